This design comes from an exercise in tuning for small area and a short achievable clock period on the open sky130 flow, not from production work. At most, simulation tests tie the RTL to the original design; equivalence was not proved. Order is by start time. A run may have started before the one above it ended, and the first run may already hold edits. Not every run is shown, and edits may drop behaviour that the tests do not exercise. The RTL of runs 13, 16, 17, 21, 22, 24, 25 and 27 to 31 was laid out without a check of its function.

`flow/run.sh`:
```
#!/bin/bash
# synth_recipe.tcl (not shown) runs the flow's synth.tcl, then flattens the netlist and writes it again
# the make line also repeats each setting of config.mk as NAME=value (left out here)
make -C /OpenROAD-flow-scripts/flow DESIGN_CONFIG=/design/flow/config.mk WORK_HOME=/design/flow/orfs CLKGATE_MAP_FILE= SYNTH_SCRIPT=/design/flow/synth_recipe.tcl finish
```
`flow/config.mk`:
```
export PLATFORM = sky130hd
export DESIGN_NAME = DOUBLY_PIPELINE
export DESIGN_NICKNAME = DOUBLY_PIPELINE
export VERILOG_FILES = /design/flow/design.v
export SDC_FILE = /design/flow/constraint.sdc
export NUM_CORES = 4
export LEC_CHECK = 0
export CAP_MARGIN = 20
export CORE_MARGIN = 2
export CORE_UTILIZATION = 40
export SLEW_MARGIN = 20
```
`flow/constraint.sdc`:
```
create_clock -name core_clock -period 22.0 [get_ports {clk}]
set_input_delay 4.4000 -clock core_clock [delete_from_list [all_inputs] [get_ports {clk}]]
set_output_delay 4.4000 -clock core_clock [all_outputs]
set_load 0.01 [all_outputs]
```
`flow/design.v`:
```
module DOUBLY_PIPELINE(clk,xi,yi,r,ang,xf,yf);
input signed[15:0] xi,yi;
input clk;
output reg signed [15:0] r,ang;
output reg signed [15:0] xf,yf;
 wire signed [15:0] ri,angi;
 wire  signed [15:0] xfi,yfi;
wire  signed [15:0] g1,g2,g3,g4,g5,g6,g7,g8;
mycordic x1(clk,xi,yi,g1,g2,g3,g4,g5,g6,g7,g8,xfi,yfi);     
cordic_vec x2(clk,xi,yi,g1,g2,g3,g4,g5,g6,g7,g8,ri,angi);  
always @(*)
begin 
xf<=xfi;
yf<=yfi;  
r<=ri;
ang<=angi;
end
endmodule
module mycordic(clk,xi,yi,a1,a2,a3,a4,a5,a6,a7,a8,xf,yf);
input signed[15:0] xi,yi;
input   signed [15:0] a1,a2,a3,a4,a5,a6,a7,a8;
input clk;
output reg  signed [15:0] xf,yf;
reg  signed [15:0] x1,x2,x3,x4,x5,x6,x7,x8;
reg  signed [15:0] y1,y2,y3,y4,y5,y6,y7,y8;
wire signed [15:0] angle45,angle26,angle14,angle7,angle3_5,angle1_79,angle0_89,angle0_44;
reg  signed [15:0] angle_i [8:0];  
wire signed [15:0] s = 16'd607;
assign angle45 = 16'd4500;           
assign angle26  = 16'd2657;  
assign angle14  = 16'd1404;   
assign angle7   = 16'd713;   
assign angle3_5 = 16'd358;   
assign angle1_79 = 16'd179;  
assign angle0_89 = 16'd89;  
assign angle0_44 = 16'd44;  
always @(posedge clk)
begin  
    angle_i[0] <= angle45 ;
	    x1<= xi + yi;   
		y1<= yi - xi;
	   if (angle_i[0] > a2)
		begin 
		x2<= x1 - (y1>>>1);  
		y2<= y1 + (x1>>>1); 
		angle_i[1] <= angle_i[0] - angle26 ; 
		end 
	   else
		begin 
		x2<= x1+(y1>>>1); 
		y2<= y1-(x1>>>1);
	    angle_i[1] <= angle_i[0] + angle26 ;  
	   end
	 if (angle_i[1] > a3)
	    begin 
		 angle_i[2] <= angle_i[1] - angle14 ;  
		  x3<= x2 - (y2>>>2); 
		  y3<= y2 +(x2>>>2);
		end 
		else 
		begin 
	      angle_i[2] <= angle_i[1] + angle14 ;  
		  x3<= x2+(y2>>>2); 
		  y3<= y2-(x2>>>2);
		end 
	if (angle_i[2] > a4)
	    begin 
		  angle_i[3] <= angle_i[2] - angle7 ;  
		  x4<= x3 - (y3>>>3); 
		  y4<= y3 +(x3>>>3);
		 end 
		else 
		begin 
	     angle_i[3] <= angle_i[2] + angle7 ;  
		  x4<= x3+(y3>>>3); 
		  y4<= y3-(x3>>>3);
		end 
		if (angle_i[3] > a5)
	    begin 
			angle_i[4] <= angle_i[3] - angle3_5 ;  
			x5<= x4 - (y4>>>4); 
			y5<= y4 + (x4>>>4);
		 end 
		else 
		begin
			angle_i[4] <= angle_i[3] + angle3_5 ;  
			x5<= x4+(y4>>>4); 
			y5<= y4-(x4>>>4);
		end 
	   if (angle_i[4] > a6)
	    begin 
			angle_i[5] <= angle_i[4] - angle1_79 ;  
			x6<= x5 - (y5>>>5); 
			y6<= y5 +(x5>>>5);
		end
		else 
		begin 
	       angle_i[5] <= angle_i[4] + angle1_79 ;  
		   x6<= x5+(y5>>>5); 
		   y6<= y5-(x5>>>5);
		end 
		if (angle_i[5] > a7)
	    begin 
			angle_i[6] <= angle_i[5] - angle0_89 ;  
			x7<= x6 - (y6>>>6); 
			y7<= y6 +(x6>>>6);
		end
		else 
		begin 
			angle_i[6] <= angle_i[5] + angle0_89;  
			x7<= x6+(y6>>>6); 
			y7<= y6-(x6>>>6);
		end 
		if (angle_i[6] > a8)
	     begin 
			angle_i[7] <= angle_i[6] - angle0_44 ;  
			x8<= x7 - (y7>>>7); 
			y8<= y7 +(x7>>>7);
		 end 
		 else 
         begin 	     
			angle_i[7] <= angle_i[6] + angle0_44 ;  
			x8<= x7+(y7>>>7); 
			y8<= y7-(x7>>>7);
		 end  
      xf <=  (s*x8)/1000 ;
      yf <=  (s*y8)/1000 ;	  
end 
endmodule
module cordic_vec(clk,a0,b0,ang1,ang2,ang3,ang4,ang5,ang6,ang7,ang8,r,ang);
input signed[15:0]a0,b0;
input clk;
  output reg signed [15:0]r,ang;  
  output reg signed[15:0] ang1,ang2,ang3,ang4,ang5,ang6,ang7,ang8;  
  reg signed [15:0] a1,a2,a3,a4,a5,a6,a7,a8;
  reg signed [15:0] b1,b2,b3,b4,b5,b6,b7,b8;
  reg signed[15:0] angle_x1,angle_x2,angle_x3,angle_x4,angle_x5,angle_x6,angle_x7,angle_x8;
wire signed [15:0] v;
assign v=16'd0607;
wire [15:0]angle[7:0];
  assign angle[0]=16'd4500;
  assign angle[1]=16'd2657;
  assign angle[2]=16'd1404;
  assign angle[3]=16'd713;
  assign angle[4]=16'd358;
  assign angle[5]=16'd179;
  assign angle[6]=16'd089;
  assign angle[7]=16'd044;
  always @ (posedge clk)
   begin
      a1<=a0+b0;
      b1<=b0-a0;
      angle_x1 <= angle[0];
	  ang1 <= angle_x1;
    if(b1 < 0)  
   begin
      a2<= a1 - (b1>>>1);
      b2<= b1 + (a1>>>1);
     angle_x2<=angle_x1-angle[1];
	   ang2<= angle_x2;
     end
    else
   begin
      a2<=a1+(b1>>>1);
      b2<=b1-(a1>>>1);
      angle_x2<=angle_x1+angle[1];
	  ang2<= angle_x2;
    end
     if(b2<0)
	begin
     a3<=a2-(b2>>>2);
     b3<=b2+(a2>>>2);
     angle_x3<=angle_x2-angle[2];
	  ang3<= angle_x3;
     end
  	else
  	begin
      a3<=a2+(b2>>>2);
      b3<=b2-(a2>>>2);
      angle_x3<=angle_x2+angle[2];
	  ang3<= angle_x3;
	end
     if(b3<0)
	begin
     a4<=a3-(b3>>>3);
     b4<=b3+(a3>>>3);
     angle_x4<=angle_x3-angle[3];
	 ang4<=angle_x4;
     end
  	else
  	begin
      a4<=a3+(b3>>>3);
      b4<=b3-(a3>>>3);
     angle_x4<=angle_x3+angle[3];
	 ang4<=angle_x4;
	end
     if(b4<0)
	begin
     a5<=a4-(b4>>>4);
     b5<=b4+(a4>>>4);
      angle_x5<=angle_x4-angle[4];
	   ang5<=angle_x5;
     end
  	else
  	begin
      a5<=a4+(b4>>>4);
      b5<=b4-(a4>>>4);
      angle_x5<=angle_x4+angle[4];
	   ang5<=angle_x5;
	end
     if(b5<0)
	begin
     a6<=a5-(b5>>>5);
     b6<=b5+(a5>>>5);
    angle_x6<=angle_x5-angle[5];
	 ang6<=angle_x6;
     end
  	else
  	begin
      a6<=a5+(b5>>>5);
      b6<=b5-(a5>>>5);
      angle_x6<=angle_x5+angle[5];
	  ang6<=angle_x6;
	end
     if(b6<0)
	begin
     a7<=a6-(b6>>>6);
     b7<=b6+(a6>>>6);
     angle_x7<=angle_x6-angle[6];
	 ang7<=angle_x7;
     end
  	else
  	begin
     a7<=a6+(b6>>>6);
     b7<=b6-(a6>>>6);
      angle_x7<=angle_x6+angle[6];
	  ang7<=angle_x7;
 	 end
     if(b7<0)
	begin
      a8<=a7-(b7>>>7);
      b8<=b7+(a7>>>7);
      angle_x8<=angle_x7-angle[7];
	  ang8<=angle_x8;
     end
  	else
      begin
      a8<=a7+(b7>>>7);
      b8<=b7-(a7>>>7);
       angle_x8<=angle_x7-angle[7];
	   ang8<=angle_x8;
     end
r<=v*a8/1000;
ang<=angle_x8;
end
endmodule
```
==> impl_results.md, run 1 <==
* Core area at 0.1827 sq mm
* Worst slew pin tran at 1.056 ns
* Via Count at 59480
* WS Path Type: flip-flop to flip-flop
* Simple-gate share of the synthesized area at 0.1362
* Clk slew on worst S/H paths at 0.06 ns
* Cell mode on critical path: mux2i_1
* Share of cells above drive strength 1 at 0.05037
* Biggest register: x1.angle_i
* Synth Area in Compound Gates at 0.2173
* Layout Skew at 0.02721 ns
* Most common cell in the netlist: inv_1
* Antenna diode count at 0
* Non-filler cells, final at 11200
* Ranking of synthesized cells by area: dfxtp_1, ha_1, xnor2_1, fa_1, inv_1
* Startpoint Class: flip-flop
* DR vias/cell at 5.311
* Largest family of logic cells by synthesized area: adder cells
* Critical path arrival at 20.96 ns
* Crit-path max cell delay at 0.88 ns
* Avg Cell Area, Syn at 8.407 sq um
* Grt ovf at 0
* Post-synthesis sequential area ratio at 0.2047
* RSZ-0062 raised after global routing: false
* Ys flop type: dfxtp_1
* Placed cell count at 11040
* Share of the synthesized area in the top cell type at 0.2047
* Drt drc at 0
* Post-synth ARST share at 0
* First-pass DRT Iterations at 5
* Max stage delay cell, worst path: a21boi_1
* Iter 0 DRT Violations at 2962
* Multiplexer share of the synthesized area at 0.02555
* Final period utilization at 0.9274
* FMAX at 0.04901 GHz
* Gr usage total at 0.1776
* Vias in the first global route at 58770
* Port Buffers at 95
* Die Y-Extent at 432.2 um
* Post-CTS Hold Buffers at 0
* Initial antenna violation count at 0
* First-pass GRT wire length at 283900 um
* Clock Latency Late Sink at 0.70 ns
* Slew Limit Fails at 0
* CP required at 22.56 ns
* Post-CTS Setup Bufs at 0
* Instance count of the mapped netlist at 8725
* Register bit total from synthesis at 750
* Yosys cell types at 155
* Area Overhead vs Synth at 8.607%
* Number of flip-flops in the largest register at 74
* YS warnings at 4
* TritonCTS clock tree: built
* CTS Buffer Depth at 3
* Initial Util at 0.4015
* Final ANT Viol Nets at 0
* Number of flops mapped to enable cells by yosys at 0
* DIE WIDTH at 432.2 um
* Final WL at 168200 um
* Clock net sink count at 750
* Status: complete, no violations
* FP Rows at 157
* Largest net degree at the start of global routing at 42
* I/O pin cnt at 97
* WL/cell at 15.02 um
* Setup TNS at 0 ns
* Endpoint type of the worst setup path: flip-flop
* Endpoints failing setup at 0
* Syn Nets at 9923
* Tmin final at 20.40 ns
* Detailed Place HPWL at 137900 um
* Crit path max fanout at 15
* CTS buffer count at 87
* Slew HR at 0.2850
* Syn Std Cell Area at 0.07335 sq mm
* XOR/XNOR share of the synthesized area at 0.1258
* Yosys top cell by area: dfxtp_1
* Clock root cell: clkbuf_16
* Post-synthesis adder-cell area fraction at 0.2267
* MaxCap Viol Count at 0
* Final net count at 9946
* Top cells by count, synth: inv_1, ha_1, dfxtp_1
* Die ar. at 0.1868 sq mm
* Gpl congestion at 0.8945
* Final count of hold timing violations at 0
* H-tree depth at 3
* Hold WC Path Type: flip-flop to flip-flop
[cell families (layout without fill, tap and decap cells)]
group | Yosys count | count (layout)
AO/OA/AOI/OAI | 2358 | 2358
AND/OR/NAND/NOR | 2018 | 2018
buffers and inverters | 1198 | 1287
adder cells (fa/ha/maj) | 1178 | 1178
XOR/XNOR | 1045 | 1045
flip-flops | 750 | 750
multiplexers | 177 | 177
other | 1 | 1
[cell type report]
cell class / count / area (sq um)
flip-flops and latches: 750 / 15010
clock buffers: 107 / 2352
clock inverters: 48 / 644.4
multi-input cells: 6777 / 53710
fillers: 18040 / 103000
inverters: 1006 / 3776
repair buffers: 126 / 1184
well taps: 2385 / 2984
[worst max-delay path, delay by kind of cell, from the launching register on]
family | cells | cell delay [ns]
xor gates and xnor gates | 5 | 0.99
AOI/OAI and AO/OA | 29 | 10.28
muxes | 7 | 2.41
buffers and inverters | 3 | 0.43
DFF | 1 | 0.69
and+or+nand+nor | 9 | 2.96
adders and majority gates | 6 | 2.50
[stage by stage]
step	setup WS [ns]	util	hold slack (ns)	instance area [sq um]
floorplan	4.847	-	0.3096	73350
global placement	2.352	0.4196	0.3100	76650
detailed placement	1.826	0.4196	0.3121	76650
CTS	1.755	0.4360	0.3235	79650
global route	0.03390	0.4361	0.3294	79670
finish	1.598	0.4361	0.3235	79670
[routing by layer]
layer  track usage  up-vias  wire, um
met5             0        -         0
met2        0.3152      900     81230
met1        0.2247    27780     77090
li1              -    30580         -
met3       0.01824      227      5209
met4       0.05531        0      4695
[repair_timing]
| item | in CTS | in global routing |
|---|---|---|
| endpoints found under the setup margin | 0 | 1 |
| endpoints found under the hold margin | 0 | 0 |
| gates resized for setup | 0 | 1 |
[path summary, 6_finish.rpt]
| kind | start | to | slack, ns | cells after the start |
|---|---|---|---|---|
| max reg2reg | x2.a8[15] | x2.r[14] | 1.60 | 59 |
| min reg2reg | x2.angle_x8[12] | x2.ang8[12] | 0.32 | 0 |
| min | x2.angle_x8[12] | x2.ang8[12] | 0.32 | 0 |
| max | x2.a8[15] | x2.r[14] | 1.60 | 59 |
[placed cells by master (no fill, tap or decap), types with 49 or more instances in the layout]
| cell type | count |
|---|---|
| inv_1 | 1003 |
| ha_1 | 909 |
| dfxtp_1 | 750 |
| a21oi_1 | 717 |
| xnor2_1 | 669 |
| nor2_1 | 629 |
| nand2_1 | 398 |
| xor2_1 | 368 |
| o21ai_0 | 366 |
| fa_1 | 256 |
| a21o_1 | 211 |
| nor3_1 | 203 |
| o21bai_1 | 190 |
| nand3_1 | 147 |
| mux2i_1 | 121 |
| clkdlybuf4s50_1 | 95 |
| clkbuf_16 | 87 |
| nand2b_1 | 82 |
| o21a_1 | 81 |
| a211oi_1 | 79 |
| or3_1 | 73 |
| o211ai_1 | 69 |
| a31oi_1 | 67 |
| and2_1 | 67 |
| nor2b_1 | 61 |
| o31ai_1 | 58 |
| nor4_1 | 56 |
| and3_1 | 55 |
| nand4_1 | 50 |
| mux2_2 | 49 |
Power of run 1 is not shown: default switching activity piles up to over one toggle a cycle in this logic, so the estimate is an artifact.
==> run 2, diff against run 1 <==
==> flow/design.v (replaced) <==
module DOUBLY_PIPELINE(clk,xi,yi,r,ang,xf,yf);
input signed [15:0] xi,yi;
input clk;
output signed [15:0] r,ang;
output signed [15:0] xf,yf;
function [15:0] scale;
  input signed [15:0] v;
  reg signed [27:0] e, s;
  begin
    e = v;
    s = (e>>>11) - (e>>>9) - (e>>>7) + (e>>>5) + (e>>>2)
      - (e<<1) - (e<<3) - (e<<6) + (e<<9) + (e<<11)
      + (v[15] ? 28'sd4093 : 28'sd1);
    scale = s[27:12];
  end
endfunction
reg signed [15:0] a1,b1;
reg signed [15:0] a2,a3,a4,a5,a6,a7,a8;
reg signed [15:0] b2,b3,b4,b5,b6,b7;
reg        t2;
reg [1:0]  t3;
reg [2:0]  t4;
reg [3:0]  t5;
reg [4:0]  t6;
reg [5:0]  t7;
reg [5:0]  t8;
reg signed [15:0] x2,x3,x4,x5,x6,x7,x8;
reg signed [15:0] y2,y3,y4,y5,y6,y7,y8;
reg signed [15:0] r_q, xf_q, yf_q;
reg [13:0] ang_q;
wire [13:0] ang_half = 14'd4928 - (t8[0] ? 14'd2657 : 14'd0) - (t8[1] ? 14'd1404 : 14'd0)
                     - (t8[2] ? 14'd713 : 14'd0) - (t8[3] ? 14'd358 : 14'd0)
                     - (t8[4] ? 14'd179 : 14'd0) - (t8[5] ? 14'd89 : 14'd0);
always @(posedge clk) begin
  a1 <= xi + yi;
  b1 <= yi - xi;
  a2 <= b1[15] ? a1 - (b1>>>1) : a1 + (b1>>>1);
  b2 <= b1[15] ? b1 + (a1>>>1) : b1 - (a1>>>1);
  a3 <= b2[15] ? a2 - (b2>>>2) : a2 + (b2>>>2);
  b3 <= b2[15] ? b2 + (a2>>>2) : b2 - (a2>>>2);
  a4 <= b3[15] ? a3 - (b3>>>3) : a3 + (b3>>>3);
  b4 <= b3[15] ? b3 + (a3>>>3) : b3 - (a3>>>3);
  a5 <= b4[15] ? a4 - (b4>>>4) : a4 + (b4>>>4);
  b5 <= b4[15] ? b4 + (a4>>>4) : b4 - (a4>>>4);
  a6 <= b5[15] ? a5 - (b5>>>5) : a5 + (b5>>>5);
  b6 <= b5[15] ? b5 + (a5>>>5) : b5 - (a5>>>5);
  a7 <= b6[15] ? a6 - (b6>>>6) : a6 + (b6>>>6);
  b7 <= b6[15] ? b6 + (a6>>>6) : b6 - (a6>>>6);
  a8 <= b7[15] ? a7 - (b7>>>7) : a7 + (b7>>>7);
  t2 <= b1[15];
  t3 <= {b2[15], t2};
  t4 <= {b3[15], t3};
  t5 <= {b4[15], t4};
  t6 <= {b5[15], t5};
  t7 <= {b6[15], t6};
  t8 <= t7;
  x2 <= t3[0] ? a1 - (b1>>>1) : a1 + (b1>>>1);
  y2 <= t3[0] ? b1 + (a1>>>1) : b1 - (a1>>>1);
  x3 <= t4[1] ? x2 - (y2>>>2) : x2 + (y2>>>2);
  y3 <= t4[1] ? y2 + (x2>>>2) : y2 - (x2>>>2);
  x4 <= t5[2] ? x3 - (y3>>>3) : x3 + (y3>>>3);
  y4 <= t5[2] ? y3 + (x3>>>3) : y3 - (x3>>>3);
  x5 <= t6[3] ? x4 - (y4>>>4) : x4 + (y4>>>4);
  y5 <= t6[3] ? y4 + (x4>>>4) : y4 - (x4>>>4);
  x6 <= t7[4] ? x5 - (y5>>>5) : x5 + (y5>>>5);
  y6 <= t7[4] ? y5 + (x5>>>5) : y5 - (x5>>>5);
  x7 <= t8[5] ? x6 - (y6>>>6) : x6 + (y6>>>6);
  y7 <= t8[5] ? y6 + (x6>>>6) : y6 - (x6>>>6);
  x8 <= x7 - (y7>>>7);
  y8 <= y7 + (x7>>>7);
  r_q   <= scale(a8);
  xf_q  <= scale(x8);
  yf_q  <= scale(y8);
  ang_q <= ang_half;
end
assign r = r_q;
assign xf = xf_q;
assign yf = yf_q;
assign ang = {ang_q[13], ang_q, 1'b0};
endmodule
==> run 2 against run 1 <==
Against the previous run: hold slack worse by 0.0070 ns; fmax grew to 3.0 times the previous value; wire length is 37% lower; synthesized area is 34% lower; count of clock-buffer cells in the layout is 18 lower; first-iteration DRC count is 49% lower; clock skew is 0.00063 ns lower; design area is 33% lower; via count is 40% lower; critical path type is now input port to flip-flop; highest routed layer unchanged.
==> impl_results.md, run 2 <==
* Status: complete, no violations
* CP required at 22.57 ns (about the same)
* FMAX at 0.1470 GHz (+200%)
* Initial antenna violation count at 0 (unchanged)
* First-pass GRT wire length at 179500 um (-37%)
* Post-synthesis sequential area ratio at 0.2251 (+0.02043)
* Hold WC Path Type: flip-flop to flip-flop
* Initial Util at 0.4030 (+0.001499)
* Share of the synthesized area in the top cell type at 0.2251 (+0.02043)
* I/O pin cnt at 97 (unchanged)
* CTS buffer count at 68 (-22%)
* RSZ-0062 raised after global routing: false
* Share of cells above drive strength 1 at 0.03511 (-0.01526)
* Crit path max fanout at 4 (-11)
* Post-CTS Setup Bufs at 0 (unchanged)
* Via Count at 35670 (-40%)
* Post-synth ARST share at 0 (unchanged)
* Die ar. at 0.1235 sq mm (-34%)
* Grt ovf at 0 (unchanged)
* Endpoint type of the worst setup path: flip-flop
* MaxCap Viol Count at 0 (unchanged)
* Final net count at 6523 (-34%)
* Worst slew pin tran at 0.9716 ns (-0.08415 ns)
* Gpl congestion at 0.9030 (+0.95%)
* Antenna diode count at 0 (unchanged)
* Tmin final at 6.803 ns (-13.60 ns)
* Yosys cell types at 82 (-47%)
* Placed cell count at 7017 (-36%)
* TritonCTS clock tree: built
* Die Y-Extent at 351.4 um (-19%)
* Final period utilization at 0.3092 (-0.6182)
* Iter 0 DRT Violations at 1510 (-49%)
* Final WL at 106200 um (-37%)
* Top cells by count, synth: inv_1, ha_1, dfxtp_1
* Register bit total from synthesis at 543 (-28%)
* Post-CTS Hold Buffers at 0 (unchanged)
* Final Cell Area at 0.05337 sq mm (-33%)
* Instance count of the mapped netlist at 5367 (-38%)
* DIE WIDTH at 351.4 um (-19%)
* Ranking of synthesized cells by area: dfxtp_1, ha_1, fa_1, xnor2_1, inv_1
* Layout Skew at 0.02658 ns (-0.0006316 ns)
* Final ANT Viol Nets at 0 (unchanged)
* Area Overhead vs Synth at 10.53%
* Yosys top cell by area: dfxtp_1
* Largest net degree at the start of global routing at 35 (-17%)
* Port Buffers at 95 (unchanged)
* Drt drc at 0 (unchanged)
* Ys flop type: dfxtp_1
* Syn Std Cell Area at 0.04829 sq mm (-34%)
* Gr usage total at 0.1755 (-0.002147)
* YS warnings at 1 (-3)
* Detailed Place HPWL at 88130 um (-36%)
* Final count of hold timing violations at 0 (unchanged)
* WS Path Type: input port to flip-flop
* Avg Cell Area, Syn at 8.997 sq um (+7.0%)
* Endpoints failing setup at 0 (unchanged)
* Vias in the first global route at 36230 (-38%)
* Clock root cell: clkbuf_16
* Startpoint Class: input port
* WL/cell at 14.88 um (-0.94%)
* Number of flops mapped to enable cells by yosys at 0 (unchanged)
* DR vias/cell at 4.998 (-5.9%)
* Slew HR at 0.3515 (+0.06652)
* Core area at 0.1198 sq mm (-34%)
* Non-filler cells, final at 7137 (-36%)
* CTS-repair resized insts at 0 (unchanged)
* Setup TNS at 0 ns (unchanged)
* Most common cell in the netlist: inv_1
* H-tree depth at 3 (unchanged)
* Clock Latency Late Sink at 0.65 ns (-0.05 ns)
* FP Rows at 127 (-19%)
* CTS Buffer Depth at 3 (unchanged)
* Clk slew on worst S/H paths at 0.05 ns (about the same)
* Commonest non-fill, non-tap cell in the layout: inv_1
* Clock net sink count at 543 (-28%)
* First-pass DRT Iterations at 7 (+2)
* Most frequent cells in the layout: inv_1, ha_1, dfxtp_1
* Critical path arrival at 7.38 ns (-13.58 ns)
* Syn Nets at 6415 (-35%)
* Slew Limit Fails at 0 (unchanged)
* DP Area at 0.05105 sq mm (-33%)
-- run 2: cell types whose count changed in the layout (fill, tap and decap cells not counted), moves of 90 or more --
cell / delta
dfxtp_1: -207
xnor2_1: -238
ha_1: -240
a21oi_1: -294
nand3_1: -98
o21bai_1: -142
xor2_1: -160
fa_1: +90
o21ai_0: -176
inv_1: -234
nand2_1: -240
nor2_1: -204
-- run 2: final timing paths --
path | startpoint | end | slack, ns | cells after the start
worst max-delay path | xi[1] | a1[15] | 15.20 | 11
worst min register to register | t3[1] | t4[1] | 0.32 | 0
worst max register to register | x8[15] | xf_q[11] | 16.21 | 19
worst min-delay path | t3[1] | t4[1] | 0.32 | 0
-- run 2: kinds of logic (layout without fill, tap and decap cells) --
group                      count (synthesis)  in the layout  synth area share
AOI/OAI and AO/OA                       1124           1124            0.1466
xor gates and xnor gates                 639            639            0.1159
adders and majority gates               1015           1015            0.3168
buffers and inverters                    846           1004           0.06716
DFF                                      543            543            0.2251
muxes                                     64             64           0.01376
other                                      1              1        0.00007766
and+or+nand+nor                         1135           1135            0.1146
-- run 2: metrics by stage --
stage | worst slack, ns | hold slack [ns] | utilization
after global placement | 14.62 | 0.3121 | 0.4260
after CTS | 15.23 | 0.3172 | 0.4455
final | 15.20 | 0.3164 | 0.4455
after global routing | 15.08 | 0.3120 | 0.4455
after detailed placement | 14.56 | 0.3121 | 0.4260
after floorplan | 15.62 | 0.3096 | -
-- run 2: worst max-delay path, stage by stage --
cell and delay (ns):
clkdlybuf4s50_1 0.54, inv_1 0.10, ha_1 0.29, nand2b_1 0.10
a21oi_1 0.07, o21ai_0 0.19, a21oi_1 0.12, o41ai_2 0.54
a21oi_1 0.24, or4b_2 0.67, nand3_1 0.11
-- run 2: cell type report --
cell class                      instances  area (sq um)
Clock buffer                           89          1932
Timing Repair Buffer                  114          1094
Fill cell                           11740         66440
Multi-Input combinational cell       3978         34170
Tap cell                             1612          2017
Clock inverter                         31         396.6
Sequential cell                       543         10870
Inverter                              770          2890
-- run 2: layer usage --
metal | up-vias | GRT usage | wire [um]
li1 | 18250 | - | -
met1 | 16710 | 0.2101 | 46290
met2 | 514 | 0.3240 | 53620
met3 | 199 | 0.02094 | 2963
met4 | 0 | 0.05651 | 3327
met5 | - | 0 | 0
Power of run 2 is left out for the same reason.
==> run 3, diff against run 2 <==
==> flow/design.v (replaced) <==
module DOUBLY_PIPELINE(clk,xi,yi,r,ang,xf,yf);
input signed [15:0] xi,yi;
input clk;
output signed [15:0] r,ang;
output signed [15:0] xf,yf;
function [15:0] scale;
  input signed [15:0] v;
  reg signed [27:0] e, s;
  begin
    e = v;
    s = (e>>>11) - (e>>>9) - (e>>>7) + (e>>>5) + (e>>>2)
      - (e<<1) - (e<<3) - (e<<6) + (e<<9) + (e<<11)
      + (v[15] ? 28'sd4093 : 28'sd1);
    scale = s[27:12];
  end
endfunction
reg signed [15:0] xr, yr;
reg signed [15:0] a2,a3,a4,a5,a6,a7,a8;
reg signed [15:0] b2,b3,b4,b5,b6,b7;
reg        t2;
reg [1:0]  t3;
reg [2:0]  t4;
reg [3:0]  t5;
reg [4:0]  t6;
reg [5:0]  t7;
reg [5:0]  t8;
reg signed [15:0] x2,x3,x4,x5,x6,x7,x8;
reg signed [15:0] y2,y3,y4,y5,y6,y7,y8;
reg signed [15:0] r_q, xf_q, yf_q;
reg [13:0] ang_q;
wire signed [15:0] a1, b1;
wire c_a1, c_b1;
add_skl16 u_a1(.a(xr), .b(yr), .cin(1'b0), .s(a1), .cout(c_a1));
add_skl16 u_b1(.a(yr), .b(~xr), .cin(1'b1), .s(b1), .cout(c_b1));
wire signed [15:0] sh_a2 = b1 >>> 1;
wire [15:0] n_a2; wire co_a2;
add_skl16 u_a2(.a(a1), .b(sh_a2 ^ {16{b1[15]}}), .cin(b1[15]), .s(n_a2), .cout(co_a2));
wire signed [15:0] sh_b2 = a1 >>> 1;
wire [15:0] n_b2; wire co_b2;
add_skl16 u_b2(.a(b1), .b(sh_b2 ^ {16{~b1[15]}}), .cin(~b1[15]), .s(n_b2), .cout(co_b2));
wire signed [15:0] sh_x2 = b1 >>> 1;
wire [15:0] n_x2; wire co_x2;
add_skl16 u_x2(.a(a1), .b(sh_x2 ^ {16{t3[0]}}), .cin(t3[0]), .s(n_x2), .cout(co_x2));
wire signed [15:0] sh_y2 = a1 >>> 1;
wire [15:0] n_y2; wire co_y2;
add_skl16 u_y2(.a(b1), .b(sh_y2 ^ {16{~t3[0]}}), .cin(~t3[0]), .s(n_y2), .cout(co_y2));
wire signed [15:0] sh_a3 = b2 >>> 2;
wire [15:0] n_a3; wire co_a3;
add_skl8 u_a3(.a(a2), .b(sh_a3 ^ {16{b2[15]}}), .cin(b2[15]), .s(n_a3), .cout(co_a3));
wire signed [15:0] sh_b3 = a2 >>> 2;
wire [15:0] n_b3; wire co_b3;
add_skl8 u_b3(.a(b2), .b(sh_b3 ^ {16{~b2[15]}}), .cin(~b2[15]), .s(n_b3), .cout(co_b3));
wire signed [15:0] sh_a4 = b3 >>> 3;
wire [15:0] n_a4; wire co_a4;
add_skl8 u_a4(.a(a3), .b(sh_a4 ^ {16{b3[15]}}), .cin(b3[15]), .s(n_a4), .cout(co_a4));
wire signed [15:0] sh_b4 = a3 >>> 3;
wire [15:0] n_b4; wire co_b4;
add_skl8 u_b4(.a(b3), .b(sh_b4 ^ {16{~b3[15]}}), .cin(~b3[15]), .s(n_b4), .cout(co_b4));
wire signed [15:0] sh_a5 = b4 >>> 4;
wire [15:0] n_a5; wire co_a5;
add_skl8 u_a5(.a(a4), .b(sh_a5 ^ {16{b4[15]}}), .cin(b4[15]), .s(n_a5), .cout(co_a5));
wire signed [15:0] sh_b5 = a4 >>> 4;
wire [15:0] n_b5; wire co_b5;
add_skl8 u_b5(.a(b4), .b(sh_b5 ^ {16{~b4[15]}}), .cin(~b4[15]), .s(n_b5), .cout(co_b5));
wire signed [15:0] sh_a6 = b5 >>> 5;
wire [15:0] n_a6; wire co_a6;
add_skl8 u_a6(.a(a5), .b(sh_a6 ^ {16{b5[15]}}), .cin(b5[15]), .s(n_a6), .cout(co_a6));
wire signed [15:0] sh_b6 = a5 >>> 5;
wire [15:0] n_b6; wire co_b6;
add_skl8 u_b6(.a(b5), .b(sh_b6 ^ {16{~b5[15]}}), .cin(~b5[15]), .s(n_b6), .cout(co_b6));
wire signed [15:0] sh_a7 = b6 >>> 6;
wire [15:0] n_a7; wire co_a7;
add_skl8 u_a7(.a(a6), .b(sh_a7 ^ {16{b6[15]}}), .cin(b6[15]), .s(n_a7), .cout(co_a7));
wire signed [15:0] sh_b7 = a6 >>> 6;
wire [15:0] n_b7; wire co_b7;
add_skl8 u_b7(.a(b6), .b(sh_b7 ^ {16{~b6[15]}}), .cin(~b6[15]), .s(n_b7), .cout(co_b7));
wire signed [15:0] sh_a8 = b7 >>> 7;
wire [15:0] n_a8; wire co_a8;
add_skl8 u_a8(.a(a7), .b(sh_a8 ^ {16{b7[15]}}), .cin(b7[15]), .s(n_a8), .cout(co_a8));
wire signed [15:0] sh_x3 = y2 >>> 2;
wire [15:0] n_x3; wire co_x3;
add_skl8 u_x3(.a(x2), .b(sh_x3 ^ {16{t4[1]}}), .cin(t4[1]), .s(n_x3), .cout(co_x3));
wire signed [15:0] sh_y3 = x2 >>> 2;
wire [15:0] n_y3; wire co_y3;
add_skl8 u_y3(.a(y2), .b(sh_y3 ^ {16{~t4[1]}}), .cin(~t4[1]), .s(n_y3), .cout(co_y3));
wire signed [15:0] sh_x4 = y3 >>> 3;
wire [15:0] n_x4; wire co_x4;
add_skl8 u_x4(.a(x3), .b(sh_x4 ^ {16{t5[2]}}), .cin(t5[2]), .s(n_x4), .cout(co_x4));
wire signed [15:0] sh_y4 = x3 >>> 3;
wire [15:0] n_y4; wire co_y4;
add_skl8 u_y4(.a(y3), .b(sh_y4 ^ {16{~t5[2]}}), .cin(~t5[2]), .s(n_y4), .cout(co_y4));
wire signed [15:0] sh_x5 = y4 >>> 4;
wire [15:0] n_x5; wire co_x5;
add_skl8 u_x5(.a(x4), .b(sh_x5 ^ {16{t6[3]}}), .cin(t6[3]), .s(n_x5), .cout(co_x5));
wire signed [15:0] sh_y5 = x4 >>> 4;
wire [15:0] n_y5; wire co_y5;
add_skl8 u_y5(.a(y4), .b(sh_y5 ^ {16{~t6[3]}}), .cin(~t6[3]), .s(n_y5), .cout(co_y5));
wire signed [15:0] sh_x6 = y5 >>> 5;
wire [15:0] n_x6; wire co_x6;
add_skl8 u_x6(.a(x5), .b(sh_x6 ^ {16{t7[4]}}), .cin(t7[4]), .s(n_x6), .cout(co_x6));
wire signed [15:0] sh_y6 = x5 >>> 5;
wire [15:0] n_y6; wire co_y6;
add_skl8 u_y6(.a(y5), .b(sh_y6 ^ {16{~t7[4]}}), .cin(~t7[4]), .s(n_y6), .cout(co_y6));
wire signed [15:0] sh_x7 = y6 >>> 6;
wire [15:0] n_x7; wire co_x7;
add_skl8 u_x7(.a(x6), .b(sh_x7 ^ {16{t8[5]}}), .cin(t8[5]), .s(n_x7), .cout(co_x7));
wire signed [15:0] sh_y7 = x6 >>> 6;
wire [15:0] n_y7; wire co_y7;
add_skl8 u_y7(.a(y6), .b(sh_y7 ^ {16{~t8[5]}}), .cin(~t8[5]), .s(n_y7), .cout(co_y7));
wire signed [15:0] sh_x8 = y7 >>> 7;
wire [15:0] n_x8; wire co_x8;
add_skl8 u_x8(.a(x7), .b(sh_x8 ^ {16{1'b1}}), .cin(1'b1), .s(n_x8), .cout(co_x8));
wire signed [15:0] sh_y8 = x7 >>> 7;
wire [15:0] n_y8; wire co_y8;
add_skl8 u_y8(.a(y7), .b(sh_y8 ^ {16{1'b0}}), .cin(1'b0), .s(n_y8), .cout(co_y8));
wire [13:0] ang_half = 14'd4928 - (t8[0] ? 14'd2657 : 14'd0) - (t8[1] ? 14'd1404 : 14'd0)
                     - (t8[2] ? 14'd713 : 14'd0) - (t8[3] ? 14'd358 : 14'd0)
                     - (t8[4] ? 14'd179 : 14'd0) - (t8[5] ? 14'd89 : 14'd0);
always @(posedge clk) begin
  xr <= xi;
  yr <= yi;
  a2 <= n_a2; b2 <= n_b2;
  a3 <= n_a3; b3 <= n_b3;
  a4 <= n_a4; b4 <= n_b4;
  a5 <= n_a5; b5 <= n_b5;
  a6 <= n_a6; b6 <= n_b6;
  a7 <= n_a7; b7 <= n_b7;
  a8 <= n_a8;
  t2 <= b1[15];
  t3 <= {b2[15], t2};
  t4 <= {b3[15], t3};
  t5 <= {b4[15], t4};
  t6 <= {b5[15], t5};
  t7 <= {b6[15], t6};
  t8 <= t7;
  x2 <= n_x2; y2 <= n_y2;
  x3 <= n_x3; y3 <= n_y3;
  x4 <= n_x4; y4 <= n_y4;
  x5 <= n_x5; y5 <= n_y5;
  x6 <= n_x6; y6 <= n_y6;
  x7 <= n_x7; y7 <= n_y7;
  x8 <= n_x8; y8 <= n_y8;
  r_q   <= scale(a8);
  xf_q  <= scale(x8);
  yf_q  <= scale(y8);
  ang_q <= ang_half;
end
assign r = r_q;
assign xf = xf_q;
assign yf = yf_q;
assign ang = {ang_q[13], ang_q, 1'b0};
endmodule
module add_skl16(input [15:0] a, b, input cin, output [15:0] s, output cout);
wire [15:0] p = a ^ b; wire [15:0] g = a & b;
wire gg0 = g[0] | (p[0] & cin);
wire gg1 = g[2] | (p[2] & g[1]); wire pp1 = p[2] & p[1];
wire gg2 = g[4] | (p[4] & g[3]); wire pp2 = p[4] & p[3];
wire gg3 = g[6] | (p[6] & g[5]); wire pp3 = p[6] & p[5];
wire gg4 = g[8] | (p[8] & g[7]); wire pp4 = p[8] & p[7];
wire gg5 = g[10] | (p[10] & g[9]); wire pp5 = p[10] & p[9];
wire gg6 = g[12] | (p[12] & g[11]); wire pp6 = p[12] & p[11];
wire gg7 = g[14] | (p[14] & g[13]); wire pp7 = p[14] & p[13];
wire gg8 = g[1] | (p[1] & gg0);
wire gg9 = gg1 | (pp1 & gg0);
wire gg10 = g[5] | (p[5] & gg2); wire pp10 = p[5] & pp2;
wire gg11 = gg3 | (pp3 & gg2); wire pp11 = pp3 & pp2;
wire gg12 = g[9] | (p[9] & gg4); wire pp12 = p[9] & pp4;
wire gg13 = gg5 | (pp5 & gg4); wire pp13 = pp5 & pp4;
wire gg14 = g[13] | (p[13] & gg6); wire pp14 = p[13] & pp6;
wire gg15 = gg7 | (pp7 & gg6); wire pp15 = pp7 & pp6;
wire gg16 = g[3] | (p[3] & gg9);
wire gg17 = gg2 | (pp2 & gg9);
wire gg18 = gg10 | (pp10 & gg9);
wire gg19 = gg11 | (pp11 & gg9);
wire gg20 = g[11] | (p[11] & gg13); wire pp20 = p[11] & pp13;
wire gg21 = gg6 | (pp6 & gg13); wire pp21 = pp6 & pp13;
wire gg22 = gg14 | (pp14 & gg13); wire pp22 = pp14 & pp13;
wire gg23 = gg15 | (pp15 & gg13); wire pp23 = pp15 & pp13;
wire gg24 = g[7] | (p[7] & gg19);
wire gg25 = gg4 | (pp4 & gg19);
wire gg26 = gg12 | (pp12 & gg19);
wire gg27 = gg13 | (pp13 & gg19);
wire gg28 = gg20 | (pp20 & gg19);
wire gg29 = gg21 | (pp21 & gg19);
wire gg30 = gg22 | (pp22 & gg19);
wire gg31 = gg23 | (pp23 & gg19);
wire gg32 = g[15] | (p[15] & gg31);
assign s[0] = p[0] ^ cin;
assign s[1] = p[1] ^ gg0;
assign s[2] = p[2] ^ gg8;
assign s[3] = p[3] ^ gg9;
assign s[4] = p[4] ^ gg16;
assign s[5] = p[5] ^ gg17;
assign s[6] = p[6] ^ gg18;
assign s[7] = p[7] ^ gg19;
assign s[8] = p[8] ^ gg24;
assign s[9] = p[9] ^ gg25;
assign s[10] = p[10] ^ gg26;
assign s[11] = p[11] ^ gg27;
assign s[12] = p[12] ^ gg28;
assign s[13] = p[13] ^ gg29;
assign s[14] = p[14] ^ gg30;
assign s[15] = p[15] ^ gg31;
assign cout = gg32;
endmodule
module add_skl8(input [15:0] a, b, input cin, output [15:0] s, output cout);
wire [15:0] p = a ^ b; wire [15:0] g = a & b;
wire gg0 = g[0] | (p[0] & cin);
wire gg1 = g[2] | (p[2] & g[1]); wire pp1 = p[2] & p[1];
wire gg2 = g[4] | (p[4] & g[3]); wire pp2 = p[4] & p[3];
wire gg3 = g[6] | (p[6] & g[5]); wire pp3 = p[6] & p[5];
wire gg4 = g[1] | (p[1] & gg0);
wire gg5 = gg1 | (pp1 & gg0);
wire gg6 = g[5] | (p[5] & gg2); wire pp6 = p[5] & pp2;
wire gg7 = gg3 | (pp3 & gg2); wire pp7 = pp3 & pp2;
wire gg8 = g[3] | (p[3] & gg5);
wire gg9 = gg2 | (pp2 & gg5);
wire gg10 = gg6 | (pp6 & gg5);
wire gg11 = gg7 | (pp7 & gg5);
wire gg12 = g[7] | (p[7] & gg11);
assign s[0] = p[0] ^ cin;
assign s[1] = p[1] ^ gg0;
assign s[2] = p[2] ^ gg4;
assign s[3] = p[3] ^ gg5;
assign s[4] = p[4] ^ gg8;
assign s[5] = p[5] ^ gg9;
assign s[6] = p[6] ^ gg10;
assign s[7] = p[7] ^ gg11;
wire [16:8] c; assign c[8] = gg12;
assign s[8] = a[8]^b[8]^c[8]; assign c[9] = (a[8]&b[8]) | (c[8]&(a[8]^b[8]));
assign s[9] = a[9]^b[9]^c[9]; assign c[10] = (a[9]&b[9]) | (c[9]&(a[9]^b[9]));
assign s[10] = a[10]^b[10]^c[10]; assign c[11] = (a[10]&b[10]) | (c[10]&(a[10]^b[10]));
assign s[11] = a[11]^b[11]^c[11]; assign c[12] = (a[11]&b[11]) | (c[11]&(a[11]^b[11]));
assign s[12] = a[12]^b[12]^c[12]; assign c[13] = (a[12]&b[12]) | (c[12]&(a[12]^b[12]));
assign s[13] = a[13]^b[13]^c[13]; assign c[14] = (a[13]&b[13]) | (c[13]&(a[13]^b[13]));
assign s[14] = a[14]^b[14]^c[14]; assign c[15] = (a[14]&b[14]) | (c[14]&(a[14]^b[14]));
assign s[15] = a[15]^b[15]^c[15]; assign c[16] = (a[15]&b[15]) | (c[15]&(a[15]^b[15]));
assign cout = c[16];
endmodule
==> run 3 against run 2 <==
Against the previous run: still clean on timing, DRC and antenna; sequential share of layout area grew 4.0 points; via count shrank 35%; first-iteration DRC count shrank 49%; critical path type is now flip-flop to flip-flop; die area shrank 17%; synthesized cell count shrank 30%; flip-flop and latch count grew 3; synthesized area shrank 17%; core utilization grew 0.46 points; global-route usage shrank 2.7 points.
==> impl_results.md, run 3 <==
* CP required at 22.49 ns (-0.08 ns)
* Critical path arrival at 6.82 ns (-0.56 ns)
* YS warnings at 1 (unchanged)
* Slew Limit Fails at 0 (unchanged)
* Register bit total from synthesis at 546 (+0.55%)
* Grt ovf at 0 (unchanged)
* Final ANT Viol Nets at 0 (unchanged)
* CTS Buffer Depth at 3 (unchanged)
* Worst slew pin tran at 0.9848 ns (+0.01318 ns)
* MaxCap Viol Count at 0 (unchanged)
* Detailed Place HPWL at 59760 um (-32%)
* Final period utilization at 0.2876 (-0.02158)
* WP buf/inv at 4 (+2)
* Gr usage total at 0.1487 (-0.02680)
* Commonest non-fill, non-tap cell in the layout: inv_1
* Delay-heaviest family, CP: adder cells
* Ys flop type: dfxtp_1
* Clock root cell: clkbuf_16
* Core area at 0.09971 sq mm (-17%)
* Setup TNS at 0 ns (unchanged)
* Iter 0 DRT Violations at 763 (-49%)
* Ranking of synthesized cells by area: dfxtp_1, fa_1, ha_1, inv_1, xnor2_1
* H-tree depth at 3 (unchanged)
* Endpoints failing setup at 0 (unchanged)
* FILL cells at 9302 (-21%)
* Startpoint Class: flip-flop
* Die Y-Extent at 320.4 um (-8.8%)
* FP Rows at 116 (-8.7%)
* Cell depth of the worst setup path at 17 (+6)
* Most common cell in the netlist: inv_1
* CTS-repair resized insts at 0 (unchanged)
* Final net count at 4935 (-24%)
* RSZ-0062 raised after global routing: false
* Final count of hold timing violations at 0 (unchanged)
* DIE WIDTH at 320.4 um (-8.8%)
* WL/cell at 13.77 um (-7.4%)
* Clock Latency Late Sink at 0.62 ns (-0.03 ns)
* Gpl congestion at 0.8869 (-1.8%)
* Clk slew on worst S/H paths at 0.06 ns (about the same)
* First-pass GRT wire length at 123300 um (-31%)
* I/O pin cnt at 97 (unchanged)
* Post-synth ARST share at 0 (unchanged)
* Share of cells above drive strength 1 at 0.04328 (+0.008167)
* Layout Skew at 0.02195 ns (-0.004627 ns)
* Final WL at 72300 um (-32%)
* Endpoint type of the worst setup path: flip-flop
* Max stage delay cell, worst path: clkinv_1
* Post-synthesis sequential area ratio at 0.2729 (+0.04778)
* Cell mode on critical path: fa_1
* Antenna diode count at 0 (unchanged)
* Drt drc at 0 (unchanged)
* Clock net sink count at 546 (+0.55%)
* Yosys top cell by area: dfxtp_1
* Placed cell count at 5128 (-27%)
* Port Buffers at 95 (unchanged)
* CP cell instances: buf_4, clkinv_1, ha_1, inv_1, fa_1, inv_1, fa_1, fa_1, ha_1, a2111oi_0, o221ai_1, o211a_1, o211ai_1, a21boi_0, o311a_1, o41a_1, xor2_1
* Non-filler cells, final at 5249 (-26%)
* Crit path max fanout at 25 (+21)
* Crit-path max cell delay at 0.85 ns (+0.18 ns)
* Largest net degree at the start of global routing at 30 (-14%)
* Most frequent cells in the layout: inv_1, dfxtp_1, fa_1
* Area Overhead vs Synth at 12.04%
* Syn Nets at 4791 (-25%)
* DR vias/cell at 4.432 (-11%)
* Via Count at 23260 (-35%)
* First-pass DRT Iterations at 5 (-2)
* Avg Cell Area, Syn at 10.67 sq um (+19%)
* Tmin final at 6.328 ns (-0.4747 ns)
* Top cells by count, synth: inv_1, dfxtp_1, fa_1
* Initial Util at 0.4017 (-0.001330)
* Hold WC Path Type: flip-flop to flip-flop
* WHS Path Cells at 0 (unchanged)
* Initial antenna violation count at 1 (+1)
* Number of flops mapped to enable cells by yosys at 0 (unchanged)
* Slew HR at 0.3387 (-0.01279)
* Post-CTS Setup Bufs at 0 (unchanged)
* Status: complete, no violations
* TritonCTS clock tree: built
* Syn Std Cell Area at 0.04005 sq mm (-17%)
* Vias in the first global route at 25110 (-31%)
* FMAX at 0.1580 GHz (+7.5%)
* Share of the synthesized area in the top cell type at 0.2729 (+0.04778)
* WS Path Type: flip-flop to flip-flop
* Post-CTS Hold Buffers at 0 (unchanged)
* CTS buffer count at 67 (-1.5%)
* Instance count of the mapped netlist at 3755 (-30%)
* Setup ws final at 15.67 ns (+0.4747 ns)
* Die ar. at 0.1027 sq mm (-17%)
* Worst r2r path cells at 17 (-2)
* Yosys cell types at 77 (-6.1%)
* Pre-CTS WS at 15.67 ns (+1.109 ns)
## run 3: cells by family (layout without fill, tap and decap cells)
kind of cell             count (synthesis)  after routing  synth area share
adder cells (fa/ha/maj)               1003           1003            0.4134
buffers and inverters                  947           1143           0.08934
flip-flops                             546            546            0.2729
XOR/XNOR                               516            516            0.1136
AO/OA/AOI/OAI                          373            373           0.06257
AND/OR/NAND/NOR                        347            347           0.04214
multiplexers                            22             22          0.005967
other                                    1              1        0.00009362
## run 3: cell type report
class	instances	area, sq um	area share
clock buffer	85	1864	0.04154
timing repair buffer	115	1101	0.02454
tap	1298	1624	0.03619
sequential	546	10930	0.2436
multi-input combinational	2262	25540	0.5692
clock inverter	36	402.9	0.008978
inverter	907	3410	0.07598
## run 3: path summary, 6_finish.rpt
check	startpoint	to	slack [ns]
setup reg to reg	a8[15]	r_q[14]	15.67
hold / removal	t4[2]	t5[2]	0.33
hold reg to reg	t4[2]	t5[2]	0.33
setup / recovery	a8[15]	r_q[14]	15.67
## run 3: routing by layer
layer  GRT usage  vias up  share of wire
met5           0        -        0.00018
met4     0.05373        2          0.035
met3     0.02418      145          0.031
met2      0.2697      279           0.51
met1      0.1765    11100           0.42
li1            -    11740              -
## run 3: stage by stage
| stage | hold slack, ns | util | area (sq um) |
|---|---|---|---|
| after floorplan | 0.3096 | - | 40050 |
| after global placement | 0.3121 | 0.4273 | 42610 |
| after detailed placement | 0.3121 | 0.4273 | 42610 |
| after CTS | 0.3262 | 0.4501 | 44880 |
| after global routing | 0.3332 | 0.4501 | 44880 |
| final | 0.3257 | 0.4501 | 44880 |
Power of run 3 is left out for the same reason.
==> run 4, diff against run 3 <==
--- a/flow/design.v
+++ b/flow/design.v
@@ -3,17 +3,6 @@
 input clk;
 output signed [15:0] r,ang;
 output signed [15:0] xf,yf;
-function [15:0] scale;
-  input signed [15:0] v;
-  reg signed [27:0] e, s;
-  begin
-    e = v;
-    s = (e>>>11) - (e>>>9) - (e>>>7) + (e>>>5) + (e>>>2)
-      - (e<<1) - (e<<3) - (e<<6) + (e<<9) + (e<<11)
-      + (v[15] ? 28'sd4093 : 28'sd1);
-    scale = s[27:12];
-  end
-endfunction
 reg signed [15:0] xr, yr;
 reg signed [15:0] a2,a3,a4,a5,a6,a7,a8;
 reg signed [15:0] b2,b3,b4,b5,b6,b7;
@@ -28,6 +17,10 @@
 reg signed [15:0] y2,y3,y4,y5,y6,y7,y8;
 reg signed [15:0] r_q, xf_q, yf_q;
 reg [13:0] ang_q;
+wire [15:0] sc_r, sc_x, sc_y;
+scale16 u_sr(.v(a8), .q(sc_r));
+scale16 u_sx(.v(x8), .q(sc_x));
+scale16 u_sy(.v(y8), .q(sc_y));
 wire signed [15:0] a1, b1;
 wire c_a1, c_b1;
 add_skl16 u_a1(.a(xr), .b(yr), .cin(1'b0), .s(a1), .cout(c_a1));
@@ -140,9 +133,9 @@
   x6 <= n_x6; y6 <= n_y6;
   x7 <= n_x7; y7 <= n_y7;
   x8 <= n_x8; y8 <= n_y8;
-  r_q   <= scale(a8);
-  xf_q  <= scale(x8);
-  yf_q  <= scale(y8);
+  r_q   <= sc_r;
+  xf_q  <= sc_x;
+  yf_q  <= sc_y;
   ang_q <= ang_half;
 end
 assign r = r_q;
@@ -237,3 +230,217 @@
 assign s[15] = a[15]^b[15]^c[15]; assign c[16] = (a[15]&b[15]) | (c[15]&(a[15]^b[15]));
 assign cout = c[16];
 endmodule
+module scale16(input [15:0] v, output [15:0] q);
+wire fs0 = v[13] ^ v[7]; wire fc0 = v[13] & v[7];
+wire fs1 = v[14] ^ v[8] ^ v[5]; wire fc1 = (v[14] & v[8]) | (v[14] & v[5]) | (v[8] & v[5]);
+wire fs2 = ~v[12] ^ ~v[10]; wire fc2 = ~v[12] & ~v[10];
+wire fs3 = v[9] ^ v[6] ^ ~v[15]; wire fc3 = (v[9] & v[6]) | (v[9] & ~v[15]) | (v[6] & ~v[15]);
+wire fs4 = v[13] ^ v[11] ^ v[3]; wire fc4 = (v[13] & v[11]) | (v[13] & v[3]) | (v[11] & v[3]);
+wire fs5 = v[10] ^ v[7] ^ ~v[14]; wire fc5 = (v[10] & v[7]) | (v[10] & ~v[14]) | (v[7] & ~v[14]);
+wire fs6 = ~v[12] ^ ~v[4]; wire fc6 = ~v[12] & ~v[4];
+wire fs7 = v[15] ^ v[11] ^ v[8]; wire fc7 = (v[15] & v[11]) | (v[15] & v[8]) | (v[11] & v[8]);
+wire fs8 = v[13] ^ v[5] ^ v[3]; wire fc8 = (v[13] & v[5]) | (v[13] & v[3]) | (v[5] & v[3]);
+wire fs9 = v[12] ^ v[9] ^ ~v[14]; wire fc9 = (v[12] & v[9]) | (v[12] & ~v[14]) | (v[9] & ~v[14]);
+wire fs10 = ~v[6] ^ ~v[4]; wire fc10 = ~v[6] & ~v[4];
+wire fs11 = v[15] ^ v[13] ^ v[10]; wire fc11 = (v[15] & v[13]) | (v[15] & v[10]) | (v[13] & v[10]);
+wire fs12 = v[14] ^ v[11] ^ v[0]; wire fc12 = (v[14] & v[11]) | (v[14] & v[0]) | (v[11] & v[0]);
+wire fs13 = v[12] ^ v[1]; wire fc13 = v[12] & v[1];
+wire fs14 = v[13] ^ v[2] ^ v[0]; wire fc14 = (v[13] & v[2]) | (v[13] & v[0]) | (v[2] & v[0]);
+wire fs15 = v[14] ^ v[3] ^ v[1]; wire fc15 = (v[14] & v[3]) | (v[14] & v[1]) | (v[3] & v[1]);
+wire fs16 = v[15] ^ ~v[11]; wire fc16 = v[15] & ~v[11];
+wire fs17 = v[4] ^ v[2] ^ ~v[15]; wire fc17 = (v[4] & v[2]) | (v[4] & ~v[15]) | (v[2] & ~v[15]);
+wire fs18 = v[5] ^ v[3]; wire fc18 = v[5] & v[3];
+wire fs19 = v[6] ^ v[4]; wire fc19 = v[6] & v[4];
+wire fs20 = v[11] ^ v[5] ^ v[2]; wire fc20 = (v[11] & v[5]) | (v[11] & v[2]) | (v[5] & v[2]);
+wire fs21 = v[12] ^ v[6] ^ v[3]; wire fc21 = (v[12] & v[6]) | (v[12] & v[3]) | (v[6] & v[3]);
+wire fs22 = ~v[10] ^ ~v[8]; wire fc22 = ~v[10] & ~v[8];
+wire fs23 = fs0 ^ v[4] ^ ~v[11]; wire fc23 = (fs0 & v[4]) | (fs0 & ~v[11]) | (v[4] & ~v[11]);
+wire fs24 = v[9] ^ v[1] ^ v[15]; wire fc24 = (v[9] & v[1]) | (v[9] & v[15]) | (v[1] & v[15]);
+wire fs25 = fc0 ^ fs1 ^ fs2; wire fc25 = (fc0 & fs1) | (fc0 & fs2) | (fs1 & fs2);
+wire fs26 = v[2] ^ v[0] ^ ~1'b1; wire fc26 = (v[2] & v[0]) | (v[2] & ~1'b1) | (v[0] & ~1'b1);
+wire fs27 = fc1 ^ fc2 ^ fs3; wire fc27 = (fc1 & fc2) | (fc1 & fs3) | (fc2 & fs3);
+wire fs28 = fs4 ^ v[1] ^ ~1'b1; wire fc28 = (fs4 & v[1]) | (fs4 & ~1'b1) | (v[1] & ~1'b1);
+wire fs29 = fc3 ^ fs5 ^ fs6; wire fc29 = (fc3 & fs5) | (fc3 & fs6) | (fs5 & fs6);
+wire fs30 = fc4 ^ v[2] ^ ~1'b1; wire fc30 = (fc4 & v[2]) | (fc4 & ~1'b1) | (v[2] & ~1'b1);
+wire fs31 = fc5 ^ fc6 ^ fs7; wire fc31 = (fc5 & fc6) | (fc5 & fs7) | (fc6 & fs7);
+wire fs32 = fs8 ^ v[0] ^ ~1'b1; wire fc32 = (fs8 & v[0]) | (fs8 & ~1'b1) | (v[0] & ~1'b1);
+wire fs33 = fc7 ^ fs9 ^ fs10; wire fc33 = (fc7 & fs9) | (fc7 & fs10) | (fs9 & fs10);
+wire fs34 = fc8 ^ v[1] ^ ~1'b1; wire fc34 = (fc8 & v[1]) | (fc8 & ~1'b1) | (v[1] & ~1'b1);
+wire fs35 = fc9 ^ fc10 ^ fs11; wire fc35 = (fc9 & fc10) | (fc9 & fs11) | (fc10 & fs11);
+wire fs36 = v[7] ^ v[5] ^ v[2]; wire fc36 = (v[7] & v[5]) | (v[7] & v[2]) | (v[5] & v[2]);
+wire fs37 = fc11 ^ fs12 ^ ~v[8]; wire fc37 = (fc11 & fs12) | (fc11 & ~v[8]) | (fs12 & ~v[8]);
+wire fs38 = v[6] ^ v[3] ^ ~1'b1; wire fc38 = (v[6] & v[3]) | (v[6] & ~1'b1) | (v[3] & ~1'b1);
+wire fs39 = fc12 ^ fs13 ^ ~v[15]; wire fc39 = (fc12 & fs13) | (fc12 & ~v[15]) | (fs13 & ~v[15]);
+wire fs40 = v[9] ^ v[7] ^ v[4]; wire fc40 = (v[9] & v[7]) | (v[9] & v[4]) | (v[7] & v[4]);
+wire fs41 = fc13 ^ fs14 ^ ~v[10]; wire fc41 = (fc13 & fs14) | (fc13 & ~v[10]) | (fs14 & ~v[10]);
+wire fs42 = v[8] ^ v[5] ^ ~1'b1; wire fc42 = (v[8] & v[5]) | (v[8] & ~1'b1) | (v[5] & ~1'b1);
+wire fs43 = fc14 ^ fs15 ^ fs16; wire fc43 = (fc14 & fs15) | (fc14 & fs16) | (fs15 & fs16);
+wire fs44 = v[9] ^ v[6] ^ ~1'b1; wire fc44 = (v[9] & v[6]) | (v[9] & ~1'b1) | (v[6] & ~1'b1);
+wire fs45 = fc15 ^ fc16 ^ fs17; wire fc45 = (fc15 & fc16) | (fc15 & fs17) | (fc16 & fs17);
+wire fs46 = v[12] ^ v[10] ^ v[7]; wire fc46 = (v[12] & v[10]) | (v[12] & v[7]) | (v[10] & v[7]);
+wire fs47 = fc17 ^ fs18 ^ ~v[13]; wire fc47 = (fc17 & fs18) | (fc17 & ~v[13]) | (fs18 & ~v[13]);
+wire fs48 = v[11] ^ v[8] ^ ~1'b1; wire fc48 = (v[11] & v[8]) | (v[11] & ~1'b1) | (v[8] & ~1'b1);
+wire fs49 = fc18 ^ fs19 ^ ~v[14]; wire fc49 = (fc18 & fs19) | (fc18 & ~v[14]) | (fs19 & ~v[14]);
+wire fs50 = v[12] ^ v[9] ^ ~1'b1; wire fc50 = (v[12] & v[9]) | (v[12] & ~1'b1) | (v[9] & ~1'b1);
+wire fs51 = fc19 ^ v[15] ^ v[7]; wire fc51 = (fc19 & v[15]) | (fc19 & v[7]) | (v[15] & v[7]);
+wire fs52 = ~v[5] ^ v[13] ^ v[10]; wire fc52 = (~v[5] & v[13]) | (~v[5] & v[10]) | (v[13] & v[10]);
+wire fs53 = v[8] ^ v[6] ^ ~v[14]; wire fc53 = (v[8] & v[6]) | (v[8] & ~v[14]) | (v[6] & ~v[14]);
+wire fs54 = ~v[11] ^ 1'b1; wire fc54 = ~v[11] & 1'b1;
+wire fs55 = v[15] ^ v[9] ^ v[7]; wire fc55 = (v[15] & v[9]) | (v[15] & v[7]) | (v[9] & v[7]);
+wire fs56 = v[10] ^ v[8]; wire fc56 = v[10] & v[8];
+wire fs57 = v[11] ^ v[9]; wire fc57 = v[11] & v[9];
+wire fs58 = fs20 ^ ~v[9]; wire fc58 = fs20 & ~v[9];
+wire fs59 = fc20 ^ fs21 ^ fs22; wire fc59 = (fc20 & fs21) | (fc20 & fs22) | (fs21 & fs22);
+wire fs60 = fc21 ^ fc22 ^ fs23; wire fc60 = (fc21 & fc22) | (fc21 & fs23) | (fc22 & fs23);
+wire fs61 = fc23 ^ fs25 ^ ~fc24; wire fc61 = (fc23 & fs25) | (fc23 & ~fc24) | (fs25 & ~fc24);
+wire fs62 = fc25 ^ fs27 ^ ~fc26; wire fc62 = (fc25 & fs27) | (fc25 & ~fc26) | (fs27 & ~fc26);
+wire fs63 = fc27 ^ fs29 ^ ~fc28; wire fc63 = (fc27 & fs29) | (fc27 & ~fc28) | (fs29 & ~fc28);
+wire fs64 = fc29 ^ fs31 ^ ~fc30; wire fc64 = (fc29 & fs31) | (fc29 & ~fc30) | (fs31 & ~fc30);
+wire fs65 = fc31 ^ fs33 ^ ~fc32; wire fc65 = (fc31 & fs33) | (fc31 & ~fc32) | (fs33 & ~fc32);
+wire fs66 = fc33 ^ fs35 ^ ~fc34; wire fc66 = (fc33 & fs35) | (fc33 & ~fc34) | (fs35 & ~fc34);
+wire fs67 = fc35 ^ fs37 ^ ~fc36; wire fc67 = (fc35 & fs37) | (fc35 & ~fc36) | (fs37 & ~fc36);
+wire fs68 = fc37 ^ fs39 ^ ~fc38; wire fc68 = (fc37 & fs39) | (fc37 & ~fc38) | (fs39 & ~fc38);
+wire fs69 = fc39 ^ fs41 ^ ~fc40; wire fc69 = (fc39 & fs41) | (fc39 & ~fc40) | (fs41 & ~fc40);
+wire fs70 = fc41 ^ fs43 ^ ~fc42; wire fc70 = (fc41 & fs43) | (fc41 & ~fc42) | (fs43 & ~fc42);
+wire fs71 = fc43 ^ fs45 ^ ~fc44; wire fc71 = (fc43 & fs45) | (fc43 & ~fc44) | (fs45 & ~fc44);
+wire fs72 = fc45 ^ fs47 ^ ~fc46; wire fc72 = (fc45 & fs47) | (fc45 & ~fc46) | (fs47 & ~fc46);
+wire fs73 = fc47 ^ fs49 ^ ~fc48; wire fc73 = (fc47 & fs49) | (fc47 & ~fc48) | (fs49 & ~fc48);
+wire fs74 = fc49 ^ fs51 ^ ~fc50; wire fc74 = (fc49 & fs51) | (fc49 & ~fc50) | (fs51 & ~fc50);
+wire fs75 = fc51 ^ fs53 ^ fs54; wire fc75 = (fc51 & fs53) | (fc51 & fs54) | (fs53 & fs54);
+wire fs76 = fc53 ^ fc54 ^ fs55; wire fc76 = (fc53 & fc54) | (fc53 & fs55) | (fc54 & fs55);
+wire fs77 = fc55 ^ fs56 ^ ~v[13]; wire fc77 = (fc55 & fs56) | (fc55 & ~v[13]) | (fs56 & ~v[13]);
+wire fs78 = fc56 ^ fs57 ^ ~v[14]; wire fc78 = (fc56 & fs57) | (fc56 & ~v[14]) | (fs57 & ~v[14]);
+wire fs79 = fc57 ^ v[15] ^ v[12]; wire fc79 = (fc57 & v[15]) | (fc57 & v[12]) | (v[15] & v[12]);
+wire fs80 = v[13] ^ v[11]; wire fc80 = v[13] & v[11];
+wire fs81 = v[14] ^ v[12]; wire fc81 = v[14] & v[12];
+wire fs82 = fs58 ^ ~v[7]; wire fc82 = fs58 & ~v[7];
+wire fs83 = fc58 ^ fs59 ^ ~v[0]; wire fc83 = (fc58 & fs59) | (fc58 & ~v[0]) | (fs59 & ~v[0]);
+wire fs84 = fc59 ^ fs60 ^ ~fs24; wire fc84 = (fc59 & fs60) | (fc59 & ~fs24) | (fs60 & ~fs24);
+wire fs85 = fc60 ^ fs61 ^ ~fs26; wire fc85 = (fc60 & fs61) | (fc60 & ~fs26) | (fs61 & ~fs26);
+wire fs86 = fc61 ^ fs62 ^ ~fs28; wire fc86 = (fc61 & fs62) | (fc61 & ~fs28) | (fs62 & ~fs28);
+wire fs87 = fc62 ^ fs63 ^ ~fs30; wire fc87 = (fc62 & fs63) | (fc62 & ~fs30) | (fs63 & ~fs30);
+wire fs88 = fc63 ^ fs64 ^ ~fs32; wire fc88 = (fc63 & fs64) | (fc63 & ~fs32) | (fs64 & ~fs32);
+wire fs89 = fc64 ^ fs65 ^ ~fs34; wire fc89 = (fc64 & fs65) | (fc64 & ~fs34) | (fs65 & ~fs34);
+wire fs90 = fc65 ^ fs66 ^ ~fs36; wire fc90 = (fc65 & fs66) | (fc65 & ~fs36) | (fs66 & ~fs36);
+wire fs91 = fc66 ^ fs67 ^ ~fs38; wire fc91 = (fc66 & fs67) | (fc66 & ~fs38) | (fs67 & ~fs38);
+wire fs92 = fc67 ^ fs68 ^ ~fs40; wire fc92 = (fc67 & fs68) | (fc67 & ~fs40) | (fs68 & ~fs40);
+wire fs93 = fc68 ^ fs69 ^ ~fs42; wire fc93 = (fc68 & fs69) | (fc68 & ~fs42) | (fs69 & ~fs42);
+wire fs94 = fc69 ^ fs70 ^ ~fs44; wire fc94 = (fc69 & fs70) | (fc69 & ~fs44) | (fs70 & ~fs44);
+wire fs95 = fc70 ^ fs71 ^ ~fs46; wire fc95 = (fc70 & fs71) | (fc70 & ~fs46) | (fs71 & ~fs46);
+wire fs96 = fc71 ^ fs72 ^ ~fs48; wire fc96 = (fc71 & fs72) | (fc71 & ~fs48) | (fs72 & ~fs48);
+wire fs97 = fc72 ^ fs73 ^ ~fs50; wire fc97 = (fc72 & fs73) | (fc72 & ~fs50) | (fs73 & ~fs50);
+wire fs98 = fc73 ^ fs74 ^ ~fs52; wire fc98 = (fc73 & fs74) | (fc73 & ~fs52) | (fs74 & ~fs52);
+wire fs99 = fc74 ^ fs75 ^ ~fc52; wire fc99 = (fc74 & fs75) | (fc74 & ~fc52) | (fs75 & ~fc52);
+wire fs100 = fc75 ^ fs76 ^ ~v[12]; wire fc100 = (fc75 & fs76) | (fc75 & ~v[12]) | (fs76 & ~v[12]);
+wire fs101 = fc76 ^ fs77 ^ 1'b1; wire fc101 = (fc76 & fs77) | (fc76 & 1'b1) | (fs77 & 1'b1);
+wire fs102 = fc77 ^ fs78 ^ 1'b1; wire fc102 = (fc77 & fs78) | (fc77 & 1'b1) | (fs78 & 1'b1);
+wire fs103 = fc78 ^ fs79 ^ v[10]; wire fc103 = (fc78 & fs79) | (fc78 & v[10]) | (fs79 & v[10]);
+wire fs104 = fc79 ^ fs80 ^ 1'b1; wire fc104 = (fc79 & fs80) | (fc79 & 1'b1) | (fs80 & 1'b1);
+wire fs105 = fc80 ^ fs81 ^ 1'b1; wire fc105 = (fc80 & fs81) | (fc80 & 1'b1) | (fs81 & 1'b1);
+wire fs106 = fc81 ^ v[13] ^ ~v[15]; wire fc106 = (fc81 & v[13]) | (fc81 & ~v[15]) | (v[13] & ~v[15]);
+wire fs107 = v[14] ^ 1'b1; wire fc107 = v[14] & 1'b1;
+wire [27:0] ra = {1'b1, fc107, fc106, fc105, fc104, fc103, fc102, fc101, fc100, fc99, fc98, fc97, fc96, fc95, fc94, fc93, fc92, fc91, fc90, fc89, fc88, fc87, fc86, fc85, fc84, fc83, fc82, fs82};
+wire [27:0] rb = {1'b0, ~v[15], fs107, fs106, fs105, fs104, fs103, fs102, fs101, fs100, fs99, fs98, fs97, fs96, fs95, fs94, fs93, fs92, fs91, fs90, fs89, fs88, fs87, fs86, fs85, fs84, fs83, 1'b1};
+wire [27:0] rs; wire rco;
+scale16_fin u_fin(.a(ra), .b(rb), .cin(1'b0), .s(rs), .cout(rco));
+assign q = rs[27:12];
+endmodule
+module scale16_fin(input [27:0] a, b, input cin, output [27:0] s, output cout);
+wire [27:0] p = a ^ b; wire [27:0] g = a & b;
+wire gg0 = g[0] | (p[0] & cin);
+wire gg1 = g[2] | (p[2] & g[1]); wire pp1 = p[2] & p[1];
+wire gg2 = g[4] | (p[4] & g[3]); wire pp2 = p[4] & p[3];
+wire gg3 = g[6] | (p[6] & g[5]); wire pp3 = p[6] & p[5];
+wire gg4 = g[8] | (p[8] & g[7]); wire pp4 = p[8] & p[7];
+wire gg5 = g[10] | (p[10] & g[9]); wire pp5 = p[10] & p[9];
+wire gg6 = g[12] | (p[12] & g[11]); wire pp6 = p[12] & p[11];
+wire gg7 = g[14] | (p[14] & g[13]); wire pp7 = p[14] & p[13];
+wire gg8 = g[16] | (p[16] & g[15]); wire pp8 = p[16] & p[15];
+wire gg9 = g[18] | (p[18] & g[17]); wire pp9 = p[18] & p[17];
+wire gg10 = g[20] | (p[20] & g[19]); wire pp10 = p[20] & p[19];
+wire gg11 = g[22] | (p[22] & g[21]); wire pp11 = p[22] & p[21];
+wire gg12 = g[24] | (p[24] & g[23]); wire pp12 = p[24] & p[23];
+wire gg13 = g[26] | (p[26] & g[25]); wire pp13 = p[26] & p[25];
+wire gg14 = g[1] | (p[1] & gg0);
+wire gg15 = gg1 | (pp1 & gg0);
+wire gg16 = g[5] | (p[5] & gg2); wire pp16 = p[5] & pp2;
+wire gg17 = gg3 | (pp3 & gg2); wire pp17 = pp3 & pp2;
+wire gg18 = g[9] | (p[9] & gg4); wire pp18 = p[9] & pp4;
+wire gg19 = gg5 | (pp5 & gg4); wire pp19 = pp5 & pp4;
+wire gg20 = g[13] | (p[13] & gg6); wire pp20 = p[13] & pp6;
+wire gg21 = gg7 | (pp7 & gg6); wire pp21 = pp7 & pp6;
+wire gg22 = g[17] | (p[17] & gg8); wire pp22 = p[17] & pp8;
+wire gg23 = gg9 | (pp9 & gg8); wire pp23 = pp9 & pp8;
+wire gg24 = g[21] | (p[21] & gg10); wire pp24 = p[21] & pp10;
+wire gg25 = gg11 | (pp11 & gg10); wire pp25 = pp11 & pp10;
+wire gg26 = g[25] | (p[25] & gg12); wire pp26 = p[25] & pp12;
+wire gg27 = gg13 | (pp13 & gg12); wire pp27 = pp13 & pp12;
+wire gg28 = g[3] | (p[3] & gg15);
+wire gg29 = gg2 | (pp2 & gg15);
+wire gg30 = gg16 | (pp16 & gg15);
+wire gg31 = gg17 | (pp17 & gg15);
+wire gg32 = g[11] | (p[11] & gg19); wire pp32 = p[11] & pp19;
+wire gg33 = gg6 | (pp6 & gg19); wire pp33 = pp6 & pp19;
+wire gg34 = gg20 | (pp20 & gg19); wire pp34 = pp20 & pp19;
+wire gg35 = gg21 | (pp21 & gg19); wire pp35 = pp21 & pp19;
+wire gg36 = g[19] | (p[19] & gg23); wire pp36 = p[19] & pp23;
+wire gg37 = gg10 | (pp10 & gg23); wire pp37 = pp10 & pp23;
+wire gg38 = gg24 | (pp24 & gg23); wire pp38 = pp24 & pp23;
+wire gg39 = gg25 | (pp25 & gg23); wire pp39 = pp25 & pp23;
+wire gg40 = g[27] | (p[27] & gg27); wire pp40 = p[27] & pp27;
+wire gg41 = g[7] | (p[7] & gg31);
+wire gg42 = gg4 | (pp4 & gg31);
+wire gg43 = gg18 | (pp18 & gg31);
+wire gg44 = gg19 | (pp19 & gg31);
+wire gg45 = gg32 | (pp32 & gg31);
+wire gg46 = gg33 | (pp33 & gg31);
+wire gg47 = gg34 | (pp34 & gg31);
+wire gg48 = gg35 | (pp35 & gg31);
+wire gg49 = g[23] | (p[23] & gg39); wire pp49 = p[23] & pp39;
+wire gg50 = gg12 | (pp12 & gg39); wire pp50 = pp12 & pp39;
+wire gg51 = gg26 | (pp26 & gg39); wire pp51 = pp26 & pp39;
+wire gg52 = gg27 | (pp27 & gg39); wire pp52 = pp27 & pp39;
+wire gg53 = gg40 | (pp40 & gg39); wire pp53 = pp40 & pp39;
+wire gg54 = g[15] | (p[15] & gg48);
+wire gg55 = gg8 | (pp8 & gg48);
+wire gg56 = gg22 | (pp22 & gg48);
+wire gg57 = gg23 | (pp23 & gg48);
+wire gg58 = gg36 | (pp36 & gg48);
+wire gg59 = gg37 | (pp37 & gg48);
+wire gg60 = gg38 | (pp38 & gg48);
+wire gg61 = gg39 | (pp39 & gg48);
+wire gg62 = gg49 | (pp49 & gg48);
+wire gg63 = gg50 | (pp50 & gg48);
+wire gg64 = gg51 | (pp51 & gg48);
+wire gg65 = gg52 | (pp52 & gg48);
+wire gg66 = gg53 | (pp53 & gg48);
+assign s[0] = p[0] ^ cin;
+assign s[1] = p[1] ^ gg0;
+assign s[2] = p[2] ^ gg14;
+assign s[3] = p[3] ^ gg15;
+assign s[4] = p[4] ^ gg28;
+assign s[5] = p[5] ^ gg29;
+assign s[6] = p[6] ^ gg30;
+assign s[7] = p[7] ^ gg31;
+assign s[8] = p[8] ^ gg41;
+assign s[9] = p[9] ^ gg42;
+assign s[10] = p[10] ^ gg43;
+assign s[11] = p[11] ^ gg44;
+assign s[12] = p[12] ^ gg45;
+assign s[13] = p[13] ^ gg46;
+assign s[14] = p[14] ^ gg47;
+assign s[15] = p[15] ^ gg48;
+assign s[16] = p[16] ^ gg54;
+assign s[17] = p[17] ^ gg55;
+assign s[18] = p[18] ^ gg56;
+assign s[19] = p[19] ^ gg57;
+assign s[20] = p[20] ^ gg58;
+assign s[21] = p[21] ^ gg59;
+assign s[22] = p[22] ^ gg60;
+assign s[23] = p[23] ^ gg61;
+assign s[24] = p[24] ^ gg62;
+assign s[25] = p[25] ^ gg63;
+assign s[26] = p[26] ^ gg64;
+assign s[27] = p[27] ^ gg65;
+assign cout = gg66;
+endmodule
==> run 4 against run 3 <==
Against the previous run: still clean on timing, DRC and antenna; global-route usage shrank 0.45 points; fmax grew 8.1%; count of clock-buffer cells in the layout grew 11; hold slack lost 0.0068 ns.
==> impl_results.md, run 4 <==
* Status: complete, no violations
* Syn Std Cell Area at 0.03758 sq mm (-6.2%)
* Post-synth ARST share at 0 (unchanged)
* Synth Area in Compound Gates at 0.06176 (-0.0008090)
* Port Buffers at 95 (unchanged)
* Post-synthesis sequential area ratio at 0.2909 (+0.01796)
* DR vias/cell at 4.368 (-1.4%)
* Initial Util at 0.4033 (+0.001566)
* CP cell instances: clkdlybuf4s50_1
* Clock Latency Late Sink at 0.61 ns (about the same)
* Ys flop type: dfxtp_1
* FF-to-FF setup slack at 16.24 ns (+0.57 ns)
* Die Y-Extent at 310.5 um (-3.1%)
* WP buf/inv at 1 (-3)
* Detailed Place HPWL at 55790 um (-6.6%)
* Iter 0 DRT Violations at 685 (-10%)
* CP required at 17.60 ns (-4.89 ns)
* DIE WIDTH at 310.5 um (-3.1%)
* Simple-gate share of the synthesized area at 0.04105 (-0.001088)
* Die ar. at 0.09642 sq mm (-6.1%)
* Antenna diode count at 0 (unchanged)
* CTS-repair resized insts at 0 (unchanged)
* FP Rows at 112 (-3.4%)
* First-pass DRT Iterations at 5 (unchanged)
* Post-CTS Hold Buffers at 0 (unchanged)
* Pre-CTS WS at 16.25 ns (+0.5839 ns)
* MaxCap Viol Count at 0 (unchanged)
* Core area at 0.09319 sq mm (-6.5%)
* Startpoint Class: flip-flop
* Final WL at 66910 um (-7.5%)
* Max stage delay cell, worst path: clkdlybuf4s50_1
* YS warnings at 1 (unchanged)
* Drt drc at 0 (unchanged)
* Final ANT Viol Nets at 0 (unchanged)
* Final count of hold timing violations at 0 (unchanged)
* Setup ws final at 16.14 ns (+0.4717 ns)
* Share of cells above drive strength 1 at 0.04150 (-0.001783)
* FMAX at 0.1708 GHz (+8.1%)
* Post-CTS Setup Bufs at 0 (unchanged)
* Most common cell in the netlist: inv_1
* Worst slew pin tran at 1.021 ns (+0.03657 ns)
* I/O pin cnt at 97 (unchanged)
* Largest family of logic cells by synthesized area: adder cells
* Slew Limit Fails at 0 (unchanged)
* Crit-path max cell delay at 0.54 ns (-0.31 ns)
* Slew HR at 0.3142 (-0.02456)
* Layout Skew at 0.01372 ns (-0.008232 ns)
* Crit path max fanout at 1 (-96%)
* WL/cell at 13.54 um (-1.7%)
* Area of the multi-input gates at 0.02339 sq mm (-8.4%)
* Share of the synthesized area in the top cell type at 0.2909 (+0.01796)
* Instance count of the mapped netlist at 3500 (-6.8%)
* Initial antenna violation count at 0 (-1)
* R2R Path End: b7[15]
* Worst r2r path cells at 18 (+1)
* Ranking of synthesized cells by area: dfxtp_1, fa_1, ha_1, inv_1, xnor2_1
* Clock net sink count at 546 (unchanged)
* TritonCTS clock tree: built
* Endpoints failing setup at 0 (unchanged)
* Most frequent cells in the layout: inv_1, dfxtp_1, fa_1
* Via Count at 21580 (-7.2%)
* FILL cells at 8772 (-5.7%)
* H-tree depth at 3 (unchanged)
* Critical hold path startpoint: t7[3]
* Number of flops mapped to enable cells by yosys at 0 (unchanged)
* First-pass GRT wire length at 114000 um (-7.5%)
* Critical R2R Launch: b6[15]
* Clk slew on worst S/H paths at 0.06 ns (about the same)
* Sequential standard cell area at 0.01093 sq mm (unchanged)
* CTS Buffer Depth at 3 (unchanged)
* Largest net degree at the start of global routing at 30 (unchanged)
* Final net count at 4593 (-6.9%)
* WHS Path Cells at 0 (unchanged)
* WS Path Type: flip-flop to output port
* Post-synthesis adder-cell area fraction at 0.3993 (-0.01414)
* Critical path arrival at 1.46 ns (-5.36 ns)
* Grt ovf at 0 (unchanged)
* Commonest non-fill, non-tap cell in the layout: inv_1
* XOR/XNOR share of the synthesized area at 0.1165 (+0.002882)
* Setup TNS at 0 ns (unchanged)
* Tmin final at 5.856 ns (-0.4717 ns)
* Delay-heaviest family, CP: buffers and inverters
* Gpl congestion at 0.8839 (-0.34%)
* Top cells by count, synth: inv_1, dfxtp_1, fa_1
* Vias in the first global route at 23300 (-7.2%)
* Final period utilization at 0.2662 (-0.02144)
* Clock root cell: clkbuf_16
* CTS buffer count at 67 (unchanged)
* Area Overhead vs Synth at 12.38%
* Register bit total from synthesis at 546 (unchanged)
* Syn Nets at 4455 (-7.0%)
* RSZ-0062 raised after global routing: false
* Yosys top cell by area: dfxtp_1
* Yosys cell types at 72 (-6.5%)
* Non-filler cells, final at 4941 (-5.9%)
* Placed cell count at 4823 (-5.9%)
* Gr usage total at 0.1442 (-0.004488)
* Hold WC Path Type: flip-flop to flip-flop
* Multiplexer share of the synthesized area at 0.003829 (-0.002138)
* Hold Path Sink: t8[3]
* Endpoint type of the worst setup path: output port
* Avg Cell Area, Syn at 10.74 sq um (+0.66%)
==> run 4: cell count changes after synthesis, sizes merged, moves of 8 or more <==
cell,previous run,this run
inv,905,828
fa,534,462
nand2,51,27
nor2,128,109
xnor2,273,256
o21a,52,40
ha,469,460
a31oi,11,3
mux2i,10,2
==> run 4: cell type report <==
type	instances	share of cell area
Multi-Input combinational cell	2089	0.5539
Sequential cell	546	0.2588
Inverter	828	0.07360
Clock buffer	96	0.04640
Tap cell	1254	0.03715
Timing Repair Buffer	106	0.02447
Clock inverter	22	0.005629
==> run 4: metal layers <==
metal / track usage / wire length [um] / vias to the layer above / part of all wire
li1: - / - / 11010 / -
met1: 0.1777 / 29840 / 10200 / 0.45
met2: 0.2567 / 33270 / 248 / 0.50
met3: 0.02343 / 1921 / 122 / 0.029
met4: 0.04490 / 1878 / 0 / 0.028
met5: 0 / 0 / - / 0
==> run 4: metrics by stage <==
step / utilization / hold WS (ns) / instance area (sq um)
floorplan: - / 0.3096 / 37580
global placement: 0.4296 / 0.3149 / 40030
detailed placement: 0.4296 / 0.3121 / 40030
CTS: 0.4532 / 0.3177 / 42230
global route: 0.4532 / 0.3224 / 42230
finish: 0.4532 / 0.3189 / 42230
==> run 4: worst max-delay path by stage <==
stage                  start      to  slack (ns)  cells past startpoint
floorplan             b5[15]  b6[15]       15.96                     21
global placement      b6[15]  b7[15]       16.34                     18
detailed placement    b6[15]  b7[15]       16.25                     18
CTS                 ang_q[0]  ang[1]       16.07                      1
global route          b6[15]  b7[15]       15.87                     18
finish              ang_q[0]  ang[1]       16.14                      1
==> run 4: cells by family after synthesis <==
kind of cell               count (synthesis)
adders and majority gates                922
buffers and inverters                    865
DFF                                      546
xor gates and xnor gates                 498
AOI/OAI and AO/OA                        350
and+or+nand+nor                          305
muxes                                     13
other                                      1
Power of run 4 is left out for the same reason.
==> run 5, diff against run 4 <==
--- a/flow/config.mk
+++ b/flow/config.mk
@@ -8,4 +8,5 @@
 export CAP_MARGIN = 20
 export CORE_MARGIN = 2
 export CORE_UTILIZATION = 40
+export CTS_BUF_LIST = sky130_fd_sc_hd__clkbuf_8
 export SLEW_MARGIN = 20
==> run 5 against run 4 <==
Against the previous run: synthesized cell count unchanged; register-to-register slack improved by 0.07 ns; clock skew rose by 0.023 ns; wire length is essentially flat; fmax down 1.7%; worst setup slack lost 0.099 ns; first-iteration DRC count down 18%; still clean; critical endpoint is now ang[15]; critical path depth did not move; final cell count rose by 1.2%; highest routed layer unchanged; count of clock-buffer cells in the layout is 22 higher.
==> impl_results.md, run 5 <==
* RSZ-0062 raised after global routing: false
* CTS buffer count at 98 (+46%)
* Share of the synthesized area in the top cell type at 0.2909 (unchanged)
* Via Count at 21730 (+0.70%)
* Clock root cell: clkbuf_8
* Max stage delay cell, worst path: clkdlybuf4s50_1
* Detailed Place HPWL at 55790 um (unchanged)
* Tmin final at 5.955 ns (+0.09860 ns)
* FILL cells at 8815 (+0.49%)
* Status: complete, no violations
* Area Overhead vs Synth at 11.98%
* Delay-heaviest family, CP: buffers and inverters
* Die Y-Extent at 310.5 um (unchanged)
* CTS-repair resized insts at 0 (unchanged)
* Startpoint Class: flip-flop
* Area of the multi-input gates at 0.02339 sq mm (unchanged)
* Iter 0 DRT Violations at 561 (-18%)
* Final WL at 66950 um (about the same)
* Core area at 0.09319 sq mm (unchanged)
* Endpoints failing setup at 0 (unchanged)
* CTS Buffer Depth at 3 (unchanged)
* Final net count at 4624 (+0.67%)
* CP cell instances: clkdlybuf4s50_1
* Ranking of synthesized cells by area: dfxtp_1, fa_1, ha_1, inv_1, xnor2_1
* DIE WIDTH at 310.5 um (unchanged)
* Worst slew pin tran at 1.003 ns (-0.01857 ns)
* WP buf/inv at 1 (unchanged)
* CP required at 17.60 ns (about the same)
* Post-synthesis sequential area ratio at 0.2909 (unchanged)
* First-pass GRT wire length at 114100 um (about the same)
* Instance count of the mapped netlist at 3500 (unchanged)
* Crit path max fanout at 2 (+1)
* Drt drc at 0 (unchanged)
* Die ar. at 0.09642 sq mm (unchanged)
* Slew Limit Fails at 0 (unchanged)
* Ys flop type: dfxtp_1
* Port Buffers at 95 (unchanged)
* Syn Std Cell Area at 0.03758 sq mm (unchanged)
* Final Cell Area at 0.04208 sq mm (-0.35%)
* Grt ovf at 0 (unchanged)
* WL/cell at 13.38 um (-1.2%)
* YS warnings at 1 (unchanged)
* Initial Util at 0.4033 (unchanged)
* Avg Cell Area, Syn at 10.74 sq um (unchanged)
* Gpl congestion at 0.8839 (unchanged)
* Syn Nets at 4455 (unchanged)
* Setup ws final at 16.05 ns (-0.09860 ns)
* Crit-path max cell delay at 0.53 ns (about the same)
* MaxCap Viol Count at 0 (unchanged)
* Initial antenna violation count at 1 (+1)
* Endpoint type of the worst setup path: output port
* Commonest non-fill, non-tap cell in the layout: inv_1
* FMAX at 0.1679 GHz (-1.7%)
* Pre-CTS WS at 16.25 ns (unchanged)
* Clk slew on worst S/H paths at 0.06 ns (about the same)
* Yosys cell types at 72 (unchanged)
* WS Path Type: flip-flop to output port
* Yosys top cell by area: dfxtp_1
* Post-CTS Setup Bufs at 0 (unchanged)
* Final ANT Viol Nets at 0 (unchanged)
* Number of flops mapped to enable cells by yosys at 0 (unchanged)
* Most common cell in the netlist: inv_1
* DP Area at 0.04003 sq mm (unchanged)
* FP Rows at 112 (unchanged)
* I/O pin cnt at 97 (unchanged)
* Gr usage total at 0.1442 (about the same)
* Hold WC Path Type: flip-flop to flip-flop
* Post-synth ARST share at 0 (unchanged)
* Post-CTS Hold Buffers at 0 (unchanged)
* Slew HR at 0.3267 (+0.01247)
* Final period utilization at 0.2707 (+0.004482)
* Largest net degree at the start of global routing at 30 (unchanged)
* Sequential standard cell area at 0.01093 sq mm (unchanged)
* Final count of hold timing violations at 0 (unchanged)
* DR vias/cell at 4.345 (-0.53%)
* Share of cells above drive strength 1 at 0.05284 (+0.01135)
* H-tree depth at 3 (unchanged)
* Critical path arrival at 1.55 ns (+0.09 ns)
* Setup TNS at 0 ns (unchanged)
* Clock net sink count at 546 (unchanged)
* Layout Skew at 0.03649 ns (+0.02277 ns)
* Clock Latency Late Sink at 0.70 ns (+0.09 ns)
* Top cells by count, synth: inv_1, dfxtp_1, fa_1
* Vias in the first global route at 23490 (+0.79%)
* Register bit total from synthesis at 546 (unchanged)
* Most frequent cells in the layout: inv_1, dfxtp_1, fa_1
* First-pass DRT Iterations at 4 (-1)
* TritonCTS clock tree: built
## run 5: path summary, 6_finish.rpt
check | from | endpoint | slack (ns) | depth (start not counted)
setup / recovery | ang_q[13] | ang[15] | 16.05 | 1
hold / removal | t5[0] | t6[0] | 0.32 | 0
setup reg to reg | b6[15] | b7[15] | 16.31 | 18
hold reg to reg | t5[0] | t6[0] | 0.32 | 0
## run 5: final cells by class
type	instances	area share
multi-input combinational	2089	0.5559
sequential	546	0.2597
timing repair buffer	106	0.02456
antenna	1	0.00005947
clock inverter	60	0.01002
clock buffer	118	0.03859
inverter	828	0.07386
tap	1254	0.03728
## run 5: through the flow
| step | hold WS [ns] | utilization | std cells |
|---|---|---|---|
| final | 0.3170 | 0.4516 | 5002 |
| after floorplan | 0.3096 | - | 3500 |
| after global routing | 0.3319 | 0.4516 | 5002 |
| after global placement | 0.3149 | 0.4296 | 4823 |
| after detailed placement | 0.3121 | 0.4296 | 4823 |
| after CTS | 0.3210 | 0.4515 | 5001 |
## run 5: logic make-up (layout without fill, tap and decap cells)
kind of cell             after synthesis  count (layout)  synth area share
buffers and inverters                865            1112           0.08667
adder cells (fa/ha/maj)              922             922            0.3993
XOR/XNOR                             498             498            0.1165
other                                  1               2        0.00009979
flip-flops                           546             546            0.2909
AND/OR/NAND/NOR                      305             305           0.04105
multiplexers                          13              13          0.003829
AO/OA/AOI/OAI                        350             350           0.06176
## run 5: per-layer routing
metal	vias to the layer above	global-route usage	wire length, um
met5	-	0	0
met4	0	0.04921	1838
met3	131	0.02463	2127
met2	262	0.2560	33310
met1	10250	0.1758	29670
li1	11090	-	-
Power of run 5 is left out for the same reason.
==> run 6, diff against run 5 <==
==> flow/flow/run.sh (new file) <==
#!/bin/bash
set -euo pipefail
export BUFFER_PORTS_ARGS="-buffer_cell sky130_fd_sc_hd__buf_2"
bash standard.sh > standard_flow.log 2>&1
==> flow/standard.sh (new file) <==
#!/bin/bash
# synth_recipe.tcl (not shown) runs the flow's synth.tcl, then flattens the netlist and writes it again
# the make line also repeats each setting of config.mk as NAME=value (left out here)
make -C /OpenROAD-flow-scripts/flow DESIGN_CONFIG=/design/flow/config.mk WORK_HOME=/design/flow/orfs CLKGATE_MAP_FILE= SYNTH_SCRIPT=/design/flow/synth_recipe.tcl "${@:-finish}"
--- a/flow/config.mk
+++ b/flow/config.mk
@@ -8,5 +8,4 @@
 export CAP_MARGIN = 20
 export CORE_MARGIN = 2
 export CORE_UTILIZATION = 40
-export CTS_BUF_LIST = sky130_fd_sc_hd__clkbuf_8
 export SLEW_MARGIN = 20
removed: flow/run.sh
==> run 6 against run 5 <==
Against the previous run: sequential share of layout area rose by 0.070 points; core utilization fell by 0.12 points; design area fell by 0.27%; global-route usage is 0.081 points lower; hold slack worse by 0.00084 ns; wire length down 0.36%; non-clock buffer count fell by 1; first-iteration DRC count grew 15%; register-to-register slack lost 0.46 ns.
==> impl_results.md, run 6 <==
* Final WL at 66710 um (-0.36%)
* Slew HR at 0.2817 (-0.04500)
* First-pass GRT wire length at 113200 um (-0.85%)
* Post-CTS Hold Buffers at 0 (unchanged)
* Antenna diode count at 0 (-1)
* Clk slew on worst S/H paths at 0.06 ns (about the same)
* Yosys cell types at 72 (unchanged)
* Hold WC Path Type: flip-flop to flip-flop
* FP Rows at 112 (unchanged)
* Top cells by count, synth: inv_1, dfxtp_1, fa_1
* Post-synthesis adder-cell area fraction at 0.3993 (unchanged)
* Final period utilization at 0.2794 (+0.008705)
* Simple-gate share of the synthesized area at 0.04105 (unchanged)
* Instance count of the mapped netlist at 3500 (unchanged)
* Non-filler cells, final at 4944 (-1.2%)
* Endpoints failing setup at 0 (unchanged)
* First-pass DRT Iterations at 5 (+1)
* Final net count at 4595 (-0.63%)
* WL/cell at 13.49 um (+0.81%)
* Placed cell count at 4822 (-0.021%)
* RSZ-0062 raised after global routing: false
* FF-to-FF setup slack at 15.85 ns (-0.46 ns)
* CP cell instances: xnor2_1, ha_1, a21o_1, a21o_1, a21oi_1, inv_1, a21oi_1, nor2b_1, o21a_1, nor2_1, fa_1, fa_1, fa_1, fa_1, fa_1, fa_1, fa_1, fa_1, xor2_1
* Final count of hold timing violations at 0 (unchanged)
* Gpl congestion at 0.8721 (-1.3%)
* CP required at 22.49 ns (+4.89 ns)
* MaxCap Viol Count at 0 (unchanged)
* Cell mode on critical path: fa_1
* Post-synthesis sequential area ratio at 0.2909 (unchanged)
* Share of cells above drive strength 1 at 0.07019 (+0.01735)
* DP Area at 0.03955 sq mm (-1.2%)
* Core area at 0.09319 sq mm (unchanged)
* Multiplexer share of the synthesized area at 0.003829 (unchanged)
* Syn Nets at 4455 (unchanged)
* Iter 0 DRT Violations at 647 (+15%)
* Ys flop type: dfxtp_1
* Drt drc at 0 (unchanged)
* Initial antenna violation count at 0 (-1)
* Hold Slack at 0.3161 ns (-0.0008450 ns)
* Initial Util at 0.4033 (unchanged)
* Crit-path max cell delay at 1.03 ns (+0.50 ns)
* Detailed Place HPWL at 55100 um (-1.2%)
* Avg Cell Area, Syn at 10.74 sq um (unchanged)
* Final Cell Area at 0.04197 sq mm (-0.27%)
* WS Path Type: flip-flop to flip-flop
* Die Y-Extent at 310.5 um (unchanged)
* Status: complete, no violations
* Synth Area in Compound Gates at 0.06176 (unchanged)
* WP buf/inv at 1 (unchanged)
* CTS buffer count at 70 (-29%)
* Commonest non-fill, non-tap cell in the layout: inv_1
* Worst slew pin tran at 1.076 ns (+0.07323 ns)
* Via Count at 21640 (-0.45%)
* Tmin final at 6.146 ns (+0.1915 ns)
* CTS-repair resized insts at 0 (unchanged)
* FMAX at 0.1627 GHz (-3.1%)
* Gr usage total at 0.1434 (-0.0008125)
* Share of the synthesized area in the top cell type at 0.2909 (unchanged)
* DR vias/cell at 4.376 (+0.72%)
* H-tree depth at 3 (unchanged)
* Delay-heaviest family, CP: adder cells
* Slew Limit Fails at 0 (unchanged)
* Setup TNS at 0 ns (unchanged)
* Max stage delay cell, worst path: dfxtp_1
* Final ANT Viol Nets at 0 (unchanged)
* Most frequent cells in the layout: inv_1, dfxtp_1, fa_1
* CTS Buffer Depth at 3 (unchanged)
* Post-synth ARST share at 0 (unchanged)
* XOR/XNOR share of the synthesized area at 0.1165 (unchanged)
* Syn Std Cell Area at 0.03758 sq mm (unchanged)
* Layout Skew at 0.01973 ns (-0.01677 ns)
* Post-CTS Setup Bufs at 0 (unchanged)
* Number of flops mapped to enable cells by yosys at 0 (unchanged)
* Port Buffers at 95 (unchanged)
* I/O pin cnt at 97 (unchanged)
* Most common cell in the netlist: inv_1
* Clock root cell: clkbuf_16
* Crit path max fanout at 22 (+20)
* DIE WIDTH at 310.5 um (unchanged)
* Endpoint type of the worst setup path: flip-flop
* Vias in the first global route at 23320 (-0.69%)
* Critical path arrival at 6.63 ns (+5.08 ns)
* TritonCTS clock tree: built
* Register bit total from synthesis at 546 (unchanged)
* YS warnings at 1 (unchanged)
* Yosys top cell by area: dfxtp_1
* Ranking of synthesized cells by area: dfxtp_1, fa_1, ha_1, inv_1, xnor2_1
* Grt ovf at 0 (unchanged)
* Area Overhead vs Synth at 11.68%
* Largest net degree at the start of global routing at 30 (unchanged)
* Clock net sink count at 546 (unchanged)
* Die ar. at 0.09642 sq mm (unchanged)
* Startpoint Class: flip-flop
* Clock Latency Late Sink at 0.61 ns (-0.09 ns)
* Largest family of logic cells by synthesized area: adder cells
[run 6: area by class of cell]
class	count	area, sq um
timing repair buffer	105	550.5
clock buffer	96	2073
sequential	546	10930
inverter	828	3108
fill	8808	51220
tap	1254	1569
multi-input combinational	2089	23390
clock inverter	26	345.3
[run 6: worst register-to-register path: cells and delay by family (launching register included)]
kind	cells	cell delay [ns]
adder cells (fa/ha/maj)	9	3.76
flip-flops	1	1.03
AO/OA/AOI/OAI	5	0.57
XOR/XNOR	2	0.40
AND/OR/NAND/NOR	2	0.23
buffers and inverters	1	0.05
[run 6: through the flow]
step / utilization / setup WS (ns)
6_report: 0.4504 / 15.85
3_3_place_gp: 0.4244 / 15.92
3_5_place_dp: 0.4244 / 15.84
2_1_floorplan: - / 15.96
5_1_grt: 0.4504 / 15.51
4_1_cts: 0.4504 / 15.79
[run 6: cells by family after synthesis]
kind of cell               count (synthesis)
xor gates and xnor gates                 498
adders and majority gates                922
muxes                                     13
DFF                                      546
other                                      1
AOI/OAI and AO/OA                        350
buffers and inverters                    865
and+or+nand+nor                          305
[run 6: worst paths after layout]
kind              startpoint     end  cells past startpoint
setup / recovery      b5[15]  b6[15]                     19
hold / removal            t2   t3[0]                      0
hold reg to reg           t2   t3[0]                      0
setup reg to reg      b5[15]  b6[15]                     19
[run 6: per-layer routing]
layer | vias up | track usage | share of wire
li1 | 11020 | - | -
met2 | 247 | 0.2556 | 0.49
met1 | 10240 | 0.1749 | 0.45
met3 | 124 | 0.02476 | 0.031
met4 | 0 | 0.04634 | 0.029
met5 | - | 0 | 0
Power of run 6 is left out for the same reason.
==> run 7, diff against run 6 <==
==> flow/run.sh (new file) <==
#!/bin/bash
# synth_recipe.tcl (not shown) runs the flow's synth.tcl, then flattens the netlist and writes it again
# the make line also repeats each setting of config.mk as NAME=value (left out here)
make -C /OpenROAD-flow-scripts/flow DESIGN_CONFIG=/design/flow/config.mk WORK_HOME=/design/flow/orfs CLKGATE_MAP_FILE= SYNTH_SCRIPT=/design/flow/synth_recipe.tcl finish
--- a/flow/config.mk
+++ b/flow/config.mk
@@ -8,4 +8,6 @@
 export CAP_MARGIN = 20
 export CORE_MARGIN = 2
 export CORE_UTILIZATION = 40
+export CTS_BUF_LIST = sky130_fd_sc_hd__clkbuf_8
+export CTS_CLUSTER_SIZE = 30
 export SLEW_MARGIN = 20
removed: flow/flow/run.sh
removed: flow/standard.sh
==> run 7 against run 6 <==
Against the previous run: still clean on timing, DRC and antenna; first-iteration DRC count down 13%; flip-flop and latch count did not move; synthesized area did not move.
==> impl_results.md, run 7 <==
* CTS buffer count at 98 (+40%)
* CTS-repair resized insts at 0 (unchanged)
* Endpoint type of the worst setup path: output port
* I/O pin cnt at 97 (unchanged)
* Clock Latency Late Sink at 0.70 ns (+0.09 ns)
* Gpl congestion at 0.8839 (+1.4%)
* Non-filler cells, final at 5002 (+1.2%)
* Final WL at 66950 um (+0.36%)
* Slew Limit Fails at 0 (unchanged)
* Avg Cell Area, Syn at 10.74 sq um (unchanged)
* WL/cell at 13.38 um (-0.80%)
* R2R Path End: b7[15]
* Hold WC Path Type: flip-flop to flip-flop
* MaxCap Viol Count at 0 (unchanged)
* Yosys top cell by area: dfxtp_1
* FMAX at 0.1679 GHz (+3.2%)
* Worst slew pin tran at 1.003 ns (-0.07323 ns)
* CP cell instances: clkdlybuf4s50_1
* Syn Std Cell Area at 0.03758 sq mm (unchanged)
* Endpoints failing setup at 0 (unchanged)
* Critical hold path startpoint: t5[0]
* FF-to-FF setup slack at 16.31 ns (+0.46 ns)
* Core area at 0.09319 sq mm (unchanged)
* Share of cells above drive strength 1 at 0.05284 (-0.01735)
* Setup TNS at 0 ns (unchanged)
* Final count of hold timing violations at 0 (unchanged)
* Top cells by count, synth: inv_1, dfxtp_1, fa_1
* First-pass GRT wire length at 114100 um (+0.86%)
* Gr usage total at 0.1442 (+0.0008125)
* Hold Path Sink: t6[0]
* Ranking of synthesized cells by area: dfxtp_1, fa_1, ha_1, inv_1, xnor2_1
* Instance count of the mapped netlist at 3500 (unchanged)
* Slew HR at 0.3267 (+0.04500)
* Commonest non-fill, non-tap cell in the layout: inv_1
* Iter 0 DRT Violations at 561 (-13%)
* Most common cell in the netlist: inv_1
* H-tree depth at 3 (unchanged)
* Syn Nets at 4455 (unchanged)
* First-pass DRT Iterations at 4 (-1)
* WP buf/inv at 1 (unchanged)
* Most frequent cells in the layout: inv_1, dfxtp_1, fa_1
* Worst r2r path cells at 18 (-1)
* Setup ws final at 16.05 ns (+0.1915 ns)
* Crit-path max cell delay at 0.53 ns (-0.50 ns)
* Delay-heaviest family, CP: buffers and inverters
* Layout Skew at 0.03649 ns (+0.01677 ns)
* Vias in the first global route at 23490 (+0.69%)
* WHS Path Cells at 0 (unchanged)
* Clock net sink count at 546 (unchanged)
* Drt drc at 0 (unchanged)
* Die ar. at 0.09642 sq mm (unchanged)
* FP Rows at 112 (unchanged)
* CTS Buffer Depth at 3 (unchanged)
* Final net count at 4624 (+0.63%)
* Status: complete, no violations
* Register bit total from synthesis at 546 (unchanged)
* Port Buffers at 95 (unchanged)
* Clk slew on worst S/H paths at 0.06 ns (about the same)
* Pre-CTS WS at 16.25 ns (+0.4111 ns)
* Startpoint Class: flip-flop
* WS Path Type: flip-flop to output port
* Max stage delay cell, worst path: clkdlybuf4s50_1
* Die Y-Extent at 310.5 um (unchanged)
* Post-CTS Hold Buffers at 0 (unchanged)
* Ys flop type: dfxtp_1
* Grt ovf at 0 (unchanged)
* DIE WIDTH at 310.5 um (unchanged)
* RSZ-0062 raised after global routing: false
* Critical R2R Launch: b6[15]
* TritonCTS clock tree: built
* Tmin final at 5.955 ns (-0.1915 ns)
* Yosys cell types at 72 (unchanged)
* Critical path arrival at 1.55 ns (-5.08 ns)
* Largest net degree at the start of global routing at 30 (unchanged)
* CP required at 17.60 ns (-4.89 ns)
* Detailed Place HPWL at 55790 um (+1.2%)
* Post-synth ARST share at 0 (unchanged)
* Initial antenna violation count at 1 (+1)
* Post-CTS Setup Bufs at 0 (unchanged)
* Final ANT Viol Nets at 0 (unchanged)
* Via Count at 21730 (+0.45%)
* YS warnings at 1 (unchanged)
* Clock root cell: clkbuf_8
* DR vias/cell at 4.345 (-0.72%)
* Share of the synthesized area in the top cell type at 0.2909 (unchanged)
* Number of flops mapped to enable cells by yosys at 0 (unchanged)
* Crit path max fanout at 2 (-91%)
* Post-synthesis sequential area ratio at 0.2909 (unchanged)
* Final period utilization at 0.2707 (-0.008705)
* Placed cell count at 4823 (+0.021%)
* Initial Util at 0.4033 (unchanged)
* Area Overhead vs Synth at 11.98%
run 7: cell counts after synthesis:
No cell type changed its count.
run 7: area by class of cell:
class / count / area (sq um)
well taps: 1254 / 1569
repair buffers: 106 / 1033
flip-flops and latches: 546 / 10930
diodes: 1 / 2.502
fillers: 8815 / 51110
inverters: 828 / 3108
clock inverters: 60 / 421.7
multi-input cells: 2089 / 23390
clock buffers: 118 / 1624
run 7: kinds of logic (layout without fill, tap and decap cells):
logic type | count (synthesis) | count (layout) | synth area share
other | 1 | 2 | 0.00009979
DFF | 546 | 546 | 0.2909
adders and majority gates | 922 | 922 | 0.3993
muxes | 13 | 13 | 0.003829
AOI/OAI and AO/OA | 350 | 350 | 0.06176
buffers and inverters | 865 | 1112 | 0.08667
and+or+nand+nor | 305 | 305 | 0.04105
xor gates and xnor gates | 498 | 498 | 0.1165
run 7: through the flow:
step | hold slack, ns | area, sq um | utilization
2_1_floorplan | 0.3096 | 37580 | -
3_3_place_gp | 0.3149 | 40030 | 0.4296
3_5_place_dp | 0.3121 | 40030 | 0.4296
4_1_cts | 0.3210 | 42080 | 0.4515
5_1_grt | 0.3319 | 42080 | 0.4516
6_report | 0.3170 | 42080 | 0.4516
run 7: worst register-to-register path, delay by kind of cell, from the launching register on:
family	cells	cell delay, ns
AOI/OAI and AO/OA	5	0.41
xor gates and xnor gates	2	0.32
adders and majority gates	9	3.72
DFF	1	0.97
and+or+nand+nor	2	0.16
run 7: how the worst max path moves through the flow:
stage	start	end	slack, ns	cells after the start
detailed placement	b6[15]	b7[15]	16.25	18
floorplan	b5[15]	b6[15]	15.96	21
global route	b6[15]	b7[15]	15.91	18
global placement	b6[15]	b7[15]	16.34	18
finish	ang_q[13]	ang[15]	16.05	1
CTS	yf_q[13]	yf[13]	15.94	1
run 7: metal layers:
layer  GRT usage  vias to the layer above  share of wire
li1            -                    11090              -
met1      0.1758                    10250           0.44
met2      0.2560                      262           0.50
met3     0.02463                      131          0.032
met4     0.04921                        0          0.027
met5           0                        -              0
Power of run 7 is left out for the same reason.
==> run 8, diff against run 7 <==
--- a/flow/config.mk
+++ b/flow/config.mk
@@ -8,6 +8,5 @@
 export CAP_MARGIN = 20
 export CORE_MARGIN = 2
 export CORE_UTILIZATION = 40
-export CTS_BUF_LIST = sky130_fd_sc_hd__clkbuf_8
-export CTS_CLUSTER_SIZE = 30
+export CTS_CLUSTER_SIZE = 40
 export SLEW_MARGIN = 20
==> run 8 against run 7 <==
Against the previous run: still clean; via count fell by 0.77%; non-clock buffer count did not move; critical path depth stayed put; hold slack improved by 0.0018 ns; clock skew decreased by 0.019 ns; sequential share of layout area down 0.089 points; register-to-register slack got worse by 0.07 ns; critical endpoint is now ang[1]; highest routed layer unchanged.
==> impl_results.md, run 8 <==
* FMAX at 0.1708 GHz (+1.7%)
* Vias in the first global route at 23300 (-0.79%)
* Most frequent cells in the layout: inv_1, dfxtp_1, fa_1
* Clock net sink count at 546 (unchanged)
* Metal3 WL at 1989 um (-6.5%)
* H-tree depth at 3 (unchanged)
* Final period utilization at 0.2662 (-0.004495)
* Tmin final at 5.856 ns (-0.09890 ns)
* I/O pin cnt at 97 (unchanged)
* Antenna diode count at 0 (-1)
* Yosys cell types at 72 (unchanged)
* Yosys top cell by area: dfxtp_1
* Drt drc at 0 (unchanged)
* Post-CTS Hold Buffers at 0 (unchanged)
* TritonCTS clock tree: built
* RSZ-0062 raised after global routing: false
* CTS buffer count at 67 (-32%)
* Area Overhead vs Synth at 12.36%
* Startpoint Class: flip-flop
* YS warnings at 1 (unchanged)
* Worst slew pin tran at 1.021 ns (+0.01856 ns)
* Post-synthesis sequential area ratio at 0.2909 (unchanged)
* Critical hold path startpoint: t7[3]
* Via Count at 21560 (-0.77%)
* Ys flop type: dfxtp_1
* WL met2 at 33250 um (-0.20%)
* Commonest non-fill, non-tap cell in the layout: inv_1
* Gpl congestion at 0.8839 (unchanged)
* Initial Util at 0.4033 (unchanged)
* DIE WIDTH at 310.5 um (unchanged)
* Final ANT Viol Nets at 0 (unchanged)
* Crit path max fanout at 1 (-1)
* Most common cell in the netlist: inv_1
* WP buf/inv at 1 (unchanged)
* Endpoints failing setup at 0 (unchanged)
* Setup crit start: ang_q[0]
* Instance count of the mapped netlist at 3500 (unchanged)
* WS Path Type: flip-flop to output port
* Post-synth ARST share at 0 (unchanged)
* CTS-repair resized insts at 0 (unchanged)
* Share of the synthesized area in the top cell type at 0.2909 (unchanged)
* Initial antenna violation count at 0 (-1)
* Post-CTS Setup Bufs at 0 (unchanged)
* Endpoint type of the worst setup path: output port
* First-pass GRT wire length at 114000 um (-0.12%)
* FP Rows at 112 (unchanged)
* CP required at 17.60 ns (about the same)
* Register bit total from synthesis at 546 (unchanged)
* Iter 0 DRT Violations at 635 (+13%)
* Final net count at 4593 (-0.67%)
* Avg Cell Area, Syn at 10.74 sq um (unchanged)
* Final WL at 66820 um (-0.19%)
* Critical path arrival at 1.46 ns (-0.09 ns)
* Delay-heaviest family, CP: buffers and inverters
* CP cell instances: clkdlybuf4s50_1
* Syn Nets at 4455 (unchanged)
* Grt ovf at 0 (unchanged)
* Clock Latency Late Sink at 0.61 ns (-0.09 ns)
* Crit-path max cell delay at 0.54 ns (about the same)
* Number of flops mapped to enable cells by yosys at 0 (unchanged)
* Top cells by count, synth: inv_1, dfxtp_1, fa_1
* First-pass DRT Iterations at 4 (unchanged)
* Hold WC Path Type: flip-flop to flip-flop
* MaxCap Viol Count at 0 (unchanged)
* DR vias/cell at 4.365 (+0.47%)
* Slew HR at 0.3142 (-0.01247)
* Non-filler cells, final at 4940 (-1.2%)
* Die Y-Extent at 310.5 um (unchanged)
* Critical R2R Launch: b6[15]
* CTS Buffer Depth at 3 (unchanged)
* Top sig layer: met4
* Clk slew on worst S/H paths at 0.06 ns (about the same)
* WL/cell at 13.53 um (+1.1%)
* Clock root cell: clkbuf_16
* Layout Skew at 0.01753 ns (-0.01896 ns)
* Setup TNS at 0 ns (unchanged)
* Detailed Place HPWL at 55790 um (unchanged)
* Final count of hold timing violations at 0 (unchanged)
* Max stage delay cell, worst path: clkdlybuf4s50_1
* Port Buffers at 95 (unchanged)
* Status: complete, no violations
* Gr usage total at 0.1442 (about the same)
* Core area at 0.09319 sq mm (unchanged)
* Placed cell count at 4823 (unchanged)
* Slew Limit Fails at 0 (unchanged)
* Largest net degree at the start of global routing at 30 (unchanged)
* FILL cells at 8771 (-0.50%)
* Syn Std Cell Area at 0.03758 sq mm (unchanged)
* Die ar. at 0.09642 sq mm (unchanged)
* Share of cells above drive strength 1 at 0.04097 (-0.01188)
* Ranking of synthesized cells by area: dfxtp_1, fa_1, ha_1, inv_1, xnor2_1
* Wire length on met1 at 29730 um (+0.21%)
## run 8: cell count changes in the layout (fill, tap and decap cells not counted), sizes merged
| cell | previous run | this run |
|---|---|---|
| bufinv | 5 | 4 |
| clkbuf | 118 | 95 |
| clkinv | 18 | 12 |
| clkinvlp | 6 | 2 |
| diode | 1 | 0 |
| inv | 859 | 832 |
## run 8: kinds of logic after synthesis
group                    count (synthesis)  synth area share
AO/OA/AOI/OAI                          350           0.06176
AND/OR/NAND/NOR                        305           0.04105
XOR/XNOR                               498            0.1165
flip-flops                             546            0.2909
multiplexers                            13          0.003829
adder cells (fa/ha/maj)                922            0.3993
buffers and inverters                  865           0.08667
other                                    1        0.00009979
## run 8: final timing paths
check             endpoint  slack (ns)  depth (start not counted)
setup / recovery    ang[1]       16.14                          1
hold / removal       t8[3]        0.32                          0
setup reg to reg    b7[15]       16.24                         18
hold reg to reg      t8[3]        0.32                          0
## run 8: per-stage QoR
step           area [sq um]  hold slack, ns    util  worst slack, ns
4_1_cts               42230          0.3177  0.4531            16.07
3_5_place_dp          40030          0.3121  0.4296            16.25
3_3_place_gp          40030          0.3149  0.4296            16.34
2_1_floorplan         37580          0.3096       -            15.96
5_1_grt               42230          0.3224  0.4531            15.87
6_report              42230          0.3188  0.4531            16.14
## run 8: area by class of cell
| cell class | count | area [sq um] | area share |
|---|---|---|---|
| sequential | 546 | 10930 | 0.2589 |
| multi-input combinational | 2089 | 23390 | 0.5540 |
| tap | 1254 | 1569 | 0.03716 |
| clock buffer | 95 | 1936 | 0.04584 |
| inverter | 828 | 3108 | 0.07360 |
| clock inverter | 22 | 256.5 | 0.006074 |
| timing repair buffer | 106 | 1033 | 0.02448 |
## run 8: per-layer routing
layer,vias to the layer above,track usage
met5,-,0
met4,0,0.04468
met3,121,0.02343
met2,251,0.2568
met1,10180,0.1777
li1,11010,-
Power of run 8 is left out for the same reason.
==> run 9, diff against run 8 <==
--- a/flow/config.mk
+++ b/flow/config.mk
@@ -8,5 +8,6 @@
 export CAP_MARGIN = 20
 export CORE_MARGIN = 2
 export CORE_UTILIZATION = 40
-export CTS_CLUSTER_SIZE = 40
+export CTS_CLUSTER_DIAMETER = 150
+export CTS_CLUSTER_SIZE = 20
 export SLEW_MARGIN = 20
==> run 9 against run 8 <==
Against the previous run: first-iteration DRC count rose by 2.7%; synthesized area did not move; worst setup slack got worse by 0.019 ns; non-clock buffer count did not move; flip-flop and latch count did not move; hold slack improved by 0.0081 ns; die area did not move; register-to-register slack improved by 0.03 ns; core utilization fell by 1.5 points.
==> impl_results.md, run 9 <==
* Status: complete, no violations
* WL/cell at 13.51 um (-0.14%)
* Delay-heaviest family, CP: buffers and inverters
* Setup TNS at 0 ns (unchanged)
* Syn Nets at 4455 (unchanged)
* Post-CTS Hold Buffers at 0 (unchanged)
* CTS-repair resized insts at 0 (unchanged)
* Port Buffers at 95 (unchanged)
* CP cell instances: clkdlybuf4s50_1
* Critical hold path startpoint: t7[3]
* Layout Skew at 0.01782 ns (+0.0002822 ns)
* Synth Area in Compound Gates at 0.06176 (unchanged)
* FMAX at 0.1702 GHz (-0.32%)
* Hold WC Path Type: flip-flop to flip-flop
* MaxCap Viol Count at 0 (unchanged)
* Clock net sink count at 546 (unchanged)
* Final ANT Viol Nets at 0 (unchanged)
* FP Rows at 112 (unchanged)
* Simple-gate share of the synthesized area at 0.04105 (unchanged)
* Number of flops mapped to enable cells by yosys at 0 (unchanged)
* Crit-path max cell delay at 0.53 ns (about the same)
* Avg Cell Area, Syn at 10.74 sq um (unchanged)
* CTS buffer count at 31 (-54%)
* WHS Path Cells at 0 (unchanged)
* Via Count at 21250 (-1.5%)
* Syn Std Cell Area at 0.03758 sq mm (unchanged)
* Die ar. at 0.09642 sq mm (unchanged)
* Die Y-Extent at 310.5 um (unchanged)
* Hold Slack at 0.3268 ns (+0.008074 ns)
* Vias in the first global route at 22800 (-2.1%)
* Drt drc at 0 (unchanged)
* Tmin final at 5.875 ns (+0.01870 ns)
* H-tree depth at 1 (-2)
* Largest net degree at the start of global routing at 30 (unchanged)
* Final count of hold timing violations at 0 (unchanged)
* Clk slew on worst S/H paths at 0.09 ns (+0.03 ns)
* Yosys cell types at 72 (unchanged)
* Register bit total from synthesis at 546 (unchanged)
* Final net count at 4557 (-0.78%)
* Ys flop type: dfxtp_1
* Yosys top cell by area: dfxtp_1
* Share of cells above drive strength 1 at 0.02331 (-0.01765)
* Post-synthesis adder-cell area fraction at 0.3993 (unchanged)
* Top cells by count, synth: inv_1, dfxtp_1, fa_1
* Post-CTS Setup Bufs at 0 (unchanged)
* Critical path arrival at 1.47 ns (about the same)
* Endpoint type of the worst setup path: output port
* Grt ovf at 0 (unchanged)
* Final Cell Area at 0.04084 sq mm (-3.3%)
* Slew Limit Fails at 0 (unchanged)
* XOR/XNOR share of the synthesized area at 0.1165 (unchanged)
* I/O pin cnt at 97 (unchanged)
* Startpoint Class: flip-flop
* CP required at 17.60 ns (about the same)
* Crit path max fanout at 2 (+1)
* R2R Path End: b7[15]
* Post-synthesis sequential area ratio at 0.2909 (unchanged)
* Iter 0 DRT Violations at 652 (+2.7%)
* Instance count of the mapped netlist at 3500 (unchanged)
* Max stage delay cell, worst path: clkdlybuf4s50_1
* Initial Util at 0.4033 (unchanged)
* Slew HR at 0.3233 (+0.009116)
* Final period utilization at 0.2670 (+0.0008500)
* First-pass DRT Iterations at 4 (unchanged)
* Hold Path Sink: t8[3]
* Endpoints failing setup at 0 (unchanged)
* RSZ-0062 raised after global routing: false
* Ranking of synthesized cells by area: dfxtp_1, fa_1, ha_1, inv_1, xnor2_1
* Most common cell in the netlist: inv_1
* Most frequent cells in the layout: inv_1, dfxtp_1, fa_1
* FF-to-FF setup slack at 16.27 ns (+0.03 ns)
* CTS Buffer Depth at 3 (unchanged)
* Detailed Place HPWL at 55790 um (unchanged)
* Commonest non-fill, non-tap cell in the layout: inv_1
* Multiplexer share of the synthesized area at 0.003829 (unchanged)
* Initial antenna violation count at 0 (unchanged)
* DR vias/cell at 4.375 (+0.22%)
* WP buf/inv at 1 (unchanged)
* Gpl congestion at 0.8839 (unchanged)
* TritonCTS clock tree: built
* DP Area at 0.04003 sq mm (unchanged)
* Antenna diode count at 0 (unchanged)
* Clock Latency Late Sink at 0.62 ns (about the same)
* Critical R2R Launch: b6[15]
* Clock root cell: clkbuf_16
* Worst slew pin tran at 1.008 ns (-0.01358 ns)
* YS warnings at 1 (unchanged)
* Share of the synthesized area in the top cell type at 0.2909 (unchanged)
* Largest family of logic cells by synthesized area: adder cells
* DIE WIDTH at 310.5 um (unchanged)
* Final WL at 65610 um (-1.8%)
* Gr usage total at 0.1397 (-0.004474)
* Core area at 0.09319 sq mm (unchanged)
* Post-synth ARST share at 0 (unchanged)
* WS Path Type: flip-flop to output port
* Area Overhead vs Synth at 8.663%
* First-pass GRT wire length at 111900 um (-1.8%)
* Worst r2r path cells at 18 (unchanged)
run 9: changes by cell type in the layout (fill, tap and decap cells not counted), moves of 2 or more:
cell / delta
clkbuf_16: -39
clkinvlp_4: -2
clkbuf_8: -9
clkinv_2: -10
clkbuf_1: -16
bufinv_16: -4
run 9: final cells by class:
| cell class | count | area [sq um] |
|---|---|---|
| Inverter | 828 | 3108 |
| Tap cell | 1254 | 1569 |
| Fill cell | 8886 | 52350 |
| Sequential cell | 546 | 10930 |
| Clock inverter | 3 | 26.28 |
| Clock buffer | 31 | 775.7 |
| Timing Repair Buffer | 106 | 1033 |
| Multi-Input combinational cell | 2089 | 23390 |
run 9: layer usage:
metal,global-route usage,vias up,part of all wire
met3,0.01415,75,0.022
met2,0.2565,190,0.50
met4,0.02913,0,0.020
li1,-,10890,-
met5,0,-,0
met1,0.1768,10100,0.45
run 9: cell families after synthesis:
| kind of cell | Yosys count |
|---|---|
| adder cells (fa/ha/maj) | 922 |
| buffers and inverters | 865 |
| flip-flops | 546 |
| XOR/XNOR | 498 |
| AO/OA/AOI/OAI | 350 |
| AND/OR/NAND/NOR | 305 |
| multiplexers | 13 |
| other | 1 |
run 9: per-stage QoR:
step / cells / utilization / setup slack, ns
after global placement: 4823 / 0.4296 / 16.34
final: 4857 / 0.4382 / 16.13
after floorplan: 3500 / - / 15.96
after global routing: 4857 / 0.4382 / 15.90
after CTS: 4857 / 0.4382 / 16.06
after detailed placement: 4823 / 0.4296 / 16.25
run 9: worst max-delay path by stage:
stage                     slack (ns)       from      end  cells after the start
after floorplan                15.96     b5[15]   b6[15]                     21
after global placement         16.34     b6[15]   b7[15]                     18
after detailed placement       16.25     b6[15]   b7[15]                     18
after CTS                      16.06   yf_q[13]   yf[13]                      1
after global routing           15.90     b6[15]   b7[15]                     18
final                          16.13  ang_q[13]  ang[15]                      1
Power of run 9 is left out for the same reason.
==> run 10, diff against run 9 <==
--- a/flow/config.mk
+++ b/flow/config.mk
@@ -8,6 +8,6 @@
 export CAP_MARGIN = 20
 export CORE_MARGIN = 2
 export CORE_UTILIZATION = 40
-export CTS_CLUSTER_DIAMETER = 150
-export CTS_CLUSTER_SIZE = 20
+export CTS_CLUSTER_DIAMETER = 200
+export CTS_CLUSTER_SIZE = 25
 export SLEW_MARGIN = 20
==> run 10 against run 9 <==
Against the previous run: still clean on timing, DRC and antenna; hold slack improved by 0.0023 ns; die area did not move; sequential share of layout area rose by 0.096 points; via count is 0.42% lower; flip-flop and latch count unchanged; non-clock buffer count unchanged; synthesized area did not move; synthesized cell count unchanged; worst setup slack improved by 0.020 ns; critical path depth unchanged; global-route usage about the same.
==> impl_results.md, run 10 <==
* DR vias/cell at 4.364 (-0.25%)
* Simple-gate share of the synthesized area at 0.04105 (unchanged)
* Ys flop type: dfxtp_1
* CP required at 17.60 ns (about the same)
* H-tree depth at 1 (unchanged)
* Register bit total from synthesis at 546 (unchanged)
* Critical R2R Launch: b6[15]
* MaxCap Viol Count at 0 (unchanged)
* Worst slew pin tran at 1.002 ns (-0.005368 ns)
* Startpoint Class: flip-flop
* Setup crit start: yf_q[12]
* Core area at 0.09319 sq mm (unchanged)
* Port Buffers at 95 (unchanged)
* WHS Path Cells at 0 (unchanged)
* Antenna diode count at 0 (unchanged)
* Gpl congestion at 0.8839 (unchanged)
* Syn Std Cell Area at 0.03758 sq mm (unchanged)
* Tmin final at 5.854 ns (-0.02030 ns)
* Initial Util at 0.4033 (unchanged)
* Multiplexer share of the synthesized area at 0.003829 (unchanged)
* Die Y-Extent at 310.5 um (unchanged)
* Hold WC Path Type: flip-flop to flip-flop
* WS Path Type: flip-flop to output port
* Initial antenna violation count at 0 (unchanged)
* Commonest non-fill, non-tap cell in the layout: inv_1
* Crit path max fanout at 1 (-1)
* Hold Path Sink: t6[1]
* Detailed Place HPWL at 55790 um (unchanged)
* Post-CTS Hold Buffers at 0 (unchanged)
* Share of cells above drive strength 1 at 0.02114 (-0.002173)
* Endpoint type of the worst setup path: output port
* WL/cell at 13.49 um (-0.16%)
* RSZ-0062 raised after global routing: false
* CTS Buffer Depth at 3 (unchanged)
* Post-synth ARST share at 0 (unchanged)
* Final ANT Viol Nets at 0 (unchanged)
* FMAX at 0.1708 GHz (+0.35%)
* Iter 0 DRT Violations at 676 (+3.7%)
* Die ar. at 0.09642 sq mm (unchanged)
* Avg Cell Area, Syn at 10.74 sq um (unchanged)
* Largest family of logic cells by synthesized area: adder cells
* Setup TNS at 0 ns (unchanged)
* Clock root cell: clkbuf_16
* XOR/XNOR share of the synthesized area at 0.1165 (unchanged)
* Grt ovf at 0 (unchanged)
* I/O pin cnt at 97 (unchanged)
* Clock Latency Late Sink at 0.59 ns (-0.03 ns)
* Post-synthesis sequential area ratio at 0.2909 (unchanged)
* Endpoints failing setup at 0 (unchanged)
* FP Rows at 112 (unchanged)
* Share of the synthesized area in the top cell type at 0.2909 (unchanged)
* Critical path arrival at 1.45 ns (-0.02 ns)
* Max stage delay cell, worst path: clkdlybuf4s50_1
* Number of flops mapped to enable cells by yosys at 0 (unchanged)
* Delay-heaviest family, CP: buffers and inverters
* Most common cell in the netlist: inv_1
* TritonCTS clock tree: built
* CP cell instances: clkdlybuf4s50_1
* Gr usage total at 0.1396 (-0.0001488)
* R2R Path End: b7[15]
* Post-synthesis adder-cell area fraction at 0.3993 (unchanged)
* First-pass GRT wire length at 111700 um (-0.14%)
* Clock net sink count at 546 (unchanged)
* Final net count at 4551 (-0.13%)
* CTS buffer count at 25 (-19%)
* Largest net degree at the start of global routing at 30 (unchanged)
* Slew HR at 0.3269 (+0.003604)
* First-pass DRT Iterations at 4 (unchanged)
* WP buf/inv at 1 (unchanged)
* Via Count at 21160 (-0.42%)
* Drt drc at 0 (unchanged)
* YS warnings at 1 (unchanged)
* Slew Limit Fails at 0 (unchanged)
* FF-to-FF setup slack at 16.30 ns (+0.03 ns)
* Synth Area in Compound Gates at 0.06176 (unchanged)
* Final WL at 65400 um (-0.32%)
* Syn Nets at 4455 (unchanged)
* Yosys cell types at 72 (unchanged)
* Critical hold path startpoint: t5[1]
* Crit-path max cell delay at 0.54 ns (about the same)
* Area Overhead vs Synth at 8.274%
* Instance count of the mapped netlist at 3500 (unchanged)
* Final period utilization at 0.2661 (-0.0009227)
* Worst r2r path cells at 18 (unchanged)
* Post-CTS Setup Bufs at 0 (unchanged)
* Vias in the first global route at 22720 (-0.36%)
* Ranking of synthesized cells by area: dfxtp_1, fa_1, ha_1, inv_1, xnor2_1
* Clk slew on worst S/H paths at 0.10 ns (about the same)
* Status: complete, no violations
* CTS-repair resized insts at 0 (unchanged)
* Yosys top cell by area: dfxtp_1
* Layout Skew at 0.01789 ns (+0.00007850 ns)
* Most frequent cells in the layout: inv_1, dfxtp_1, fa_1
* DIE WIDTH at 310.5 um (unchanged)
* Top cells by count, synth: inv_1, dfxtp_1, fa_1
* Final count of hold timing violations at 0 (unchanged)
## run 10: cell counts after synthesis
Identical to the previous run, type by type.
## run 10: kinds of logic (layout without fill, tap and decap cells)
logic type / count (synthesis) / after routing
buffers and inverters: 865 / 960
XOR/XNOR: 498 / 498
adder cells (fa/ha/maj): 922 / 922
multiplexers: 13 / 13
AND/OR/NAND/NOR: 305 / 305
other: 1 / 1
AO/OA/AOI/OAI: 350 / 350
flip-flops: 546 / 546
## run 10: per-stage QoR
stage	hold WS (ns)	worst slack, ns	std cells	utilization	cell area (sq um)
2_1_floorplan	0.3096	15.96	3500	-	37580
3_3_place_gp	0.3149	16.34	4823	0.4296	40030
3_5_place_dp	0.3121	16.25	4823	0.4296	40030
4_1_cts	0.3183	16.05	4849	0.4366	40690
5_1_grt	0.3308	15.91	4849	0.4366	40690
6_report	0.3292	16.15	4849	0.4366	40690
## run 10: metal layers
layer	vias up	global-route usage	wire [um]
li1	10870	-	-
met1	10030	0.1768	29640
met2	191	0.2558	32970
met3	69	0.01368	1345
met4	0	0.03023	1446
met5	-	0	0
## run 10: final cells by class
class | count | area (sq um)
fillers | 8884 | 52500
flip-flops and latches | 546 | 10930
multi-input cells | 2089 | 23390
well taps | 1254 | 1569
inverters | 828 | 3108
clock buffers | 25 | 625.6
repair buffers | 106 | 1033
clock inverters | 1 | 30.03
## run 10: how the worst max path moves through the flow
stage	to	depth (start not counted)	slack, ns
after CTS	yf[13]	1	16.05
after global routing	b7[15]	18	15.91
after detailed placement	b7[15]	18	16.25
after floorplan	b6[15]	21	15.96
final	yf[12]	1	16.15
after global placement	b7[15]	18	16.34
Power of run 10 is left out for the same reason.
==> run 11: too many edits to list; what changed since run 10 <==
flow/design.v: 446 -> 460 lines; modules unchanged: 3
  DOUBLY_PIPELINE: edited, 145 -> 158 lines, not shown
  scale16: edited, 115 -> 116 lines, shown in part
==> module scale16, changes in run 11, first 24 of 116 lines <==
@@ -1,28 +1,29 @@
 module scale16(input [15:0] v, output [15:0] q);
+wire [15:0] nv = ~v;
 wire fs0 = v[13] ^ v[7]; wire fc0 = v[13] & v[7];
 wire fs1 = v[14] ^ v[8] ^ v[5]; wire fc1 = (v[14] & v[8]) | (v[14] & v[5]) | (v[8] & v[5]);
-wire fs2 = ~v[12] ^ ~v[10]; wire fc2 = ~v[12] & ~v[10];
-wire fs3 = v[9] ^ v[6] ^ ~v[15]; wire fc3 = (v[9] & v[6]) | (v[9] & ~v[15]) | (v[6] & ~v[15]);
+wire fs2 = nv[12] ^ nv[10]; wire fc2 = nv[12] & nv[10];
+wire fs3 = v[9] ^ v[6] ^ nv[15]; wire fc3 = (v[9] & v[6]) | (v[9] & nv[15]) | (v[6] & nv[15]);
 wire fs4 = v[13] ^ v[11] ^ v[3]; wire fc4 = (v[13] & v[11]) | (v[13] & v[3]) | (v[11] & v[3]);
-wire fs5 = v[10] ^ v[7] ^ ~v[14]; wire fc5 = (v[10] & v[7]) | (v[10] & ~v[14]) | (v[7] & ~v[14]);
-wire fs6 = ~v[12] ^ ~v[4]; wire fc6 = ~v[12] & ~v[4];
+wire fs5 = v[10] ^ v[7] ^ nv[14]; wire fc5 = (v[10] & v[7]) | (v[10] & nv[14]) | (v[7] & nv[14]);
+wire fs6 = nv[12] ^ nv[4]; wire fc6 = nv[12] & nv[4];
 wire fs7 = v[15] ^ v[11] ^ v[8]; wire fc7 = (v[15] & v[11]) | (v[15] & v[8]) | (v[11] & v[8]);
 wire fs8 = v[13] ^ v[5] ^ v[3]; wire fc8 = (v[13] & v[5]) | (v[13] & v[3]) | (v[5] & v[3]);
-wire fs9 = v[12] ^ v[9] ^ ~v[14]; wire fc9 = (v[12] & v[9]) | (v[12] & ~v[14]) | (v[9] & ~v[14]);
-wire fs10 = ~v[6] ^ ~v[4]; wire fc10 = ~v[6] & ~v[4];
+wire fs9 = v[12] ^ v[9] ^ nv[14]; wire fc9 = (v[12] & v[9]) | (v[12] & nv[14]) | (v[9] & nv[14]);
+wire fs10 = nv[6] ^ nv[4]; wire fc10 = nv[6] & nv[4];
 wire fs11 = v[15] ^ v[13] ^ v[10]; wire fc11 = (v[15] & v[13]) | (v[15] & v[10]) | (v[13] & v[10]);
 wire fs12 = v[14] ^ v[11] ^ v[0]; wire fc12 = (v[14] & v[11]) | (v[14] & v[0]) | (v[11] & v[0]);
 wire fs13 = v[12] ^ v[1]; wire fc13 = v[12] & v[1];
 wire fs14 = v[13] ^ v[2] ^ v[0]; wire fc14 = (v[13] & v[2]) | (v[13] & v[0]) | (v[2] & v[0]);
==> run 11 against run 10 <==
Against the previous run: non-clock buffer count is 8 lower; largest cell class unchanged; core utilization increased by 0.077 points; register-to-register slack worse by 0.39 ns; final cell count shrank 0.14%; global-route usage is 0.10 points lower; critical endpoint is now r_q[14]; design area up 0.63%.
==> impl_results.md, run 11 <==
* Die Y-Extent at 311.8 um (+0.40%)
* Post-synth ARST share at 0 (unchanged)
* Critical path arrival at 6.58 ns (+5.13 ns)
* Endpoints failing setup at 0 (unchanged)
* Commonest non-fill, non-tap cell in the layout: inv_1
* Most common cell in the netlist: inv_1
* Share of the synthesized area in the top cell type at 0.2943 (+0.003469)
* Register bit total from synthesis at 557 (+2.0%)
* Port Buffers at 95 (unchanged)
* MaxCap Viol Count at 0 (unchanged)
* First-pass GRT wire length at 111200 um (-0.45%)
* Final ANT Viol Nets at 0 (unchanged)
* Final period utilization at 0.2770 (+0.01093)
* Via Count at 20950 (-0.97%)
* Yosys top cell by area: dfxtp_1
* Tmin final at 6.095 ns (+0.2405 ns)
* Crit path max fanout at 8 (+7)
* Post-CTS Hold Buffers at 0 (unchanged)
* WL/cell at 13.42 um (-0.47%)
* Endpoint type of the worst setup path: flip-flop
* Gr usage total at 0.1385 (-0.001031)
* Slew Limit Fails at 0 (unchanged)
* Ys flop type: dfxtp_1
* Avg Cell Area, Syn at 10.81 sq um (+0.67%)
* Clock net sink count at 557 (+2.0%)
* Slew HR at 0.3609 (+0.03402)
* CP required at 22.49 ns (+4.89 ns)
* Critical hold path startpoint: t5[0]
* Setup crit start: a8[15]
* Vias in the first global route at 22750 (+0.16%)
* Largest net degree at the start of global routing at 33 (+10%)
* Hold WC Path Type: flip-flop to flip-flop
* H-tree depth at 1 (unchanged)
* Core area at 0.09361 sq mm (+0.45%)
* Drt drc at 0 (unchanged)
* Share of cells above drive strength 1 at 0.01728 (-0.003861)
* WHS Path Cells at 0 (unchanged)
* Yosys cell types at 66 (-8.3%)
* Post-synthesis sequential area ratio at 0.2943 (+0.003469)
* DR vias/cell at 4.328 (-0.83%)
* FF-to-FF setup slack at 15.91 ns (-0.39 ns)
* R2R Path End: r_q[14]
* Number of flops mapped to enable cells by yosys at 0 (unchanged)
* Post-CTS Setup Bufs at 0 (unchanged)
* Final net count at 4542 (-0.20%)
* Instance count of the mapped netlist at 3505 (+0.14%)
* Status: complete, no violations
* Setup TNS at 0 ns (unchanged)
* Clock root cell: clkbuf_16
* Syn Nets at 4460 (+0.11%)
* First-pass DRT Iterations at 5 (+1)
* Detailed Place HPWL at 55760 um (about the same)
* Antenna diode count at 0 (unchanged)
* Hold Path Sink: t6[0]
* WS Path Type: flip-flop to flip-flop
* RSZ-0062 raised after global routing: false
* Initial Util at 0.4047 (+0.001450)
* Initial antenna violation count at 0 (unchanged)
* Clock Latency Late Sink at 0.60 ns (about the same)
* Most frequent cells in the layout: inv_1, dfxtp_1, fa_1
* FMAX at 0.1641 GHz (-3.9%)
* Ranking of synthesized cells by area: dfxtp_1, fa_1, ha_1, inv_1, xnor2_1
* Clk slew on worst S/H paths at 0.09 ns (about the same)
* CTS buffer count at 26 (+4.0%)
* Worst slew pin tran at 0.9573 ns (-0.04514 ns)
* TritonCTS clock tree: built
* Gpl congestion at 0.8571 (-3.0%)
* Area Overhead vs Synth at 8.075%
* Top cells by count, synth: inv_1, dfxtp_1, fa_1
* I/O pin cnt at 97 (unchanged)
* YS warnings at 1 (unchanged)
* Layout Skew at 0.01751 ns (-0.0003865 ns)
* Critical R2R Launch: a8[15]
* Die ar. at 0.09719 sq mm (+0.80%)
* Final WL at 65000 um (-0.61%)
* FP Rows at 112 (unchanged)
* Grt ovf at 0 (unchanged)
* DIE WIDTH at 311.8 um (+0.40%)
* CTS-repair resized insts at 0 (unchanged)
* Startpoint Class: flip-flop
* Iter 0 DRT Violations at 595 (-12%)
* Final count of hold timing violations at 0 (unchanged)
* CTS Buffer Depth at 3 (unchanged)
* Worst r2r path cells at 19 (+1)
* Syn Std Cell Area at 0.03789 sq mm (+0.81%)
run 11: cell types whose count changed after synthesis, sizes merged, moves of 6 or more:
cell / before / now
a21o: 77 / 88
buf: 11 / 23
dfxtp: 546 / 557
mux2i: 2 / 12
nand2: 27 / 21
nand3: 12 / 25
nor2b: 41 / 35
nor3: 52 / 36
o21ai: 49 / 35
o31ai: 2 / 8
xnor2: 256 / 270
xor2: 242 / 248
run 11: final cells by class:
| class | count | area (sq um) |
|---|---|---|
| repair buffers | 98 | 973.4 |
| inverters | 832 | 3123 |
| clock inverters | 1 | 20.02 |
| clock buffers | 28 | 679.4 |
| multi-input cells | 2072 | 23430 |
| well taps | 1254 | 1569 |
| flip-flops and latches | 557 | 11150 |
| fillers | 9067 | 52670 |
run 11: metal layers:
metal	track usage	vias up	part of all wire	routed length (um)
li1	-	10830	-	-
met1	0.1727	9879	0.45	29490
met2	0.2562	186	0.50	32620
met3	0.01584	60	0.024	1545
met4	0.02852	0	0.021	1336
met5	0	-	0	0
run 11: worst max-delay path, cell delays in order (launching register included):
cell and delay (ns):
dfxtp_1 0.61, inv_1 0.28, fa_1 0.54, inv_1 0.05, fa_1 0.52, fa_1 0.55, inv_1 0.06, fa_1 0.45
ha_1 0.33, a21o_1 0.17, a21oi_1 0.26, nand3b_1 0.14, a211oi_1 0.57, a211oi_1 0.21, a211oi_1 0.35, o31ai_1 0.17
a21oi_1 0.28, nand3b_1 0.18, nand3b_1 0.12, xor2_1 0.15
run 11: how the worst max path moves through the flow:
stage / slack (ns) / depth (start not counted) / to
final: 15.91 / 19 / r_q[14]
after global routing: 15.44 / 19 / r_q[14]
after CTS: 15.85 / 19 / r_q[14]
after detailed placement: 15.89 / 19 / r_q[14]
after global placement: 15.97 / 20 / b3[15]
after floorplan: 16.18 / 21 / x3[15]
run 11: stage by stage:
step                std cells  hold slack [ns]  cell area [sq um]  setup slack, ns  utilization
floorplan                3505           0.3096              37890            16.18            -
global placement         4813           0.3117              40240            15.97       0.4299
detailed placement       4813           0.3121              40240            15.89       0.4299
CTS                      4842           0.3366              40940            15.85       0.4374
global route             4842           0.3394              40940            15.44       0.4374
finish                   4842           0.3341              40940            15.91       0.4374
run 11: logic make-up (layout without fill, tap and decap cells):
| family | count (synthesis) | after routing | share of synthesized area |
|---|---|---|---|
| muxes | 24 | 24 | 0.006737 |
| DFF | 557 | 557 | 0.2943 |
| xor gates and xnor gates | 518 | 518 | 0.1198 |
| and+or+nand+nor | 276 | 276 | 0.03600 |
| buffers and inverters | 876 | 959 | 0.08726 |
| adders and majority gates | 922 | 922 | 0.3961 |
| other | 1 | 1 | 0.00009898 |
| AOI/OAI and AO/OA | 331 | 331 | 0.05978 |
Power of run 11 is left out for the same reason.
==> run 12, diff against run 11 <==
--- a/flow/config.mk
+++ b/flow/config.mk
@@ -10,4 +10,5 @@
 export CORE_UTILIZATION = 40
 export CTS_CLUSTER_DIAMETER = 200
 export CTS_CLUSTER_SIZE = 25
+export GPL_TIMING_DRIVEN = 0
 export SLEW_MARGIN = 20
==> run 12 against run 11 <==
Against the previous run: sequential share of layout area shrank 0.10 points; fmax shrank 6.0%; synthesized cell count is the same; flip-flop and latch count is the same; hold slack lost 0.0095 ns; register-to-register slack lost 0.39 ns; via count grew 1.1%; first-iteration DRC count shrank 14%; core utilization grew 0.16 points; non-clock buffer count grew 41; global-route usage grew 0.43 points.
==> impl_results.md, run 12 <==
* Initial Util at 0.4047 (unchanged)
* Syn Nets at 4460 (unchanged)
* Endpoint type of the worst setup path: flip-flop
* Post-CTS Hold Buffers at 0 (unchanged)
* XOR/XNOR share of the synthesized area at 0.1198 (unchanged)
* Synth Area in Compound Gates at 0.05978 (unchanged)
* Tmin final at 6.487 ns (+0.3922 ns)
* Final period utilization at 0.2949 (+0.01783)
* Antenna diode count at 0 (unchanged)
* Hold Path Sink: t8[0]
* Final count of hold timing violations at 0 (unchanged)
* Final WL at 66420 um (+2.2%)
* Crit-path max cell delay at 0.58 ns (-0.03 ns)
* CP cell instances: clkbuf_1, clkbuf_1, xnor2_1, ha_1, a21o_1, a21oi_1, inv_1, a21oi_1, nor2b_1, o21a_1, nor2_1, fa_1, fa_1, fa_1, fa_1, fa_1, fa_1, fa_1, fa_1, xnor2_1, xnor2_1
* CTS-repair resized insts at 0 (unchanged)
* DIE WIDTH at 311.8 um (unchanged)
* Endpoints failing setup at 0 (unchanged)
* Clk slew on worst S/H paths at 0.10 ns (about the same)
* CTS Buffer Depth at 3 (unchanged)
* H-tree depth at 1 (unchanged)
* Ranking of synthesized cells by area: dfxtp_1, fa_1, ha_1, inv_1, xnor2_1
* Yosys cell types at 66 (unchanged)
* Simple-gate share of the synthesized area at 0.03600 (unchanged)
* Number of flops mapped to enable cells by yosys at 0 (unchanged)
* Critical R2R Launch: dxn2
* WL met2 at 33550 um (+2.8%)
* I/O pin cnt at 97 (unchanged)
* WL/cell at 13.60 um (+1.3%)
* Top sig layer: met4
* Core area at 0.09361 sq mm (unchanged)
* R2R Path End: x3[15]
* Post-CTS Setup Bufs at 0 (unchanged)
* RSZ-0062 raised after global routing: false
* Most frequent cells in the layout: inv_1, dfxtp_1, fa_1
* Slew HR at 0.4283 (+0.06738)
* Detailed Place HPWL at 56670 um (+1.6%)
* Worst r2r path cells at 21 (+2)
* Commonest non-fill, non-tap cell in the layout: inv_1
* Setup TNS at 0 ns (unchanged)
* Crit path max fanout at 10 (+2)
* YS warnings at 1 (unchanged)
* Yosys top cell by area: dfxtp_1
* DP Area at 0.04041 sq mm (+0.40%)
* Area Overhead vs Synth at 8.475%
* FP Rows at 112 (unchanged)
* Setup ws final at 15.51 ns (-0.3922 ns)
* Largest net degree at the start of global routing at 26 (-21%)
* Most common cell in the netlist: inv_1
* Grt ovf at 0 (unchanged)
* First-pass DRT Iterations at 4 (-1)
* Top cells by count, synth: inv_1, dfxtp_1, fa_1
* TritonCTS clock tree: built
* Pre-CTS WS at 15.49 ns (-0.3963 ns)
* Wire length on met1 at 29520 um (+0.11%)
* Multiplexer share of the synthesized area at 0.006737 (unchanged)
* Gr usage total at 0.1428 (+0.004250)
* Clock Latency Late Sink at 0.61 ns (about the same)
* Post-synth ARST share at 0 (unchanged)
* Max stage delay cell, worst path: clkbuf_1
* Port Buffers at 95 (unchanged)
* Share of cells above drive strength 1 at 0.01873 (+0.001453)
* Critical path arrival at 6.99 ns (+0.41 ns)
* Metal3 WL at 1721 um (+11%)
* Status: complete, no violations
* Critical hold path startpoint: t7[0]
* Post-synthesis sequential area ratio at 0.2943 (unchanged)
* Startpoint Class: flip-flop
* WHS Path Cells at 0 (unchanged)
* FF-to-FF setup slack at 15.51 ns (-0.39 ns)
* Clock net sink count at 557 (unchanged)
* Drt drc at 0 (unchanged)
* Post-synthesis adder-cell area fraction at 0.3961 (unchanged)
* Share of the synthesized area in the top cell type at 0.2943 (unchanged)
* First-pass GRT wire length at 114000 um (+2.5%)
* Vias in the first global route at 23090 (+1.5%)
* Register bit total from synthesis at 557 (unchanged)
* Final ANT Viol Nets at 0 (unchanged)
* Cell mode on critical path: fa_1
* Initial antenna violation count at 0 (unchanged)
* Largest family of logic cells by synthesized area: adder cells
* CTS buffer count at 26 (unchanged)
* Final net count at 4583 (+0.90%)
* FMAX at 0.1542 GHz (-6.0%)
* Avg Cell Area, Syn at 10.81 sq um (unchanged)
* Layout Skew at 0.02469 ns (+0.007181 ns)
* DR vias/cell at 4.337 (+0.22%)
* MaxCap Viol Count at 0 (unchanged)
* WS Path Type: flip-flop to flip-flop
* Clock root cell: clkbuf_16
* Worst slew pin tran at 0.8546 ns (-0.1027 ns)
* Die ar. at 0.09719 sq mm (unchanged)
* Die Y-Extent at 311.8 um (unchanged)
* Hold Slack at 0.3246 ns (-0.009480 ns)
* Slew Limit Fails at 0 (unchanged)
* Iter 0 DRT Violations at 512 (-14%)
* Syn Std Cell Area at 0.03789 sq mm (unchanged)
* Hold WC Path Type: flip-flop to flip-flop
* Ys flop type: dfxtp_1
* Instance count of the mapped netlist at 3505 (unchanged)
* CP required at 22.50 ns (about the same)
* Gpl congestion at 0.8861 (+3.4%)
* Final Cell Area at 0.04110 sq mm (+0.37%)
* Via Count at 21180 (+1.1%)
[run 12: cell counts after synthesis]
No cell type changed its count.
[run 12: worst max path at each step]
stage | slack [ns] | cells after the start | endpoint | from
6_report | 15.51 | 21 | x3[15] | dxn2
4_1_cts | 15.47 | 21 | x3[15] | dxn2
2_1_floorplan | 16.18 | 21 | x3[15] | dxn2
3_3_place_gp | 15.51 | 21 | x3[15] | dxn2
5_1_grt | 15.20 | 21 | x3[15] | dxn2
3_5_place_dp | 15.49 | 21 | x3[15] | dxn2
[run 12: stage by stage]
stage               instances    util
floorplan                3505       -
global placement         4854  0.4316
detailed placement       4854  0.4316
CTS                      4884  0.4390
global route             4884  0.4390
finish                   4884  0.4390
[run 12: cells by family (layout without fill, tap and decap cells)]
| family | Yosys count | in the layout |
|---|---|---|
| simple gates | 276 | 276 |
| mux | 24 | 24 |
| compound gates | 331 | 331 |
| flops | 557 | 557 |
| other cells | 1 | 1 |
| xor+xnor | 518 | 518 |
| fa+ha+maj | 922 | 922 |
| buf+inv | 876 | 1001 |
[run 12: area by class of cell]
cell class              instances  area [sq um]
plain buffers                  44         182.7
clock buffers                  27         654.4
clock inverters                 3         36.28
fillers                      9116         52510
inverters                     832          3123
multi-input cells            2072         23430
flip-flops and latches        557         11150
well taps                    1254          1569
repair buffers                 95         950.9
[run 12: routing by layer]
layer	vias to the layer above	global-route usage
li1	10910	-
met2	203	0.2632
met5	-	0
met3	75	0.01637
met4	0	0.03409
met1	9992	0.1769
[run 12: critical path, delay by kind of cell (launching register included)]
kind,cells,cell delay [ns]
AO/OA/AOI/OAI,4,0.50
XOR/XNOR,3,0.48
AND/OR/NAND/NOR,2,0.22
flip-flops,1,0.32
buffers and inverters,3,1.06
adder cells (fa/ha/maj),9,3.80
Power of run 12 is left out for the same reason.
==> run 13, diff against run 12 <==
--- a/flow/design.v
+++ b/flow/design.v
@@ -41,73 +41,73 @@
 add_skl16 u_y2(.a(b1), .b(sh_y2 ^ {16{~t3[0]}}), .cin(~t3[0]), .s(n_y2), .cout(co_y2));
 wire signed [15:0] sh_a3 = b2 >>> 2;
 wire [15:0] n_a3; wire co_a3;
-add_skl8 u_a3(.a(a2), .b(sh_a3 ^ {16{b2[15]}}), .cin(b2[15]), .s(n_a3), .cout(co_a3));
+add_skl12 u_a3(.a(a2), .b(sh_a3 ^ {16{b2[15]}}), .cin(b2[15]), .s(n_a3), .cout(co_a3));
 wire signed [15:0] sh_b3 = a2 >>> 2;
 wire [15:0] n_b3; wire co_b3;
-add_skl8 u_b3(.a(b2), .b(sh_b3 ^ {16{svn2}}), .cin(svn2), .s(n_b3), .cout(co_b3));
+add_skl12 u_b3(.a(b2), .b(sh_b3 ^ {16{svn2}}), .cin(svn2), .s(n_b3), .cout(co_b3));
 wire signed [15:0] sh_a4 = b3 >>> 3;
 wire [15:0] n_a4; wire co_a4;
-add_skl8 u_a4(.a(a3), .b(sh_a4 ^ {16{b3[15]}}), .cin(b3[15]), .s(n_a4), .cout(co_a4));
+add_skl12 u_a4(.a(a3), .b(sh_a4 ^ {16{b3[15]}}), .cin(b3[15]), .s(n_a4), .cout(co_a4));
 wire signed [15:0] sh_b4 = a3 >>> 3;
 wire [15:0] n_b4; wire co_b4;
-add_skl8 u_b4(.a(b3), .b(sh_b4 ^ {16{svn3}}), .cin(svn3), .s(n_b4), .cout(co_b4));
+add_skl12 u_b4(.a(b3), .b(sh_b4 ^ {16{svn3}}), .cin(svn3), .s(n_b4), .cout(co_b4));
 wire signed [15:0] sh_a5 = b4 >>> 4;
 wire [15:0] n_a5; wire co_a5;
-add_skl8 u_a5(.a(a4), .b(sh_a5 ^ {16{b4[15]}}), .cin(b4[15]), .s(n_a5), .cout(co_a5));
+add_skl12 u_a5(.a(a4), .b(sh_a5 ^ {16{b4[15]}}), .cin(b4[15]), .s(n_a5), .cout(co_a5));
 wire signed [15:0] sh_b5 = a4 >>> 4;
 wire [15:0] n_b5; wire co_b5;
-add_skl8 u_b5(.a(b4), .b(sh_b5 ^ {16{svn4}}), .cin(svn4), .s(n_b5), .cout(co_b5));
+add_skl12 u_b5(.a(b4), .b(sh_b5 ^ {16{svn4}}), .cin(svn4), .s(n_b5), .cout(co_b5));
 wire signed [15:0] sh_a6 = b5 >>> 5;
 wire [15:0] n_a6; wire co_a6;
-add_skl8 u_a6(.a(a5), .b(sh_a6 ^ {16{b5[15]}}), .cin(b5[15]), .s(n_a6), .cout(co_a6));
+add_skl12 u_a6(.a(a5), .b(sh_a6 ^ {16{b5[15]}}), .cin(b5[15]), .s(n_a6), .cout(co_a6));
 wire signed [15:0] sh_b6 = a5 >>> 5;
 wire [15:0] n_b6; wire co_b6;
-add_skl8 u_b6(.a(b5), .b(sh_b6 ^ {16{svn5}}), .cin(svn5), .s(n_b6), .cout(co_b6));
+add_skl12 u_b6(.a(b5), .b(sh_b6 ^ {16{svn5}}), .cin(svn5), .s(n_b6), .cout(co_b6));
 wire signed [15:0] sh_a7 = b6 >>> 6;
 wire [15:0] n_a7; wire co_a7;
-add_skl8 u_a7(.a(a6), .b(sh_a7 ^ {16{b6[15]}}), .cin(b6[15]), .s(n_a7), .cout(co_a7));
+add_skl12 u_a7(.a(a6), .b(sh_a7 ^ {16{b6[15]}}), .cin(b6[15]), .s(n_a7), .cout(co_a7));
 wire signed [15:0] sh_b7 = a6 >>> 6;
 wire [15:0] n_b7; wire co_b7;
-add_skl8 u_b7(.a(b6), .b(sh_b7 ^ {16{svn6}}), .cin(svn6), .s(n_b7), .cout(co_b7));
+add_skl12 u_b7(.a(b6), .b(sh_b7 ^ {16{svn6}}), .cin(svn6), .s(n_b7), .cout(co_b7));
 wire signed [15:0] sh_a8 = b7 >>> 7;
 wire [15:0] n_a8; wire co_a8;
-add_skl8 u_a8(.a(a7), .b(sh_a8 ^ {16{b7[15]}}), .cin(b7[15]), .s(n_a8), .cout(co_a8));
+add_skl12 u_a8(.a(a7), .b(sh_a8 ^ {16{b7[15]}}), .cin(b7[15]), .s(n_a8), .cout(co_a8));
 wire signed [15:0] sh_x3 = y2 >>> 2;
 wire [15:0] n_x3; wire co_x3;
-add_skl8 u_x3(.a(x2), .b(sh_x3 ^ {16{~dxn2}}), .cin(~dxn2), .s(n_x3), .cout(co_x3));
+add_skl12 u_x3(.a(x2), .b(sh_x3 ^ {16{~dxn2}}), .cin(~dxn2), .s(n_x3), .cout(co_x3));
 wire signed [15:0] sh_y3 = x2 >>> 2;
 wire [15:0] n_y3; wire co_y3;
-add_skl8 u_y3(.a(y2), .b(sh_y3 ^ {16{~t4[1]}}), .cin(~t4[1]), .s(n_y3), .cout(co_y3));
+add_skl12 u_y3(.a(y2), .b(sh_y3 ^ {16{~t4[1]}}), .cin(~t4[1]), .s(n_y3), .cout(co_y3));
 wire signed [15:0] sh_x4 = y3 >>> 3;
 wire [15:0] n_x4; wire co_x4;
-add_skl8 u_x4(.a(x3), .b(sh_x4 ^ {16{~dxn3}}), .cin(~dxn3), .s(n_x4), .cout(co_x4));
+add_skl12 u_x4(.a(x3), .b(sh_x4 ^ {16{~dxn3}}), .cin(~dxn3), .s(n_x4), .cout(co_x4));
 wire signed [15:0] sh_y4 = x3 >>> 3;
 wire [15:0] n_y4; wire co_y4;
-add_skl8 u_y4(.a(y3), .b(sh_y4 ^ {16{~t5[2]}}), .cin(~t5[2]), .s(n_y4), .cout(co_y4));
+add_skl12 u_y4(.a(y3), .b(sh_y4 ^ {16{~t5[2]}}), .cin(~t5[2]), .s(n_y4), .cout(co_y4));
 wire signed [15:0] sh_x5 = y4 >>> 4;
 wire [15:0] n_x5; wire co_x5;
-add_skl8 u_x5(.a(x4), .b(sh_x5 ^ {16{~dxn4}}), .cin(~dxn4), .s(n_x5), .cout(co_x5));
+add_skl12 u_x5(.a(x4), .b(sh_x5 ^ {16{~dxn4}}), .cin(~dxn4), .s(n_x5), .cout(co_x5));
 wire signed [15:0] sh_y5 = x4 >>> 4;
 wire [15:0] n_y5; wire co_y5;
-add_skl8 u_y5(.a(y4), .b(sh_y5 ^ {16{~t6[3]}}), .cin(~t6[3]), .s(n_y5), .cout(co_y5));
+add_skl12 u_y5(.a(y4), .b(sh_y5 ^ {16{~t6[3]}}), .cin(~t6[3]), .s(n_y5), .cout(co_y5));
 wire signed [15:0] sh_x6 = y5 >>> 5;
 wire [15:0] n_x6; wire co_x6;
-add_skl8 u_x6(.a(x5), .b(sh_x6 ^ {16{~dxn5}}), .cin(~dxn5), .s(n_x6), .cout(co_x6));
+add_skl12 u_x6(.a(x5), .b(sh_x6 ^ {16{~dxn5}}), .cin(~dxn5), .s(n_x6), .cout(co_x6));
 wire signed [15:0] sh_y6 = x5 >>> 5;
 wire [15:0] n_y6; wire co_y6;
-add_skl8 u_y6(.a(y5), .b(sh_y6 ^ {16{~t7[4]}}), .cin(~t7[4]), .s(n_y6), .cout(co_y6));
+add_skl12 u_y6(.a(y5), .b(sh_y6 ^ {16{~t7[4]}}), .cin(~t7[4]), .s(n_y6), .cout(co_y6));
 wire signed [15:0] sh_x7 = y6 >>> 6;
 wire [15:0] n_x7; wire co_x7;
-add_skl8 u_x7(.a(x6), .b(sh_x7 ^ {16{~dxn6}}), .cin(~dxn6), .s(n_x7), .cout(co_x7));
+add_skl12 u_x7(.a(x6), .b(sh_x7 ^ {16{~dxn6}}), .cin(~dxn6), .s(n_x7), .cout(co_x7));
 wire signed [15:0] sh_y7 = x6 >>> 6;
 wire [15:0] n_y7; wire co_y7;
-add_skl8 u_y7(.a(y6), .b(sh_y7 ^ {16{~t8[5]}}), .cin(~t8[5]), .s(n_y7), .cout(co_y7));
+add_skl12 u_y7(.a(y6), .b(sh_y7 ^ {16{~t8[5]}}), .cin(~t8[5]), .s(n_y7), .cout(co_y7));
 wire signed [15:0] sh_x8 = y7 >>> 7;
 wire [15:0] n_x8; wire co_x8;
-add_skl8 u_x8(.a(x7), .b(sh_x8 ^ {16{1'b1}}), .cin(1'b1), .s(n_x8), .cout(co_x8));
+add_skl12 u_x8(.a(x7), .b(sh_x8 ^ {16{1'b1}}), .cin(1'b1), .s(n_x8), .cout(co_x8));
 wire signed [15:0] sh_y8 = x7 >>> 7;
 wire [15:0] n_y8; wire co_y8;
-add_skl8 u_y8(.a(y7), .b(sh_y8 ^ {16{1'b0}}), .cin(1'b0), .s(n_y8), .cout(co_y8));
+add_skl12 u_y8(.a(y7), .b(sh_y8 ^ {16{1'b0}}), .cin(1'b0), .s(n_y8), .cout(co_y8));
 wire [13:0] ang_half = 14'd4928 - (t8[0] ? 14'd2657 : 14'd0) - (t8[1] ? 14'd1404 : 14'd0)
                      - (t8[2] ? 14'd713 : 14'd0) - (t8[3] ? 14'd358 : 14'd0)
                      - (t8[4] ? 14'd179 : 14'd0) - (t8[5] ? 14'd89 : 14'd0);
@@ -156,6 +156,49 @@
 assign yf = yf_q;
 assign ang = {ang_q[13], ang_q, 1'b0};
 endmodule
+module add_skl12(input [15:0] a, b, input cin, output [15:0] s, output cout);
+wire [15:0] p = a ^ b; wire [15:0] g = a & b;
+wire gg0 = g[0] | (p[0] & cin);
+wire gg1 = g[2] | (p[2] & g[1]); wire pp1 = p[2] & p[1];
+wire gg2 = g[4] | (p[4] & g[3]); wire pp2 = p[4] & p[3];
+wire gg3 = g[6] | (p[6] & g[5]); wire pp3 = p[6] & p[5];
+wire gg4 = g[8] | (p[8] & g[7]); wire pp4 = p[8] & p[7];
+wire gg5 = g[10] | (p[10] & g[9]); wire pp5 = p[10] & p[9];
+wire gg6 = g[1] | (p[1] & gg0);
+wire gg7 = gg1 | (pp1 & gg0);
+wire gg8 = g[5] | (p[5] & gg2); wire pp8 = p[5] & pp2;
+wire gg9 = gg3 | (pp3 & gg2); wire pp9 = pp3 & pp2;
+wire gg10 = g[9] | (p[9] & gg4); wire pp10 = p[9] & pp4;
+wire gg11 = gg5 | (pp5 & gg4); wire pp11 = pp5 & pp4;
+wire gg12 = g[3] | (p[3] & gg7);
+wire gg13 = gg2 | (pp2 & gg7);
+wire gg14 = gg8 | (pp8 & gg7);
+wire gg15 = gg9 | (pp9 & gg7);
+wire gg16 = g[11] | (p[11] & gg11); wire pp16 = p[11] & pp11;
+wire gg17 = g[7] | (p[7] & gg15);
+wire gg18 = gg4 | (pp4 & gg15);
+wire gg19 = gg10 | (pp10 & gg15);
+wire gg20 = gg11 | (pp11 & gg15);
+wire gg21 = gg16 | (pp16 & gg15);
+assign s[0] = p[0] ^ cin;
+assign s[1] = p[1] ^ gg0;
+assign s[2] = p[2] ^ gg6;
+assign s[3] = p[3] ^ gg7;
+assign s[4] = p[4] ^ gg12;
+assign s[5] = p[5] ^ gg13;
+assign s[6] = p[6] ^ gg14;
+assign s[7] = p[7] ^ gg15;
+assign s[8] = p[8] ^ gg17;
+assign s[9] = p[9] ^ gg18;
+assign s[10] = p[10] ^ gg19;
+assign s[11] = p[11] ^ gg20;
+wire [16:12] c; assign c[12] = gg21;
+assign s[12] = a[12]^b[12]^c[12]; assign c[13] = (a[12]&b[12]) | (c[12]&(a[12]^b[12]));
+assign s[13] = a[13]^b[13]^c[13]; assign c[14] = (a[13]&b[13]) | (c[13]&(a[13]^b[13]));
+assign s[14] = a[14]^b[14]^c[14]; assign c[15] = (a[14]&b[14]) | (c[14]&(a[14]^b[14]));
+assign s[15] = a[15]^b[15]^c[15]; assign c[16] = (a[15]&b[15]) | (c[15]&(a[15]^b[15]));
+assign cout = c[16];
+endmodule
 module add_skl16(input [15:0] a, b, input cin, output [15:0] s, output cout);
 wire [15:0] p = a ^ b; wire [15:0] g = a & b;
 wire gg0 = g[0] | (p[0] & cin);
@@ -209,40 +252,6 @@
 assign s[15] = p[15] ^ gg31;
 assign cout = gg32;
 endmodule
-module add_skl8(input [15:0] a, b, input cin, output [15:0] s, output cout);
-wire [15:0] p = a ^ b; wire [15:0] g = a & b;
-wire gg0 = g[0] | (p[0] & cin);
-wire gg1 = g[2] | (p[2] & g[1]); wire pp1 = p[2] & p[1];
-wire gg2 = g[4] | (p[4] & g[3]); wire pp2 = p[4] & p[3];
-wire gg3 = g[6] | (p[6] & g[5]); wire pp3 = p[6] & p[5];
-wire gg4 = g[1] | (p[1] & gg0);
-wire gg5 = gg1 | (pp1 & gg0);
-wire gg6 = g[5] | (p[5] & gg2); wire pp6 = p[5] & pp2;
-wire gg7 = gg3 | (pp3 & gg2); wire pp7 = pp3 & pp2;
-wire gg8 = g[3] | (p[3] & gg5);
-wire gg9 = gg2 | (pp2 & gg5);
-wire gg10 = gg6 | (pp6 & gg5);
-wire gg11 = gg7 | (pp7 & gg5);
-wire gg12 = g[7] | (p[7] & gg11);
-assign s[0] = p[0] ^ cin;
-assign s[1] = p[1] ^ gg0;
-assign s[2] = p[2] ^ gg4;
-assign s[3] = p[3] ^ gg5;
-assign s[4] = p[4] ^ gg8;
-assign s[5] = p[5] ^ gg9;
-assign s[6] = p[6] ^ gg10;
-assign s[7] = p[7] ^ gg11;
-wire [16:8] c; assign c[8] = gg12;
-assign s[8] = a[8]^b[8]^c[8]; assign c[9] = (a[8]&b[8]) | (c[8]&(a[8]^b[8]));
-assign s[9] = a[9]^b[9]^c[9]; assign c[10] = (a[9]&b[9]) | (c[9]&(a[9]^b[9]));
-assign s[10] = a[10]^b[10]^c[10]; assign c[11] = (a[10]&b[10]) | (c[10]&(a[10]^b[10]));
-assign s[11] = a[11]^b[11]^c[11]; assign c[12] = (a[11]&b[11]) | (c[11]&(a[11]^b[11]));
-assign s[12] = a[12]^b[12]^c[12]; assign c[13] = (a[12]&b[12]) | (c[12]&(a[12]^b[12]));
-assign s[13] = a[13]^b[13]^c[13]; assign c[14] = (a[13]&b[13]) | (c[13]&(a[13]^b[13]));
-assign s[14] = a[14]^b[14]^c[14]; assign c[15] = (a[14]&b[14]) | (c[14]&(a[14]^b[14]));
-assign s[15] = a[15]^b[15]^c[15]; assign c[16] = (a[15]&b[15]) | (c[15]&(a[15]^b[15]));
-assign cout = c[16];
-endmodule
 module scale16(input [15:0] v, output [15:0] q);
 wire [15:0] nv = ~v;
 wire fs0 = v[13] ^ v[7]; wire fc0 = v[13] & v[7];
--- a/flow/config.mk
+++ b/flow/config.mk
@@ -10,5 +10,4 @@
 export CORE_UTILIZATION = 40
 export CTS_CLUSTER_DIAMETER = 200
 export CTS_CLUSTER_SIZE = 25
-export GPL_TIMING_DRIVEN = 0
 export SLEW_MARGIN = 20
==> run 13 against run 12 <==
Against the previous run: count of clock-buffer cells in the layout fell by 1; sequential share of layout area fell by 1.0 points; highest routed layer unchanged; global-route usage rose by 0.073 points; clock skew fell by 0.0024 ns; critical path type is now flip-flop to output port; final cell count rose by 6.0%; synthesized cell count rose by 8.3%; via count rose by 11%.
==> impl_results.md, run 13 <==
* R2R Path End: r_q[14]
* Ranking of synthesized cells by area: dfxtp_1, fa_1, ha_1, xnor2_1, inv_1
* First-pass GRT wire length at 120700 um (+5.9%)
* Initial Util at 0.4030 (-0.001666)
* TritonCTS clock tree: built
* Hold WC Path Type: flip-flop to flip-flop
* Layout Skew at 0.02227 ns (-0.002424 ns)
* Detailed Place HPWL at 61070 um (+7.8%)
* Die Y-Extent at 318.5 um (+2.1%)
* Yosys top cell by area: dfxtp_1
* CTS Buffer Depth at 3 (unchanged)
* Final WL at 71360 um (+7.4%)
* Grt ovf at 0 (unchanged)
* FF-to-FF setup slack at 16.42 ns (+0.91 ns)
* First-pass DRT Iterations at 5 (+1)
* Most common cell in the netlist: inv_1
* CTS buffer count at 26 (unchanged)
* Register bit total from synthesis at 557 (unchanged)
* Final count of hold timing violations at 0 (unchanged)
* Post-synthesis sequential area ratio at 0.2819 (-0.01240)
* RSZ-0062 raised after global routing: false
* Vias in the first global route at 24560 (+6.4%)
* Slew Limit Fails at 0 (unchanged)
* YS warnings at 1 (unchanged)
* Ys flop type: dfxtp_1
* Syn Std Cell Area at 0.03955 sq mm (+4.4%)
* WP buf/inv at 1 (-2)
* DIE WIDTH at 318.5 um (+2.1%)
* Clock root cell: clkbuf_16
* MaxCap Viol Count at 0 (unchanged)
* H-tree depth at 1 (unchanged)
* Most frequent cells in the layout: inv_1, dfxtp_1, ha_1
* DR vias/cell at 4.524 (+4.3%)
* FP Rows at 115 (+2.7%)
* Commonest non-fill, non-tap cell in the layout: inv_1
* CTS-repair resized insts at 0 (unchanged)
* Worst r2r path cells at 19 (-9.5%)
* Die ar. at 0.1014 sq mm (+4.3%)
* Crit-path max cell delay at 0.56 ns (-0.02 ns)
* Post-CTS Setup Bufs at 0 (unchanged)
* Number of flops mapped to enable cells by yosys at 0 (unchanged)
* Gpl congestion at 0.8719 (-1.6%)
* Slew HR at 0.3974 (-0.03097)
* I/O pin cnt at 97 (unchanged)
* Worst slew pin tran at 0.8975 ns (+0.04290 ns)
* WHS Path Cells at 0 (unchanged)
* Endpoint type of the worst setup path: output port
* Critical hold path startpoint: t7[2]
* Avg Cell Area, Syn at 10.42 sq um (-3.6%)
* Antenna diode count at 0 (unchanged)
* WS Path Type: flip-flop to output port
* Final period utilization at 0.2708 (-0.02409)
* Endpoints failing setup at 0 (unchanged)
* Clock Latency Late Sink at 0.62 ns (about the same)
* Core area at 0.09813 sq mm (+4.8%)
* Delay-heaviest family, CP: buffers and inverters
* Post-synth ARST share at 0 (unchanged)
* CP Capture Point: r[15]
* Cell depth of the worst setup path at 1 (-95%)
* Crit path max fanout at 1 (-9)
* FMAX at 0.1679 GHz (+8.9%)
* Critical R2R Launch: a8[9]
* Share of cells above drive strength 1 at 0.02700 (+0.008266)
* Syn Nets at 4764 (+6.8%)
* FILL cells at 9411 (+3.2%)
* Setup crit start: r_q[15]
* Share of the synthesized area in the top cell type at 0.2819 (-0.01240)
* Clock net sink count at 557 (unchanged)
* Final ANT Viol Nets at 0 (unchanged)
* Drt drc at 0 (unchanged)
* Instance count of the mapped netlist at 3796 (+8.3%)
* Gr usage total at 0.1435 (+0.0007252)
* Final net count at 4857 (+6.0%)
* Initial antenna violation count at 0 (unchanged)
* Iter 0 DRT Violations at 738 (+44%)
* Area Overhead vs Synth at 7.972%
* Clk slew on worst S/H paths at 0.10 ns (about the same)
* Tmin final at 5.957 ns (-0.5299 ns)
* Via Count at 23420 (+11%)
* CP required at 17.60 ns (-4.90 ns)
* Largest net degree at the start of global routing at 26 (unchanged)
* Port Buffers at 95 (unchanged)
* Critical path arrival at 1.56 ns (-5.43 ns)
* Post-CTS Hold Buffers at 0 (unchanged)
* CP cell instances: clkdlybuf4s50_1
* Max stage delay cell, worst path: clkdlybuf4s50_1
* Startpoint Class: flip-flop
* Status: complete, no violations
* WL/cell at 13.79 um (+1.4%)
* Yosys cell types at 81 (+23%)
* Top cells by count, synth: inv_1, dfxtp_1, ha_1
* Setup TNS at 0 ns (unchanged)
-- run 13: changes by cell type in the layout (fill, tap and decap cells not counted), moves of 16 or more --
| cell | before | now |
|---|---|---|
| a21o_1 | 88 | 109 |
| nor3_1 | 36 | 63 |
| nand2b_1 | 14 | 53 |
| a31o_2 | 1 | 20 |
| fa_1 | 462 | 380 |
| xor2_1 | 248 | 264 |
| nand2_1 | 21 | 70 |
| nor2b_1 | 35 | 18 |
| clkbuf_1 | 22 | 0 |
| nor2_1 | 104 | 175 |
| xnor2_1 | 270 | 342 |
| inv_1 | 832 | 728 |
| ha_1 | 460 | 555 |
-- run 13: stage by stage --
stage | cell area [sq um] | hold WS, ns | util | setup WS, ns | std cells
5_1_grt | 42700 | 0.3449 | 0.4352 | 15.95 | 5176
2_1_floorplan | 39550 | 0.3096 | - | 16.94 | 3796
4_1_cts | 42700 | 0.3364 | 0.4352 | 15.94 | 5176
6_report | 42700 | 0.3325 | 0.4352 | 16.04 | 5176
3_3_place_gp | 42020 | 0.3125 | 0.4282 | 16.47 | 5148
3_5_place_dp | 42020 | 0.3121 | 0.4282 | 16.43 | 5148
-- run 13: per-layer routing --
| layer | vias up | track usage | routed length, um |
|---|---|---|---|
| li1 | 12190 | - | - |
| met1 | 10900 | 0.1785 | 32500 |
| met2 | 246 | 0.2667 | 35660 |
| met3 | 86 | 0.01386 | 1583 |
| met4 | 0 | 0.03170 | 1623 |
| met5 | - | 0 | 0 |
-- run 13: logic make-up (layout without fill, tap and decap cells) --
kind of cell / count (synthesis) / after routing / synth area share
buf+inv: 772 / 865 / 0.07399
simple gates: 452 / 452 / 0.05429
fa+ha+maj: 935 / 935 / 0.3679
flops: 557 / 557 / 0.2819
compound gates: 454 / 454 / 0.08165
other cells: 1 / 1 / 0.00009481
mux: 16 / 16 / 0.004714
xor+xnor: 609 / 609 / 0.1354
-- run 13: worst min-delay path by stage --
stage / endpoint / slack (ns)
2_1_floorplan: t5[0] / 0.31
3_3_place_gp: t8[3] / 0.31
3_5_place_dp: t6[1] / 0.31
4_1_cts: t6[1] / 0.34
5_1_grt: t5[0] / 0.34
6_report: t8[2] / 0.33
-- run 13: final cells by class --
type                    instances  area [sq um]  area share
clock inverters                 2         36.28   0.0008497
well taps                    1287          1610     0.03771
multi-input cells            2467         25470      0.5965
repair buffers                106          1033     0.02420
flip-flops and latches        557         11150      0.2611
inverters                     731          2749     0.06437
clock buffers                  26         650.6     0.01524
Power of run 13 is left out for the same reason.
==> run 14, diff against run 13 <==
--- a/flow/design.v
+++ b/flow/design.v
@@ -41,73 +41,73 @@
 add_skl16 u_y2(.a(b1), .b(sh_y2 ^ {16{~t3[0]}}), .cin(~t3[0]), .s(n_y2), .cout(co_y2));
 wire signed [15:0] sh_a3 = b2 >>> 2;
 wire [15:0] n_a3; wire co_a3;
-add_skl12 u_a3(.a(a2), .b(sh_a3 ^ {16{b2[15]}}), .cin(b2[15]), .s(n_a3), .cout(co_a3));
+add_skl10 u_a3(.a(a2), .b(sh_a3 ^ {16{b2[15]}}), .cin(b2[15]), .s(n_a3), .cout(co_a3));
 wire signed [15:0] sh_b3 = a2 >>> 2;
 wire [15:0] n_b3; wire co_b3;
-add_skl12 u_b3(.a(b2), .b(sh_b3 ^ {16{svn2}}), .cin(svn2), .s(n_b3), .cout(co_b3));
+add_skl10 u_b3(.a(b2), .b(sh_b3 ^ {16{svn2}}), .cin(svn2), .s(n_b3), .cout(co_b3));
 wire signed [15:0] sh_a4 = b3 >>> 3;
 wire [15:0] n_a4; wire co_a4;
-add_skl12 u_a4(.a(a3), .b(sh_a4 ^ {16{b3[15]}}), .cin(b3[15]), .s(n_a4), .cout(co_a4));
+add_skl10 u_a4(.a(a3), .b(sh_a4 ^ {16{b3[15]}}), .cin(b3[15]), .s(n_a4), .cout(co_a4));
 wire signed [15:0] sh_b4 = a3 >>> 3;
 wire [15:0] n_b4; wire co_b4;
-add_skl12 u_b4(.a(b3), .b(sh_b4 ^ {16{svn3}}), .cin(svn3), .s(n_b4), .cout(co_b4));
+add_skl10 u_b4(.a(b3), .b(sh_b4 ^ {16{svn3}}), .cin(svn3), .s(n_b4), .cout(co_b4));
 wire signed [15:0] sh_a5 = b4 >>> 4;
 wire [15:0] n_a5; wire co_a5;
-add_skl12 u_a5(.a(a4), .b(sh_a5 ^ {16{b4[15]}}), .cin(b4[15]), .s(n_a5), .cout(co_a5));
+add_skl10 u_a5(.a(a4), .b(sh_a5 ^ {16{b4[15]}}), .cin(b4[15]), .s(n_a5), .cout(co_a5));
 wire signed [15:0] sh_b5 = a4 >>> 4;
 wire [15:0] n_b5; wire co_b5;
-add_skl12 u_b5(.a(b4), .b(sh_b5 ^ {16{svn4}}), .cin(svn4), .s(n_b5), .cout(co_b5));
+add_skl10 u_b5(.a(b4), .b(sh_b5 ^ {16{svn4}}), .cin(svn4), .s(n_b5), .cout(co_b5));
 wire signed [15:0] sh_a6 = b5 >>> 5;
 wire [15:0] n_a6; wire co_a6;
-add_skl12 u_a6(.a(a5), .b(sh_a6 ^ {16{b5[15]}}), .cin(b5[15]), .s(n_a6), .cout(co_a6));
+add_skl10 u_a6(.a(a5), .b(sh_a6 ^ {16{b5[15]}}), .cin(b5[15]), .s(n_a6), .cout(co_a6));
 wire signed [15:0] sh_b6 = a5 >>> 5;
 wire [15:0] n_b6; wire co_b6;
-add_skl12 u_b6(.a(b5), .b(sh_b6 ^ {16{svn5}}), .cin(svn5), .s(n_b6), .cout(co_b6));
+add_skl10 u_b6(.a(b5), .b(sh_b6 ^ {16{svn5}}), .cin(svn5), .s(n_b6), .cout(co_b6));
 wire signed [15:0] sh_a7 = b6 >>> 6;
 wire [15:0] n_a7; wire co_a7;
-add_skl12 u_a7(.a(a6), .b(sh_a7 ^ {16{b6[15]}}), .cin(b6[15]), .s(n_a7), .cout(co_a7));
+add_skl10 u_a7(.a(a6), .b(sh_a7 ^ {16{b6[15]}}), .cin(b6[15]), .s(n_a7), .cout(co_a7));
 wire signed [15:0] sh_b7 = a6 >>> 6;
 wire [15:0] n_b7; wire co_b7;
-add_skl12 u_b7(.a(b6), .b(sh_b7 ^ {16{svn6}}), .cin(svn6), .s(n_b7), .cout(co_b7));
+add_skl10 u_b7(.a(b6), .b(sh_b7 ^ {16{svn6}}), .cin(svn6), .s(n_b7), .cout(co_b7));
 wire signed [15:0] sh_a8 = b7 >>> 7;
 wire [15:0] n_a8; wire co_a8;
-add_skl12 u_a8(.a(a7), .b(sh_a8 ^ {16{b7[15]}}), .cin(b7[15]), .s(n_a8), .cout(co_a8));
+add_skl10 u_a8(.a(a7), .b(sh_a8 ^ {16{b7[15]}}), .cin(b7[15]), .s(n_a8), .cout(co_a8));
 wire signed [15:0] sh_x3 = y2 >>> 2;
 wire [15:0] n_x3; wire co_x3;
-add_skl12 u_x3(.a(x2), .b(sh_x3 ^ {16{~dxn2}}), .cin(~dxn2), .s(n_x3), .cout(co_x3));
+add_skl10 u_x3(.a(x2), .b(sh_x3 ^ {16{~dxn2}}), .cin(~dxn2), .s(n_x3), .cout(co_x3));
 wire signed [15:0] sh_y3 = x2 >>> 2;
 wire [15:0] n_y3; wire co_y3;
-add_skl12 u_y3(.a(y2), .b(sh_y3 ^ {16{~t4[1]}}), .cin(~t4[1]), .s(n_y3), .cout(co_y3));
+add_skl10 u_y3(.a(y2), .b(sh_y3 ^ {16{~t4[1]}}), .cin(~t4[1]), .s(n_y3), .cout(co_y3));
 wire signed [15:0] sh_x4 = y3 >>> 3;
 wire [15:0] n_x4; wire co_x4;
-add_skl12 u_x4(.a(x3), .b(sh_x4 ^ {16{~dxn3}}), .cin(~dxn3), .s(n_x4), .cout(co_x4));
+add_skl10 u_x4(.a(x3), .b(sh_x4 ^ {16{~dxn3}}), .cin(~dxn3), .s(n_x4), .cout(co_x4));
 wire signed [15:0] sh_y4 = x3 >>> 3;
 wire [15:0] n_y4; wire co_y4;
-add_skl12 u_y4(.a(y3), .b(sh_y4 ^ {16{~t5[2]}}), .cin(~t5[2]), .s(n_y4), .cout(co_y4));
+add_skl10 u_y4(.a(y3), .b(sh_y4 ^ {16{~t5[2]}}), .cin(~t5[2]), .s(n_y4), .cout(co_y4));
 wire signed [15:0] sh_x5 = y4 >>> 4;
 wire [15:0] n_x5; wire co_x5;
-add_skl12 u_x5(.a(x4), .b(sh_x5 ^ {16{~dxn4}}), .cin(~dxn4), .s(n_x5), .cout(co_x5));
+add_skl10 u_x5(.a(x4), .b(sh_x5 ^ {16{~dxn4}}), .cin(~dxn4), .s(n_x5), .cout(co_x5));
 wire signed [15:0] sh_y5 = x4 >>> 4;
 wire [15:0] n_y5; wire co_y5;
-add_skl12 u_y5(.a(y4), .b(sh_y5 ^ {16{~t6[3]}}), .cin(~t6[3]), .s(n_y5), .cout(co_y5));
+add_skl10 u_y5(.a(y4), .b(sh_y5 ^ {16{~t6[3]}}), .cin(~t6[3]), .s(n_y5), .cout(co_y5));
 wire signed [15:0] sh_x6 = y5 >>> 5;
 wire [15:0] n_x6; wire co_x6;
-add_skl12 u_x6(.a(x5), .b(sh_x6 ^ {16{~dxn5}}), .cin(~dxn5), .s(n_x6), .cout(co_x6));
+add_skl10 u_x6(.a(x5), .b(sh_x6 ^ {16{~dxn5}}), .cin(~dxn5), .s(n_x6), .cout(co_x6));
 wire signed [15:0] sh_y6 = x5 >>> 5;
 wire [15:0] n_y6; wire co_y6;
-add_skl12 u_y6(.a(y5), .b(sh_y6 ^ {16{~t7[4]}}), .cin(~t7[4]), .s(n_y6), .cout(co_y6));
+add_skl10 u_y6(.a(y5), .b(sh_y6 ^ {16{~t7[4]}}), .cin(~t7[4]), .s(n_y6), .cout(co_y6));
 wire signed [15:0] sh_x7 = y6 >>> 6;
 wire [15:0] n_x7; wire co_x7;
-add_skl12 u_x7(.a(x6), .b(sh_x7 ^ {16{~dxn6}}), .cin(~dxn6), .s(n_x7), .cout(co_x7));
+add_skl10 u_x7(.a(x6), .b(sh_x7 ^ {16{~dxn6}}), .cin(~dxn6), .s(n_x7), .cout(co_x7));
 wire signed [15:0] sh_y7 = x6 >>> 6;
 wire [15:0] n_y7; wire co_y7;
-add_skl12 u_y7(.a(y6), .b(sh_y7 ^ {16{~t8[5]}}), .cin(~t8[5]), .s(n_y7), .cout(co_y7));
+add_skl10 u_y7(.a(y6), .b(sh_y7 ^ {16{~t8[5]}}), .cin(~t8[5]), .s(n_y7), .cout(co_y7));
 wire signed [15:0] sh_x8 = y7 >>> 7;
 wire [15:0] n_x8; wire co_x8;
-add_skl12 u_x8(.a(x7), .b(sh_x8 ^ {16{1'b1}}), .cin(1'b1), .s(n_x8), .cout(co_x8));
+add_skl10 u_x8(.a(x7), .b(sh_x8 ^ {16{1'b1}}), .cin(1'b1), .s(n_x8), .cout(co_x8));
 wire signed [15:0] sh_y8 = x7 >>> 7;
 wire [15:0] n_y8; wire co_y8;
-add_skl12 u_y8(.a(y7), .b(sh_y8 ^ {16{1'b0}}), .cin(1'b0), .s(n_y8), .cout(co_y8));
+add_skl10 u_y8(.a(y7), .b(sh_y8 ^ {16{1'b0}}), .cin(1'b0), .s(n_y8), .cout(co_y8));
 wire [13:0] ang_half = 14'd4928 - (t8[0] ? 14'd2657 : 14'd0) - (t8[1] ? 14'd1404 : 14'd0)
                      - (t8[2] ? 14'd713 : 14'd0) - (t8[3] ? 14'd358 : 14'd0)
                      - (t8[4] ? 14'd179 : 14'd0) - (t8[5] ? 14'd89 : 14'd0);
@@ -156,43 +156,38 @@
 assign yf = yf_q;
 assign ang = {ang_q[13], ang_q, 1'b0};
 endmodule
-module add_skl12(input [15:0] a, b, input cin, output [15:0] s, output cout);
+module add_skl10(input [15:0] a, b, input cin, output [15:0] s, output cout);
 wire [15:0] p = a ^ b; wire [15:0] g = a & b;
 wire gg0 = g[0] | (p[0] & cin);
 wire gg1 = g[2] | (p[2] & g[1]); wire pp1 = p[2] & p[1];
 wire gg2 = g[4] | (p[4] & g[3]); wire pp2 = p[4] & p[3];
 wire gg3 = g[6] | (p[6] & g[5]); wire pp3 = p[6] & p[5];
 wire gg4 = g[8] | (p[8] & g[7]); wire pp4 = p[8] & p[7];
-wire gg5 = g[10] | (p[10] & g[9]); wire pp5 = p[10] & p[9];
-wire gg6 = g[1] | (p[1] & gg0);
-wire gg7 = gg1 | (pp1 & gg0);
-wire gg8 = g[5] | (p[5] & gg2); wire pp8 = p[5] & pp2;
-wire gg9 = gg3 | (pp3 & gg2); wire pp9 = pp3 & pp2;
-wire gg10 = g[9] | (p[9] & gg4); wire pp10 = p[9] & pp4;
-wire gg11 = gg5 | (pp5 & gg4); wire pp11 = pp5 & pp4;
-wire gg12 = g[3] | (p[3] & gg7);
-wire gg13 = gg2 | (pp2 & gg7);
-wire gg14 = gg8 | (pp8 & gg7);
-wire gg15 = gg9 | (pp9 & gg7);
-wire gg16 = g[11] | (p[11] & gg11); wire pp16 = p[11] & pp11;
-wire gg17 = g[7] | (p[7] & gg15);
-wire gg18 = gg4 | (pp4 & gg15);
-wire gg19 = gg10 | (pp10 & gg15);
-wire gg20 = gg11 | (pp11 & gg15);
-wire gg21 = gg16 | (pp16 & gg15);
+wire gg5 = g[1] | (p[1] & gg0);
+wire gg6 = gg1 | (pp1 & gg0);
+wire gg7 = g[5] | (p[5] & gg2); wire pp7 = p[5] & pp2;
+wire gg8 = gg3 | (pp3 & gg2); wire pp8 = pp3 & pp2;
+wire gg9 = g[9] | (p[9] & gg4); wire pp9 = p[9] & pp4;
+wire gg10 = g[3] | (p[3] & gg6);
+wire gg11 = gg2 | (pp2 & gg6);
+wire gg12 = gg7 | (pp7 & gg6);
+wire gg13 = gg8 | (pp8 & gg6);
+wire gg14 = g[7] | (p[7] & gg13);
+wire gg15 = gg4 | (pp4 & gg13);
+wire gg16 = gg9 | (pp9 & gg13);
 assign s[0] = p[0] ^ cin;
 assign s[1] = p[1] ^ gg0;
-assign s[2] = p[2] ^ gg6;
-assign s[3] = p[3] ^ gg7;
-assign s[4] = p[4] ^ gg12;
-assign s[5] = p[5] ^ gg13;
-assign s[6] = p[6] ^ gg14;
-assign s[7] = p[7] ^ gg15;
-assign s[8] = p[8] ^ gg17;
-assign s[9] = p[9] ^ gg18;
-assign s[10] = p[10] ^ gg19;
-assign s[11] = p[11] ^ gg20;
-wire [16:12] c; assign c[12] = gg21;
+assign s[2] = p[2] ^ gg5;
+assign s[3] = p[3] ^ gg6;
+assign s[4] = p[4] ^ gg10;
+assign s[5] = p[5] ^ gg11;
+assign s[6] = p[6] ^ gg12;
+assign s[7] = p[7] ^ gg13;
+assign s[8] = p[8] ^ gg14;
+assign s[9] = p[9] ^ gg15;
+wire [16:10] c; assign c[10] = gg16;
+assign s[10] = a[10]^b[10]^c[10]; assign c[11] = (a[10]&b[10]) | (c[10]&(a[10]^b[10]));
+assign s[11] = a[11]^b[11]^c[11]; assign c[12] = (a[11]&b[11]) | (c[11]&(a[11]^b[11]));
 assign s[12] = a[12]^b[12]^c[12]; assign c[13] = (a[12]&b[12]) | (c[12]&(a[12]^b[12]));
 assign s[13] = a[13]^b[13]^c[13]; assign c[14] = (a[13]&b[13]) | (c[13]&(a[13]^b[13]));
 assign s[14] = a[14]^b[14]^c[14]; assign c[15] = (a[14]&b[14]) | (c[14]&(a[14]^b[14]));
==> run 14 against run 13 <==
Against the previous run: global-route usage fell by 0.30 points; final cell count decreased by 5.1%; count of clock-buffer cells in the layout up 1; via count is 8.8% lower; first-iteration DRC count decreased by 25%; non-clock buffer count fell by 5; sequential share of layout area increased by 0.66 points; register-to-register slack better by 0.02 ns; fmax rose by 1.4%; critical path depth did not move; synthesized area is 2.5% lower; core utilization increased by 0.19 points; highest routed layer unchanged.
==> impl_results.md, run 14 <==
* Status: complete, no violations
* RSZ-0062 raised after global routing: false
* Number of flops mapped to enable cells by yosys at 0 (unchanged)
* Cell depth of the worst setup path at 1 (unchanged)
* CP cell instances: clkdlybuf4s50_1
* Vias in the first global route at 23320 (-5.0%)
* CTS-repair resized insts at 0 (unchanged)
* Share of cells above drive strength 1 at 0.02057 (-0.006429)
* Most frequent cells in the layout: inv_1, dfxtp_1, ha_1
* Gpl congestion at 0.8825 (+1.2%)
* Tmin final at 5.872 ns (-0.08480 ns)
* Yosys cell types at 74 (-8.6%)
* WL/cell at 13.47 um (-2.3%)
* FMAX at 0.1703 GHz (+1.4%)
* Critical path arrival at 1.47 ns (-0.09 ns)
* WS Path Type: flip-flop to output port
* Slew HR at 0.3835 (-0.01381)
* CP Capture Point: xf[14]
* Detailed Place HPWL at 57110 um (-6.5%)
* Drt drc at 0 (unchanged)
* Ranking of synthesized cells by area: dfxtp_1, fa_1, ha_1, inv_1, xnor2_1
* CTS buffer count at 26 (unchanged)
* R2R Path End: r_q[14]
* Final net count at 4620 (-4.9%)
* WP buf/inv at 1 (unchanged)
* Initial antenna violation count at 0 (unchanged)
* CP required at 17.60 ns (about the same)
* Slew Limit Fails at 0 (unchanged)
* H-tree depth at 1 (unchanged)
* Register bit total from synthesis at 557 (unchanged)
* DIE WIDTH at 314.5 um (-1.2%)
* Initial Util at 0.4047 (+0.001656)
* Antenna diode count at 0 (unchanged)
* I/O pin cnt at 97 (unchanged)
* Crit path max fanout at 1 (unchanged)
* Setup TNS at 0 ns (unchanged)
* Most common cell in the netlist: inv_1
* Iter 0 DRT Violations at 553 (-25%)
* FP Rows at 113 (-1.7%)
* Post-synth ARST share at 0 (unchanged)
* TritonCTS clock tree: built
* Endpoint type of the worst setup path: output port
* Hold WC Path Type: flip-flop to flip-flop
* Post-CTS Hold Buffers at 0 (unchanged)
* WHS Path Cells at 0 (unchanged)
* Syn Nets at 4535 (-4.8%)
* Ys flop type: dfxtp_1
* Post-CTS Setup Bufs at 0 (unchanged)
* Delay-heaviest family, CP: buffers and inverters
* Top cells by count, synth: inv_1, dfxtp_1, ha_1
* FF-to-FF setup slack at 16.44 ns (+0.02 ns)
* Syn Std Cell Area at 0.03857 sq mm (-2.5%)
* Via Count at 21350 (-8.8%)
* Final WL at 66140 um (-7.3%)
* Clock root cell: clkbuf_16
* Port Buffers at 95 (unchanged)
* First-pass DRT Iterations at 5 (unchanged)
* Crit-path max cell delay at 0.53 ns (-0.03 ns)
* DR vias/cell at 4.346 (-3.9%)
* CTS Buffer Depth at 3 (unchanged)
* First-pass GRT wire length at 114600 um (-5.0%)
* Worst r2r path cells at 16 (-3)
* Grt ovf at 0 (unchanged)
* Gr usage total at 0.1405 (-0.003012)
* Setup crit start: xf_q[14]
* Startpoint Class: flip-flop
* Non-filler cells, final at 4911 (-5.1%)
* Worst slew pin tran at 0.9216 ns (+0.02404 ns)
* Share of the synthesized area in the top cell type at 0.2891 (+0.007208)
* Placed cell count at 4882 (-5.2%)
* Final count of hold timing violations at 0 (unchanged)
* Final ANT Viol Nets at 0 (unchanged)
* Clock Latency Late Sink at 0.62 ns (about the same)
* Clock net sink count at 557 (unchanged)
* Post-synthesis sequential area ratio at 0.2891 (+0.007208)
* MaxCap Viol Count at 0 (unchanged)
* Layout Skew at 0.02854 ns (+0.006271 ns)
* Area Overhead vs Synth at 8.010% (about the same)
* Die Y-Extent at 314.5 um (-1.2%)
* Instance count of the mapped netlist at 3560 (-6.2%)
* Die ar. at 0.09891 sq mm (-2.5%)
* Endpoints failing setup at 0 (unchanged)
* Critical R2R Launch: a8[15]
* Clk slew on worst S/H paths at 0.10 ns (about the same)
* Avg Cell Area, Syn at 10.83 sq um (+4.0%)
* Largest net degree at the start of global routing at 31 (+19%)
* Commonest non-fill, non-tap cell in the layout: inv_1
* Yosys top cell by area: dfxtp_1
* YS warnings at 1 (unchanged)
* Final period utilization at 0.2669 (-0.003855)
* Max stage delay cell, worst path: clkdlybuf4s50_1
* Core area at 0.09529 sq mm (-2.9%)
run 14: changes by cell type in the layout (fill, tap and decap cells not counted), sizes merged, moves of 15 or more:
| cell | change |
|---|---|
| nor2 | -85 |
| fa | +39 |
| xnor2 | -37 |
| nand2 | -34 |
| ha | -32 |
| nor3 | -31 |
| o21ai | -15 |
| xor2 | +15 |
run 14: final cells by class:
| cell class | count | area [sq um] |
|---|---|---|
| Inverter | 734 | 2755 |
| Clock inverter | 2 | 25.02 |
| Timing Repair Buffer | 101 | 996.0 |
| Multi-Input combinational cell | 2225 | 24470 |
| Tap cell | 1265 | 1583 |
| Fill cell | 9138 | 53640 |
| Sequential cell | 557 | 11150 |
| Clock buffer | 27 | 675.6 |
run 14: how the worst min path moves through the flow:
stage | start | endpoint
finish | t7[3] | t8[3]
global route | t7[3] | t8[3]
CTS | t7[3] | t8[3]
detailed placement | t7[1] | t8[1]
global placement | t7[2] | t8[2]
floorplan | t4[0] | t5[0]
run 14: metrics by stage:
step	setup slack, ns	hold slack (ns)	utilization	area [sq um]
after floorplan	16.95	0.3096	-	38570
after global placement	16.48	0.3115	0.4298	40950
after detailed placement	16.41	0.3121	0.4298	40950
after CTS	16.06	0.3215	0.4371	41660
after global routing	16.01	0.3232	0.4371	41660
final	16.13	0.3308	0.4371	41660
run 14: cells by family (layout without fill, tap and decap cells):
logic type      Yosys count  count (layout)  synth area share
xor+xnor                587             587            0.1335
other cells               1               1        0.00009724
mux                      14              14          0.003991
flops                   557             557            0.2891
fa+ha+maj               942             942            0.3872
simple gates            285             285           0.03718
buf+inv                 778             864           0.07657
compound gates          396             396           0.07235
run 14: per-layer routing:
layer	routed length, um	global-route usage
met1	30440	0.1792
met4	1000	0.02262
met2	33270	0.2602
met5	0	0
met3	1425	0.01298
Power of run 14 is left out for the same reason.
==> run 15, diff against run 14 <==
==> flow/flow/run.sh (new file) <==
#!/bin/bash
set -euo pipefail
export BUFFER_PORTS_ARGS="-buffer_cell sky130_fd_sc_hd__buf_2"
bash standard.sh > standard_flow.log 2>&1
==> flow/standard.sh (new file) <==
#!/bin/bash
# synth_recipe.tcl (not shown) runs the flow's synth.tcl, then flattens the netlist and writes it again
# the make line also repeats each setting of config.mk as NAME=value (left out here)
make -C /OpenROAD-flow-scripts/flow DESIGN_CONFIG=/design/flow/config.mk WORK_HOME=/design/flow/orfs CLKGATE_MAP_FILE= SYNTH_SCRIPT=/design/flow/synth_recipe.tcl "${@:-finish}"
removed: flow/run.sh
==> run 15 against run 14 <==
Against the previous run: critical path depth increased by 15; sequential share of layout area is 0.31 points higher; worst setup slack gained 0.28 ns; core utilization shrank 0.50 points; synthesized area unchanged; synthesized cell count is the same; design area is 1.2% lower; flip-flop and latch count is the same; final cell count hardly changed; critical endpoint is now r_q[14]; highest routed layer unchanged.
==> impl_results.md, run 15 <==
* Status: complete, no violations
* Vias in the first global route at 23150 (-0.75%)
* Avg Cell Area, Syn at 10.83 sq um (unchanged)
* Startpoint Class: flip-flop
* RSZ-0062 raised after global routing: false
* Hold WC Path Type: flip-flop to flip-flop
* Register bit total from synthesis at 557 (unchanged)
* Yosys cell types at 74 (unchanged)
* Number of flops mapped to enable cells by yosys at 0 (unchanged)
* Share of cells above drive strength 1 at 0.04636 (+0.02579)
* Setup TNS at 0 ns (unchanged)
* Tmin final at 5.596 ns (-0.2765 ns)
* Clock Latency Late Sink at 0.60 ns (-0.02 ns)
* Area Overhead vs Synth at 6.764%
* Die Y-Extent at 314.5 um (unchanged)
* TritonCTS clock tree: built
* Post-synth ARST share at 0 (unchanged)
* Crit path max fanout at 8 (+7)
* FF-to-FF setup slack at 16.40 ns (-0.04 ns)
* Share of the synthesized area in the top cell type at 0.2891 (unchanged)
* Die ar. at 0.09891 sq mm (unchanged)
* Critical hold path startpoint: t7[2]
* Via Count at 21610 (+1.2%)
* Yosys top cell by area: dfxtp_1
* H-tree depth at 1 (unchanged)
* First-pass DRT Iterations at 5 (unchanged)
* YS warnings at 1 (unchanged)
* Most frequent cells in the layout: inv_1, dfxtp_1, ha_1
* Worst r2r path cells at 16 (unchanged)
* Slew Limit Fails at 0 (unchanged)
* DR vias/cell at 4.400 (+1.2%)
* CTS buffer count at 26 (unchanged)
* Post-CTS Hold Buffers at 0 (unchanged)
* Gr usage total at 0.1420 (+0.001462)
* Commonest non-fill, non-tap cell in the layout: inv_1
* Most common cell in the netlist: inv_1
* First-pass GRT wire length at 114800 um (+0.15%)
* Endpoints failing setup at 0 (unchanged)
* Critical path arrival at 6.10 ns (+4.63 ns)
* Endpoint type of the worst setup path: flip-flop
* WL/cell at 13.77 um (+2.3%)
* Critical R2R Launch: a8[15]
* Clk slew on worst S/H paths at 0.11 ns (about the same)
* Detailed Place HPWL at 58020 um (+1.6%)
* Syn Nets at 4535 (unchanged)
* Antenna diode count at 0 (unchanged)
* WHS Path Cells at 0 (unchanged)
* Final ANT Viol Nets at 0 (unchanged)
* Final net count at 4620 (unchanged)
* Final period utilization at 0.2544 (-0.01257)
* Layout Skew at 0.01732 ns (-0.01122 ns)
* Gpl congestion at 0.8767 (-0.66%)
* Hold Path Sink: t8[2]
* Worst slew pin tran at 0.9299 ns (+0.008384 ns)
* Largest net degree at the start of global routing at 31 (unchanged)
* FMAX at 0.1787 GHz (+4.9%)
* Port Buffers at 95 (unchanged)
* CTS Buffer Depth at 3 (unchanged)
* Initial antenna violation count at 0 (unchanged)
* WS Path Type: flip-flop to flip-flop
* Initial Util at 0.4047 (unchanged)
* FP Rows at 113 (unchanged)
* Iter 0 DRT Violations at 564 (+2.0%)
* Slew HR at 0.3779 (-0.005608)
* Post-CTS Setup Bufs at 0 (unchanged)
* Final WL at 67630 um (+2.3%)
* Final count of hold timing violations at 0 (unchanged)
* Drt drc at 0 (unchanged)
* R2R Path End: r_q[14]
* Post-synthesis sequential area ratio at 0.2891 (unchanged)
* I/O pin cnt at 97 (unchanged)
* Top cells by count, synth: inv_1, dfxtp_1, ha_1
* CTS-repair resized insts at 0 (unchanged)
* Clock root cell: clkbuf_16
* Ranking of synthesized cells by area: dfxtp_1, fa_1, ha_1, inv_1, xnor2_1
* Syn Std Cell Area at 0.03857 sq mm (unchanged)
* Grt ovf at 0 (unchanged)
* Ys flop type: dfxtp_1
* CP required at 22.50 ns (+4.90 ns)
* MaxCap Viol Count at 0 (unchanged)
* Instance count of the mapped netlist at 3560 (unchanged)
* DIE WIDTH at 314.5 um (unchanged)
* Core area at 0.09529 sq mm (unchanged)
* Clock net sink count at 557 (unchanged)
run 15: changes by cell type in the layout (fill, tap and decap cells not counted):
cell             previous run  this run
buf_2                       0        95
clkdlybuf4s50_1            95         0
clkinv_8                    1         0
inv_16                      0         1
inv_6                       1         0
run 15: layer usage:
layer | part of all wire | vias up | track usage
li1 | - | 11200 | -
met1 | 0.46 | 10150 | 0.1815
met2 | 0.50 | 188 | 0.2571
met3 | 0.023 | 65 | 0.01509
met4 | 0.022 | 0 | 0.03095
met5 | 0 | - | 0
run 15: worst max path at each step:
stage / start / endpoint / slack [ns] / cells past startpoint
6_report: a8[15] / r_q[14] / 16.40 / 16
5_1_grt: a8[15] / r_q[15] / 16.06 / 16
4_1_cts: a8[15] / r_q[14] / 16.34 / 16
3_5_place_dp: a8[15] / r_q[14] / 16.34 / 16
3_3_place_gp: a8[15] / r_q[14] / 16.43 / 16
2_1_floorplan: dxn2 / x3[15] / 16.95 / 20
run 15: worst max-delay path, stage by stage (launching register included):
cell,delay (ns)
dfxtp_1,0.66
inv_1,0.27
fa_1,0.54
fa_1,0.52
fa_1,0.51
inv_1,0.05
fa_1,0.45
ha_1,0.22
or3_1,0.36
a221oi_1,0.30
o32ai_1,0.22
a41o_1,0.30
a41oi_1,0.28
a21oi_1,0.17
a211o_1,0.31
a21o_1,0.20
xor2_1,0.14
run 15: cells by family (layout without fill, tap and decap cells):
logic type               Yosys count  in the layout  share of synthesized area
flip-flops                       557            557                     0.2891
adder cells (fa/ha/maj)          942            942                     0.3872
XOR/XNOR                         587            587                     0.1335
other                              1              1                 0.00009724
AO/OA/AOI/OAI                    396            396                    0.07235
multiplexers                      14             14                   0.003991
AND/OR/NAND/NOR                  285            285                    0.03718
buffers and inverters            778            863                    0.07657
run 15: final cells by class:
cell class	count	area, sq um
repair buffers	101	520.5
fillers	9082	54120
well taps	1265	1583
clock inverters	1	20.02
flip-flops and latches	557	11150
inverters	734	2755
multi-input cells	2225	24470
clock buffers	27	675.6
run 15: per-stage QoR:
stage               utilization  cells  hold WS, ns  worst slack [ns]  instance area [sq um]
CTS                      0.4321   4910       0.3291             16.34                  41170
global placement         0.4248   4882       0.3113             16.43                  40480
detailed placement       0.4248   4882       0.3121             16.34                  40480
global route             0.4321   4910       0.3214             16.06                  41170
finish                   0.4321   4910       0.3338             16.40                  41170
floorplan                     -   3560       0.3096             16.95                  38570
Power of run 15 is left out for the same reason.
==> run 16, diff against run 15 <==
--- a/flow/design.v
+++ b/flow/design.v
@@ -35,43 +35,43 @@
 add_skl16 u_b2(.a(b1), .b(sh_b2 ^ {16{~b1[15]}}), .cin(~b1[15]), .s(n_b2), .cout(co_b2));
 wire signed [15:0] sh_x2 = b1 >>> 1;
 wire [15:0] n_x2; wire co_x2;
-add_skl16 u_x2(.a(a1), .b(sh_x2 ^ {16{~dxn1}}), .cin(~dxn1), .s(n_x2), .cout(co_x2));
+add_skl12 u_x2(.a(a1), .b(sh_x2 ^ {16{~dxn1}}), .cin(~dxn1), .s(n_x2), .cout(co_x2));
 wire signed [15:0] sh_y2 = a1 >>> 1;
 wire [15:0] n_y2; wire co_y2;
-add_skl16 u_y2(.a(b1), .b(sh_y2 ^ {16{~t3[0]}}), .cin(~t3[0]), .s(n_y2), .cout(co_y2));
+add_skl12 u_y2(.a(b1), .b(sh_y2 ^ {16{~t3[0]}}), .cin(~t3[0]), .s(n_y2), .cout(co_y2));
 wire signed [15:0] sh_a3 = b2 >>> 2;
 wire [15:0] n_a3; wire co_a3;
-add_skl10 u_a3(.a(a2), .b(sh_a3 ^ {16{b2[15]}}), .cin(b2[15]), .s(n_a3), .cout(co_a3));
+add_skl6 u_a3(.a(a2), .b(sh_a3 ^ {16{b2[15]}}), .cin(b2[15]), .s(n_a3), .cout(co_a3));
 wire signed [15:0] sh_b3 = a2 >>> 2;
 wire [15:0] n_b3; wire co_b3;
 add_skl10 u_b3(.a(b2), .b(sh_b3 ^ {16{svn2}}), .cin(svn2), .s(n_b3), .cout(co_b3));
 wire signed [15:0] sh_a4 = b3 >>> 3;
 wire [15:0] n_a4; wire co_a4;
-add_skl10 u_a4(.a(a3), .b(sh_a4 ^ {16{b3[15]}}), .cin(b3[15]), .s(n_a4), .cout(co_a4));
+add_skl6 u_a4(.a(a3), .b(sh_a4 ^ {16{b3[15]}}), .cin(b3[15]), .s(n_a4), .cout(co_a4));
 wire signed [15:0] sh_b4 = a3 >>> 3;
 wire [15:0] n_b4; wire co_b4;
 add_skl10 u_b4(.a(b3), .b(sh_b4 ^ {16{svn3}}), .cin(svn3), .s(n_b4), .cout(co_b4));
 wire signed [15:0] sh_a5 = b4 >>> 4;
 wire [15:0] n_a5; wire co_a5;
-add_skl10 u_a5(.a(a4), .b(sh_a5 ^ {16{b4[15]}}), .cin(b4[15]), .s(n_a5), .cout(co_a5));
+add_skl6 u_a5(.a(a4), .b(sh_a5 ^ {16{b4[15]}}), .cin(b4[15]), .s(n_a5), .cout(co_a5));
 wire signed [15:0] sh_b5 = a4 >>> 4;
 wire [15:0] n_b5; wire co_b5;
 add_skl10 u_b5(.a(b4), .b(sh_b5 ^ {16{svn4}}), .cin(svn4), .s(n_b5), .cout(co_b5));
 wire signed [15:0] sh_a6 = b5 >>> 5;
 wire [15:0] n_a6; wire co_a6;
-add_skl10 u_a6(.a(a5), .b(sh_a6 ^ {16{b5[15]}}), .cin(b5[15]), .s(n_a6), .cout(co_a6));
+add_skl6 u_a6(.a(a5), .b(sh_a6 ^ {16{b5[15]}}), .cin(b5[15]), .s(n_a6), .cout(co_a6));
 wire signed [15:0] sh_b6 = a5 >>> 5;
 wire [15:0] n_b6; wire co_b6;
 add_skl10 u_b6(.a(b5), .b(sh_b6 ^ {16{svn5}}), .cin(svn5), .s(n_b6), .cout(co_b6));
 wire signed [15:0] sh_a7 = b6 >>> 6;
 wire [15:0] n_a7; wire co_a7;
-add_skl10 u_a7(.a(a6), .b(sh_a7 ^ {16{b6[15]}}), .cin(b6[15]), .s(n_a7), .cout(co_a7));
+add_skl6 u_a7(.a(a6), .b(sh_a7 ^ {16{b6[15]}}), .cin(b6[15]), .s(n_a7), .cout(co_a7));
 wire signed [15:0] sh_b7 = a6 >>> 6;
 wire [15:0] n_b7; wire co_b7;
 add_skl10 u_b7(.a(b6), .b(sh_b7 ^ {16{svn6}}), .cin(svn6), .s(n_b7), .cout(co_b7));
 wire signed [15:0] sh_a8 = b7 >>> 7;
 wire [15:0] n_a8; wire co_a8;
-add_skl10 u_a8(.a(a7), .b(sh_a8 ^ {16{b7[15]}}), .cin(b7[15]), .s(n_a8), .cout(co_a8));
+add_skl6 u_a8(.a(a7), .b(sh_a8 ^ {16{b7[15]}}), .cin(b7[15]), .s(n_a8), .cout(co_a8));
 wire signed [15:0] sh_x3 = y2 >>> 2;
 wire [15:0] n_x3; wire co_x3;
 add_skl10 u_x3(.a(x2), .b(sh_x3 ^ {16{~dxn2}}), .cin(~dxn2), .s(n_x3), .cout(co_x3));
@@ -104,10 +104,10 @@
 add_skl10 u_y7(.a(y6), .b(sh_y7 ^ {16{~t8[5]}}), .cin(~t8[5]), .s(n_y7), .cout(co_y7));
 wire signed [15:0] sh_x8 = y7 >>> 7;
 wire [15:0] n_x8; wire co_x8;
-add_skl10 u_x8(.a(x7), .b(sh_x8 ^ {16{1'b1}}), .cin(1'b1), .s(n_x8), .cout(co_x8));
+add_skl6 u_x8(.a(x7), .b(sh_x8 ^ {16{1'b1}}), .cin(1'b1), .s(n_x8), .cout(co_x8));
 wire signed [15:0] sh_y8 = x7 >>> 7;
 wire [15:0] n_y8; wire co_y8;
-add_skl10 u_y8(.a(y7), .b(sh_y8 ^ {16{1'b0}}), .cin(1'b0), .s(n_y8), .cout(co_y8));
+add_skl6 u_y8(.a(y7), .b(sh_y8 ^ {16{1'b0}}), .cin(1'b0), .s(n_y8), .cout(co_y8));
 wire [13:0] ang_half = 14'd4928 - (t8[0] ? 14'd2657 : 14'd0) - (t8[1] ? 14'd1404 : 14'd0)
                      - (t8[2] ? 14'd713 : 14'd0) - (t8[3] ? 14'd358 : 14'd0)
                      - (t8[4] ? 14'd179 : 14'd0) - (t8[5] ? 14'd89 : 14'd0);
@@ -194,6 +194,49 @@
 assign s[15] = a[15]^b[15]^c[15]; assign c[16] = (a[15]&b[15]) | (c[15]&(a[15]^b[15]));
 assign cout = c[16];
 endmodule
+module add_skl12(input [15:0] a, b, input cin, output [15:0] s, output cout);
+wire [15:0] p = a ^ b; wire [15:0] g = a & b;
+wire gg0 = g[0] | (p[0] & cin);
+wire gg1 = g[2] | (p[2] & g[1]); wire pp1 = p[2] & p[1];
+wire gg2 = g[4] | (p[4] & g[3]); wire pp2 = p[4] & p[3];
+wire gg3 = g[6] | (p[6] & g[5]); wire pp3 = p[6] & p[5];
+wire gg4 = g[8] | (p[8] & g[7]); wire pp4 = p[8] & p[7];
+wire gg5 = g[10] | (p[10] & g[9]); wire pp5 = p[10] & p[9];
+wire gg6 = g[1] | (p[1] & gg0);
+wire gg7 = gg1 | (pp1 & gg0);
+wire gg8 = g[5] | (p[5] & gg2); wire pp8 = p[5] & pp2;
+wire gg9 = gg3 | (pp3 & gg2); wire pp9 = pp3 & pp2;
+wire gg10 = g[9] | (p[9] & gg4); wire pp10 = p[9] & pp4;
+wire gg11 = gg5 | (pp5 & gg4); wire pp11 = pp5 & pp4;
+wire gg12 = g[3] | (p[3] & gg7);
+wire gg13 = gg2 | (pp2 & gg7);
+wire gg14 = gg8 | (pp8 & gg7);
+wire gg15 = gg9 | (pp9 & gg7);
+wire gg16 = g[11] | (p[11] & gg11); wire pp16 = p[11] & pp11;
+wire gg17 = g[7] | (p[7] & gg15);
+wire gg18 = gg4 | (pp4 & gg15);
+wire gg19 = gg10 | (pp10 & gg15);
+wire gg20 = gg11 | (pp11 & gg15);
+wire gg21 = gg16 | (pp16 & gg15);
+assign s[0] = p[0] ^ cin;
+assign s[1] = p[1] ^ gg0;
+assign s[2] = p[2] ^ gg6;
+assign s[3] = p[3] ^ gg7;
+assign s[4] = p[4] ^ gg12;
+assign s[5] = p[5] ^ gg13;
+assign s[6] = p[6] ^ gg14;
+assign s[7] = p[7] ^ gg15;
+assign s[8] = p[8] ^ gg17;
+assign s[9] = p[9] ^ gg18;
+assign s[10] = p[10] ^ gg19;
+assign s[11] = p[11] ^ gg20;
+wire [16:12] c; assign c[12] = gg21;
+assign s[12] = a[12]^b[12]^c[12]; assign c[13] = (a[12]&b[12]) | (c[12]&(a[12]^b[12]));
+assign s[13] = a[13]^b[13]^c[13]; assign c[14] = (a[13]&b[13]) | (c[13]&(a[13]^b[13]));
+assign s[14] = a[14]^b[14]^c[14]; assign c[15] = (a[14]&b[14]) | (c[14]&(a[14]^b[14]));
+assign s[15] = a[15]^b[15]^c[15]; assign c[16] = (a[15]&b[15]) | (c[15]&(a[15]^b[15]));
+assign cout = c[16];
+endmodule
 module add_skl16(input [15:0] a, b, input cin, output [15:0] s, output cout);
 wire [15:0] p = a ^ b; wire [15:0] g = a & b;
 wire gg0 = g[0] | (p[0] & cin);
@@ -247,6 +290,36 @@
 assign s[15] = p[15] ^ gg31;
 assign cout = gg32;
 endmodule
+module add_skl6(input [15:0] a, b, input cin, output [15:0] s, output cout);
+wire [15:0] p = a ^ b; wire [15:0] g = a & b;
+wire gg0 = g[0] | (p[0] & cin);
+wire gg1 = g[2] | (p[2] & g[1]); wire pp1 = p[2] & p[1];
+wire gg2 = g[4] | (p[4] & g[3]); wire pp2 = p[4] & p[3];
+wire gg3 = g[1] | (p[1] & gg0);
+wire gg4 = gg1 | (pp1 & gg0);
+wire gg5 = g[5] | (p[5] & gg2); wire pp5 = p[5] & pp2;
+wire gg6 = g[3] | (p[3] & gg4);
+wire gg7 = gg2 | (pp2 & gg4);
+wire gg8 = gg5 | (pp5 & gg4);
+assign s[0] = p[0] ^ cin;
+assign s[1] = p[1] ^ gg0;
+assign s[2] = p[2] ^ gg3;
+assign s[3] = p[3] ^ gg4;
+assign s[4] = p[4] ^ gg6;
+assign s[5] = p[5] ^ gg7;
+wire [16:6] c; assign c[6] = gg8;
+assign s[6] = a[6]^b[6]^c[6]; assign c[7] = (a[6]&b[6]) | (c[6]&(a[6]^b[6]));
+assign s[7] = a[7]^b[7]^c[7]; assign c[8] = (a[7]&b[7]) | (c[7]&(a[7]^b[7]));
+assign s[8] = a[8]^b[8]^c[8]; assign c[9] = (a[8]&b[8]) | (c[8]&(a[8]^b[8]));
+assign s[9] = a[9]^b[9]^c[9]; assign c[10] = (a[9]&b[9]) | (c[9]&(a[9]^b[9]));
+assign s[10] = a[10]^b[10]^c[10]; assign c[11] = (a[10]&b[10]) | (c[10]&(a[10]^b[10]));
+assign s[11] = a[11]^b[11]^c[11]; assign c[12] = (a[11]&b[11]) | (c[11]&(a[11]^b[11]));
+assign s[12] = a[12]^b[12]^c[12]; assign c[13] = (a[12]&b[12]) | (c[12]&(a[12]^b[12]));
+assign s[13] = a[13]^b[13]^c[13]; assign c[14] = (a[13]&b[13]) | (c[13]&(a[13]^b[13]));
+assign s[14] = a[14]^b[14]^c[14]; assign c[15] = (a[14]&b[14]) | (c[14]&(a[14]^b[14]));
+assign s[15] = a[15]^b[15]^c[15]; assign c[16] = (a[15]&b[15]) | (c[15]&(a[15]^b[15]));
+assign cout = c[16];
+endmodule
 module scale16(input [15:0] v, output [15:0] q);
 wire [15:0] nv = ~v;
 wire fs0 = v[13] ^ v[7]; wire fc0 = v[13] & v[7];
==> run 16 against run 15 <==
Against the previous run: non-clock buffer count shrank 2; count of clock-buffer cells in the layout shrank 1; first-iteration DRC count grew 0.89%; die area shrank 0.22%; synthesized area shrank 0.22%; flip-flop and latch count is the same; final cell count grew 1.1%; critical path type unchanged.
==> impl_results.md, run 16 <==
* Setup ws final at 16.32 ns (-0.08250 ns)
* Share of the synthesized area in the top cell type at 0.2898 (+0.0006487)
* Critical R2R Launch: a8[15]
* Yosys cell types at 75 (+1.4%)
* DIE WIDTH at 314.2 um (-0.11%)
* Tmin final at 5.678 ns (+0.08250 ns)
* Met2 Usage GRT at 0.2569 (about the same)
* Max stage delay cell, worst path: o41ai_1
* Layout Skew at 0.01872 ns (+0.001395 ns)
* Final period utilization at 0.2581 (+0.003750)
* Met3 usage at 0.01370 (-0.001383)
* Endpoint type of the worst setup path: flip-flop
* R2R Path End: r_q[15]
* Number of flops mapped to enable cells by yosys at 0 (unchanged)
* Delay-heaviest family, CP: adder cells
* CTS Buffer Depth at 3 (unchanged)
* WP buf/inv at 2 (unchanged)
* Vias in the first global route at 23230 (+0.38%)
* Iter 0 DRT Violations at 569 (+0.89%)
* Hold Path Sink: t3[0]
* Synth Area in Compound Gates at 0.06373 (-0.008617)
* H-tree depth at 1 (unchanged)
* Avg Cell Area, Syn at 10.65 sq um (-1.7%)
* Critical hold path startpoint: t2
* TritonCTS clock tree: built
* Area of the multi-input gates at 0.02381 sq mm (-2.7%)
* CTS buffer count at 26 (unchanged)
* Clk slew on worst S/H paths at 0.11 ns (about the same)
* Largest net degree at the start of global routing at 26 (-16%)
* Top cells by count, synth: inv_1, dfxtp_1, ha_1
* Non-filler cells, final at 4964 (+1.1%)
* Clock Latency Late Sink at 0.61 ns (about the same)
* Initial antenna violation count at 0 (unchanged)
* Busiest grt layer: met2
* FP Rows at 113 (unchanged)
* First-pass DRT Iterations at 4 (-1)
* Clock net sink count at 557 (unchanged)
* Die Y-Extent at 314.2 um (-0.11%)
* Final ANT Viol Nets at 0 (unchanged)
* Ranking of synthesized cells by area: dfxtp_1, fa_1, ha_1, inv_1, xnor2_1
* Slew HR at 0.3966 (+0.01870)
* Post-synth ARST share at 0 (unchanged)
* CTS-repair resized insts at 0 (unchanged)
* Final count of hold timing violations at 0 (unchanged)
* Crit-path max cell delay at 0.69 ns (+0.03 ns)
* Simple-gate share of the synthesized area at 0.03148 (-0.005704)
* XOR/XNOR share of the synthesized area at 0.1281 (-0.005391)
* Area Overhead vs Synth at 6.744% (about the same)
* Hold Slack at 0.3351 ns (+0.001261 ns)
* Initial Util at 0.4044 (about the same)
* Final WL at 65920 um (-2.5%)
* Sequential standard cell area at 0.01115 sq mm (unchanged)
* Antenna diode count at 0 (unchanged)
* Core area at 0.09515 sq mm (-0.15%)
* WL/cell at 13.28 um (-3.6%)
* WHS Path Cells at 0 (unchanged)
* DR vias/cell at 4.330 (-1.6%)
* Ys flop type: dfxtp_1
* FF-to-FF setup slack at 16.32 ns (-0.08 ns)
* CP cell instances: inv_1, fa_1, fa_1, fa_1, inv_1, fa_1, ha_1, o21ai_1, a211oi_1, and2_1, a221oi_1, o41ai_1, a21oi_1, nor2b_1, o21ai_1, nand4b_1, and3b_1
* Startpoint Class: flip-flop
* MaxCap Viol Count at 0 (unchanged)
* First-pass GRT wire length at 113400 um (-1.2%)
* Yosys top cell by area: dfxtp_1
* Worst r2r path cells at 17 (+1)
* I/O pin cnt at 97 (unchanged)
* YS warnings at 1 (unchanged)
* Final net count at 4668 (+1.0%)
* Pre-CTS WS at 16.29 ns (-0.05460 ns)
* FILL cells at 9114 (+0.35%)
* Post-synthesis sequential area ratio at 0.2898 (+0.0006487)
* Clock root cell: clkbuf_16
* Share of cells above drive strength 1 at 0.04569 (-0.0006769)
* Port Buffers at 95 (unchanged)
* Via Count at 21500 (-0.51%)
* Status: complete, no violations
* Gpl congestion at 0.8642 (-1.4%)
* Crit path max fanout at 9 (+1)
* Placed cell count at 4935 (+1.1%)
* Register bit total from synthesis at 557 (unchanged)
* Post-CTS Hold Buffers at 0 (unchanged)
* CP required at 22.51 ns (about the same)
* Detailed Place HPWL at 56600 um (-2.4%)
* Post-synthesis adder-cell area fraction at 0.3917 (+0.004510)
* Worst slew pin tran at 0.9038 ns (-0.02613 ns)
* Critical path arrival at 6.19 ns (+0.09 ns)
* WS Path Type: flip-flop to flip-flop
* Most common cell in the netlist: inv_1
* Die ar. at 0.09870 sq mm (-0.22%)
* Syn Std Cell Area at 0.03848 sq mm (-0.22%)
* Hold WC Path Type: flip-flop to flip-flop
* Syn Nets at 4583 (+1.1%)
* Endpoints failing setup at 0 (unchanged)
* Most frequent cells in the layout: inv_1, dfxtp_1, ha_1
* Slew Limit Fails at 0 (unchanged)
* RSZ-0062 raised after global routing: false
* Instance count of the mapped netlist at 3613 (+1.5%)
* Largest family of logic cells by synthesized area: adder cells
* GR Layer Usage met1 at 0.1756 (-0.005923)
* Setup TNS at 0 ns (unchanged)
* Multiplexer share of the synthesized area at 0.003739 (-0.0002512)
* Drt drc at 0 (unchanged)
* Commonest non-fill, non-tap cell in the layout: inv_1
* Cell mode on critical path: fa_1
* FMAX at 0.1761 GHz (-1.5%)
* Grt ovf at 0 (unchanged)
* Gr usage total at 0.1397 (-0.002258)
* Post-CTS Setup Bufs at 0 (unchanged)
[run 16: cell types whose count changed in the layout (fill, tap and decap cells not counted), moves of 17 or more]
| cell | change |
|---|---|
| inv_1 | +152 |
| xor2_1 | -58 |
| ha_1 | -32 |
| a21o_1 | -31 |
| xnor2_1 | +29 |
| fa_1 | +27 |
| a21oi_1 | +23 |
| o21a_1 | -17 |
[run 16: cell type report]
type | instances | area share
Clock inverter | 3 | 0.0009443
Clock buffer | 26 | 0.01584
Multi-Input combinational cell | 2126 | 0.5797
Timing Repair Buffer | 99 | 0.01231
Sequential cell | 557 | 0.2715
Inverter | 888 | 0.08115
Tap cell | 1265 | 0.03853
[run 16: routing by layer]
| layer | up-vias | share of wire |
|---|---|---|
| li1 | 11130 | - |
| met5 | - | 0 |
| met2 | 189 | 0.50 |
| met4 | 0 | 0.024 |
| met1 | 10100 | 0.45 |
| met3 | 74 | 0.020 |
[run 16: how the worst max path moves through the flow]
| stage | end | slack (ns) | start | cells past startpoint |
|---|---|---|---|---|
| 4_1_cts | r_q[15] | 16.28 | a8[15] | 17 |
| 3_5_place_dp | r_q[15] | 16.29 | a8[15] | 17 |
| 5_1_grt | r_q[14] | 15.84 | a8[15] | 17 |
| 6_report | r_q[15] | 16.32 | a8[15] | 17 |
| 2_1_floorplan | a3[15] | 16.57 | b2[15] | 21 |
| 3_3_place_gp | r_q[14] | 16.32 | a8[15] | 17 |
[run 16: through the flow]
step / cell area (sq um) / util
2_1_floorplan: 38480 / -
3_3_place_gp: 40390 / 0.4244
3_5_place_dp: 40390 / 0.4244
4_1_cts: 41070 / 0.4317
5_1_grt: 41070 / 0.4317
6_report: 41070 / 0.4317
[run 16: kinds of logic after synthesis]
| kind of cell | count (synthesis) |
|---|---|
| fa+ha+maj | 937 |
| buf+inv | 930 |
| xor+xnor | 559 |
| flops | 557 |
| compound gates | 374 |
| simple gates | 242 |
| mux | 13 |
| other cells | 1 |
[run 16: worst reg2reg max path: cells and delay by family (launching register included)]
family,cells,cell delay (ns)
buffers and inverters,2,0.29
and+or+nand+nor,4,0.83
AOI/OAI and AO/OA,6,1.50
adders and majority gates,5,2.34
DFF,1,0.64
Power of run 16 is left out for the same reason.
==> run 17, diff against run 16 <==
--- a/flow/design.v
+++ b/flow/design.v
@@ -20,9 +20,10 @@
 reg svn2, svn3, svn4, svn5, svn6;         
 reg dxn1, dxn2, dxn3, dxn4, dxn5, dxn6;   
 wire [15:0] sc_r, sc_x, sc_y;
-scale16 u_sr(.v(a8), .q(sc_r));
-scale16 u_sx(.v(x8), .q(sc_x));
-scale16 u_sy(.v(y8), .q(sc_y));
+reg a8sn, x8sn, y8sn;
+scale16 u_sr(.v(a8), .vn15(a8sn), .q(sc_r));
+scale16 u_sx(.v(x8), .vn15(x8sn), .q(sc_x));
+scale16 u_sy(.v(y8), .vn15(y8sn), .q(sc_y));
 wire signed [15:0] a1, b1;
 wire c_a1, c_b1;
 add_skl16 u_a1(.a(xr), .b(yr), .cin(1'b0), .s(a1), .cout(c_a1));
@@ -35,13 +36,13 @@
 add_skl16 u_b2(.a(b1), .b(sh_b2 ^ {16{~b1[15]}}), .cin(~b1[15]), .s(n_b2), .cout(co_b2));
 wire signed [15:0] sh_x2 = b1 >>> 1;
 wire [15:0] n_x2; wire co_x2;
-add_skl12 u_x2(.a(a1), .b(sh_x2 ^ {16{~dxn1}}), .cin(~dxn1), .s(n_x2), .cout(co_x2));
+add_skl16 u_x2(.a(a1), .b(sh_x2 ^ {16{~dxn1}}), .cin(~dxn1), .s(n_x2), .cout(co_x2));
 wire signed [15:0] sh_y2 = a1 >>> 1;
 wire [15:0] n_y2; wire co_y2;
-add_skl12 u_y2(.a(b1), .b(sh_y2 ^ {16{~t3[0]}}), .cin(~t3[0]), .s(n_y2), .cout(co_y2));
+add_skl16 u_y2(.a(b1), .b(sh_y2 ^ {16{~t3[0]}}), .cin(~t3[0]), .s(n_y2), .cout(co_y2));
 wire signed [15:0] sh_a3 = b2 >>> 2;
 wire [15:0] n_a3; wire co_a3;
-add_skl6 u_a3(.a(a2), .b(sh_a3 ^ {16{b2[15]}}), .cin(b2[15]), .s(n_a3), .cout(co_a3));
+add_skl10 u_a3(.a(a2), .b(sh_a3 ^ {16{b2[15]}}), .cin(b2[15]), .s(n_a3), .cout(co_a3));
 wire signed [15:0] sh_b3 = a2 >>> 2;
 wire [15:0] n_b3; wire co_b3;
 add_skl10 u_b3(.a(b2), .b(sh_b3 ^ {16{svn2}}), .cin(svn2), .s(n_b3), .cout(co_b3));
@@ -135,6 +136,7 @@
   x6 <= n_x6; y6 <= n_y6;
   x7 <= n_x7; y7 <= n_y7;
   x8 <= n_x8; y8 <= n_y8;
+  a8sn <= ~n_a8[15]; x8sn <= ~n_x8[15]; y8sn <= ~n_y8[15];
   r_q   <= sc_r;
   xf_q  <= sc_x;
   yf_q  <= sc_y;
@@ -194,49 +196,6 @@
 assign s[15] = a[15]^b[15]^c[15]; assign c[16] = (a[15]&b[15]) | (c[15]&(a[15]^b[15]));
 assign cout = c[16];
 endmodule
-module add_skl12(input [15:0] a, b, input cin, output [15:0] s, output cout);
-wire [15:0] p = a ^ b; wire [15:0] g = a & b;
-wire gg0 = g[0] | (p[0] & cin);
-wire gg1 = g[2] | (p[2] & g[1]); wire pp1 = p[2] & p[1];
-wire gg2 = g[4] | (p[4] & g[3]); wire pp2 = p[4] & p[3];
-wire gg3 = g[6] | (p[6] & g[5]); wire pp3 = p[6] & p[5];
-wire gg4 = g[8] | (p[8] & g[7]); wire pp4 = p[8] & p[7];
-wire gg5 = g[10] | (p[10] & g[9]); wire pp5 = p[10] & p[9];
-wire gg6 = g[1] | (p[1] & gg0);
-wire gg7 = gg1 | (pp1 & gg0);
-wire gg8 = g[5] | (p[5] & gg2); wire pp8 = p[5] & pp2;
-wire gg9 = gg3 | (pp3 & gg2); wire pp9 = pp3 & pp2;
-wire gg10 = g[9] | (p[9] & gg4); wire pp10 = p[9] & pp4;
-wire gg11 = gg5 | (pp5 & gg4); wire pp11 = pp5 & pp4;
-wire gg12 = g[3] | (p[3] & gg7);
-wire gg13 = gg2 | (pp2 & gg7);
-wire gg14 = gg8 | (pp8 & gg7);
-wire gg15 = gg9 | (pp9 & gg7);
-wire gg16 = g[11] | (p[11] & gg11); wire pp16 = p[11] & pp11;
-wire gg17 = g[7] | (p[7] & gg15);
-wire gg18 = gg4 | (pp4 & gg15);
-wire gg19 = gg10 | (pp10 & gg15);
-wire gg20 = gg11 | (pp11 & gg15);
-wire gg21 = gg16 | (pp16 & gg15);
-assign s[0] = p[0] ^ cin;
-assign s[1] = p[1] ^ gg0;
-assign s[2] = p[2] ^ gg6;
-assign s[3] = p[3] ^ gg7;
-assign s[4] = p[4] ^ gg12;
-assign s[5] = p[5] ^ gg13;
-assign s[6] = p[6] ^ gg14;
-assign s[7] = p[7] ^ gg15;
-assign s[8] = p[8] ^ gg17;
-assign s[9] = p[9] ^ gg18;
-assign s[10] = p[10] ^ gg19;
-assign s[11] = p[11] ^ gg20;
-wire [16:12] c; assign c[12] = gg21;
-assign s[12] = a[12]^b[12]^c[12]; assign c[13] = (a[12]&b[12]) | (c[12]&(a[12]^b[12]));
-assign s[13] = a[13]^b[13]^c[13]; assign c[14] = (a[13]&b[13]) | (c[13]&(a[13]^b[13]));
-assign s[14] = a[14]^b[14]^c[14]; assign c[15] = (a[14]&b[14]) | (c[14]&(a[14]^b[14]));
-assign s[15] = a[15]^b[15]^c[15]; assign c[16] = (a[15]&b[15]) | (c[15]&(a[15]^b[15]));
-assign cout = c[16];
-endmodule
 module add_skl16(input [15:0] a, b, input cin, output [15:0] s, output cout);
 wire [15:0] p = a ^ b; wire [15:0] g = a & b;
 wire gg0 = g[0] | (p[0] & cin);
@@ -320,8 +279,8 @@
 assign s[15] = a[15]^b[15]^c[15]; assign c[16] = (a[15]&b[15]) | (c[15]&(a[15]^b[15]));
 assign cout = c[16];
 endmodule
-module scale16(input [15:0] v, output [15:0] q);
-wire [15:0] nv = ~v;
+module scale16(input [15:0] v, input vn15, output [15:0] q);
+wire [15:0] nv = {vn15, ~v[14:0]};
 wire fs0 = v[13] ^ v[7]; wire fc0 = v[13] & v[7];
 wire fs1 = v[14] ^ v[8] ^ v[5]; wire fc1 = (v[14] & v[8]) | (v[14] & v[5]) | (v[8] & v[5]);
 wire fs2 = nv[12] ^ nv[10]; wire fc2 = nv[12] & nv[10];
==> run 17 against run 16 <==
Against the previous run: fmax down 4.5%; register-to-register slack worse by 0.27 ns; sequential share of layout area down 0.14 points; worst setup slack worse by 0.27 ns; first-iteration DRC count up 8.4%.
==> impl_results.md, run 17 <==
* Wire length on met1 at 31020 um (+3.5%)
* Syn Std Cell Area at 0.03887 sq mm (+1.0%)
* Syn Nets at 4648 (+1.4%)
* MaxCap Viol Count at 0 (unchanged)
* First-pass DRT Iterations at 5 (+1)
* WL/cell at 13.34 um (+0.44%)
* Yosys cell types at 80 (+6.7%)
* Iter 0 DRT Violations at 617 (+8.4%)
* WHS Path Cells at 0 (unchanged)
* Most common cell in the netlist: inv_1
* RSZ-0062 raised after global routing: false
* Gpl congestion at 0.8623 (-0.22%)
* Delay-heaviest family, CP: adder cells
* Area of the multi-input gates at 0.02415 sq mm (+1.4%)
* Instance count of the mapped netlist at 3677 (+1.8%)
* Tmin final at 5.948 ns (+0.2702 ns)
* First-pass GRT wire length at 116100 um (+2.4%)
* Most frequent cells in the layout: inv_1, dfxtp_1, ha_1
* Endpoints failing setup at 0 (unchanged)
* Ranking of synthesized cells by area: dfxtp_1, fa_1, ha_1, inv_1, xnor2_1
* Post-synth ARST share at 0 (unchanged)
* CP required at 22.51 ns (about the same)
* Initial antenna violation count at 0 (unchanged)
* Slew HR at 0.3754 (-0.02125)
* FP Rows at 114 (+0.88%)
* CTS buffer count at 26 (unchanged)
* Final period utilization at 0.2704 (+0.01228)
* I/O pin cnt at 97 (unchanged)
* TritonCTS clock tree: built
* Post-synthesis sequential area ratio at 0.2884 (-0.001365)
* Core area at 0.09657 sq mm (+1.5%)
* Share of the synthesized area in the top cell type at 0.2884 (-0.001365)
* Max stage delay cell, worst path: dfxtp_1
* DIE WIDTH at 315.7 um (+0.50%)
* Clock net sink count at 560 (+0.54%)
* Sequential standard cell area at 0.01121 sq mm (+0.54%)
* Share of cells above drive strength 1 at 0.04434 (-0.001344)
* Critical path arrival at 6.45 ns (+0.26 ns)
* Gr usage total at 0.1416 (+0.001938)
* Area Overhead vs Synth at 6.795% (about the same)
* Vias in the first global route at 23600 (+1.6%)
* Antenna diode count at 0 (unchanged)
* Crit-path max cell delay at 0.56 ns (-0.13 ns)
* Ys flop type: dfxtp_1
* Status: complete, no violations
* Clock root cell: clkbuf_16
* Non-filler cells, final at 5042 (+1.6%)
* Via Count at 21970 (+2.2%)
* WP buf/inv at 4 (+2)
* Crit path max fanout at 7 (-2)
* CTS-repair resized insts at 0 (unchanged)
* Hold WC Path Type: flip-flop to flip-flop
* Port Buffers at 95 (unchanged)
* WS Path Type: flip-flop to flip-flop
* Post-CTS Hold Buffers at 0 (unchanged)
* Final ANT Viol Nets at 0 (unchanged)
* Worst slew pin tran at 0.9302 ns (+0.02643 ns)
* Top sig layer: met4
* Detailed Place HPWL at 57440 um (+1.5%)
* Grt ovf at 0 (unchanged)
* Commonest non-fill, non-tap cell in the layout: inv_1
* Metal3 WL at 1616 um (+24%)
* Layout Skew at 0.02581 ns (+0.007096 ns)
* Pre-CTS WS at 16.04 ns (-0.2489 ns)
* YS warnings at 1 (unchanged)
* Layout Utilization at 0.4299 (-0.001793)
* CP cell instances: inv_1, fa_1, inv_1, fa_1, inv_1, fa_1, fa_1, inv_1, ha_1, a21o_1, a21o_1, a221oi_1, o21bai_1, nor4b_1, o31ai_1, o2111ai_1, or3_1, a21oi_1, a21oi_1
* Die ar. at 0.09969 sq mm (+1.0%)
* Clk slew on worst S/H paths at 0.11 ns (about the same)
* Setup TNS at 0 ns (unchanged)
* Setup ws final at 16.05 ns (-0.2702 ns)
* Die Y-Extent at 315.7 um (+0.50%)
* CTS Buffer Depth at 3 (unchanged)
* Startpoint Class: flip-flop
* WL met2 at 33450 um (+1.1%)
* Avg Cell Area, Syn at 10.57 sq um (-0.74%)
* FMAX at 0.1681 GHz (-4.5%)
* Worst r2r path cells at 19 (+2)
* Register bit total from synthesis at 560 (+0.54%)
* DR vias/cell at 4.358 (+0.64%)
* Endpoint type of the worst setup path: flip-flop
* Final count of hold timing violations at 0 (unchanged)
* Top cells by count, synth: inv_1, dfxtp_1, ha_1
* Placed cell count at 5014 (+1.6%)
* Post-CTS Setup Bufs at 0 (unchanged)
* Largest net degree at the start of global routing at 26 (unchanged)
* Yosys top cell by area: dfxtp_1
* Cell depth of the worst setup path at 19 (+2)
* Drt drc at 0 (unchanged)
* Initial Util at 0.4025 (-0.001873)
* FILL cells at 9341 (+2.5%)
* Number of flops mapped to enable cells by yosys at 0 (unchanged)
* H-tree depth at 1 (unchanged)
* Clock Latency Late Sink at 0.60 ns (about the same)
* Final net count at 4737 (+1.5%)
* Final WL at 67250 um (+2.0%)
* Slew Limit Fails at 0 (unchanged)
## run 17: layout make-up
cell class | instances | area share
multi-input combinational | 2189 | 0.5818
sequential | 560 | 0.2701
inverter | 886 | 0.08012
tap | 1276 | 0.03846
clock buffer | 27 | 0.01628
timing repair buffer | 103 | 0.01290
clock inverter | 1 | 0.0003918
## run 17: path summary, 6_finish.rpt
path                            slack [ns]      end   from
worst min register to register        0.32    t5[0]  t4[0]
worst max-delay path                 16.05  r_q[14]  a8[9]
worst min-delay path                  0.32    t5[0]  t4[0]
worst max register to register       16.05  r_q[14]  a8[9]
## run 17: kinds of logic (layout without fill, tap and decap cells)
| group | count (synthesis) | after routing | synth area share |
|---|---|---|---|
| flops | 560 | 560 | 0.2884 |
| fa+ha+maj | 938 | 938 | 0.3863 |
| compound gates | 405 | 405 | 0.06831 |
| simple gates | 268 | 268 | 0.03454 |
| mux | 15 | 15 | 0.004217 |
| xor+xnor | 562 | 562 | 0.1275 |
| other cells | 1 | 1 | 0.00009648 |
| buf+inv | 928 | 1017 | 0.09055 |
## run 17: metrics by stage
stage          cell area, sq um  hold slack [ns]
2_1_floorplan             38870           0.3096
3_3_place_gp              40820           0.3117
3_5_place_dp              40820           0.3121
4_1_cts                   41510           0.3161
5_1_grt                   41510           0.3245
6_report                  41510           0.3214
## run 17: layer usage
metal	vias up	GRT usage
li1	11430	-
met1	10290	0.1827
met2	199	0.2587
met3	58	0.01384
met4	0	0.02542
met5	-	0
## run 17: worst register-to-register path, delay by kind of cell, from the launching register on
family	cells	cell delay, ns
compound gates	8	1.96
simple gates	2	0.62
buf+inv	4	0.35
flops	1	0.56
fa+ha+maj	5	2.40
Power of run 17 is left out for the same reason.
==> run 18, diff against run 17 <==
==> flow/design.v: back to that of run 14 <==
--- a/flow/config.mk
+++ b/flow/config.mk
@@ -7,7 +7,8 @@
 export LEC_CHECK = 0
 export CAP_MARGIN = 20
 export CORE_MARGIN = 2
-export CORE_UTILIZATION = 40
+export CORE_UTILIZATION = 65
 export CTS_CLUSTER_DIAMETER = 200
 export CTS_CLUSTER_SIZE = 25
+export PLACE_DENSITY = 0.75
 export SLEW_MARGIN = 20
==> run 18 against run 17 <==
Against the previous run: wire length is 6.8% higher; first-iteration DRC count down 2.3%; flip-flop and latch count down 3; worst setup slack improved by 0.24 ns; global-route usage is 10 points higher; critical path type unchanged; largest cell class unchanged; core utilization up 26 points; design area down 2.3%; fmax rose by 4.2%; synthesized area down 0.78%; count of clock-buffer cells in the layout stayed put; hold slack improved by 0.0035 ns; final cell count is 12% lower.
==> impl_results.md, run 18 <==
* Post-synth ARST share at 0 (unchanged)
* Post-synthesis sequential area ratio at 0.2891 (+0.0007165)
* Port Buffers at 95 (unchanged)
* Share of the synthesized area in the top cell type at 0.2891 (+0.0007165)
* Status: complete, no violations
* WL/cell at 16.26 um (+22%)
* Max stage delay cell, worst path: dfxtp_1
* CTS-repair resized insts at 0 (unchanged)
* Commonest non-fill, non-tap cell in the layout: inv_1
* Number of flops mapped to enable cells by yosys at 0 (unchanged)
* Crit path max fanout at 8 (+1)
* YS warnings at 1 (unchanged)
* Gr usage total at 0.2429 (+0.1012)
* Ys flop type: dfxtp_1
* Core area at 0.05880 sq mm (-39%)
* Area Overhead vs Synth at 5.172%
* Final net count at 4620 (-2.5%)
* Grt ovf at 0 (unchanged)
* Clock Latency Late Sink at 0.60 ns (about the same)
* Slew HR at 0.3935 (+0.01808)
* Register bit total from synthesis at 557 (-0.54%)
* Syn Nets at 4535 (-2.4%)
* MaxCap Viol Count at 0 (unchanged)
* Via Count at 22640 (+3.0%)
* Most frequent cells in the layout: inv_1, dfxtp_1, ha_1
* Share of cells above drive strength 1 at 0.04663 (+0.002282)
* Worst slew pin tran at 0.9067 ns (-0.02351 ns)
* Layout Skew at 0.02276 ns (-0.003052 ns)
* Initial Util at 0.6559 (+0.2534)
* Cell mode on critical path: fa_1
* First-pass GRT wire length at 118700 um (+2.3%)
* Initial antenna violation count at 0 (unchanged)
* I/O pin cnt at 97 (unchanged)
* Avg Cell Area, Syn at 10.83 sq um (+2.5%)
* Clock net sink count at 557 (-0.54%)
* RSZ-0062 raised after global routing: false
* Post-CTS Setup Bufs at 0 (unchanged)
* Gpl congestion at 0.9125 (+5.8%)
* Ranking of synthesized cells by area: dfxtp_1, fa_1, ha_1, inv_1, xnor2_1
* Yosys top cell by area: dfxtp_1
* FMAX at 0.1752 GHz (+4.2%)
* Crit-path max cell delay at 0.67 ns (+0.11 ns)
* Iter 0 DRT Violations at 603 (-2.3%)
* CTS Buffer Depth at 3 (unchanged)
* Final WL at 71850 um (+6.8%)
* Endpoints failing setup at 0 (unchanged)
* H-tree depth at 1 (unchanged)
* FP Rows at 89 (-22%)
* Detailed Place HPWL at 61790 um (+7.6%)
* Clk slew on worst S/H paths at 0.11 ns (about the same)
* DIE WIDTH at 247.6 um (-22%)
* Delay-heaviest family, CP: adder cells
* Tmin final at 5.707 ns (-0.2414 ns)
* Antenna diode count at 0 (unchanged)
* Post-CTS Hold Buffers at 0 (unchanged)
* Largest net degree at the start of global routing at 31 (+19%)
* Clock root cell: clkbuf_16
* Die ar. at 0.06130 sq mm (-39%)
* Drt drc at 0 (unchanged)
* Final period utilization at 0.2594 (-0.01097)
* Endpoint type of the worst setup path: flip-flop
* Die Y-Extent at 247.6 um (-22%)
* Vias in the first global route at 24950 (+5.7%)
* Slew Limit Fails at 0 (unchanged)
* WS Path Type: flip-flop to flip-flop
* FILL cells at 4476 (-52%)
* WP buf/inv at 2 (-2)
* Setup TNS at 0 ns (unchanged)
* First-pass DRT Iterations at 5 (unchanged)
* DR vias/cell at 5.124 (+18%)
* Most common cell in the netlist: inv_1
* Yosys cell types at 74 (-7.5%)
* Syn Std Cell Area at 0.03857 sq mm (-0.78%)
* Instance count of the mapped netlist at 3560 (-3.2%)
* CP cell instances: inv_1, fa_1, fa_1, fa_1, inv_1, fa_1, ha_1, or3_1, a221oi_1, o32ai_1, a41o_1, a41oi_1, a21oi_1, a211o_1, a21o_1, xor2_1
* Top cells by count, synth: inv_1, dfxtp_1, ha_1
* Final ANT Viol Nets at 0 (unchanged)
* Startpoint Class: flip-flop
* CP required at 22.49 ns (-0.02 ns)
* CTS buffer count at 26 (unchanged)
* Critical path arrival at 6.20 ns (-0.25 ns)
* Final count of hold timing violations at 0 (unchanged)
* Hold WC Path Type: flip-flop to flip-flop
* TritonCTS clock tree: built
-- run 18: cell families (layout without fill, tap and decap cells) --
| kind of cell | after synthesis | count (layout) | synth area share |
|---|---|---|---|
| xor+xnor | 587 | 587 | 0.1335 |
| fa+ha+maj | 942 | 942 | 0.3872 |
| other cells | 1 | 1 | 0.00009724 |
| compound gates | 396 | 396 | 0.07235 |
| simple gates | 285 | 285 | 0.03718 |
| buf+inv | 778 | 864 | 0.07657 |
| mux | 14 | 14 | 0.003991 |
| flops | 557 | 557 | 0.2891 |
-- run 18: path summary, 6_finish.rpt --
check                           startpoint      end  slack [ns]  cells past startpoint
worst min register to register       t6[2]    t7[2]        0.32                      0
worst max register to register      a8[15]  r_q[14]       16.29                     16
worst min-delay path                 t6[2]    t7[2]        0.32                      0
worst max-delay path                a8[15]  r_q[14]       16.29                     16
-- run 18: area by class of cell --
| class | instances | area (sq um) | area share |
|---|---|---|---|
| Multi-Input combinational cell | 2225 | 24470 | 0.6033 |
| Sequential cell | 557 | 11150 | 0.2749 |
| Inverter | 734 | 2755 | 0.06793 |
| Tap cell | 773 | 967.2 | 0.02385 |
| Clock buffer | 27 | 675.6 | 0.01666 |
| Timing Repair Buffer | 101 | 520.5 | 0.01283 |
| Clock inverter | 2 | 21.27 | 0.0005244 |
-- run 18: per-stage QoR --
stage	cell area, sq um	hold WS (ns)	instances	utilization	worst slack (ns)
after detailed placement	39860	0.3121	4390	0.6780	16.27
after global routing	40560	0.3414	4419	0.6898	15.94
final	40560	0.3249	4419	0.6898	16.29
after floorplan	38570	0.3096	3560	-	16.95
after global placement	39860	0.3128	4390	0.6780	16.34
after CTS	40560	0.3336	4419	0.6898	16.22
-- run 18: per-layer routing --
metal | track usage | vias to the layer above | part of all wire
met5 | 0 | - | 0
met4 | 0.1046 | 0 | 0.045
met3 | 0.02325 | 155 | 0.026
met2 | 0.4591 | 301 | 0.52
met1 | 0.2778 | 10970 | 0.41
li1 | - | 11210 | -
-- run 18: worst reg2reg max path: cells and delay by family (launching register included) --
family	cells	cell delay (ns)
and+or+nand+nor	1	0.37
buffers and inverters	2	0.36
DFF	1	0.67
adders and majority gates	5	2.25
xor gates and xnor gates	1	0.14
AOI/OAI and AO/OA	7	1.80
Power of run 18 is left out for the same reason.
==> run 19, diff against run 18 <==
--- a/flow/config.mk
+++ b/flow/config.mk
@@ -7,8 +7,7 @@
 export LEC_CHECK = 0
 export CAP_MARGIN = 20
 export CORE_MARGIN = 2
-export CORE_UTILIZATION = 65
-export CTS_CLUSTER_DIAMETER = 200
-export CTS_CLUSTER_SIZE = 25
-export PLACE_DENSITY = 0.75
+export CORE_UTILIZATION = 40
+export CTS_CLUSTER_DIAMETER = 150
+export CTS_CLUSTER_SIZE = 30
 export SLEW_MARGIN = 20
==> run 19 against run 18 <==
Against the previous run: die area rose by 61%; final cell count grew 11%; synthesized area stayed put; via count decreased by 4.6%; register-to-register slack improved by 0.097 ns; flip-flop and latch count did not move; fmax is 1.7% higher; synthesized cell count unchanged; critical endpoint unchanged.
==> impl_results.md, run 19 <==
* Status: complete, no violations
* Setup TNS at 0 ns (unchanged)
* Syn Nets at 4535 (unchanged)
* Endpoint type of the worst setup path: flip-flop
* Final ANT Viol Nets at 0 (unchanged)
* Hold Slack at 0.3169 ns (-0.008058 ns)
* Hold WC Path Type: flip-flop to flip-flop
* Layout Skew at 0.02783 ns (+0.005074 ns)
* Crit path max fanout at 8 (unchanged)
* FILL cells at 9096 (+100%)
* Initial Util at 0.4047 (-0.2512)
* DIE WIDTH at 314.5 um (+27%)
* Clk slew on worst S/H paths at 0.11 ns (about the same)
* Number of flops mapped to enable cells by yosys at 0 (unchanged)
* Die Y-Extent at 314.5 um (+27%)
* Most common cell in the netlist: inv_1
* CTS-repair resized insts at 0 (unchanged)
* Final period utilization at 0.2550 (-0.004405)
* Clock net sink count at 557 (unchanged)
* Final count of hold timing violations at 0 (unchanged)
* Share of the synthesized area in the top cell type at 0.2891 (unchanged)
* Final net count at 4617 (-0.065%)
* Startpoint Class: flip-flop
* First-pass DRT Iterations at 5 (unchanged)
* Slew HR at 0.3777 (-0.01580)
* Post-CTS Setup Bufs at 0 (unchanged)
* CP cell instances: inv_1, fa_1, fa_1, fa_1, inv_1, fa_1, ha_1, or3_1, a221oi_1, o32ai_1, a41o_1, a41oi_1, a21oi_1, a211o_1, a21o_1, xor2_1
* TritonCTS clock tree: built
* Setup ws final at 16.39 ns (+0.09690 ns)
* Initial antenna violation count at 0 (unchanged)
* Ranking of synthesized cells by area: dfxtp_1, fa_1, ha_1, inv_1, xnor2_1
* Post-CTS Hold Buffers at 0 (unchanged)
* Ys flop type: dfxtp_1
* Register bit total from synthesis at 557 (unchanged)
* RSZ-0062 raised after global routing: false
* Top cells by count, synth: inv_1, dfxtp_1, ha_1
* WS Path Type: flip-flop to flip-flop
* Max stage delay cell, worst path: dfxtp_1
* Delay-heaviest family, CP: adder cells
* WL/cell at 13.78 um (-15%)
* Yosys top cell by area: dfxtp_1
* MaxCap Viol Count at 0 (unchanged)
* Largest net degree at the start of global routing at 31 (unchanged)
* FMAX at 0.1782 GHz (+1.7%)
* Iter 0 DRT Violations at 563 (-6.6%)
* Critical path arrival at 6.12 ns (-0.08 ns)
* Post-synth ARST share at 0 (unchanged)
* Endpoints failing setup at 0 (unchanged)
* Layout Utilization at 0.4317 (-0.2581)
* I/O pin cnt at 97 (unchanged)
* Post-synthesis sequential area ratio at 0.2891 (unchanged)
* Gpl congestion at 0.8767 (-3.9%)
* Cell mode on critical path: fa_1
* Yosys cell types at 74 (unchanged)
* Commonest non-fill, non-tap cell in the layout: inv_1
* Vias in the first global route at 23100 (-7.4%)
* Gr usage total at 0.1421 (-0.1008)
* Worst slew pin tran at 0.9303 ns (+0.02361 ns)
* Avg Cell Area, Syn at 10.83 sq um (unchanged)
* Port Buffers at 95 (unchanged)
* Crit-path max cell delay at 0.66 ns (about the same)
* Share of cells above drive strength 1 at 0.04582 (-0.0008103)
* Die ar. at 0.09891 sq mm (+61%)
* WP buf/inv at 2 (unchanged)
* Via Count at 21590 (-4.6%)
* Pre-CTS WS at 16.34 ns (+0.07110 ns)
* Clock Latency Late Sink at 0.61 ns (about the same)
* CTS Buffer Depth at 3 (unchanged)
* CP required at 22.51 ns (+0.02 ns)
* DR vias/cell at 4.398 (-14%)
* FP Rows at 113 (+27%)
* Final WL at 67650 um (-5.9%)
* Area Overhead vs Synth at 6.670%
* YS warnings at 1 (unchanged)
* Detailed Place HPWL at 58020 um (-6.1%)
* Instance count of the mapped netlist at 3560 (unchanged)
* CTS buffer count at 23 (-12%)
* Most frequent cells in the layout: inv_1, dfxtp_1, ha_1
* Drt drc at 0 (unchanged)
* First-pass GRT wire length at 114700 um (-3.4%)
* Grt ovf at 0 (unchanged)
* Core area at 0.09529 sq mm (+62%)
* Tmin final at 5.610 ns (-0.09690 ns)
* Clock root cell: clkbuf_16
* Slew Limit Fails at 0 (unchanged)
* Syn Std Cell Area at 0.03857 sq mm (unchanged)
* Antenna diode count at 0 (unchanged)
* H-tree depth at 1 (unchanged)
-- run 19: routing by layer --
metal	global-route usage	share of wire
met1	0.1816	0.46
met5	0	0
met3	0.01700	0.024
met4	0.03095	0.022
met2	0.2562	0.49
-- run 19: layout make-up --
class / instances / area (sq um) / share of cell area
inverter: 734 / 2755 / 0.06697
clock buffer: 25 / 583.1 / 0.01417
multi-input combinational: 2225 / 24470 / 0.5948
sequential: 557 / 11150 / 0.2711
timing repair buffer: 101 / 520.5 / 0.01265
tap: 1265 / 1583 / 0.03847
clock inverter: 3 / 76.32 / 0.001855
-- run 19: kinds of logic after synthesis --
logic type               after synthesis  synth area share
AO/OA/AOI/OAI                        396           0.07235
XOR/XNOR                             587            0.1335
adder cells (fa/ha/maj)              942            0.3872
buffers and inverters                778           0.07657
flip-flops                           557            0.2891
multiplexers                          14          0.003991
other                                  1        0.00009724
AND/OR/NAND/NOR                      285           0.03718
-- run 19: per-stage QoR --
stage / instances / cell area [sq um]
4_1_cts: 4910 / 41140
3_5_place_dp: 4882 / 40480
3_3_place_gp: 4882 / 40480
5_1_grt: 4910 / 41140
2_1_floorplan: 3560 / 38570
6_report: 4910 / 41140
-- run 19: path summary, 6_finish.rpt --
check | startpoint | cells after the start | slack (ns) | end
max | a8[15] | 16 | 16.39 | r_q[14]
min | t7[3] | 0 | 0.32 | t8[3]
max reg2reg | a8[15] | 16 | 16.39 | r_q[14]
min reg2reg | t7[3] | 0 | 0.32 | t8[3]
Power of run 19 is left out for the same reason.
==> run 20, diff against run 19 <==
--- a/flow/config.mk
+++ b/flow/config.mk
@@ -9,5 +9,5 @@
 export CORE_MARGIN = 2
 export CORE_UTILIZATION = 40
 export CTS_CLUSTER_DIAMETER = 150
-export CTS_CLUSTER_SIZE = 30
+export CTS_CLUSTER_SIZE = 20
 export SLEW_MARGIN = 20
==> run 20 against run 19 <==
Against the previous run: non-clock buffer count did not move; critical path depth did not move; worst setup slack improved by 0.026 ns; first-iteration DRC count fell by 4.3%; critical path type unchanged; critical endpoint unchanged; largest cell class unchanged; highest routed layer unchanged.
==> impl_results.md, run 20 <==
* DR vias/cell at 4.392 (-0.13%)
* Share of cells above drive strength 1 at 0.04741 (+0.001594)
* Die ar. at 0.09891 sq mm (unchanged)
* Die Y-Extent at 314.5 um (unchanged)
* Setup TNS at 0 ns (unchanged)
* Commonest non-fill, non-tap cell in the layout: inv_1
* Syn Nets at 4535 (unchanged)
* Cell mode on critical path: fa_1
* YS warnings at 1 (unchanged)
* Final ANT Viol Nets at 0 (unchanged)
* Ranking of synthesized cells by area: dfxtp_1, fa_1, ha_1, inv_1, xnor2_1
* Final period utilization at 0.2538 (-0.001173)
* WL/cell at 13.79 um (about the same)
* Largest net degree at the start of global routing at 31 (unchanged)
* Port Buffers at 95 (unchanged)
* Syn Std Cell Area at 0.03857 sq mm (unchanged)
* Hold WC Path Type: flip-flop to flip-flop
* RSZ-0062 raised after global routing: false
* WS Path Type: flip-flop to flip-flop
* Critical hold path startpoint: t7[3]
* Delay-heaviest family, CP: adder cells
* I/O pin cnt at 97 (unchanged)
* Post-synth ARST share at 0 (unchanged)
* Gpl congestion at 0.8767 (unchanged)
* Status: complete, no violations
* Startpoint Class: flip-flop
* CP required at 22.51 ns (about the same)
* DIE WIDTH at 314.5 um (unchanged)
* Yosys cell types at 74 (unchanged)
* Endpoint type of the worst setup path: flip-flop
* Drt drc at 0 (unchanged)
* Share of the synthesized area in the top cell type at 0.2891 (unchanged)
* Met2 Usage GRT at 0.2560 (about the same)
* MaxCap Viol Count at 0 (unchanged)
* Tmin final at 5.584 ns (-0.02580 ns)
* H-tree depth at 1 (unchanged)
* Final net count at 4625 (+0.17%)
* CTS-repair resized insts at 0 (unchanged)
* Clock root cell: clkbuf_16
* Initial antenna violation count at 0 (unchanged)
* Slew Limit Fails at 0 (unchanged)
* Initial Util at 0.4047 (unchanged)
* Slew HR at 0.3809 (+0.003185)
* WP buf/inv at 2 (unchanged)
* Endpoints failing setup at 0 (unchanged)
* Antenna diode count at 0 (unchanged)
* Register bit total from synthesis at 557 (unchanged)
* TritonCTS clock tree: built
* Final WL at 67740 um (+0.14%)
* First-pass GRT wire length at 115000 um (+0.27%)
* Cell depth of the worst setup path at 16 (unchanged)
* Hold Slack at 0.3151 ns (-0.001778 ns)
* Worst r2r path cells at 16 (unchanged)
* Detailed Place HPWL at 58020 um (unchanged)
* Most frequent cells in the layout: inv_1, dfxtp_1, ha_1
* Ys flop type: dfxtp_1
* Crit path max fanout at 8 (unchanged)
* Yosys top cell by area: dfxtp_1
* Busiest grt layer: met2
* Worst slew pin tran at 0.9256 ns (-0.004762 ns)
* Crit-path max cell delay at 0.65 ns (about the same)
* CTS Buffer Depth at 3 (unchanged)
* Vias in the first global route at 23180 (+0.32%)
* Top cells by count, synth: inv_1, dfxtp_1, ha_1
* Clock Latency Late Sink at 0.62 ns (about the same)
* Setup ws final at 16.42 ns (+0.02580 ns)
* FP Rows at 113 (unchanged)
* Number of flops mapped to enable cells by yosys at 0 (unchanged)
* Area Overhead vs Synth at 6.985%
* Post-synthesis sequential area ratio at 0.2891 (unchanged)
* Setup crit start: a8[15]
* Core area at 0.09529 sq mm (unchanged)
* Avg Cell Area, Syn at 10.83 sq um (unchanged)
* Layout Skew at 0.01956 ns (-0.008272 ns)
* WHS Path Cells at 0 (unchanged)
* Post-CTS Hold Buffers at 0 (unchanged)
* Instance count of the mapped netlist at 3560 (unchanged)
* Most common cell in the netlist: inv_1
* CP cell instances: inv_1, fa_1, fa_1, fa_1, inv_1, fa_1, ha_1, or3_1, a221oi_1, o32ai_1, a41o_1, a41oi_1, a21oi_1, a211o_1, a21o_1, xor2_1
* Iter 0 DRT Violations at 539 (-4.3%)
* FILL cells at 9077 (-0.21%)
* First-pass DRT Iterations at 5 (unchanged)
* GR Layer Usage met1 at 0.1820 (+0.0003450)
* Grt ovf at 0 (unchanged)
* Met3 usage at 0.01700 (unchanged)
* Critical R2R Launch: a8[15]
* Post-CTS Setup Bufs at 0 (unchanged)
* CTS buffer count at 31 (+35%)
* Clk slew on worst S/H paths at 0.09 ns (-0.02 ns)
* Pre-CTS WS at 16.34 ns (unchanged)
* Final count of hold timing violations at 0 (unchanged)
* Via Count at 21580 (-0.046%)
* Critical path arrival at 6.10 ns (-0.02 ns)
* FMAX at 0.1791 GHz (+0.46%)
* Gr usage total at 0.1422 (about the same)
* Clock net sink count at 557 (unchanged)
* Max stage delay cell, worst path: dfxtp_1
## run 20: cell types whose count changed in the layout (fill, tap and decap cells not counted)
cell and delta:
clkbuf_16 +8, clkbuf_1 -2, clkinv_16 -1, inv_12 -1
bufinv_16 -1, clkinv_2 +1
## run 20: cell type report
class | count | area, sq um | area share
Multi-Input combinational cell | 2225 | 24470 | 0.5931
Timing Repair Buffer | 101 | 520.5 | 0.01262
Sequential cell | 557 | 11150 | 0.2703
Clock inverter | 1 | 5.005 | 0.0001213
Clock buffer | 31 | 775.7 | 0.01880
Tap cell | 1265 | 1583 | 0.03836
Inverter | 734 | 2755 | 0.06678
## run 20: path summary, 6_finish.rpt
kind                            endpoint  slack [ns]
worst min-delay path               t8[3]        0.32
worst max-delay path             r_q[14]       16.42
worst min register to register     t8[3]        0.32
worst max register to register   r_q[14]       16.42
## run 20: cell families after synthesis
family                     Yosys count  synth area share
other                                1        0.00009724
xor gates and xnor gates           587            0.1335
AOI/OAI and AO/OA                  396           0.07235
muxes                               14          0.003991
DFF                                557            0.2891
buffers and inverters              778           0.07657
and+or+nand+nor                    285           0.03718
adders and majority gates          942            0.3872
## run 20: through the flow
stage / util / cell area (sq um) / instances
4_1_cts: 0.4330 / 41260 / 4914
5_1_grt: 0.4330 / 41260 / 4914
2_1_floorplan: - / 38570 / 3560
3_5_place_dp: 0.4248 / 40480 / 4882
6_report: 0.4330 / 41260 / 4914
3_3_place_gp: 0.4248 / 40480 / 4882
## run 20: routing by layer
| metal | share of wire | up-vias |
|---|---|---|
| met5 | 0 | - |
| met4 | 0.022 | 0 |
| met3 | 0.025 | 81 |
| met2 | 0.49 | 186 |
| met1 | 0.46 | 10100 |
| li1 | - | 11220 |
## run 20: worst reg2reg max path: stages, from the launching register on
cell,delay (ns)
dfxtp_1,0.65
inv_1,0.27
fa_1,0.54
fa_1,0.52
fa_1,0.51
inv_1,0.05
fa_1,0.45
ha_1,0.22
or3_1,0.36
a221oi_1,0.29
o32ai_1,0.22
a41o_1,0.30
a41oi_1,0.28
a21oi_1,0.17
a211o_1,0.31
a21o_1,0.20
xor2_1,0.14
Power of run 20 is left out for the same reason.
==> run 21, diff against run 20 <==
--- a/flow/design.v
+++ b/flow/design.v
@@ -3,7 +3,7 @@
 input clk;
 output signed [15:0] r,ang;
 output signed [15:0] xf,yf;
-reg signed [15:0] xr, yr;
+reg signed [15:6] xr, yr;   
 reg signed [15:0] a2,a3,a4,a5,a6,a7,a8;
 reg signed [15:0] b2,b3,b4,b5,b6,b7;
 reg        t2;
@@ -25,8 +25,15 @@
 scale16 u_sy(.v(y8), .q(sc_y));
 wire signed [15:0] a1, b1;
 wire c_a1, c_b1;
-add_skl16 u_a1(.a(xr), .b(yr), .cin(1'b0), .s(a1), .cout(c_a1));
-add_skl16 u_b1(.a(yr), .b(~xr), .cin(1'b1), .s(b1), .cout(c_b1));
+wire [5:0] a1lo_n, b1lo_n; wire ca_n, cb_n;
+add6_skl u_a1lo(.a(xi[5:0]), .b(yi[5:0]), .cin(1'b0), .s(a1lo_n), .cout(ca_n));
+add6_skl u_b1lo(.a(yi[5:0]), .b(~xi[5:0]), .cin(1'b1), .s(b1lo_n), .cout(cb_n));
+reg [5:0] a1lo, b1lo; reg ca, cb;
+wire [9:0] a1hi, b1hi;
+add10_skl u_a1hi(.a(xr[15:6]), .b(yr[15:6]), .cin(ca), .s(a1hi), .cout(c_a1));
+add10_skl u_b1hi(.a(yr[15:6]), .b(~xr[15:6]), .cin(cb), .s(b1hi), .cout(c_b1));
+assign a1 = {a1hi, a1lo};
+assign b1 = {b1hi, b1lo};
 wire signed [15:0] sh_a2 = b1 >>> 1;
 wire [15:0] n_a2; wire co_a2;
 add_skl16 u_a2(.a(a1), .b(sh_a2 ^ {16{b1[15]}}), .cin(b1[15]), .s(n_a2), .cout(co_a2));
@@ -112,8 +119,9 @@
                      - (t8[2] ? 14'd713 : 14'd0) - (t8[3] ? 14'd358 : 14'd0)
                      - (t8[4] ? 14'd179 : 14'd0) - (t8[5] ? 14'd89 : 14'd0);
 always @(posedge clk) begin
-  xr <= xi;
-  yr <= yi;
+  xr <= xi[15:6];
+  yr <= yi[15:6];
+  a1lo <= a1lo_n; b1lo <= b1lo_n; ca <= ca_n; cb <= cb_n;
   a2 <= n_a2; b2 <= n_b2;
   a3 <= n_a3; b3 <= n_b3;
   a4 <= n_a4; b4 <= n_b4;
@@ -156,6 +164,56 @@
 assign yf = yf_q;
 assign ang = {ang_q[13], ang_q, 1'b0};
 endmodule
+module add10_skl(input [9:0] a, b, input cin, output [9:0] s, output cout);
+wire [9:0] p = a ^ b; wire [9:0] g = a & b;
+wire gg0 = g[0] | (p[0] & cin);
+wire gg1 = g[2] | (p[2] & g[1]); wire pp1 = p[2] & p[1];
+wire gg2 = g[4] | (p[4] & g[3]); wire pp2 = p[4] & p[3];
+wire gg3 = g[6] | (p[6] & g[5]); wire pp3 = p[6] & p[5];
+wire gg4 = g[8] | (p[8] & g[7]); wire pp4 = p[8] & p[7];
+wire gg5 = g[1] | (p[1] & gg0);
+wire gg6 = gg1 | (pp1 & gg0);
+wire gg7 = g[5] | (p[5] & gg2); wire pp7 = p[5] & pp2;
+wire gg8 = gg3 | (pp3 & gg2); wire pp8 = pp3 & pp2;
+wire gg9 = g[9] | (p[9] & gg4); wire pp9 = p[9] & pp4;
+wire gg10 = g[3] | (p[3] & gg6);
+wire gg11 = gg2 | (pp2 & gg6);
+wire gg12 = gg7 | (pp7 & gg6);
+wire gg13 = gg8 | (pp8 & gg6);
+wire gg14 = g[7] | (p[7] & gg13);
+wire gg15 = gg4 | (pp4 & gg13);
+wire gg16 = gg9 | (pp9 & gg13);
+assign s[0] = p[0] ^ cin;
+assign s[1] = p[1] ^ gg0;
+assign s[2] = p[2] ^ gg5;
+assign s[3] = p[3] ^ gg6;
+assign s[4] = p[4] ^ gg10;
+assign s[5] = p[5] ^ gg11;
+assign s[6] = p[6] ^ gg12;
+assign s[7] = p[7] ^ gg13;
+assign s[8] = p[8] ^ gg14;
+assign s[9] = p[9] ^ gg15;
+assign cout = gg16;
+endmodule
+module add6_skl(input [5:0] a, b, input cin, output [5:0] s, output cout);
+wire [5:0] p = a ^ b; wire [5:0] g = a & b;
+wire gg0 = g[0] | (p[0] & cin);
+wire gg1 = g[2] | (p[2] & g[1]); wire pp1 = p[2] & p[1];
+wire gg2 = g[4] | (p[4] & g[3]); wire pp2 = p[4] & p[3];
+wire gg3 = g[1] | (p[1] & gg0);
+wire gg4 = gg1 | (pp1 & gg0);
+wire gg5 = g[5] | (p[5] & gg2); wire pp5 = p[5] & pp2;
+wire gg6 = g[3] | (p[3] & gg4);
+wire gg7 = gg2 | (pp2 & gg4);
+wire gg8 = gg5 | (pp5 & gg4);
+assign s[0] = p[0] ^ cin;
+assign s[1] = p[1] ^ gg0;
+assign s[2] = p[2] ^ gg3;
+assign s[3] = p[3] ^ gg4;
+assign s[4] = p[4] ^ gg6;
+assign s[5] = p[5] ^ gg7;
+assign cout = gg8;
+endmodule
 module add_skl10(input [15:0] a, b, input cin, output [15:0] s, output cout);
 wire [15:0] p = a ^ b; wire [15:0] g = a & b;
 wire gg0 = g[0] | (p[0] & cin);
--- a/flow/config.mk
+++ b/flow/config.mk
@@ -8,6 +8,6 @@
 export CAP_MARGIN = 20
 export CORE_MARGIN = 2
 export CORE_UTILIZATION = 40
-export CTS_CLUSTER_DIAMETER = 150
-export CTS_CLUSTER_SIZE = 20
+export CTS_CLUSTER_DIAMETER = 200
+export CTS_CLUSTER_SIZE = 25
 export SLEW_MARGIN = 20
==> run 21 against run 20 <==
Against the previous run: still clean on timing, DRC and antenna; non-clock buffer count is 2 lower; clock skew is 0.0074 ns higher; via count is 0.22% higher; global-route usage is 0.26 points lower; critical path depth stayed put; core utilization is 0.11 points lower; critical endpoint unchanged.
==> impl_results.md, run 21 <==
* Final ANT Viol Nets at 0 (unchanged)
* Clock net sink count at 556 (-0.18%)
* Busiest grt layer: met2
* Gr usage total at 0.1396 (-0.002645)
* Clock root cell: clkbuf_16
* Die Y-Extent at 314.1 um (-0.12%)
* Slew HR at 0.3429 (-0.03794)
* Tmin final at 5.554 ns (-0.03040 ns)
* CP required at 22.54 ns (+0.03 ns)
* Largest net degree at the start of global routing at 34 (+9.7%)
* Hold WC Path Type: flip-flop to flip-flop
* First-pass DRT Iterations at 6 (+1)
* YS warnings at 1 (unchanged)
* Die ar. at 0.09867 sq mm (-0.24%)
* Port Buffers at 95 (unchanged)
* FP Rows at 113 (unchanged)
* Hold Slack at 0.3295 ns (+0.01439 ns)
* Yosys top cell by area: dfxtp_1
* Share of the synthesized area in the top cell type at 0.2893 (about the same)
* Drt drc at 0 (unchanged)
* WL/cell at 13.41 um (-2.8%)
* Post-CTS Hold Buffers at 0 (unchanged)
* Worst slew pin tran at 0.9843 ns (+0.05870 ns)
* Grt ovf at 0 (unchanged)
* CTS-repair resized insts at 0 (unchanged)
* Startpoint Class: flip-flop
* Clk slew on worst S/H paths at 0.10 ns (about the same)
* Met3 usage at 0.01410 (-0.002899)
* Vias in the first global route at 22980 (-0.85%)
* Syn Std Cell Area at 0.03847 sq mm (-0.25%)
* Commonest non-fill, non-tap cell in the layout: inv_1
* Antenna diode count at 0 (unchanged)
* Clock Latency Late Sink at 0.60 ns (-0.02 ns)
* Critical path arrival at 6.10 ns (about the same)
* Number of flops mapped to enable cells by yosys at 0 (unchanged)
* Final WL at 66210 um (-2.3%)
* MaxCap Viol Count at 0 (unchanged)
* Initial Util at 0.4043 (-0.0004112)
* Iter 0 DRT Violations at 654 (+21%)
* Syn Nets at 4566 (+0.68%)
* DIE WIDTH at 314.1 um (-0.12%)
* Instance count of the mapped netlist at 3587 (+0.76%)
* Final period utilization at 0.2525 (-0.001382)
* Final count of hold timing violations at 0 (unchanged)
* CTS Buffer Depth at 3 (unchanged)
* Detailed Place HPWL at 56500 um (-2.6%)
* Layout Skew at 0.02701 ns (+0.007445 ns)
* Met2 Usage GRT at 0.2513 (-0.004742)
* Non-filler cells, final at 4939 (+0.51%)
* Endpoints failing setup at 0 (unchanged)
* Final net count at 4652 (+0.58%)
* Placed cell count at 4910 (+0.57%)
* Pre-CTS WS at 16.13 ns (-0.2120 ns)
* I/O pin cnt at 97 (unchanged)
* DR vias/cell at 4.380 (-0.29%)
* WS Path Type: flip-flop to flip-flop
* Ranking of synthesized cells by area: dfxtp_1, fa_1, ha_1, inv_1, xor2_1
* Slew Limit Fails at 0 (unchanged)
* Ys flop type: dfxtp_1
* Initial antenna violation count at 0 (unchanged)
* Yosys cell types at 63 (-15%)
* Via Count at 21630 (+0.22%)
* Setup TNS at 0 ns (unchanged)
* Most common cell in the netlist: inv_1
* GR Layer Usage met1 at 0.1825 (+0.0005294)
* Area Overhead vs Synth at 6.827%
* Core area at 0.09515 sq mm (-0.15%)
* Most frequent cells in the layout: inv_1, dfxtp_1, ha_1
* Status: complete, no violations
* H-tree depth at 1 (unchanged)
* TritonCTS clock tree: built
* Gpl congestion at 0.8865 (+1.1%)
* Post-CTS Setup Bufs at 0 (unchanged)
* FF-to-FF setup slack at 16.45 ns (+0.03 ns)
* Post-synth ARST share at 0 (unchanged)
* Endpoint type of the worst setup path: flip-flop
* Register bit total from synthesis at 556 (-0.18%)
* Setup ws final at 16.45 ns (+0.03040 ns)
* FMAX at 0.1800 GHz (+0.55%)
* CTS buffer count at 26 (-16%)
* Share of cells above drive strength 1 at 0.04709 (-0.0003226)
* First-pass GRT wire length at 113700 um (-1.2%)
* RSZ-0062 raised after global routing: false
* Crit path max fanout at 8 (unchanged)
* Avg Cell Area, Syn at 10.72 sq um (-1.0%)
* Post-synthesis sequential area ratio at 0.2893 (about the same)
* Top cells by count, synth: inv_1, dfxtp_1, ha_1
run 21: final cells by class:
cell class | instances | area, sq um
Clock buffer | 27 | 675.6
Clock inverter | 2 | 25.02
Fill cell | 9152 | 54060
Inverter | 756 | 2838
Multi-Input combinational cell | 2234 | 24340
Sequential cell | 556 | 11130
Tap cell | 1265 | 1583
Timing Repair Buffer | 99 | 505.5
run 21: cell families (layout without fill, tap and decap cells):
logic type	after synthesis	count (layout)	synth area share
AO/OA/AOI/OAI	418	418	0.07064
AND/OR/NAND/NOR	275	275	0.03409
buffers and inverters	797	884	0.07799
multiplexers	21	21	0.005855
XOR/XNOR	573	573	0.1314
other	1	1	0.00009748
flip-flops	556	556	0.2893
adder cells (fa/ha/maj)	946	946	0.3906
run 21: stage by stage:
stage / util / instance area [sq um]
2_1_floorplan: - / 38470
3_3_place_gp: 0.4245 / 40400
3_5_place_dp: 0.4245 / 40400
4_1_cts: 0.4319 / 41100
5_1_grt: 0.4319 / 41100
6_report: 0.4319 / 41100
run 21: layer usage:
layer  vias to the layer above  wire length [um]
met1                     10050             30810
met4                         0              1020
li1                      11320                 -
met2                       206             32580
met3                        56              1804
met5                         -                 0
run 21: worst paths after layout:
check             cells past startpoint  endpoint   start
setup / recovery                     16   r_q[14]  a8[11]
hold / removal                        0     t6[1]   t5[1]
setup reg to reg                     16   r_q[14]  a8[11]
hold reg to reg                       0     t6[1]   t5[1]
run 21: worst max-delay path, stage by stage, from the launching register on:
cell	delay, ns
dfxtp_1	0.66
inv_1	0.27
fa_1	0.52
fa_1	0.52
fa_1	0.52
inv_1	0.05
fa_1	0.45
ha_1	0.22
a2111oi_0	0.35
o21ai_0	0.16
a32oi_1	0.42
o21ai_0	0.23
a41oi_1	0.36
a21oi_1	0.20
o211a_1	0.27
o21a_1	0.18
nor2_1	0.10
Power of run 21 is left out for the same reason.
## Run 22: large edit since run 21, in outline
flow/design.v: 522 -> 511 lines; modules unchanged: 3
  DOUBLY_PIPELINE: edited, 166 -> 158 lines, not shown
  scale16_fin: edited, 99 -> 146 lines, shown in part
  removed: add10_skl, add6_skl
==> module scale16_fin as of run 22, first 29 of 146 lines <==
module scale16_fin(input [27:0] a, b, input cin, output [27:0] s, output cout);
wire [27:0] p = a ^ b; wire [27:0] g = a & b;
wire gg0 = g[0] | (p[0] & cin);
wire gg1 = g[1] | (p[1] & g[0]); wire pp1 = p[1] & p[0];
wire gg2 = g[2] | (p[2] & g[1]); wire pp2 = p[2] & p[1];
wire gg3 = g[3] | (p[3] & g[2]); wire pp3 = p[3] & p[2];
wire gg4 = g[4] | (p[4] & g[3]); wire pp4 = p[4] & p[3];
wire gg5 = g[5] | (p[5] & g[4]); wire pp5 = p[5] & p[4];
wire gg6 = g[6] | (p[6] & g[5]); wire pp6 = p[6] & p[5];
wire gg7 = g[7] | (p[7] & g[6]); wire pp7 = p[7] & p[6];
wire gg8 = g[8] | (p[8] & g[7]); wire pp8 = p[8] & p[7];
wire gg9 = g[9] | (p[9] & g[8]); wire pp9 = p[9] & p[8];
wire gg10 = g[10] | (p[10] & g[9]); wire pp10 = p[10] & p[9];
wire gg11 = g[11] | (p[11] & g[10]); wire pp11 = p[11] & p[10];
wire gg12 = g[12] | (p[12] & g[11]); wire pp12 = p[12] & p[11];
wire gg13 = g[13] | (p[13] & g[12]); wire pp13 = p[13] & p[12];
wire gg14 = g[14] | (p[14] & g[13]); wire pp14 = p[14] & p[13];
wire gg15 = g[15] | (p[15] & g[14]); wire pp15 = p[15] & p[14];
wire gg16 = g[16] | (p[16] & g[15]); wire pp16 = p[16] & p[15];
wire gg17 = g[17] | (p[17] & g[16]); wire pp17 = p[17] & p[16];
wire gg18 = g[18] | (p[18] & g[17]); wire pp18 = p[18] & p[17];
wire gg19 = g[19] | (p[19] & g[18]); wire pp19 = p[19] & p[18];
wire gg20 = g[20] | (p[20] & g[19]); wire pp20 = p[20] & p[19];
wire gg21 = g[21] | (p[21] & g[20]); wire pp21 = p[21] & p[20];
wire gg22 = g[22] | (p[22] & g[21]); wire pp22 = p[22] & p[21];
wire gg23 = g[23] | (p[23] & g[22]); wire pp23 = p[23] & p[22];
wire gg24 = g[24] | (p[24] & g[23]); wire pp24 = p[24] & p[23];
wire gg25 = g[25] | (p[25] & g[24]); wire pp25 = p[25] & p[24];
wire gg26 = g[26] | (p[26] & g[25]); wire pp26 = p[26] & p[25];
==> run 22 against run 21 <==
Against the previous run: clock skew shrank 0.011 ns; synthesized area rose by 0.13%; first-iteration DRC count fell by 8.3%; register-to-register slack lost 0.19 ns; sequential share of layout area barely moved; hold slack improved by 0.0051 ns; critical path depth rose by 3; design area up 0.26%; flip-flop and latch count up 1; via count increased by 0.71%; highest routed layer unchanged.
==> impl_results.md, run 22 <==
* RSZ-0062 raised after global routing: false
* Final count of hold timing violations at 0 (unchanged)
* Most frequent cells in the layout: inv_1, dfxtp_1, ha_1
* Ranking of synthesized cells by area: dfxtp_1, fa_1, ha_1, inv_1, xor2_1
* Antenna diode count at 0 (unchanged)
* Status: complete, no violations
* XOR/XNOR share of the synthesized area at 0.1321 (+0.0007020)
* Gr usage total at 0.1421 (+0.002539)
* Clock root cell: clkbuf_16
* Clock net sink count at 557 (+0.18%)
* TritonCTS clock tree: built
* FMAX at 0.1741 GHz (-3.3%)
* Initial antenna violation count at 0 (unchanged)
* Share of cells above drive strength 1 at 0.04184 (-0.005251)
* Largest net degree at the start of global routing at 26 (-24%)
* Syn Std Cell Area at 0.03852 sq mm (+0.13%)
* Critical R2R Launch: a8[14]
* Avg Cell Area, Syn at 10.73 sq um (about the same)
* Die ar. at 0.09880 sq mm (+0.13%)
* Most common cell in the netlist: inv_1
* WS Path Type: flip-flop to flip-flop
* Endpoint type of the worst setup path: flip-flop
* Vias in the first global route at 23440 (+2.0%)
* Crit path max fanout at 7 (-1)
* CTS buffer count at 26 (unchanged)
* H-tree depth at 1 (unchanged)
* DR vias/cell at 4.404 (+0.56%)
* Final period utilization at 0.2610 (+0.008568)
* Tmin final at 5.743 ns (+0.1885 ns)
* Area Overhead vs Synth at 6.967%
* Instance count of the mapped netlist at 3590 (+0.084%)
* Largest family of logic cells by synthesized area: adder cells
* CP cell instances: inv_1, fa_1, inv_1, fa_1, inv_1, fa_1, inv_1, fa_1, ha_1, a21oi_1, o21ai_1, a31o_1, a31o_1, a41o_1, o221a_2, o41a_1, a211oi_1, o21bai_1, xor2_1
* Commonest non-fill, non-tap cell in the layout: inv_1
* Placed cell count at 4917 (+0.14%)
* Register bit total from synthesis at 557 (+0.18%)
* Startpoint Class: flip-flop
* DP Area at 0.04048 sq mm (+0.22%)
* Clk slew on worst S/H paths at 0.10 ns (about the same)
* Post-synthesis adder-cell area fraction at 0.3861 (-0.004548)
* First-pass DRT Iterations at 4 (-2)
* Port Buffers at 95 (unchanged)
* Final net count at 4652 (unchanged)
* I/O pin cnt at 97 (unchanged)
* Non-filler cells, final at 4946 (+0.14%)
* Gpl congestion at 0.8875 (+0.11%)
* Drt drc at 0 (unchanged)
* Slew Limit Fails at 0 (unchanged)
* Synth Area in Compound Gates at 0.07312 (+0.002472)
* Post-synthesis sequential area ratio at 0.2895 (about the same)
* Setup TNS at 0 ns (unchanged)
* Top cells by count, synth: inv_1, dfxtp_1, ha_1
* FF-to-FF setup slack at 16.26 ns (-0.19 ns)
* Endpoints failing setup at 0 (unchanged)
* DIE WIDTH at 314.3 um (about the same)
* Die Y-Extent at 314.3 um (about the same)
* Critical hold path startpoint: t7[3]
* Share of the synthesized area in the top cell type at 0.2895 (about the same)
* Syn Nets at 4562 (-0.088%)
* Ys flop type: dfxtp_1
* Yosys top cell by area: dfxtp_1
* Max stage delay cell, worst path: dfxtp_1
* Post-CTS Hold Buffers at 0 (unchanged)
* Critical path arrival at 6.23 ns (+0.13 ns)
* Yosys cell types at 68 (+7.9%)
* CTS Buffer Depth at 3 (unchanged)
* Crit-path max cell delay at 0.57 ns (-0.09 ns)
* Hold Path Sink: t8[3]
* Worst slew pin tran at 0.8916 ns (-0.09272 ns)
* Clock Latency Late Sink at 0.60 ns (about the same)
* Slew HR at 0.4036 (+0.06069)
* WHS Path Cells at 0 (unchanged)
* YS warnings at 1 (unchanged)
* Detailed Place HPWL at 57580 um (+1.9%)
* Final WL at 67430 um (+1.8%)
* MaxCap Viol Count at 0 (unchanged)
* Simple-gate share of the synthesized area at 0.03644 (+0.002358)
* Post-CTS Setup Bufs at 0 (unchanged)
* Via Count at 21780 (+0.71%)
* Post-synth ARST share at 0 (unchanged)
* WL/cell at 13.63 um (+1.7%)
* Final ANT Viol Nets at 0 (unchanged)
* CP required at 22.49 ns (-0.05 ns)
* Setup crit start: a8[14]
* Multiplexer share of the synthesized area at 0.003735 (-0.002119)
* FP Rows at 113 (unchanged)
* Initial Util at 0.4048 (+0.0005391)
* R2R Path End: r_q[14]
* Grt ovf at 0 (unchanged)
* Worst r2r path cells at 19 (+3)
* Hold WC Path Type: flip-flop to flip-flop
* Number of flops mapped to enable cells by yosys at 0 (unchanged)
* Core area at 0.09515 sq mm (unchanged)
* First-pass GRT wire length at 115400 um (+1.5%)
* Iter 0 DRT Violations at 600 (-8.3%)
* Layout Skew at 0.01625 ns (-0.01076 ns)
* CTS-repair resized insts at 0 (unchanged)
* Final Cell Area at 0.04120 sq mm (+0.26%)
==> run 22: how the worst max path moves through the flow <==
stage	slack [ns]	end
2_1_floorplan	16.77	r_q[14]
3_3_place_gp	16.32	r_q[14]
3_5_place_dp	16.22	r_q[14]
4_1_cts	16.19	r_q[14]
5_1_grt	15.93	r_q[14]
6_report	16.26	r_q[14]
==> run 22: routing by layer <==
| layer | GRT usage | vias up | wire [um] |
|---|---|---|---|
| li1 | - | 11310 | - |
| met1 | 0.1787 | 10200 | 30730 |
| met2 | 0.2624 | 208 | 33720 |
| met3 | 0.01548 | 72 | 1684 |
| met4 | 0.02719 | 0 | 1292 |
| met5 | 0 | - | 0 |
==> run 22: kinds of logic (layout without fill, tap and decap cells) <==
kind of cell               Yosys count  in the layout
and+or+nand+nor                    284            284
adders and majority gates          939            939
xor gates and xnor gates           580            580
other                                1              1
muxes                               13             13
AOI/OAI and AO/OA                  412            412
DFF                                557            557
buffers and inverters              804            895
==> run 22: area by class of cell <==
| class | instances | area, sq um |
|---|---|---|
| Tap cell | 1265 | 1583 |
| Sequential cell | 557 | 11150 |
| Clock inverter | 2 | 46.29 |
| Timing Repair Buffer | 106 | 558.0 |
| Multi-Input combinational cell | 2229 | 24340 |
| Inverter | 760 | 2853 |
| Clock buffer | 27 | 675.6 |
| Fill cell | 9067 | 53950 |
==> run 22: critical path, delay by kind of cell, from the launching register on <==
| kind | cells | cell delay [ns] |
|---|---|---|
| AOI/OAI and AO/OA | 9 | 2.11 |
| adders and majority gates | 5 | 2.34 |
| DFF | 1 | 0.57 |
| xor gates and xnor gates | 1 | 0.15 |
| buffers and inverters | 4 | 0.45 |
==> run 22: per-stage QoR <==
step	util	setup WS (ns)	hold WS, ns
final	0.4330	16.26	0.3346
after CTS	0.4330	16.19	0.3366
after global placement	0.4254	16.32	0.3124
after global routing	0.4330	15.93	0.3387
after detailed placement	0.4254	16.22	0.3121
after floorplan	-	16.77	0.3096
Power of run 22 is left out for the same reason.
--- run 23: outline of the changes from run 22 ---
flow/design.v: 511 -> 556 lines; modules unchanged: 3
  DOUBLY_PIPELINE: edited, 158 -> 166 lines, not shown
  add10_skl: new, 31 lines, not shown
  add6_skl: new, 19 lines
  add_skl8: new, 34 lines, not shown
  scale16_fin: edited, 146 -> 99 lines, not shown
==> module add6_skl as of run 23 <==
module add6_skl(input [5:0] a, b, input cin, output [5:0] s, output cout);
wire [5:0] p = a ^ b; wire [5:0] g = a & b;
wire gg0 = g[0] | (p[0] & cin);
wire gg1 = g[2] | (p[2] & g[1]); wire pp1 = p[2] & p[1];
wire gg2 = g[4] | (p[4] & g[3]); wire pp2 = p[4] & p[3];
wire gg3 = g[1] | (p[1] & gg0);
wire gg4 = gg1 | (pp1 & gg0);
wire gg5 = g[5] | (p[5] & gg2); wire pp5 = p[5] & pp2;
wire gg6 = g[3] | (p[3] & gg4);
wire gg7 = gg2 | (pp2 & gg4);
wire gg8 = gg5 | (pp5 & gg4);
assign s[0] = p[0] ^ cin;
assign s[1] = p[1] ^ gg0;
assign s[2] = p[2] ^ gg3;
assign s[3] = p[3] ^ gg4;
assign s[4] = p[4] ^ gg6;
assign s[5] = p[5] ^ gg7;
assign cout = gg8;
endmodule
==> run 23 against run 22 <==
Against the previous run: hold slack lost 0.0011 ns; first-iteration DRC count up 4.2%; design area fell by 1.2%; sequential share of layout area is 0.29 points higher; fmax decreased by 6.8%; register-to-register slack worse by 0.42 ns; via count is 2.3% lower; final cell count down 1.9%; count of clock-buffer cells in the layout unchanged; die area is 1.3% lower; critical endpoint unchanged; largest cell class unchanged.
==> impl_results.md, run 23 <==
* Status: complete, no violations
* Register bit total from synthesis at 556 (-0.18%)
* Post-synthesis sequential area ratio at 0.2927 (+0.003236)
* Most common cell in the netlist: inv_1
* Max stage delay cell, worst path: a2111oi_0
* Crit-path max cell delay at 0.80 ns (+0.23 ns)
* WL met2 at 33160 um (-1.7%)
* Area Overhead vs Synth at 7.015% (about the same)
* Final WL at 65630 um (-2.7%)
* CP required at 22.48 ns (about the same)
* Ys flop type: dfxtp_1
* Top sig layer: met4
* Antenna diode count at 0 (unchanged)
* Syn Std Cell Area at 0.03803 sq mm (-1.3%)
* Slew Limit Fails at 0 (unchanged)
* Share of cells above drive strength 1 at 0.05017 (+0.008331)
* Tmin final at 6.161 ns (+0.4184 ns)
* Endpoints failing setup at 0 (unchanged)
* Number of flops mapped to enable cells by yosys at 0 (unchanged)
* Clk slew on worst S/H paths at 0.10 ns (about the same)
* Final period utilization at 0.2800 (+0.01902)
* Vias in the first global route at 22970 (-2.0%)
* Final count of hold timing violations at 0 (unchanged)
* Via Count at 21280 (-2.3%)
* Critical path arrival at 6.64 ns (+0.41 ns)
* DR vias/cell at 4.386 (-0.43%)
* WHS Path Cells at 0 (unchanged)
* Port Buffers at 95 (unchanged)
* Final ANT Viol Nets at 0 (unchanged)
* TritonCTS clock tree: built
* Ranking of synthesized cells by area: dfxtp_1, fa_1, ha_1, inv_1, xnor2_1
* Slew HR at 0.4066 (+0.003033)
* DIE WIDTH at 312.3 um (-0.63%)
* CTS buffer count at 26 (unchanged)
* Cell mode on critical path: fa_1
* Syn Nets at 4469 (-2.0%)
* WS Path Type: flip-flop to flip-flop
* Post-CTS Hold Buffers at 0 (unchanged)
* YS warnings at 1 (unchanged)
* Commonest non-fill, non-tap cell in the layout: inv_1
* I/O pin cnt at 97 (unchanged)
* Core area at 0.09459 sq mm (-0.59%)
* Gr usage total at 0.1397 (-0.002372)
* Layout Skew at 0.02316 ns (+0.006915 ns)
* Startpoint Class: flip-flop
* WP buf/inv at 2 (-2)
* Die ar. at 0.09755 sq mm (-1.3%)
* Grt ovf at 0 (unchanged)
* Final net count at 4563 (-1.9%)
* Die Y-Extent at 312.3 um (-0.63%)
* Worst r2r path cells at 17 (-2)
* Clock Latency Late Sink at 0.60 ns (about the same)
* Initial antenna violation count at 0 (unchanged)
* Largest net degree at the start of global routing at 30 (+15%)
* Setup TNS at 0 ns (unchanged)
* Post-CTS Setup Bufs at 0 (unchanged)
* Delay-heaviest family, CP: compound AO/OA/AOI/OAI gates
* WL/cell at 13.52 um (-0.80%)
* First-pass DRT Iterations at 6 (+2)
* Wire length on met1 at 29560 um (-3.8%)
* Top cells by count, synth: inv_1, dfxtp_1, ha_1
* Share of the synthesized area in the top cell type at 0.2927 (+0.003236)
* Initial Util at 0.4020 (-0.002805)
* Metal3 WL at 1662 um (-1.3%)
* Worst slew pin tran at 0.8676 ns (-0.02396 ns)
* H-tree depth at 1 (unchanged)
* MaxCap Viol Count at 0 (unchanged)
* Detailed Place HPWL at 56560 um (-1.8%)
* Hold WC Path Type: flip-flop to flip-flop
* Avg Cell Area, Syn at 10.88 sq um (+1.4%)
* FP Rows at 113 (unchanged)
* Layout Utilization at 0.4302 (-0.002808)
* Iter 0 DRT Violations at 625 (+4.2%)
* Instance count of the mapped netlist at 3494 (-2.7%)
* Most frequent cells in the layout: inv_1, dfxtp_1, ha_1
* Yosys top cell by area: dfxtp_1
* FMAX at 0.1623 GHz (-6.8%)
* RSZ-0062 raised after global routing: false
* CTS-repair resized insts at 0 (unchanged)
* CTS Buffer Depth at 3 (unchanged)
* Clock net sink count at 556 (-0.18%)
* Crit path max fanout at 8 (+1)
* Post-synth ARST share at 0 (unchanged)
* CP cell instances: inv_1, fa_1, fa_1, fa_1, inv_1, fa_1, ha_1, a21oi_1, o21ai_0, a2111oi_0, o21bai_1, a21oi_1, o211a_1, nor3_1, a2111oi_4, a21oi_1, xor2_1
* Endpoint type of the worst setup path: flip-flop
* Cell depth of the worst setup path at 17 (-2)
* Yosys cell types at 53 (-22%)
* Clock root cell: clkbuf_16
* Drt drc at 0 (unchanged)
* Gpl congestion at 0.8855 (-0.23%)
* First-pass GRT wire length at 112700 um (-2.4%)
-- run 23: cell families (layout without fill, tap and decap cells) --
kind of cell / Yosys count / after routing / synth area share
xor+xnor: 559 / 559 / 0.1288
buf+inv: 795 / 889 / 0.07887
compound gates: 377 / 377 / 0.06742
fa+ha+maj: 942 / 942 / 0.3960
mux: 13 / 13 / 0.003784
flops: 556 / 556 / 0.2927
simple gates: 251 / 251 / 0.03234
other cells: 1 / 1 / 0.00009862
-- run 23: routing by layer --
layer,global-route usage,vias up
li1,-,10950
met1,0.1760,10090
met2,0.2580,194
met3,0.01513,54
met4,0.02688,0
met5,0,-
-- run 23: worst paths after layout --
kind	start	endpoint	slack, ns
worst max-delay path	a8[15]	r_q[14]	15.84
worst min-delay path	t7[1]	t8[1]	0.33
worst min register to register	t7[1]	t8[1]	0.33
worst max register to register	a8[15]	r_q[14]	15.84
-- run 23: layout make-up --
class,instances,area [sq um]
Clock buffer,27,675.6
Inverter,758,2845
Clock inverter,1,20.02
Fill cell,8974,53890
Tap cell,1265,1583
Sequential cell,556,11130
Timing Repair Buffer,103,535.5
Multi-Input combinational cell,2143,23900
-- run 23: per-stage QoR --
step / cell area, sq um / std cells / worst slack [ns] / hold slack (ns)
3_5_place_dp: 40000 / 4825 / 15.78 / 0.3121
2_1_floorplan: 38030 / 3494 / 16.41 / 0.3096
3_3_place_gp: 40000 / 4825 / 15.85 / 0.3111
4_1_cts: 40690 / 4853 / 15.76 / 0.3350
5_1_grt: 40690 / 4853 / 15.30 / 0.3347
6_report: 40690 / 4853 / 15.84 / 0.3335
-- run 23: worst reg2reg max path: stages, from the launching register on --
cell	delay (ns)
dfxtp_1	0.66
inv_1	0.30
fa_1	0.52
fa_1	0.51
fa_1	0.51
inv_1	0.05
fa_1	0.45
ha_1	0.32
a21oi_1	0.16
o21ai_0	0.14
a2111oi_0	0.80
o21bai_1	0.23
a21oi_1	0.40
o211a_1	0.25
nor3_1	0.08
a2111oi_4	0.35
a21oi_1	0.16
xor2_1	0.16
Power of run 23 is left out for the same reason.
==> run 24: too many edits to list; what changed since run 23 <==
flow/design.v: 556 -> 538 lines; modules unchanged: 5
  DOUBLY_PIPELINE: edited, 166 -> 166 lines, shown in part
  add_skl12: new, 43 lines, not shown
  add_skl6: new, 30 lines, not shown
  removed: add_skl10, add_skl16
==> module DOUBLY_PIPELINE, changes in run 24, first 30 of 113 lines <==
@@ -36,85 +36,85 @@
 assign b1 = {b1hi, b1lo};
 wire signed [15:0] sh_a2 = b1 >>> 1;
 wire [15:0] n_a2; wire co_a2;
-add_skl16 u_a2(.a(a1), .b(sh_a2 ^ {16{b1[15]}}), .cin(b1[15]), .s(n_a2), .cout(co_a2));
+add_skl12 u_a2(.a(a1), .b(sh_a2 ^ {16{b1[15]}}), .cin(b1[15]), .s(n_a2), .cout(co_a2));
 wire signed [15:0] sh_b2 = a1 >>> 1;
 wire [15:0] n_b2; wire co_b2;
-add_skl16 u_b2(.a(b1), .b(sh_b2 ^ {16{~b1[15]}}), .cin(~b1[15]), .s(n_b2), .cout(co_b2));
+add_skl12 u_b2(.a(b1), .b(sh_b2 ^ {16{~b1[15]}}), .cin(~b1[15]), .s(n_b2), .cout(co_b2));
 wire signed [15:0] sh_x2 = b1 >>> 1;
 wire [15:0] n_x2; wire co_x2;
-add_skl16 u_x2(.a(a1), .b(sh_x2 ^ {16{~dxn1}}), .cin(~dxn1), .s(n_x2), .cout(co_x2));
+add_skl12 u_x2(.a(a1), .b(sh_x2 ^ {16{~dxn1}}), .cin(~dxn1), .s(n_x2), .cout(co_x2));
 wire signed [15:0] sh_y2 = a1 >>> 1;
 wire [15:0] n_y2; wire co_y2;
-add_skl16 u_y2(.a(b1), .b(sh_y2 ^ {16{~t3[0]}}), .cin(~t3[0]), .s(n_y2), .cout(co_y2));
+add_skl12 u_y2(.a(b1), .b(sh_y2 ^ {16{~t3[0]}}), .cin(~t3[0]), .s(n_y2), .cout(co_y2));
 wire signed [15:0] sh_a3 = b2 >>> 2;
 wire [15:0] n_a3; wire co_a3;
-add_skl10 u_a3(.a(a2), .b(sh_a3 ^ {16{b2[15]}}), .cin(b2[15]), .s(n_a3), .cout(co_a3));
+add_skl8 u_a3(.a(a2), .b(sh_a3 ^ {16{b2[15]}}), .cin(b2[15]), .s(n_a3), .cout(co_a3));
 wire signed [15:0] sh_b3 = a2 >>> 2;
 wire [15:0] n_b3; wire co_b3;
-add_skl10 u_b3(.a(b2), .b(sh_b3 ^ {16{svn2}}), .cin(svn2), .s(n_b3), .cout(co_b3));
+add_skl8 u_b3(.a(b2), .b(sh_b3 ^ {16{svn2}}), .cin(svn2), .s(n_b3), .cout(co_b3));
 wire signed [15:0] sh_a4 = b3 >>> 3;
 wire [15:0] n_a4; wire co_a4;
-add_skl8 u_a4(.a(a3), .b(sh_a4 ^ {16{b3[15]}}), .cin(b3[15]), .s(n_a4), .cout(co_a4));
+add_skl6 u_a4(.a(a3), .b(sh_a4 ^ {16{b3[15]}}), .cin(b3[15]), .s(n_a4), .cout(co_a4));
==> flow/flow/run.sh (replaced) <==
#!/bin/bash
set -euo pipefail
export BUFFER_PORTS_ARGS="-buffer_cell sky130_fd_sc_hd__buf_2"
export SETUP_SLACK_MARGIN=16.5
bash standard.sh > standard_flow.log 2>&1
==> run 24 against run 23 <==
Against the previous run: wire length is 0.25% higher; fmax is 12% higher; highest routed layer unchanged; global-route usage hardly changed; design area is 2.6% higher; synthesized cell count is 2.0% lower; first-iteration DRC count is 7.0% lower; still clean; largest cell class unchanged.
==> impl_results.md, run 24 <==
* FF-to-FF setup slack at 16.58 ns (+0.74 ns)
* Initial antenna violation count at 0 (unchanged)
* Top cells by count, synth: inv_1, dfxtp_1, fa_1
* Ranking of synthesized cells by area: dfxtp_1, fa_1, ha_1, inv_1, xnor2_1
* MaxCap Viol Count at 0 (unchanged)
* FP Rows at 112 (-0.88%)
* WL/cell at 13.45 um (-0.51%)
* Crit-path max cell delay at 0.38 ns (-0.42 ns)
* Tmin final at 5.484 ns (-0.6768 ns)
* Slew HR at 0.4075 (+0.0008540)
* Final count of hold timing violations at 0 (unchanged)
* R2R Path End: xf_q[14]
* Slew Limit Fails at 0 (unchanged)
* Final net count at 4595 (+0.70%)
* First-pass GRT wire length at 108700 um (-3.5%)
* Antenna diode count at 0 (unchanged)
* CTS Buffer Depth at 3 (unchanged)
* First-pass DRT Iterations at 4 (-2)
* Detailed Place HPWL at 54530 um (-3.6%)
* FILL cells at 8803 (-1.9%)
* DR vias/cell at 4.301 (-1.9%)
* Yosys cell types at 54 (+1.9%)
* CP cell instances: buf_6
* Register bit total from synthesis at 556 (unchanged)
* Vias in the first global route at 22100 (-3.8%)
* Status: complete, no violations
* Clock Latency Late Sink at 0.61 ns (about the same)
* Final ANT Viol Nets at 0 (unchanged)
* Hold Path Sink: t8[1]
* Die Y-Extent at 309.8 um (-0.81%)
* Final period utilization at 0.2493 (-0.03076)
* TritonCTS clock tree: built
* Final WL at 65790 um (+0.25%)
* Drt drc at 0 (unchanged)
* Worst slew pin tran at 0.8857 ns (+0.01815 ns)
* Post-synthesis sequential area ratio at 0.2976 (+0.004846)
* Die ar. at 0.09598 sq mm (-1.6%)
* Share of the synthesized area in the top cell type at 0.2976 (+0.004846)
* Critical path arrival at 1.08 ns (-5.56 ns)
* Port Buffers at 95 (unchanged)
* Startpoint Class: flip-flop
* WHS Path Cells at 0 (unchanged)
* RSZ-0062 raised after global routing: true
* Number of flops mapped to enable cells by yosys at 0 (unchanged)
* Endpoint type of the worst setup path: output port
* DP Area at 0.03940 sq mm (-1.5%)
* YS warnings at 1 (unchanged)
* Delay-heaviest family, CP: flip-flops
* Clock root cell: clkbuf_16
* H-tree depth at 1 (unchanged)
* Critical R2R Launch: x8[6]
* Most frequent cells in the layout: inv_1, dfxtp_1, fa_1
* Ys flop type: dfxtp_1
* Setup TNS at 0 ns (unchanged)
* Commonest non-fill, non-tap cell in the layout: inv_1
* Via Count at 21030 (-1.2%)
* Gpl congestion at 0.8803 (-0.59%)
* Grt ovf at 0 (unchanged)
* Hold Slack at 0.3308 ns (-0.002710 ns)
* DIE WIDTH at 309.8 um (-0.81%)
* I/O pin cnt at 97 (unchanged)
* Yosys top cell by area: dfxtp_1
* Share of cells above drive strength 1 at 0.1232 (+0.07305)
* Instance count of the mapped netlist at 3423 (-2.0%)
* Worst r2r path cells at 16 (-1)
* Critical hold path startpoint: t7[1]
* Largest net degree at the start of global routing at 26 (-13%)
* Syn Nets at 4383 (-1.9%)
* Clock net sink count at 556 (unchanged)
* Iter 0 DRT Violations at 581 (-7.0%)
* Avg Cell Area, Syn at 10.93 sq um (+0.41%)
* WS Path Type: flip-flop to output port
* Initial Util at 0.4020 (about the same)
* Final Cell Area at 0.04176 sq mm (+2.6%)
* CP required at 17.60 ns (-4.88 ns)
* FMAX at 0.1823 GHz (+12%)
* Area Overhead vs Synth at 11.63%
* Max stage delay cell, worst path: dfxtp_4
* Gr usage total at 0.1402 (+0.0004392)
* Post-synth ARST share at 0 (unchanged)
* Hold WC Path Type: flip-flop to flip-flop
* CTS buffer count at 26 (unchanged)
* Layout Skew at 0.02621 ns (+0.003048 ns)
* Crit path max fanout at 1 (-7)
* Clk slew on worst S/H paths at 0.10 ns (about the same)
* WP buf/inv at 1 (-1)
* Post-CTS Hold Buffers at 0 (unchanged)
* Core area at 0.09305 sq mm (-1.6%)
* Most common cell in the netlist: inv_1
* Syn Std Cell Area at 0.03741 sq mm (-1.6%)
* Endpoints failing setup at 0 (unchanged)
==> run 24: changes by cell type after synthesis, sizes merged, moves of 22 or more <==
cell / delta
a21o: -25
inv: +82
ha: -65
nand2b: -25
xnor2: -40
fa: +50
a21oi: -22
==> run 24: worst register-to-register path, delay by kind of cell, from the launching register on <==
| family | cells | cell delay [ns] |
|---|---|---|
| compound gates | 8 | 2.42 |
| fa+ha+maj | 5 | 2.24 |
| flops | 1 | 0.40 |
| xor+xnor | 1 | 0.14 |
| buf+inv | 2 | 0.12 |
==> run 24: kinds of logic after synthesis <==
family | synth area share
other cells | 0.0001002
xor+xnor | 0.1171
compound gates | 0.05315
fa+ha+maj | 0.4076
mux | 0.005720
buf+inv | 0.08860
flops | 0.2976
simple gates | 0.03020
==> run 24: metrics by stage <==
step | setup slack, ns | instances | utilization
2_1_floorplan | 16.44 | 3423 | -
3_3_place_gp | 15.98 | 4737 | 0.4235
3_5_place_dp | 15.85 | 4737 | 0.4235
4_1_cts | 16.44 | 4781 | 0.4338
5_1_grt | 16.40 | 4890 | 0.4488
6_report | 16.52 | 4890 | 0.4488
==> run 24: final cells by class <==
class / instances / area [sq um] / share of cell area
multi-input cells: 1986 / 23420 / 0.5609
inverters: 840 / 3188 / 0.07634
flip-flops and latches: 556 / 11280 / 0.2702
well taps: 1254 / 1569 / 0.03757
clock buffers: 26 / 650.6 / 0.01558
repair buffers: 225 / 1605 / 0.03844
clock inverters: 3 / 41.29 / 0.0009888
==> run 24: per-layer routing <==
layer / vias to the layer above / GRT usage / part of all wire
met5: - / 0 / 0
met4: 0 / 0.03438 / 0.024
met1: 10030 / 0.1741 / 0.44
met3: 77 / 0.01448 / 0.024
met2: 200 / 0.2592 / 0.51
li1: 10730 / - / -
==> run 24: what timing repair did <==
item,in CTS,in global routing
setup buffers,15,109
pin swaps,7,38
setup endpoints to repair,91,101
resized for setup,72,155
==> run 24: worst max-delay path by stage <==
stage	cells past startpoint	startpoint	end	slack, ns
after floorplan	7	xi[1]	b1lo[4]	16.44
after global placement	22	xr[7]	b2[15]	15.98
after detailed placement	22	xr[7]	b2[15]	15.85
after CTS	1	yf_q[10]	yf[10]	16.44
after global routing	18	x8[8]	xf_q[14]	16.40
final	1	yf_q[10]	yf[10]	16.52
Power of run 24 is left out for the same reason.
==> run 25, diff against run 24 <==
--- a/flow/design.v
+++ b/flow/design.v
@@ -42,7 +42,7 @@
 add_skl12 u_b2(.a(b1), .b(sh_b2 ^ {16{~b1[15]}}), .cin(~b1[15]), .s(n_b2), .cout(co_b2));
 wire signed [15:0] sh_x2 = b1 >>> 1;
 wire [15:0] n_x2; wire co_x2;
-add_skl12 u_x2(.a(a1), .b(sh_x2 ^ {16{~dxn1}}), .cin(~dxn1), .s(n_x2), .cout(co_x2));
+add_skl12 u_x2(.a(a1), .b(sh_x2 ^ {16{t3[0]}}), .cin(t3[0]), .s(n_x2), .cout(co_x2));
 wire signed [15:0] sh_y2 = a1 >>> 1;
 wire [15:0] n_y2; wire co_y2;
 add_skl12 u_y2(.a(b1), .b(sh_y2 ^ {16{~t3[0]}}), .cin(~t3[0]), .s(n_y2), .cout(co_y2));
@@ -51,61 +51,61 @@
 add_skl8 u_a3(.a(a2), .b(sh_a3 ^ {16{b2[15]}}), .cin(b2[15]), .s(n_a3), .cout(co_a3));
 wire signed [15:0] sh_b3 = a2 >>> 2;
 wire [15:0] n_b3; wire co_b3;
-add_skl8 u_b3(.a(b2), .b(sh_b3 ^ {16{svn2}}), .cin(svn2), .s(n_b3), .cout(co_b3));
+add_skl8 u_b3(.a(b2), .b(sh_b3 ^ {16{~b2[15]}}), .cin(~b2[15]), .s(n_b3), .cout(co_b3));
 wire signed [15:0] sh_a4 = b3 >>> 3;
 wire [15:0] n_a4; wire co_a4;
 add_skl6 u_a4(.a(a3), .b(sh_a4 ^ {16{b3[15]}}), .cin(b3[15]), .s(n_a4), .cout(co_a4));
 wire signed [15:0] sh_b4 = a3 >>> 3;
 wire [15:0] n_b4; wire co_b4;
-add_skl8 u_b4(.a(b3), .b(sh_b4 ^ {16{svn3}}), .cin(svn3), .s(n_b4), .cout(co_b4));
+add_skl8 u_b4(.a(b3), .b(sh_b4 ^ {16{~b3[15]}}), .cin(~b3[15]), .s(n_b4), .cout(co_b4));
 wire signed [15:0] sh_a5 = b4 >>> 4;
 wire [15:0] n_a5; wire co_a5;
 add_skl6 u_a5(.a(a4), .b(sh_a5 ^ {16{b4[15]}}), .cin(b4[15]), .s(n_a5), .cout(co_a5));
 wire signed [15:0] sh_b5 = a4 >>> 4;
 wire [15:0] n_b5; wire co_b5;
-add_skl8 u_b5(.a(b4), .b(sh_b5 ^ {16{svn4}}), .cin(svn4), .s(n_b5), .cout(co_b5));
+add_skl8 u_b5(.a(b4), .b(sh_b5 ^ {16{~b4[15]}}), .cin(~b4[15]), .s(n_b5), .cout(co_b5));
 wire signed [15:0] sh_a6 = b5 >>> 5;
 wire [15:0] n_a6; wire co_a6;
 add_skl6 u_a6(.a(a5), .b(sh_a6 ^ {16{b5[15]}}), .cin(b5[15]), .s(n_a6), .cout(co_a6));
 wire signed [15:0] sh_b6 = a5 >>> 5;
 wire [15:0] n_b6; wire co_b6;
-add_skl8 u_b6(.a(b5), .b(sh_b6 ^ {16{svn5}}), .cin(svn5), .s(n_b6), .cout(co_b6));
+add_skl8 u_b6(.a(b5), .b(sh_b6 ^ {16{~b5[15]}}), .cin(~b5[15]), .s(n_b6), .cout(co_b6));
 wire signed [15:0] sh_a7 = b6 >>> 6;
 wire [15:0] n_a7; wire co_a7;
 add_skl6 u_a7(.a(a6), .b(sh_a7 ^ {16{b6[15]}}), .cin(b6[15]), .s(n_a7), .cout(co_a7));
 wire signed [15:0] sh_b7 = a6 >>> 6;
 wire [15:0] n_b7; wire co_b7;
-add_skl8 u_b7(.a(b6), .b(sh_b7 ^ {16{svn6}}), .cin(svn6), .s(n_b7), .cout(co_b7));
+add_skl8 u_b7(.a(b6), .b(sh_b7 ^ {16{~b6[15]}}), .cin(~b6[15]), .s(n_b7), .cout(co_b7));
 wire signed [15:0] sh_a8 = b7 >>> 7;
 wire [15:0] n_a8; wire co_a8;
 add_skl6 u_a8(.a(a7), .b(sh_a8 ^ {16{b7[15]}}), .cin(b7[15]), .s(n_a8), .cout(co_a8));
 wire signed [15:0] sh_x3 = y2 >>> 2;
 wire [15:0] n_x3; wire co_x3;
-add_skl8 u_x3(.a(x2), .b(sh_x3 ^ {16{~dxn2}}), .cin(~dxn2), .s(n_x3), .cout(co_x3));
+add_skl8 u_x3(.a(x2), .b(sh_x3 ^ {16{t4[1]}}), .cin(t4[1]), .s(n_x3), .cout(co_x3));
 wire signed [15:0] sh_y3 = x2 >>> 2;
 wire [15:0] n_y3; wire co_y3;
 add_skl8 u_y3(.a(y2), .b(sh_y3 ^ {16{~t4[1]}}), .cin(~t4[1]), .s(n_y3), .cout(co_y3));
 wire signed [15:0] sh_x4 = y3 >>> 3;
 wire [15:0] n_x4; wire co_x4;
-add_skl8 u_x4(.a(x3), .b(sh_x4 ^ {16{~dxn3}}), .cin(~dxn3), .s(n_x4), .cout(co_x4));
+add_skl8 u_x4(.a(x3), .b(sh_x4 ^ {16{t5[2]}}), .cin(t5[2]), .s(n_x4), .cout(co_x4));
 wire signed [15:0] sh_y4 = x3 >>> 3;
 wire [15:0] n_y4; wire co_y4;
 add_skl8 u_y4(.a(y3), .b(sh_y4 ^ {16{~t5[2]}}), .cin(~t5[2]), .s(n_y4), .cout(co_y4));
 wire signed [15:0] sh_x5 = y4 >>> 4;
 wire [15:0] n_x5; wire co_x5;
-add_skl8 u_x5(.a(x4), .b(sh_x5 ^ {16{~dxn4}}), .cin(~dxn4), .s(n_x5), .cout(co_x5));
+add_skl8 u_x5(.a(x4), .b(sh_x5 ^ {16{t6[3]}}), .cin(t6[3]), .s(n_x5), .cout(co_x5));
 wire signed [15:0] sh_y5 = x4 >>> 4;
 wire [15:0] n_y5; wire co_y5;
 add_skl8 u_y5(.a(y4), .b(sh_y5 ^ {16{~t6[3]}}), .cin(~t6[3]), .s(n_y5), .cout(co_y5));
 wire signed [15:0] sh_x6 = y5 >>> 5;
 wire [15:0] n_x6; wire co_x6;
-add_skl8 u_x6(.a(x5), .b(sh_x6 ^ {16{~dxn5}}), .cin(~dxn5), .s(n_x6), .cout(co_x6));
+add_skl8 u_x6(.a(x5), .b(sh_x6 ^ {16{t7[4]}}), .cin(t7[4]), .s(n_x6), .cout(co_x6));
 wire signed [15:0] sh_y6 = x5 >>> 5;
 wire [15:0] n_y6; wire co_y6;
 add_skl8 u_y6(.a(y5), .b(sh_y6 ^ {16{~t7[4]}}), .cin(~t7[4]), .s(n_y6), .cout(co_y6));
 wire signed [15:0] sh_x7 = y6 >>> 6;
 wire [15:0] n_x7; wire co_x7;
-add_skl8 u_x7(.a(x6), .b(sh_x7 ^ {16{~dxn6}}), .cin(~dxn6), .s(n_x7), .cout(co_x7));
+add_skl8 u_x7(.a(x6), .b(sh_x7 ^ {16{t8[5]}}), .cin(t8[5]), .s(n_x7), .cout(co_x7));
 wire signed [15:0] sh_y7 = x6 >>> 6;
 wire [15:0] n_y7; wire co_y7;
 add_skl8 u_y7(.a(y6), .b(sh_y7 ^ {16{~t8[5]}}), .cin(~t8[5]), .s(n_y7), .cout(co_y7));
@@ -147,17 +147,6 @@
   xf_q  <= sc_x;
   yf_q  <= sc_y;
   ang_q <= ang_half;
-  svn2 <= ~n_b2[15];
-  svn3 <= ~n_b3[15];
-  svn4 <= ~n_b4[15];
-  svn5 <= ~n_b5[15];
-  svn6 <= ~n_b6[15];
-  dxn1 <= ~t2;
-  dxn2 <= ~t3[1];
-  dxn3 <= ~t4[2];
-  dxn4 <= ~t5[3];
-  dxn5 <= ~t6[4];
-  dxn6 <= ~t7[5];
 end
 assign r = r_q;
 assign xf = xf_q;
==> run 25 against run 24 <==
Against the previous run: wire length decreased by 2.4%; non-clock buffer count decreased by 68; final cell count decreased by 2.0%; design area decreased by 1.9%; sequential share of layout area decreased by 0.20 points; fmax increased by 0.15%.
==> impl_results.md, run 25 <==
* DIE WIDTH at 308.8 um (-0.32%)
* TritonCTS clock tree: built
* Final net count at 4507 (-1.9%)
* Final ANT Viol Nets at 0 (unchanged)
* Simple-gate share of the synthesized area at 0.03124 (+0.001038)
* Largest family of logic cells by synthesized area: adder cells
* Syn Nets at 4361 (-0.50%)
* Grt ovf at 0 (unchanged)
* Share of cells above drive strength 1 at 0.09755 (-0.02567)
* Layout Skew at 0.02856 ns (+0.002355 ns)
* Commonest non-fill, non-tap cell in the layout: inv_1
* Ranking of synthesized cells by area: dfxtp_1, fa_1, ha_1, inv_1, xor2_1
* Syn Std Cell Area at 0.03717 sq mm (-0.65%)
* Gpl congestion at 0.8353 (-5.1%)
* Crit path max fanout at 1 (unchanged)
* Largest net degree at the start of global routing at 30 (+15%)
* R2R Path End: x4[14]
* RSZ-0062 raised after global routing: true
* Final period utilization at 0.2489 (-0.0003727)
* Most common cell in the netlist: inv_1
* Avg Cell Area, Syn at 10.93 sq um (about the same)
* WP buf/inv at 1 (unchanged)
* Via Count at 20650 (-1.8%)
* Final count of hold timing violations at 0 (unchanged)
* Critical R2R Launch: t5[2]
* Hold WC Path Type: flip-flop to flip-flop
* Antenna diode count at 0 (unchanged)
* Ys flop type: dfxtp_1
* Number of flops mapped to enable cells by yosys at 0 (unchanged)
* YS warnings at 1 (unchanged)
* FILL cells at 8729 (-0.84%)
* CTS Buffer Depth at 3 (unchanged)
* Critical hold path startpoint: t7[5]
* Worst r2r path cells at 19 (+3)
* Clock root cell: clkbuf_16
* Share of the synthesized area in the top cell type at 0.2936 (-0.003992)
* Max stage delay cell, worst path: dfxtp_4
* H-tree depth at 1 (unchanged)
* Clock Latency Late Sink at 0.59 ns (-0.02 ns)
* Register bit total from synthesis at 545 (-2.0%)
* DR vias/cell at 4.311 (+0.21%)
* Vias in the first global route at 22260 (+0.76%)
* Worst slew pin tran at 0.9851 ns (+0.09938 ns)
* Initial Util at 0.4042 (+0.002221)
* Final WL at 64210 um (-2.4%)
* WS Path Type: flip-flop to output port
* XOR/XNOR share of the synthesized area at 0.1134 (-0.003717)
* Slew Limit Fails at 0 (unchanged)
* Yosys cell types at 61 (+13%)
* Die Y-Extent at 308.8 um (-0.32%)
* WL met2 at 31680 um (-5.8%)
* First-pass GRT wire length at 108700 um (about the same)
* Yosys top cell by area: dfxtp_1
* Drt drc at 0 (unchanged)
* Most frequent cells in the layout: inv_1, dfxtp_1, fa_1
* CP cell instances: buf_6
* Top sig layer: met4
* Post-synthesis sequential area ratio at 0.2936 (-0.003992)
* WHS Path Cells at 0 (unchanged)
* Post-synthesis adder-cell area fraction at 0.4102 (+0.002648)
* Detailed Place HPWL at 52350 um (-4.0%)
* Multiplexer share of the synthesized area at 0.004175 (-0.001545)
* Instance count of the mapped netlist at 3401 (-0.64%)
* MaxCap Viol Count at 0 (unchanged)
* Core area at 0.09194 sq mm (-1.2%)
* Endpoint type of the worst setup path: output port
* Wire length on met1 at 29910 um (+3.1%)
* Top cells by count, synth: inv_1, dfxtp_1, fa_1
* Hold Path Sink: t8[5]
* Clk slew on worst S/H paths at 0.11 ns (about the same)
* Status: complete, no violations
* Post-synth ARST share at 0 (unchanged)
* CP required at 17.60 ns (about the same)
* First-pass DRT Iterations at 5 (+1)
* FP Rows at 111 (-0.89%)
* WL/cell at 13.41 um (-0.37%)
* Gr usage total at 0.1385 (-0.001655)
* Clock net sink count at 545 (-2.0%)
* Area Overhead vs Synth at 10.25%
* Startpoint Class: flip-flop
* Slew HR at 0.3385 (-0.06897)
* Metal3 WL at 1377 um (-13%)
* Endpoints failing setup at 0 (unchanged)
* Critical path arrival at 1.08 ns (about the same)
* Iter 0 DRT Violations at 625 (+7.6%)
* Die ar. at 0.09537 sq mm (-0.63%)
* I/O pin cnt at 97 (unchanged)
* Setup TNS at 0 ns (unchanged)
* Crit-path max cell delay at 0.38 ns (about the same)
* FF-to-FF setup slack at 16.67 ns (+0.09 ns)
* Tmin final at 5.476 ns (-0.008200 ns)
* Delay-heaviest family, CP: flip-flops
* Initial antenna violation count at 0 (unchanged)
* FMAX at 0.1826 GHz (+0.15%)
* CTS buffer count at 25 (-3.8%)
* Synth Area in Compound Gates at 0.05932 (+0.006169)
* Port Buffers at 95 (unchanged)
-- run 25: changes by cell type after synthesis, sizes merged, moves of 8 or more --
cell and change:
a21oi +10, dfxtp -11, inv -10, nand2 +8
nand4 +9, nor2 -9, xnor2 -26
-- run 25: what timing repair did --
action / CTS / global route
pin swaps: 1 / 23
endpoints found under the setup margin: 37 / 70
resized for setup: 44 / 143
buffers inserted: 6 / 36
hold buffers: 0 / 0
cloned: 2 / 7
-- run 25: area by class of cell --
class,instances,area (sq um),share of cell area
inverter,830,3151,0.07689
clock inverter,2,16.27,0.0003970
clock buffer,25,625.6,0.01527
sequential,545,10990,0.2682
multi-input combinational,1988,23350,0.5699
tap,1243,1555,0.03796
timing repair buffer,157,1284,0.03133
-- run 25: per-layer routing --
layer,vias up,GRT usage
li1,10590,-
met1,9794,0.1836
met2,208,0.2463
met3,60,0.01295
met4,0,0.02834
met5,-,0
-- run 25: per-stage QoR --
step	worst slack, ns	area [sq um]	hold slack [ns]	cells	utilization
finish	16.52	40980	0.3181	4790	0.4457
global route	16.43	40980	0.3277	4790	0.4457
CTS	16.40	40050	0.3215	4747	0.4356
detailed placement	15.85	39160	0.3121	4712	0.4259
global placement	15.95	39160	0.3119	4712	0.4259
floorplan	16.44	37230	0.3096	3401	-
-- run 25: how the worst max path moves through the flow --
stage | start | cells after the start | to
finish | yf_q[8] | 1 | yf[8]
global route | xr[7] | 21 | b2[15]
CTS | xr[7] | 21 | b2[15]
detailed placement | xr[7] | 21 | b2[15]
global placement | xr[7] | 21 | b2[15]
floorplan | xi[1] | 7 | b1lo[4]
-- run 25: cell families after synthesis --
logic type,count (synthesis)
other cells,1
flops,545
simple gates,240
compound gates,325
xor+xnor,481
fa+ha+maj,927
mux,14
buf+inv,868
Power of run 25 is left out for the same reason.
==> run 26, diff against run 25 <==
==> flow/design.v: back to that of run 23 <==
==> run 26 against run 25 <==
Against the previous run: still clean; wire length is 4.6% higher; count of clock-buffer cells in the layout is 1 higher; global-route usage is 0.45 points higher; core utilization is 1.2 points lower; largest cell class unchanged.
==> impl_results.md, run 26 <==
* Status: complete, no violations
* Number of flops mapped to enable cells by yosys at 0 (unchanged)
* Sequential standard cell area at 0.01121 sq mm (+2.0%)
* RSZ-0062 raised after global routing: true
* Crit-path max cell delay at 0.33 ns (-0.05 ns)
* Setup TNS at 0 ns (unchanged)
* Core area at 0.09459 sq mm (+2.9%)
* Gr usage total at 0.1430 (+0.004467)
* Instance count of the mapped netlist at 3494 (+2.7%)
* Clock Latency Late Sink at 0.61 ns (+0.02 ns)
* Drt drc at 0 (unchanged)
* Final net count at 4565 (+1.3%)
* Post-synth ARST share at 0 (unchanged)
* Yosys top cell by area: dfxtp_1
* Final ANT Viol Nets at 0 (unchanged)
* Top cells by count, synth: inv_1, dfxtp_1, ha_1
* Endpoints failing setup at 0 (unchanged)
* Clock net sink count at 556 (+2.0%)
* WL/cell at 13.83 um (+3.2%)
* Most frequent cells in the layout: inv_1, ha_1, dfxtp_1
* Detailed Place HPWL at 57130 um (+9.1%)
* Vias in the first global route at 23120 (+3.8%)
* Crit path max fanout at 1 (unchanged)
* FILL cells at 8935 (+2.4%)
* Hold WC Path Type: flip-flop to flip-flop
* Endpoint type of the worst setup path: output port
* CP required at 17.60 ns (about the same)
* Yosys cell types at 53 (-13%)
* Final WL at 67160 um (+4.6%)
* Slew Limit Fails at 0 (unchanged)
* Initial antenna violation count at 0 (unchanged)
* FP Rows at 113 (+1.8%)
* TritonCTS clock tree: built
* Avg Cell Area, Syn at 10.88 sq um (-0.41%)
* First-pass GRT wire length at 114700 um (+5.5%)
* FMAX at 0.1833 GHz (+0.35%)
* Slew HR at 0.3915 (+0.05299)
* Max stage delay cell, worst path: dfxtp_2
* Share of the synthesized area in the top cell type at 0.2927 (-0.0008545)
* Die Y-Extent at 312.3 um (+1.1%)
* Share of cells above drive strength 1 at 0.07324 (-0.02431)
* Final count of hold timing violations at 0 (unchanged)
* Commonest non-fill, non-tap cell in the layout: inv_1
* Most common cell in the netlist: inv_1
* CTS Buffer Depth at 3 (unchanged)
* Grt ovf at 0 (unchanged)
* H-tree depth at 1 (unchanged)
* Syn Std Cell Area at 0.03803 sq mm (+2.3%)
* Iter 0 DRT Violations at 678 (+8.5%)
* I/O pin cnt at 97 (unchanged)
* YS warnings at 1 (unchanged)
* Clk slew on worst S/H paths at 0.11 ns (about the same)
* Post-CTS Hold Buffers at 0 (unchanged)
* Critical path arrival at 1.06 ns (-0.02 ns)
* Layout Skew at 0.01897 ns (-0.009593 ns)
* DIE WIDTH at 312.3 um (+1.1%)
* DR vias/cell at 4.397 (+2.0%)
* Initial Util at 0.4020 (-0.002209)
* Port Buffers at 95 (unchanged)
* Area Overhead vs Synth at 7.982%
* MaxCap Viol Count at 0 (unchanged)
* Ys flop type: dfxtp_1
* Register bit total from synthesis at 556 (+2.0%)
* CP cell instances: buf_6
* Via Count at 21350 (+3.4%)
* Clock root cell: clkbuf_16
* Area of the multi-input gates at 0.02400 sq mm (+2.8%)
* Antenna diode count at 0 (unchanged)
* Worst slew pin tran at 0.9115 ns (-0.07365 ns)
* Delay-heaviest family, CP: flip-flops
* WS Path Type: flip-flop to output port
* First-pass DRT Iterations at 5 (unchanged)
* Final period utilization at 0.2480 (-0.0008636)
* CTS buffer count at 26 (+4.0%)
* Largest net degree at the start of global routing at 30 (unchanged)
* Post-synthesis sequential area ratio at 0.2927 (-0.0008545)
* Startpoint Class: flip-flop
* Tmin final at 5.457 ns (-0.01900 ns)
* Syn Nets at 4469 (+2.5%)
* Gpl congestion at 0.8730 (+4.5%)
* Ranking of synthesized cells by area: dfxtp_1, fa_1, ha_1, inv_1, xnor2_1
* WP buf/inv at 1 (unchanged)
* Die ar. at 0.09755 sq mm (+2.3%)
[run 26: changes by cell type in the layout (fill, tap and decap cells not counted), sizes merged, moves of 13 or more]
cell / delta
and2: +13
nand2b: +26
fa: -50
xnor2: +66
inv: -68
ha: +65
a31o: +14
a21o: +18
o21a: -16
nor2b: -14
buf: -43
[run 26: cell families (layout without fill, tap and decap cells)]
family | count (synthesis) | count (layout) | synth area share
compound gates | 377 | 377 | 0.06742
xor+xnor | 559 | 559 | 0.1288
fa+ha+maj | 942 | 942 | 0.3960
buf+inv | 795 | 892 | 0.07887
flops | 556 | 556 | 0.2927
mux | 13 | 13 | 0.003784
other cells | 1 | 1 | 0.00009862
simple gates | 251 | 251 | 0.03234
[run 26: metal layers]
metal	GRT usage	part of all wire	vias up	routed length (um)
met5	0	0	-	0
met4	0.02983	0.019	0	1295
met3	0.01427	0.027	65	1842
met2	0.2653	0.51	234	34040
met1	0.1790	0.45	10100	29980
li1	-	-	10950	-
[run 26: what timing repair did]
item                       4_1_cts  5_1_grt
pin swaps                        1        4
gates resized for setup         40       64
setup buffers                    1        7
setup endpoints to repair       51       73
[run 26: final cells by class]
class                           instances  share of cell area
Clock buffer                           26             0.01584
Clock inverter                          3            0.001524
Multi-Input combinational cell       2143              0.5844
Tap cell                             1265             0.03855
Timing Repair Buffer                  105             0.01670
Inverter                              758             0.06987
Sequential cell                       556              0.2731
[run 26: worst paths after layout]
kind | start | end | slack (ns) | depth (start not counted)
max reg2reg | x8[9] | xf_q[14] | 16.80 | 19
min reg2reg | t7[2] | t8[2] | 0.34 | 0
max | yf_q[13] | yf[13] | 16.54 | 1
min | t7[2] | t8[2] | 0.34 | 0
[run 26: per-stage QoR]
step	cells	utilization	worst slack, ns	area, sq um	hold slack, ns
2_1_floorplan	3494	-	16.48	38070	0.3096
3_3_place_gp	4819	0.4228	15.88	39990	0.3118
3_5_place_dp	4819	0.4228	15.79	39990	0.3121
4_1_cts	4849	0.4316	16.47	40820	0.3371
5_1_grt	4856	0.4341	16.47	41060	0.3474
6_report	4856	0.4341	16.54	41060	0.3352
[run 26: worst reg2reg max path, delay by kind of cell (launching register included)]
family | cells | cell delay (ns)
compound gates | 8 | 1.81
xor+xnor | 1 | 0.14
fa+ha+maj | 5 | 2.27
buf+inv | 4 | 0.35
flops | 1 | 0.48
simple gates | 1 | 0.07
Power of run 26 is left out for the same reason.
==> run 27, diff against run 26 <==
--- a/flow/design.v
+++ b/flow/design.v
@@ -471,86 +471,68 @@
 wire gg11 = g[22] | (p[22] & g[21]); wire pp11 = p[22] & p[21];
 wire gg12 = g[24] | (p[24] & g[23]); wire pp12 = p[24] & p[23];
 wire gg13 = g[26] | (p[26] & g[25]); wire pp13 = p[26] & p[25];
-wire gg14 = g[1] | (p[1] & gg0);
-wire gg15 = gg1 | (pp1 & gg0);
-wire gg16 = g[5] | (p[5] & gg2); wire pp16 = p[5] & pp2;
-wire gg17 = gg3 | (pp3 & gg2); wire pp17 = pp3 & pp2;
-wire gg18 = g[9] | (p[9] & gg4); wire pp18 = p[9] & pp4;
-wire gg19 = gg5 | (pp5 & gg4); wire pp19 = pp5 & pp4;
-wire gg20 = g[13] | (p[13] & gg6); wire pp20 = p[13] & pp6;
-wire gg21 = gg7 | (pp7 & gg6); wire pp21 = pp7 & pp6;
-wire gg22 = g[17] | (p[17] & gg8); wire pp22 = p[17] & pp8;
-wire gg23 = gg9 | (pp9 & gg8); wire pp23 = pp9 & pp8;
-wire gg24 = g[21] | (p[21] & gg10); wire pp24 = p[21] & pp10;
-wire gg25 = gg11 | (pp11 & gg10); wire pp25 = pp11 & pp10;
-wire gg26 = g[25] | (p[25] & gg12); wire pp26 = p[25] & pp12;
-wire gg27 = gg13 | (pp13 & gg12); wire pp27 = pp13 & pp12;
-wire gg28 = g[3] | (p[3] & gg15);
-wire gg29 = gg2 | (pp2 & gg15);
-wire gg30 = gg16 | (pp16 & gg15);
-wire gg31 = gg17 | (pp17 & gg15);
-wire gg32 = g[11] | (p[11] & gg19); wire pp32 = p[11] & pp19;
-wire gg33 = gg6 | (pp6 & gg19); wire pp33 = pp6 & pp19;
-wire gg34 = gg20 | (pp20 & gg19); wire pp34 = pp20 & pp19;
-wire gg35 = gg21 | (pp21 & gg19); wire pp35 = pp21 & pp19;
-wire gg36 = g[19] | (p[19] & gg23); wire pp36 = p[19] & pp23;
-wire gg37 = gg10 | (pp10 & gg23); wire pp37 = pp10 & pp23;
-wire gg38 = gg24 | (pp24 & gg23); wire pp38 = pp24 & pp23;
-wire gg39 = gg25 | (pp25 & gg23); wire pp39 = pp25 & pp23;
-wire gg40 = g[27] | (p[27] & gg27); wire pp40 = p[27] & pp27;
-wire gg41 = g[7] | (p[7] & gg31);
-wire gg42 = gg4 | (pp4 & gg31);
-wire gg43 = gg18 | (pp18 & gg31);
-wire gg44 = gg19 | (pp19 & gg31);
-wire gg45 = gg32 | (pp32 & gg31);
-wire gg46 = gg33 | (pp33 & gg31);
-wire gg47 = gg34 | (pp34 & gg31);
-wire gg48 = gg35 | (pp35 & gg31);
-wire gg49 = g[23] | (p[23] & gg39); wire pp49 = p[23] & pp39;
-wire gg50 = gg12 | (pp12 & gg39); wire pp50 = pp12 & pp39;
-wire gg51 = gg26 | (pp26 & gg39); wire pp51 = pp26 & pp39;
-wire gg52 = gg27 | (pp27 & gg39); wire pp52 = pp27 & pp39;
-wire gg53 = gg40 | (pp40 & gg39); wire pp53 = pp40 & pp39;
-wire gg54 = g[15] | (p[15] & gg48);
-wire gg55 = gg8 | (pp8 & gg48);
-wire gg56 = gg22 | (pp22 & gg48);
-wire gg57 = gg23 | (pp23 & gg48);
-wire gg58 = gg36 | (pp36 & gg48);
-wire gg59 = gg37 | (pp37 & gg48);
-wire gg60 = gg38 | (pp38 & gg48);
-wire gg61 = gg39 | (pp39 & gg48);
-wire gg62 = gg49 | (pp49 & gg48);
-wire gg63 = gg50 | (pp50 & gg48);
-wire gg64 = gg51 | (pp51 & gg48);
-wire gg65 = gg52 | (pp52 & gg48);
-wire gg66 = gg53 | (pp53 & gg48);
+wire gg14 = gg1 | (pp1 & gg0);
+wire gg15 = gg3 | (pp3 & gg2); wire pp15 = pp3 & pp2;
+wire gg16 = gg5 | (pp5 & gg4); wire pp16 = pp5 & pp4;
+wire gg17 = gg7 | (pp7 & gg6); wire pp17 = pp7 & pp6;
+wire gg18 = gg9 | (pp9 & gg8); wire pp18 = pp9 & pp8;
+wire gg19 = gg11 | (pp11 & gg10); wire pp19 = pp11 & pp10;
+wire gg20 = gg13 | (pp13 & gg12); wire pp20 = pp13 & pp12;
+wire gg21 = gg15 | (pp15 & gg14);
+wire gg22 = gg17 | (pp17 & gg16); wire pp22 = pp17 & pp16;
+wire gg23 = gg19 | (pp19 & gg18); wire pp23 = pp19 & pp18;
+wire gg24 = gg22 | (pp22 & gg21);
+wire gg25 = gg23 | (pp23 & gg24);
+wire gg26 = gg16 | (pp16 & gg21);
+wire gg27 = gg18 | (pp18 & gg24);
+wire gg28 = gg20 | (pp20 & gg25);
+wire gg29 = gg2 | (pp2 & gg14);
+wire gg30 = gg4 | (pp4 & gg21);
+wire gg31 = gg6 | (pp6 & gg26);
+wire gg32 = gg8 | (pp8 & gg24);
+wire gg33 = gg10 | (pp10 & gg27);
+wire gg34 = gg12 | (pp12 & gg25);
+wire gg35 = g[1] | (p[1] & gg0);
+wire gg36 = g[3] | (p[3] & gg14);
+wire gg37 = g[5] | (p[5] & gg29);
+wire gg38 = g[7] | (p[7] & gg21);
+wire gg39 = g[9] | (p[9] & gg30);
+wire gg40 = g[11] | (p[11] & gg26);
+wire gg41 = g[13] | (p[13] & gg31);
+wire gg42 = g[15] | (p[15] & gg24);
+wire gg43 = g[17] | (p[17] & gg32);
+wire gg44 = g[19] | (p[19] & gg27);
+wire gg45 = g[21] | (p[21] & gg33);
+wire gg46 = g[23] | (p[23] & gg25);
+wire gg47 = g[25] | (p[25] & gg34);
+wire gg48 = g[27] | (p[27] & gg28);
 assign s[0] = p[0] ^ cin;
 assign s[1] = p[1] ^ gg0;
-assign s[2] = p[2] ^ gg14;
-assign s[3] = p[3] ^ gg15;
-assign s[4] = p[4] ^ gg28;
+assign s[2] = p[2] ^ gg35;
+assign s[3] = p[3] ^ gg14;
+assign s[4] = p[4] ^ gg36;
 assign s[5] = p[5] ^ gg29;
-assign s[6] = p[6] ^ gg30;
-assign s[7] = p[7] ^ gg31;
-assign s[8] = p[8] ^ gg41;
-assign s[9] = p[9] ^ gg42;
-assign s[10] = p[10] ^ gg43;
-assign s[11] = p[11] ^ gg44;
-assign s[12] = p[12] ^ gg45;
-assign s[13] = p[13] ^ gg46;
-assign s[14] = p[14] ^ gg47;
-assign s[15] = p[15] ^ gg48;
-assign s[16] = p[16] ^ gg54;
-assign s[17] = p[17] ^ gg55;
-assign s[18] = p[18] ^ gg56;
-assign s[19] = p[19] ^ gg57;
-assign s[20] = p[20] ^ gg58;
-assign s[21] = p[21] ^ gg59;
-assign s[22] = p[22] ^ gg60;
-assign s[23] = p[23] ^ gg61;
-assign s[24] = p[24] ^ gg62;
-assign s[25] = p[25] ^ gg63;
-assign s[26] = p[26] ^ gg64;
-assign s[27] = p[27] ^ gg65;
-assign cout = gg66;
+assign s[6] = p[6] ^ gg37;
+assign s[7] = p[7] ^ gg21;
+assign s[8] = p[8] ^ gg38;
+assign s[9] = p[9] ^ gg30;
+assign s[10] = p[10] ^ gg39;
+assign s[11] = p[11] ^ gg26;
+assign s[12] = p[12] ^ gg40;
+assign s[13] = p[13] ^ gg31;
+assign s[14] = p[14] ^ gg41;
+assign s[15] = p[15] ^ gg24;
+assign s[16] = p[16] ^ gg42;
+assign s[17] = p[17] ^ gg32;
+assign s[18] = p[18] ^ gg43;
+assign s[19] = p[19] ^ gg27;
+assign s[20] = p[20] ^ gg44;
+assign s[21] = p[21] ^ gg33;
+assign s[22] = p[22] ^ gg45;
+assign s[23] = p[23] ^ gg25;
+assign s[24] = p[24] ^ gg46;
+assign s[25] = p[25] ^ gg34;
+assign s[26] = p[26] ^ gg47;
+assign s[27] = p[27] ^ gg28;
+assign cout = gg48;
 endmodule
==> run 27 against run 26 <==
Against the previous run: still clean on timing, DRC and antenna; count of clock-buffer cells in the layout grew 1; fmax decreased by 0.14%; synthesized area is 2.7% higher; non-clock buffer count is 9 higher; core utilization rose by 0.20 points; die area increased by 2.7%; critical path type unchanged; largest cell class unchanged.
==> impl_results.md, run 27 <==
* Vias in the first global route at 24030 (+3.9%)
* MaxCap Viol Count at 0 (unchanged)
* Final count of hold timing violations at 0 (unchanged)
* RSZ-0062 raised after global routing: true
* Number of flops mapped to enable cells by yosys at 0 (unchanged)
* Commonest non-fill, non-tap cell in the layout: inv_1
* Post-synthesis sequential area ratio at 0.2849 (-0.007790)
* Port Buffers at 95 (unchanged)
* WL/cell at 13.66 um (-1.3%)
* Syn Std Cell Area at 0.03907 sq mm (+2.7%)
* Sequential standard cell area at 0.01125 sq mm (+0.31%)
* Clock net sink count at 556 (unchanged)
* Grt ovf at 0 (unchanged)
* Top cells by count, synth: inv_1, dfxtp_1, ha_1
* Instance count of the mapped netlist at 3708 (+6.1%)
* YS warnings at 1 (unchanged)
* Initial antenna violation count at 0 (unchanged)
* FMAX at 0.1830 GHz (-0.14%)
* Share of cells above drive strength 1 at 0.07160 (-0.001641)
* Clock root cell: clkbuf_16
* Ys flop type: dfxtp_1
* Startpoint Class: flip-flop
* WP buf/inv at 1 (unchanged)
* CTS buffer count at 26 (unchanged)
* Initial Util at 0.4040 (+0.001935)
* Setup TNS at 0 ns (unchanged)
* Area Overhead vs Synth at 7.972% (about the same)
* Core area at 0.09671 sq mm (+2.2%)
* DR vias/cell at 4.391 (-0.15%)
* Syn Nets at 4701 (+5.2%)
* Die ar. at 0.1002 sq mm (+2.7%)
* Crit-path max cell delay at 0.35 ns (+0.02 ns)
* CP required at 17.60 ns (about the same)
* Post-CTS Hold Buffers at 0 (unchanged)
* H-tree depth at 1 (unchanged)
* Endpoint type of the worst setup path: output port
* Setup ws final at 16.54 ns (-0.007800 ns)
* Ranking of synthesized cells by area: dfxtp_1, fa_1, ha_1, inv_1, xnor2_1
* Final period utilization at 0.2484 (+0.0003545)
* Drt drc at 0 (unchanged)
* Die Y-Extent at 316.5 um (+1.3%)
* Yosys top cell by area: dfxtp_1
* Final ANT Viol Nets at 0 (unchanged)
* Layout Skew at 0.02068 ns (+0.001708 ns)
* First-pass GRT wire length at 117900 um (+2.8%)
* DIE WIDTH at 316.5 um (+1.3%)
* Via Count at 22340 (+4.6%)
* Clock Latency Late Sink at 0.60 ns (about the same)
* Avg Cell Area, Syn at 10.54 sq um (-3.2%)
* Yosys cell types at 72 (+36%)
* First-pass DRT Iterations at 5 (unchanged)
* Final WL at 69500 um (+3.5%)
* Slew HR at 0.3506 (-0.04088)
* Iter 0 DRT Violations at 536 (-21%)
* WS Path Type: flip-flop to output port
* Final net count at 4806 (+5.3%)
* Max stage delay cell, worst path: dfxtp_2
* Most frequent cells in the layout: inv_1, ha_1, dfxtp_1
* CTS Buffer Depth at 3 (unchanged)
* Most common cell in the netlist: inv_1
* Post-synth ARST share at 0 (unchanged)
* Hold Slack at 0.3230 ns (-0.01222 ns)
* Worst slew pin tran at 0.9708 ns (+0.05928 ns)
* Gpl congestion at 0.8852 (+1.4%)
* Status: complete, no violations
* Endpoints failing setup at 0 (unchanged)
* Pre-CTS WS at 16.07 ns (+0.2779 ns)
* Delay-heaviest family, CP: flip-flops
* Area of the multi-input gates at 0.02450 sq mm (+2.1%)
* FILL cells at 9301 (+4.1%)
* TritonCTS clock tree: built
* Share of the synthesized area in the top cell type at 0.2849 (-0.007790)
* Detailed Place HPWL at 59570 um (+4.3%)
* Antenna diode count at 0 (unchanged)
* Clk slew on worst S/H paths at 0.11 ns (about the same)
* Tmin final at 5.465 ns (+0.007800 ns)
* Register bit total from synthesis at 556 (unchanged)
* Critical path arrival at 1.06 ns (about the same)
* Largest net degree at the start of global routing at 30 (unchanged)
* FP Rows at 114 (+0.88%)
* I/O pin cnt at 97 (unchanged)
* CP cell instances: buf_6
* Hold WC Path Type: flip-flop to flip-flop
* Crit path max fanout at 2 (+1)
* Gr usage total at 0.1441 (+0.001110)
* Slew Limit Fails at 0 (unchanged)
-- run 27: changes by cell type in the layout (fill, tap and decap cells not counted), moves of 15 or more --
cell | before | now
a21o_1 | 96 | 57
a31oi_1 | 4 | 19
dfxtp_2 | 57 | 40
dfxtp_4 | 3 | 18
fa_1 | 435 | 450
inv_1 | 753 | 888
nor2_1 | 80 | 112
nor2b_1 | 14 | 41
nor3_1 | 25 | 53
o21a_1 | 17 | 46
xnor2_1 | 301 | 316
xor2_1 | 257 | 209
-- run 27: cell type report --
cell class                      count  share of cell area
Multi-Input combinational cell   2220              0.5808
Sequential cell                   556              0.2667
Inverter                          895             0.08039
Tap cell                         1276             0.03785
Timing Repair Buffer              114             0.01777
Clock buffer                       27             0.01602
Clock inverter                      1           0.0004746
-- run 27: kinds of logic (layout without fill, tap and decap cells) --
family | count (synthesis) | after routing | synth area share
flip-flops | 556 | 556 | 0.2849
buffers and inverters | 932 | 1037 | 0.08987
XOR/XNOR | 525 | 525 | 0.1177
multiplexers | 11 | 11 | 0.003171
AND/OR/NAND/NOR | 351 | 351 | 0.04484
other | 1 | 1 | 0.00009599
AO/OA/AOI/OAI | 372 | 372 | 0.06470
adder cells (fa/ha/maj) | 960 | 960 | 0.3947
-- run 27: metrics by stage --
step	utilization	instances	area (sq um)
after floorplan	-	3708	39110
after global placement	0.4245	5046	41060
after CTS	0.4335	5080	41920
final	0.4362	5089	42180
after detailed placement	0.4245	5046	41060
after global routing	0.4362	5089	42180
-- run 27: worst paths after layout --
| check | from | to | slack, ns | cells after the start |
|---|---|---|---|---|
| max | ang_q[13] | ang[14] | 16.54 | 1 |
| min | t6[2] | t7[2] | 0.32 | 0 |
| max reg2reg | a8[6] | r_q[14] | 16.66 | 19 |
| min reg2reg | t6[2] | t7[2] | 0.32 | 0 |
-- run 27: layer usage --
layer / GRT usage / wire [um] / up-vias / share of wire
met4: 0.02509 / 1206 / 0 / 0.017
met2: 0.2672 / 35290 / 188 / 0.51
met5: 0 / 0 / - / 0
met1: 0.1826 / 31280 / 10570 / 0.45
met3: 0.01400 / 1725 / 68 / 0.025
li1: - / - / 11520 / -
-- run 27: what timing repair did --
action,4_1_cts,5_1_grt
gates resized for setup,50,68
pin swaps,1,8
hold endpoints to repair,0,0
setup buffers,6,9
setup endpoints to repair,63,86
Power of run 27 is left out for the same reason.
## Run 28: large edit since run 27, in outline
flow/design.v: 538 -> 545 lines; modules unchanged: 6
  DOUBLY_PIPELINE: edited, 166 -> 155 lines, shown in part
  scale16_fin: edited, 81 -> 99 lines, not shown
==> module DOUBLY_PIPELINE, changes in run 28, first 31 of 99 lines <==
@@ -42,7 +42,7 @@
 add_skl16 u_b2(.a(b1), .b(sh_b2 ^ {16{~b1[15]}}), .cin(~b1[15]), .s(n_b2), .cout(co_b2));
 wire signed [15:0] sh_x2 = b1 >>> 1;
 wire [15:0] n_x2; wire co_x2;
-add_skl16 u_x2(.a(a1), .b(sh_x2 ^ {16{~dxn1}}), .cin(~dxn1), .s(n_x2), .cout(co_x2));
+add_skl16 u_x2(.a(a1), .b(sh_x2 ^ {16{t3[0]}}), .cin(t3[0]), .s(n_x2), .cout(co_x2));
 wire signed [15:0] sh_y2 = a1 >>> 1;
 wire [15:0] n_y2; wire co_y2;
 add_skl16 u_y2(.a(b1), .b(sh_y2 ^ {16{~t3[0]}}), .cin(~t3[0]), .s(n_y2), .cout(co_y2));
@@ -51,61 +51,61 @@
 add_skl10 u_a3(.a(a2), .b(sh_a3 ^ {16{b2[15]}}), .cin(b2[15]), .s(n_a3), .cout(co_a3));
 wire signed [15:0] sh_b3 = a2 >>> 2;
 wire [15:0] n_b3; wire co_b3;
-add_skl10 u_b3(.a(b2), .b(sh_b3 ^ {16{svn2}}), .cin(svn2), .s(n_b3), .cout(co_b3));
+add_skl10 u_b3(.a(b2), .b(sh_b3 ^ {16{~b2[15]}}), .cin(~b2[15]), .s(n_b3), .cout(co_b3));
 wire signed [15:0] sh_a4 = b3 >>> 3;
 wire [15:0] n_a4; wire co_a4;
 add_skl8 u_a4(.a(a3), .b(sh_a4 ^ {16{b3[15]}}), .cin(b3[15]), .s(n_a4), .cout(co_a4));
 wire signed [15:0] sh_b4 = a3 >>> 3;
 wire [15:0] n_b4; wire co_b4;
-add_skl10 u_b4(.a(b3), .b(sh_b4 ^ {16{svn3}}), .cin(svn3), .s(n_b4), .cout(co_b4));
+add_skl10 u_b4(.a(b3), .b(sh_b4 ^ {16{~b3[15]}}), .cin(~b3[15]), .s(n_b4), .cout(co_b4));
 wire signed [15:0] sh_a5 = b4 >>> 4;
 wire [15:0] n_a5; wire co_a5;
 add_skl8 u_a5(.a(a4), .b(sh_a5 ^ {16{b4[15]}}), .cin(b4[15]), .s(n_a5), .cout(co_a5));
 wire signed [15:0] sh_b5 = a4 >>> 4;
 wire [15:0] n_b5; wire co_b5;
-add_skl10 u_b5(.a(b4), .b(sh_b5 ^ {16{svn4}}), .cin(svn4), .s(n_b5), .cout(co_b5));
+add_skl10 u_b5(.a(b4), .b(sh_b5 ^ {16{~b4[15]}}), .cin(~b4[15]), .s(n_b5), .cout(co_b5));
 wire signed [15:0] sh_a6 = b5 >>> 5;
 wire [15:0] n_a6; wire co_a6;
==> run 28 against run 27 <==
Against the previous run: still clean on timing, DRC and antenna; clock skew is 0.0035 ns higher; via count shrank 6.0%; critical path depth unchanged; fmax up 0.21%; sequential share of layout area grew 0.27 points; critical path type unchanged; critical endpoint is now ang[15].
==> impl_results.md, run 28 <==
* Most common cell in the netlist: inv_1
* Number of flops mapped to enable cells by yosys at 0 (unchanged)
* Worst r2r path cells at 17 (-2)
* Critical path arrival at 1.05 ns (about the same)
* Final ANT Viol Nets at 0 (unchanged)
* Clock root cell: clkbuf_16
* Crit-path max cell delay at 0.33 ns (-0.02 ns)
* Gr usage total at 0.1368 (-0.007266)
* Antenna diode count at 0 (unchanged)
* Tmin final at 5.453 ns (-0.01130 ns)
* CP cell instances: buf_2
* YS warnings at 1 (unchanged)
* FILL cells at 8943 (-3.8%)
* Clk slew on worst S/H paths at 0.11 ns (about the same)
* First-pass DRT Iterations at 6 (+1)
* Share of the synthesized area in the top cell type at 0.2883 (+0.003375)
* Commonest non-fill, non-tap cell in the layout: inv_1
* DR vias/cell at 4.356 (-0.79%)
* Startpoint Class: flip-flop
* Final period utilization at 0.2479 (-0.0005136)
* Syn Std Cell Area at 0.03785 sq mm (-3.1%)
* CTS buffer count at 25 (-3.8%)
* FF-to-FF setup slack at 16.76 ns (+0.10 ns)
* Top cells by count, synth: inv_1, dfxtp_1, ha_1
* FMAX at 0.1834 GHz (+0.21%)
* TritonCTS clock tree: built
* Placed cell count at 4795 (-5.0%)
* Final WL at 64280 um (-7.5%)
* Yosys top cell by area: dfxtp_1
* Critical R2R Launch: y8[10]
* Most frequent cells in the layout: inv_1, dfxtp_1, ha_1
* Hold Path Sink: t8[5]
* Grt ovf at 0 (unchanged)
* Via Count at 21010 (-6.0%)
* MaxCap Viol Count at 0 (unchanged)
* Iter 0 DRT Violations at 607 (+13%)
* Slew HR at 0.4217 (+0.07104)
* Setup TNS at 0 ns (unchanged)
* Non-filler cells, final at 4824 (-5.2%)
* Max stage delay cell, worst path: dfxtp_2
* Slew Limit Fails at 0 (unchanged)
* Initial antenna violation count at 0 (unchanged)
* Gpl congestion at 0.8830 (-0.25%)
* Crit path max fanout at 2 (unchanged)
* Layout Skew at 0.02414 ns (+0.003464 ns)
* WS Path Type: flip-flop to output port
* Ranking of synthesized cells by area: dfxtp_1, fa_1, ha_1, inv_1, xnor2_1
* Core area at 0.09361 sq mm (-3.2%)
* Endpoints failing setup at 0 (unchanged)
* WHS Path Cells at 0 (unchanged)
* I/O pin cnt at 97 (unchanged)
* FP Rows at 112 (-1.8%)
* Status: complete, no violations
* WL/cell at 13.32 um (-2.4%)
* Yosys cell types at 68 (-5.6%)
* Initial Util at 0.4043 (about the same)
* Final count of hold timing violations at 0 (unchanged)
* Critical hold path startpoint: t7[5]
* Vias in the first global route at 22670 (-5.7%)
* R2R Path End: yf_q[14]
* Hold WC Path Type: flip-flop to flip-flop
* H-tree depth at 1 (unchanged)
* CTS Buffer Depth at 3 (unchanged)
* RSZ-0062 raised after global routing: true
* Drt drc at 0 (unchanged)
* Die Y-Extent at 311.6 um (-1.6%)
* Avg Cell Area, Syn at 10.89 sq um (+3.4%)
* Worst slew pin tran at 0.8613 ns (-0.1095 ns)
* DIE WIDTH at 311.6 um (-1.6%)
* Die ar. at 0.09709 sq mm (-3.1%)
* WP buf/inv at 1 (unchanged)
* Area Overhead vs Synth at 7.402%
* Final net count at 4545 (-5.4%)
* Post-synthesis sequential area ratio at 0.2883 (+0.003375)
* Detailed Place HPWL at 54550 um (-8.4%)
* Clock net sink count at 545 (-2.0%)
* Port Buffers at 95 (unchanged)
* Instance count of the mapped netlist at 3475 (-6.3%)
* CP required at 17.60 ns (about the same)
* Register bit total from synthesis at 545 (-2.0%)
* Ys flop type: dfxtp_1
* Delay-heaviest family, CP: flip-flops
* Endpoint type of the worst setup path: output port
* First-pass GRT wire length at 110700 um (-6.1%)
* Post-synth ARST share at 0 (unchanged)
* Largest net degree at the start of global routing at 31 (+3.3%)
* Share of cells above drive strength 1 at 0.06218 (-0.009412)
* Post-CTS Hold Buffers at 0 (unchanged)
* Clock Latency Late Sink at 0.60 ns (about the same)
* Syn Nets at 4450 (-5.3%)
[run 28: stage by stage]
step | utilization | instance area, sq um | setup slack (ns) | hold slack (ns)
2_1_floorplan | - | 37890 | 16.48 | 0.3096
3_3_place_gp | 0.4256 | 39840 | 16.16 | 0.3112
3_5_place_dp | 0.4256 | 39840 | 16.15 | 0.3121
4_1_cts | 0.4327 | 40510 | 16.48 | 0.3204
5_1_grt | 0.4342 | 40650 | 16.47 | 0.3317
6_report | 0.4342 | 40650 | 16.55 | 0.3208
[run 28: cells by family after synthesis]
family,after synthesis,share of synthesized area
DFF,545,0.2883
AOI/OAI and AO/OA,383,0.07002
xor gates and xnor gates,543,0.1259
buffers and inverters,789,0.07918
muxes,14,0.004067
and+or+nand+nor,258,0.03455
other,1,0.00009909
adders and majority gates,942,0.3979
[run 28: worst max-delay path by stage]
stage | from | end | slack (ns) | cells past startpoint
after floorplan | xi[1] | a1lo[4] | 16.48 | 7
after detailed placement | xi[1] | b1lo[4] | 16.15 | 8
final | ang_q[13] | ang[15] | 16.55 | 1
after global routing | a8[9] | r_q[14] | 16.47 | 19
after CTS | yf_q[4] | yf[4] | 16.48 | 1
after global placement | xi[1] | a1lo[3] | 16.16 | 7
[run 28: repair_timing]
action	CTS	global route
gates resized for setup	6	43
endpoints found under the setup margin	7	49
buffers inserted	0	2
[run 28: layout make-up]
| cell class | instances | area, sq um | share of cell area |
|---|---|---|---|
| timing repair buffer | 109 | 661.9 | 0.01628 |
| sequential | 545 | 10950 | 0.2694 |
| multi-input combinational | 2141 | 23990 | 0.5902 |
| clock buffer | 25 | 625.6 | 0.01539 |
| clock inverter | 2 | 27.53 | 0.0006772 |
| tap | 1254 | 1569 | 0.03860 |
| inverter | 748 | 2824 | 0.06948 |
[run 28: metal layers]
layer,global-route usage,vias up,share of wire
li1,-,10900,-
met1,0.1779,9857,0.47
met2,0.2421,181,0.48
met3,0.01504,73,0.021
met4,0.03453,0,0.026
met5,0,-,0
Power of run 28 is left out for the same reason.
==> run 29, diff against run 28 <==
--- a/flow/design.v
+++ b/flow/design.v
@@ -54,31 +54,31 @@
 add_skl10 u_b3(.a(b2), .b(sh_b3 ^ {16{~b2[15]}}), .cin(~b2[15]), .s(n_b3), .cout(co_b3));
 wire signed [15:0] sh_a4 = b3 >>> 3;
 wire [15:0] n_a4; wire co_a4;
-add_skl8 u_a4(.a(a3), .b(sh_a4 ^ {16{b3[15]}}), .cin(b3[15]), .s(n_a4), .cout(co_a4));
+add_skl10 u_a4(.a(a3), .b(sh_a4 ^ {16{b3[15]}}), .cin(b3[15]), .s(n_a4), .cout(co_a4));
 wire signed [15:0] sh_b4 = a3 >>> 3;
 wire [15:0] n_b4; wire co_b4;
 add_skl10 u_b4(.a(b3), .b(sh_b4 ^ {16{~b3[15]}}), .cin(~b3[15]), .s(n_b4), .cout(co_b4));
 wire signed [15:0] sh_a5 = b4 >>> 4;
 wire [15:0] n_a5; wire co_a5;
-add_skl8 u_a5(.a(a4), .b(sh_a5 ^ {16{b4[15]}}), .cin(b4[15]), .s(n_a5), .cout(co_a5));
+add_skl10 u_a5(.a(a4), .b(sh_a5 ^ {16{b4[15]}}), .cin(b4[15]), .s(n_a5), .cout(co_a5));
 wire signed [15:0] sh_b5 = a4 >>> 4;
 wire [15:0] n_b5; wire co_b5;
 add_skl10 u_b5(.a(b4), .b(sh_b5 ^ {16{~b4[15]}}), .cin(~b4[15]), .s(n_b5), .cout(co_b5));
 wire signed [15:0] sh_a6 = b5 >>> 5;
 wire [15:0] n_a6; wire co_a6;
-add_skl8 u_a6(.a(a5), .b(sh_a6 ^ {16{b5[15]}}), .cin(b5[15]), .s(n_a6), .cout(co_a6));
+add_skl10 u_a6(.a(a5), .b(sh_a6 ^ {16{b5[15]}}), .cin(b5[15]), .s(n_a6), .cout(co_a6));
 wire signed [15:0] sh_b6 = a5 >>> 5;
 wire [15:0] n_b6; wire co_b6;
 add_skl10 u_b6(.a(b5), .b(sh_b6 ^ {16{~b5[15]}}), .cin(~b5[15]), .s(n_b6), .cout(co_b6));
 wire signed [15:0] sh_a7 = b6 >>> 6;
 wire [15:0] n_a7; wire co_a7;
-add_skl8 u_a7(.a(a6), .b(sh_a7 ^ {16{b6[15]}}), .cin(b6[15]), .s(n_a7), .cout(co_a7));
+add_skl10 u_a7(.a(a6), .b(sh_a7 ^ {16{b6[15]}}), .cin(b6[15]), .s(n_a7), .cout(co_a7));
 wire signed [15:0] sh_b7 = a6 >>> 6;
 wire [15:0] n_b7; wire co_b7;
 add_skl10 u_b7(.a(b6), .b(sh_b7 ^ {16{~b6[15]}}), .cin(~b6[15]), .s(n_b7), .cout(co_b7));
 wire signed [15:0] sh_a8 = b7 >>> 7;
 wire [15:0] n_a8; wire co_a8;
-add_skl8 u_a8(.a(a7), .b(sh_a8 ^ {16{b7[15]}}), .cin(b7[15]), .s(n_a8), .cout(co_a8));
+add_skl10 u_a8(.a(a7), .b(sh_a8 ^ {16{b7[15]}}), .cin(b7[15]), .s(n_a8), .cout(co_a8));
 wire signed [15:0] sh_x3 = y2 >>> 2;
 wire [15:0] n_x3; wire co_x3;
 add_skl10 u_x3(.a(x2), .b(sh_x3 ^ {16{t4[1]}}), .cin(t4[1]), .s(n_x3), .cout(co_x3));
@@ -111,10 +111,10 @@
 add_skl10 u_y7(.a(y6), .b(sh_y7 ^ {16{~t8[5]}}), .cin(~t8[5]), .s(n_y7), .cout(co_y7));
 wire signed [15:0] sh_x8 = y7 >>> 7;
 wire [15:0] n_x8; wire co_x8;
-add_skl8 u_x8(.a(x7), .b(sh_x8 ^ {16{1'b1}}), .cin(1'b1), .s(n_x8), .cout(co_x8));
+add_skl10 u_x8(.a(x7), .b(sh_x8 ^ {16{1'b1}}), .cin(1'b1), .s(n_x8), .cout(co_x8));
 wire signed [15:0] sh_y8 = x7 >>> 7;
 wire [15:0] n_y8; wire co_y8;
-add_skl8 u_y8(.a(y7), .b(sh_y8 ^ {16{1'b0}}), .cin(1'b0), .s(n_y8), .cout(co_y8));
+add_skl10 u_y8(.a(y7), .b(sh_y8 ^ {16{1'b0}}), .cin(1'b0), .s(n_y8), .cout(co_y8));
 wire [13:0] ang_half = 14'd4928 - (t8[0] ? 14'd2657 : 14'd0) - (t8[1] ? 14'd1404 : 14'd0)
                      - (t8[2] ? 14'd713 : 14'd0) - (t8[3] ? 14'd358 : 14'd0)
                      - (t8[4] ? 14'd179 : 14'd0) - (t8[5] ? 14'd89 : 14'd0);
@@ -294,40 +294,6 @@
 assign s[15] = p[15] ^ gg31;
 assign cout = gg32;
 endmodule
-module add_skl8(input [15:0] a, b, input cin, output [15:0] s, output cout);
-wire [15:0] p = a ^ b; wire [15:0] g = a & b;
-wire gg0 = g[0] | (p[0] & cin);
-wire gg1 = g[2] | (p[2] & g[1]); wire pp1 = p[2] & p[1];
-wire gg2 = g[4] | (p[4] & g[3]); wire pp2 = p[4] & p[3];
-wire gg3 = g[6] | (p[6] & g[5]); wire pp3 = p[6] & p[5];
-wire gg4 = g[1] | (p[1] & gg0);
-wire gg5 = gg1 | (pp1 & gg0);
-wire gg6 = g[5] | (p[5] & gg2); wire pp6 = p[5] & pp2;
-wire gg7 = gg3 | (pp3 & gg2); wire pp7 = pp3 & pp2;
-wire gg8 = g[3] | (p[3] & gg5);
-wire gg9 = gg2 | (pp2 & gg5);
-wire gg10 = gg6 | (pp6 & gg5);
-wire gg11 = gg7 | (pp7 & gg5);
-wire gg12 = g[7] | (p[7] & gg11);
-assign s[0] = p[0] ^ cin;
-assign s[1] = p[1] ^ gg0;
-assign s[2] = p[2] ^ gg4;
-assign s[3] = p[3] ^ gg5;
-assign s[4] = p[4] ^ gg8;
-assign s[5] = p[5] ^ gg9;
-assign s[6] = p[6] ^ gg10;
-assign s[7] = p[7] ^ gg11;
-wire [16:8] c; assign c[8] = gg12;
-assign s[8] = a[8]^b[8]^c[8]; assign c[9] = (a[8]&b[8]) | (c[8]&(a[8]^b[8]));
-assign s[9] = a[9]^b[9]^c[9]; assign c[10] = (a[9]&b[9]) | (c[9]&(a[9]^b[9]));
-assign s[10] = a[10]^b[10]^c[10]; assign c[11] = (a[10]&b[10]) | (c[10]&(a[10]^b[10]));
-assign s[11] = a[11]^b[11]^c[11]; assign c[12] = (a[11]&b[11]) | (c[11]&(a[11]^b[11]));
-assign s[12] = a[12]^b[12]^c[12]; assign c[13] = (a[12]&b[12]) | (c[12]&(a[12]^b[12]));
-assign s[13] = a[13]^b[13]^c[13]; assign c[14] = (a[13]&b[13]) | (c[13]&(a[13]^b[13]));
-assign s[14] = a[14]^b[14]^c[14]; assign c[15] = (a[14]&b[14]) | (c[14]&(a[14]^b[14]));
-assign s[15] = a[15]^b[15]^c[15]; assign c[16] = (a[15]&b[15]) | (c[15]&(a[15]^b[15]));
-assign cout = c[16];
-endmodule
 module scale16(input [15:0] v, output [15:0] q);
 wire [15:0] nv = ~v;
 wire fs0 = v[13] ^ v[7]; wire fc0 = v[13] & v[7];
==> run 29 against run 28 <==
Against the previous run: global-route usage is 0.20 points higher; clock skew is 0.0057 ns higher; fmax is 0.11% higher; critical path depth stayed put; highest routed layer unchanged; via count is 1.6% higher; die area is 0.17% higher.
==> impl_results.md, run 29 <==
* CP required at 17.60 ns (about the same)
* Delay-heaviest family, CP: flip-flops
* Setup crit start: r_q[15]
* Critical path arrival at 1.05 ns (about the same)
* Crit-path max cell delay at 0.34 ns (about the same)
* Setup TNS at 0 ns (unchanged)
* Endpoint type of the worst setup path: output port
* Status: complete, no violations
* CP cell instances: buf_6
* YS warnings at 1 (unchanged)
* Syn Std Cell Area at 0.03791 sq mm (+0.17%)
* DR vias/cell at 4.392 (+0.83%)
* Post-CTS Hold Buffers at 0 (unchanged)
* Instance count of the mapped netlist at 3502 (+0.78%)
* Gpl congestion at 0.8798 (-0.36%)
* WHS Path Cells at 0 (unchanged)
* WS Path Type: flip-flop to output port
* Initial Util at 0.4050 (+0.0006950)
* Slew Limit Fails at 0 (unchanged)
* Tmin final at 5.447 ns (-0.006100 ns)
* Post-synthesis sequential area ratio at 0.2878 (-0.0004948)
* Wire length on met1 at 31010 um (+2.4%)
* TritonCTS clock tree: built
* Most common cell in the netlist: inv_1
* Hold WC Path Type: flip-flop to flip-flop
* Share of the synthesized area in the top cell type at 0.2878 (-0.0004948)
* Gr usage total at 0.1388 (+0.002020)
* I/O pin cnt at 97 (unchanged)
* Number of flops mapped to enable cells by yosys at 0 (unchanged)
* CTS Buffer Depth at 3 (unchanged)
* Critical hold path startpoint: t7[1]
* Final period utilization at 0.2476 (-0.0002773)
* WP buf/inv at 1 (unchanged)
* Area Overhead vs Synth at 7.703%
* Drt drc at 0 (unchanged)
* Ys flop type: dfxtp_1
* Startpoint Class: flip-flop
* Final ANT Viol Nets at 0 (unchanged)
* Iter 0 DRT Violations at 684 (+13%)
* Share of cells above drive strength 1 at 0.06574 (+0.003557)
* Die ar. at 0.09725 sq mm (+0.17%)
* Slew HR at 0.3485 (-0.07317)
* Initial antenna violation count at 0 (unchanged)
* FP Rows at 112 (unchanged)
* Register bit total from synthesis at 545 (unchanged)
* CP Capture Point: r[15]
* MaxCap Viol Count at 0 (unchanged)
* WL/cell at 13.47 um (+1.1%)
* Worst r2r path cells at 17 (unchanged)
* Grt ovf at 0 (unchanged)
* Critical R2R Launch: a8[15]
* Yosys cell types at 68 (unchanged)
* Endpoints failing setup at 0 (unchanged)
* Clock net sink count at 545 (unchanged)
* Port Buffers at 95 (unchanged)
* H-tree depth at 1 (unchanged)
* WL met2 at 31010 um (+0.20%)
* Top sig layer: met4
* Final count of hold timing violations at 0 (unchanged)
* Max stage delay cell, worst path: dfxtp_2
* Clock Latency Late Sink at 0.59 ns (about the same)
* Crit path max fanout at 1 (-1)
* Clk slew on worst S/H paths at 0.10 ns (about the same)
* Metal3 WL at 1621 um (+19%)
* First-pass GRT wire length at 112400 um (+1.5%)
* Cell depth of the worst setup path at 1 (unchanged)
* Final WL at 65470 um (+1.8%)
* Yosys top cell by area: dfxtp_1
* Clock root cell: clkbuf_16
* Detailed Place HPWL at 55730 um (+2.2%)
* FF-to-FF setup slack at 16.74 ns (-0.02 ns)
* R2R Path End: r_q[14]
* DIE WIDTH at 311.9 um (about the same)
* First-pass DRT Iterations at 5 (-1)
* Commonest non-fill, non-tap cell in the layout: inv_1
* FILL cells at 9064 (+1.4%)
* Via Count at 21340 (+1.6%)
* FMAX at 0.1836 GHz (+0.11%)
* Top cells by count, synth: inv_1, dfxtp_1, ha_1
* Avg Cell Area, Syn at 10.83 sq um (-0.60%)
* Layout Skew at 0.02986 ns (+0.005712 ns)
* Antenna diode count at 0 (unchanged)
* Largest net degree at the start of global routing at 33 (+6.5%)
* Final net count at 4585 (+0.88%)
* Syn Nets at 4481 (+0.70%)
* Most frequent cells in the layout: inv_1, ha_1, dfxtp_1
* RSZ-0062 raised after global routing: true
* Core area at 0.09361 sq mm (unchanged)
* Worst slew pin tran at 0.9739 ns (+0.1126 ns)
* Vias in the first global route at 22980 (+1.4%)
* Ranking of synthesized cells by area: dfxtp_1, fa_1, ha_1, inv_1, xor2_1
* CTS buffer count at 25 (unchanged)
* Die Y-Extent at 311.9 um (about the same)
* Post-synth ARST share at 0 (unchanged)
-- run 29: timing repair --
action / CTS / global route
buffers inserted: 2 / 6
setup endpoints to repair: 14 / 63
gates resized for setup: 17 / 50
pin swaps: 0 / 2
-- run 29: routing by layer --
| layer | vias to the layer above | track usage |
|---|---|---|
| met5 | - | 0 |
| met4 | 0 | 0.03573 |
| met3 | 76 | 0.01504 |
| met2 | 219 | 0.2432 |
| met1 | 9980 | 0.1821 |
| li1 | 11070 | - |
-- run 29: cell type report --
type,count,area (sq um),share of cell area
Clock buffer,25,625.6,0.01532
Tap cell,1254,1569,0.03843
Inverter,742,2805,0.06870
Clock inverter,1,7.507,0.0001839
Sequential cell,545,10970,0.2686
Multi-Input combinational cell,2176,24090,0.5899
Timing Repair Buffer,116,770.7,0.01888
-- run 29: cell families after synthesis --
logic type      after synthesis  synth area share
xor+xnor                    561            0.1296
compound gates              419           0.07278
buf+inv                     781           0.07799
simple gates                235           0.03129
fa+ha+maj                   946            0.3964
mux                          14          0.004060
other cells                   1        0.00009892
flops                       545            0.2878
-- run 29: how the worst min path moves through the flow --
stage | endpoint
after floorplan | t3[0]
after global placement | t4[1]
after detailed placement | t5[2]
after CTS | t8[1]
after global routing | t8[1]
final | t8[1]
-- run 29: stage by stage --
step	worst slack, ns	util	hold WS (ns)	cell area (sq um)	cells
after floorplan	16.49	-	0.3096	37950	3502
after global placement	16.18	0.4266	0.3118	39930	4825
after detailed placement	16.16	0.4266	0.3121	39930	4825
after CTS	16.49	0.4340	0.3205	40630	4853
after global routing	16.46	0.4362	0.3294	40830	4859
final	16.55	0.4362	0.3262	40830	4859
Power of run 29 is left out for the same reason.
==> run 30, diff against run 29 <==
--- a/flow/design.v
+++ b/flow/design.v
@@ -42,10 +42,10 @@
 add_skl16 u_b2(.a(b1), .b(sh_b2 ^ {16{~b1[15]}}), .cin(~b1[15]), .s(n_b2), .cout(co_b2));
 wire signed [15:0] sh_x2 = b1 >>> 1;
 wire [15:0] n_x2; wire co_x2;
-add_skl16 u_x2(.a(a1), .b(sh_x2 ^ {16{t3[0]}}), .cin(t3[0]), .s(n_x2), .cout(co_x2));
+add_skl10 u_x2(.a(a1), .b(sh_x2 ^ {16{t3[0]}}), .cin(t3[0]), .s(n_x2), .cout(co_x2));
 wire signed [15:0] sh_y2 = a1 >>> 1;
 wire [15:0] n_y2; wire co_y2;
-add_skl16 u_y2(.a(b1), .b(sh_y2 ^ {16{~t3[0]}}), .cin(~t3[0]), .s(n_y2), .cout(co_y2));
+add_skl10 u_y2(.a(b1), .b(sh_y2 ^ {16{~t3[0]}}), .cin(~t3[0]), .s(n_y2), .cout(co_y2));
 wire signed [15:0] sh_a3 = b2 >>> 2;
 wire [15:0] n_a3; wire co_a3;
 add_skl10 u_a3(.a(a2), .b(sh_a3 ^ {16{b2[15]}}), .cin(b2[15]), .s(n_a3), .cout(co_a3));
@@ -54,31 +54,31 @@
 add_skl10 u_b3(.a(b2), .b(sh_b3 ^ {16{~b2[15]}}), .cin(~b2[15]), .s(n_b3), .cout(co_b3));
 wire signed [15:0] sh_a4 = b3 >>> 3;
 wire [15:0] n_a4; wire co_a4;
-add_skl10 u_a4(.a(a3), .b(sh_a4 ^ {16{b3[15]}}), .cin(b3[15]), .s(n_a4), .cout(co_a4));
+add_skl8 u_a4(.a(a3), .b(sh_a4 ^ {16{b3[15]}}), .cin(b3[15]), .s(n_a4), .cout(co_a4));
 wire signed [15:0] sh_b4 = a3 >>> 3;
 wire [15:0] n_b4; wire co_b4;
 add_skl10 u_b4(.a(b3), .b(sh_b4 ^ {16{~b3[15]}}), .cin(~b3[15]), .s(n_b4), .cout(co_b4));
 wire signed [15:0] sh_a5 = b4 >>> 4;
 wire [15:0] n_a5; wire co_a5;
-add_skl10 u_a5(.a(a4), .b(sh_a5 ^ {16{b4[15]}}), .cin(b4[15]), .s(n_a5), .cout(co_a5));
+add_skl8 u_a5(.a(a4), .b(sh_a5 ^ {16{b4[15]}}), .cin(b4[15]), .s(n_a5), .cout(co_a5));
 wire signed [15:0] sh_b5 = a4 >>> 4;
 wire [15:0] n_b5; wire co_b5;
 add_skl10 u_b5(.a(b4), .b(sh_b5 ^ {16{~b4[15]}}), .cin(~b4[15]), .s(n_b5), .cout(co_b5));
 wire signed [15:0] sh_a6 = b5 >>> 5;
 wire [15:0] n_a6; wire co_a6;
-add_skl10 u_a6(.a(a5), .b(sh_a6 ^ {16{b5[15]}}), .cin(b5[15]), .s(n_a6), .cout(co_a6));
+add_skl8 u_a6(.a(a5), .b(sh_a6 ^ {16{b5[15]}}), .cin(b5[15]), .s(n_a6), .cout(co_a6));
 wire signed [15:0] sh_b6 = a5 >>> 5;
 wire [15:0] n_b6; wire co_b6;
 add_skl10 u_b6(.a(b5), .b(sh_b6 ^ {16{~b5[15]}}), .cin(~b5[15]), .s(n_b6), .cout(co_b6));
 wire signed [15:0] sh_a7 = b6 >>> 6;
 wire [15:0] n_a7; wire co_a7;
-add_skl10 u_a7(.a(a6), .b(sh_a7 ^ {16{b6[15]}}), .cin(b6[15]), .s(n_a7), .cout(co_a7));
+add_skl8 u_a7(.a(a6), .b(sh_a7 ^ {16{b6[15]}}), .cin(b6[15]), .s(n_a7), .cout(co_a7));
 wire signed [15:0] sh_b7 = a6 >>> 6;
 wire [15:0] n_b7; wire co_b7;
 add_skl10 u_b7(.a(b6), .b(sh_b7 ^ {16{~b6[15]}}), .cin(~b6[15]), .s(n_b7), .cout(co_b7));
 wire signed [15:0] sh_a8 = b7 >>> 7;
 wire [15:0] n_a8; wire co_a8;
-add_skl10 u_a8(.a(a7), .b(sh_a8 ^ {16{b7[15]}}), .cin(b7[15]), .s(n_a8), .cout(co_a8));
+add_skl8 u_a8(.a(a7), .b(sh_a8 ^ {16{b7[15]}}), .cin(b7[15]), .s(n_a8), .cout(co_a8));
 wire signed [15:0] sh_x3 = y2 >>> 2;
 wire [15:0] n_x3; wire co_x3;
 add_skl10 u_x3(.a(x2), .b(sh_x3 ^ {16{t4[1]}}), .cin(t4[1]), .s(n_x3), .cout(co_x3));
@@ -111,10 +111,10 @@
 add_skl10 u_y7(.a(y6), .b(sh_y7 ^ {16{~t8[5]}}), .cin(~t8[5]), .s(n_y7), .cout(co_y7));
 wire signed [15:0] sh_x8 = y7 >>> 7;
 wire [15:0] n_x8; wire co_x8;
-add_skl10 u_x8(.a(x7), .b(sh_x8 ^ {16{1'b1}}), .cin(1'b1), .s(n_x8), .cout(co_x8));
+add_skl8 u_x8(.a(x7), .b(sh_x8 ^ {16{1'b1}}), .cin(1'b1), .s(n_x8), .cout(co_x8));
 wire signed [15:0] sh_y8 = x7 >>> 7;
 wire [15:0] n_y8; wire co_y8;
-add_skl10 u_y8(.a(y7), .b(sh_y8 ^ {16{1'b0}}), .cin(1'b0), .s(n_y8), .cout(co_y8));
+add_skl8 u_y8(.a(y7), .b(sh_y8 ^ {16{1'b0}}), .cin(1'b0), .s(n_y8), .cout(co_y8));
 wire [13:0] ang_half = 14'd4928 - (t8[0] ? 14'd2657 : 14'd0) - (t8[1] ? 14'd1404 : 14'd0)
                      - (t8[2] ? 14'd713 : 14'd0) - (t8[3] ? 14'd358 : 14'd0)
                      - (t8[4] ? 14'd179 : 14'd0) - (t8[5] ? 14'd89 : 14'd0);
@@ -294,6 +294,40 @@
 assign s[15] = p[15] ^ gg31;
 assign cout = gg32;
 endmodule
+module add_skl8(input [15:0] a, b, input cin, output [15:0] s, output cout);
+wire [15:0] p = a ^ b; wire [15:0] g = a & b;
+wire gg0 = g[0] | (p[0] & cin);
+wire gg1 = g[2] | (p[2] & g[1]); wire pp1 = p[2] & p[1];
+wire gg2 = g[4] | (p[4] & g[3]); wire pp2 = p[4] & p[3];
+wire gg3 = g[6] | (p[6] & g[5]); wire pp3 = p[6] & p[5];
+wire gg4 = g[1] | (p[1] & gg0);
+wire gg5 = gg1 | (pp1 & gg0);
+wire gg6 = g[5] | (p[5] & gg2); wire pp6 = p[5] & pp2;
+wire gg7 = gg3 | (pp3 & gg2); wire pp7 = pp3 & pp2;
+wire gg8 = g[3] | (p[3] & gg5);
+wire gg9 = gg2 | (pp2 & gg5);
+wire gg10 = gg6 | (pp6 & gg5);
+wire gg11 = gg7 | (pp7 & gg5);
+wire gg12 = g[7] | (p[7] & gg11);
+assign s[0] = p[0] ^ cin;
+assign s[1] = p[1] ^ gg0;
+assign s[2] = p[2] ^ gg4;
+assign s[3] = p[3] ^ gg5;
+assign s[4] = p[4] ^ gg8;
+assign s[5] = p[5] ^ gg9;
+assign s[6] = p[6] ^ gg10;
+assign s[7] = p[7] ^ gg11;
+wire [16:8] c; assign c[8] = gg12;
+assign s[8] = a[8]^b[8]^c[8]; assign c[9] = (a[8]&b[8]) | (c[8]&(a[8]^b[8]));
+assign s[9] = a[9]^b[9]^c[9]; assign c[10] = (a[9]&b[9]) | (c[9]&(a[9]^b[9]));
+assign s[10] = a[10]^b[10]^c[10]; assign c[11] = (a[10]&b[10]) | (c[10]&(a[10]^b[10]));
+assign s[11] = a[11]^b[11]^c[11]; assign c[12] = (a[11]&b[11]) | (c[11]&(a[11]^b[11]));
+assign s[12] = a[12]^b[12]^c[12]; assign c[13] = (a[12]&b[12]) | (c[12]&(a[12]^b[12]));
+assign s[13] = a[13]^b[13]^c[13]; assign c[14] = (a[13]&b[13]) | (c[13]&(a[13]^b[13]));
+assign s[14] = a[14]^b[14]^c[14]; assign c[15] = (a[14]&b[14]) | (c[14]&(a[14]^b[14]));
+assign s[15] = a[15]^b[15]^c[15]; assign c[16] = (a[15]&b[15]) | (c[15]&(a[15]^b[15]));
+assign cout = c[16];
+endmodule
 module scale16(input [15:0] v, output [15:0] q);
 wire [15:0] nv = ~v;
 wire fs0 = v[13] ^ v[7]; wire fc0 = v[13] & v[7];
==> run 30 against run 29 <==
Against the previous run: core utilization decreased by 0.39 points; hold slack better by 0.0078 ns; flip-flop and latch count unchanged; highest routed layer unchanged; sequential share of layout area fell by 0.083 points; design area rose by 0.14%; synthesized cell count is 0.83% higher; critical path depth stayed put; clock skew grew 0.0049 ns; fmax shrank 0.89%; count of clock-buffer cells in the layout increased by 1; wire length down 1.7%; global-route usage shrank 0.087 points.
==> impl_results.md, run 30 <==
* Most frequent cells in the layout: inv_1, dfxtp_1, ha_1
* WP buf/inv at 1 (unchanged)
* FMAX at 0.1820 GHz (-0.89%)
* Register bit total from synthesis at 545 (unchanged)
* Initial antenna violation count at 0 (unchanged)
* Share of cells above drive strength 1 at 0.06531 (-0.0004348)
* I/O pin cnt at 97 (unchanged)
* Top cells by count, synth: inv_1, dfxtp_1, ha_1
* Vias in the first global route at 22900 (-0.39%)
* Die Y-Extent at 312.4 um (+0.18%)
* Final net count at 4603 (+0.39%)
* Gr usage total at 0.1380 (-0.0008726)
* Worst slew pin tran at 0.7977 ns (-0.1762 ns)
* CP cell instances: buf_6
* Antenna diode count at 0 (unchanged)
* Clk slew on worst S/H paths at 0.11 ns (about the same)
* WL/cell at 13.15 um (-2.4%)
* WS Path Type: flip-flop to output port
* First-pass GRT wire length at 111300 um (-0.96%)
* Number of flops mapped to enable cells by yosys at 0 (unchanged)
* Crit path max fanout at 1 (unchanged)
* Clock Latency Late Sink at 0.61 ns (+0.02 ns)
* Max stage delay cell, worst path: dfxtp_4
* Iter 0 DRT Violations at 541 (-21%)
* Ranking of synthesized cells by area: dfxtp_1, fa_1, ha_1, inv_1, xnor2_1
* Endpoint type of the worst setup path: output port
* Final WL at 64350 um (-1.7%)
* Endpoints failing setup at 0 (unchanged)
* RSZ-0062 raised after global routing: true
* CP required at 17.60 ns (about the same)
* Final count of hold timing violations at 0 (unchanged)
* Tmin final at 5.496 ns (+0.04870 ns)
* Port Buffers at 95 (unchanged)
* Commonest non-fill, non-tap cell in the layout: inv_1
* Critical path arrival at 1.10 ns (+0.05 ns)
* FF-to-FF setup slack at 16.79 ns (+0.05 ns)
* Clock net sink count at 545 (unchanged)
* Crit-path max cell delay at 0.38 ns (+0.04 ns)
* H-tree depth at 1 (unchanged)
* Syn Std Cell Area at 0.03805 sq mm (+0.36%)
* Area Overhead vs Synth at 7.465%
* Largest net degree at the start of global routing at 31 (-6.1%)
* DR vias/cell at 4.307 (-1.9%)
* DIE WIDTH at 312.4 um (+0.18%)
* Yosys cell types at 61 (-10%)
* CTS Buffer Depth at 3 (unchanged)
* Post-synth ARST share at 0 (unchanged)
* Startpoint Class: flip-flop
* Clock root cell: clkbuf_16
* Die ar. at 0.09760 sq mm (+0.36%)
* First-pass DRT Iterations at 4 (-1)
* Slew HR at 0.4644 (+0.1159)
* Core area at 0.09459 sq mm (+1.0%)
* Layout Skew at 0.03473 ns (+0.004874 ns)
* Most common cell in the netlist: inv_1
* Delay-heaviest family, CP: flip-flops
* CTS buffer count at 25 (unchanged)
* Slew Limit Fails at 0 (unchanged)
* FP Rows at 113 (+0.89%)
* Setup ws final at 16.50 ns (-0.04870 ns)
* Avg Cell Area, Syn at 10.77 sq um (-0.46%)
* Final ANT Viol Nets at 0 (unchanged)
* Pre-CTS WS at 16.15 ns (-0.01250 ns)
* Initial Util at 0.4022 (-0.002742)
* Ys flop type: dfxtp_1
* Share of the synthesized area in the top cell type at 0.2868 (-0.001032)
* Hold WC Path Type: flip-flop to flip-flop
* Final period utilization at 0.2498 (+0.002214)
* Post-CTS Setup Bufs at 0 (-2)
* MaxCap Viol Count at 0 (unchanged)
* Via Count at 21080 (-1.2%)
* Status: complete, no violations
* Post-synthesis sequential area ratio at 0.2868 (-0.001032)
* Syn Nets at 4506 (+0.56%)
* TritonCTS clock tree: built
* Yosys top cell by area: dfxtp_1
* Setup TNS at 0 ns (unchanged)
* YS warnings at 1 (unchanged)
* Drt drc at 0 (unchanged)
* Gpl congestion at 0.8710 (-1.0%)
* Grt ovf at 0 (unchanged)
* Instance count of the mapped netlist at 3531 (+0.83%)
* Non-filler cells, final at 4894 (+0.72%)
* Hold Slack at 0.3341 ns (+0.007834 ns)
* Detailed Place HPWL at 55080 um (-1.2%)
* Placed cell count at 4866 (+0.85%)
-- run 30: cell types whose count changed after synthesis, moves of 25 or more --
cell,before,now
ha_1,521,496
a21o_1,124,94
a21oi_1,126,99
xor2_1,296,241
xnor2_1,265,293
inv_1,741,852
-- run 30: cell families (layout without fill, tap and decap cells) --
| group | Yosys count | in the layout | share of synthesized area |
|---|---|---|---|
| AND/OR/NAND/NOR | 224 | 224 | 0.02878 |
| adder cells (fa/ha/maj) | 942 | 942 | 0.3978 |
| multiplexers | 14 | 14 | 0.004045 |
| AO/OA/AOI/OAI | 379 | 379 | 0.07057 |
| buffers and inverters | 892 | 990 | 0.08902 |
| flip-flops | 545 | 545 | 0.2868 |
| XOR/XNOR | 534 | 534 | 0.1229 |
| other | 1 | 1 | 0.00009856 |
-- run 30: repair_timing --
action,in CTS,in global routing
setup endpoints to repair,33,49
hold buffers,0,0
pin swaps,0,0
gates resized for setup,23,22
-- run 30: area by class of cell --
| type | count | area, sq um |
|---|---|---|
| tap | 1265 | 1583 |
| timing repair buffer | 108 | 676.9 |
| sequential | 545 | 10950 |
| inverter | 854 | 3218 |
| clock inverter | 2 | 38.79 |
| multi-input combinational | 2094 | 23790 |
| clock buffer | 26 | 629.4 |
| fill | 9095 | 53700 |
-- run 30: per-stage QoR --
stage          utilization  instance area, sq um
3_3_place_gp        0.4236                 40070
6_report            0.4323                 40890
2_1_floorplan            -                 38090
5_1_grt             0.4323                 40890
4_1_cts             0.4315                 40810
3_5_place_dp        0.4236                 40070
-- run 30: path summary, 6_finish.rpt --
check | depth (start not counted) | startpoint | endpoint
hold reg to reg | 0 | t5[3] | t6[3]
hold / removal | 0 | t5[3] | t6[3]
setup / recovery | 1 | yf_q[10] | yf[10]
setup reg to reg | 18 | y7[8] | x8[15]
-- run 30: layer usage --
layer	GRT usage	share of wire	wire (um)	vias to the layer above
li1	-	-	-	10940
met5	0	0	0	-
met1	0.1765	0.46	29550	9900
met3	0.01208	0.021	1362	68
met4	0.03103	0.020	1291	0
met2	0.2517	0.50	32150	177
Power of run 30 is left out for the same reason.
==> run 31, diff against run 30 <==
--- a/flow/design.v
+++ b/flow/design.v
@@ -36,16 +36,16 @@
 assign b1 = {b1hi, b1lo};
 wire signed [15:0] sh_a2 = b1 >>> 1;
 wire [15:0] n_a2; wire co_a2;
-add_skl16 u_a2(.a(a1), .b(sh_a2 ^ {16{b1[15]}}), .cin(b1[15]), .s(n_a2), .cout(co_a2));
+add_skl12 u_a2(.a(a1), .b(sh_a2 ^ {16{b1[15]}}), .cin(b1[15]), .s(n_a2), .cout(co_a2));
 wire signed [15:0] sh_b2 = a1 >>> 1;
 wire [15:0] n_b2; wire co_b2;
-add_skl16 u_b2(.a(b1), .b(sh_b2 ^ {16{~b1[15]}}), .cin(~b1[15]), .s(n_b2), .cout(co_b2));
+add_skl12 u_b2(.a(b1), .b(sh_b2 ^ {16{~b1[15]}}), .cin(~b1[15]), .s(n_b2), .cout(co_b2));
 wire signed [15:0] sh_x2 = b1 >>> 1;
 wire [15:0] n_x2; wire co_x2;
-add_skl10 u_x2(.a(a1), .b(sh_x2 ^ {16{t3[0]}}), .cin(t3[0]), .s(n_x2), .cout(co_x2));
+add_skl12 u_x2(.a(a1), .b(sh_x2 ^ {16{t3[0]}}), .cin(t3[0]), .s(n_x2), .cout(co_x2));
 wire signed [15:0] sh_y2 = a1 >>> 1;
 wire [15:0] n_y2; wire co_y2;
-add_skl10 u_y2(.a(b1), .b(sh_y2 ^ {16{~t3[0]}}), .cin(~t3[0]), .s(n_y2), .cout(co_y2));
+add_skl12 u_y2(.a(b1), .b(sh_y2 ^ {16{~t3[0]}}), .cin(~t3[0]), .s(n_y2), .cout(co_y2));
 wire signed [15:0] sh_a3 = b2 >>> 2;
 wire [15:0] n_a3; wire co_a3;
 add_skl10 u_a3(.a(a2), .b(sh_a3 ^ {16{b2[15]}}), .cin(b2[15]), .s(n_a3), .cout(co_a3));
@@ -241,7 +241,7 @@
 assign s[15] = a[15]^b[15]^c[15]; assign c[16] = (a[15]&b[15]) | (c[15]&(a[15]^b[15]));
 assign cout = c[16];
 endmodule
-module add_skl16(input [15:0] a, b, input cin, output [15:0] s, output cout);
+module add_skl12(input [15:0] a, b, input cin, output [15:0] s, output cout);
 wire [15:0] p = a ^ b; wire [15:0] g = a & b;
 wire gg0 = g[0] | (p[0] & cin);
 wire gg1 = g[2] | (p[2] & g[1]); wire pp1 = p[2] & p[1];
@@ -249,50 +249,40 @@
 wire gg3 = g[6] | (p[6] & g[5]); wire pp3 = p[6] & p[5];
 wire gg4 = g[8] | (p[8] & g[7]); wire pp4 = p[8] & p[7];
 wire gg5 = g[10] | (p[10] & g[9]); wire pp5 = p[10] & p[9];
-wire gg6 = g[12] | (p[12] & g[11]); wire pp6 = p[12] & p[11];
-wire gg7 = g[14] | (p[14] & g[13]); wire pp7 = p[14] & p[13];
-wire gg8 = g[1] | (p[1] & gg0);
-wire gg9 = gg1 | (pp1 & gg0);
-wire gg10 = g[5] | (p[5] & gg2); wire pp10 = p[5] & pp2;
-wire gg11 = gg3 | (pp3 & gg2); wire pp11 = pp3 & pp2;
-wire gg12 = g[9] | (p[9] & gg4); wire pp12 = p[9] & pp4;
-wire gg13 = gg5 | (pp5 & gg4); wire pp13 = pp5 & pp4;
-wire gg14 = g[13] | (p[13] & gg6); wire pp14 = p[13] & pp6;
-wire gg15 = gg7 | (pp7 & gg6); wire pp15 = pp7 & pp6;
-wire gg16 = g[3] | (p[3] & gg9);
-wire gg17 = gg2 | (pp2 & gg9);
-wire gg18 = gg10 | (pp10 & gg9);
-wire gg19 = gg11 | (pp11 & gg9);
-wire gg20 = g[11] | (p[11] & gg13); wire pp20 = p[11] & pp13;
-wire gg21 = gg6 | (pp6 & gg13); wire pp21 = pp6 & pp13;
-wire gg22 = gg14 | (pp14 & gg13); wire pp22 = pp14 & pp13;
-wire gg23 = gg15 | (pp15 & gg13); wire pp23 = pp15 & pp13;
-wire gg24 = g[7] | (p[7] & gg19);
-wire gg25 = gg4 | (pp4 & gg19);
-wire gg26 = gg12 | (pp12 & gg19);
-wire gg27 = gg13 | (pp13 & gg19);
-wire gg28 = gg20 | (pp20 & gg19);
-wire gg29 = gg21 | (pp21 & gg19);
-wire gg30 = gg22 | (pp22 & gg19);
-wire gg31 = gg23 | (pp23 & gg19);
-wire gg32 = g[15] | (p[15] & gg31);
+wire gg6 = g[1] | (p[1] & gg0);
+wire gg7 = gg1 | (pp1 & gg0);
+wire gg8 = g[5] | (p[5] & gg2); wire pp8 = p[5] & pp2;
+wire gg9 = gg3 | (pp3 & gg2); wire pp9 = pp3 & pp2;
+wire gg10 = g[9] | (p[9] & gg4); wire pp10 = p[9] & pp4;
+wire gg11 = gg5 | (pp5 & gg4); wire pp11 = pp5 & pp4;
+wire gg12 = g[3] | (p[3] & gg7);
+wire gg13 = gg2 | (pp2 & gg7);
+wire gg14 = gg8 | (pp8 & gg7);
+wire gg15 = gg9 | (pp9 & gg7);
+wire gg16 = g[11] | (p[11] & gg11); wire pp16 = p[11] & pp11;
+wire gg17 = g[7] | (p[7] & gg15);
+wire gg18 = gg4 | (pp4 & gg15);
+wire gg19 = gg10 | (pp10 & gg15);
+wire gg20 = gg11 | (pp11 & gg15);
+wire gg21 = gg16 | (pp16 & gg15);
 assign s[0] = p[0] ^ cin;
 assign s[1] = p[1] ^ gg0;
-assign s[2] = p[2] ^ gg8;
-assign s[3] = p[3] ^ gg9;
-assign s[4] = p[4] ^ gg16;
-assign s[5] = p[5] ^ gg17;
-assign s[6] = p[6] ^ gg18;
-assign s[7] = p[7] ^ gg19;
-assign s[8] = p[8] ^ gg24;
-assign s[9] = p[9] ^ gg25;
-assign s[10] = p[10] ^ gg26;
-assign s[11] = p[11] ^ gg27;
-assign s[12] = p[12] ^ gg28;
-assign s[13] = p[13] ^ gg29;
-assign s[14] = p[14] ^ gg30;
-assign s[15] = p[15] ^ gg31;
-assign cout = gg32;
+assign s[2] = p[2] ^ gg6;
+assign s[3] = p[3] ^ gg7;
+assign s[4] = p[4] ^ gg12;
+assign s[5] = p[5] ^ gg13;
+assign s[6] = p[6] ^ gg14;
+assign s[7] = p[7] ^ gg15;
+assign s[8] = p[8] ^ gg17;
+assign s[9] = p[9] ^ gg18;
+assign s[10] = p[10] ^ gg19;
+assign s[11] = p[11] ^ gg20;
+wire [16:12] c; assign c[12] = gg21;
+assign s[12] = a[12]^b[12]^c[12]; assign c[13] = (a[12]&b[12]) | (c[12]&(a[12]^b[12]));
+assign s[13] = a[13]^b[13]^c[13]; assign c[14] = (a[13]&b[13]) | (c[13]&(a[13]^b[13]));
+assign s[14] = a[14]^b[14]^c[14]; assign c[15] = (a[14]&b[14]) | (c[14]&(a[14]^b[14]));
+assign s[15] = a[15]^b[15]^c[15]; assign c[16] = (a[15]&b[15]) | (c[15]&(a[15]^b[15]));
+assign cout = c[16];
 endmodule
 module add_skl8(input [15:0] a, b, input cin, output [15:0] s, output cout);
 wire [15:0] p = a ^ b; wire [15:0] g = a & b;
==> run 31 against run 30 <==
Against the previous run: clock skew is 0.020 ns lower; synthesized area increased by 0.87%; flip-flop and latch count unchanged; count of clock-buffer cells in the layout down 1; register-to-register slack worse by 0.08 ns; still clean; first-iteration DRC count is 21% higher; synthesized cell count is 2.0% higher; core utilization up 0.47 points; fmax is 0.12% higher.
==> impl_results.md, run 31 <==
* Status: complete, no violations
* TritonCTS clock tree: built
* Slew Limit Fails at 0 (unchanged)
* Endpoints failing setup at 0 (unchanged)
* H-tree depth at 1 (unchanged)
* FP Rows at 113 (unchanged)
* Most frequent cells in the layout: inv_1, dfxtp_1, ha_1
* Syn Nets at 4577 (+1.6%)
* Worst slew pin tran at 0.9042 ns (+0.1065 ns)
* Clk slew on worst S/H paths at 0.11 ns (about the same)
* First-pass GRT wire length at 113800 um (+2.3%)
* Final count of hold timing violations at 0 (unchanged)
* Die Y-Extent at 313.8 um (+0.43%)
* Antenna diode count at 0 (unchanged)
* YS warnings at 1 (unchanged)
* Clock net sink count at 545 (unchanged)
* Area Overhead vs Synth at 8.180%
* CTS buffer count at 25 (unchanged)
* Initial Util at 0.4039 (+0.001707)
* Critical hold path startpoint: t7[5]
* FMAX at 0.1822 GHz (+0.12%)
* FILL cells at 9144 (+0.54%)
* Clock root cell: clkbuf_16
* DIE WIDTH at 313.8 um (+0.43%)
* CTS Buffer Depth at 3 (unchanged)
* First-pass DRT Iterations at 5 (+1)
* Final net count at 4692 (+1.9%)
* Gr usage total at 0.1389 (+0.0009312)
* Critical path arrival at 1.09 ns (about the same)
* WL/cell at 13.22 um (+0.55%)
* Share of the synthesized area in the top cell type at 0.2843 (-0.002487)
* MaxCap Viol Count at 0 (unchanged)
* Detailed Place HPWL at 55290 um (+0.39%)
* Yosys top cell by area: dfxtp_1
* Most common cell in the netlist: inv_1
* CP cell instances: buf_6
* Final WL at 65860 um (+2.3%)
* Largest net degree at the start of global routing at 30 (-3.2%)
* Top cells by count, synth: inv_1, dfxtp_1, ha_1
* Layout Skew at 0.01496 ns (-0.01977 ns)
* Final ANT Viol Nets at 0 (unchanged)
* Post-CTS Hold Buffers at 0 (unchanged)
* Startpoint Class: flip-flop
* Crit-path max cell delay at 0.38 ns (about the same)
* RSZ-0062 raised after global routing: true
* Drt drc at 0 (unchanged)
* Crit path max fanout at 1 (unchanged)
* Grt ovf at 0 (unchanged)
* Initial antenna violation count at 0 (unchanged)
* Die ar. at 0.09844 sq mm (+0.86%)
* DR vias/cell at 4.404 (+2.2%)
* Avg Cell Area, Syn at 10.66 sq um (-1.1%)
* I/O pin cnt at 97 (unchanged)
* Port Buffers at 95 (unchanged)
* Number of flops mapped to enable cells by yosys at 0 (unchanged)
* CP required at 17.60 ns (about the same)
* Share of cells above drive strength 1 at 0.07427 (+0.008966)
* Gpl congestion at 0.8517 (-2.2%)
* Delay-heaviest family, CP: flip-flops
* Ys flop type: dfxtp_1
* Instance count of the mapped netlist at 3601 (+2.0%)
* Post-synth ARST share at 0 (unchanged)
* Clock Latency Late Sink at 0.59 ns (-0.02 ns)
* WP buf/inv at 1 (unchanged)
* Commonest non-fill, non-tap cell in the layout: inv_1
* WS Path Type: flip-flop to output port
* Hold WC Path Type: flip-flop to flip-flop
* Slew HR at 0.3929 (-0.07150)
* Ranking of synthesized cells by area: dfxtp_1, fa_1, ha_1, inv_1, xnor2_1
* Setup crit start: yf_q[10]
* Yosys cell types at 67 (+9.8%)
* Final period utilization at 0.2495 (-0.0002909)
* Tmin final at 5.490 ns (-0.006400 ns)
* Register bit total from synthesis at 545 (unchanged)
* Syn Std Cell Area at 0.03838 sq mm (+0.87%)
* Via Count at 21940 (+4.1%)
* Critical R2R Launch: xr[8]
* Post-synthesis sequential area ratio at 0.2843 (-0.002487)
* Max stage delay cell, worst path: dfxtp_4
* Vias in the first global route at 23510 (+2.7%)
* Core area at 0.09501 sq mm (+0.45%)
* Endpoint type of the worst setup path: output port
* Setup TNS at 0 ns (unchanged)
* Iter 0 DRT Violations at 654 (+21%)
[run 31: cell count changes after synthesis, sizes merged, moves of 15 or more]
cell | previous run | this run
nand2 | 34 | 57
o21bai | 42 | 16
xnor2 | 293 | 267
xor2 | 241 | 256
[run 31: routing by layer]
| metal | vias to the layer above | wire length, um | GRT usage |
|---|---|---|---|
| li1 | 11330 | - | - |
| met1 | 10380 | 30540 | 0.1787 |
| met2 | 182 | 32990 | 0.2550 |
| met3 | 44 | 1569 | 0.01379 |
| met4 | 0 | 763 | 0.02240 |
| met5 | - | 0 | 0 |
[run 31: layout make-up]
class | count | area [sq um] | share of cell area
clock inverter | 2 | 16.27 | 0.0003918
tap | 1265 | 1583 | 0.03812
sequential | 545 | 10970 | 0.2642
multi-input combinational | 2170 | 24270 | 0.5845
inverter | 847 | 3198 | 0.07703
timing repair buffer | 127 | 859.6 | 0.02070
clock buffer | 25 | 625.6 | 0.01507
[run 31: kinds of logic (layout without fill, tap and decap cells)]
logic type | count (synthesis) | count (layout) | share of synthesized area
adder cells (fa/ha/maj) | 943 | 943 | 0.3949
buffers and inverters | 886 | 1001 | 0.08708
flip-flops | 545 | 545 | 0.2843
XOR/XNOR | 526 | 526 | 0.1213
AO/OA/AOI/OAI | 424 | 424 | 0.07475
AND/OR/NAND/NOR | 262 | 262 | 0.03351
multiplexers | 14 | 14 | 0.004075
other | 1 | 1 | 0.00009771
[run 31: path summary, 6_finish.rpt]
check | to | slack, ns | depth (start not counted)
setup / recovery | yf[10] | 16.51 | 1
hold / removal | t8[5] | 0.32 | 0
setup reg to reg | b2[15] | 16.71 | 19
hold reg to reg | t8[5] | 0.32 | 0
[run 31: through the flow]
step | instance area (sq um) | util | hold WS [ns] | setup WS [ns] | std cells
3_3_place_gp | 40410 | 0.4253 | 0.3119 | 16.20 | 4934
5_1_grt | 41520 | 0.4370 | 0.3338 | 16.43 | 4981
4_1_cts | 41200 | 0.4336 | 0.3220 | 16.44 | 4965
6_report | 41520 | 0.4370 | 0.3239 | 16.51 | 4981
3_5_place_dp | 40410 | 0.4253 | 0.3121 | 16.18 | 4934
2_1_floorplan | 38410 | - | 0.3096 | 16.49 | 3601
[run 31: repair_timing]
item,in CTS,in global routing
gates cloned,1,0
gates resized for setup,25,59
buffers inserted,3,16
pin swaps,0,3
endpoints found under the setup margin,22,68
Power of run 31 is left out for the same reason.
==> run 32, diff against run 31 <==
--- a/flow/design.v
+++ b/flow/design.v
@@ -36,10 +36,10 @@
 assign b1 = {b1hi, b1lo};
 wire signed [15:0] sh_a2 = b1 >>> 1;
 wire [15:0] n_a2; wire co_a2;
-add_skl12 u_a2(.a(a1), .b(sh_a2 ^ {16{b1[15]}}), .cin(b1[15]), .s(n_a2), .cout(co_a2));
+add_skl16 u_a2(.a(a1), .b(sh_a2 ^ {16{b1[15]}}), .cin(b1[15]), .s(n_a2), .cout(co_a2));
 wire signed [15:0] sh_b2 = a1 >>> 1;
 wire [15:0] n_b2; wire co_b2;
-add_skl12 u_b2(.a(b1), .b(sh_b2 ^ {16{~b1[15]}}), .cin(~b1[15]), .s(n_b2), .cout(co_b2));
+add_skl16 u_b2(.a(b1), .b(sh_b2 ^ {16{~b1[15]}}), .cin(~b1[15]), .s(n_b2), .cout(co_b2));
 wire signed [15:0] sh_x2 = b1 >>> 1;
 wire [15:0] n_x2; wire co_x2;
 add_skl12 u_x2(.a(a1), .b(sh_x2 ^ {16{t3[0]}}), .cin(t3[0]), .s(n_x2), .cout(co_x2));
@@ -284,6 +284,59 @@
 assign s[15] = a[15]^b[15]^c[15]; assign c[16] = (a[15]&b[15]) | (c[15]&(a[15]^b[15]));
 assign cout = c[16];
 endmodule
+module add_skl16(input [15:0] a, b, input cin, output [15:0] s, output cout);
+wire [15:0] p = a ^ b; wire [15:0] g = a & b;
+wire gg0 = g[0] | (p[0] & cin);
+wire gg1 = g[2] | (p[2] & g[1]); wire pp1 = p[2] & p[1];
+wire gg2 = g[4] | (p[4] & g[3]); wire pp2 = p[4] & p[3];
+wire gg3 = g[6] | (p[6] & g[5]); wire pp3 = p[6] & p[5];
+wire gg4 = g[8] | (p[8] & g[7]); wire pp4 = p[8] & p[7];
+wire gg5 = g[10] | (p[10] & g[9]); wire pp5 = p[10] & p[9];
+wire gg6 = g[12] | (p[12] & g[11]); wire pp6 = p[12] & p[11];
+wire gg7 = g[14] | (p[14] & g[13]); wire pp7 = p[14] & p[13];
+wire gg8 = g[1] | (p[1] & gg0);
+wire gg9 = gg1 | (pp1 & gg0);
+wire gg10 = g[5] | (p[5] & gg2); wire pp10 = p[5] & pp2;
+wire gg11 = gg3 | (pp3 & gg2); wire pp11 = pp3 & pp2;
+wire gg12 = g[9] | (p[9] & gg4); wire pp12 = p[9] & pp4;
+wire gg13 = gg5 | (pp5 & gg4); wire pp13 = pp5 & pp4;
+wire gg14 = g[13] | (p[13] & gg6); wire pp14 = p[13] & pp6;
+wire gg15 = gg7 | (pp7 & gg6); wire pp15 = pp7 & pp6;
+wire gg16 = g[3] | (p[3] & gg9);
+wire gg17 = gg2 | (pp2 & gg9);
+wire gg18 = gg10 | (pp10 & gg9);
+wire gg19 = gg11 | (pp11 & gg9);
+wire gg20 = g[11] | (p[11] & gg13); wire pp20 = p[11] & pp13;
+wire gg21 = gg6 | (pp6 & gg13); wire pp21 = pp6 & pp13;
+wire gg22 = gg14 | (pp14 & gg13); wire pp22 = pp14 & pp13;
+wire gg23 = gg15 | (pp15 & gg13); wire pp23 = pp15 & pp13;
+wire gg24 = g[7] | (p[7] & gg19);
+wire gg25 = gg4 | (pp4 & gg19);
+wire gg26 = gg12 | (pp12 & gg19);
+wire gg27 = gg13 | (pp13 & gg19);
+wire gg28 = gg20 | (pp20 & gg19);
+wire gg29 = gg21 | (pp21 & gg19);
+wire gg30 = gg22 | (pp22 & gg19);
+wire gg31 = gg23 | (pp23 & gg19);
+wire gg32 = g[15] | (p[15] & gg31);
+assign s[0] = p[0] ^ cin;
+assign s[1] = p[1] ^ gg0;
+assign s[2] = p[2] ^ gg8;
+assign s[3] = p[3] ^ gg9;
+assign s[4] = p[4] ^ gg16;
+assign s[5] = p[5] ^ gg17;
+assign s[6] = p[6] ^ gg18;
+assign s[7] = p[7] ^ gg19;
+assign s[8] = p[8] ^ gg24;
+assign s[9] = p[9] ^ gg25;
+assign s[10] = p[10] ^ gg26;
+assign s[11] = p[11] ^ gg27;
+assign s[12] = p[12] ^ gg28;
+assign s[13] = p[13] ^ gg29;
+assign s[14] = p[14] ^ gg30;
+assign s[15] = p[15] ^ gg31;
+assign cout = gg32;
+endmodule
 module add_skl8(input [15:0] a, b, input cin, output [15:0] s, output cout);
 wire [15:0] p = a ^ b; wire [15:0] g = a & b;
 wire gg0 = g[0] | (p[0] & cin);
==> run 32 against run 31 <==
Against the previous run: count of clock-buffer cells in the layout unchanged; via count down 6.2%; worst setup slack better by 0.030 ns; design area down 2.7%; largest cell class unchanged; first-iteration DRC count down 9.2%; wire length down 3.7%; fmax up 0.55%; register-to-register slack better by 0.13 ns; critical path type unchanged.
==> impl_results.md, run 32 <==
* RSZ-0062 raised after global routing: true
* Post-synthesis adder-cell area fraction at 0.4024 (+0.007511)
* Multiplexer share of the synthesized area at 0.003833 (-0.0002420)
* MaxCap Viol Count at 0 (unchanged)
* Worst slew pin tran at 0.7426 ns (-0.1616 ns)
* Critical R2R Launch: x7[8]
* Most common cell in the netlist: inv_1
* Slew HR at 0.5014 (+0.1085)
* Worst r2r path cells at 17 (-2)
* Setup TNS at 0 ns (unchanged)
* Hold WC Path Type: flip-flop to flip-flop
* Area Overhead vs Synth at 7.640%
* Grt ovf at 0 (unchanged)
* Final net count at 4503 (-4.0%)
* Post-synthesis sequential area ratio at 0.2906 (+0.006367)
* Critical path arrival at 1.06 ns (-0.03 ns)
* First-pass DRT Iterations at 4 (-1)
* CP cell instances: buf_6
* Gpl congestion at 0.8722 (+2.4%)
* Crit path max fanout at 1 (unchanged)
* Drt drc at 0 (unchanged)
* WS Path Type: flip-flop to output port
* Endpoints failing setup at 0 (unchanged)
* Max stage delay cell, worst path: dfxtp_2
* Cell depth of the worst setup path at 1 (unchanged)
* Initial Util at 0.4028 (-0.001126)
* XOR/XNOR share of the synthesized area at 0.1270 (+0.005651)
* Simple-gate share of the synthesized area at 0.02970 (-0.003816)
* Clk slew on worst S/H paths at 0.12 ns (about the same)
* Slew Limit Fails at 0 (unchanged)
* Yosys cell types at 59 (-12%)
* Post-synth ARST share at 0 (unchanged)
* DIE WIDTH at 310.3 um (-1.1%)
* Startpoint Class: flip-flop
* Iter 0 DRT Violations at 594 (-9.2%)
* Core area at 0.09319 sq mm (-1.9%)
* Initial antenna violation count at 1 (+1)
* Ys flop type: dfxtp_1
* Final count of hold timing violations at 0 (unchanged)
* Gr usage total at 0.1378 (-0.001090)
* Port Buffers at 95 (unchanged)
* CP required at 17.60 ns (about the same)
* Delay-heaviest family, CP: flip-flops
* Endpoint type of the worst setup path: output port
* Ranking of synthesized cells by area: dfxtp_1, fa_1, ha_1, inv_1, xnor2_1
* Largest net degree at the start of global routing at 30 (unchanged)
* Register bit total from synthesis at 545 (unchanged)
* Final ANT Viol Nets at 0 (unchanged)
* Via Count at 20580 (-6.2%)
* Status: complete, no violations
* Syn Nets at 4402 (-3.8%)
* First-pass GRT wire length at 108300 um (-4.9%)
* Detailed Place HPWL at 54070 um (-2.2%)
* Avg Cell Area, Syn at 10.95 sq um (+2.8%)
* Clock root cell: clkbuf_16
* Crit-path max cell delay at 0.34 ns (-0.04 ns)
* Final WL at 63410 um (-3.7%)
* YS warnings at 1 (unchanged)
* Clock Latency Late Sink at 0.61 ns (+0.02 ns)
* CTS buffer count at 25 (unchanged)
* Share of cells above drive strength 1 at 0.06831 (-0.005963)
* Yosys top cell by area: dfxtp_1
* FF-to-FF setup slack at 16.84 ns (+0.13 ns)
* Die ar. at 0.09631 sq mm (-2.2%)
* Share of the synthesized area in the top cell type at 0.2906 (+0.006367)
* FP Rows at 112 (-0.88%)
* TritonCTS clock tree: built
* Antenna diode count at 0 (unchanged)
* I/O pin cnt at 97 (unchanged)
* Layout Skew at 0.03769 ns (+0.02273 ns)
* Die Y-Extent at 310.3 um (-1.1%)
* Tmin final at 5.459 ns (-0.03010 ns)
* Top cells by count, synth: inv_1, dfxtp_1, ha_1
* Largest family of logic cells by synthesized area: adder cells
* FMAX at 0.1832 GHz (+0.55%)
* Clock net sink count at 545 (unchanged)
* Instance count of the mapped netlist at 3427 (-4.8%)
* Post-CTS Hold Buffers at 0 (unchanged)
* Most frequent cells in the layout: inv_1, dfxtp_1, ha_1
* Final period utilization at 0.2482 (-0.001368)
* Setup crit start: yf_q[0]
* Pre-CTS WS at 15.93 ns (-0.2506 ns)
* H-tree depth at 1 (unchanged)
* FILL cells at 8891 (-2.8%)
* Vias in the first global route at 21880 (-7.0%)
* R2R Path End: y8[15]
* Synth Area in Compound Gates at 0.06646 (-0.008292)
* DR vias/cell at 4.304 (-2.3%)
* Syn Std Cell Area at 0.03754 sq mm (-2.2%)
* WL/cell at 13.26 um (+0.30%)
* Setup ws final at 16.54 ns (+0.03010 ns)
* WP buf/inv at 1 (unchanged)
* CP Capture Point: yf[0]
* CTS Buffer Depth at 3 (unchanged)
* Commonest non-fill, non-tap cell in the layout: inv_1
* Number of flops mapped to enable cells by yosys at 0 (unchanged)
run 32: cell count changes after synthesis, sizes merged, moves of 12 or more:
cell | before | now
inv | 847 | 755
nand2 | 57 | 29
a21o | 95 | 113
o21a | 29 | 11
o21ai | 53 | 35
a21oi | 132 | 116
xnor2 | 267 | 280
o21ba | 0 | 12
o21bai | 16 | 28
run 32: final cells by class:
type / instances / area (sq um) / share of cell area
multi-input combinational: 2089 / 23690 / 0.5863
sequential: 545 / 10960 / 0.2712
inverter: 755 / 2856 / 0.07069
tap: 1254 / 1569 / 0.03883
timing repair buffer: 112 / 690.7 / 0.01709
clock buffer: 25 / 625.6 / 0.01548
clock inverter: 2 / 16.27 / 0.0004026
run 32: cells by family after synthesis:
logic type / after synthesis
mux: 13
other cells: 1
simple gates: 221
xor+xnor: 541
buf+inv: 793
flops: 545
compound gates: 371
fa+ha+maj: 942
run 32: layer usage:
layer  global-route usage  vias up  part of all wire
met4              0.03786        2             0.027
li1                     -    10730                 -
met5                    0        -           0.00021
met3              0.01383       75             0.027
met1               0.1802     9575              0.47
met2               0.2423      202              0.48
run 32: worst min-delay path by stage:
stage	depth (start not counted)	end	slack [ns]	startpoint
2_1_floorplan	0	t3[0]	0.31	t2
3_3_place_gp	0	t3[0]	0.31	t2
3_5_place_dp	0	t3[0]	0.31	t2
4_1_cts	0	t5[2]	0.32	t4[2]
5_1_grt	0	t5[2]	0.34	t4[2]
6_report	0	t5[2]	0.32	t4[2]
run 32: timing repair:
action,4_1_cts,5_1_grt
setup buffers,0,3
gates resized for setup,19,45
pin swaps,0,1
endpoints found under the hold margin,0,0
endpoints found under the setup margin,21,43
run 32: per-stage QoR:
stage               hold slack (ns)  utilization  instances  cell area, sq um
finish                       0.3247       0.4336       4782             40410
CTS                          0.3248       0.4319       4779             40250
detailed placement           0.3121       0.4245       4752             39560
global route                 0.3354       0.4336       4782             40410
global placement             0.3110       0.4245       4752             39560
floorplan                    0.3096            -       3427             37580
Power of run 32 is left out for the same reason.
==> run 33, diff against run 32 <==
--- a/flow/config.mk
+++ b/flow/config.mk
@@ -10,4 +10,5 @@
 export CORE_UTILIZATION = 40
 export CTS_CLUSTER_DIAMETER = 200
 export CTS_CLUSTER_SIZE = 25
+export PLACE_DENSITY = 0.7
 export SLEW_MARGIN = 20
==> run 33 against run 32 <==
Against the previous run: still clean on timing, DRC and antenna; critical path depth is the same; core utilization is essentially flat; final cell count is essentially flat; worst setup slack gained 0.022 ns; critical endpoint is now yf[6]; fmax grew 0.40%; flip-flop and latch count is the same; count of clock-buffer cells in the layout is the same; sequential share of layout area is essentially flat.
==> impl_results.md, run 33 <==
* Critical R2R Launch: y7[8]
* Core area at 0.09319 sq mm (unchanged)
* I/O pin cnt at 97 (unchanged)
* DIE WIDTH at 310.3 um (unchanged)
* Yosys top cell by area: dfxtp_1
* Max stage delay cell, worst path: dfxtp_2
* Layout Skew at 0.02100 ns (-0.01669 ns)
* Register bit total from synthesis at 545 (unchanged)
* Post-CTS Hold Buffers at 0 (unchanged)
* FP Rows at 112 (unchanged)
* Antenna diode count at 0 (unchanged)
* Clock Latency Late Sink at 0.59 ns (-0.02 ns)
* CTS buffer count at 25 (unchanged)
* Clock root cell: clkbuf_16
* WS Path Type: flip-flop to output port
* WL/cell at 13.37 um (+0.83%)
* Share of the synthesized area in the top cell type at 0.2906 (unchanged)
* Avg Cell Area, Syn at 10.95 sq um (unchanged)
* Final net count at 4500 (-0.067%)
* Slew HR at 0.2989 (-0.2024)
* Ranking of synthesized cells by area: dfxtp_1, fa_1, ha_1, inv_1, xnor2_1
* CP required at 17.60 ns (about the same)
* Tmin final at 5.438 ns (-0.02190 ns)
* Final WL at 63900 um (+0.76%)
* FILL cells at 8784 (-1.2%)
* Vias in the first global route at 22700 (+3.8%)
* TritonCTS clock tree: built
* Drt drc at 0 (unchanged)
* Iter 0 DRT Violations at 694 (+17%)
* Area Overhead vs Synth at 7.649% (about the same)
* Commonest non-fill, non-tap cell in the layout: inv_1
* Initial Util at 0.4028 (unchanged)
* Top cells by count, synth: inv_1, dfxtp_1, ha_1
* Final ANT Viol Nets at 0 (unchanged)
* Most common cell in the netlist: inv_1
* CTS Buffer Depth at 3 (unchanged)
* CP cell instances: buf_6
* Worst slew pin tran at 1.044 ns (+0.3015 ns)
* Endpoints failing setup at 0 (unchanged)
* Crit path max fanout at 1 (unchanged)
* Die Y-Extent at 310.3 um (unchanged)
* RSZ-0062 raised after global routing: true
* Most frequent cells in the layout: inv_1, dfxtp_1, ha_1
* Gr usage total at 0.1386 (+0.0008029)
* Syn Std Cell Area at 0.03754 sq mm (unchanged)
* Post-synthesis sequential area ratio at 0.2906 (unchanged)
* FMAX at 0.1839 GHz (+0.40%)
* WP buf/inv at 1 (unchanged)
* First-pass DRT Iterations at 6 (+2)
* MaxCap Viol Count at 0 (unchanged)
* Die ar. at 0.09631 sq mm (unchanged)
* Detailed Place HPWL at 54070 um (about the same)
* Final count of hold timing violations at 0 (unchanged)
* Critical hold path startpoint: t6[1]
* Clk slew on worst S/H paths at 0.10 ns (-0.02 ns)
* Via Count at 21180 (+2.9%)
* Setup TNS at 0 ns (unchanged)
* Endpoint type of the worst setup path: output port
* Setup crit start: yf_q[6]
* Status: complete, no violations
* Yosys cell types at 59 (unchanged)
* Port Buffers at 95 (unchanged)
* Post-synth ARST share at 0 (unchanged)
* Final period utilization at 0.2472 (-0.0009955)
* Share of cells above drive strength 1 at 0.06752 (-0.0007929)
* Initial antenna violation count at 0 (-1)
* Number of flops mapped to enable cells by yosys at 0 (unchanged)
* H-tree depth at 1 (unchanged)
* Crit-path max cell delay at 0.34 ns (about the same)
* Ys flop type: dfxtp_1
* Hold WC Path Type: flip-flop to flip-flop
* YS warnings at 1 (unchanged)
* Grt ovf at 0 (unchanged)
* Instance count of the mapped netlist at 3427 (unchanged)
* Largest net degree at the start of global routing at 30 (unchanged)
* DR vias/cell at 4.431 (+3.0%)
* Gpl congestion at 0.8893 (+2.0%)
* Slew Limit Fails at 0 (unchanged)
* First-pass GRT wire length at 109600 um (+1.3%)
* Delay-heaviest family, CP: flip-flops
* Startpoint Class: flip-flop
* Syn Nets at 4402 (unchanged)
* Critical path arrival at 1.04 ns (-0.02 ns)
* Clock net sink count at 545 (unchanged)
[run 33: cell counts after synthesis]
No cell type changed its count.
[run 33: per-stage QoR]
step	area [sq um]	hold WS, ns	std cells	worst slack (ns)	utilization
final	40410	0.3297	4779	16.56	0.4336
after global routing	40410	0.3364	4779	16.48	0.4336
after CTS	40250	0.3341	4777	16.49	0.4319
after detailed placement	39550	0.3121	4750	16.06	0.4244
after global placement	39550	0.3109	4750	16.14	0.4244
after floorplan	37580	0.3096	3427	16.48	-
[run 33: final cells by class]
cell class,instances,area (sq um),area share
clock buffer,25,625.6,0.01548
clock inverter,2,16.27,0.0004025
timing repair buffer,109,699.4,0.01731
inverter,755,2850,0.07053
sequential,545,10970,0.2714
multi-input combinational,2089,23680,0.5861
tap,1254,1569,0.03883
[run 33: what timing repair did]
| item | in CTS | in global routing |
|---|---|---|
| gates resized for setup | 19 | 50 |
| endpoints found under the hold margin | 0 | 0 |
| buffers inserted | 0 | 2 |
| pin swaps | 0 | 1 |
| endpoints found under the setup margin | 15 | 43 |
[run 33: kinds of logic (layout without fill, tap and decap cells)]
| kind of cell | count (synthesis) | count (layout) | share of synthesized area |
|---|---|---|---|
| adders and majority gates | 942 | 942 | 0.4024 |
| other | 1 | 1 | 0.00009990 |
| xor gates and xnor gates | 541 | 541 | 0.1270 |
| muxes | 13 | 13 | 0.003833 |
| AOI/OAI and AO/OA | 371 | 371 | 0.06646 |
| DFF | 545 | 545 | 0.2906 |
| buffers and inverters | 793 | 891 | 0.07989 |
| and+or+nand+nor | 221 | 221 | 0.02970 |
[run 33: per-layer routing]
layer / GRT usage / vias up / wire length [um]
met5: 0 / - / 0
met4: 0.03281 / 0 / 1542
met3: 0.01376 / 84 / 1725
met2: 0.2502 / 251 / 31610
met1: 0.1779 / 10100 / 29020
li1: - / 10740 / -
[run 33: worst paths after layout]
path,to,slack (ns),cells after the start
min reg2reg,t7[1],0.33,0
max reg2reg,x8[14],16.78,18
max,yf[6],16.56,1
min,t7[1],0.33,0
Power of run 33 is left out for the same reason.
==> run 34, diff against run 33 <==
--- a/flow/config.mk
+++ b/flow/config.mk
@@ -8,7 +8,6 @@
 export CAP_MARGIN = 20
 export CORE_MARGIN = 2
 export CORE_UTILIZATION = 40
-export CTS_CLUSTER_DIAMETER = 200
-export CTS_CLUSTER_SIZE = 25
-export PLACE_DENSITY = 0.7
+export CTS_CLUSTER_DIAMETER = 150
+export CTS_CLUSTER_SIZE = 20
 export SLEW_MARGIN = 20
==> run 34 against run 33 <==
Against the previous run: global-route usage is essentially flat; count of clock-buffer cells in the layout grew 6; synthesized area is the same; design area grew 0.66%; die area is the same; clock skew grew 0.012 ns; core utilization grew 0.29 points; still clean on timing, DRC and antenna; non-clock buffer count grew 3; flip-flop and latch count is the same; wire length shrank 0.56%.
==> impl_results.md, run 34 <==
* First-pass DRT Iterations at 6 (unchanged)
* CP required at 17.60 ns (about the same)
* Commonest non-fill, non-tap cell in the layout: inv_1
* Gr usage total at 0.1383 (-0.0002714)
* Synth Area in Compound Gates at 0.06646 (unchanged)
* Via Count at 20590 (-2.8%)
* Yosys top cell by area: dfxtp_1
* Wire length on met1 at 29340 um (+1.1%)
* Initial antenna violation count at 0 (unchanged)
* WS Path Type: flip-flop to output port
* TritonCTS clock tree: built
* Vias in the first global route at 21930 (-3.4%)
* Worst r2r path cells at 17 (-1)
* Antenna diode count at 0 (unchanged)
* Setup TNS at 0 ns (unchanged)
* Worst slew pin tran at 0.7624 ns (-0.2817 ns)
* Post-synth ARST share at 0 (unchanged)
* Status: complete, no violations
* Most frequent cells in the layout: inv_1, dfxtp_1, ha_1
* First-pass GRT wire length at 108600 um (-0.99%)
* Register bit total from synthesis at 545 (unchanged)
* Delay-heaviest family, CP: flip-flops
* Final net count at 4509 (+0.20%)
* Post-synthesis sequential area ratio at 0.2906 (unchanged)
* Startpoint Class: flip-flop
* Cell depth of the worst setup path at 1 (unchanged)
* Most common cell in the netlist: inv_1
* Post-synthesis adder-cell area fraction at 0.4024 (unchanged)
* Largest family of logic cells by synthesized area: adder cells
* Area Overhead vs Synth at 8.359%
* MaxCap Viol Count at 0 (unchanged)
* Critical path arrival at 1.07 ns (+0.03 ns)
* Gpl congestion at 0.8722 (-1.9%)
* Share of the synthesized area in the top cell type at 0.2906 (unchanged)
* Number of flops mapped to enable cells by yosys at 0 (unchanged)
* Final count of hold timing violations at 0 (unchanged)
* XOR/XNOR share of the synthesized area at 0.1270 (unchanged)
* Final period utilization at 0.2486 (+0.001386)
* Avg Cell Area, Syn at 10.95 sq um (unchanged)
* YS warnings at 1 (unchanged)
* Layout Skew at 0.03317 ns (+0.01217 ns)
* Initial Util at 0.4028 (unchanged)
* Hold WC Path Type: flip-flop to flip-flop
* H-tree depth at 1 (unchanged)
* Clock net sink count at 545 (unchanged)
* CTS Buffer Depth at 3 (unchanged)
* Endpoints failing setup at 0 (unchanged)
* Ranking of synthesized cells by area: dfxtp_1, fa_1, ha_1, inv_1, xnor2_1
* Core area at 0.09319 sq mm (unchanged)
* Crit path max fanout at 1 (unchanged)
* Clock Latency Late Sink at 0.62 ns (+0.03 ns)
* Detailed Place HPWL at 54070 um (about the same)
* Tmin final at 5.468 ns (+0.03050 ns)
* Die ar. at 0.09631 sq mm (unchanged)
* WL met2 at 30720 um (-2.8%)
* Critical R2R Launch: a8[5]
* Top sig layer: met4
* Slew Limit Fails at 0 (unchanged)
* Final Cell Area at 0.04068 sq mm (+0.66%)
* Simple-gate share of the synthesized area at 0.02970 (unchanged)
* Grt ovf at 0 (unchanged)
* Largest net degree at the start of global routing at 30 (unchanged)
* Share of cells above drive strength 1 at 0.07187 (+0.004356)
* Iter 0 DRT Violations at 590 (-15%)
* Syn Std Cell Area at 0.03754 sq mm (unchanged)
* Syn Nets at 4402 (unchanged)
* Setup crit start: yf_q[3]
* Clock root cell: clkbuf_16
* Instance count of the mapped netlist at 3427 (unchanged)
* Endpoint type of the worst setup path: output port
* Yosys cell types at 59 (unchanged)
* Metal3 WL at 1830 um (+6.1%)
* Critical hold path startpoint: t7[3]
* DR vias/cell at 4.299 (-3.0%)
* I/O pin cnt at 97 (unchanged)
* Port Buffers at 95 (unchanged)
* Final WL at 63540 um (-0.56%)
* CP cell instances: buf_6
* Multiplexer share of the synthesized area at 0.003833 (unchanged)
* WHS Path Cells at 0 (unchanged)
* CTS buffer count at 31 (+24%)
* Clk slew on worst S/H paths at 0.09 ns (about the same)
* Crit-path max cell delay at 0.34 ns (about the same)
* Slew HR at 0.4881 (+0.1891)
* FP Rows at 112 (unchanged)
* WP buf/inv at 1 (unchanged)
* Final ANT Viol Nets at 0 (unchanged)
* DP Area at 0.03956 sq mm (about the same)
* Max stage delay cell, worst path: dfxtp_2
* DIE WIDTH at 310.3 um (unchanged)
* Top cells by count, synth: inv_1, dfxtp_1, ha_1
* FMAX at 0.1829 GHz (-0.56%)
* WL/cell at 13.27 um (-0.75%)
* RSZ-0062 raised after global routing: true
* Die Y-Extent at 310.3 um (unchanged)
* Drt drc at 0 (unchanged)
* FILL cells at 8879 (+1.1%)
* Ys flop type: dfxtp_1
## run 34: cell counts after synthesis
Identical to the previous run, type by type.
## run 34: layer usage
layer  GRT usage  vias to the layer above
met3     0.01532                       70
li1            -                    10750
met4     0.03707                        0
met5           0                        -
met1      0.1794                     9551
met2      0.2442                      218
## run 34: path summary, 6_finish.rpt
path / end / slack [ns]
worst max register to register: r_q[14] / 16.84
worst min-delay path: t8[3] / 0.33
worst min register to register: t8[3] / 0.33
worst max-delay path: yf[3] / 16.53
## run 34: cell type report
cell class / instances / area, sq um / area share
repair buffers: 112 / 809.5 / 0.01990
clock inverters: 2 / 20.02 / 0.0004922
inverters: 755 / 2853 / 0.07013
clock buffers: 31 / 775.7 / 0.01907
multi-input cells: 2089 / 23680 / 0.5822
flip-flops and latches: 545 / 10970 / 0.2697
well taps: 1254 / 1569 / 0.03857
## run 34: logic make-up (layout without fill, tap and decap cells)
kind of cell    Yosys count  in the layout
other cells               1              1
flops                   545            545
fa+ha+maj               942            942
xor+xnor                541            541
buf+inv                 793            900
compound gates          371            371
simple gates            221            221
mux                      13             13
## run 34: through the flow
step / cells / setup slack [ns] / hold WS [ns] / util
detailed placement: 4752 / 15.93 / 0.3121 / 0.4245
global route: 4788 / 16.47 / 0.3305 / 0.4365
finish: 4788 / 16.53 / 0.3266 / 0.4365
CTS: 4785 / 16.46 / 0.3254 / 0.4337
global placement: 4752 / 16.05 / 0.3110 / 0.4245
floorplan: 3427 / 16.48 / 0.3096 / -
## run 34: what timing repair did
action / CTS / global route
setup buffers: 0 / 3
setup endpoints to repair: 42 / 74
resized for setup: 19 / 69
hold buffers: 0 / 0
pin swaps: 0 / 1
Power of run 34 is left out for the same reason.
==> run 35, diff against run 34 <==
==> flow/flow/run.sh (replaced) <==
#!/bin/bash
set -euo pipefail
export BUFFER_PORTS_ARGS="-buffer_cell sky130_fd_sc_hd__buf_2"
export SETUP_SLACK_MARGIN=16.65
bash standard.sh > standard_flow.log 2>&1
--- a/flow/config.mk
+++ b/flow/config.mk
@@ -8,6 +8,6 @@
 export CAP_MARGIN = 20
 export CORE_MARGIN = 2
 export CORE_UTILIZATION = 40
-export CTS_CLUSTER_DIAMETER = 150
-export CTS_CLUSTER_SIZE = 20
+export CTS_CLUSTER_DIAMETER = 200
+export CTS_CLUSTER_SIZE = 25
 export SLEW_MARGIN = 20
==> run 35 against run 34 <==
Against the previous run: hold slack better by 0.0083 ns; flip-flop and latch count stayed put; die area stayed put; fmax is 0.28% higher; design area is 0.34% lower; largest cell class unchanged; highest routed layer unchanged.
==> impl_results.md, run 35 <==
* CTS buffer count at 25 (-19%)
* FF-to-FF setup slack at 16.91 ns (+0.07 ns)
* CP required at 17.60 ns (about the same)
* Die ar. at 0.09631 sq mm (unchanged)
* Yosys top cell by area: dfxtp_1
* FMAX at 0.1834 GHz (+0.28%)
* DR vias/cell at 4.330 (+0.73%)
* H-tree depth at 1 (unchanged)
* Clock Latency Late Sink at 0.61 ns (about the same)
* Yosys cell types at 59 (unchanged)
* Clock net sink count at 545 (unchanged)
* Grt ovf at 0 (unchanged)
* WS Path Type: flip-flop to output port
* FP Rows at 112 (unchanged)
* Tmin final at 5.453 ns (-0.01490 ns)
* First-pass GRT wire length at 109400 um (+0.76%)
* Post-CTS Hold Buffers at 0 (unchanged)
* Final period utilization at 0.2479 (-0.0006773)
* Clock root cell: clkbuf_16
* Final ANT Viol Nets at 0 (unchanged)
* Gr usage total at 0.1390 (+0.0006885)
* Crit-path max cell delay at 0.34 ns (about the same)
* Worst slew pin tran at 0.7918 ns (+0.02945 ns)
* Hold WC Path Type: flip-flop to flip-flop
* RSZ-0062 raised after global routing: true
* Endpoint type of the worst setup path: output port
* Share of the synthesized area in the top cell type at 0.2906 (unchanged)
* Antenna diode count at 0 (unchanged)
* YS warnings at 1 (unchanged)
* Detailed Place HPWL at 54260 um (+0.34%)
* CTS Buffer Depth at 3 (unchanged)
* Layout Skew at 0.02752 ns (-0.005653 ns)
* Initial Util at 0.4028 (unchanged)
* Port Buffers at 95 (unchanged)
* Critical R2R Launch: x7[8]
* Core area at 0.09319 sq mm (unchanged)
* CP cell instances: buf_6
* Share of cells above drive strength 1 at 0.07280 (+0.0009313)
* Worst r2r path cells at 17 (unchanged)
* Setup ws final at 16.55 ns (+0.01490 ns)
* Status: complete, no violations
* Number of flops mapped to enable cells by yosys at 0 (unchanged)
* Post-synthesis sequential area ratio at 0.2906 (unchanged)
* First-pass DRT Iterations at 4 (-2)
* I/O pin cnt at 97 (unchanged)
* Hold Path Sink: t7[1]
* Syn Std Cell Area at 0.03754 sq mm (unchanged)
* WL/cell at 13.42 um (+1.1%)
* WP buf/inv at 1 (unchanged)
* DIE WIDTH at 310.3 um (unchanged)
* Initial antenna violation count at 0 (unchanged)
* Slew HR at 0.4683 (-0.01977)
* Commonest non-fill, non-tap cell in the layout: inv_1
* Avg Cell Area, Syn at 10.95 sq um (unchanged)
* Post-synth ARST share at 0 (unchanged)
* MaxCap Viol Count at 0 (unchanged)
* Max stage delay cell, worst path: dfxtp_2
* Iter 0 DRT Violations at 581 (-1.5%)
* Startpoint Class: flip-flop
* Most frequent cells in the layout: inv_1, dfxtp_1, ha_1
* Delay-heaviest family, CP: flip-flops
* Die Y-Extent at 310.3 um (unchanged)
* Vias in the first global route at 22140 (+0.92%)
* Syn Nets at 4402 (unchanged)
* Register bit total from synthesis at 545 (unchanged)
* Via Count at 20720 (+0.64%)
* R2R Path End: y8[15]
* Hold Slack at 0.3348 ns (+0.008282 ns)
* Ranking of synthesized cells by area: dfxtp_1, fa_1, ha_1, inv_1, xnor2_1
* Drt drc at 0 (unchanged)
* Crit path max fanout at 1 (unchanged)
* Setup TNS at 0 ns (unchanged)
* Top cells by count, synth: inv_1, dfxtp_1, ha_1
* Largest net degree at the start of global routing at 30 (unchanged)
* Most common cell in the netlist: inv_1
* Ys flop type: dfxtp_1
* Final WL at 64190 um (+1.0%)
* Critical hold path startpoint: t6[1]
* Instance count of the mapped netlist at 3427 (unchanged)
* Slew Limit Fails at 0 (unchanged)
* TritonCTS clock tree: built
* Critical path arrival at 1.05 ns (-0.02 ns)
* Endpoints failing setup at 0 (unchanged)
* Area Overhead vs Synth at 7.993%
* Pre-CTS WS at 15.99 ns (+0.05480 ns)
* Clk slew on worst S/H paths at 0.10 ns (about the same)
* WHS Path Cells at 0 (unchanged)
* Final net count at 4505 (-0.089%)
* Final count of hold timing violations at 0 (unchanged)
* Gpl congestion at 0.8740 (+0.21%)
[run 35: cell counts after synthesis]
No cell type changed its count.
[run 35: cell type report]
| cell class | instances | area (sq um) |
|---|---|---|
| Tap cell | 1254 | 1569 |
| Timing Repair Buffer | 114 | 762.0 |
| Clock inverter | 2 | 16.27 |
| Inverter | 755 | 2856 |
| Fill cell | 8833 | 52650 |
| Clock buffer | 25 | 625.6 |
| Multi-Input combinational cell | 2089 | 23740 |
| Sequential cell | 545 | 10970 |
[run 35: layer usage]
| metal | vias up | routed length, um | track usage |
|---|---|---|---|
| met4 | 0 | 1648 | 0.03449 |
| met3 | 63 | 1392 | 0.01464 |
| met2 | 181 | 31170 | 0.2478 |
| li1 | 10730 | - | - |
| met5 | - | 0 | 0 |
| met1 | 9742 | 29980 | 0.1799 |
[run 35: how the worst max path moves through the flow]
stage	cells after the start	startpoint	endpoint
6_report	1	yf_q[6]	yf[6]
5_1_grt	1	yf_q[14]	yf[14]
4_1_cts	1	yf_q[5]	yf[5]
3_5_place_dp	17	x8[14]	xf_q[14]
3_3_place_gp	17	x8[14]	xf_q[14]
2_1_floorplan	7	xi[1]	a1lo[4]
[run 35: through the flow]
stage          utilization  cell area, sq um  std cells
6_report            0.4350             40540       4784
5_1_grt             0.4350             40540       4784
4_1_cts             0.4326             40320       4782
3_5_place_dp        0.4247             39570       4753
3_3_place_gp        0.4247             39570       4753
2_1_floorplan            -             37580       3427
[run 35: cells by family (layout without fill, tap and decap cells)]
group	count (synthesis)	in the layout	share of synthesized area
multiplexers	13	13	0.003833
buffers and inverters	793	896	0.07989
other	1	1	0.00009990
adder cells (fa/ha/maj)	942	942	0.4024
XOR/XNOR	541	541	0.1270
AO/OA/AOI/OAI	371	371	0.06646
AND/OR/NAND/NOR	221	221	0.02970
flip-flops	545	545	0.2906
[run 35: what timing repair did]
item	4_1_cts	5_1_grt
setup buffers	2	2
endpoints found under the setup margin	77	95
gates resized for setup	28	63
pin swaps	1	0
Power of run 35 is left out for the same reason.
==> run 36, diff against run 35 <==
==> flow/flow/run.sh (replaced) <==
#!/bin/bash
set -euo pipefail
export BUFFER_PORTS_ARGS="-buffer_cell sky130_fd_sc_hd__buf_2"
bash standard.sh > standard_flow.log 2>&1
==> run 36 against run 35 <==
Against the previous run: still clean on timing, DRC and antenna; first-iteration DRC count is 2.1% higher; non-clock buffer count is 5 lower; design area is 0.90% lower; global-route usage is 0.10 points higher; fmax is 9.4% lower; synthesized area stayed put; hold slack worse by 0.0082 ns; core utilization is 0.39 points lower; flip-flop and latch count stayed put; critical path type is now flip-flop to flip-flop; critical endpoint is now xf_q[14]; highest routed layer unchanged.
==> impl_results.md, run 36 <==
* Status: complete, no violations
* Clock Latency Late Sink at 0.61 ns (about the same)
* Startpoint Class: flip-flop
* Core area at 0.09319 sq mm (unchanged)
* Crit path max fanout at 7 (+6)
* Layout Skew at 0.02490 ns (-0.002612 ns)
* Avg Cell Area, Syn at 10.95 sq um (unchanged)
* R2R Path End: xf_q[14]
* WHS Path Cells at 0 (unchanged)
* Detailed Place HPWL at 54300 um (about the same)
* Area Overhead vs Synth at 7.026%
* DR vias/cell at 4.338 (+0.18%)
* Final count of hold timing violations at 0 (unchanged)
* Most frequent cells in the layout: inv_1, dfxtp_1, ha_1
* Endpoints failing setup at 0 (unchanged)
* Die Y-Extent at 310.3 um (unchanged)
* Die ar. at 0.09631 sq mm (unchanged)
* Initial Util at 0.4028 (unchanged)
* Endpoint type of the worst setup path: flip-flop
* I/O pin cnt at 97 (unchanged)
* Yosys cell types at 59 (unchanged)
* Clock net sink count at 545 (unchanged)
* Vias in the first global route at 22440 (+1.4%)
* Drt drc at 0 (unchanged)
* Initial antenna violation count at 0 (unchanged)
* Gr usage total at 0.1400 (+0.0009992)
* Tmin final at 6.017 ns (+0.5641 ns)
* RSZ-0062 raised after global routing: false
* First-pass GRT wire length at 110300 um (+0.80%)
* Post-synthesis sequential area ratio at 0.2906 (unchanged)
* YS warnings at 1 (unchanged)
* H-tree depth at 1 (unchanged)
* Slew Limit Fails at 0 (unchanged)
* FMAX at 0.1662 GHz (-9.4%)
* Final net count at 4500 (-0.11%)
* CTS Buffer Depth at 3 (unchanged)
* Final ANT Viol Nets at 0 (unchanged)
* Syn Std Cell Area at 0.03754 sq mm (unchanged)
* Gpl congestion at 0.8839 (+1.1%)
* Register bit total from synthesis at 545 (unchanged)
* Yosys top cell by area: dfxtp_1
* Share of cells above drive strength 1 at 0.05362 (-0.01919)
* Final WL at 63520 um (-1.1%)
* Setup TNS at 0 ns (unchanged)
* Commonest non-fill, non-tap cell in the layout: inv_1
* Largest net degree at the start of global routing at 30 (unchanged)
* Port Buffers at 95 (unchanged)
* Iter 0 DRT Violations at 593 (+2.1%)
* Worst r2r path cells at 19 (+2)
* Ranking of synthesized cells by area: dfxtp_1, fa_1, ha_1, inv_1, xnor2_1
* MaxCap Viol Count at 0 (unchanged)
* Setup ws final at 15.98 ns (-0.5641 ns)
* DIE WIDTH at 310.3 um (unchanged)
* Post-CTS Setup Bufs at 0 (-2)
* Top cells by count, synth: inv_1, dfxtp_1, ha_1
* TritonCTS clock tree: built
* FF-to-FF setup slack at 15.98 ns (-0.93 ns)
* Placed cell count at 4752 (-0.021%)
* Grt ovf at 0 (unchanged)
* Non-filler cells, final at 4779 (-0.10%)
* WS Path Type: flip-flop to flip-flop
* Hold Path Sink: t5[2]
* Slew HR at 0.3755 (-0.09284)
* Worst slew pin tran at 0.9301 ns (+0.1383 ns)
* Final period utilization at 0.2735 (+0.02564)
* Share of the synthesized area in the top cell type at 0.2906 (unchanged)
* Instance count of the mapped netlist at 3427 (unchanged)
* Via Count at 20730 (+0.077%)
* Antenna diode count at 0 (unchanged)
* CTS-repair resized insts at 0 (-100%)
* Critical R2R Launch: x8[14]
* CP required at 22.50 ns (+4.90 ns)
* First-pass DRT Iterations at 5 (+1)
* Critical path arrival at 6.51 ns (+5.46 ns)
* Hold WC Path Type: flip-flop to flip-flop
* Clk slew on worst S/H paths at 0.12 ns (+0.02 ns)
* Most common cell in the netlist: inv_1
* Pre-CTS WS at 16.02 ns (+0.03310 ns)
* Ys flop type: dfxtp_1
* Clock root cell: clkbuf_16
* Number of flops mapped to enable cells by yosys at 0 (unchanged)
* Hold Slack at 0.3267 ns (-0.008171 ns)
* Post-synth ARST share at 0 (unchanged)
* FP Rows at 112 (unchanged)
* WL/cell at 13.29 um (-0.95%)
* Critical hold path startpoint: t4[2]
* Syn Nets at 4402 (unchanged)
* Post-CTS Hold Buffers at 0 (unchanged)
* CTS buffer count at 25 (unchanged)
run 36: critical path, stage by stage, from the launching register on:
cell and delay, ns:
dfxtp_1 0.60, inv_1 0.32, fa_1 0.59, inv_1 0.05, fa_1 0.49, inv_1 0.05, fa_1 0.48, fa_1 0.52
inv_1 0.04, ha_1 0.26, nand4_1 0.10, a21oi_1 0.05, a2111oi_0 0.72, o31a_1 0.34, o21ai_0 0.24, a41oi_1 0.39
a21oi_1 0.16, a21oi_1 0.24, o21bai_1 0.12, xor2_1 0.15
run 36: cell type report:
type	count	area, sq um
flip-flops and latches	545	10910
multi-input cells	2089	23630
clock inverters	2	27.53
fillers	8906	53010
inverters	755	2834
clock buffers	25	625.6
repair buffers	109	580.6
well taps	1254	1569
run 36: how the worst max path moves through the flow:
stage                      start  slack [ns]  cells after the start  endpoint
after floorplan            xi[1]       16.41                      9        cb
after global placement    x8[14]       16.08                     17  xf_q[14]
after detailed placement  x8[14]       16.02                     19  xf_q[14]
after CTS                 x8[14]       15.98                     19  xf_q[14]
after global routing      x8[14]       15.48                     19  xf_q[14]
final                     x8[14]       15.98                     19  xf_q[14]
run 36: kinds of logic after synthesis:
kind of cell               Yosys count  share of synthesized area
and+or+nand+nor                    221                    0.02970
other                                1                 0.00009990
muxes                               13                   0.003833
buffers and inverters              793                    0.07989
DFF                                545                     0.2906
xor gates and xnor gates           541                     0.1270
AOI/OAI and AO/OA                  371                    0.06646
adders and majority gates          942                     0.4024
run 36: per-stage QoR:
| stage | utilization | instance area, sq um |
|---|---|---|
| finish | 0.4311 | 40180 |
| global placement | 0.4241 | 39520 |
| CTS | 0.4311 | 40180 |
| floorplan | - | 37540 |
| global route | 0.4311 | 40180 |
| detailed placement | 0.4241 | 39520 |
run 36: metal layers:
layer / up-vias / global-route usage / part of all wire
li1: 10740 / - / -
met5: - / 0 / 0
met4: 0 / 0.03898 / 0.031
met3: 72 / 0.01260 / 0.023
met2: 198 / 0.2481 / 0.48
met1: 9722 / 0.1822 / 0.47
Power of run 36 is left out for the same reason.
==> run 37, diff against run 36 <==
==> flow/run.sh (new file) <==
#!/bin/bash
# synth_recipe.tcl (not shown) runs the flow's synth.tcl, then flattens the netlist and writes it again
# the make line also repeats each setting of config.mk as NAME=value (left out here)
make -C /OpenROAD-flow-scripts/flow DESIGN_CONFIG=/design/flow/config.mk WORK_HOME=/design/flow/orfs CLKGATE_MAP_FILE= SYNTH_SCRIPT=/design/flow/synth_recipe.tcl finish
removed: flow/flow/run.sh
removed: flow/standard.sh
==> run 37 against run 36 <==
Against the previous run: core utilization increased by 0.51 points; critical path type unchanged; wire length rose by 1.5%; register-to-register slack lost 0.07 ns.
==> impl_results.md, run 37 <==
* Endpoints failing setup at 0 (unchanged)
* Drt drc at 0 (unchanged)
* Core area at 0.09319 sq mm (unchanged)
* Most common cell in the netlist: inv_1
* FILL cells at 8829 (-0.86%)
* Post-CTS Hold Buffers at 0 (unchanged)
* WL/cell at 13.50 um (+1.6%)
* Slew Limit Fails at 0 (unchanged)
* FMAX at 0.1641 GHz (-1.2%)
* Vias in the first global route at 22430 (-0.045%)
* CTS buffer count at 25 (unchanged)
* Post-synthesis sequential area ratio at 0.2906 (unchanged)
* Syn Std Cell Area at 0.03754 sq mm (unchanged)
* Worst slew pin tran at 1.025 ns (+0.09465 ns)
* Final WL at 64490 um (+1.5%)
* Most frequent cells in the layout: inv_1, dfxtp_1, ha_1
* Critical path arrival at 6.57 ns (+0.06 ns)
* Gpl congestion at 0.8820 (-0.21%)
* Final period utilization at 0.2769 (+0.003409)
* Gr usage total at 0.1405 (+0.0004935)
* Area Overhead vs Synth at 8.293%
* Clk slew on worst S/H paths at 0.10 ns (-0.02 ns)
* Final net count at 4498 (-0.044%)
* Ys flop type: dfxtp_1
* Wire length on met1 at 29530 um (-0.13%)
* Iter 0 DRT Violations at 695 (+17%)
* Post-CTS Setup Bufs at 0 (unchanged)
* Instance count of the mapped netlist at 3427 (unchanged)
* Post-synth ARST share at 0 (unchanged)
* DR vias/cell at 4.376 (+0.87%)
* H-tree depth at 1 (unchanged)
* Layout Skew at 0.02498 ns (+0.00007180 ns)
* Startpoint Class: flip-flop
* Final count of hold timing violations at 0 (unchanged)
* Port Buffers at 95 (unchanged)
* Yosys top cell by area: dfxtp_1
* Setup ws final at 15.91 ns (-0.07500 ns)
* Die Y-Extent at 310.3 um (unchanged)
* Clock net sink count at 545 (unchanged)
* I/O pin cnt at 97 (unchanged)
* Grt ovf at 0 (unchanged)
* Top sig layer: met4
* CTS Buffer Depth at 3 (unchanged)
* Final Cell Area at 0.04065 sq mm (+1.2%)
* Hold WC Path Type: flip-flop to flip-flop
* First-pass DRT Iterations at 5 (unchanged)
* Pre-CTS WS at 15.64 ns (-0.3800 ns)
* YS warnings at 1 (unchanged)
* Initial antenna violation count at 0 (unchanged)
* FP Rows at 112 (unchanged)
* Crit path max fanout at 7 (unchanged)
* Number of flops mapped to enable cells by yosys at 0 (unchanged)
* Setup TNS at 0 ns (unchanged)
* Status: complete, no violations
* CP required at 22.48 ns (-0.02 ns)
* Ranking of synthesized cells by area: dfxtp_1, fa_1, ha_1, inv_1, xnor2_1
* Slew HR at 0.3119 (-0.06355)
* Final ANT Viol Nets at 0 (unchanged)
* Share of cells above drive strength 1 at 0.02611 (-0.02751)
* Initial Util at 0.4028 (unchanged)
* CTS-repair resized insts at 0 (unchanged)
* Top cells by count, synth: inv_1, dfxtp_1, ha_1
* MaxCap Viol Count at 0 (unchanged)
* Metal3 WL at 1740 um (+21%)
* Die ar. at 0.09631 sq mm (unchanged)
* Syn Nets at 4402 (unchanged)
* Antenna diode count at 0 (unchanged)
* Endpoint type of the worst setup path: flip-flop
* TritonCTS clock tree: built
* Via Count at 20910 (+0.85%)
* Detailed Place HPWL at 54900 um (+1.1%)
* Clock root cell: clkbuf_16
* WS Path Type: flip-flop to flip-flop
* Commonest non-fill, non-tap cell in the layout: inv_1
* Tmin final at 6.092 ns (+0.07500 ns)
* RSZ-0062 raised after global routing: false
* First-pass GRT wire length at 110300 um (about the same)
* Clock Latency Late Sink at 0.60 ns (about the same)
* WL met2 at 31830 um (+4.2%)
* Register bit total from synthesis at 545 (unchanged)
* Largest net degree at the start of global routing at 30 (unchanged)
* Share of the synthesized area in the top cell type at 0.2906 (unchanged)
* Avg Cell Area, Syn at 10.95 sq um (unchanged)
* DP Area at 0.03998 sq mm (+1.2%)
* DIE WIDTH at 310.3 um (unchanged)
* Yosys cell types at 59 (unchanged)
run 37: cell counts after synthesis:
Identical to the previous run, type by type.
run 37: layout make-up:
cell class,instances,area [sq um],share of cell area
Multi-Input combinational cell,2089,23630,0.5813
Sequential cell,545,10910,0.2684
Inverter,755,2834,0.06971
Tap cell,1254,1569,0.03860
Timing Repair Buffer,107,1041,0.02561
Clock buffer,26,629.4,0.01548
Clock inverter,2,38.79,0.0009541
run 37: per-layer routing:
layer | track usage | up-vias
met2 | 0.2553 | 245
met4 | 0.02955 | 0
li1 | - | 10730
met3 | 0.01512 | 78
met1 | 0.1796 | 9854
met5 | 0 | -
run 37: cells by family after synthesis:
logic type / count (synthesis) / synth area share
compound gates: 371 / 0.06646
xor+xnor: 541 / 0.1270
fa+ha+maj: 942 / 0.4024
buf+inv: 793 / 0.07989
flops: 545 / 0.2906
mux: 13 / 0.003833
other cells: 1 / 0.00009990
simple gates: 221 / 0.02970
run 37: worst max-delay path, cell delays in order (launching register included):
cell and delay, ns:
dfxtp_1 0.58, inv_1 0.32, fa_1 0.60, inv_1 0.05, fa_1 0.50, inv_1 0.05, fa_1 0.48, fa_1 0.51
inv_1 0.04, ha_1 0.26, nand4_1 0.11, a21oi_1 0.07, a2111oi_0 0.77, o31a_1 0.34, o21ai_0 0.20, a41oi_1 0.40
a21oi_1 0.16, a21oi_1 0.27, o21bai_1 0.13, xor2_1 0.15
run 37: final timing paths:
check / end / cells after the start / slack, ns / from
max: xf_q[14] / 19 / 15.91 / x8[14]
max reg2reg: xf_q[14] / 19 / 15.91 / x8[14]
min: t8[2] / 0 / 0.33 / t7[2]
min reg2reg: t8[2] / 0 / 0.33 / t7[2]
run 37: per-stage QoR:
step	util	hold slack, ns	cells
after floorplan	-	0.3096	3427
after global placement	0.4291	0.3119	4750
after detailed placement	0.4291	0.3121	4750
after CTS	0.4362	0.3349	4778
after global routing	0.4362	0.3407	4778
final	0.4362	0.3323	4778
Power of run 37 is left out for the same reason.
==> run 38, diff against run 37 <==
==> flow/flow/run.sh (new file) <==
#!/bin/bash
set -euo pipefail
export BUFFER_PORTS_ARGS="-buffer_cell sky130_fd_sc_hd__buf_2"
export SETUP_SLACK_MARGIN=16.5
bash standard.sh > standard_flow.log 2>&1
==> flow/standard.sh (new file) <==
#!/bin/bash
# synth_recipe.tcl (not shown) runs the flow's synth.tcl, then flattens the netlist and writes it again
# the make line also repeats each setting of config.mk as NAME=value (left out here)
make -C /OpenROAD-flow-scripts/flow DESIGN_CONFIG=/design/flow/config.mk WORK_HOME=/design/flow/orfs CLKGATE_MAP_FILE= SYNTH_SCRIPT=/design/flow/synth_recipe.tcl "${@:-finish}"
--- a/flow/config.mk
+++ b/flow/config.mk
@@ -8,6 +8,7 @@
 export CAP_MARGIN = 20
 export CORE_MARGIN = 2
 export CORE_UTILIZATION = 40
+export CTS_BUF_LIST = sky130_fd_sc_hd__clkbuf_8 sky130_fd_sc_hd__clkbuf_16
 export CTS_CLUSTER_DIAMETER = 200
 export CTS_CLUSTER_SIZE = 25
 export SLEW_MARGIN = 20
removed: flow/run.sh
==> run 38 against run 37 <==
Against the previous run: largest cell class unchanged; wire length decreased by 1.7%; non-clock buffer count increased by 5; core utilization decreased by 0.26 points; first-iteration DRC count decreased by 15%; critical path type is now flip-flop to output port; still clean on timing, DRC and antenna; final cell count about the same; synthesized area unchanged; global-route usage decreased by 0.27 points; register-to-register slack improved by 0.93 ns; die area unchanged; critical path depth decreased by 18; synthesized cell count unchanged.
==> impl_results.md, run 38 <==
* Status: complete, no violations
* Max stage delay cell, worst path: dfxtp_2
* Hold WC Path Type: flip-flop to flip-flop
* Clock net sink count at 545 (unchanged)
* Via Count at 20580 (-1.6%)
* Post-CTS Hold Buffers at 0 (unchanged)
* First-pass DRT Iterations at 4 (-1)
* DIE WIDTH at 310.3 um (unchanged)
* Die ar. at 0.09631 sq mm (unchanged)
* FP Rows at 112 (unchanged)
* H-tree depth at 1 (unchanged)
* Share of cells above drive strength 1 at 0.06831 (+0.04220)
* CTS buffer count at 25 (unchanged)
* Iter 0 DRT Violations at 594 (-15%)
* I/O pin cnt at 97 (unchanged)
* First-pass GRT wire length at 108300 um (-1.9%)
* DR vias/cell at 4.304 (-1.6%)
* Drt drc at 0 (unchanged)
* Worst r2r path cells at 17 (-2)
* Post-synth ARST share at 0 (unchanged)
* Antenna diode count at 0 (unchanged)
* MaxCap Viol Count at 0 (unchanged)
* Detailed Place HPWL at 54070 um (-1.5%)
* Final net count at 4503 (+0.11%)
* R2R Path End: y8[15]
* WHS Path Cells at 0 (unchanged)
* Most frequent cells in the layout: inv_1, dfxtp_1, ha_1
* WS Path Type: flip-flop to output port
* Yosys top cell by area: dfxtp_1
* Crit path max fanout at 1 (-6)
* Layout Skew at 0.03769 ns (+0.01272 ns)
* Metal3 WL at 1716 um (-1.4%)
* Slew Limit Fails at 0 (unchanged)
* Share of the synthesized area in the top cell type at 0.2906 (unchanged)
* Worst slew pin tran at 0.7426 ns (-0.2822 ns)
* Gpl congestion at 0.8722 (-1.1%)
* Clock Latency Late Sink at 0.61 ns (about the same)
* XOR/XNOR share of the synthesized area at 0.1270 (unchanged)
* WP buf/inv at 1 (-3)
* Post-synthesis adder-cell area fraction at 0.4024 (unchanged)
* Crit-path max cell delay at 0.34 ns (-0.43 ns)
* TritonCTS clock tree: built
* Critical hold path startpoint: t4[2]
* Grt ovf at 0 (unchanged)
* Endpoint type of the worst setup path: output port
* Endpoints failing setup at 0 (unchanged)
* Hold Path Sink: t5[2]
* Critical R2R Launch: x7[8]
* RSZ-0062 raised after global routing: true
* Final ANT Viol Nets at 0 (unchanged)
* Ys flop type: dfxtp_1
* Core area at 0.09319 sq mm (unchanged)
* Top cells by count, synth: inv_1, dfxtp_1, ha_1
* Final count of hold timing violations at 0 (unchanged)
* Clock root cell: clkbuf_16
* Most common cell in the netlist: inv_1
* FF-to-FF setup slack at 16.84 ns (+0.93 ns)
* Number of flops mapped to enable cells by yosys at 0 (unchanged)
* Critical path arrival at 1.06 ns (-5.51 ns)
* Post-synthesis sequential area ratio at 0.2906 (unchanged)
* Ranking of synthesized cells by area: dfxtp_1, fa_1, ha_1, inv_1, xnor2_1
* Syn Nets at 4402 (unchanged)
* Simple-gate share of the synthesized area at 0.02970 (unchanged)
* WL met2 at 30500 um (-4.2%)
* CP required at 17.60 ns (-4.88 ns)
* Setup TNS at 0 ns (unchanged)
* Yosys cell types at 59 (unchanged)
* Top sig layer: met5
* Largest family of logic cells by synthesized area: adder cells
* Die Y-Extent at 310.3 um (unchanged)
* Wire length on met1 at 29490 um (-0.12%)
* Vias in the first global route at 21880 (-2.5%)
* Multiplexer share of the synthesized area at 0.003833 (unchanged)
* Delay-heaviest family, CP: flip-flops
* Area Overhead vs Synth at 7.640%
* Startpoint Class: flip-flop
* Syn Std Cell Area at 0.03754 sq mm (unchanged)
* Port Buffers at 95 (unchanged)
* Slew HR at 0.5014 (+0.1895)
* Initial Util at 0.4028 (unchanged)
* FMAX at 0.1832 GHz (+12%)
* CP cell instances: buf_6
* CTS Buffer Depth at 3 (unchanged)
* Register bit total from synthesis at 545 (unchanged)
* Final WL at 63410 um (-1.7%)
* Clk slew on worst S/H paths at 0.12 ns (+0.02 ns)
* Tmin final at 5.459 ns (-0.6328 ns)
* WL/cell at 13.26 um (-1.8%)
* Avg Cell Area, Syn at 10.95 sq um (unchanged)
* Setup crit start: yf_q[0]
* YS warnings at 1 (unchanged)
* Largest net degree at the start of global routing at 30 (unchanged)
* Synth Area in Compound Gates at 0.06646 (unchanged)
* Initial antenna violation count at 1 (+1)
* Gr usage total at 0.1378 (-0.002713)
* Commonest non-fill, non-tap cell in the layout: inv_1
* Cell depth of the worst setup path at 1 (-18)
* Final period utilization at 0.2482 (-0.02876)
* Instance count of the mapped netlist at 3427 (unchanged)
* FILL cells at 8891 (+0.70%)
## run 38: cell types whose count changed in the layout (fill, tap and decap cells not counted), sizes merged
cell           before  now
bufinv              1    0
clkbuf             26   25
inv               756  754
clkdlybuf4s50      95    0
clkinvlp            0    3
buf                12  112
## run 38: layout make-up
type,count,area [sq um],area share
Tap cell,1254,1569,0.03883
Multi-Input combinational cell,2089,23690,0.5863
Timing Repair Buffer,112,690.7,0.01709
Sequential cell,545,10960,0.2712
Clock buffer,25,625.6,0.01548
Inverter,755,2856,0.07069
Clock inverter,2,16.27,0.0004026
## run 38: worst max path at each step
stage,endpoint,slack (ns)
2_1_floorplan,a1lo[4],16.48
3_3_place_gp,xf_q[14],16.05
3_5_place_dp,xf_q[14],15.93
4_1_cts,xf_q[14],16.48
5_1_grt,yf[14],16.46
6_report,yf[0],16.54
## run 38: cell families after synthesis
group | count (synthesis)
compound gates | 371
xor+xnor | 541
fa+ha+maj | 942
buf+inv | 793
flops | 545
mux | 13
other cells | 1
simple gates | 221
## run 38: through the flow
step / instances / hold WS, ns / instance area, sq um / util / setup WS [ns]
finish: 4782 / 0.3247 / 40410 / 0.4336 / 16.54
global route: 4782 / 0.3354 / 40410 / 0.4336 / 16.46
CTS: 4779 / 0.3248 / 40250 / 0.4319 / 16.48
detailed placement: 4752 / 0.3121 / 39560 / 0.4245 / 15.93
global placement: 4752 / 0.3110 / 39560 / 0.4245 / 16.05
floorplan: 3427 / 0.3096 / 37580 / - / 16.48
## run 38: what timing repair did
item                                    in CTS  in global routing
resized for setup                           19                 45
pin swaps                                    0                  1
buffers inserted                             0                  3
endpoints found under the setup margin      21                 43
## run 38: per-layer routing
layer | GRT usage | up-vias
met3 | 0.01383 | 75
met4 | 0.03786 | 2
met5 | 0 | -
li1 | - | 10730
met1 | 0.1802 | 9575
met2 | 0.2423 | 202
Power of run 38 is left out for the same reason.
==> run 39, diff against run 38 <==
--- a/flow/config.mk
+++ b/flow/config.mk
@@ -7,8 +7,8 @@
 export LEC_CHECK = 0
 export CAP_MARGIN = 20
 export CORE_MARGIN = 2
-export CORE_UTILIZATION = 40
-export CTS_BUF_LIST = sky130_fd_sc_hd__clkbuf_8 sky130_fd_sc_hd__clkbuf_16
+export CORE_UTILIZATION = 60
 export CTS_CLUSTER_DIAMETER = 200
 export CTS_CLUSTER_SIZE = 25
+export PLACE_DENSITY = 0.72
 export SLEW_MARGIN = 20
==> run 39 against run 38 <==
Against the previous run: die area decreased by 33%; register-to-register slack worse by 0.19 ns; core utilization up 21 points; critical path type unchanged; non-clock buffer count down 3; global-route usage rose by 8.0 points; count of clock-buffer cells in the layout unchanged; still clean on timing, DRC and antenna; via count grew 4.7%; worst setup slack gained 0.013 ns; synthesized cell count stayed put; design area down 1.6%; critical path depth unchanged; hold slack better by 0.0097 ns.
==> impl_results.md, run 39 <==
* Most frequent cells in the layout: inv_1, dfxtp_1, ha_1
* YS warnings at 1 (unchanged)
* Syn Nets at 4402 (unchanged)
* WL/cell at 15.23 um (+15%)
* Critical hold path startpoint: t7[2]
* Avg Cell Area, Syn at 10.95 sq um (unchanged)
* Detailed Place HPWL at 57490 um (+6.3%)
* MaxCap Viol Count at 0 (unchanged)
* Share of cells above drive strength 1 at 0.06241 (-0.005899)
* Vias in the first global route at 24130 (+10%)
* Ranking of synthesized cells by area: dfxtp_1, fa_1, ha_1, inv_1, xnor2_1
* Share of the synthesized area in the top cell type at 0.2906 (unchanged)
* DR vias/cell at 4.941 (+15%)
* Gpl congestion at 0.9366 (+7.4%)
* Top cells by count, synth: inv_1, dfxtp_1, ha_1
* Sequential standard cell area at 0.01094 sq mm (-0.17%)
* RSZ-0062 raised after global routing: true
* CP required at 17.60 ns (about the same)
* Setup TNS at 0 ns (unchanged)
* Slew HR at 0.2652 (-0.2362)
* Port Buffers at 95 (unchanged)
* First-pass DRT Iterations at 5 (+1)
* FP Rows at 91 (-19%)
* Endpoint type of the worst setup path: output port
* DIE WIDTH at 254.1 um (-18%)
* Delay-heaviest family, CP: flip-flops
* Status: complete, no violations
* WS Path Type: flip-flop to output port
* CTS buffer count at 25 (unchanged)
* Core area at 0.06183 sq mm (-34%)
* Tmin final at 5.447 ns (-0.01300 ns)
* Initial Util at 0.6072 (+0.2043)
* Most common cell in the netlist: inv_1
* Yosys top cell by area: dfxtp_1
* CP cell instances: buf_6
* Die ar. at 0.06458 sq mm (-33%)
* Ys flop type: dfxtp_1
* Hold WC Path Type: flip-flop to flip-flop
* Crit path max fanout at 1 (unchanged)
* Instance count of the mapped netlist at 3427 (unchanged)
* Number of flops mapped to enable cells by yosys at 0 (unchanged)
* Placed cell count at 4334 (-8.8%)
* TritonCTS clock tree: built
* Clock root cell: clkbuf_16
* Syn Std Cell Area at 0.03754 sq mm (unchanged)
* Setup crit start: yf_q[3]
* Layout Skew at 0.03519 ns (-0.002499 ns)
* Endpoints failing setup at 0 (unchanged)
* Max stage delay cell, worst path: dfxtp_2
* Crit-path max cell delay at 0.34 ns (about the same)
* H-tree depth at 1 (unchanged)
* Gr usage total at 0.2182 (+0.08038)
* Startpoint Class: flip-flop
* FILL cells at 4887 (-45%)
* Final ANT Viol Nets at 0 (unchanged)
* Critical R2R Launch: yr[6]
* WP buf/inv at 1 (unchanged)
* Via Count at 21550 (+4.7%)
* Area Overhead vs Synth at 5.966%
* Post-synth ARST share at 0 (unchanged)
* Largest net degree at the start of global routing at 30 (unchanged)
* Commonest non-fill, non-tap cell in the layout: inv_1
* Critical path arrival at 1.05 ns (about the same)
* Iter 0 DRT Violations at 616 (+3.7%)
* Slew Limit Fails at 0 (unchanged)
* First-pass GRT wire length at 114200 um (+5.5%)
* Area of the multi-input gates at 0.02368 sq mm (about the same)
* Final WL at 66450 um (+4.8%)
* Post-synthesis sequential area ratio at 0.2906 (unchanged)
* Final count of hold timing violations at 0 (unchanged)
* Initial antenna violation count at 0 (-1)
* Hold Slack at 0.3344 ns (+0.009663 ns)
* Drt drc at 0 (unchanged)
* Register bit total from synthesis at 545 (unchanged)
* Die Y-Extent at 254.1 um (-18%)
* CTS Buffer Depth at 3 (unchanged)
* I/O pin cnt at 97 (unchanged)
* Clock net sink count at 545 (unchanged)
* Final period utilization at 0.2476 (-0.0005909)
* Final net count at 4500 (-0.067%)
* Clk slew on worst S/H paths at 0.10 ns (-0.02 ns)
* FMAX at 0.1836 GHz (+0.24%)
* Worst slew pin tran at 1.094 ns (+0.3517 ns)
* Clock Latency Late Sink at 0.59 ns (-0.02 ns)
* Antenna diode count at 0 (unchanged)
* Non-filler cells, final at 4362 (-8.8%)
* Grt ovf at 0 (unchanged)
* Yosys cell types at 59 (unchanged)
## run 39: worst paths after layout
kind            end  slack [ns]  depth (start not counted)
max           yf[3]       16.55                          1
min           t8[2]        0.33                          0
max reg2reg  x2[15]       16.65                         16
min reg2reg   t8[2]        0.33                          0
## run 39: cell families after synthesis
| logic type | count (synthesis) | synth area share |
|---|---|---|
| flops | 545 | 0.2906 |
| mux | 13 | 0.003833 |
| buf+inv | 793 | 0.07989 |
| simple gates | 221 | 0.02970 |
| compound gates | 371 | 0.06646 |
| xor+xnor | 541 | 0.1270 |
| other cells | 1 | 0.00009990 |
| fa+ha+maj | 942 | 0.4024 |
## run 39: routing by layer
metal	global-route usage	vias to the layer above	wire, um
li1	-	10740	-
met1	0.2500	10460	26830
met2	0.4228	232	35840
met3	0.01970	117	1440
met4	0.07412	0	2339
met5	0	-	0
## run 39: final cells by class
class / instances / area share
inverter: 755 / 0.07172
clock inverter: 2 / 0.0004089
sequential: 545 / 0.2750
clock buffer: 25 / 0.01573
multi-input combinational: 2089 / 0.5953
timing repair buffer: 109 / 0.01554
tap: 837 / 0.02633
## run 39: what timing repair did
item                       4_1_cts  5_1_grt
setup endpoints to repair       10       39
hold buffers                     0        0
pin swaps                        0        1
gates resized for setup         14       24
buffers inserted                 0        1
## run 39: metrics by stage
stage,util,worst slack [ns],area [sq um]
6_report,0.6434,16.55,39780
4_1_cts,0.6422,16.50,39710
5_1_grt,0.6434,16.48,39780
3_3_place_gp,0.6314,16.07,39030
3_5_place_dp,0.6314,15.96,39030
2_1_floorplan,-,16.48,37580
Power of run 39 is left out for the same reason.

separate check: timing with driven ports:
The results above use ideal ports. As a check the final layouts listed here were re-extracted and re-timed, cells and wires unchanged. Step 1: set_driving_cell puts a clkbuf_16 on clk and a buf_2 on each other input, an assumption about the parent block. Step 2 times the ports against the registers' clock, not the clock port: input delays grow and output delays shrink by t, the midpoint of the rising clock arrivals with the driver on. Three values: no drivers, after step 1, after step 2; two values: the first two.
run | shift t [ns] | setup WS [ns] | worst slew at a driven data input, ns
run 1 | 0.756 | 1.598 / 1.598 / 1.598 | 0.03
run 2 | 0.706 | 15.197 / 15.244 / 14.538 | 0.04
run 3 | 0.673 | 15.672 / 15.672 / 15.672 | 0.03
run 4 | 0.665 | 16.144 / 16.081 / 16.244 | 0.04
run 5 | 0.750 | 16.045 / 15.984 / 16.311 | 0.04
run 6 | 0.665 | 15.854 / 15.854 / 15.854 | 0.03
run 7 | 0.750 | 16.045 / 15.984 / 16.311 | 0.04
run 8 | 0.663 | 16.144 / 16.081 / 16.242 | 0.04
run 9 | 0.667 | 16.125 / 16.065 / 16.270 | 0.04
run 10 | 0.645 | 16.146 / 16.084 / 16.297 | 0.04
run 11 | 0.653 | 15.905 / 15.905 / 15.905 | 0.05
run 12 | 0.662 | 15.513 / 15.513 / 15.513 | 0.05
run 13 | 0.678 | 16.043 / 15.978 / 16.425 | 0.03
run 14 | 0.657 | 16.128 / 16.068 / 16.435 | 0.05
run 15 | 0.655 | 16.404 / 16.404 / 16.404 | 0.04
run 16 | 0.675 | 16.322 / 16.322 / 16.322 | 0.04
run 17 | 0.657 | 16.052 / 16.052 / 16.052 | 0.03
run 18 | 0.654 | 16.293 / 16.293 / 16.293 | 0.05
run 19 | 0.653 | 16.390 / 16.390 / 16.390 | 0.04
run 20 | 0.667 | 16.416 / 16.416 / 16.416 | 0.04
run 21 | 0.649 | 16.446 / 16.433 / 16.163 | 0.03
run 22 | 0.659 | 16.258 / 16.258 / 16.258 | 0.03
run 23 | 0.647 | 15.839 / 15.839 / 15.839 | 0.03
run 24 | 0.655 | 16.516 / 16.456 / 16.230 | 0.05
run 25 | 0.643 | 16.524 / 16.462 / 16.237 | 0.04
run 26 | 0.658 | 16.543 / 16.482 / 16.085 | 0.03
run 27 | 0.657 | 16.535 / 16.471 / 16.151 | 0.04
run 28 | 0.655 | 16.547 / 16.483 / 16.177 | 0.03
run 29 | 0.646 | 16.553 / 16.488 / 16.157 | 0.03
run 30 | 0.655 | 16.504 / 16.442 / 16.158 | 0.03
run 31 | 0.649 | 16.510 / 16.447 / 16.178 | 0.07
run 32 | 0.656 | 16.540 / 16.479 / 16.144 | 0.03
run 33 | 0.645 | 16.562 / 16.499 / 16.174 | 0.03
run 34 | 0.664 | 16.532 / 16.471 / 16.127 | 0.03
run 35 | 0.657 | 16.547 / 16.484 / 16.182 | 0.03
run 36 | 0.657 | 15.983 / 15.983 / 15.983 | 0.03
run 37 | 0.643 | 15.908 / 15.908 / 15.652 | 0.03
run 38 | 0.656 | 16.540 / 16.479 / 16.144 | 0.03
run 39 | 0.637 | 16.554 / 16.494 / 16.177 | 0.04
After both steps setup and hold are still met in every run listed. The setup slack of run 2, which loses most, moves by +0.047 ns with the drivers and by -0.659 ns with both steps.
